Context: an optimization exercise on an open-source flow, tuned for small area. The choices shown serve that exercise and are no tape-out recipe. Where RTL was checked, it was by simulation tests only, not by an equivalence proof against the original. The runs stand in the order in which they began. Some may have run side by side, so a run need not build on the results above it, and the first need not be the original design. Not every run is shown, and edits may drop behaviour that the tests do not exercise. Function not checked in run 2: the RTL went through the layout flow alone. Power and IR drop assume default switching activity.

File: design/flow/run.sh
#!/bin/bash
# synth_recipe.tcl (not shown) runs the flow's synth.tcl, then flattens the netlist and writes it again
# the make line also repeats each setting of config.mk as NAME=value (left out here)
make -C /OpenROAD-flow-scripts/flow DESIGN_CONFIG=/design/flow/config.mk WORK_HOME=/design/flow/orfs CLKGATE_MAP_FILE= SYNTH_SCRIPT=/design/flow/synth_recipe.tcl finish
File: design/flow/config.mk
export PLATFORM = sky130hd
export DESIGN_NAME = vga_display
export DESIGN_NICKNAME = vga_display
export VERILOG_FILES = /design/flow/design.v
export SDC_FILE = /design/flow/constraint.sdc
export NUM_CORES = 4
export LEC_CHECK = 0
export CAP_MARGIN = 20
export CORE_MARGIN = 2
export CORE_UTILIZATION = 40
export SLEW_MARGIN = 20
File: design/flow/constraint.sdc
create_clock -name core_clock -period 10.0 [get_ports {clk}]
set_input_delay 2.0000 -clock core_clock [delete_from_list [all_inputs] [get_ports {clk}]]
set_output_delay 2.0000 -clock core_clock [all_outputs]
set_load 0.01 [all_outputs]
File: design/flow/design.v
`timescale 1ns / 1ps
module vga_controller(input wire clk_25mhz, pixel_strobe, reset,
    output wire hSync, vSync, blank, active, screenEnd, animate, 
    output wire [9:0] xPos, 
    output wire [8:0] yPos
    );
    localparam hSync_start = 16;
    localparam hSync_end = hSync_start + 96;
    localparam hActive_start = hSync_start + hSync_end + 48;
    localparam vSync_start = 480 + 10;
    localparam vSync_end = vSync_start + 2;
    localparam vActive_end = 480;
    localparam line = 800;
    localparam screen = 525;
    reg [9:0] hCount, vCount;
    assign hSync = ~((hCount >= hSync_start) & (hCount < hSync_end));
    assign vSync = ~((vCount >= vSync_start) & (vCount < vSync_end));
    assign xPos = (hCount < hActive_start) ? 0 : (hCount - hActive_start);
    assign yPos = (vCount >= vActive_end) ? (vActive_end - 1) : (vCount);
    assign blank = ((hCount < hActive_start) | (vCount > vActive_end - 1));
    assign active = ~((hCount < hActive_start) | (vCount > vActive_end - 1));
    assign screenEnd = ((vCount == screen - 1) & (hCount == line));
    assign animate = ((vCount == vActive_end -1) & (hCount == line));
    always @ (posedge clk_25mhz) begin
        if (reset) begin
            hCount = 0;
            vCount = 0;
        end
        if (pixel_strobe) begin
            if (hCount == line) begin
                hCount = 0;
                vCount = vCount + 1;
            end
            else 
                hCount = hCount + 1;
            end
            if (vCount == screen)
                vCount = 0;
    end
endmodule
`timescale 1ns / 1ps
module vga_display(
    input wire clk, reset,
    input cpu_isAttacking,
    input wire [3:0] p1_health_out, cpu_health_out,
    input wire [3:0] keyboard_input,
    output wire hSync, vSync,
    output wire [11:0] VGA
    );
    reg [15:0] count;
    reg pixel_strobe;
    always @(posedge clk)
        if (reset)
            {pixel_strobe, count} <= 17'd0;
        else
            {pixel_strobe, count} <= count + 16'h4000;
    wire [9:0] x;
    wire [8:0] y;
    vga_controller display (.clk_25mhz(clk), .pixel_strobe(pixel_strobe), .reset(reset), .hSync(hSync), .vSync(vSync), .xPos(x), .yPos(y));
    reg [11:0] playerL11_reg;
    reg [11:0] playerL21_reg;
	reg [11:0] playerL22_reg;
	reg [11:0] playerL23_reg;
	reg [11:0] playerL24_reg;
	reg [11:0] playerL25_reg;
	reg [11:0] playerL26_reg;
	reg [11:0] playerL31_reg;
	reg [11:0] playerL32_reg;
	reg [11:0] playerL33_reg;
	reg [11:0] playerL34_reg;
	reg [11:0] playerL35_reg;
	reg [11:0] playerL36_reg;
	reg [11:0] playerL41_reg;
	reg [11:0] playerL42_reg;
	reg [11:0] playerL43_reg;
	reg [11:0] playerL44_reg;
	reg [11:0] playerL45_reg;
	reg [11:0] playerL46_reg;
	reg [11:0] playerL47_reg;
	reg [11:0] playerL51_reg;
	reg [11:0] playerL52_reg;
	reg [11:0] playerL53_reg;
	reg [11:0] playerL54_reg;
	reg [11:0] playerL55_reg;
	reg [11:0] playerL56_reg;
	reg [11:0] playerL57_reg;
	reg [11:0] playerL58_reg;
	reg [11:0] playerL61_reg;
	reg [11:0] playerL62_reg;
	reg [11:0] playerL63_reg;
	reg [11:0] playerL64_reg;
	reg [11:0] playerL65_reg;
	reg [11:0] playerL66_reg;
	reg [11:0] playerL67_reg;
	reg [11:0] playerL68_reg;
	reg [11:0] playerL71_reg;
	reg [11:0] playerL72_reg;
	reg [11:0] playerL73_reg;
	reg [11:0] playerL74_reg;
	reg [11:0] playerL75_reg;
	reg [11:0] playerL76_reg;
	reg [11:0] playerL77_reg;
	reg [11:0] playerL78_reg;	
	reg [11:0] playerL79_reg;
	reg [11:0] playerL81_reg;
	reg [11:0] playerL82_reg;
	reg [11:0] playerL83_reg;
	reg [11:0] playerL84_reg;
	reg [11:0] playerL85_reg;
	reg [11:0] playerL86_reg;
	reg [11:0] playerL87_reg;
	reg [11:0] playerL91_reg;
	reg [11:0] playerL92_reg;
	reg [11:0] playerL93_reg;
	reg [11:0] playerL101_reg;
	reg [11:0] playerL111_reg;
	reg [11:0] playerL121_reg;
	reg [11:0] playerL122_reg;
	reg [11:0] playerL131_reg;
	reg [11:0] playerL132_reg;
    reg [11:0] cpuL11_reg;
	reg [11:0] cpuL21_reg;
	reg [11:0] cpuL22_reg;
	reg [11:0] cpuL23_reg;
	reg [11:0] cpuL24_reg;
	reg [11:0] cpuL25_reg;
	reg [11:0] cpuL26_reg;
	reg [11:0] cpuL31_reg;
	reg [11:0] cpuL32_reg;
	reg [11:0] cpuL33_reg;
	reg [11:0] cpuL34_reg;
	reg [11:0] cpuL35_reg;
	reg [11:0] cpuL36_reg;
	reg [11:0] cpuL41_reg;
	reg [11:0] cpuL42_reg;
	reg [11:0] cpuL43_reg;
	reg [11:0] cpuL44_reg;
	reg [11:0] cpuL45_reg;
	reg [11:0] cpuL46_reg;
	reg [11:0] cpuL47_reg;	
	reg [11:0] cpuL51_reg;
	reg [11:0] cpuL52_reg;
	reg [11:0] cpuL53_reg;
	reg [11:0] cpuL54_reg;
	reg [11:0] cpuL55_reg;
	reg [11:0] cpuL56_reg;
	reg [11:0] cpuL57_reg;
	reg [11:0] cpuL58_reg;	
	reg [11:0] cpuL61_reg;
	reg [11:0] cpuL62_reg;
	reg [11:0] cpuL63_reg;
	reg [11:0] cpuL64_reg;
	reg [11:0] cpuL65_reg;
	reg [11:0] cpuL66_reg;
	reg [11:0] cpuL67_reg;
	reg [11:0] cpuL68_reg;	
	reg [11:0] cpuL71_reg;
	reg [11:0] cpuL72_reg;
	reg [11:0] cpuL73_reg;
	reg [11:0] cpuL74_reg;
	reg [11:0] cpuL75_reg;
	reg [11:0] cpuL76_reg;
	reg [11:0] cpuL77_reg;
	reg [11:0] cpuL78_reg;	
	reg [11:0] cpuL79_reg;	
	reg [11:0] cpuL81_reg;
	reg [11:0] cpuL82_reg;
	reg [11:0] cpuL83_reg;
	reg [11:0] cpuL84_reg;
	reg [11:0] cpuL85_reg;
	reg [11:0] cpuL86_reg;
	reg [11:0] cpuL87_reg; 
	reg [11:0] cpuL91_reg;
	reg [11:0] cpuL92_reg;
	reg [11:0] cpuL93_reg;
	reg [11:0] cpuL101_reg;
	reg [11:0] cpuL111_reg;
	reg [11:0] cpuL121_reg;
	reg [11:0] cpuL122_reg;
	reg [11:0] cpuL131_reg;
	reg [11:0] cpuL132_reg;
	reg [11:0] playerHealthBarFull, cpuHealthBarFull;
	always @(*) begin
	playerL11_reg = 0; playerL21_reg = 0; playerL22_reg = 0; playerL23_reg = 0; playerL24_reg = 0; playerL25_reg = 0;
	playerL26_reg = 0; playerL31_reg = 0; playerL32_reg = 0; playerL33_reg = 0; playerL34_reg = 0; playerL35_reg = 0;
	playerL36_reg = 0; playerL41_reg = 0; playerL42_reg = 0; playerL43_reg = 0; playerL44_reg = 0; playerL45_reg = 0;
	playerL46_reg = 0; playerL47_reg = 0; playerL51_reg = 0; playerL52_reg = 0; playerL53_reg = 0; playerL54_reg = 0;
	playerL55_reg = 0; playerL56_reg = 0; playerL57_reg = 0; playerL58_reg = 0; playerL61_reg = 0; playerL62_reg = 0;
	playerL63_reg = 0; playerL64_reg = 0; playerL65_reg = 0; playerL66_reg = 0; playerL67_reg = 0; playerL68_reg = 0;
	playerL71_reg = 0; playerL72_reg = 0; playerL73_reg = 0; playerL74_reg = 0; playerL75_reg = 0; playerL76_reg = 0;
	playerL77_reg = 0; playerL78_reg = 0; playerL79_reg = 0; playerL81_reg = 0; playerL82_reg = 0; playerL83_reg = 0;
	playerL84_reg = 0; playerL85_reg = 0; playerL86_reg = 0; playerL87_reg = 0; playerL91_reg = 0; playerL92_reg = 0;
	playerL93_reg = 0; playerL101_reg = 0; playerL111_reg = 0; playerL121_reg = 0; playerL122_reg = 0; playerL131_reg = 0;
	playerL132_reg = 0; cpuL11_reg = 0; cpuL21_reg = 0; cpuL22_reg = 0; cpuL23_reg = 0; cpuL24_reg = 0;
	cpuL25_reg = 0; cpuL26_reg = 0; cpuL31_reg = 0; cpuL32_reg = 0; cpuL33_reg = 0; cpuL34_reg = 0;
	cpuL35_reg = 0; cpuL36_reg = 0; cpuL41_reg = 0; cpuL42_reg = 0; cpuL43_reg = 0; cpuL44_reg = 0;
	cpuL45_reg = 0; cpuL46_reg = 0; cpuL47_reg = 0; cpuL51_reg = 0; cpuL52_reg = 0; cpuL53_reg = 0;
	cpuL54_reg = 0; cpuL55_reg = 0; cpuL56_reg = 0; cpuL57_reg = 0; cpuL58_reg = 0; cpuL61_reg = 0;
	cpuL62_reg = 0; cpuL63_reg = 0; cpuL64_reg = 0; cpuL65_reg = 0; cpuL66_reg = 0; cpuL67_reg = 0;
	cpuL68_reg = 0; cpuL71_reg = 0; cpuL72_reg = 0; cpuL73_reg = 0; cpuL74_reg = 0; cpuL75_reg = 0;
	cpuL76_reg = 0; cpuL77_reg = 0; cpuL78_reg = 0; cpuL79_reg = 0; cpuL81_reg = 0; cpuL82_reg = 0;
	cpuL83_reg = 0; cpuL84_reg = 0; cpuL85_reg = 0; cpuL86_reg = 0; cpuL87_reg = 0; cpuL91_reg = 0;
	cpuL92_reg = 0; cpuL93_reg = 0; cpuL101_reg = 0; cpuL111_reg = 0; cpuL121_reg = 0; cpuL122_reg = 0;
	cpuL131_reg = 0; cpuL132_reg = 0;
	if(cpu_health_out == 0 && p1_health_out > 0)
	   begin
	        playerL11_reg = ((x >= 31) & (y >=  333) & (x <= 50) & (y <= 412)) ? 12'hB20 : 0;  
            playerL21_reg = ((x >= 51) & (y >=  253) & (x <= 70) & (y <= 312)) ? 12'h29A : 0;
            playerL22_reg = ((x >= 51) & (y >=  313) & (x <= 70) & (y <= 332)) ? 12'h4BC : 0;
            playerL23_reg = ((x >= 51) & (y >=  333) & (x <= 70) & (y <= 372)) ? 12'hB20  : 0; 
            playerL24_reg = ((x >= 51) & (y >=  373) & (x <= 70) & (y <= 392)) ? 12'hC20  : 0; 
            playerL25_reg = ((x >= 51) & (y >=  393) & (x <= 70) & (y <= 412)) ? 12'h66D  : 0; 
            playerL26_reg = ((x >= 51) & (y >=  413) & (x <= 70) & (y <= 452)) ? 12'h29A  : 0;
            playerL31_reg = ((x >= 71) & (y >=  233) & (x <= 90) & (y <= 252)) ? 12'h29A  : 0;
            playerL32_reg = ((x >= 71) & (y >=  253) & (x <= 90) & (y <= 312)) ? 12'h5AC  : 0;
            playerL33_reg = ((x >= 71) & (y >=  313) & (x <= 90) & (y <= 332)) ? 12'h4BC  : 0; 
            playerL34_reg = ((x >= 71) & (y >=  333) & (x <= 90) & (y <= 352)) ? 12'hB20  : 0; 
            playerL35_reg = ((x >= 71) & (y >=  353) & (x <= 90) & (y <= 372)) ? 12'hC20  : 0; 
            playerL36_reg = ((x >= 71) & (y >=  413) & (x <= 90) & (y <= 452)) ? 12'h5AC  : 0;
            playerL41_reg = ((x >= 91) & (y >=  213) & (x <= 110) & (y <= 232)) ? 12'h29A  : 0;
            playerL42_reg = ((x >= 91) & (y >=  233) & (x <= 110) & (y <= 252)) ? 12'h5AC  : 0;
            playerL43_reg = ((x >= 91) & (y >=  253) & (x <= 110) & (y <= 292)) ? 12'h4BC  : 0; 
            playerL44_reg = ((x >= 91) & (y >=  293) & (x <= 110) & (y <= 332)) ? 12'h5AC  : 0; 
            playerL45_reg = ((x >= 91) & (y >=  333) & (x <= 110) & (y <= 352)) ? 12'hB20  : 0; 
            playerL46_reg = ((x >= 91) & (y >=  353) & (x <= 110) & (y <= 372)) ? 12'hC20  : 0; 
            playerL47_reg = ((x >= 91) & (y >=  433) & (x <= 110) & (y <= 452)) ? 12'h5AC  : 0;
            playerL51_reg = ((x >= 111) & (y >=  153) & (x <= 130) & (y <= 172)) ? 12'h29A  : 0;
            playerL52_reg = ((x >= 111) & (y >=  173) & (x <= 130) & (y <= 212)) ? 12'h4BC  : 0;
            playerL53_reg = ((x >= 111) & (y >=  213) & (x <= 130) & (y <= 232)) ? 12'h66D  : 0; 
            playerL54_reg = ((x >= 111) & (y >=  233) & (x <= 130) & (y <= 252)) ? 12'h4BC  : 0; 
            playerL55_reg = ((x >= 111) & (y >=  253) & (x <= 130) & (y <= 292)) ? 12'h66D  : 0; 
            playerL56_reg = ((x >= 111) & (y >=  293) & (x <= 130) & (y <= 312)) ? 12'h4BC  : 0; 
            playerL57_reg = ((x >= 111) & (y >=  313) & (x <= 130) & (y <= 352)) ? 12'h5AC  : 0; 
            playerL58_reg = ((x >= 111) & (y >=  353) & (x <= 130) & (y <= 412)) ? 12'hC20  : 0; 
            playerL61_reg = ((x >= 131) & (y >=  133) & (x <= 150) & (y <= 212)) ? 12'h4BC  : 0;
            playerL62_reg = ((x >= 131) & (y >=  213) & (x <= 150) & (y <= 232)) ? 12'h66D  : 0;
            playerL63_reg = ((x >= 131) & (y >=  233) & (x <= 150) & (y <= 252)) ? 12'h4BC  : 0; 
            playerL64_reg = ((x >= 131) & (y >=  253) & (x <= 150) & (y <= 332)) ? 12'h66D  : 0; 
            playerL65_reg = ((x >= 131) & (y >=  333) & (x <= 150) & (y <= 352)) ? 12'h4BC  : 0;
            playerL66_reg = ((x >= 131) & (y >=  353) & (x <= 150) & (y <= 372)) ? 12'h5AC  : 0; 
            playerL67_reg = ((x >= 131) & (y >=  373) & (x <= 150) & (y <= 412)) ? 12'hF30  : 0; 
            playerL68_reg = ((x >= 131) & (y >=  413) & (x <= 150) & (y <= 452)) ? 12'h29A  : 0; 
            playerL71_reg = ((x >= 151) & (y >=  133) & (x <= 170) & (y <= 172)) ? 12'h4BC  : 0;
            playerL72_reg = ((x >= 151) & (y >=  173) & (x <= 170) & (y <= 193)) ? 12'hF30  : 0;
            playerL73_reg = ((x >= 151) & (y >=  193) & (x <= 170) & (y <= 232)) ? 12'h66D  : 0; 
            playerL74_reg = ((x >= 151) & (y >=  233) & (x <= 170) & (y <= 252)) ? 12'h4BC  : 0; 
            playerL75_reg = ((x >= 151) & (y >=  253) & (x <= 170) & (y <= 272)) ? 12'h66D  : 0; 
            playerL76_reg = ((x >= 151) & (y >=  273) & (x <= 170) & (y <= 292)) ? 12'h4BC  : 0; 
            playerL77_reg = ((x >= 151) & (y >=  293) & (x <= 170) & (y <= 312)) ? 12'h66D  : 0; 
            playerL78_reg = ((x >= 151) & (y >=  333) & (x <= 170) & (y <= 412)) ? 12'h66D  : 0; 
            playerL79_reg = ((x >= 151) & (y >=  413) & (x <= 170) & (y <= 452)) ? 12'h5AC  : 0; 
            playerL81_reg = ((x >= 171) & (y >=  133) & (x <= 190) & (y <= 172)) ? 12'h66D  : 0;
            playerL82_reg = ((x >= 171) & (y >=  173) & (x <= 190) & (y <= 193)) ? 12'hB20  : 0;
            playerL83_reg = ((x >= 171) & (y >=  193) & (x <= 190) & (y <= 232)) ? 12'h66D  : 0; 
            playerL84_reg = ((x >= 171) & (y >=  273) & (x <= 190) & (y <= 332)) ? 12'h4BC  : 0; 
            playerL85_reg = ((x >= 171) & (y >=  373) & (x <= 190) & (y <= 392)) ? 12'h66D  : 0; 
            playerL86_reg = ((x >= 171) & (y >=  433) & (x <= 190) & (y <= 452)) ? 12'h5AC  : 0;
            playerL87_reg = 0; 
            playerL91_reg = ((x >= 191) & (y >=  173) & (x <= 210) & (y <= 212)) ? 12'h66D  : 0;
            playerL92_reg = ((x >= 191) & (y >=  273) & (x <= 210) & (y <= 292)) ? 12'h4BC  : 0;
            playerL93_reg = ((x >= 191) & (y >=  293) & (x <= 210) & (y <= 312)) ? 12'h66D  : 0; 
            playerL101_reg = ((x >= 211) & (y >=  273) & (x <= 230) & (y <= 292)) ? 12'h4BC  : 0;
            playerL111_reg = ((x >= 231) & (y >=  273) & (x <= 250) & (y <= 292)) ? 12'h4BC  : 0;
            playerL121_reg = ((x >= 251) & (y >=  253) & (x <= 270) & (y <= 272)) ? 12'h66D  : 0;
            playerL122_reg = ((x >= 251) & (y >=  273) & (x <= 270) & (y <= 292)) ? 12'h66D  : 0;
            playerL131_reg = ((x >= 271) & (y >=  253) & (x <= 290) & (y <= 272)) ? 12'h66D  : 0;
            playerL132_reg = ((x >= 271) & (y >=  273) & (x <= 290) & (y <= 292)) ? 12'h4BC  : 0;
            cpuL11_reg = ((x >= 314) & (y >=  433) & (x <= 393) & (y <= 452)) ? 12'hB20 : 0;  
            cpuL21_reg = ((x >= 274) & (y >=  413) & (x <= 313) & (y <= 432)) ? 12'h29A : 0;
            cpuL22_reg = ((x >= 314) & (y >=  413) & (x <= 333) & (y <= 432)) ? 12'h4BC : 0;
            cpuL23_reg = ((x >= 334) & (y >=  413) & (x <= 353) & (y <= 432)) ? 12'hB20  : 0; 
            cpuL24_reg = ((x >= 354) & (y >=  413) & (x <= 393) & (y <= 432)) ? 12'hC20  : 0; 
            cpuL25_reg = ((x >= 394) & (y >=  413) & (x <= 413) & (y <= 432)) ? 12'h66D  : 0; 
            cpuL26_reg = ((x >= 414) & (y >=  413) & (x <= 473) & (y <= 432)) ? 12'h29A  : 0; 
            cpuL31_reg = ((x >= 274) & (y >=  393) & (x <= 313) & (y <= 412)) ? 12'h29A  : 0;
            cpuL32_reg = ((x >= 354) & (y >=  393) & (x <= 373) & (y <= 412)) ? 12'h5AC  : 0;
            cpuL33_reg = ((x >= 374) & (y >=  393) & (x <= 393) & (y <= 412)) ? 12'h4BC  : 0; 
            cpuL34_reg = ((x >= 394) & (y >=  393) & (x <= 413) & (y <= 412)) ? 12'hB20  : 0; 
            cpuL35_reg = ((x >= 414) & (y >=  393) & (x <= 473) & (y <= 412)) ? 12'hC20  : 0; 
            cpuL36_reg = ((x >= 474) & (y >=  393) & (x <= 493) & (y <= 412)) ? 12'h5AC  : 0; 
            cpuL41_reg = ((x >= 274) & (y >=  373) & (x <= 293) & (y <= 293)) ? 12'h29A  : 0;
            cpuL42_reg = ((x >= 354) & (y >=  373) & (x <= 373) & (y <= 373)) ? 12'h5AC  : 0;
            cpuL43_reg = ((x >= 374) & (y >=  373) & (x <= 393) & (y <= 393)) ? 12'h4BC  : 0; 
            cpuL44_reg = ((x >= 394) & (y >=  373) & (x <= 230) & (y <= 433)) ? 12'h5AC  : 0; 
            cpuL45_reg = ((x >= 434) & (y >=  373) & (x <= 250) & (y <= 473)) ? 12'hB20  : 0; 
            cpuL46_reg = ((x >= 474) & (y >=  373) & (x <= 270) & (y <= 493)) ? 12'hC20  : 0; 
            cpuL47_reg = ((x >= 494) & (y >=  373) & (x <= 350) & (y <= 513)) ? 12'h5AC  : 0; 	
            cpuL51_reg = ((x >= 314) & (y >=  353) & (x <= 130) & (y <= 373)) ? 12'h29A  : 0;
            cpuL52_reg = ((x >= 374) & (y >=  353) & (x <= 130) & (y <= 413)) ? 12'h4BC  : 0;
            cpuL53_reg = ((x >= 414) & (y >=  353) & (x <= 130) & (y <= 433)) ? 12'h66D  : 0; 
            cpuL54_reg = ((x >= 434) & (y >=  353) & (x <= 130) & (y <= 473)) ? 12'h4BC  : 0; 
            cpuL55_reg = ((x >= 474) & (y >=  353) & (x <= 130) & (y <= 493)) ? 12'h66D  : 0; 
            cpuL56_reg = ((x >= 494) & (y >=  353) & (x <= 130) & (y <= 513)) ? 12'h4BC  : 0; 
            cpuL57_reg = ((x >= 514) & (y >=  353) & (x <= 130) & (y <= 553)) ? 12'h5AC  : 0; 
            cpuL58_reg = ((x >= 554) & (y >=  353) & (x <= 130) & (y <= 573)) ? 12'hC20  : 0; 
            cpuL61_reg = ((x >= 274) & (y >=  333) & (x <= 313) & (y <= 352)) ? 12'h4BC  : 0;
            cpuL62_reg = ((x >= 314) & (y >=  333) & (x <= 353) & (y <= 352)) ? 12'h66D  : 0;
            cpuL63_reg = ((x >= 354) & (y >=  333) & (x <= 373) & (y <= 352)) ? 12'h4BC  : 0; 
            cpuL64_reg = ((x >= 374) & (y >=  333) & (x <= 393) & (y <= 352)) ? 12'h66D  : 0; 
            cpuL65_reg = ((x >= 394) & (y >=  333) & (x <= 473) & (y <= 352)) ? 12'h4BC  : 0; 
            cpuL66_reg = ((x >= 474) & (y >=  333) & (x <= 493) & (y <= 352)) ? 12'h5AC  : 0; 
            cpuL67_reg = ((x >= 494) & (y >=  333) & (x <= 513) & (y <= 352)) ? 12'hF30  : 0; 
            cpuL68_reg = ((x >= 514) & (y >=  333) & (x <= 593) & (y <= 352)) ? 12'h29A  : 0; 
            cpuL71_reg = ((x >= 274) & (y >=  313) & (x <= 313) & (y <= 332)) ? 12'h4BC  : 0;
            cpuL72_reg = ((x >= 314) & (y >=  313) & (x <= 393) & (y <= 332)) ? 12'hF30  : 0;
            cpuL73_reg = ((x >= 434) & (y >=  313) & (x <= 493) & (y <= 332)) ? 12'h66D  : 0; 
            cpuL74_reg = ((x >= 494) & (y >=  313) & (x <= 533) & (y <= 332)) ? 12'h4BC  : 0; 
            cpuL75_reg = ((x >= 534) & (y >=  313) & (x <= 553) & (y <= 332)) ? 12'h66D  : 0; 
            cpuL76_reg = ((x >= 554) & (y >=  313) & (x <= 593) & (y <= 332)) ? 12'h4BC  : 0;
            cpuL77_reg = 0; 
            cpuL78_reg = 0; 
            cpuL79_reg = 0; 
            cpuL81_reg = ((x >= 274) & (y >=  293) & (x <= 294) & (y <= 312)) ? 12'h66D  : 0;
            cpuL82_reg = ((x >= 334) & (y >=  293) & (x <= 353) & (y <= 312)) ? 12'hB20  : 0;
            cpuL83_reg = ((x >= 394) & (y >=  293) & (x <= 433) & (y <= 312)) ? 12'h66D  : 0;
            cpuL84_reg = ((x >= 434) & (y >=  293) & (x <= 473) & (y <= 312)) ? 12'h4BC  : 0; 
            cpuL85_reg = ((x >= 494) & (y >=  293) & (x <= 533) & (y <= 312)) ? 12'h66D  : 0;
            cpuL86_reg = ((x >= 534) & (y >=  293) & (x <= 553) & (y <= 312)) ? 12'h66D  : 0;
            cpuL87_reg = ((x >= 554) & (y >=  293) & (x <= 593) & (y <= 312)) ? 12'h5AC  : 0; 
            cpuL91_reg = ((x >= 374) & (y >=  273) & (x <= 393) & (y <= 292)) ? 12'h66D  : 0;
            cpuL92_reg = ((x >= 394) & (y >=  273) & (x <= 433) & (y <= 292)) ? 12'h4BC  : 0;
            cpuL93_reg = ((x >= 514) & (y >=  273) & (x <= 553) & (y <= 292)) ? 12'h66D  : 0; 
            cpuL101_reg = ((x >= 354) & (y >=  253) & (x <= 393) & (y <= 272)) ? 12'h4BC  : 0;
            cpuL111_reg = ((x >= 374) & (y >=  233) & (x <= 393) & (y <= 252)) ? 12'h4BC  : 0;
            cpuL121_reg = 0;
            cpuL122_reg = 0;
            cpuL131_reg = 0;
            cpuL132_reg = 0;
	   end
	   else if(p1_health_out == 0 && cpu_health_out > 0)
	   begin
	        playerL11_reg = ((x >= 231) & (y >=  433) & (x <= 310) & (y <= 452)) ? 12'hB20 : 0;  
            playerL21_reg = ((x >= 151) & (y >=  413) & (x <= 210) & (y <= 432)) ? 12'h29A : 0;
            playerL22_reg = ((x >= 211) & (y >=  413) & (x <= 230) & (y <= 432)) ? 12'h4BC : 0;
            playerL23_reg = ((x >= 231) & (y >=  413) & (x <= 270) & (y <= 432)) ? 12'hB20  : 0; 
            playerL24_reg = ((x >= 271) & (y >=  413) & (x <= 290) & (y <= 432)) ? 12'hC20  : 0; 
            playerL25_reg = ((x >= 291) & (y >=  413) & (x <= 310) & (y <= 432)) ? 12'h66D  : 0; 
            playerL26_reg = ((x >= 311) & (y >=  413) & (x <= 350) & (y <= 432)) ? 12'h29A  : 0;
            playerL31_reg = ((x >= 131) & (y >=  393) & (x <= 150) & (y <= 412)) ? 12'h29A  : 0;
            playerL32_reg = ((x >= 151) & (y >=  393) & (x <= 210) & (y <= 412)) ? 12'h5AC  : 0;
            playerL33_reg = ((x >= 211) & (y >=  393) & (x <= 230) & (y <= 412)) ? 12'h4BC  : 0; 
            playerL34_reg = ((x >= 231) & (y >=  393) & (x <= 250) & (y <= 412)) ? 12'hB20  : 0; 
            playerL35_reg = ((x >= 251) & (y >=  393) & (x <= 270) & (y <= 412)) ? 12'hC20  : 0; 
            playerL36_reg = ((x >= 311) & (y >=  393) & (x <= 350) & (y <= 412)) ? 12'h5AC  : 0;
            playerL41_reg = ((x >= 111) & (y >=  373) & (x <= 130) & (y <= 392)) ? 12'h29A  : 0;
            playerL42_reg = ((x >= 131) & (y >=  373) & (x <= 150) & (y <= 392)) ? 12'h5AC  : 0;
            playerL43_reg = ((x >= 151) & (y >=  373) & (x <= 190) & (y <= 392)) ? 12'h4BC  : 0; 
            playerL44_reg = ((x >= 191) & (y >=  373) & (x <= 230) & (y <= 392)) ? 12'h5AC  : 0; 
            playerL45_reg = ((x >= 231) & (y >=  373) & (x <= 250) & (y <= 392)) ? 12'hB20  : 0; 
            playerL46_reg = ((x >= 251) & (y >=  373) & (x <= 270) & (y <= 392)) ? 12'hC20  : 0; 
            playerL47_reg = ((x >= 331) & (y >=  373) & (x <= 350) & (y <= 392)) ? 12'h5AC  : 0;
            playerL51_reg = ((x >= 51) & (y >=  353) & (x <= 130) & (y <= 372)) ? 12'h29A  : 0;
            playerL52_reg = ((x >= 71) & (y >=  353) & (x <= 130) & (y <= 372)) ? 12'h4BC  : 0;
            playerL53_reg = ((x >= 111) & (y >=  353) & (x <= 130) & (y <= 372)) ? 12'h66D  : 0; 
            playerL54_reg = ((x >= 131) & (y >=  353) & (x <= 130) & (y <= 372)) ? 12'h4BC  : 0; 
            playerL55_reg = ((x >= 151) & (y >=  353) & (x <= 130) & (y <= 372)) ? 12'h66D  : 0; 
            playerL56_reg = ((x >= 191) & (y >=  353) & (x <= 130) & (y <= 372)) ? 12'h4BC  : 0; 
            playerL57_reg = ((x >= 211) & (y >=  353) & (x <= 130) & (y <= 372)) ? 12'h5AC  : 0; 
            playerL58_reg = ((x >= 251) & (y >=  353) & (x <= 130) & (y <= 372)) ? 12'hC20  : 0;
            playerL61_reg = ((x >= 31) & (y >=  333) & (x <= 150) & (y <= 352)) ? 12'h4BC  : 0;
            playerL62_reg = ((x >= 111) & (y >=  333) & (x <= 150) & (y <= 352)) ? 12'h66D  : 0;
            playerL63_reg = ((x >= 131) & (y >=  333) & (x <= 150) & (y <= 352)) ? 12'h4BC  : 0; 
            playerL64_reg = ((x >= 151) & (y >=  333) & (x <= 150) & (y <= 352)) ? 12'h66D  : 0; 
            playerL65_reg = ((x >= 231) & (y >=  333) & (x <= 150) & (y <= 352)) ? 12'h4BC  : 0; 
            playerL66_reg = ((x >= 251) & (y >=  333) & (x <= 150) & (y <= 352)) ? 12'h5AC  : 0; 
            playerL67_reg = ((x >= 271) & (y >=  333) & (x <= 150) & (y <= 352)) ? 12'hF30  : 0; 
            playerL68_reg = ((x >= 311) & (y >=  333) & (x <= 150) & (y <= 352)) ? 12'h29A  : 0; 
            playerL71_reg = ((x >= 31) & (y >=  313) & (x <= 70) & (y <= 332)) ? 12'h4BC  : 0;
            playerL72_reg = ((x >= 71) & (y >=  313) & (x <= 90) & (y <= 332)) ? 12'hF30  : 0;
            playerL73_reg = ((x >= 91) & (y >=  313) & (x <= 130) & (y <= 332)) ? 12'h66D  : 0; 
            playerL74_reg = ((x >= 131) & (y >=  313) & (x <= 190) & (y <= 332)) ? 12'h4BC  : 0; 
            playerL75_reg = ((x >= 231) & (y >=  313) & (x <= 310) & (y <= 332)) ? 12'h66D  : 0; 
            playerL76_reg = ((x >= 311) & (y >=  313) & (x <= 350) & (y <= 332)) ? 12'h4BC  : 0;  
            playerL77_reg = 0; 
            playerL78_reg = 0; 
            playerL81_reg = ((x >= 31) & (y >=  293) & (x <= 70) & (y <= 312)) ? 12'h66D  : 0;
            playerL82_reg = ((x >= 71) & (y >=  293) & (x <= 90) & (y <= 312)) ? 12'hB20  : 0;
            playerL83_reg = ((x >= 91) & (y >=  293) & (x <= 130) & (y <= 312)) ? 12'h66D  : 0;
            playerL84_reg = ((x >= 151) & (y >=  293) & (x <= 190) & (y <= 312)) ? 12'h4BC  : 0; 
            playerL85_reg = ((x >= 191) & (y >=  293) & (x <= 230) & (y <= 312)) ? 12'h66D  : 0;
            playerL86_reg = ((x >= 271) & (y >=  293) & (x <= 290) & (y <= 312)) ? 12'h66D  : 0;
            playerL87_reg = ((x >= 331) & (y >=  293) & (x <= 350) & (y <= 312)) ? 12'h5AC  : 0; 
            playerL91_reg = ((x >= 71) & (y >=  273) & (x <= 110) & (y <= 292)) ? 12'h66D  : 0;
            playerL92_reg = ((x >= 191) & (y >=  273) & (x <= 230) & (y <= 292)) ? 12'h4BC  : 0;
            playerL93_reg = ((x >= 231) & (y >=  273) & (x <= 250) & (y <= 292)) ? 12'h66D  : 0; 
            playerL101_reg = ((x >= 231) & (y >=  253) & (x <= 270) & (y <= 272)) ? 12'h4BC  : 0;
            playerL111_reg = ((x >= 231) & (y >=  233) & (x <= 250) & (y <= 252)) ? 12'h4BC  : 0;
            playerL121_reg = 0;
            playerL122_reg = 0;
            playerL131_reg = 0;
            playerL132_reg = 0;
	        cpuL11_reg = ((x >= 576) & (y >=  333) & (x <= 595) & (y <= 412)) ? 12'h29A : 0;  
            cpuL21_reg = ((x >= 556) & (y >=  253) & (x <= 575) & (y <= 312)) ? 12'hB20 : 0;
            cpuL22_reg = ((x >= 556) & (y >=  313) & (x <= 575) & (y <= 332)) ? 12'hE30 : 0;
            cpuL23_reg = ((x >= 556) & (y >=  333) & (x <= 575) & (y <= 372)) ? 12'h29A : 0; 
            cpuL24_reg = ((x >= 556) & (y >=  373) & (x <= 575) & (y <= 392)) ? 12'h5AC : 0; 
            cpuL25_reg = ((x >= 556) & (y >=  393) & (x <= 575) & (y <= 412)) ? 12'h66D : 0; 
            cpuL26_reg = ((x >= 556) & (y >=  413) & (x <= 575) & (y <= 452)) ? 12'hB20 : 0; 
            cpuL31_reg = ((x >= 536) & (y >=  233) & (x <= 555) & (y <= 252)) ? 12'hB20 : 0;
            cpuL32_reg = ((x >= 536) & (y >=  253) & (x <= 555) & (y <= 312)) ? 12'hC20 : 0;
            cpuL33_reg = ((x >= 536) & (y >=  313) & (x <= 555) & (y <= 332)) ? 12'hE30 : 0; 
            cpuL34_reg = ((x >= 536) & (y >=  333) & (x <= 555) & (y <= 352)) ? 12'h29A : 0; 
            cpuL35_reg = ((x >= 536) & (y >=  353) & (x <= 555) & (y <= 372)) ? 12'h5AC : 0; 
            cpuL36_reg = ((x >= 536) & (y >=  413) & (x <= 555) & (y <= 452)) ? 12'hC20 : 0; 
            cpuL41_reg = ((x >= 516) & (y >=  213) & (x <= 535) & (y <= 232)) ? 12'hB20 : 0;
            cpuL42_reg = ((x >= 516) & (y >=  233) & (x <= 535) & (y <= 252)) ? 12'hC20 : 0;
            cpuL43_reg = ((x >= 516) & (y >=  253) & (x <= 535) & (y <= 292)) ? 12'hE30 : 0; 
            cpuL44_reg = ((x >= 516) & (y >=  293) & (x <= 535) & (y <= 332)) ? 12'hC20 : 0; 
            cpuL45_reg = ((x >= 516) & (y >=  333) & (x <= 535) & (y <= 352)) ? 12'h29A : 0; 
            cpuL46_reg = ((x >= 516) & (y >=  353) & (x <= 535) & (y <= 372)) ? 12'h5AC : 0; 
            cpuL47_reg = ((x >= 516) & (y >=  433) & (x <= 535) & (y <= 452)) ? 12'hC20 : 0; 	
            cpuL51_reg = ((x >= 496) & (y >=  153) & (x <= 515) & (y <= 172)) ? 12'hB20 : 0;
            cpuL52_reg = ((x >= 496) & (y >=  173) & (x <= 515) & (y <= 212)) ? 12'hE30 : 0;
            cpuL53_reg = ((x >= 496) & (y >=  213) & (x <= 515) & (y <= 232)) ? 12'hF30 : 0; 
            cpuL54_reg = ((x >= 496) & (y >=  233) & (x <= 515) & (y <= 252)) ? 12'hE30 : 0; 
            cpuL55_reg = ((x >= 496) & (y >=  253) & (x <= 515) & (y <= 292)) ? 12'hF30 : 0; 
            cpuL56_reg = ((x >= 496) & (y >=  293) & (x <= 515) & (y <= 312)) ? 12'hE30 : 0; 
            cpuL57_reg = ((x >= 496) & (y >=  313) & (x <= 515) & (y <= 352)) ? 12'hC20 : 0; 
            cpuL58_reg = ((x >= 496) & (y >=  353) & (x <= 515) & (y <= 412)) ? 12'h5AC : 0; 
            cpuL61_reg = ((x >= 476) & (y >=  133) & (x <= 495) & (y <= 212)) ? 12'hE30 : 0;
            cpuL62_reg = ((x >= 476) & (y >=  213) & (x <= 495) & (y <= 232)) ? 12'hF30 : 0;
            cpuL63_reg = ((x >= 476) & (y >=  233) & (x <= 495) & (y <= 252)) ? 12'hE30 : 0; 
            cpuL64_reg = ((x >= 476) & (y >=  253) & (x <= 495) & (y <= 332)) ? 12'hF30 : 0; 
            cpuL65_reg = ((x >= 476) & (y >=  333) & (x <= 495) & (y <= 352)) ? 12'hE30 : 0; 
            cpuL66_reg = ((x >= 476) & (y >=  353) & (x <= 495) & (y <= 372)) ? 12'hC20 : 0; 
            cpuL67_reg = ((x >= 476) & (y >=  373) & (x <= 495) & (y <= 412)) ? 12'h66D : 0; 
            cpuL68_reg = ((x >= 476) & (y >=  413) & (x <= 495) & (y <= 452)) ? 12'hB20 : 0; 
            cpuL71_reg = ((x >= 456) & (y >=  133) & (x <= 475) & (y <= 172)) ? 12'hE30 : 0;
            cpuL72_reg = ((x >= 456) & (y >=  173) & (x <= 475) & (y <= 193)) ? 12'h66D : 0;
            cpuL73_reg = ((x >= 456) & (y >=  193) & (x <= 475) & (y <= 232)) ? 12'hF30 : 0; 
            cpuL74_reg = ((x >= 456) & (y >=  233) & (x <= 475) & (y <= 252)) ? 12'hE30 : 0; 
            cpuL75_reg = ((x >= 456) & (y >=  253) & (x <= 475) & (y <= 272)) ? 12'hF30 : 0; 
            cpuL76_reg = ((x >= 456) & (y >=  273) & (x <= 475) & (y <= 292)) ? 12'hE30 : 0; 
            cpuL77_reg = ((x >= 456) & (y >=  293) & (x <= 475) & (y <= 312)) ? 12'hF30 : 0; 
            cpuL78_reg = ((x >= 456) & (y >=  333) & (x <= 475) & (y <= 412)) ? 12'hF30 : 0; 
            cpuL79_reg = ((x >= 456) & (y >=  413) & (x <= 475) & (y <= 452)) ? 12'hC20 : 0; 
            cpuL81_reg = ((x >= 436) & (y >=  133) & (x <= 455) & (y <= 172)) ? 12'hF30 : 0;
            cpuL82_reg = ((x >= 436) & (y >=  173) & (x <= 455) & (y <= 193)) ? 12'h29A : 0;
            cpuL83_reg = ((x >= 436) & (y >=  193) & (x <= 455) & (y <= 232)) ? 12'hF30 : 0; 
            cpuL84_reg = ((x >= 436) & (y >=  273) & (x <= 455) & (y <= 332)) ? 12'hE30 : 0; 
            cpuL85_reg = ((x >= 436) & (y >=  373) & (x <= 455) & (y <= 392)) ? 12'hF30 : 0; 
            cpuL86_reg = ((x >= 436) & (y >=  433) & (x <= 455) & (y <= 452)) ? 12'hC20 : 0; 
            cpuL91_reg = ((x >= 416) & (y >=  173) & (x <= 435) & (y <= 212)) ? 12'hF30 : 0;
            cpuL92_reg = ((x >= 416) & (y >=  273) & (x <= 435) & (y <= 292)) ? 12'hE30 : 0;
            cpuL93_reg = ((x >= 416) & (y >=  293) & (x <= 435) & (y <= 312)) ? 12'hF30 : 0; 
            cpuL101_reg = ((x >= 396) & (y >=  273) & (x <= 415) & (y <= 292)) ? 12'hE30 : 0;
            cpuL111_reg = ((x >= 376) & (y >=  273) & (x <= 395) & (y <= 292)) ? 12'hE30 : 0;
            cpuL121_reg = ((x >= 356) & (y >=  253) & (x <= 375) & (y <= 272)) ? 12'hF30 : 0;
            cpuL122_reg = ((x >= 356) & (y >=  273) & (x <= 375) & (y <= 292)) ? 12'hF30 : 0;
            cpuL131_reg = ((x >= 336) & (y >=  253) & (x <= 355) & (y <= 272)) ? 12'hF30 : 0;
            cpuL132_reg = ((x >= 336) & (y >=  273) & (x <= 355) & (y <= 292)) ? 12'hE30 : 0;
	   end
	   else begin
	   if(keyboard_input == 4'b0010 || keyboard_input == 4'b0001)
	   begin
	        playerL11_reg = ((x >= 31) & (y >=  333) & (x <= 50) & (y <= 412)) ? 12'hB20 : 0;  
            playerL21_reg = ((x >= 51) & (y >=  253) & (x <= 70) & (y <= 312)) ? 12'h29A : 0;
            playerL22_reg = ((x >= 51) & (y >=  313) & (x <= 70) & (y <= 332)) ? 12'h4BC : 0;
            playerL23_reg = ((x >= 51) & (y >=  333) & (x <= 70) & (y <= 372)) ? 12'hB20  : 0; 
            playerL24_reg = ((x >= 51) & (y >=  373) & (x <= 70) & (y <= 392)) ? 12'hC20  : 0; 
            playerL25_reg = ((x >= 51) & (y >=  393) & (x <= 70) & (y <= 412)) ? 12'h66D  : 0; 
            playerL26_reg = ((x >= 51) & (y >=  413) & (x <= 70) & (y <= 452)) ? 12'h29A  : 0;
            playerL31_reg = ((x >= 71) & (y >=  233) & (x <= 90) & (y <= 252)) ? 12'h29A  : 0;
            playerL32_reg = ((x >= 71) & (y >=  253) & (x <= 90) & (y <= 312)) ? 12'h5AC  : 0;
            playerL33_reg = ((x >= 71) & (y >=  313) & (x <= 90) & (y <= 332)) ? 12'h4BC  : 0; 
            playerL34_reg = ((x >= 71) & (y >=  333) & (x <= 90) & (y <= 352)) ? 12'hB20  : 0; 
            playerL35_reg = ((x >= 71) & (y >=  353) & (x <= 90) & (y <= 372)) ? 12'hC20  : 0; 
            playerL36_reg = ((x >= 71) & (y >=  413) & (x <= 90) & (y <= 452)) ? 12'h5AC  : 0;
            playerL41_reg = ((x >= 91) & (y >=  213) & (x <= 110) & (y <= 232)) ? 12'h29A  : 0;
            playerL42_reg = ((x >= 91) & (y >=  233) & (x <= 110) & (y <= 252)) ? 12'h5AC  : 0;
            playerL43_reg = ((x >= 91) & (y >=  253) & (x <= 110) & (y <= 292)) ? 12'h4BC  : 0; 
            playerL44_reg = ((x >= 91) & (y >=  293) & (x <= 110) & (y <= 332)) ? 12'h5AC  : 0; 
            playerL45_reg = ((x >= 91) & (y >=  333) & (x <= 110) & (y <= 352)) ? 12'hB20  : 0; 
            playerL46_reg = ((x >= 91) & (y >=  353) & (x <= 110) & (y <= 372)) ? 12'hC20  : 0; 
            playerL47_reg = ((x >= 91) & (y >=  433) & (x <= 110) & (y <= 452)) ? 12'h5AC  : 0;
            playerL51_reg = ((x >= 111) & (y >=  153) & (x <= 130) & (y <= 172)) ? 12'h29A  : 0;
            playerL52_reg = ((x >= 111) & (y >=  173) & (x <= 130) & (y <= 212)) ? 12'h4BC  : 0;
            playerL53_reg = ((x >= 111) & (y >=  213) & (x <= 130) & (y <= 232)) ? 12'h66D  : 0; 
            playerL54_reg = ((x >= 111) & (y >=  233) & (x <= 130) & (y <= 252)) ? 12'h4BC  : 0; 
            playerL55_reg = ((x >= 111) & (y >=  253) & (x <= 130) & (y <= 292)) ? 12'h66D  : 0; 
            playerL56_reg = ((x >= 111) & (y >=  293) & (x <= 130) & (y <= 312)) ? 12'h4BC  : 0; 
            playerL57_reg = ((x >= 111) & (y >=  313) & (x <= 130) & (y <= 352)) ? 12'h5AC  : 0; 
            playerL58_reg = ((x >= 111) & (y >=  353) & (x <= 130) & (y <= 412)) ? 12'hC20  : 0; 
            playerL61_reg = ((x >= 131) & (y >=  133) & (x <= 150) & (y <= 212)) ? 12'h4BC  : 0;
            playerL62_reg = ((x >= 131) & (y >=  213) & (x <= 150) & (y <= 232)) ? 12'h66D  : 0;
            playerL63_reg = ((x >= 131) & (y >=  233) & (x <= 150) & (y <= 252)) ? 12'h4BC  : 0; 
            playerL64_reg = ((x >= 131) & (y >=  253) & (x <= 150) & (y <= 332)) ? 12'h66D  : 0; 
            playerL65_reg = ((x >= 131) & (y >=  333) & (x <= 150) & (y <= 352)) ? 12'h4BC  : 0;
            playerL66_reg = ((x >= 131) & (y >=  353) & (x <= 150) & (y <= 372)) ? 12'h5AC  : 0; 
            playerL67_reg = ((x >= 131) & (y >=  373) & (x <= 150) & (y <= 412)) ? 12'hF30  : 0; 
            playerL68_reg = ((x >= 131) & (y >=  413) & (x <= 150) & (y <= 452)) ? 12'h29A  : 0; 
            playerL71_reg = ((x >= 151) & (y >=  133) & (x <= 170) & (y <= 172)) ? 12'h4BC  : 0;
            playerL72_reg = ((x >= 151) & (y >=  173) & (x <= 170) & (y <= 193)) ? 12'hF30  : 0;
            playerL73_reg = ((x >= 151) & (y >=  193) & (x <= 170) & (y <= 232)) ? 12'h66D  : 0; 
            playerL74_reg = ((x >= 151) & (y >=  233) & (x <= 170) & (y <= 252)) ? 12'h4BC  : 0; 
            playerL75_reg = ((x >= 151) & (y >=  253) & (x <= 170) & (y <= 272)) ? 12'h66D  : 0; 
            playerL76_reg = ((x >= 151) & (y >=  273) & (x <= 170) & (y <= 292)) ? 12'h4BC  : 0; 
            playerL77_reg = ((x >= 151) & (y >=  293) & (x <= 170) & (y <= 312)) ? 12'h66D  : 0; 
            playerL78_reg = ((x >= 151) & (y >=  333) & (x <= 170) & (y <= 412)) ? 12'h66D  : 0; 
            playerL79_reg = ((x >= 151) & (y >=  413) & (x <= 170) & (y <= 452)) ? 12'h5AC  : 0; 
            playerL81_reg = ((x >= 171) & (y >=  133) & (x <= 190) & (y <= 172)) ? 12'h66D  : 0;
            playerL82_reg = ((x >= 171) & (y >=  173) & (x <= 190) & (y <= 193)) ? 12'hB20  : 0;
            playerL83_reg = ((x >= 171) & (y >=  193) & (x <= 190) & (y <= 232)) ? 12'h66D  : 0; 
            playerL84_reg = ((x >= 171) & (y >=  273) & (x <= 190) & (y <= 332)) ? 12'h4BC  : 0; 
            playerL85_reg = ((x >= 171) & (y >=  373) & (x <= 190) & (y <= 392)) ? 12'h66D  : 0; 
            playerL86_reg = ((x >= 171) & (y >=  433) & (x <= 190) & (y <= 452)) ? 12'h5AC  : 0;
            playerL87_reg = 0; 
            playerL91_reg = ((x >= 191) & (y >=  173) & (x <= 210) & (y <= 212)) ? 12'h66D  : 0;
            playerL92_reg = ((x >= 191) & (y >=  273) & (x <= 210) & (y <= 292)) ? 12'h4BC  : 0;
            playerL93_reg = ((x >= 191) & (y >=  293) & (x <= 210) & (y <= 312)) ? 12'h66D  : 0; 
            playerL101_reg = ((x >= 211) & (y >=  273) & (x <= 230) & (y <= 292)) ? 12'h4BC  : 0;
            playerL111_reg = ((x >= 231) & (y >=  273) & (x <= 250) & (y <= 292)) ? 12'h4BC  : 0;
            playerL121_reg = ((x >= 251) & (y >=  253) & (x <= 270) & (y <= 272)) ? 12'h66D  : 0;
            playerL122_reg = ((x >= 251) & (y >=  273) & (x <= 270) & (y <= 292)) ? 12'h66D  : 0;
            playerL131_reg = ((x >= 271) & (y >=  253) & (x <= 290) & (y <= 272)) ? 12'h66D  : 0;
            playerL132_reg = ((x >= 271) & (y >=  273) & (x <= 290) & (y <= 292)) ? 12'h4BC  : 0;
            cpuL11_reg = ((x >= 576) & (y >=  333) & (x <= 595) & (y <= 412)) ? 12'h29A : 0;  
            cpuL21_reg = ((x >= 556) & (y >=  253) & (x <= 575) & (y <= 312)) ? 12'hB20 : 0;
            cpuL22_reg = ((x >= 556) & (y >=  313) & (x <= 575) & (y <= 332)) ? 12'hE30 : 0;
            cpuL23_reg = ((x >= 556) & (y >=  333) & (x <= 575) & (y <= 372)) ? 12'h29A : 0; 
            cpuL24_reg = ((x >= 556) & (y >=  373) & (x <= 575) & (y <= 392)) ? 12'h5AC : 0; 
            cpuL25_reg = ((x >= 556) & (y >=  393) & (x <= 575) & (y <= 412)) ? 12'h66D : 0; 
            cpuL26_reg = ((x >= 556) & (y >=  413) & (x <= 575) & (y <= 452)) ? 12'hB20 : 0; 
            cpuL31_reg = ((x >= 536) & (y >=  233) & (x <= 555) & (y <= 252)) ? 12'hB20 : 0;
            cpuL32_reg = ((x >= 536) & (y >=  253) & (x <= 555) & (y <= 312)) ? 12'hC20 : 0;
            cpuL33_reg = ((x >= 536) & (y >=  313) & (x <= 555) & (y <= 332)) ? 12'hE30 : 0; 
            cpuL34_reg = ((x >= 536) & (y >=  333) & (x <= 555) & (y <= 352)) ? 12'h29A : 0; 
            cpuL35_reg = ((x >= 536) & (y >=  353) & (x <= 555) & (y <= 372)) ? 12'h5AC : 0; 
            cpuL36_reg = ((x >= 536) & (y >=  413) & (x <= 555) & (y <= 452)) ? 12'hC20 : 0;
            cpuL41_reg = ((x >= 516) & (y >=  213) & (x <= 535) & (y <= 232)) ? 12'hB20 : 0;
            cpuL42_reg = ((x >= 516) & (y >=  233) & (x <= 535) & (y <= 252)) ? 12'hC20 : 0;
            cpuL43_reg = ((x >= 516) & (y >=  253) & (x <= 535) & (y <= 292)) ? 12'hE30 : 0; 
            cpuL44_reg = ((x >= 516) & (y >=  293) & (x <= 535) & (y <= 332)) ? 12'hC20 : 0; 
            cpuL45_reg = ((x >= 516) & (y >=  333) & (x <= 535) & (y <= 352)) ? 12'h29A : 0; 
            cpuL46_reg = ((x >= 516) & (y >=  353) & (x <= 535) & (y <= 372)) ? 12'h5AC : 0; 
            cpuL47_reg = ((x >= 516) & (y >=  433) & (x <= 535) & (y <= 452)) ? 12'hC20 : 0; 	
            cpuL51_reg = ((x >= 496) & (y >=  153) & (x <= 515) & (y <= 172)) ? 12'hB20 : 0;
            cpuL52_reg = ((x >= 496) & (y >=  173) & (x <= 515) & (y <= 212)) ? 12'hE30 : 0;
            cpuL53_reg = ((x >= 496) & (y >=  213) & (x <= 515) & (y <= 232)) ? 12'hF30 : 0; 
            cpuL54_reg = ((x >= 496) & (y >=  233) & (x <= 515) & (y <= 252)) ? 12'hE30 : 0; 
            cpuL55_reg = ((x >= 496) & (y >=  253) & (x <= 515) & (y <= 292)) ? 12'hF30 : 0; 
            cpuL56_reg = ((x >= 496) & (y >=  293) & (x <= 515) & (y <= 312)) ? 12'hE30 : 0; 
            cpuL57_reg = ((x >= 496) & (y >=  313) & (x <= 515) & (y <= 352)) ? 12'hC20 : 0; 
            cpuL58_reg = ((x >= 496) & (y >=  353) & (x <= 515) & (y <= 412)) ? 12'h5AC : 0;
            cpuL61_reg = ((x >= 476) & (y >=  133) & (x <= 495) & (y <= 212)) ? 12'hE30 : 0;
            cpuL62_reg = ((x >= 476) & (y >=  213) & (x <= 495) & (y <= 232)) ? 12'hF30 : 0;
            cpuL63_reg = ((x >= 476) & (y >=  233) & (x <= 495) & (y <= 252)) ? 12'hE30 : 0; 
            cpuL64_reg = ((x >= 476) & (y >=  253) & (x <= 495) & (y <= 332)) ? 12'hF30 : 0; 
            cpuL65_reg = ((x >= 476) & (y >=  333) & (x <= 495) & (y <= 352)) ? 12'hE30 : 0; 
            cpuL66_reg = ((x >= 476) & (y >=  353) & (x <= 495) & (y <= 372)) ? 12'hC20 : 0; 
            cpuL67_reg = ((x >= 476) & (y >=  373) & (x <= 495) & (y <= 412)) ? 12'h66D : 0; 
            cpuL68_reg = ((x >= 476) & (y >=  413) & (x <= 495) & (y <= 452)) ? 12'hB20 : 0;
            cpuL71_reg = ((x >= 456) & (y >=  133) & (x <= 475) & (y <= 172)) ? 12'hE30 : 0;
            cpuL72_reg = ((x >= 456) & (y >=  173) & (x <= 475) & (y <= 193)) ? 12'h66D : 0;
            cpuL73_reg = ((x >= 456) & (y >=  193) & (x <= 475) & (y <= 232)) ? 12'hF30 : 0; 
            cpuL74_reg = ((x >= 456) & (y >=  233) & (x <= 475) & (y <= 252)) ? 12'hE30 : 0; 
            cpuL75_reg = ((x >= 456) & (y >=  253) & (x <= 475) & (y <= 272)) ? 12'hF30 : 0; 
            cpuL76_reg = ((x >= 456) & (y >=  273) & (x <= 475) & (y <= 292)) ? 12'hE30 : 0; 
            cpuL77_reg = ((x >= 456) & (y >=  333) & (x <= 475) & (y <= 412)) ? 12'hF30 : 0; 
            cpuL78_reg = ((x >= 456) & (y >=  413) & (x <= 475) & (y <= 452)) ? 12'hC20 : 0;  
            cpuL79_reg = 0; 
            cpuL81_reg = ((x >= 436) & (y >=  133) & (x <= 455) & (y <= 172)) ? 12'hF30 : 0;
            cpuL82_reg = ((x >= 436) & (y >=  173) & (x <= 455) & (y <= 193)) ? 12'h29A : 0;
            cpuL83_reg = ((x >= 436) & (y >=  193) & (x <= 455) & (y <= 232)) ? 12'hF30 : 0; 
            cpuL84_reg = ((x >= 436) & (y >=  253) & (x <= 455) & (y <= 292)) ? 12'hE30 : 0; 
            cpuL85_reg = ((x >= 436) & (y >=  293) & (x <= 455) & (y <= 332)) ? 12'hF30 : 0; 
            cpuL86_reg = ((x >= 436) & (y >=  373) & (x <= 455) & (y <= 392)) ? 12'hF30 : 0; 
            cpuL87_reg = ((x >= 436) & (y >=  433) & (x <= 455) & (y <= 452)) ? 12'hC20 : 0;
            cpuL91_reg = ((x >= 416) & (y >=  173) & (x <= 435) & (y <= 212)) ? 12'hF30 : 0;
            cpuL92_reg = ((x >= 416) & (y >=  293) & (x <= 435) & (y <= 332)) ? 12'hE30 : 0;
            cpuL93_reg = ((x >= 416) & (y >=  333) & (x <= 435) & (y <= 352)) ? 12'hF30 : 0; 
            cpuL101_reg = ((x >= 396) & (y >=  333) & (x <= 415) & (y <= 372)) ? 12'hE30 : 0;
            cpuL111_reg = ((x >= 376) & (y >=  333) & (x <= 395) & (y <= 352)) ? 12'hE30 : 0;
            cpuL121_reg = 0;
            cpuL122_reg = 0;
            cpuL131_reg = 0;
            cpuL132_reg = 0;
	   end
	   else if(cpu_isAttacking == 1'b1)
	   begin
	       playerL11_reg = ((x >= 31) & (y >=  333) & (x <= 50) & (y <= 412)) ? 12'hB20 : 0;  
            playerL21_reg = ((x >= 51) & (y >=  253) & (x <= 70) & (y <= 312)) ? 12'h29A : 0;
            playerL22_reg = ((x >= 51) & (y >=  313) & (x <= 70) & (y <= 332)) ? 12'h4BC : 0;
            playerL23_reg = ((x >= 51) & (y >=  333) & (x <= 70) & (y <= 372)) ? 12'hB20 : 0; 
            playerL24_reg = ((x >= 51) & (y >=  373) & (x <= 70) & (y <= 392)) ? 12'hC20 : 0; 
            playerL25_reg = ((x >= 51) & (y >=  393) & (x <= 70) & (y <= 412)) ? 12'h66D : 0; 
            playerL26_reg = ((x >= 51) & (y >=  413) & (x <= 70) & (y <= 452)) ? 12'h29A : 0;
            playerL31_reg = ((x >= 71) & (y >=  233) & (x <= 90) & (y <= 252)) ? 12'h29A  : 0;
            playerL32_reg = ((x >= 71) & (y >=  253) & (x <= 90) & (y <= 312)) ? 12'h5AC  : 0;
            playerL33_reg = ((x >= 71) & (y >=  313) & (x <= 90) & (y <= 332)) ? 12'h4BC  : 0; 
            playerL34_reg = ((x >= 71) & (y >=  333) & (x <= 90) & (y <= 352)) ? 12'hB20  : 0; 
            playerL35_reg = ((x >= 71) & (y >=  353) & (x <= 90) & (y <= 372)) ? 12'hC20  : 0; 
            playerL36_reg = ((x >= 71) & (y >=  413) & (x <= 90) & (y <= 452)) ? 12'h5AC  : 0;
            playerL41_reg = ((x >= 91) & (y >=  213) & (x <= 110) & (y <= 232)) ? 12'h29A  : 0;
            playerL42_reg = ((x >= 91) & (y >=  233) & (x <= 110) & (y <= 252)) ? 12'h5AC  : 0;
            playerL43_reg = ((x >= 91) & (y >=  253) & (x <= 110) & (y <= 292)) ? 12'h4BC  : 0; 
            playerL44_reg = ((x >= 91) & (y >=  293) & (x <= 110) & (y <= 332)) ? 12'h5AC  : 0; 
            playerL45_reg = ((x >= 91) & (y >=  333) & (x <= 110) & (y <= 352)) ? 12'hB20  : 0; 
            playerL46_reg = ((x >= 91) & (y >=  353) & (x <= 110) & (y <= 372)) ? 12'hC20  : 0; 
            playerL47_reg = ((x >= 91) & (y >=  433) & (x <= 110) & (y <= 452)) ? 12'h5AC  : 0;
            playerL51_reg = ((x >= 111) & (y >=  153) & (x <= 130) & (y <= 172)) ? 12'h29A  : 0;
            playerL52_reg = ((x >= 111) & (y >=  173) & (x <= 130) & (y <= 212)) ? 12'h4BC  : 0;
            playerL53_reg = ((x >= 111) & (y >=  213) & (x <= 130) & (y <= 232)) ? 12'h66D  : 0; 
            playerL54_reg = ((x >= 111) & (y >=  233) & (x <= 130) & (y <= 252)) ? 12'h4BC  : 0; 
            playerL55_reg = ((x >= 111) & (y >=  253) & (x <= 130) & (y <= 292)) ? 12'h66D  : 0; 
            playerL56_reg = ((x >= 111) & (y >=  293) & (x <= 130) & (y <= 312)) ? 12'h4BC  : 0; 
            playerL57_reg = ((x >= 111) & (y >=  313) & (x <= 130) & (y <= 352)) ? 12'h5AC  : 0; 
            playerL58_reg = ((x >= 111) & (y >=  353) & (x <= 130) & (y <= 412)) ? 12'hC20  : 0;
            playerL61_reg = ((x >= 131) & (y >=  133) & (x <= 150) & (y <= 212)) ? 12'h4BC  : 0;
            playerL62_reg = ((x >= 131) & (y >=  213) & (x <= 150) & (y <= 232)) ? 12'h66D  : 0;
            playerL63_reg = ((x >= 131) & (y >=  233) & (x <= 150) & (y <= 252)) ? 12'h4BC  : 0; 
            playerL64_reg = ((x >= 131) & (y >=  253) & (x <= 150) & (y <= 332)) ? 12'h66D  : 0; 
            playerL65_reg = ((x >= 131) & (y >=  333) & (x <= 150) & (y <= 352)) ? 12'h4BC  : 0; 
            playerL66_reg = ((x >= 131) & (y >=  353) & (x <= 150) & (y <= 372)) ? 12'h5AC  : 0; 
            playerL67_reg = ((x >= 131) & (y >=  373) & (x <= 150) & (y <= 412)) ? 12'hF30  : 0; 
            playerL68_reg = ((x >= 131) & (y >=  413) & (x <= 150) & (y <= 452)) ? 12'h29A  : 0; 
            playerL71_reg = ((x >= 151) & (y >=  133) & (x <= 170) & (y <= 172)) ? 12'h4BC  : 0;
            playerL72_reg = ((x >= 151) & (y >=  173) & (x <= 170) & (y <= 193)) ? 12'hF30  : 0;
            playerL73_reg = ((x >= 151) & (y >=  193) & (x <= 170) & (y <= 232)) ? 12'h66D  : 0; 
            playerL74_reg = ((x >= 151) & (y >=  233) & (x <= 170) & (y <= 252)) ? 12'h4BC  : 0; 
            playerL75_reg = ((x >= 151) & (y >=  253) & (x <= 170) & (y <= 272)) ? 12'h66D  : 0; 
            playerL76_reg = ((x >= 151) & (y >=  273) & (x <= 170) & (y <= 292)) ? 12'h4BC  : 0; 
            playerL77_reg = ((x >= 151) & (y >=  333) & (x <= 170) & (y <= 412)) ? 12'h66D  : 0; 
            playerL78_reg = ((x >= 151) & (y >=  413) & (x <= 170) & (y <= 452)) ? 12'h5AC  : 0; 
            playerL81_reg = ((x >= 171) & (y >=  133) & (x <= 190) & (y <= 172)) ? 12'h66D  : 0;
            playerL82_reg = ((x >= 171) & (y >=  173) & (x <= 190) & (y <= 193)) ? 12'hB20  : 0;
            playerL83_reg = ((x >= 171) & (y >=  193) & (x <= 190) & (y <= 232)) ? 12'h66D  : 0;
            playerL84_reg = ((x >= 171) & (y >=  253) & (x <= 190) & (y <= 292)) ? 12'h4BC  : 0; 
            playerL85_reg = ((x >= 171) & (y >=  293) & (x <= 190) & (y <= 332)) ? 12'h66D  : 0;
            playerL86_reg = ((x >= 171) & (y >=  373) & (x <= 190) & (y <= 393)) ? 12'h66D  : 0;
            playerL87_reg = ((x >= 171) & (y >=  433) & (x <= 190) & (y <= 452)) ? 12'h5AC  : 0;
            playerL91_reg = ((x >= 191) & (y >=  173) & (x <= 210) & (y <= 212)) ? 12'h66D  : 0;
            playerL92_reg = ((x >= 191) & (y >=  293) & (x <= 210) & (y <= 332)) ? 12'h4BC  : 0;
            playerL93_reg = ((x >= 191) & (y >=  333) & (x <= 210) & (y <= 352)) ? 12'h66D  : 0; 
            playerL101_reg = ((x >= 211) & (y >=  333) & (x <= 230) & (y <= 372)) ? 12'h4BC  : 0;
            playerL111_reg = ((x >= 231) & (y >=  333) & (x <= 250) & (y <= 352)) ? 12'h4BC  : 0;
            playerL121_reg = 0;
            playerL122_reg = 0;
            playerL131_reg = 0;
            playerL132_reg = 0;
	        cpuL11_reg = ((x >= 576) & (y >=  333) & (x <= 595) & (y <= 412)) ? 12'h29A : 0;  
            cpuL21_reg = ((x >= 556) & (y >=  253) & (x <= 575) & (y <= 312)) ? 12'hB20 : 0;
            cpuL22_reg = ((x >= 556) & (y >=  313) & (x <= 575) & (y <= 332)) ? 12'hE30 : 0;
            cpuL23_reg = ((x >= 556) & (y >=  333) & (x <= 575) & (y <= 372)) ? 12'h29A : 0; 
            cpuL24_reg = ((x >= 556) & (y >=  373) & (x <= 575) & (y <= 392)) ? 12'h5AC : 0; 
            cpuL25_reg = ((x >= 556) & (y >=  393) & (x <= 575) & (y <= 412)) ? 12'h66D : 0; 
            cpuL26_reg = ((x >= 556) & (y >=  413) & (x <= 575) & (y <= 452)) ? 12'hB20 : 0; 
            cpuL31_reg = ((x >= 536) & (y >=  233) & (x <= 555) & (y <= 252)) ? 12'hB20 : 0;
            cpuL32_reg = ((x >= 536) & (y >=  253) & (x <= 555) & (y <= 312)) ? 12'hC20 : 0;
            cpuL33_reg = ((x >= 536) & (y >=  313) & (x <= 555) & (y <= 332)) ? 12'hE30 : 0; 
            cpuL34_reg = ((x >= 536) & (y >=  333) & (x <= 555) & (y <= 352)) ? 12'h29A : 0; 
            cpuL35_reg = ((x >= 536) & (y >=  353) & (x <= 555) & (y <= 372)) ? 12'h5AC : 0; 
            cpuL36_reg = ((x >= 536) & (y >=  413) & (x <= 555) & (y <= 452)) ? 12'hC20 : 0; 
            cpuL41_reg = ((x >= 516) & (y >=  213) & (x <= 535) & (y <= 232)) ? 12'hB20 : 0;
            cpuL42_reg = ((x >= 516) & (y >=  233) & (x <= 535) & (y <= 252)) ? 12'hC20 : 0;
            cpuL43_reg = ((x >= 516) & (y >=  253) & (x <= 535) & (y <= 292)) ? 12'hE30 : 0; 
            cpuL44_reg = ((x >= 516) & (y >=  293) & (x <= 535) & (y <= 332)) ? 12'hC20 : 0; 
            cpuL45_reg = ((x >= 516) & (y >=  333) & (x <= 535) & (y <= 352)) ? 12'h29A : 0; 
            cpuL46_reg = ((x >= 516) & (y >=  353) & (x <= 535) & (y <= 372)) ? 12'h5AC : 0; 
            cpuL47_reg = ((x >= 516) & (y >=  433) & (x <= 535) & (y <= 452)) ? 12'hC20 : 0; 	
            cpuL51_reg = ((x >= 496) & (y >=  153) & (x <= 515) & (y <= 172)) ? 12'hB20 : 0;
            cpuL52_reg = ((x >= 496) & (y >=  173) & (x <= 515) & (y <= 212)) ? 12'hE30 : 0;
            cpuL53_reg = ((x >= 496) & (y >=  213) & (x <= 515) & (y <= 232)) ? 12'hF30 : 0; 
            cpuL54_reg = ((x >= 496) & (y >=  233) & (x <= 515) & (y <= 252)) ? 12'hE30 : 0; 
            cpuL55_reg = ((x >= 496) & (y >=  253) & (x <= 515) & (y <= 292)) ? 12'hF30 : 0; 
            cpuL56_reg = ((x >= 496) & (y >=  293) & (x <= 515) & (y <= 312)) ? 12'hE30 : 0; 
            cpuL57_reg = ((x >= 496) & (y >=  313) & (x <= 515) & (y <= 352)) ? 12'hC20 : 0; 
            cpuL58_reg = ((x >= 496) & (y >=  353) & (x <= 515) & (y <= 412)) ? 12'h5AC : 0; 
            cpuL61_reg = ((x >= 476) & (y >=  133) & (x <= 495) & (y <= 212)) ? 12'hE30 : 0;
            cpuL62_reg = ((x >= 476) & (y >=  213) & (x <= 495) & (y <= 232)) ? 12'hF30 : 0;
            cpuL63_reg = ((x >= 476) & (y >=  233) & (x <= 495) & (y <= 252)) ? 12'hE30 : 0; 
            cpuL64_reg = ((x >= 476) & (y >=  253) & (x <= 495) & (y <= 332)) ? 12'hF30 : 0; 
            cpuL65_reg = ((x >= 476) & (y >=  333) & (x <= 495) & (y <= 352)) ? 12'hE30 : 0; 
            cpuL66_reg = ((x >= 476) & (y >=  353) & (x <= 495) & (y <= 372)) ? 12'hC20 : 0; 
            cpuL67_reg = ((x >= 476) & (y >=  373) & (x <= 495) & (y <= 412)) ? 12'h66D : 0; 
            cpuL68_reg = ((x >= 476) & (y >=  413) & (x <= 495) & (y <= 452)) ? 12'hB20 : 0; 
            cpuL71_reg = ((x >= 456) & (y >=  133) & (x <= 475) & (y <= 172)) ? 12'hE30 : 0;
            cpuL72_reg = ((x >= 456) & (y >=  173) & (x <= 475) & (y <= 193)) ? 12'h66D : 0;
            cpuL73_reg = ((x >= 456) & (y >=  193) & (x <= 475) & (y <= 232)) ? 12'hF30 : 0; 
            cpuL74_reg = ((x >= 456) & (y >=  233) & (x <= 475) & (y <= 252)) ? 12'hE30 : 0; 
            cpuL75_reg = ((x >= 456) & (y >=  253) & (x <= 475) & (y <= 272)) ? 12'hF30 : 0; 
            cpuL76_reg = ((x >= 456) & (y >=  273) & (x <= 475) & (y <= 292)) ? 12'hE30 : 0; 
            cpuL77_reg = ((x >= 456) & (y >=  293) & (x <= 475) & (y <= 312)) ? 12'hF30 : 0; 
            cpuL78_reg = ((x >= 456) & (y >=  333) & (x <= 475) & (y <= 412)) ? 12'hF30 : 0; 
            cpuL79_reg = ((x >= 456) & (y >=  413) & (x <= 475) & (y <= 452)) ? 12'hC20 : 0; 
            cpuL81_reg = ((x >= 436) & (y >=  133) & (x <= 455) & (y <= 172)) ? 12'hF30 : 0;
            cpuL82_reg = ((x >= 436) & (y >=  173) & (x <= 455) & (y <= 193)) ? 12'h29A : 0;
            cpuL83_reg = ((x >= 436) & (y >=  193) & (x <= 455) & (y <= 232)) ? 12'hF30 : 0; 
            cpuL84_reg = ((x >= 436) & (y >=  273) & (x <= 455) & (y <= 332)) ? 12'hE30 : 0; 
            cpuL85_reg = ((x >= 436) & (y >=  373) & (x <= 455) & (y <= 392)) ? 12'hF30 : 0; 
            cpuL86_reg = ((x >= 436) & (y >=  433) & (x <= 455) & (y <= 452)) ? 12'hC20 : 0; 
            cpuL91_reg = ((x >= 416) & (y >=  173) & (x <= 435) & (y <= 212)) ? 12'hF30 : 0;
            cpuL92_reg = ((x >= 416) & (y >=  273) & (x <= 435) & (y <= 292)) ? 12'hE30 : 0;
            cpuL93_reg = ((x >= 416) & (y >=  293) & (x <= 435) & (y <= 312)) ? 12'hF30 : 0; 
            cpuL101_reg = ((x >= 396) & (y >=  273) & (x <= 415) & (y <= 292)) ? 12'hE30 : 0;
            cpuL111_reg = ((x >= 376) & (y >=  273) & (x <= 395) & (y <= 292)) ? 12'hE30 : 0;
            cpuL121_reg = ((x >= 356) & (y >=  253) & (x <= 375) & (y <= 272)) ? 12'hF30 : 0;
            cpuL122_reg = ((x >= 356) & (y >=  273) & (x <= 375) & (y <= 292)) ? 12'hF30 : 0;
            cpuL131_reg = ((x >= 336) & (y >=  253) & (x <= 355) & (y <= 272)) ? 12'hF30 : 0;
            cpuL132_reg = ((x >= 336) & (y >=  273) & (x <= 355) & (y <= 292)) ? 12'hE30 : 0;
	   end
	   else if(cpu_isAttacking == 1'b1 && (keyboard_input == 4'b0010 || keyboard_input == 4'b0001))
	   begin
	       playerL11_reg = ((x >= 31) & (y >=  333) & (x <= 50) & (y <= 412)) ? 12'hB20 : 0;  
            playerL21_reg = ((x >= 51) & (y >=  253) & (x <= 70) & (y <= 312)) ? 12'h29A : 0;
            playerL22_reg = ((x >= 51) & (y >=  313) & (x <= 70) & (y <= 332)) ? 12'h4BC : 0;
            playerL23_reg = ((x >= 51) & (y >=  333) & (x <= 70) & (y <= 372)) ? 12'hB20  : 0; 
            playerL24_reg = ((x >= 51) & (y >=  373) & (x <= 70) & (y <= 392)) ? 12'hC20  : 0; 
            playerL25_reg = ((x >= 51) & (y >=  393) & (x <= 70) & (y <= 412)) ? 12'h66D  : 0; 
            playerL26_reg = ((x >= 51) & (y >=  413) & (x <= 70) & (y <= 452)) ? 12'h29A  : 0;
            playerL31_reg = ((x >= 71) & (y >=  233) & (x <= 90) & (y <= 252)) ? 12'h29A  : 0;
            playerL32_reg = ((x >= 71) & (y >=  253) & (x <= 90) & (y <= 312)) ? 12'h5AC  : 0;
            playerL33_reg = ((x >= 71) & (y >=  313) & (x <= 90) & (y <= 332)) ? 12'h4BC  : 0; 
            playerL34_reg = ((x >= 71) & (y >=  333) & (x <= 90) & (y <= 352)) ? 12'hB20  : 0; 
            playerL35_reg = ((x >= 71) & (y >=  353) & (x <= 90) & (y <= 372)) ? 12'hC20  : 0; 
            playerL36_reg = ((x >= 71) & (y >=  413) & (x <= 90) & (y <= 452)) ? 12'h5AC  : 0;
            playerL41_reg = ((x >= 91) & (y >=  213) & (x <= 110) & (y <= 232)) ? 12'h29A  : 0;
            playerL42_reg = ((x >= 91) & (y >=  233) & (x <= 110) & (y <= 252)) ? 12'h5AC  : 0;
            playerL43_reg = ((x >= 91) & (y >=  253) & (x <= 110) & (y <= 292)) ? 12'h4BC  : 0; 
            playerL44_reg = ((x >= 91) & (y >=  293) & (x <= 110) & (y <= 332)) ? 12'h5AC  : 0; 
            playerL45_reg = ((x >= 91) & (y >=  333) & (x <= 110) & (y <= 352)) ? 12'hB20  : 0; 
            playerL46_reg = ((x >= 91) & (y >=  353) & (x <= 110) & (y <= 372)) ? 12'hC20  : 0; 
            playerL47_reg = ((x >= 91) & (y >=  433) & (x <= 110) & (y <= 452)) ? 12'h5AC  : 0;
            playerL51_reg = ((x >= 111) & (y >=  153) & (x <= 130) & (y <= 172)) ? 12'h29A  : 0;
            playerL52_reg = ((x >= 111) & (y >=  173) & (x <= 130) & (y <= 212)) ? 12'h4BC  : 0;
            playerL53_reg = ((x >= 111) & (y >=  213) & (x <= 130) & (y <= 232)) ? 12'h66D  : 0; 
            playerL54_reg = ((x >= 111) & (y >=  233) & (x <= 130) & (y <= 252)) ? 12'h4BC  : 0; 
            playerL55_reg = ((x >= 111) & (y >=  253) & (x <= 130) & (y <= 292)) ? 12'h66D  : 0; 
            playerL56_reg = ((x >= 111) & (y >=  293) & (x <= 130) & (y <= 312)) ? 12'h4BC  : 0; 
            playerL57_reg = ((x >= 111) & (y >=  313) & (x <= 130) & (y <= 352)) ? 12'h5AC  : 0; 
            playerL58_reg = ((x >= 111) & (y >=  353) & (x <= 130) & (y <= 412)) ? 12'hC20  : 0; 
            playerL61_reg = ((x >= 131) & (y >=  133) & (x <= 150) & (y <= 212)) ? 12'h4BC  : 0;
            playerL62_reg = ((x >= 131) & (y >=  213) & (x <= 150) & (y <= 232)) ? 12'h66D  : 0;
            playerL63_reg = ((x >= 131) & (y >=  233) & (x <= 150) & (y <= 252)) ? 12'h4BC  : 0; 
            playerL64_reg = ((x >= 131) & (y >=  253) & (x <= 150) & (y <= 332)) ? 12'h66D  : 0; 
            playerL65_reg = ((x >= 131) & (y >=  333) & (x <= 150) & (y <= 352)) ? 12'h4BC  : 0;
            playerL66_reg = ((x >= 131) & (y >=  353) & (x <= 150) & (y <= 372)) ? 12'h5AC  : 0; 
            playerL67_reg = ((x >= 131) & (y >=  373) & (x <= 150) & (y <= 412)) ? 12'hF30  : 0; 
            playerL68_reg = ((x >= 131) & (y >=  413) & (x <= 150) & (y <= 452)) ? 12'h29A  : 0; 
            playerL71_reg = ((x >= 151) & (y >=  133) & (x <= 170) & (y <= 172)) ? 12'h4BC  : 0;
            playerL72_reg = ((x >= 151) & (y >=  173) & (x <= 170) & (y <= 193)) ? 12'hF30  : 0;
            playerL73_reg = ((x >= 151) & (y >=  193) & (x <= 170) & (y <= 232)) ? 12'h66D  : 0; 
            playerL74_reg = ((x >= 151) & (y >=  233) & (x <= 170) & (y <= 252)) ? 12'h4BC  : 0; 
            playerL75_reg = ((x >= 151) & (y >=  253) & (x <= 170) & (y <= 272)) ? 12'h66D  : 0; 
            playerL76_reg = ((x >= 151) & (y >=  273) & (x <= 170) & (y <= 292)) ? 12'h4BC  : 0; 
            playerL77_reg = ((x >= 151) & (y >=  293) & (x <= 170) & (y <= 312)) ? 12'h66D  : 0; 
            playerL78_reg = ((x >= 151) & (y >=  333) & (x <= 170) & (y <= 412)) ? 12'h66D  : 0; 
            playerL79_reg = ((x >= 151) & (y >=  413) & (x <= 170) & (y <= 452)) ? 12'h5AC  : 0; 
            playerL81_reg = ((x >= 171) & (y >=  133) & (x <= 190) & (y <= 172)) ? 12'h66D  : 0;
            playerL82_reg = ((x >= 171) & (y >=  173) & (x <= 190) & (y <= 193)) ? 12'hB20  : 0;
            playerL83_reg = ((x >= 171) & (y >=  193) & (x <= 190) & (y <= 232)) ? 12'h66D  : 0; 
            playerL84_reg = ((x >= 171) & (y >=  273) & (x <= 190) & (y <= 332)) ? 12'h4BC  : 0; 
            playerL85_reg = ((x >= 171) & (y >=  373) & (x <= 190) & (y <= 392)) ? 12'h66D  : 0; 
            playerL86_reg = ((x >= 171) & (y >=  433) & (x <= 190) & (y <= 452)) ? 12'h5AC  : 0;
            playerL87_reg = 0; 
            playerL91_reg = ((x >= 191) & (y >=  173) & (x <= 210) & (y <= 212)) ? 12'h66D  : 0;
            playerL92_reg = ((x >= 191) & (y >=  273) & (x <= 210) & (y <= 292)) ? 12'h4BC  : 0;
            playerL93_reg = ((x >= 191) & (y >=  293) & (x <= 210) & (y <= 312)) ? 12'h66D  : 0; 
            playerL101_reg = ((x >= 211) & (y >=  273) & (x <= 230) & (y <= 292)) ? 12'h4BC  : 0;
            playerL111_reg = ((x >= 231) & (y >=  273) & (x <= 250) & (y <= 292)) ? 12'h4BC  : 0;
            playerL121_reg = ((x >= 251) & (y >=  253) & (x <= 270) & (y <= 272)) ? 12'h66D  : 0;
            playerL122_reg = ((x >= 251) & (y >=  273) & (x <= 270) & (y <= 292)) ? 12'h66D  : 0;
            playerL131_reg = ((x >= 271) & (y >=  253) & (x <= 290) & (y <= 272)) ? 12'h66D  : 0;
            playerL132_reg = ((x >= 271) & (y >=  273) & (x <= 290) & (y <= 292)) ? 12'h4BC  : 0;
	   end
	   else
	   begin
	        playerL11_reg = ((x >= 31) & (y >=  333) & (x <= 50) & (y <= 412)) ? 12'hB20 : 0;  
            playerL21_reg = ((x >= 51) & (y >=  253) & (x <= 70) & (y <= 312)) ? 12'h29A : 0;
            playerL22_reg = ((x >= 51) & (y >=  313) & (x <= 70) & (y <= 332)) ? 12'h4BC : 0;
            playerL23_reg = ((x >= 51) & (y >=  333) & (x <= 70) & (y <= 372)) ? 12'hB20 : 0; 
            playerL24_reg = ((x >= 51) & (y >=  373) & (x <= 70) & (y <= 392)) ? 12'hC20 : 0; 
            playerL25_reg = ((x >= 51) & (y >=  393) & (x <= 70) & (y <= 412)) ? 12'h66D : 0; 
            playerL26_reg = ((x >= 51) & (y >=  413) & (x <= 70) & (y <= 452)) ? 12'h29A : 0;
            playerL31_reg = ((x >= 71) & (y >=  233) & (x <= 90) & (y <= 252)) ? 12'h29A  : 0;
            playerL32_reg = ((x >= 71) & (y >=  253) & (x <= 90) & (y <= 312)) ? 12'h5AC  : 0;
            playerL33_reg = ((x >= 71) & (y >=  313) & (x <= 90) & (y <= 332)) ? 12'h4BC  : 0; 
            playerL34_reg = ((x >= 71) & (y >=  333) & (x <= 90) & (y <= 352)) ? 12'hB20  : 0; 
            playerL35_reg = ((x >= 71) & (y >=  353) & (x <= 90) & (y <= 372)) ? 12'hC20  : 0; 
            playerL36_reg = ((x >= 71) & (y >=  413) & (x <= 90) & (y <= 452)) ? 12'h5AC  : 0;
            playerL41_reg = ((x >= 91) & (y >=  213) & (x <= 110) & (y <= 232)) ? 12'h29A  : 0;
            playerL42_reg = ((x >= 91) & (y >=  233) & (x <= 110) & (y <= 252)) ? 12'h5AC  : 0;
            playerL43_reg = ((x >= 91) & (y >=  253) & (x <= 110) & (y <= 292)) ? 12'h4BC  : 0; 
            playerL44_reg = ((x >= 91) & (y >=  293) & (x <= 110) & (y <= 332)) ? 12'h5AC  : 0; 
            playerL45_reg = ((x >= 91) & (y >=  333) & (x <= 110) & (y <= 352)) ? 12'hB20  : 0; 
            playerL46_reg = ((x >= 91) & (y >=  353) & (x <= 110) & (y <= 372)) ? 12'hC20  : 0; 
            playerL47_reg = ((x >= 91) & (y >=  433) & (x <= 110) & (y <= 452)) ? 12'h5AC  : 0;
            playerL51_reg = ((x >= 111) & (y >=  153) & (x <= 130) & (y <= 172)) ? 12'h29A  : 0;
            playerL52_reg = ((x >= 111) & (y >=  173) & (x <= 130) & (y <= 212)) ? 12'h4BC  : 0;
            playerL53_reg = ((x >= 111) & (y >=  213) & (x <= 130) & (y <= 232)) ? 12'h66D  : 0; 
            playerL54_reg = ((x >= 111) & (y >=  233) & (x <= 130) & (y <= 252)) ? 12'h4BC  : 0; 
            playerL55_reg = ((x >= 111) & (y >=  253) & (x <= 130) & (y <= 292)) ? 12'h66D  : 0; 
            playerL56_reg = ((x >= 111) & (y >=  293) & (x <= 130) & (y <= 312)) ? 12'h4BC  : 0; 
            playerL57_reg = ((x >= 111) & (y >=  313) & (x <= 130) & (y <= 352)) ? 12'h5AC  : 0; 
            playerL58_reg = ((x >= 111) & (y >=  353) & (x <= 130) & (y <= 412)) ? 12'hC20  : 0;
            playerL61_reg = ((x >= 131) & (y >=  133) & (x <= 150) & (y <= 212)) ? 12'h4BC  : 0;
            playerL62_reg = ((x >= 131) & (y >=  213) & (x <= 150) & (y <= 232)) ? 12'h66D  : 0;
            playerL63_reg = ((x >= 131) & (y >=  233) & (x <= 150) & (y <= 252)) ? 12'h4BC  : 0; 
            playerL64_reg = ((x >= 131) & (y >=  253) & (x <= 150) & (y <= 332)) ? 12'h66D  : 0; 
            playerL65_reg = ((x >= 131) & (y >=  333) & (x <= 150) & (y <= 352)) ? 12'h4BC  : 0; 
            playerL66_reg = ((x >= 131) & (y >=  353) & (x <= 150) & (y <= 372)) ? 12'h5AC  : 0; 
            playerL67_reg = ((x >= 131) & (y >=  373) & (x <= 150) & (y <= 412)) ? 12'hF30  : 0; 
            playerL68_reg = ((x >= 131) & (y >=  413) & (x <= 150) & (y <= 452)) ? 12'h29A  : 0; 
            playerL71_reg = ((x >= 151) & (y >=  133) & (x <= 170) & (y <= 172)) ? 12'h4BC  : 0;
            playerL72_reg = ((x >= 151) & (y >=  173) & (x <= 170) & (y <= 193)) ? 12'hF30  : 0;
            playerL73_reg = ((x >= 151) & (y >=  193) & (x <= 170) & (y <= 232)) ? 12'h66D  : 0; 
            playerL74_reg = ((x >= 151) & (y >=  233) & (x <= 170) & (y <= 252)) ? 12'h4BC  : 0; 
            playerL75_reg = ((x >= 151) & (y >=  253) & (x <= 170) & (y <= 272)) ? 12'h66D  : 0; 
            playerL76_reg = ((x >= 151) & (y >=  273) & (x <= 170) & (y <= 292)) ? 12'h4BC  : 0; 
            playerL77_reg = ((x >= 151) & (y >=  333) & (x <= 170) & (y <= 412)) ? 12'h66D  : 0; 
            playerL78_reg = ((x >= 151) & (y >=  413) & (x <= 170) & (y <= 452)) ? 12'h5AC  : 0; 
            playerL81_reg = ((x >= 171) & (y >=  133) & (x <= 190) & (y <= 172)) ? 12'h66D  : 0;
            playerL82_reg = ((x >= 171) & (y >=  173) & (x <= 190) & (y <= 193)) ? 12'hB20  : 0;
            playerL83_reg = ((x >= 171) & (y >=  193) & (x <= 190) & (y <= 232)) ? 12'h66D  : 0;
            playerL84_reg = ((x >= 171) & (y >=  253) & (x <= 190) & (y <= 292)) ? 12'h4BC  : 0; 
            playerL85_reg = ((x >= 171) & (y >=  293) & (x <= 190) & (y <= 332)) ? 12'h66D  : 0;
            playerL86_reg = ((x >= 171) & (y >=  373) & (x <= 190) & (y <= 393)) ? 12'h66D  : 0;
            playerL87_reg = ((x >= 171) & (y >=  433) & (x <= 190) & (y <= 452)) ? 12'h5AC  : 0;
            playerL91_reg = ((x >= 191) & (y >=  173) & (x <= 210) & (y <= 212)) ? 12'h66D  : 0;
            playerL92_reg = ((x >= 191) & (y >=  293) & (x <= 210) & (y <= 332)) ? 12'h4BC  : 0;
            playerL93_reg = ((x >= 191) & (y >=  333) & (x <= 210) & (y <= 352)) ? 12'h66D  : 0; 
            playerL101_reg = ((x >= 211) & (y >=  333) & (x <= 230) & (y <= 372)) ? 12'h4BC  : 0;
            playerL111_reg = ((x >= 231) & (y >=  333) & (x <= 250) & (y <= 352)) ? 12'h4BC  : 0;
            playerL121_reg = 0;
            playerL122_reg = 0;
            playerL131_reg = 0;
            playerL132_reg = 0;
            cpuL11_reg = ((x >= 576) & (y >=  333) & (x <= 595) & (y <= 412)) ? 12'h29A : 0;  
            cpuL21_reg = ((x >= 556) & (y >=  253) & (x <= 575) & (y <= 312)) ? 12'hB20 : 0;
            cpuL22_reg = ((x >= 556) & (y >=  313) & (x <= 575) & (y <= 332)) ? 12'hE30 : 0;
            cpuL23_reg = ((x >= 556) & (y >=  333) & (x <= 575) & (y <= 372)) ? 12'h29A : 0; 
            cpuL24_reg = ((x >= 556) & (y >=  373) & (x <= 575) & (y <= 392)) ? 12'h5AC : 0; 
            cpuL25_reg = ((x >= 556) & (y >=  393) & (x <= 575) & (y <= 412)) ? 12'h66D : 0; 
            cpuL26_reg = ((x >= 556) & (y >=  413) & (x <= 575) & (y <= 452)) ? 12'hB20 : 0; 
            cpuL31_reg = ((x >= 536) & (y >=  233) & (x <= 555) & (y <= 252)) ? 12'hB20 : 0;
            cpuL32_reg = ((x >= 536) & (y >=  253) & (x <= 555) & (y <= 312)) ? 12'hC20 : 0;
            cpuL33_reg = ((x >= 536) & (y >=  313) & (x <= 555) & (y <= 332)) ? 12'hE30 : 0; 
            cpuL34_reg = ((x >= 536) & (y >=  333) & (x <= 555) & (y <= 352)) ? 12'h29A : 0; 
            cpuL35_reg = ((x >= 536) & (y >=  353) & (x <= 555) & (y <= 372)) ? 12'h5AC : 0; 
            cpuL36_reg = ((x >= 536) & (y >=  413) & (x <= 555) & (y <= 452)) ? 12'hC20 : 0;
            cpuL41_reg = ((x >= 516) & (y >=  213) & (x <= 535) & (y <= 232)) ? 12'hB20 : 0;
            cpuL42_reg = ((x >= 516) & (y >=  233) & (x <= 535) & (y <= 252)) ? 12'hC20 : 0;
            cpuL43_reg = ((x >= 516) & (y >=  253) & (x <= 535) & (y <= 292)) ? 12'hE30 : 0; 
            cpuL44_reg = ((x >= 516) & (y >=  293) & (x <= 535) & (y <= 332)) ? 12'hC20 : 0; 
            cpuL45_reg = ((x >= 516) & (y >=  333) & (x <= 535) & (y <= 352)) ? 12'h29A : 0; 
            cpuL46_reg = ((x >= 516) & (y >=  353) & (x <= 535) & (y <= 372)) ? 12'h5AC : 0; 
            cpuL47_reg = ((x >= 516) & (y >=  433) & (x <= 535) & (y <= 452)) ? 12'hC20 : 0; 	
            cpuL51_reg = ((x >= 496) & (y >=  153) & (x <= 515) & (y <= 172)) ? 12'hB20 : 0;
            cpuL52_reg = ((x >= 496) & (y >=  173) & (x <= 515) & (y <= 212)) ? 12'hE30 : 0;
            cpuL53_reg = ((x >= 496) & (y >=  213) & (x <= 515) & (y <= 232)) ? 12'hF30 : 0; 
            cpuL54_reg = ((x >= 496) & (y >=  233) & (x <= 515) & (y <= 252)) ? 12'hE30 : 0; 
            cpuL55_reg = ((x >= 496) & (y >=  253) & (x <= 515) & (y <= 292)) ? 12'hF30 : 0; 
            cpuL56_reg = ((x >= 496) & (y >=  293) & (x <= 515) & (y <= 312)) ? 12'hE30 : 0; 
            cpuL57_reg = ((x >= 496) & (y >=  313) & (x <= 515) & (y <= 352)) ? 12'hC20 : 0; 
            cpuL58_reg = ((x >= 496) & (y >=  353) & (x <= 515) & (y <= 412)) ? 12'h5AC : 0;
            cpuL61_reg = ((x >= 476) & (y >=  133) & (x <= 495) & (y <= 212)) ? 12'hE30 : 0;
            cpuL62_reg = ((x >= 476) & (y >=  213) & (x <= 495) & (y <= 232)) ? 12'hF30 : 0;
            cpuL63_reg = ((x >= 476) & (y >=  233) & (x <= 495) & (y <= 252)) ? 12'hE30 : 0; 
            cpuL64_reg = ((x >= 476) & (y >=  253) & (x <= 495) & (y <= 332)) ? 12'hF30 : 0; 
            cpuL65_reg = ((x >= 476) & (y >=  333) & (x <= 495) & (y <= 352)) ? 12'hE30 : 0; 
            cpuL66_reg = ((x >= 476) & (y >=  353) & (x <= 495) & (y <= 372)) ? 12'hC20 : 0; 
            cpuL67_reg = ((x >= 476) & (y >=  373) & (x <= 495) & (y <= 412)) ? 12'h66D : 0; 
            cpuL68_reg = ((x >= 476) & (y >=  413) & (x <= 495) & (y <= 452)) ? 12'hB20 : 0;
            cpuL71_reg = ((x >= 456) & (y >=  133) & (x <= 475) & (y <= 172)) ? 12'hE30 : 0;
            cpuL72_reg = ((x >= 456) & (y >=  173) & (x <= 475) & (y <= 193)) ? 12'h66D : 0;
            cpuL73_reg = ((x >= 456) & (y >=  193) & (x <= 475) & (y <= 232)) ? 12'hF30 : 0; 
            cpuL74_reg = ((x >= 456) & (y >=  233) & (x <= 475) & (y <= 252)) ? 12'hE30 : 0; 
            cpuL75_reg = ((x >= 456) & (y >=  253) & (x <= 475) & (y <= 272)) ? 12'hF30 : 0; 
            cpuL76_reg = ((x >= 456) & (y >=  273) & (x <= 475) & (y <= 292)) ? 12'hE30 : 0; 
            cpuL77_reg = ((x >= 456) & (y >=  333) & (x <= 475) & (y <= 412)) ? 12'hF30 : 0; 
            cpuL78_reg = ((x >= 456) & (y >=  413) & (x <= 475) & (y <= 452)) ? 12'hC20 : 0;  
            cpuL79_reg = 0; 
            cpuL81_reg = ((x >= 436) & (y >=  133) & (x <= 455) & (y <= 172)) ? 12'hF30 : 0;
            cpuL82_reg = ((x >= 436) & (y >=  173) & (x <= 455) & (y <= 193)) ? 12'h29A : 0;
            cpuL83_reg = ((x >= 436) & (y >=  193) & (x <= 455) & (y <= 232)) ? 12'hF30 : 0; 
            cpuL84_reg = ((x >= 436) & (y >=  253) & (x <= 455) & (y <= 292)) ? 12'hE30 : 0; 
            cpuL85_reg = ((x >= 436) & (y >=  293) & (x <= 455) & (y <= 332)) ? 12'hF30 : 0; 
            cpuL86_reg = ((x >= 436) & (y >=  373) & (x <= 455) & (y <= 392)) ? 12'hF30 : 0; 
            cpuL87_reg = ((x >= 436) & (y >=  433) & (x <= 455) & (y <= 452)) ? 12'hC20 : 0;
            cpuL91_reg = ((x >= 416) & (y >=  173) & (x <= 435) & (y <= 212)) ? 12'hF30 : 0;
            cpuL92_reg = ((x >= 416) & (y >=  293) & (x <= 435) & (y <= 332)) ? 12'hE30 : 0;
            cpuL93_reg = ((x >= 416) & (y >=  333) & (x <= 435) & (y <= 352)) ? 12'hF30 : 0; 
            cpuL101_reg = ((x >= 396) & (y >=  333) & (x <= 415) & (y <= 372)) ? 12'hE30 : 0;
            cpuL111_reg = ((x >= 376) & (y >=  333) & (x <= 395) & (y <= 352)) ? 12'hE30 : 0;
            cpuL121_reg = 0;
            cpuL122_reg = 0;
            cpuL131_reg = 0;
            cpuL132_reg = 0;
	   end
	end
	end
	wire [11:0] playerL11;
    assign playerL11 = playerL11_reg;  
	wire [11:0] playerL21;
	wire [11:0] playerL22;
	wire [11:0] playerL23;
	wire [11:0] playerL24;
	wire [11:0] playerL25;
	wire [11:0] playerL26;
    assign playerL21 = playerL21_reg;
	assign playerL22 = playerL22_reg;
	assign playerL23 = playerL23_reg; 
	assign playerL24 = playerL24_reg;
	assign playerL25 = playerL25_reg; 
	assign playerL26 = playerL26_reg;
	wire [11:0] playerL31;
	wire [11:0] playerL32;
	wire [11:0] playerL33;
	wire [11:0] playerL34;
	wire [11:0] playerL35;
	wire [11:0] playerL36;
    assign playerL31 = playerL31_reg;
	assign playerL32 = playerL32_reg;
	assign playerL33 = playerL33_reg;
	assign playerL34 = playerL34_reg;
	assign playerL35 = playerL35_reg;
	assign playerL36 = playerL36_reg;
	wire [11:0] playerL41;
	wire [11:0] playerL42;
	wire [11:0] playerL43;
	wire [11:0] playerL44;
	wire [11:0] playerL45;
	wire [11:0] playerL46;
	wire [11:0] playerL47;
    assign playerL41 = playerL41_reg;
	assign playerL42 = playerL42_reg;
	assign playerL43 = playerL43_reg;
	assign playerL44 = playerL44_reg;
	assign playerL45 = playerL45_reg;
	assign playerL46 = playerL46_reg;
	assign playerL47 = playerL47_reg;
	wire [11:0] playerL51;
	wire [11:0] playerL52;
	wire [11:0] playerL53;
	wire [11:0] playerL54;
	wire [11:0] playerL55;
	wire [11:0] playerL56;
	wire [11:0] playerL57;
	wire [11:0] playerL58;	
    assign playerL51 = playerL51_reg;
	assign playerL52 = playerL52_reg;
	assign playerL53 = playerL53_reg;
	assign playerL54 = playerL54_reg; 
	assign playerL55 = playerL55_reg; 
	assign playerL56 = playerL56_reg;
	assign playerL57 = playerL57_reg; 
	assign playerL58 = playerL58_reg; 
	wire [11:0] playerL61;
	wire [11:0] playerL62;
	wire [11:0] playerL63;
	wire [11:0] playerL64;
	wire [11:0] playerL65;
	wire [11:0] playerL66;
	wire [11:0] playerL67;
	wire [11:0] playerL68;	
    assign playerL61 = playerL61_reg;
	assign playerL62 = playerL62_reg;
	assign playerL63 = playerL63_reg; 
	assign playerL64 = playerL64_reg; 
	assign playerL65 = playerL65_reg;
	assign playerL66 = playerL66_reg;
	assign playerL67 = playerL67_reg; 
	assign playerL68 = playerL68_reg; 
	wire [11:0] playerL71;
	wire [11:0] playerL72;
	wire [11:0] playerL73;
	wire [11:0] playerL74;
	wire [11:0] playerL75;
	wire [11:0] playerL76;
	wire [11:0] playerL77;
	wire [11:0] playerL78;	
	wire [11:0] playerL79;	
    assign playerL71 = playerL71_reg;
	assign playerL72 = playerL72_reg;
	assign playerL73 = playerL73_reg; 
	assign playerL74 = playerL74_reg;
	assign playerL75 = playerL75_reg;
	assign playerL76 = playerL76_reg; 
	assign playerL77 = playerL77_reg; 
	assign playerL78 = playerL78_reg; 
	assign playerL79 = playerL79_reg;
	wire [11:0] playerL81;
	wire [11:0] playerL82;
	wire [11:0] playerL83;
	wire [11:0] playerL84;
	wire [11:0] playerL85;
	wire [11:0] playerL86;
	wire [11:0] playerL87;
    assign playerL81 = playerL81_reg;
	assign playerL82 = playerL82_reg;
	assign playerL83 = playerL83_reg;
	assign playerL84 = playerL84_reg;
	assign playerL85 = playerL85_reg;
	assign playerL86 = playerL86_reg;
	assign playerL87 = playerL87_reg;  
	wire [11:0] playerL91;
	wire [11:0] playerL92;
	wire [11:0] playerL93;
	assign playerL91 = playerL91_reg;
	assign playerL92 = playerL92_reg;
	assign playerL93 = playerL93_reg; 
	wire [11:0] playerL101;
	assign playerL101 = playerL101_reg;
	wire [11:0] playerL111;
	assign playerL111 = playerL111_reg;
	wire [11:0] playerL121;
	wire [11:0] playerL122;
	assign playerL121 = playerL121_reg;
	assign playerL122 = playerL122_reg;
	wire [11:0] playerL131;
	wire [11:0] playerL132;
	assign playerL131 = playerL131_reg;
	assign playerL132 = playerL132_reg;
    wire [11:0] cpuL11;
    assign cpuL11 = cpuL11_reg;  
	wire [11:0] cpuL21;
	wire [11:0] cpuL22;
	wire [11:0] cpuL23;
	wire [11:0] cpuL24;
	wire [11:0] cpuL25;
	wire [11:0] cpuL26;
    assign cpuL21 = cpuL21_reg;
	assign cpuL22 = cpuL22_reg;
	assign cpuL23 = cpuL23_reg; 
	assign cpuL24 = cpuL24_reg;
	assign cpuL25 = cpuL25_reg; 
	assign cpuL26 = cpuL26_reg; 
	wire [11:0] cpuL31;
	wire [11:0] cpuL32;
	wire [11:0] cpuL33;
	wire [11:0] cpuL34;
	wire [11:0] cpuL35;
	wire [11:0] cpuL36;
    assign cpuL31 = cpuL31_reg;
	assign cpuL32 = cpuL32_reg;
	assign cpuL33 = cpuL33_reg;
	assign cpuL34 = cpuL34_reg;
	assign cpuL35 = cpuL35_reg;
	assign cpuL36 = cpuL36_reg;
	wire [11:0] cpuL41;
	wire [11:0] cpuL42;
	wire [11:0] cpuL43;
	wire [11:0] cpuL44;
	wire [11:0] cpuL45;
	wire [11:0] cpuL46;
	wire [11:0] cpuL47;
    assign cpuL41 = cpuL41_reg;
	assign cpuL42 = cpuL42_reg;
	assign cpuL43 = cpuL43_reg; 
	assign cpuL44 = cpuL44_reg; 
	assign cpuL45 = cpuL45_reg; 
	assign cpuL46 = cpuL46_reg;
	assign cpuL47 = cpuL47_reg;	
	wire [11:0] cpuL51;
	wire [11:0] cpuL52;
	wire [11:0] cpuL53;
	wire [11:0] cpuL54;
	wire [11:0] cpuL55;
	wire [11:0] cpuL56;
	wire [11:0] cpuL57;
	wire [11:0] cpuL58;	
    assign cpuL51 = cpuL51_reg;
	assign cpuL52 = cpuL52_reg;
	assign cpuL53 = cpuL53_reg;
	assign cpuL54 = cpuL54_reg; 
	assign cpuL55 = cpuL55_reg;
	assign cpuL56 = cpuL56_reg;
	assign cpuL57 = cpuL57_reg; 
	assign cpuL58 = cpuL58_reg; 
	wire [11:0] cpuL61;
	wire [11:0] cpuL62;
	wire [11:0] cpuL63;
	wire [11:0] cpuL64;
	wire [11:0] cpuL65;
	wire [11:0] cpuL66;
	wire [11:0] cpuL67;
	wire [11:0] cpuL68;	
    assign cpuL61 = cpuL61_reg;
	assign cpuL62 = cpuL62_reg;
	assign cpuL63 = cpuL63_reg; 
	assign cpuL64 = cpuL64_reg;
	assign cpuL65 = cpuL65_reg;
	assign cpuL66 = cpuL66_reg;
	assign cpuL67 = cpuL67_reg; 
	assign cpuL68 = cpuL68_reg; 
	wire [11:0] cpuL71;
	wire [11:0] cpuL72;
	wire [11:0] cpuL73;
	wire [11:0] cpuL74;
	wire [11:0] cpuL75;
	wire [11:0] cpuL76;
	wire [11:0] cpuL77;
	wire [11:0] cpuL78;	
	wire [11:0] cpuL79;	
    assign cpuL71 = cpuL71_reg;
	assign cpuL72 = cpuL72_reg;
	assign cpuL73 = cpuL73_reg; 
	assign cpuL74 = cpuL74_reg;
	assign cpuL75 = cpuL75_reg; 
	assign cpuL76 = cpuL76_reg;
	assign cpuL77 = cpuL77_reg; 
	assign cpuL78 = cpuL78_reg;
	assign cpuL79 = cpuL79_reg; 
	wire [11:0] cpuL81;
	wire [11:0] cpuL82;
	wire [11:0] cpuL83;
	wire [11:0] cpuL84;
	wire [11:0] cpuL85;
	wire [11:0] cpuL86;
    assign cpuL81 = cpuL81_reg;
	assign cpuL82 = cpuL82_reg;
	assign cpuL83 = cpuL83_reg; 
	assign cpuL84 = cpuL84_reg;
	assign cpuL85 = cpuL85_reg; 
	assign cpuL86 = cpuL86_reg; 
	wire [11:0] cpuL91;
	wire [11:0] cpuL92;
	wire [11:0] cpuL93;
	assign cpuL91 = cpuL91_reg;
	assign cpuL92 = cpuL92_reg;
	assign cpuL93 = cpuL93_reg; 
	wire [11:0] cpuL101;
	assign cpuL101 = cpuL101_reg;
	wire [11:0] cpuL111;
	assign cpuL111 = cpuL111_reg;
	wire [11:0] cpuL121;
	wire [11:0] cpuL122;
	assign cpuL121 = cpuL121_reg;
	assign cpuL122 = cpuL122_reg;
	wire [11:0] cpuL131;
	wire [11:0] cpuL132;
	assign cpuL131 = cpuL131_reg;
	assign cpuL132 = cpuL132_reg;
	wire [11:0] playerHealthBarThreeQuarter, cpuHealthBarThreeQuarter;
	wire [11:0] playerHealthBar, cpuHealthBar;
	assign playerHealthBarThreeQuarter  = ((x >= 31) & (y >= 93) & (x <= 180) & (y <= 113)) ? 12'h0F0 : 0;
	assign cpuHealthBarThreeQuarter = ((x >= 396) & (y >= 93) & (x <= 545) & (y <= 113)) ? 12'h0F0 : 0;
	wire [11:0] ground;
	wire [11:0] post1, post2;
	wire [11:0] r1, r2, r3, r4;
	assign ground = ((x >= 0) & (y >= 450)) ? 12'hFFF : 0;
	assign post1 = ((x <= 10) & (y >= 290)) ? 12'hF00 : 0;
	assign post2 = ((x >= 600) & (y >= 290)) ? 12'h00F : 0;
	assign r1 = ((x > 10) & (x < 600) & (y >= 300) & (y <= 310)) ? 12'hFFF : 0;
	assign r2 = ((x > 10) & (x < 600) & (y >= 350) & (y <= 360)) ? 12'hFFF : 0;
	assign r3 = ((x > 10) & (x < 600)& (y >= 400) & (y <= 410)) ? 12'hFFF : 0;
     assign VGA[11:0] = playerL11 | playerL21 | playerL22 | playerL23 | playerL24 | playerL25 | playerL26 | playerL31 | playerL32 | playerL33 | playerL34 | playerL35 | playerL36 |playerL41 | playerL42 | playerL43 | playerL44 | playerL45 | playerL46 | playerL47 | 
     playerL51 | playerL52 | playerL53 | playerL54 | playerL55 | playerL56 | playerL57 | playerL58 | playerL61 | playerL62 | playerL63 | playerL64 | playerL65 | playerL66 | playerL67 | playerL68 | playerL71 |
      playerL72 | playerL73 | playerL74 | playerL75 | playerL76 | playerL77 | playerL78 | playerL79 | playerL81 | playerL82 | playerL83 | playerL84 | playerL85 | playerL86 | playerL87 |
       playerL91 | playerL92 | playerL93 | playerL101 | playerL111 | playerL121 | playerL122 | playerL131 | playerL132 | cpuL11 | cpuL21 | cpuL22 | cpuL23 | cpuL24 | cpuL25 | cpuL26 | cpuL31 | cpuL32 | cpuL33 | cpuL34 | cpuL35 | cpuL36 |cpuL41 | cpuL42 | cpuL43 | cpuL44 | cpuL45 | cpuL46 | cpuL47 | 
     cpuL51 | cpuL52 | cpuL53 | cpuL54 | cpuL55 | cpuL56 | cpuL57 | cpuL58 | cpuL61 | cpuL62 | cpuL63 | cpuL64 | cpuL65 | cpuL66 | cpuL67 | cpuL68 | cpuL71 |
      cpuL72 | cpuL73 | cpuL74 | cpuL75 | cpuL76 | cpuL77 | cpuL78 | cpuL79 | cpuL81 | cpuL82 | cpuL83 | cpuL84 | cpuL85 | cpuL86 |
       cpuL91 | cpuL92 | cpuL93 | cpuL101 | cpuL111 | cpuL121 | cpuL122 | cpuL131 | cpuL132 | ground | post1 | post2 | r1 | r2 | r3;
endmodule
==> run_results.csv, run 1 <==
group,metric,value,unit
sta,slew_viol_final,0,
synth,ys_seq_area_share,7.216,%
layout,syn2layout_area_growth,5.804,%
synth,synth_seq_cells,23,
global_routing,grtUsageMet3,5.699,%
clock_network,clk_pin_slew,0.06,ns
placement,detailed_place_hpwl,22920,µm
synth,ys_types,105,
synth,synth-edff-count,0,
drt,dr.pass1.iters,6,
drt,post_drt_wl_per_cell,25.92,µm
flow_run,maxCapViolations,0,
sta,achievable-frequency,121.6,MHz
clock_network,numCtsBuffers,3,
die,start_util,40.61,%
worst_setup_path,cp.arrival,6.23,ns
sta,setup_violations,0,
drt,via_per_inst,7.307,
clock_network,clkLatencyLatePin,0.25,ns
global_routing,grt_max_degree,41,
die,die_area,16980,µm²
clock_network,cts_buffer_depth,2,
synth,synth_mux_area_share,1.490,%
synth,synth_area,6381,µm²
synth,netlist_instances,985,
worst_setup_path,path_cells,"inv_1 > ha_1 > inv_1 > a21oi_1 > nand4_1 > o2bb2ai_1 > nand2_1 > nor3_1 > a2111oi_0 > nand4b_1 > nor3b_2 > nand4b_1 > clkdlybuf4s50_1",
clock_network,holdBufCountCts,0,
clock_network,cts_tree,"done",
drt,drc_errors,0,
die,core-area,15710,µm²
sta,fin_crit_sh,82.26,%
worst_setup_path,crit_family,"compound AO/OA/AOI/OAI gates",
worst_setup_path,start_kind,"flop",
synth,syn_nets,1007,
drt,vias,8542,
global_routing,grt-busiest-layer,"met2",
clock_network,cts_max_level,1,
worst_setup_path,cp_num_buf_inv,3,
drt,drt-total-wl,30300,µm
global_routing,grt_use_total,34.99,%
worst_setup_path,endpoint_kind,"primary output",
synth,syn_area_per_cell,6.478,µm²
sta,relSlewSlack,26.03,%
synth,synth_simple_gate_area_share,42.10,%
layout,drive_above_1_share,7.240,%
layout,layout_commonest_cell,"nor2_1",
outcome,status,"complete, no violations",
global_routing,antenna_found_initial,0,
sta,setup_ws,1.774,ns
global_routing,grt_pass1_wl,45790,µm
placement,pre_cts_ws,1.912,ns
sta,fin_crit,8.226,ns
clock_network,cts.repair.resized,0,
drt,drt-initial-drc-count,1581,
placement,portBuffers,28,
synth,synth_async_sr_flop_share,0,%
global_routing,gr-usage-met2,53.34,%
clock_network,cts_sinks,23,
synth,synthAdderAreaFrac,1.529,%
worst_setup_path,cp_num_cells,13,
clock_network,cts_setup_buffers,0,
min_path,min_delay_path_depth,1,
sta,hold_violations,0,
global_routing,gr-total-overflow,0,
global_routing,grt_pass1_vias,7353,
synth,ys_warn_count,2,
layout,nNetsFinal,976,
worst_setup_path,slowest_delay,0.87,ns
sta,finalSetupTns,0,ns
clock_network,root_buffer,"clkbuf_16",
global_routing,met1_usage,48.47,%
worst_setup_path,r2r_cells,10,
worst_setup_path,crit_type,"reg -> out",
sta,fin_skew,0.001619,ns
worst_setup_path,required,8.00,ns
placement,gp_congestion,1.075,
die,die_y,130.3,µm
sta,worstMarginPinSlew,1.100,ns
die,row_count,46,
layout,final_cell_mix,"106 x nor2_1, 103 x nand2_1, 58 x a21oi_1, 46 x nor3_1, 45 x o21ai_0",
drt,detail-route-antenna-nets,0,
die,io_pins,29,
worst_setup_path,cp_slowest_cell,"ha_1",
synth,synth_compound_area_share,38.22,%
worst_setup_path,worst-path-max-fanout,22,
synth,synth_ff_type,"dfxtp_1",
min_path,hp-class,"reg -> reg",
synth,synth_top_family_by_area,"simple AND/OR/NAND/NOR gates",
synth,synthXorXnorAreaFrac,2.569,%
layout,insertedDiodeCount,0,
sta,grt_setup_unrepaired,"no",
die,die_x,130.3,µm
## per-layer routing
layer  up-vias  part of all wire (%)
met3       128                    12
met1      3920                    41
met4         0                   5.2
met2       731                    42
met5         -                     0
li1       3763                     -
## cell usage after synthesis (7+ instances only)
library cell,count,area [µm²]
a21o_1,12,90.09
nand2_1,103,386.6
a21oi_1,58,290.3
clkbuf_1,36,135.1
a31oi_1,16,100.1
inv_1,13,48.80
a211oi_1,12,90.09
a2111oi_0,9,78.83
nand2b_1,30,187.7
or2_2,13,81.33
and3_1,9,56.30
dfxtp_1,23,460.4
o32ai_1,15,131.4
nor3_1,46,230.2
o211ai_1,14,105.1
a22oi_1,7,52.55
and2_1,10,62.56
o21ai_0,45,225.2
ha_1,7,87.58
nor4_1,14,87.58
nand4b_1,12,105.1
o22ai_1,12,75.07
o2111ai_1,7,61.31
buf_2,29,145.1
nor2b_1,18,112.6
o21a_1,9,67.56
nand4_1,26,162.7
o2bb2ai_1,7,61.31
o41ai_1,7,61.31
nor2_1,107,401.6
xnor2_1,9,78.83
nand3_1,42,210.2
o31ai_1,12,90.09
or3_1,22,137.6
## state kept, by name, indices dropped and copies added, names as in the netlist
register / count
display.vCount: 10
count: 2
pixel_strobe: 1
display.hCount: 10
## logic make-up (layout without fill, tap and decap cells)
logic type,after synthesis,after routing
AND/OR/NAND/NOR,505,505
flip-flops,23,23
buffers and inverters,95,63
adder cells (fa/ha/maj),8,8
multiplexers,8,8
AO/OA/AOI/OAI,329,329
XOR/XNOR,17,17
## per-stage QoR
stage          std cells  instance area (µm²)  hold WS, ns  util [%]
2_1_floorplan        985                 6381       0.3896         -
3_3_place_gp        1165                 6671       0.4033     42.46
3_5_place_dp        1165                 6671       0.4081     42.46
4_1_cts             1169                 6751       0.4167     42.97
5_1_grt             1169                 6751       0.4541     42.97
6_report            1169                 6751       0.4127     42.97
## path summary, 6_finish.rpt
kind / startpoint / endpoint / slack, ns
hold / removal: count[14] / count[14] / 0.41
hold reg to reg: count[14] / count[14] / 0.41
setup / recovery: display.hCount[5] / VGA[5] / 1.77
setup reg to reg: display.hCount[8] / display.vCount[0] / 6.54
## cell type report
class,instances,area [µm²]
sequential,23,460.4
tap,216,270.3
multi-input combinational,867,5484
clock inverter,1,5.005
timing repair buffer,44,400.4
fill,1734,8961
clock buffer,3,75.07
inverter,15,56.30
Power of run 1 is not shown: the default activity estimate is doubtful for this run.
==> run 2: changes to the inputs <==
==> design/flow/design.v (replaced) <==
module vga_logic(
    input wire reset,
    input wire [1:0] count, input wire pixel_strobe,
    input wire [5:0] hq, input wire [4:0] hr, input wire [4:0] vq, input wire [4:0] vr,
    input wire cpu_isAttacking, input wire [3:0] p1_health_out, input wire [3:0] cpu_health_out, input wire [3:0] keyboard_input,
    output wire [1:0] count_n, output wire pixel_strobe_n,
    output wire [5:0] hq_n, output wire [4:0] hr_n, output wire [4:0] vq_n, output wire [4:0] vr_n,
    output wire hSync, output wire vSync, output wire [11:0] VGA
);
wire new_n78, new_n79, new_n80, new_n83, new_n84, new_n85, new_n86,
    new_n87, new_n88, new_n89, new_n90, new_n91, new_n92, new_n93, new_n94,
    new_n96, new_n97, new_n98, new_n100, new_n101, new_n102, new_n103,
    new_n105, new_n106, new_n107, new_n108, new_n109, new_n110, new_n111,
    new_n112, new_n113, new_n114, new_n115, new_n116, new_n117, new_n118,
    new_n119, new_n121, new_n122, new_n123, new_n125, new_n126, new_n127,
    new_n128, new_n129, new_n131, new_n132, new_n133, new_n134, new_n135,
    new_n137, new_n138, new_n139, new_n141, new_n142, new_n143, new_n146,
    new_n147, new_n149, new_n150, new_n151, new_n152, new_n153, new_n154,
    new_n155, new_n156, new_n158, new_n159, new_n160, new_n161, new_n162,
    new_n163, new_n164, new_n165, new_n166, new_n167, new_n168, new_n169,
    new_n170, new_n171, new_n172, new_n173, new_n174, new_n176, new_n177,
    new_n178, new_n180, new_n181, new_n182, new_n183, new_n184, new_n185,
    new_n187, new_n188, new_n189, new_n191, new_n192, new_n193, new_n195,
    new_n196, new_n198, new_n199, new_n200, new_n201, new_n203, new_n204,
    new_n205, new_n207, new_n208, new_n209, new_n210, new_n212, new_n213,
    new_n214, new_n215, new_n216, new_n217, new_n218, new_n219, new_n220,
    new_n221, new_n222, new_n223, new_n224, new_n225, new_n226, new_n228,
    new_n229, new_n230, new_n231, new_n232, new_n233, new_n234, new_n236,
    new_n237, new_n238, new_n239, new_n240, new_n241, new_n242, new_n243,
    new_n244, new_n245, new_n246, new_n247, new_n248, new_n249, new_n250,
    new_n251, new_n252, new_n253, new_n254, new_n255, new_n256, new_n257,
    new_n258, new_n259, new_n260, new_n261, new_n262, new_n263, new_n264,
    new_n265, new_n266, new_n267, new_n268, new_n269, new_n270, new_n271,
    new_n272, new_n273, new_n274, new_n275, new_n276, new_n277, new_n278,
    new_n279, new_n280, new_n281, new_n282, new_n283, new_n284, new_n285,
    new_n286, new_n287, new_n288, new_n289, new_n290, new_n291, new_n292,
    new_n293, new_n294, new_n295, new_n296, new_n297, new_n298, new_n299,
    new_n300, new_n301, new_n302, new_n303, new_n304, new_n305, new_n306,
    new_n307, new_n308, new_n309, new_n310, new_n311, new_n312, new_n313,
    new_n314, new_n315, new_n316, new_n317, new_n318, new_n319, new_n320,
    new_n321, new_n322, new_n323, new_n324, new_n325, new_n326, new_n327,
    new_n328, new_n329, new_n330, new_n331, new_n332, new_n333, new_n334,
    new_n335, new_n336, new_n337, new_n338, new_n339, new_n340, new_n341,
    new_n342, new_n343, new_n344, new_n345, new_n346, new_n347, new_n348,
    new_n349, new_n350, new_n351, new_n352, new_n353, new_n354, new_n355,
    new_n356, new_n357, new_n358, new_n359, new_n360, new_n361, new_n362,
    new_n363, new_n364, new_n365, new_n366, new_n367, new_n368, new_n369,
    new_n370, new_n371, new_n372, new_n373, new_n374, new_n375, new_n376,
    new_n377, new_n378, new_n379, new_n380, new_n381, new_n382, new_n383,
    new_n384, new_n385, new_n386, new_n387, new_n388, new_n389, new_n390,
    new_n391, new_n392, new_n393, new_n394, new_n395, new_n396, new_n397,
    new_n398, new_n399, new_n400, new_n401, new_n402, new_n403, new_n404,
    new_n405, new_n406, new_n407, new_n408, new_n409, new_n410, new_n411,
    new_n412, new_n413, new_n414, new_n415, new_n416, new_n417, new_n418,
    new_n419, new_n420, new_n421, new_n422, new_n423, new_n424, new_n425,
    new_n426, new_n427, new_n428, new_n429, new_n430, new_n431, new_n432,
    new_n433, new_n434, new_n435, new_n436, new_n437, new_n438, new_n439,
    new_n440, new_n441, new_n442, new_n443, new_n444, new_n445, new_n446,
    new_n447, new_n448, new_n449, new_n450, new_n451, new_n452, new_n453,
    new_n454, new_n455, new_n456, new_n457, new_n458, new_n459, new_n460,
    new_n461, new_n462, new_n463, new_n464, new_n465, new_n466, new_n467,
    new_n468, new_n469, new_n470, new_n471, new_n472, new_n473, new_n474,
    new_n475, new_n476, new_n477, new_n478, new_n479, new_n480, new_n481,
    new_n482, new_n483, new_n484, new_n485, new_n486, new_n487, new_n488,
    new_n489, new_n490, new_n491, new_n492, new_n493, new_n494, new_n495,
    new_n496, new_n497, new_n498, new_n499, new_n500, new_n501, new_n502,
    new_n503, new_n504, new_n505, new_n506, new_n507, new_n508, new_n509,
    new_n510, new_n511, new_n512, new_n513, new_n514, new_n515, new_n516,
    new_n517, new_n518, new_n519, new_n520, new_n521, new_n522, new_n523,
    new_n524, new_n525, new_n526, new_n527, new_n528, new_n529, new_n530,
    new_n531, new_n532, new_n533, new_n534, new_n535, new_n536, new_n537,
    new_n538, new_n539, new_n540, new_n541, new_n542, new_n543, new_n544,
    new_n545, new_n546, new_n547, new_n548, new_n549, new_n550, new_n551,
    new_n552, new_n553, new_n554, new_n555, new_n556, new_n557, new_n558,
    new_n559, new_n560, new_n561, new_n562, new_n563, new_n564, new_n565,
    new_n566, new_n567, new_n568, new_n569, new_n570, new_n571, new_n572,
    new_n573, new_n574, new_n575, new_n576, new_n577, new_n578, new_n579,
    new_n580, new_n581, new_n582, new_n583, new_n584, new_n585, new_n586,
    new_n587, new_n588, new_n589, new_n590, new_n591, new_n592, new_n593,
    new_n594, new_n595, new_n596, new_n597, new_n598, new_n599, new_n600,
    new_n601, new_n602, new_n603, new_n604, new_n605, new_n606, new_n607,
    new_n608, new_n609, new_n610, new_n611, new_n612, new_n613, new_n614,
    new_n615, new_n616, new_n617, new_n618, new_n619, new_n620, new_n621,
    new_n622, new_n623, new_n624, new_n625, new_n626, new_n627, new_n628,
    new_n629, new_n630, new_n631, new_n632, new_n633, new_n634, new_n635,
    new_n636, new_n637, new_n638, new_n639, new_n640, new_n641, new_n642,
    new_n643, new_n644, new_n645, new_n646, new_n647, new_n648, new_n649,
    new_n650, new_n651, new_n652, new_n653, new_n654, new_n655, new_n656,
    new_n657, new_n658, new_n659, new_n660, new_n661, new_n662, new_n663,
    new_n664, new_n665, new_n666, new_n667, new_n668, new_n669, new_n670,
    new_n671, new_n672, new_n673, new_n674, new_n675, new_n676, new_n677,
    new_n678, new_n679, new_n680, new_n681, new_n682, new_n683, new_n684,
    new_n685, new_n686, new_n687, new_n688, new_n689, new_n690, new_n691,
    new_n692, new_n693, new_n694, new_n695, new_n696, new_n697, new_n698,
    new_n699, new_n700, new_n701, new_n702, new_n703, new_n704, new_n705,
    new_n706, new_n707, new_n708, new_n709, new_n710, new_n711, new_n712,
    new_n713, new_n714, new_n715, new_n716, new_n717, new_n718, new_n719,
    new_n720, new_n721, new_n722, new_n723, new_n724, new_n725, new_n726,
    new_n727, new_n728, new_n729, new_n730, new_n731, new_n732, new_n733,
    new_n734, new_n735, new_n736, new_n737, new_n738, new_n739, new_n740,
    new_n741, new_n742, new_n743, new_n744, new_n745, new_n746, new_n747,
    new_n748, new_n749, new_n750, new_n751, new_n752, new_n753, new_n754,
    new_n755, new_n756, new_n757, new_n758, new_n759, new_n760, new_n761,
    new_n762, new_n763, new_n764, new_n765, new_n766, new_n767, new_n768,
    new_n769, new_n770, new_n771, new_n772, new_n773, new_n774, new_n775,
    new_n776, new_n777, new_n778, new_n779, new_n780, new_n781, new_n782,
    new_n783, new_n784, new_n785, new_n786, new_n787, new_n788, new_n789,
    new_n790, new_n791, new_n792, new_n793, new_n794, new_n795, new_n796,
    new_n797, new_n798, new_n799, new_n800, new_n801, new_n802, new_n803,
    new_n804, new_n805, new_n806, new_n807, new_n808, new_n809, new_n810,
    new_n811, new_n812, new_n813, new_n814, new_n815, new_n816, new_n817,
    new_n818, new_n819, new_n820, new_n821, new_n822, new_n823, new_n824,
    new_n825, new_n826, new_n827, new_n828, new_n829, new_n830, new_n832,
    new_n833, new_n834, new_n835, new_n836, new_n837, new_n838, new_n839,
    new_n840, new_n842, new_n843, new_n846, new_n847, new_n848, new_n850,
    new_n854, new_n855, new_n857, new_n858, new_n859, new_n862;
  assign count_n[0] = ~reset & ~count[0];
  assign new_n78 = count[0] & count[1];
  assign new_n79 = ~count[0] & ~count[1];
  assign new_n80 = ~reset & ~new_n79;
  assign count_n[1] = ~new_n78 & new_n80;
  assign pixel_strobe_n = ~reset & new_n78;
  assign new_n83 = hr[0] & hr[1];
  assign new_n84 = pixel_strobe & new_n83;
  assign new_n85 = hr[2] & new_n84;
  assign new_n86 = ~hr[3] & ~new_n85;
  assign new_n87 = hr[3] & new_n85;
  assign new_n88 = ~new_n86 & ~new_n87;
  assign new_n89 = hr[4] & new_n84;
  assign new_n90 = ~new_n88 & new_n89;
  assign new_n91 = ~hr[2] & new_n90;
  assign new_n92 = hq[0] & new_n91;
  assign new_n93 = ~hq[0] & ~new_n91;
  assign new_n94 = ~reset & ~new_n93;
  assign hq_n[0] = ~new_n92 & new_n94;
  assign new_n96 = hq[1] & new_n92;
  assign new_n97 = ~hq[1] & ~new_n92;
  assign new_n98 = ~reset & ~new_n97;
  assign hq_n[1] = ~new_n96 & new_n98;
  assign new_n100 = ~hq[2] & ~new_n96;
  assign new_n101 = hq[1] & hq[2];
  assign new_n102 = new_n92 & new_n101;
  assign new_n103 = ~reset & ~new_n102;
  assign hq_n[2] = ~new_n100 & new_n103;
  assign new_n105 = ~hq[3] & ~new_n102;
  assign new_n106 = hr[2] & hr[3];
  assign new_n107 = ~hr[4] & new_n106;
  assign new_n108 = ~hq[2] & hq[5];
  assign new_n109 = hr[0] & ~hr[1];
  assign new_n110 = new_n108 & new_n109;
  assign new_n111 = ~hq[0] & ~hq[1];
  assign new_n112 = hq[3] & ~hq[4];
  assign new_n113 = new_n111 & new_n112;
  assign new_n114 = new_n110 & new_n113;
  assign new_n115 = new_n107 & new_n114;
  assign new_n116 = pixel_strobe & new_n115;
  assign new_n117 = ~reset & ~new_n116;
  assign new_n118 = hq[3] & new_n102;
  assign new_n119 = new_n117 & ~new_n118;
  assign hq_n[3] = ~new_n105 & new_n119;
  assign new_n121 = hq[4] & new_n118;
  assign new_n122 = ~hq[4] & ~new_n118;
  assign new_n123 = ~reset & ~new_n122;
  assign hq_n[4] = ~new_n121 & new_n123;
  assign new_n125 = hq[5] & ~new_n121;
  assign new_n126 = hq[3] & hq[4];
  assign new_n127 = ~hq[5] & new_n126;
  assign new_n128 = new_n102 & new_n127;
  assign new_n129 = ~new_n125 & ~new_n128;
  assign hq_n[5] = new_n117 & ~new_n129;
  assign new_n131 = hr[0] & ~new_n115;
  assign new_n132 = ~reset & ~new_n131;
  assign new_n133 = pixel_strobe & ~new_n132;
  assign new_n134 = ~reset & ~pixel_strobe;
  assign new_n135 = ~hr[0] & new_n134;
  assign hr_n[0] = ~new_n133 & ~new_n135;
  assign new_n137 = ~reset & hr[1];
  assign new_n138 = ~new_n133 & new_n137;
  assign new_n139 = new_n133 & ~new_n137;
  assign hr_n[1] = new_n138 | new_n139;
  assign new_n141 = ~hr[2] & ~new_n84;
  assign new_n142 = ~new_n85 & ~new_n141;
  assign new_n143 = ~new_n90 & new_n142;
  assign hr_n[2] = reset | new_n143;
  assign hr_n[3] = reset | new_n88;
  assign new_n146 = ~hr[4] & ~new_n87;
  assign new_n147 = ~reset & ~new_n146;
  assign hr_n[4] = ~new_n90 & new_n147;
  assign new_n149 = ~vr[2] & ~vr[3];
  assign new_n150 = vr[4] & new_n149;
  assign new_n151 = vr[0] & vr[1];
  assign new_n152 = new_n116 & new_n151;
  assign new_n153 = new_n150 & new_n152;
  assign new_n154 = ~vq[0] & ~new_n153;
  assign new_n155 = vq[0] & new_n153;
  assign new_n156 = ~reset & ~new_n155;
  assign vq_n[0] = ~new_n154 & new_n156;
  assign new_n158 = ~vq[1] & ~new_n155;
  assign new_n159 = vq[0] & vq[1];
  assign new_n160 = new_n153 & new_n159;
  assign new_n161 = ~vr[1] & new_n150;
  assign new_n162 = vr[2] & new_n151;
  assign new_n163 = ~vr[3] & ~new_n162;
  assign new_n164 = ~vr[4] & ~new_n163;
  assign new_n165 = ~new_n161 & ~new_n164;
  assign new_n166 = ~vq[0] & ~vq[2];
  assign new_n167 = vq[4] & new_n166;
  assign new_n168 = vq[1] & new_n167;
  assign new_n169 = vq[3] & ~vr[2];
  assign new_n170 = new_n168 & new_n169;
  assign new_n171 = ~new_n165 & new_n170;
  assign new_n172 = new_n152 & new_n171;
  assign new_n173 = ~reset & ~new_n172;
  assign new_n174 = ~new_n160 & new_n173;
  assign vq_n[1] = ~new_n158 & new_n174;
  assign new_n176 = ~vq[2] & ~new_n160;
  assign new_n177 = vq[2] & new_n160;
  assign new_n178 = ~reset & ~new_n177;
  assign vq_n[2] = ~new_n176 & new_n178;
  assign new_n180 = ~vq[3] & ~new_n177;
  assign new_n181 = vq[2] & vq[3];
  assign new_n182 = vq[1] & new_n181;
  assign new_n183 = vq[0] & new_n182;
  assign new_n184 = new_n153 & new_n183;
  assign new_n185 = new_n173 & ~new_n184;
  assign vq_n[3] = ~new_n180 & new_n185;
  assign new_n187 = vq[4] & new_n184;
  assign new_n188 = ~vq[4] & ~new_n184;
  assign new_n189 = new_n173 & ~new_n188;
  assign vq_n[4] = ~new_n187 & new_n189;
  assign new_n191 = vr[0] & new_n116;
  assign new_n192 = ~vr[0] & ~new_n116;
  assign new_n193 = ~new_n191 & ~new_n192;
  assign vr_n[0] = ~new_n173 | new_n193;
  assign new_n195 = ~vr[1] & ~new_n191;
  assign new_n196 = ~new_n152 & ~new_n195;
  assign vr_n[1] = ~new_n173 | new_n196;
  assign new_n198 = ~vr[2] & ~new_n152;
  assign new_n199 = new_n116 & new_n162;
  assign new_n200 = ~new_n150 & ~new_n199;
  assign new_n201 = ~new_n198 & new_n200;
  assign vr_n[2] = reset | new_n201;
  assign new_n203 = ~vr[3] & ~new_n199;
  assign new_n204 = vr[3] & new_n199;
  assign new_n205 = ~new_n203 & ~new_n204;
  assign vr_n[3] = new_n173 & new_n205;
  assign new_n207 = ~vr[4] & new_n204;
  assign new_n208 = vr[4] & ~new_n204;
  assign new_n209 = ~new_n207 & ~new_n208;
  assign new_n210 = ~reset & ~new_n153;
  assign vr_n[4] = ~new_n209 & new_n210;
  assign new_n212 = ~hq[3] & ~hq[4];
  assign new_n213 = ~hr[3] & ~hr[4];
  assign new_n214 = ~hr[0] & ~hr[1];
  assign new_n215 = hr[2] & ~new_n214;
  assign new_n216 = new_n213 & ~new_n215;
  assign new_n217 = ~hq[0] & new_n216;
  assign new_n218 = new_n101 & ~new_n217;
  assign new_n219 = new_n212 & ~new_n218;
  assign new_n220 = ~hq[1] & ~hq[2];
  assign new_n221 = ~hr[2] & ~hr[4];
  assign new_n222 = new_n214 & new_n221;
  assign new_n223 = hq[0] & ~new_n213;
  assign new_n224 = ~new_n222 & new_n223;
  assign new_n225 = new_n220 & ~new_n224;
  assign new_n226 = ~hq[5] & ~new_n225;
  assign hSync = ~new_n219 | ~new_n226;
  assign new_n228 = ~vr[0] & ~vr[1];
  assign new_n229 = vq[4] & ~new_n151;
  assign new_n230 = ~new_n228 & new_n229;
  assign new_n231 = ~vq[0] & ~vq[1];
  assign new_n232 = ~vq[2] & vq[3];
  assign new_n233 = new_n231 & new_n232;
  assign new_n234 = new_n150 & new_n233;
  assign vSync = ~new_n230 | ~new_n234;
  assign new_n236 = ~vq[2] & vq[4];
  assign new_n237 = ~vq[1] & new_n236;
  assign new_n238 = ~vq[0] & new_n237;
  assign new_n239 = vq[2] & vq[4];
  assign new_n240 = new_n231 & new_n239;
  assign new_n241 = ~new_n236 & ~new_n240;
  assign new_n242 = ~new_n238 & ~new_n241;
  assign new_n243 = ~hq[5] & ~new_n126;
  assign new_n244 = hq[4] & new_n243;
  assign new_n245 = ~hq[2] & new_n244;
  assign new_n246 = new_n111 & new_n245;
  assign new_n247 = new_n242 & new_n246;
  assign new_n248 = ~hq[5] & new_n112;
  assign new_n249 = hq[2] & new_n248;
  assign new_n250 = hq[1] & new_n249;
  assign new_n251 = hq[0] & new_n250;
  assign new_n252 = ~new_n246 & ~new_n251;
  assign new_n253 = vq[0] & new_n252;
  assign new_n254 = new_n237 & ~new_n253;
  assign new_n255 = ~hq[1] & hq[2];
  assign new_n256 = new_n244 & new_n255;
  assign new_n257 = hq[0] & new_n256;
  assign new_n258 = hq[0] & hq[1];
  assign new_n259 = ~new_n111 & ~new_n258;
  assign new_n260 = new_n249 & new_n259;
  assign new_n261 = ~vq[0] & ~new_n260;
  assign new_n262 = ~new_n257 & new_n261;
  assign new_n263 = new_n182 & ~new_n262;
  assign new_n264 = ~new_n254 & ~new_n263;
  assign new_n265 = new_n251 & ~new_n264;
  assign new_n266 = ~new_n247 & ~new_n265;
  assign new_n267 = ~new_n183 & ~new_n238;
  assign new_n268 = ~new_n159 & ~new_n231;
  assign new_n269 = new_n181 & new_n268;
  assign new_n270 = new_n267 & ~new_n269;
  assign new_n271 = ~new_n252 & ~new_n270;
  assign new_n272 = new_n266 & new_n271;
  assign new_n273 = ~p1_health_out[0] & ~p1_health_out[1];
  assign new_n274 = ~p1_health_out[2] & ~p1_health_out[3];
  assign new_n275 = new_n273 & new_n274;
  assign new_n276 = ~cpu_health_out[0] & ~cpu_health_out[1];
  assign new_n277 = ~cpu_health_out[2] & ~cpu_health_out[3];
  assign new_n278 = new_n276 & new_n277;
  assign new_n279 = ~new_n275 & new_n278;
  assign new_n280 = keyboard_input[0] & ~keyboard_input[1];
  assign new_n281 = ~keyboard_input[0] & keyboard_input[1];
  assign new_n282 = ~new_n280 & ~new_n281;
  assign new_n283 = ~keyboard_input[2] & ~keyboard_input[3];
  assign new_n284 = ~new_n282 & new_n283;
  assign new_n285 = ~new_n279 & ~new_n284;
  assign new_n286 = ~hq[0] & new_n268;
  assign new_n287 = ~hq[1] & new_n245;
  assign new_n288 = hq[2] & new_n244;
  assign new_n289 = ~new_n287 & ~new_n288;
  assign new_n290 = ~new_n286 & ~new_n289;
  assign new_n291 = ~new_n101 & ~new_n220;
  assign new_n292 = ~new_n259 & new_n291;
  assign new_n293 = new_n244 & new_n292;
  assign new_n294 = ~new_n290 & ~new_n293;
  assign new_n295 = ~vq[0] & new_n182;
  assign new_n296 = ~new_n294 & new_n295;
  assign new_n297 = ~new_n285 & ~new_n296;
  assign new_n298 = hq[1] & new_n269;
  assign new_n299 = new_n288 & new_n298;
  assign new_n300 = new_n297 & new_n299;
  assign new_n301 = vq[0] & vq[2];
  assign new_n302 = vq[1] & ~vq[3];
  assign new_n303 = new_n301 & new_n302;
  assign new_n304 = ~new_n233 & ~new_n303;
  assign new_n305 = new_n149 & new_n228;
  assign new_n306 = ~vr[4] & new_n305;
  assign new_n307 = new_n240 & new_n306;
  assign new_n308 = new_n267 & ~new_n307;
  assign new_n309 = new_n285 & ~new_n308;
  assign new_n310 = new_n304 & ~new_n309;
  assign new_n311 = ~hq[0] & ~new_n310;
  assign new_n312 = vq[0] & new_n237;
  assign new_n313 = new_n285 & ~new_n312;
  assign new_n314 = ~new_n183 & ~new_n285;
  assign new_n315 = hq[0] & ~new_n314;
  assign new_n316 = ~new_n313 & new_n315;
  assign new_n317 = new_n232 & new_n268;
  assign new_n318 = new_n258 & ~new_n317;
  assign new_n319 = hq[0] & new_n242;
  assign new_n320 = vq[4] & new_n159;
  assign new_n321 = vq[1] & new_n232;
  assign new_n322 = ~new_n320 & ~new_n321;
  assign new_n323 = ~new_n258 & new_n322;
  assign new_n324 = ~new_n319 & new_n323;
  assign new_n325 = ~new_n318 & ~new_n324;
  assign new_n326 = ~new_n316 & ~new_n325;
  assign new_n327 = ~new_n311 & new_n326;
  assign new_n328 = ~new_n111 & new_n245;
  assign new_n329 = ~new_n327 & new_n328;
  assign new_n330 = ~new_n251 & ~new_n287;
  assign new_n331 = new_n159 & new_n232;
  assign new_n332 = ~vq[1] & new_n181;
  assign new_n333 = vq[0] & new_n332;
  assign new_n334 = ~new_n331 & ~new_n333;
  assign new_n335 = ~new_n330 & ~new_n334;
  assign new_n336 = new_n275 & ~new_n278;
  assign new_n337 = new_n111 & new_n240;
  assign new_n338 = new_n249 & new_n337;
  assign new_n339 = ~new_n336 & ~new_n338;
  assign new_n340 = ~new_n335 & new_n339;
  assign new_n341 = ~new_n329 & new_n340;
  assign new_n342 = ~new_n300 & new_n341;
  assign new_n343 = ~new_n272 & new_n342;
  assign new_n344 = ~new_n111 & new_n288;
  assign new_n345 = ~hq[2] & new_n127;
  assign new_n346 = new_n111 & new_n345;
  assign new_n347 = new_n238 & ~new_n346;
  assign new_n348 = ~new_n344 & new_n347;
  assign new_n349 = ~new_n183 & ~new_n348;
  assign new_n350 = ~new_n212 & new_n243;
  assign new_n351 = new_n183 & new_n350;
  assign new_n352 = new_n292 & new_n351;
  assign new_n353 = new_n258 & new_n288;
  assign new_n354 = ~new_n250 & ~new_n353;
  assign new_n355 = ~new_n352 & new_n354;
  assign new_n356 = ~new_n349 & new_n355;
  assign new_n357 = ~new_n264 & ~new_n356;
  assign new_n358 = vq[4] & new_n301;
  assign new_n359 = new_n346 & new_n358;
  assign new_n360 = new_n168 & new_n249;
  assign new_n361 = ~new_n111 & new_n360;
  assign new_n362 = new_n336 & ~new_n361;
  assign new_n363 = ~new_n359 & new_n362;
  assign new_n364 = ~new_n357 & new_n363;
  assign new_n365 = ~new_n343 & ~new_n364;
  assign new_n366 = hq[0] & ~new_n216;
  assign new_n367 = ~new_n217 & ~new_n366;
  assign new_n368 = hq[5] & new_n212;
  assign new_n369 = ~hq[2] & new_n368;
  assign new_n370 = ~hq[1] & ~new_n217;
  assign new_n371 = ~hq[0] & hq[1];
  assign new_n372 = new_n216 & new_n371;
  assign new_n373 = ~new_n370 & ~new_n372;
  assign new_n374 = new_n369 & ~new_n373;
  assign new_n375 = new_n367 & new_n374;
  assign new_n376 = vq[0] & ~vq[1];
  assign new_n377 = new_n375 & new_n376;
  assign new_n378 = hq[2] & new_n127;
  assign new_n379 = new_n367 & new_n378;
  assign new_n380 = ~hr[2] & new_n213;
  assign new_n381 = ~new_n83 & new_n380;
  assign new_n382 = hq[0] & ~new_n381;
  assign new_n383 = hq[1] & new_n382;
  assign new_n384 = hq[2] & new_n383;
  assign new_n385 = new_n126 & new_n384;
  assign new_n386 = ~hq[5] & ~new_n385;
  assign new_n387 = ~new_n379 & ~new_n386;
  assign new_n388 = ~new_n101 & new_n212;
  assign new_n389 = hq[5] & ~new_n388;
  assign new_n390 = ~hq[0] & new_n381;
  assign new_n391 = hq[1] & ~new_n390;
  assign new_n392 = ~hq[2] & ~new_n391;
  assign new_n393 = new_n368 & ~new_n392;
  assign new_n394 = ~hq[1] & ~new_n382;
  assign new_n395 = new_n369 & ~new_n391;
  assign new_n396 = ~new_n394 & new_n395;
  assign new_n397 = ~new_n393 & ~new_n396;
  assign new_n398 = ~new_n389 & new_n397;
  assign new_n399 = ~new_n374 & new_n398;
  assign new_n400 = ~new_n375 & ~new_n399;
  assign new_n401 = new_n387 & ~new_n400;
  assign new_n402 = ~vq[0] & vq[1];
  assign new_n403 = new_n306 & new_n402;
  assign new_n404 = new_n401 & new_n403;
  assign new_n405 = ~new_n377 & ~new_n404;
  assign new_n406 = new_n232 & ~new_n405;
  assign new_n407 = ~new_n367 & new_n374;
  assign new_n408 = ~new_n240 & ~new_n320;
  assign new_n409 = new_n407 & ~new_n408;
  assign new_n410 = new_n239 & ~new_n268;
  assign new_n411 = hq[2] & hq[5];
  assign new_n412 = new_n366 & new_n411;
  assign new_n413 = ~new_n389 & ~new_n412;
  assign new_n414 = new_n219 & ~new_n413;
  assign new_n415 = new_n410 & new_n414;
  assign new_n416 = ~new_n279 & ~new_n415;
  assign new_n417 = ~new_n409 & new_n416;
  assign new_n418 = ~new_n406 & new_n417;
  assign new_n419 = ~new_n382 & ~new_n390;
  assign new_n420 = ~hq[1] & new_n419;
  assign new_n421 = ~new_n292 & ~new_n420;
  assign new_n422 = ~hq[2] & ~new_n383;
  assign new_n423 = new_n368 & ~new_n422;
  assign new_n424 = ~new_n421 & new_n423;
  assign new_n425 = new_n378 & ~new_n383;
  assign new_n426 = ~new_n394 & new_n425;
  assign new_n427 = new_n288 & new_n383;
  assign new_n428 = new_n369 & new_n391;
  assign new_n429 = new_n346 & new_n380;
  assign new_n430 = ~new_n428 & ~new_n429;
  assign new_n431 = ~new_n427 & new_n430;
  assign new_n432 = ~new_n426 & new_n431;
  assign new_n433 = vq[0] & ~new_n432;
  assign new_n434 = ~new_n424 & ~new_n433;
  assign new_n435 = new_n182 & ~new_n434;
  assign new_n436 = new_n378 & new_n394;
  assign new_n437 = ~new_n345 & ~new_n436;
  assign new_n438 = ~new_n422 & ~new_n437;
  assign new_n439 = new_n419 & new_n438;
  assign new_n440 = new_n345 & ~new_n394;
  assign new_n441 = ~new_n383 & new_n440;
  assign new_n442 = ~new_n439 & ~new_n441;
  assign new_n443 = new_n312 & ~new_n442;
  assign new_n444 = new_n295 & new_n439;
  assign new_n445 = ~new_n384 & ~new_n420;
  assign new_n446 = new_n393 & new_n445;
  assign new_n447 = new_n238 & ~new_n389;
  assign new_n448 = ~new_n386 & new_n447;
  assign new_n449 = ~new_n446 & new_n448;
  assign new_n450 = new_n259 & new_n358;
  assign new_n451 = ~new_n419 & new_n450;
  assign new_n452 = new_n378 & new_n451;
  assign new_n453 = new_n279 & ~new_n452;
  assign new_n454 = ~new_n449 & new_n453;
  assign new_n455 = ~new_n444 & new_n454;
  assign new_n456 = ~new_n443 & new_n455;
  assign new_n457 = ~new_n435 & new_n456;
  assign new_n458 = ~new_n418 & ~new_n457;
  assign new_n459 = ~new_n365 & ~new_n458;
  assign new_n460 = ~new_n427 & new_n437;
  assign new_n461 = new_n442 & ~new_n460;
  assign new_n462 = new_n237 & new_n461;
  assign new_n463 = new_n386 & ~new_n426;
  assign new_n464 = new_n312 & ~new_n424;
  assign new_n465 = ~new_n217 & new_n411;
  assign new_n466 = ~new_n389 & ~new_n465;
  assign new_n467 = new_n464 & new_n466;
  assign new_n468 = ~new_n463 & new_n467;
  assign new_n469 = ~new_n396 & ~new_n438;
  assign new_n470 = new_n410 & ~new_n469;
  assign new_n471 = ~new_n320 & ~new_n332;
  assign new_n472 = new_n419 & ~new_n471;
  assign new_n473 = new_n306 & new_n320;
  assign new_n474 = ~new_n333 & ~new_n473;
  assign new_n475 = ~new_n472 & new_n474;
  assign new_n476 = new_n438 & ~new_n475;
  assign new_n477 = new_n295 & new_n426;
  assign new_n478 = new_n345 & new_n451;
  assign new_n479 = new_n279 & ~new_n478;
  assign new_n480 = ~new_n477 & new_n479;
  assign new_n481 = ~new_n476 & new_n480;
  assign new_n482 = ~new_n470 & new_n481;
  assign new_n483 = new_n437 & ~new_n446;
  assign new_n484 = new_n238 & ~new_n483;
  assign new_n485 = new_n183 & ~new_n386;
  assign new_n486 = new_n398 & new_n485;
  assign new_n487 = ~new_n484 & ~new_n486;
  assign new_n488 = new_n482 & new_n487;
  assign new_n489 = ~new_n468 & new_n488;
  assign new_n490 = ~new_n462 & new_n489;
  assign new_n491 = new_n379 & new_n391;
  assign new_n492 = ~new_n374 & ~new_n491;
  assign new_n493 = new_n183 & ~new_n492;
  assign new_n494 = vq[1] & new_n239;
  assign new_n495 = new_n401 & new_n494;
  assign new_n496 = ~new_n493 & ~new_n495;
  assign new_n497 = ~new_n438 & new_n463;
  assign new_n498 = new_n295 & ~new_n497;
  assign new_n499 = new_n496 & ~new_n498;
  assign new_n500 = hq[5] & ~new_n219;
  assign new_n501 = ~new_n499 & ~new_n500;
  assign new_n502 = new_n387 & new_n399;
  assign new_n503 = ~new_n267 & new_n502;
  assign new_n504 = cpu_isAttacking & ~new_n284;
  assign new_n505 = ~new_n336 & ~new_n504;
  assign new_n506 = ~new_n436 & ~new_n440;
  assign new_n507 = new_n269 & new_n373;
  assign new_n508 = ~new_n506 & new_n507;
  assign new_n509 = ~new_n505 & ~new_n508;
  assign new_n510 = new_n317 & new_n491;
  assign new_n511 = new_n509 & ~new_n510;
  assign new_n512 = ~new_n503 & new_n511;
  assign new_n513 = ~new_n501 & new_n512;
  assign new_n514 = ~new_n503 & new_n505;
  assign new_n515 = new_n269 & new_n466;
  assign new_n516 = new_n387 & new_n515;
  assign new_n517 = new_n236 & new_n268;
  assign new_n518 = ~new_n367 & new_n517;
  assign new_n519 = new_n426 & new_n518;
  assign new_n520 = new_n267 & ~new_n317;
  assign new_n521 = new_n491 & ~new_n520;
  assign new_n522 = new_n312 & new_n379;
  assign new_n523 = ~new_n521 & ~new_n522;
  assign new_n524 = ~new_n519 & new_n523;
  assign new_n525 = ~new_n516 & new_n524;
  assign new_n526 = new_n514 & new_n525;
  assign new_n527 = ~new_n513 & ~new_n526;
  assign new_n528 = new_n332 & new_n413;
  assign new_n529 = ~new_n374 & ~new_n398;
  assign new_n530 = new_n167 & ~new_n529;
  assign new_n531 = new_n219 & ~new_n270;
  assign new_n532 = new_n331 & new_n466;
  assign new_n533 = ~new_n531 & ~new_n532;
  assign new_n534 = ~new_n530 & new_n533;
  assign new_n535 = ~new_n375 & ~new_n534;
  assign new_n536 = ~new_n528 & ~new_n535;
  assign new_n537 = ~new_n399 & ~new_n536;
  assign new_n538 = ~new_n322 & new_n401;
  assign new_n539 = ~new_n367 & new_n424;
  assign new_n540 = new_n466 & ~new_n539;
  assign new_n541 = new_n413 & new_n494;
  assign new_n542 = ~new_n540 & new_n541;
  assign new_n543 = ~new_n239 & ~new_n517;
  assign new_n544 = new_n375 & ~new_n543;
  assign new_n545 = ~new_n279 & ~new_n544;
  assign new_n546 = ~new_n542 & new_n545;
  assign new_n547 = ~new_n538 & new_n546;
  assign new_n548 = new_n400 & new_n540;
  assign new_n549 = ~vq[3] & ~new_n237;
  assign new_n550 = new_n548 & ~new_n549;
  assign new_n551 = ~new_n304 & new_n387;
  assign new_n552 = ~new_n529 & new_n551;
  assign new_n553 = ~new_n231 & new_n239;
  assign new_n554 = new_n368 & new_n553;
  assign new_n555 = ~new_n373 & new_n554;
  assign new_n556 = ~new_n552 & ~new_n555;
  assign new_n557 = ~new_n550 & new_n556;
  assign new_n558 = new_n547 & new_n557;
  assign new_n559 = ~new_n537 & new_n558;
  assign new_n560 = ~new_n527 & new_n559;
  assign new_n561 = ~new_n512 & ~new_n526;
  assign new_n562 = vq[1] & ~new_n306;
  assign new_n563 = ~vq[2] & ~new_n159;
  assign new_n564 = ~new_n562 & new_n563;
  assign new_n565 = vq[3] & new_n540;
  assign new_n566 = ~new_n515 & ~new_n565;
  assign new_n567 = ~new_n564 & ~new_n566;
  assign new_n568 = ~new_n561 & ~new_n567;
  assign new_n569 = ~new_n560 & ~new_n568;
  assign new_n570 = new_n321 & new_n502;
  assign new_n571 = new_n168 & new_n413;
  assign new_n572 = new_n529 & new_n571;
  assign new_n573 = new_n237 & new_n407;
  assign new_n574 = new_n242 & new_n375;
  assign new_n575 = new_n219 & new_n238;
  assign new_n576 = ~new_n466 & new_n575;
  assign new_n577 = ~new_n279 & ~new_n576;
  assign new_n578 = ~new_n574 & new_n577;
  assign new_n579 = ~new_n573 & new_n578;
  assign new_n580 = ~new_n552 & new_n579;
  assign new_n581 = ~new_n572 & new_n580;
  assign new_n582 = ~new_n570 & new_n581;
  assign new_n583 = ~new_n241 & new_n540;
  assign new_n584 = new_n529 & new_n583;
  assign new_n585 = ~new_n237 & new_n584;
  assign new_n586 = new_n317 & new_n548;
  assign new_n587 = ~new_n585 & ~new_n586;
  assign new_n588 = new_n582 & new_n587;
  assign new_n589 = ~new_n569 & new_n588;
  assign new_n590 = ~new_n490 & ~new_n589;
  assign new_n591 = new_n258 & ~new_n267;
  assign new_n592 = new_n269 & new_n371;
  assign new_n593 = ~new_n591 & ~new_n592;
  assign new_n594 = new_n245 & ~new_n593;
  assign new_n595 = ~vq[0] & new_n259;
  assign new_n596 = new_n517 & ~new_n595;
  assign new_n597 = new_n256 & new_n596;
  assign new_n598 = new_n285 & ~new_n597;
  assign new_n599 = ~new_n594 & new_n598;
  assign new_n600 = ~vq[4] & ~new_n182;
  assign new_n601 = new_n371 & ~new_n600;
  assign new_n602 = new_n245 & new_n601;
  assign new_n603 = ~new_n270 & new_n602;
  assign new_n604 = new_n297 & ~new_n603;
  assign new_n605 = ~new_n599 & ~new_n604;
  assign new_n606 = ~new_n238 & ~new_n259;
  assign new_n607 = new_n249 & ~new_n606;
  assign new_n608 = ~new_n270 & new_n607;
  assign new_n609 = ~new_n252 & new_n317;
  assign new_n610 = ~new_n608 & ~new_n609;
  assign new_n611 = new_n250 & new_n332;
  assign new_n612 = ~new_n287 & ~new_n611;
  assign new_n613 = hq[0] & vq[2];
  assign new_n614 = vq[1] & ~new_n613;
  assign new_n615 = vq[3] & ~new_n301;
  assign new_n616 = ~new_n614 & new_n615;
  assign new_n617 = ~new_n303 & ~new_n616;
  assign new_n618 = ~new_n612 & ~new_n617;
  assign new_n619 = ~new_n245 & ~new_n249;
  assign new_n620 = ~hq[0] & ~vq[1];
  assign new_n621 = new_n259 & ~new_n620;
  assign new_n622 = new_n553 & new_n621;
  assign new_n623 = ~new_n619 & new_n622;
  assign new_n624 = ~new_n336 & ~new_n623;
  assign new_n625 = ~new_n618 & new_n624;
  assign new_n626 = new_n610 & new_n625;
  assign new_n627 = new_n266 & new_n626;
  assign new_n628 = ~new_n605 & new_n627;
  assign new_n629 = hq[0] & new_n248;
  assign new_n630 = hq[1] & new_n629;
  assign new_n631 = ~new_n246 & ~new_n630;
  assign new_n632 = ~new_n249 & new_n631;
  assign new_n633 = new_n345 & new_n595;
  assign new_n634 = new_n632 & ~new_n633;
  assign new_n635 = ~vq[0] & new_n250;
  assign new_n636 = new_n237 & ~new_n635;
  assign new_n637 = ~new_n634 & new_n636;
  assign new_n638 = new_n259 & ~new_n267;
  assign new_n639 = ~new_n320 & ~new_n638;
  assign new_n640 = new_n245 & ~new_n639;
  assign new_n641 = ~vq[1] & new_n239;
  assign new_n642 = ~new_n320 & ~new_n641;
  assign new_n643 = hq[2] & ~new_n642;
  assign new_n644 = ~new_n295 & ~new_n643;
  assign new_n645 = new_n293 & ~new_n644;
  assign new_n646 = new_n251 & new_n517;
  assign new_n647 = new_n336 & ~new_n646;
  assign new_n648 = ~new_n645 & new_n647;
  assign new_n649 = ~new_n640 & new_n648;
  assign new_n650 = ~new_n258 & new_n344;
  assign new_n651 = ~new_n262 & new_n332;
  assign new_n652 = new_n650 & new_n651;
  assign new_n653 = hq[1] & new_n345;
  assign new_n654 = ~new_n239 & ~new_n653;
  assign new_n655 = new_n259 & new_n345;
  assign new_n656 = ~new_n328 & ~new_n655;
  assign new_n657 = ~new_n654 & ~new_n656;
  assign new_n658 = new_n267 & new_n408;
  assign new_n659 = new_n657 & ~new_n658;
  assign new_n660 = ~new_n652 & ~new_n659;
  assign new_n661 = new_n649 & new_n660;
  assign new_n662 = ~new_n637 & new_n661;
  assign new_n663 = ~new_n628 & ~new_n662;
  assign new_n664 = ~new_n401 & ~new_n414;
  assign new_n665 = ~new_n279 & new_n320;
  assign new_n666 = ~new_n664 & new_n665;
  assign new_n667 = ~new_n663 & ~new_n666;
  assign new_n668 = ~new_n590 & new_n667;
  assign new_n669 = new_n181 & new_n231;
  assign new_n670 = new_n260 & new_n669;
  assign new_n671 = ~new_n361 & ~new_n670;
  assign new_n672 = new_n624 & new_n671;
  assign new_n673 = ~new_n331 & new_n371;
  assign new_n674 = new_n267 & new_n673;
  assign new_n675 = new_n111 & new_n320;
  assign new_n676 = new_n181 & ~new_n231;
  assign new_n677 = ~new_n553 & ~new_n676;
  assign new_n678 = ~hq[1] & new_n677;
  assign new_n679 = ~new_n675 & new_n678;
  assign new_n680 = ~new_n233 & new_n258;
  assign new_n681 = new_n241 & new_n680;
  assign new_n682 = new_n249 & ~new_n681;
  assign new_n683 = ~new_n679 & new_n682;
  assign new_n684 = ~new_n674 & new_n683;
  assign new_n685 = ~new_n237 & new_n247;
  assign new_n686 = new_n259 & new_n317;
  assign new_n687 = ~new_n562 & new_n686;
  assign new_n688 = ~new_n553 & ~new_n687;
  assign new_n689 = new_n287 & ~new_n688;
  assign new_n690 = ~new_n685 & ~new_n689;
  assign new_n691 = ~new_n684 & new_n690;
  assign new_n692 = new_n672 & new_n691;
  assign new_n693 = ~new_n166 & ~new_n255;
  assign new_n694 = ~new_n159 & ~new_n693;
  assign new_n695 = hq[0] & ~new_n301;
  assign new_n696 = ~new_n694 & ~new_n695;
  assign new_n697 = new_n290 & new_n696;
  assign new_n698 = new_n159 & new_n258;
  assign new_n699 = ~new_n619 & new_n698;
  assign new_n700 = ~new_n697 & ~new_n699;
  assign new_n701 = vq[4] & ~new_n700;
  assign new_n702 = ~new_n183 & new_n642;
  assign new_n703 = new_n657 & ~new_n702;
  assign new_n704 = new_n255 & new_n629;
  assign new_n705 = new_n167 & new_n704;
  assign new_n706 = new_n336 & ~new_n360;
  assign new_n707 = ~new_n705 & new_n706;
  assign new_n708 = ~new_n703 & new_n707;
  assign new_n709 = ~new_n701 & new_n708;
  assign new_n710 = ~new_n692 & ~new_n709;
  assign new_n711 = new_n438 & new_n473;
  assign new_n712 = ~new_n641 & ~new_n711;
  assign new_n713 = new_n461 & ~new_n712;
  assign new_n714 = vq[0] & ~new_n384;
  assign new_n715 = ~new_n397 & new_n714;
  assign new_n716 = new_n237 & new_n715;
  assign new_n717 = new_n378 & new_n391;
  assign new_n718 = ~new_n395 & ~new_n717;
  assign new_n719 = new_n641 & ~new_n718;
  assign new_n720 = ~new_n715 & new_n719;
  assign new_n721 = new_n358 & new_n438;
  assign new_n722 = new_n238 & ~new_n506;
  assign new_n723 = new_n279 & ~new_n722;
  assign new_n724 = ~new_n721 & new_n723;
  assign new_n725 = ~new_n720 & new_n724;
  assign new_n726 = ~new_n716 & new_n725;
  assign new_n727 = ~new_n713 & new_n726;
  assign new_n728 = ~vq[0] & new_n367;
  assign new_n729 = ~new_n509 & ~new_n728;
  assign new_n730 = new_n496 & ~new_n729;
  assign new_n731 = new_n391 & new_n522;
  assign new_n732 = new_n514 & ~new_n731;
  assign new_n733 = ~new_n730 & ~new_n732;
  assign new_n734 = ~new_n232 & ~new_n303;
  assign new_n735 = new_n502 & ~new_n734;
  assign new_n736 = new_n267 & ~new_n669;
  assign new_n737 = new_n539 & ~new_n736;
  assign new_n738 = ~new_n270 & ~new_n367;
  assign new_n739 = ~new_n333 & ~new_n738;
  assign new_n740 = new_n374 & ~new_n739;
  assign new_n741 = new_n465 & ~new_n677;
  assign new_n742 = new_n413 & new_n741;
  assign new_n743 = ~new_n510 & ~new_n742;
  assign new_n744 = ~new_n740 & new_n743;
  assign new_n745 = ~new_n737 & new_n744;
  assign new_n746 = ~new_n584 & new_n745;
  assign new_n747 = ~new_n735 & new_n746;
  assign new_n748 = ~new_n269 & ~new_n331;
  assign new_n749 = new_n548 & ~new_n748;
  assign new_n750 = new_n242 & ~new_n413;
  assign new_n751 = ~new_n415 & new_n750;
  assign new_n752 = ~vq[1] & new_n374;
  assign new_n753 = new_n517 & ~new_n752;
  assign new_n754 = ~new_n399 & new_n753;
  assign new_n755 = ~new_n751 & ~new_n754;
  assign new_n756 = new_n101 & new_n366;
  assign new_n757 = new_n212 & ~new_n756;
  assign new_n758 = ~new_n755 & new_n757;
  assign new_n759 = ~new_n749 & ~new_n758;
  assign new_n760 = new_n747 & new_n759;
  assign new_n761 = new_n547 & new_n760;
  assign new_n762 = ~new_n733 & new_n761;
  assign new_n763 = ~new_n727 & ~new_n762;
  assign new_n764 = ~new_n710 & ~new_n763;
  assign new_n765 = new_n668 & ~new_n764;
  assign new_n766 = new_n240 & new_n398;
  assign new_n767 = ~new_n463 & new_n766;
  assign new_n768 = ~hq[2] & ~new_n267;
  assign new_n769 = ~new_n553 & ~new_n768;
  assign new_n770 = ~new_n267 & new_n382;
  assign new_n771 = ~new_n392 & ~new_n770;
  assign new_n772 = ~new_n769 & new_n771;
  assign new_n773 = ~new_n494 & ~new_n772;
  assign new_n774 = ~new_n506 & ~new_n773;
  assign new_n775 = new_n428 & new_n464;
  assign new_n776 = new_n723 & ~new_n775;
  assign new_n777 = ~new_n774 & new_n776;
  assign new_n778 = ~new_n767 & new_n777;
  assign new_n779 = ~new_n560 & ~new_n778;
  assign new_n780 = ~new_n517 & ~new_n675;
  assign new_n781 = new_n330 & ~new_n780;
  assign new_n782 = ~new_n632 & new_n781;
  assign new_n783 = ~new_n408 & ~new_n631;
  assign new_n784 = new_n245 & new_n687;
  assign new_n785 = ~new_n336 & ~new_n360;
  assign new_n786 = ~new_n784 & new_n785;
  assign new_n787 = ~new_n783 & new_n786;
  assign new_n788 = ~new_n782 & new_n787;
  assign new_n789 = vq[1] & new_n346;
  assign new_n790 = ~new_n344 & ~new_n789;
  assign new_n791 = new_n553 & ~new_n790;
  assign new_n792 = vq[4] & ~new_n563;
  assign new_n793 = new_n650 & new_n792;
  assign new_n794 = ~new_n267 & new_n704;
  assign new_n795 = new_n336 & ~new_n794;
  assign new_n796 = ~new_n793 & new_n795;
  assign new_n797 = ~new_n791 & new_n796;
  assign new_n798 = ~new_n788 & ~new_n797;
  assign new_n799 = ~new_n779 & ~new_n798;
  assign new_n800 = new_n765 & ~new_n799;
  assign new_n801 = ~new_n765 & new_n799;
  assign new_n802 = ~new_n800 & ~new_n801;
  assign new_n803 = new_n668 & new_n764;
  assign new_n804 = new_n802 & ~new_n803;
  assign new_n805 = ~new_n459 & ~new_n804;
  assign new_n806 = new_n212 & ~new_n224;
  assign new_n807 = new_n389 & ~new_n806;
  assign new_n808 = vr[4] & ~new_n305;
  assign new_n809 = new_n295 & ~new_n808;
  assign new_n810 = ~new_n600 & ~new_n809;
  assign new_n811 = new_n807 & new_n810;
  assign new_n812 = ~new_n183 & ~new_n240;
  assign new_n813 = ~new_n165 & ~new_n812;
  assign new_n814 = ~vq[1] & ~new_n808;
  assign new_n815 = ~vr[3] & ~vr[4];
  assign new_n816 = ~vq[0] & ~new_n815;
  assign new_n817 = new_n517 & ~new_n816;
  assign new_n818 = ~new_n814 & new_n817;
  assign new_n819 = ~new_n813 & ~new_n818;
  assign new_n820 = hq[3] & ~new_n220;
  assign new_n821 = ~hq[4] & ~hq[5];
  assign new_n822 = ~new_n820 & new_n821;
  assign new_n823 = ~new_n807 & ~new_n822;
  assign new_n824 = ~new_n819 & new_n823;
  assign new_n825 = ~vq[0] & ~new_n808;
  assign new_n826 = new_n494 & ~new_n825;
  assign new_n827 = vq[3] & vq[4];
  assign new_n828 = ~new_n826 & ~new_n827;
  assign new_n829 = ~new_n824 & new_n828;
  assign new_n830 = ~new_n811 & new_n829;
  assign VGA[0] = new_n805 | ~new_n830;
  assign new_n832 = new_n799 & ~new_n803;
  assign new_n833 = new_n459 & ~new_n764;
  assign new_n834 = ~new_n668 & new_n833;
  assign new_n835 = new_n832 & ~new_n834;
  assign new_n836 = ~new_n764 & new_n835;
  assign new_n837 = ~new_n668 & ~new_n799;
  assign new_n838 = ~new_n459 & new_n837;
  assign new_n839 = new_n829 & ~new_n838;
  assign new_n840 = ~new_n811 & new_n839;
  assign VGA[1] = new_n836 | ~new_n840;
  assign new_n842 = new_n459 & new_n668;
  assign new_n843 = ~new_n837 & ~new_n842;
  assign VGA[2] = ~new_n830 | new_n843;
  assign VGA[3] = VGA[1] | new_n843;
  assign new_n846 = ~new_n799 & ~new_n803;
  assign new_n847 = ~new_n842 & new_n846;
  assign new_n848 = new_n829 & ~new_n835;
  assign VGA[4] = new_n847 | ~new_n848;
  assign new_n850 = new_n799 & new_n829;
  assign VGA[5] = ~new_n842 | ~new_n850;
  assign VGA[6] = new_n805 | ~new_n829;
  assign VGA[7] = new_n832 | ~new_n839;
  assign new_n854 = new_n810 & new_n822;
  assign new_n855 = new_n829 & ~new_n854;
  assign VGA[11] = ~new_n799 | ~new_n855;
  assign new_n857 = new_n459 & new_n855;
  assign new_n858 = ~new_n803 & new_n857;
  assign new_n859 = VGA[11] & ~new_n858;
  assign VGA[8] = new_n834 | new_n859;
  assign VGA[9] = new_n802 | ~new_n857;
  assign new_n862 = new_n842 & new_n855;
  assign VGA[10] = new_n800 | ~new_n862;
endmodule
module vga_display(
    input wire clk, reset,
    input cpu_isAttacking,
    input wire [3:0] p1_health_out, cpu_health_out,
    input wire [3:0] keyboard_input,
    output wire hSync, vSync,
    output wire [11:0] VGA
    );
    reg [1:0] count;
    reg pixel_strobe;
    reg [5:0] hq;
    reg [4:0] hr, vq, vr;
    wire [1:0] count_n;
    wire pixel_strobe_n;
    wire [5:0] hq_n;
    wire [4:0] hr_n, vq_n, vr_n;
    always @(posedge clk) begin
        count <= count_n;
        pixel_strobe <= pixel_strobe_n;
        hq <= hq_n;
        hr <= hr_n;
        vq <= vq_n;
        vr <= vr_n;
    end
    vga_logic logic_i (.reset(reset), .count(count), .pixel_strobe(pixel_strobe),
        .hq(hq), .hr(hr), .vq(vq), .vr(vr),
        .cpu_isAttacking(cpu_isAttacking), .p1_health_out(p1_health_out), .cpu_health_out(cpu_health_out),
        .keyboard_input(keyboard_input),
        .count_n(count_n), .pixel_strobe_n(pixel_strobe_n), .hq_n(hq_n), .hr_n(hr_n), .vq_n(vq_n), .vr_n(vr_n),
        .hSync(hSync), .vSync(vSync), .VGA(VGA));
endmodule
==> design/flow/flow/run.sh (new file) <==
#!/bin/bash
# Own layout flow: the standard ORFS flow (standard.sh), unchanged except that the
# technology-mapping ABC call of the standard synthesis uses an area-oriented script
# (flow/abc_area_own.script) instead of ORFS's delay-oriented one. Registers, their names and
# cell types are those of the standard synthesis.
set -euo pipefail
W=$(pwd)
{
  echo "proc abc {args} {"
  echo "  set i [lsearch -exact \$args -script]"
  echo "  if {\$i >= 0} { lset args [expr {\$i + 1}] $W/flow/abc_area_own.script }"
  echo "  yosys abc {*}\$args"
  echo "}"
  cat "$W/synth_recipe.tcl"
} > "$W/own_synth.tcl"
sed "s#SYNTH_SCRIPT=[^ ]*#SYNTH_SCRIPT=$W/own_synth.tcl#" "$W/standard.sh" > "$W/own_standard.sh"
grep -q "SYNTH_SCRIPT=$W/own_synth.tcl" "$W/own_standard.sh"
bash "$W/own_standard.sh" > "$W/flow_make.log" 2>&1
==> design/flow/flow/abc_area_own.script (new file) <==
strash
dch -f
map -a
topo
stime -c
==> design/flow/standard.sh (new file) <==
#!/bin/bash
# synth_recipe.tcl (not shown) runs the flow's synth.tcl, then flattens the netlist and writes it again
# the make line also repeats each setting of config.mk as NAME=value (left out here)
make -C /OpenROAD-flow-scripts/flow DESIGN_CONFIG=/design/flow/config.mk WORK_HOME=/design/flow/orfs CLKGATE_MAP_FILE= SYNTH_SCRIPT=/design/flow/synth_recipe.tcl "${@:-finish}"
removed: design/flow/run.sh
==> run_results.csv, run 2 <==
group,metric,value,unit
worst_setup_path,timing.rr.end,"vq[4]",
synth,synth_area_leaders,"dfxtp_1 14%, nor2_1 14%, clkinv_1 12%",
worst_setup_path,crit_type,"in -> out",
sta,fin_skew,0.009265,ns
synth,synth_top_area_cell,"dfxtp_1",
synth,synth_mux_area_share,0,%
synth,netlist_instances,605,
clock_network,holdBufCountCts,0,
drt,post_drt_wl_per_cell,21.07,µm
sta,hold_violations,0,
sta,grt_setup_unrepaired,"no",
layout,layout_commonest_cell,"nor2_1",
sta,fin_crit,8.046,ns
synth,synth_seq_cells,24,
global_routing,antenna_found_initial,0,
clock_network,clkLatencyLatePin,0.28,ns
worst_setup_path,regToRegSetupSlack,7.01,ns
synth,synth_compound_area_share,31.44,%
layout,nNetsFinal,675,
clock_network,clk_pin_slew,0.09,ns
clock_network,cts_buffer_depth,2,
sta,relSlewSlack,31.87,%
min_path,min_to,"pixel_strobe",
die,row_count,33,
global_routing,grt_pass1_vias,4396,
pwr,cellLeakagePower,1.394,nW
drt,dr.pass1.iters,8,
synth,synth_simple_gate_area_share,34.71,%
worst_setup_path,endpoint_kind,"primary output",
drt,drt-initial-drc-count,552,
clock_network,cts_max_level,1,
outcome,status,"complete, no violations",
layout,drive_above_1_share,2.500,%
drt,drt-total-wl,15700,µm
layout,n_fill_cell,899,
global_routing,grt_pass1_wl,24000,µm
sta,worstMarginPinSlew,0.9961,ns
pwr,pwr-share-seq,42.0,%
die,io_pins,29,
worst_setup_path,required,8.00,ns
sta,setup_ws,1.954,ns
synth,syn_area_per_cell,5.565,µm²
synth,synth_top_area_share,14.27,%
layout,syn2layout_area_growth,15.01,%
layout,final_cell_mix,"124 x nor2_1, 110 x clkinv_1, 82 x nand2_1, 57 x o21ai_0, 48 x a21oi_1",
flow_run,maxCapViolations,0,
drt,drc_errors,0,
worst_setup_path,slowest_delay,0.53,ns
worst_setup_path,worst-path-max-fanout,5,
drt,detail-route-antenna-nets,0,
placement,gp_congestion,1.110,
drt,vias,4708,
die,start_util,41.18,%
synth,synth-edff-count,0,
placement,detailed_place_hpwl,12800,µm
layout,fin_area,3872,µm²
worst_setup_path,crit_family,"buffers and inverters",
min_path,min-delay-start,"count[1]",
worst_setup_path,r2r_start,"vq[1]",
placement,portBuffers,28,
synth,synth_ff_type,"dfxtp_1",
pwr,pwr-share-comb,20.4,%
synth,ys_types,38,
synth,syn_nets,639,
pwr,ir_drop,0.05539,mV
clock_network,cts_tree,"done",
pwr,power.share.switching,25.08,%
synth,ys_warn_count,1,
die,die_x,95.75,µm
synth,ys_seq_area_share,14.27,%
synth,synth_top_family_by_area,"simple AND/OR/NAND/NOR gates",
layout,top_register,"hq",
pwr,powerDensity,60.08,nW/µm²
synth,synthAdderAreaFrac,7.061,%
sta,achievable-frequency,124.3,MHz
pwr,p_int,0.1743,mW
synth,synth_area,3367,µm²
synth,synthXorXnorAreaFrac,0.2601,%
clock_network,root_buffer,"clkbuf_8",
worst_setup_path,cp.arrival,6.05,ns
global_routing,grt_use_total,35.00,%
layout,largest_reg_flops,6,
min_path,hp-class,"reg -> reg",
worst_setup_path,cp_num_buf_inv,5,
worst_setup_path,start_kind,"input pin",
clock_network,cts_setup_buffers,0,
synth,synth_async_sr_flop_share,0,%
die,die_y,95.75,µm
global_routing,grt_max_degree,16,
sta,fin_crit_sh,80.46,%
worst_setup_path,r2r_cells,8,
sta,setup_violations,0,
clock_network,cts.repair.resized,0,
drt,via_per_inst,6.319,
synth,netlist_top_cells_count,"124 x nor2_1, 110 x clkinv_1, 82 x nand2_1",
die,core-area,8175,µm²
layout,insertedDiodeCount,0,
placement,dpl_cell_area,3801,µm²
worst_setup_path,cp_slowest_cell,"clkdlybuf4s50_1",
pwr,p_sw,0.05835,mW
clock_network,cts_sinks,24,
worst_setup_path,path_cells,"clkdlybuf4s50_1 > nor4_1 > clkinv_1 > nor2_1 > a21oi_1 > a31oi_1 > o211ai_1 > a221oi_1 > nand4_1 > a21oi_1 > clkinv_1 > ha_1 > a21oi_1 > clkinv_1 > nand2_1 > clkdlybuf4s50_1",
clock_network,numCtsBuffers,3,
placement,pre_cts_ws,1.998,ns
pwr,clockPowerShare,37.6,%
synth,post-synth-top-count-cell,"nor2_1",
sta,finalSetupTns,0,ns
die,die_area,9167,µm²
global_routing,gr-total-overflow,0,
min_path,min_delay_path_depth,2,
sta,slew_viol_final,0,
==> run 2: changes by cell type in the layout (fill, tap and decap cells not counted), moves of 13 or more <==
cell / delta
clkinv_1: +109
nand2b_1: -30
or3_1: -22
nand2_1: -21
nor3_1: -21
nand3_1: -20
nor2_1: +18
nor2b_1: -18
nand4_1: -16
o32ai_1: -15
buf_4: -13
inv_1: -13
==> run 2: per-layer routing <==
layer,track usage (%),vias up,share of wire (%)
li1,-,2170,-
met1,45.78,2116,40
met2,56.18,339,44
met3,3.211,83,9.4
met4,20.12,0,6.8
met5,0,-,0
==> run 2: power groups by stage <==
stage | Combinational [mW] | Sequential [mW] | Clock [mW]
2_1_floorplan | 0.0230 | 0.0998 | 0
3_3_place_gp | 0.0465 | 0.0999 | 0
3_5_place_dp | 0.0471 | 0.100 | 0
4_1_cts | 0.0473 | 0.0978 | 0.0880
5_1_grt | 0.0525 | 0.0980 | 0.0913
6_report | 0.0475 | 0.0978 | 0.0874
==> run 2: cells by family (layout without fill, tap and decap cells) <==
kind of cell    Yosys count  after routing
simple gates            278            278
xor+xnor                  1              1
flops                    24             24
fa+ha+maj                19             19
compound gates          173            173
buf+inv                 110            145
==> run 2: worst max-delay path by stage <==
| stage | startpoint | end | slack (ns) | cells after the start |
|---|---|---|---|---|
| finish | p1_health_out[1] | VGA[6] | 1.95 | 16 |
| global route | p1_health_out[1] | VGA[0] | 1.53 | 16 |
| CTS | p1_health_out[1] | VGA[6] | 1.98 | 16 |
| detailed placement | p1_health_out[1] | VGA[6] | 2.00 | 16 |
| global placement | p1_health_out[1] | VGA[0] | 2.11 | 15 |
| floorplan | cpu_health_out[1] | VGA[0] | 3.54 | 13 |
==> run 2: cell type report <==
| cell class | instances | area, µm² | share of cell area (%) |
|---|---|---|---|
| Clock buffer | 3 | 41.29 | 1.066 |
| Clock inverter | 1 | 30.03 | 0.7754 |
| Inverter | 110 | 412.9 | 10.66 |
| Multi-Input combinational cell | 471 | 2474 | 63.88 |
| Sequential cell | 24 | 480.5 | 12.41 |
| Tap cell | 105 | 131.4 | 3.393 |
| Timing Repair Buffer | 31 | 302.8 | 7.819 |
==> run 2: worst min-delay path: stages, from the launching register on <==
cell and delay, ns:
dfxtp_1 0.33, nand2_1 0.05, nor2_1 0.03
==> run 2: through the flow <==
step / hold WS (ns) / std cells / utilization (%) / power (mW)
after floorplan: 0.4068 / 605 / - / 0.1227
after global placement: 0.4179 / 741 / 46.50 / 0.1464
after detailed placement: 0.4381 / 741 / 46.50 / 0.1472
after CTS: 0.4544 / 745 / 47.37 / 0.2331
after global routing: 0.4793 / 745 / 47.37 / 0.2417
final: 0.4485 / 745 / 47.37 / 0.2327
--- run 3: outline of the changes from run 2 ---
design/flow/design.v: 935 -> 890 lines; modules unchanged: 1
  vga_logic: edited, 904 -> 859 lines, shown in part
==> module vga_logic, changes in run 3, first 25 of 1581 lines <==
@@ -8,24 +8,24 @@
     output wire hSync, output wire vSync, output wire [11:0] VGA
 );
 wire new_n78, new_n79, new_n80, new_n83, new_n84, new_n85, new_n86,
-    new_n87, new_n88, new_n89, new_n90, new_n91, new_n92, new_n93, new_n94,
-    new_n96, new_n97, new_n98, new_n100, new_n101, new_n102, new_n103,
+    new_n87, new_n88, new_n89, new_n90, new_n92, new_n93, new_n94, new_n96,
+    new_n97, new_n98, new_n99, new_n101, new_n102, new_n103, new_n104,
     new_n105, new_n106, new_n107, new_n108, new_n109, new_n110, new_n111,
     new_n112, new_n113, new_n114, new_n115, new_n116, new_n117, new_n118,
-    new_n119, new_n121, new_n122, new_n123, new_n125, new_n126, new_n127,
-    new_n128, new_n129, new_n131, new_n132, new_n133, new_n134, new_n135,
-    new_n137, new_n138, new_n139, new_n141, new_n142, new_n143, new_n146,
-    new_n147, new_n149, new_n150, new_n151, new_n152, new_n153, new_n154,
-    new_n155, new_n156, new_n158, new_n159, new_n160, new_n161, new_n162,
-    new_n163, new_n164, new_n165, new_n166, new_n167, new_n168, new_n169,
-    new_n170, new_n171, new_n172, new_n173, new_n174, new_n176, new_n177,
-    new_n178, new_n180, new_n181, new_n182, new_n183, new_n184, new_n185,
-    new_n187, new_n188, new_n189, new_n191, new_n192, new_n193, new_n195,
-    new_n196, new_n198, new_n199, new_n200, new_n201, new_n203, new_n204,
-    new_n205, new_n207, new_n208, new_n209, new_n210, new_n212, new_n213,
-    new_n214, new_n215, new_n216, new_n217, new_n218, new_n219, new_n220,
-    new_n221, new_n222, new_n223, new_n224, new_n225, new_n226, new_n228,
-    new_n229, new_n230, new_n231, new_n232, new_n233, new_n234, new_n236,
+    new_n119, new_n120, new_n122, new_n123, new_n124, new_n125, new_n127,
--- a/design/flow/flow/run.sh
+++ b/design/flow/flow/run.sh
@@ -2,7 +2,9 @@
 # Own layout flow: the standard ORFS flow (standard.sh), unchanged except that the
 # technology-mapping ABC call of the standard synthesis uses an area-oriented script
 # (flow/abc_area_own.script) instead of ORFS's delay-oriented one. Registers, their names and
-# cell types are those of the standard synthesis.
+# cell types are those of the standard synthesis. Ports are buffered as in the standard flow, with
+# the smallest buffer (buf_1) instead of ORFS's default choice. ORFS writes each tool's log under
+# orfs/logs/; make's own output goes to flow_make.log here.
 set -euo pipefail
 W=$(pwd)
 {
@@ -15,4 +17,5 @@
 } > "$W/own_synth.tcl"
 sed "s#SYNTH_SCRIPT=[^ ]*#SYNTH_SCRIPT=$W/own_synth.tcl#" "$W/standard.sh" > "$W/own_standard.sh"
 grep -q "SYNTH_SCRIPT=$W/own_synth.tcl" "$W/own_standard.sh"
+export BUFFER_PORTS_ARGS="-buffer_cell sky130_fd_sc_hd__buf_1"
 bash "$W/own_standard.sh" > "$W/flow_make.log" 2>&1
==> design/flow/flow/abc_area_own.script (replaced) <==
strash
dch -f
amap
topo
--- a/design/flow/config.mk
+++ b/design/flow/config.mk
@@ -7,5 +7,7 @@
 export LEC_CHECK = 0
 export CAP_MARGIN = 20
 export CORE_MARGIN = 2
-export CORE_UTILIZATION = 40
+export CORE_UTILIZATION = 50
+export CTS_BUF_LIST = sky130_fd_sc_hd__clkbuf_8
+export PLACE_DENSITY = 0.6
 export SLEW_MARGIN = 20
==> run_results.csv, run 3 <==
group,metric,value,unit
outcome,status,"complete, no violations",
worst_setup_path,worst-path-max-fanout,14,
synth,synth_top_family_by_area,"simple AND/OR/NAND/NOR gates",
clock_network,cts_buffer_depth,2,
placement,detailed_place_hpwl,10230,µm
synth,synthXorXnorAreaFrac,0,%
sta,finalSetupTns,0,ns
synth,synth_compound_area_share,32.15,%
pwr,cellLeakagePower,1.080,nW
drt,drt-total-wl,13410,µm
placement,dpl_cell_area,3351,µm²
synth,ys_seq_area_share,15.28,%
synth,synth_area_leaders,"nor2_1 16%, dfxtp_1 15%, clkinv_1 9.0%",
layout,largest_reg_flops,6,
drt,drt-initial-drc-count,876,
global_routing,grt_pass1_wl,21340,µm
synth,netlist_top_cells_count,"133 x nor2_1, 75 x clkinv_1, 47 x o21ai_0",
clock_network,cts.repair.resized,0,
sta,relSlewSlack,49.44,%
clock_network,holdBufCountCts,0,
synth,ys_warn_count,1,
synth,synth-edff-count,0,
clock_network,clkLatencyLatePin,0.26,ns
layout,top_register,"hq",
placement,portBuffers,28,
layout,drive_above_1_share,0.8803,%
worst_setup_path,start_kind,"flop",
synth,post-synth-top-count-cell,"nor2_1",
sta,fin_crit_sh,79.67,%
drt,detail-route-antenna-nets,0,
worst_setup_path,crit_type,"reg -> out",
synth,synth_seq_cells,24,
die,io_pins,29,
flow_run,maxCapViolations,0,
worst_setup_path,endpoint_kind,"primary output",
sta,hold_violations,0,
drt,post_drt_wl_per_cell,20.85,µm
drt,dr.pass1.iters,8,
global_routing,grt_use_total,37.33,%
worst_setup_path,required,8.00,ns
synth,ys_types,44,
sta,worstMarginPinSlew,0.7505,ns
die,die_y,83.30,µm
drt,drc_errors,0,
global_routing,grt_pass1_vias,4262,
layout,fin_area,3406,µm²
die,die_x,83.30,µm
die,die_area,6939,µm²
clock_network,cts_tree,"done",
drt,vias,4552,
die,row_count,28,
synth,syn_area_per_cell,5.877,µm²
clock_network,cts_setup_buffers,0,
synth,synthAdderAreaFrac,7.163,%
pwr,powerDensity,53.77,nW/µm²
layout,insertedDiodeCount,0,
clock_network,cts_sinks,24,
sta,grt_setup_unrepaired,"no",
global_routing,grt_max_degree,17,
synth,synth_top_area_share,15.88,%
worst_setup_path,path_cells,"clkinv_1 > ha_1 > nor2_1 > clkinv_1 > nor3_1 > a31oi_1 > nor2_1 > clkinv_1 > nor3_1 > or2_0 > a311oi_1 > nor2_1 > a2111oi_0 > nor3_1 > clkinv_1 > nor2_1 > nand2_1 > o21ai_0 > a22oi_1 > or2_0 > buf_1",
clock_network,root_buffer,"clkbuf_8",
sta,achievable-frequency,125.5,MHz
synth,synth_top_area_cell,"nor2_1",
pwr,ir_drop,0.1190,mV
layout,syn2layout_area_growth,8.317,%
global_routing,antenna_found_initial,0,
layout,nNetsFinal,602,
clock_network,cts_max_level,1,
worst_setup_path,cp_slowest_cell,"dfxtp_1",
sta,setup_violations,0,
clock_network,numCtsBuffers,3,
synth,synth_ff_type,"dfxtp_1",
sta,slew_viol_final,0,
global_routing,gr-total-overflow,0,
sta,fin_skew,0.004042,ns
sta,fin_crit,7.967,ns
layout,final_cell_mix,"133 x nor2_1, 75 x clkinv_1, 47 x o21ai_0, 46 x nand2_1, 28 x buf_1",
synth,synth_simple_gate_area_share,36.45,%
synth,synth_area,3144,µm²
clock_network,clk_pin_slew,0.08,ns
layout,layout_commonest_cell,"nor2_1",
drt,via_per_inst,7.079,
synth,synth_async_sr_flop_share,0,%
die,start_util,52.49,%
worst_setup_path,cp.arrival,5.97,ns
min_path,hp-class,"reg -> reg",
synth,synth_mux_area_share,0,%
worst_setup_path,slowest_delay,0.58,ns
sta,holdWs,0.4319,ns
placement,gp_congestion,1.102,
synth,netlist_instances,535,
synth,syn_nets,568,
die,core-area,5991,µm²
## run 3: changes by cell type in the layout (fill, tap and decap cells not counted), moves of 7 or more
cell | previous run | this run
nand2_1 | 82 | 46
clkinv_1 | 110 | 75
buf_1 | 0 | 28
clkdlybuf4s50_1 | 28 | 0
a21oi_1 | 48 | 26
o21ai_0 | 57 | 47
nor2_1 | 124 | 133
or3_1 | 0 | 9
or2_0 | 0 | 8
nand4_1 | 10 | 3
## run 3: area by class of cell
class	count	area (µm²)
multi-input combinational	436	2382
clock buffer	4	55.05
fill	603	2585
sequential	24	480.5
tap	75	93.84
inverter	75	281.5
timing repair buffer	29	112.6
## run 3: routing by layer
layer / global-route usage (%) / wire (µm) / up-vias / share of wire (%)
met5: 0 / 0 / - / 0
met4: 23.40 / 1024 / 0 / 7.6
met3: 9.245 / 1895 / 129 / 14
met2: 58.72 / 5645 / 466 / 42
met1: 45.39 / 4841 / 1973 / 36
li1: - / - / 1984 / -
## run 3: logic make-up (layout without fill, tap and decap cells)
family,count (synthesis),in the layout
simple gates,262,262
compound gates,156,156
buf+inv,75,108
flops,24,24
fa+ha+maj,18,18
## run 3: worst paths after layout
| kind | slack [ns] | from | depth (start not counted) | endpoint |
|---|---|---|---|---|
| setup / recovery | 2.03 | hq[0] | 21 | VGA[0] |
| hold / removal | 0.43 | count[1] | 1 | pixel_strobe |
| setup reg to reg | 6.64 | vq[0] | 8 | vq[1] |
| hold reg to reg | 0.43 | count[1] | 1 | pixel_strobe |
## run 3: power by group
part	total, mW	leakage [nW]	internal, mW	switching, mW
combinational	0.0225	0.856	0.00827	0.0143
clock	0.0632	0.0288	0.0351	0.0281
sequential	0.0974	0.194	0.0965	0.000912
## run 3: critical path: cells and delay by family (launching register included)
family / cells / cell delay (ns)
buffers and inverters: 5 / 1.55
AOI/OAI and AO/OA: 5 / 0.62
DFF: 1 / 0.58
and+or+nand+nor: 10 / 2.53
adders and majority gates: 1 / 0.43
## run 3: through the flow
stage	cells	util (%)	worst slack, ns	power, mW
after floorplan	535	-	2.952	0.1129
after global placement	639	55.93	2.450	0.1210
after detailed placement	639	55.93	2.302	0.1217
after CTS	643	56.85	2.300	0.1837
after global routing	643	56.85	1.632	0.1896
final	643	56.85	2.033	0.1831
--- run 4: outline of the changes from run 3 ---
design/flow/design.v: 890 -> 847 lines; modules unchanged: 1
  vga_logic: edited, 859 -> 816 lines, shown in part
==> module vga_logic, changes in run 4, first 24 of 1517 lines <==
@@ -12,23 +12,23 @@
     new_n97, new_n98, new_n99, new_n101, new_n102, new_n103, new_n104,
     new_n105, new_n106, new_n107, new_n108, new_n109, new_n110, new_n111,
     new_n112, new_n113, new_n114, new_n115, new_n116, new_n117, new_n118,
-    new_n119, new_n120, new_n122, new_n123, new_n124, new_n125, new_n127,
-    new_n128, new_n129, new_n130, new_n132, new_n133, new_n134, new_n135,
-    new_n137, new_n138, new_n140, new_n141, new_n142, new_n143, new_n144,
-    new_n145, new_n147, new_n148, new_n149, new_n150, new_n152, new_n153,
-    new_n154, new_n155, new_n156, new_n158, new_n159, new_n160, new_n161,
-    new_n162, new_n163, new_n164, new_n165, new_n167, new_n168, new_n169,
+    new_n120, new_n121, new_n122, new_n123, new_n125, new_n126, new_n127,
+    new_n129, new_n130, new_n131, new_n132, new_n134, new_n135, new_n136,
+    new_n138, new_n139, new_n140, new_n141, new_n143, new_n144, new_n145,
+    new_n147, new_n148, new_n149, new_n150, new_n152, new_n153, new_n154,
+    new_n155, new_n156, new_n157, new_n158, new_n159, new_n161, new_n162,
+    new_n163, new_n164, new_n165, new_n166, new_n167, new_n168, new_n169,
     new_n170, new_n171, new_n172, new_n173, new_n174, new_n175, new_n176,
-    new_n177, new_n178, new_n179, new_n180, new_n181, new_n183, new_n184,
-    new_n185, new_n187, new_n188, new_n189, new_n191, new_n192, new_n193,
-    new_n195, new_n196, new_n197, new_n199, new_n200, new_n202, new_n203,
-    new_n204, new_n205, new_n206, new_n208, new_n209, new_n210, new_n212,
-    new_n213, new_n214, new_n215, new_n217, new_n218, new_n219, new_n220,
-    new_n221, new_n223, new_n224, new_n225, new_n226, new_n227, new_n229,
-    new_n230, new_n231, new_n232, new_n233, new_n234, new_n235, new_n236,
==> run_results.csv, run 4 <==
group,metric,value,unit
drt,detail-route-antenna-nets,0,
synth,netlist_top_cells_count,"102 x nor2_1, 63 x clkinv_1, 50 x nand2_1",
placement,dpl_cell_area,3177,µm²
drt,drt-total-wl,11130,µm
drt,dr_wl_met3,1244,µm
synth,syn_area_per_cell,6.106,µm²
sta,worstMarginPinSlew,0.9023,ns
drt,vias,4014,
synth,post-synth-top-count-cell,"nor2_1",
synth,synth_async_sr_flop_share,0,%
drt,wl_met2,4781,µm
min_path,hp-class,"reg -> reg",
worst_setup_path,cp_slowest_cell,"or4_1",
layout,largest_reg_flops,6,
sta,setup_violations,0,
pwr,ir_drop,0.08922,mV
die,die_y,80.88,µm
clock_network,cts_max_level,1,
pwr,p_int,0.1689,mW
drt,top_layer,"met4",
synth,synth_top_area_share,16.26,%
drt,met1_length,4454,µm
synth,synth_top_area_cell,"dfxtp_1",
worst_setup_path,start_kind,"input pin",
layout,final_cell_mix,"102 x nor2_1, 63 x clkinv_1, 50 x nand2_1, 42 x o21ai_0, 28 x buf_1",
layout,layout_commonest_cell,"nor2_1",
sta,relSlewSlack,39.69,%
die,core-area,5816,µm²
synth,synth_area,2955,µm²
pwr,p_sw,0.06835,mW
drt,post_drt_wl_per_cell,18.73,µm
die,io_pins,29,
sta,fin_crit,9.373,ns
sta,holdWs,0.4446,ns
clock_network,clkLatencyLatePin,0.27,ns
placement,gp_congestion,1.017,
clock_network,clk_pin_slew,0.09,ns
flow_run,maxCapViolations,0,
clock_network,cts.repair.resized,0,
sta,fin_skew,0.002366,ns
drt,via_per_inst,6.758,
worst_setup_path,crit_type,"in -> out",
worst_setup_path,required,8.00,ns
global_routing,grt_max_degree,17,
worst_setup_path,endpoint_kind,"primary output",
pwr,power.share.switching,28.80,%
pwr,pwr-share-seq,42.1,%
pwr,powerDensity,73.02,nW/µm²
synth,ys_seq_area_share,16.26,%
worst_setup_path,path_cells,"buf_1 > or4_1 > nand2_1 > clkinv_1 > a31oi_1 > o21ai_0 > a31oi_1 > nor2_1 > a211o_1 > o21ai_0 > a31oi_1 > a211oi_1 > nor3_1 > o32ai_1 > a31oi_1 > o21ai_0 > a311oi_1 > a221o_1 > a21o_1 > or2_0 > a21o_1 > o21ai_0 > buf_1",
die,die_x,80.88,µm
layout,fin_util,55.87,%
drt,dr.pass1.iters,8,
synth,synth_ff_type,"dfxtp_1",
synth,synth_seq_cells,24,
clock_network,root_buffer,"clkbuf_8",
layout,insertedDiodeCount,0,
clock_network,cts_setup_buffers,0,
sta,finalSetupTns,0,ns
sta,slew_viol_final,0,
die,row_count,28,
synth,ys_types,41,
worst_setup_path,worst-path-max-fanout,5,
worst_setup_path,slowest_delay,0.53,ns
synth,synth-edff-count,0,
global_routing,grt_use_total,35.46,%
sta,hold_violations,0,
global_routing,gr-total-overflow,0,
die,die_area,6542,µm²
synth,synth_area_leaders,"dfxtp_1 16%, nor2_1 13%, clkinv_1 8.0%",
clock_network,cts_tree,"done",
die,start_util,50.82,%
sta,fin_crit_sh,93.73,%
clock_network,cts_buffer_depth,2,
global_routing,grt_pass1_vias,3768,
pwr,clockPowerShare,36.1,%
synth,netlist_instances,484,
layout,fin_area,3249,µm²
sta,achievable-frequency,106.7,MHz
layout,top_register,"hq",
worst_setup_path,cp.arrival,7.37,ns
clock_network,cts_sinks,24,
drt,drt-initial-drc-count,594,
clock_network,holdBufCountCts,0,
layout,drive_above_1_share,1.349,%
layout,n_fill_cell,632,
sta,grt_setup_unrepaired,"no",
placement,detailed_place_hpwl,8518,µm
layout,syn2layout_area_growth,9.949,%
pwr,cellLeakagePower,1.125,nW
placement,portBuffers,28,
layout,nNetsFinal,553,
outcome,status,"complete, no violations",
synth,syn_nets,517,
pwr,total_power,0.2373,mW
drt,drc_errors,0,
global_routing,antenna_found_initial,0,
global_routing,grt_pass1_wl,18360,µm
synth,ys_warn_count,1,
clock_network,numCtsBuffers,3,
pwr,pwr-share-comb,21.8,%
run 4: cell count changes in the layout (fill, tap and decap cells not counted), moves of 5 or more:
cell,delta
a31oi_1,+9
o21ai_0,-5
nor2_1,-31
clkinv_1,-12
run 4: power groups by stage:
| stage | Combinational [mW] | Sequential (mW) | Clock, mW |
|---|---|---|---|
| after global routing | 0.0573 | 0.100 | 0.0898 |
| after floorplan | 0.0340 | 0.101 | 0 |
| after detailed placement | 0.0499 | 0.102 | 0 |
| final | 0.0516 | 0.0999 | 0.0858 |
| after global placement | 0.0497 | 0.102 | 0 |
| after CTS | 0.0503 | 0.0997 | 0.0858 |
run 4: worst max-delay path, delay by kind of cell:
kind | cells | cell delay, ns
buffers and inverters | 3 | 0.37
AND/OR/NAND/NOR | 5 | 1.14
AO/OA/AOI/OAI | 15 | 3.84
run 4: cells by family (layout without fill, tap and decap cells):
group	after synthesis	after routing	share of synthesized area, %
and+or+nand+nor	227	227	34.08
AOI/OAI and AO/OA	152	152	34.04
DFF	24	24	16.26
adders and majority gates	18	18	7.621
buffers and inverters	63	98	8.002
run 4: area by class of cell:
cell class                      instances  area [µm²]  area share [%]
Timing Repair Buffer                   31       127.6           3.928
Sequential cell                        24       480.5           14.79
Clock inverter                          1       30.03          0.9241
Multi-Input combinational cell        397        2240           68.93
Tap cell                               75       93.84           2.888
Inverter                               63       236.5           7.278
Clock buffer                            3       41.29           1.271
run 4: per-stage QoR:
stage / std cells / setup WS [ns]
finish: 594 / 0.6266
global route: 594 / 0.08357
CTS: 594 / 0.7156
detailed placement: 590 / 0.7318
global placement: 590 / 1.074
floorplan: 484 / 1.561
run 4: path summary, 6_finish.rpt:
path / slack (ns) / from / endpoint / cells after the start
setup reg to reg: 6.44 / hq[4] / vq[4] / 12
hold / removal: 0.44 / count[0] / count[0] / 1
hold reg to reg: 0.44 / count[0] / count[0] / 1
setup / recovery: 0.63 / p1_health_out[0] / VGA[11] / 23
run 4: per-layer routing:
layer / GRT usage, % / up-vias
met1: 46.39 / 1786
met3: 4.667 / 66
met4: 17.29 / 0
met2: 57.36 / 312
li1: - / 1850
met5: 0 / -
==> run 5: changes to the inputs <==
==> design/flow/design.v (replaced) <==
module vga_logic(
    input wire reset,
    input wire [1:0] count, input wire pixel_strobe,
    input wire [5:0] hq, input wire [4:0] hr, input wire [4:0] vq, input wire [4:0] vr,
    input wire cpu_isAttacking, input wire [3:0] p1_health_out, input wire [3:0] cpu_health_out, input wire [3:0] keyboard_input,
    output wire [1:0] count_n, output wire pixel_strobe_n,
    output wire [5:0] hq_n, output wire [4:0] hr_n, output wire [4:0] vq_n, output wire [4:0] vr_n,
    output wire hSync, output wire vSync, output wire [11:0] VGA
);
wire new_n78, new_n79, new_n80, new_n83, new_n84, new_n85, new_n86,
    new_n87, new_n88, new_n89, new_n90, new_n92, new_n93, new_n94, new_n96,
    new_n97, new_n98, new_n99, new_n101, new_n102, new_n103, new_n104,
    new_n105, new_n106, new_n107, new_n108, new_n109, new_n110, new_n111,
    new_n112, new_n113, new_n114, new_n115, new_n116, new_n117, new_n118,
    new_n119, new_n120, new_n121, new_n122, new_n123, new_n124, new_n125,
    new_n127, new_n128, new_n129, new_n131, new_n132, new_n133, new_n134,
    new_n136, new_n137, new_n138, new_n139, new_n140, new_n142, new_n143,
    new_n144, new_n146, new_n147, new_n148, new_n149, new_n151, new_n152,
    new_n153, new_n154, new_n156, new_n157, new_n159, new_n160, new_n161,
    new_n162, new_n163, new_n164, new_n165, new_n166, new_n168, new_n169,
    new_n170, new_n171, new_n172, new_n173, new_n174, new_n175, new_n176,
    new_n177, new_n178, new_n179, new_n180, new_n181, new_n182, new_n183,
    new_n185, new_n186, new_n187, new_n188, new_n190, new_n191, new_n192,
    new_n193, new_n195, new_n196, new_n197, new_n199, new_n200, new_n202,
    new_n203, new_n205, new_n206, new_n207, new_n208, new_n210, new_n211,
    new_n212, new_n214, new_n215, new_n216, new_n217, new_n219, new_n220,
    new_n221, new_n222, new_n223, new_n224, new_n225, new_n226, new_n228,
    new_n229, new_n230, new_n231, new_n232, new_n234, new_n235, new_n236,
    new_n237, new_n238, new_n239, new_n240, new_n241, new_n242, new_n243,
    new_n244, new_n245, new_n246, new_n247, new_n248, new_n249, new_n250,
    new_n251, new_n252, new_n253, new_n254, new_n255, new_n256, new_n257,
    new_n258, new_n259, new_n260, new_n261, new_n262, new_n263, new_n264,
    new_n265, new_n266, new_n267, new_n268, new_n269, new_n270, new_n271,
    new_n272, new_n273, new_n274, new_n275, new_n276, new_n277, new_n278,
    new_n279, new_n280, new_n281, new_n282, new_n283, new_n284, new_n285,
    new_n286, new_n287, new_n288, new_n289, new_n290, new_n291, new_n292,
    new_n293, new_n294, new_n295, new_n296, new_n297, new_n298, new_n299,
    new_n300, new_n301, new_n302, new_n303, new_n304, new_n305, new_n306,
    new_n307, new_n308, new_n309, new_n310, new_n311, new_n312, new_n313,
    new_n314, new_n315, new_n316, new_n317, new_n318, new_n319, new_n320,
    new_n321, new_n322, new_n323, new_n324, new_n325, new_n326, new_n327,
    new_n328, new_n329, new_n330, new_n331, new_n332, new_n333, new_n334,
    new_n335, new_n336, new_n337, new_n338, new_n339, new_n340, new_n341,
    new_n342, new_n343, new_n344, new_n345, new_n346, new_n347, new_n348,
    new_n349, new_n350, new_n351, new_n352, new_n353, new_n354, new_n355,
    new_n356, new_n357, new_n358, new_n359, new_n360, new_n361, new_n362,
    new_n363, new_n364, new_n365, new_n366, new_n367, new_n368, new_n369,
    new_n370, new_n371, new_n372, new_n373, new_n374, new_n375, new_n376,
    new_n377, new_n378, new_n379, new_n380, new_n381, new_n382, new_n383,
    new_n384, new_n385, new_n386, new_n387, new_n388, new_n389, new_n390,
    new_n391, new_n392, new_n393, new_n394, new_n395, new_n396, new_n397,
    new_n398, new_n399, new_n400, new_n401, new_n402, new_n403, new_n404,
    new_n405, new_n406, new_n407, new_n408, new_n409, new_n410, new_n411,
    new_n412, new_n413, new_n414, new_n415, new_n416, new_n417, new_n418,
    new_n419, new_n420, new_n421, new_n422, new_n423, new_n424, new_n425,
    new_n426, new_n427, new_n428, new_n429, new_n430, new_n431, new_n432,
    new_n433, new_n434, new_n435, new_n436, new_n437, new_n438, new_n439,
    new_n440, new_n441, new_n442, new_n443, new_n444, new_n445, new_n446,
    new_n447, new_n448, new_n449, new_n450, new_n451, new_n452, new_n453,
    new_n454, new_n455, new_n456, new_n457, new_n458, new_n459, new_n460,
    new_n461, new_n462, new_n463, new_n464, new_n465, new_n466, new_n467,
    new_n468, new_n469, new_n470, new_n471, new_n472, new_n473, new_n474,
    new_n475, new_n476, new_n477, new_n478, new_n479, new_n480, new_n481,
    new_n482, new_n483, new_n484, new_n485, new_n486, new_n487, new_n488,
    new_n489, new_n490, new_n491, new_n492, new_n493, new_n494, new_n495,
    new_n496, new_n497, new_n498, new_n499, new_n500, new_n501, new_n502,
    new_n503, new_n504, new_n505, new_n506, new_n507, new_n508, new_n509,
    new_n510, new_n511, new_n512, new_n513, new_n514, new_n515, new_n516,
    new_n517, new_n518, new_n519, new_n520, new_n521, new_n522, new_n523,
    new_n524, new_n525, new_n526, new_n527, new_n528, new_n529, new_n530,
    new_n531, new_n532, new_n533, new_n534, new_n535, new_n536, new_n537,
    new_n538, new_n539, new_n540, new_n541, new_n542, new_n543, new_n544,
    new_n545, new_n546, new_n547, new_n548, new_n549, new_n550, new_n551,
    new_n552, new_n553, new_n554, new_n555, new_n556, new_n557, new_n558,
    new_n559, new_n560, new_n561, new_n562, new_n563, new_n564, new_n565,
    new_n566, new_n567, new_n568, new_n569, new_n570, new_n571, new_n572,
    new_n573, new_n574, new_n575, new_n576, new_n577, new_n578, new_n579,
    new_n580, new_n581, new_n582, new_n583, new_n584, new_n585, new_n586,
    new_n587, new_n588, new_n589, new_n590, new_n591, new_n592, new_n593,
    new_n594, new_n595, new_n596, new_n597, new_n598, new_n599, new_n600,
    new_n601, new_n602, new_n603, new_n604, new_n605, new_n606, new_n607,
    new_n608, new_n609, new_n610, new_n611, new_n612, new_n613, new_n614,
    new_n615, new_n616, new_n617, new_n618, new_n619, new_n620, new_n621,
    new_n622, new_n623, new_n624, new_n625, new_n626, new_n627, new_n628,
    new_n629, new_n630, new_n631, new_n632, new_n633, new_n634, new_n635,
    new_n636, new_n637, new_n638, new_n639, new_n640, new_n641, new_n642,
    new_n643, new_n644, new_n645, new_n646, new_n647, new_n648, new_n649,
    new_n650, new_n651, new_n652, new_n653, new_n654, new_n655, new_n656,
    new_n657, new_n658, new_n659, new_n660, new_n661, new_n662, new_n663,
    new_n664, new_n665, new_n666, new_n667, new_n668, new_n671, new_n672,
    new_n673, new_n674, new_n675, new_n676, new_n677, new_n678, new_n679,
    new_n680, new_n681, new_n682, new_n683, new_n684, new_n685, new_n686,
    new_n687, new_n688, new_n689, new_n690, new_n691, new_n692, new_n694,
    new_n695, new_n696, new_n697, new_n698, new_n699, new_n700, new_n701,
    new_n703, new_n704, new_n706, new_n707, new_n708, new_n709, new_n710,
    new_n711, new_n712, new_n713, new_n714, new_n715, new_n716, new_n717,
    new_n718, new_n719, new_n720, new_n721, new_n722, new_n724, new_n725,
    new_n726, new_n727, new_n728, new_n729, new_n730, new_n731, new_n732,
    new_n733, new_n734, new_n735, new_n736, new_n737, new_n738, new_n741,
    new_n742, new_n743, new_n744, new_n746, new_n747, new_n748, new_n749,
    new_n750, new_n751, new_n752, new_n755, new_n756;
  assign count_n[0] = ~reset & ~count[0];
  assign new_n78 = count[0] & count[1];
  assign new_n79 = ~count[0] & ~count[1];
  assign new_n80 = ~reset & ~new_n79;
  assign count_n[1] = ~new_n78 & new_n80;
  assign pixel_strobe_n = reset | ~new_n78;
  assign new_n83 = hr[2] & ~hr[3];
  assign new_n84 = ~hr[0] & ~hr[1];
  assign new_n85 = ~pixel_strobe & new_n84;
  assign new_n86 = hr[4] & new_n85;
  assign new_n87 = new_n83 & new_n86;
  assign new_n88 = hq[0] & ~new_n87;
  assign new_n89 = ~hq[0] & new_n87;
  assign new_n90 = ~new_n88 & ~new_n89;
  assign hq_n[0] = ~reset & ~new_n90;
  assign new_n92 = hq[1] & new_n89;
  assign new_n93 = ~hq[1] & ~new_n89;
  assign new_n94 = ~new_n92 & ~new_n93;
  assign hq_n[1] = reset | new_n94;
  assign new_n96 = ~hq[2] & ~new_n92;
  assign new_n97 = hq[1] & hq[2];
  assign new_n98 = new_n89 & new_n97;
  assign new_n99 = ~new_n96 & ~new_n98;
  assign hq_n[2] = reset | new_n99;
  assign new_n101 = hr[1] & ~hr[4];
  assign new_n102 = ~hr[2] & hr[3];
  assign new_n103 = ~hr[4] & ~new_n102;
  assign new_n104 = hq[1] & ~hq[4];
  assign new_n105 = ~hq[0] & hq[2];
  assign new_n106 = new_n104 & new_n105;
  assign new_n107 = ~new_n103 & new_n106;
  assign new_n108 = ~new_n101 & new_n107;
  assign new_n109 = ~hq[5] & ~new_n108;
  assign new_n110 = hr[0] & hr[1];
  assign new_n111 = hr[3] & ~new_n110;
  assign new_n112 = hq[0] & new_n103;
  assign new_n113 = ~new_n111 & new_n112;
  assign new_n114 = ~hq[3] & ~hq[4];
  assign new_n115 = new_n97 & new_n114;
  assign new_n116 = ~new_n113 & new_n115;
  assign new_n117 = new_n109 & new_n116;
  assign new_n118 = hr[0] & new_n101;
  assign new_n119 = new_n107 & ~new_n118;
  assign new_n120 = new_n117 & new_n119;
  assign new_n121 = ~pixel_strobe & new_n120;
  assign new_n122 = ~reset & ~new_n121;
  assign new_n123 = hq[3] & ~new_n98;
  assign new_n124 = ~hq[3] & new_n98;
  assign new_n125 = ~new_n123 & ~new_n124;
  assign hq_n[3] = ~new_n122 | ~new_n125;
  assign new_n127 = hq[4] & ~new_n124;
  assign new_n128 = ~hq[4] & new_n124;
  assign new_n129 = ~new_n127 & ~new_n128;
  assign hq_n[4] = ~reset & ~new_n129;
  assign new_n131 = ~hq[5] & ~new_n128;
  assign new_n132 = hq[5] & new_n114;
  assign new_n133 = new_n98 & new_n132;
  assign new_n134 = ~new_n131 & ~new_n133;
  assign hq_n[5] = ~new_n122 | new_n134;
  assign new_n136 = ~hr[0] & ~new_n120;
  assign new_n137 = ~reset & ~new_n136;
  assign new_n138 = ~pixel_strobe & ~new_n137;
  assign new_n139 = ~reset & pixel_strobe;
  assign new_n140 = hr[0] & new_n139;
  assign hr_n[0] = new_n138 | new_n140;
  assign new_n142 = ~reset & ~hr[1];
  assign new_n143 = ~new_n138 & new_n142;
  assign new_n144 = new_n138 & ~new_n142;
  assign hr_n[1] = ~new_n143 & ~new_n144;
  assign new_n146 = ~hr[2] & new_n85;
  assign new_n147 = ~hr[3] & ~new_n146;
  assign new_n148 = hr[3] & new_n146;
  assign new_n149 = ~new_n147 & ~new_n148;
  assign hr_n[3] = reset | new_n149;
  assign new_n151 = new_n86 & ~hr_n[3];
  assign new_n152 = hr[2] & ~new_n85;
  assign new_n153 = ~new_n146 & ~new_n152;
  assign new_n154 = ~reset & ~new_n153;
  assign hr_n[2] = new_n151 | new_n154;
  assign new_n156 = ~hr[4] & ~new_n148;
  assign new_n157 = ~reset & ~new_n156;
  assign hr_n[4] = ~new_n151 & new_n157;
  assign new_n159 = vr[2] & ~vr[3];
  assign new_n160 = ~vr[4] & new_n159;
  assign new_n161 = vr[0] & new_n121;
  assign new_n162 = vr[1] & new_n161;
  assign new_n163 = new_n160 & new_n162;
  assign new_n164 = vq[0] & ~new_n163;
  assign new_n165 = ~vq[0] & new_n163;
  assign new_n166 = ~new_n164 & ~new_n165;
  assign vq_n[0] = ~reset & ~new_n166;
  assign new_n168 = vq[1] & ~new_n165;
  assign new_n169 = ~vq[0] & ~vq[1];
  assign new_n170 = ~vr[2] & vr[3];
  assign new_n171 = vr[4] & ~new_n170;
  assign new_n172 = new_n169 & ~new_n171;
  assign new_n173 = ~vq[2] & vq[3];
  assign new_n174 = ~vq[4] & new_n173;
  assign new_n175 = ~new_n172 & new_n174;
  assign new_n176 = vr[0] & vr[1];
  assign new_n177 = vr[3] & new_n169;
  assign new_n178 = new_n176 & new_n177;
  assign new_n179 = new_n175 & new_n178;
  assign new_n180 = ~reset & ~new_n179;
  assign new_n181 = ~new_n122 & ~new_n180;
  assign new_n182 = new_n163 & new_n169;
  assign new_n183 = ~new_n181 & ~new_n182;
  assign vq_n[1] = new_n168 | ~new_n183;
  assign new_n185 = ~vq[2] & ~new_n182;
  assign new_n186 = vq[2] & new_n169;
  assign new_n187 = new_n163 & new_n186;
  assign new_n188 = ~reset & ~new_n187;
  assign vq_n[2] = ~new_n185 & new_n188;
  assign new_n190 = vq[3] & ~new_n187;
  assign new_n191 = vq[2] & ~vq[3];
  assign new_n192 = new_n182 & new_n191;
  assign new_n193 = ~new_n190 & ~new_n192;
  assign vq_n[3] = ~new_n181 & ~new_n193;
  assign new_n195 = vq[4] & new_n192;
  assign new_n196 = ~vq[4] & ~new_n192;
  assign new_n197 = ~reset & ~new_n196;
  assign vq_n[4] = ~new_n195 & new_n197;
  assign new_n199 = ~vr[0] & ~new_n121;
  assign new_n200 = ~new_n161 & ~new_n199;
  assign vr_n[0] = ~new_n180 | new_n200;
  assign new_n202 = ~vr[1] & ~new_n161;
  assign new_n203 = ~new_n162 & ~new_n202;
  assign vr_n[1] = ~new_n180 | new_n203;
  assign new_n205 = ~vr[2] & new_n162;
  assign new_n206 = vr[2] & ~new_n162;
  assign new_n207 = ~new_n160 & ~new_n206;
  assign new_n208 = ~new_n205 & new_n207;
  assign vr_n[2] = ~reset & ~new_n208;
  assign new_n210 = ~vr[3] & ~new_n205;
  assign new_n211 = new_n162 & new_n170;
  assign new_n212 = ~new_n181 & ~new_n211;
  assign vr_n[3] = ~new_n210 & new_n212;
  assign new_n214 = vr[4] & ~new_n211;
  assign new_n215 = ~vr[4] & new_n211;
  assign new_n216 = ~reset & ~new_n163;
  assign new_n217 = ~new_n215 & new_n216;
  assign vr_n[4] = new_n214 | ~new_n217;
  assign new_n219 = ~hq[1] & ~hq[2];
  assign new_n220 = new_n113 & new_n219;
  assign new_n221 = ~hr[4] & new_n83;
  assign new_n222 = ~hr[3] & new_n118;
  assign new_n223 = ~new_n221 & ~new_n222;
  assign new_n224 = new_n105 & new_n223;
  assign new_n225 = ~new_n97 & new_n132;
  assign new_n226 = ~new_n224 & new_n225;
  assign hSync = new_n220 | ~new_n226;
  assign new_n228 = ~vq[0] & vq[1];
  assign new_n229 = ~vr[0] & ~vr[1];
  assign new_n230 = ~new_n176 & ~new_n229;
  assign new_n231 = new_n228 & new_n230;
  assign new_n232 = new_n160 & new_n174;
  assign vSync = ~new_n231 | ~new_n232;
  assign new_n234 = new_n159 & new_n229;
  assign new_n235 = ~vr[4] & ~new_n234;
  assign new_n236 = new_n186 & new_n235;
  assign new_n237 = vq[3] & ~new_n236;
  assign new_n238 = vq[4] & ~new_n237;
  assign new_n239 = new_n117 & new_n238;
  assign new_n240 = ~vq[3] & vq[4];
  assign new_n241 = new_n236 & new_n240;
  assign new_n242 = ~new_n175 & ~new_n241;
  assign new_n243 = hq[3] & new_n119;
  assign new_n244 = ~new_n109 & ~new_n132;
  assign new_n245 = ~new_n243 & new_n244;
  assign new_n246 = ~new_n242 & ~new_n245;
  assign new_n247 = vq[0] & ~new_n235;
  assign new_n248 = ~vr[3] & vr[4];
  assign new_n249 = ~vq[0] & ~new_n248;
  assign new_n250 = ~vq[1] & ~vq[2];
  assign new_n251 = ~new_n249 & new_n250;
  assign new_n252 = ~new_n247 & new_n251;
  assign new_n253 = ~vr[2] & new_n176;
  assign new_n254 = ~vr[3] & ~new_n253;
  assign new_n255 = vr[4] & ~new_n254;
  assign new_n256 = ~vr[1] & new_n160;
  assign new_n257 = ~new_n255 & ~new_n256;
  assign new_n258 = ~vq[0] & ~vq[2];
  assign new_n259 = vq[1] & ~new_n258;
  assign new_n260 = vq[1] & vq[2];
  assign new_n261 = ~new_n250 & ~new_n260;
  assign new_n262 = vq[0] & ~new_n261;
  assign new_n263 = new_n259 & ~new_n262;
  assign new_n264 = ~new_n257 & new_n263;
  assign new_n265 = ~new_n252 & ~new_n264;
  assign new_n266 = hq[3] & new_n219;
  assign new_n267 = hq[0] & hq[4];
  assign new_n268 = new_n266 & new_n267;
  assign new_n269 = ~hq[5] & ~new_n268;
  assign new_n270 = new_n240 & new_n269;
  assign new_n271 = ~new_n116 & new_n270;
  assign new_n272 = ~new_n265 & new_n271;
  assign new_n273 = ~new_n246 & ~new_n272;
  assign new_n274 = ~hq[5] & vq[4];
  assign new_n275 = ~cpu_health_out[0] & ~cpu_health_out[1];
  assign new_n276 = ~cpu_health_out[2] & ~cpu_health_out[3];
  assign new_n277 = new_n275 & new_n276;
  assign new_n278 = ~p1_health_out[0] & ~p1_health_out[1];
  assign new_n279 = ~p1_health_out[2] & ~p1_health_out[3];
  assign new_n280 = new_n278 & new_n279;
  assign new_n281 = new_n277 & ~new_n280;
  assign new_n282 = hr[2] & ~new_n84;
  assign new_n283 = new_n281 & ~new_n282;
  assign new_n284 = ~new_n223 & ~new_n283;
  assign new_n285 = hq[0] & new_n284;
  assign new_n286 = ~hq[4] & new_n266;
  assign new_n287 = new_n285 & ~new_n286;
  assign new_n288 = ~hq[3] & hq[4];
  assign new_n289 = new_n97 & new_n288;
  assign new_n290 = ~new_n285 & ~new_n289;
  assign new_n291 = new_n281 & ~new_n290;
  assign new_n292 = ~new_n287 & new_n291;
  assign new_n293 = new_n274 & new_n292;
  assign new_n294 = ~hq[0] & ~new_n221;
  assign new_n295 = vq[1] & ~vq[3];
  assign new_n296 = ~vq[2] & new_n295;
  assign new_n297 = vq[0] & new_n296;
  assign new_n298 = ~new_n294 & new_n297;
  assign new_n299 = ~new_n285 & new_n298;
  assign new_n300 = new_n293 & new_n299;
  assign new_n301 = new_n273 & ~new_n300;
  assign new_n302 = ~hq[4] & ~new_n285;
  assign new_n303 = ~hq[4] & ~new_n219;
  assign new_n304 = ~new_n302 & ~new_n303;
  assign new_n305 = hq[3] & ~new_n304;
  assign new_n306 = ~hq[3] & new_n304;
  assign new_n307 = ~new_n305 & ~new_n306;
  assign new_n308 = ~new_n104 & ~new_n302;
  assign new_n309 = hq[2] & ~new_n308;
  assign new_n310 = ~hq[2] & new_n308;
  assign new_n311 = ~new_n309 & ~new_n310;
  assign new_n312 = ~hq[1] & ~new_n302;
  assign new_n313 = new_n104 & ~new_n285;
  assign new_n314 = ~new_n312 & ~new_n313;
  assign new_n315 = ~hq[4] & ~new_n284;
  assign new_n316 = hq[0] & ~new_n315;
  assign new_n317 = ~hq[0] & new_n315;
  assign new_n318 = ~new_n316 & ~new_n317;
  assign new_n319 = new_n314 & new_n318;
  assign new_n320 = vq[0] & new_n319;
  assign new_n321 = new_n311 & ~new_n320;
  assign new_n322 = ~new_n250 & new_n321;
  assign new_n323 = vq[2] & new_n228;
  assign new_n324 = ~new_n322 & ~new_n323;
  assign new_n325 = ~vq[2] & new_n314;
  assign new_n326 = new_n259 & ~new_n325;
  assign new_n327 = new_n311 & new_n326;
  assign new_n328 = ~hq[4] & new_n281;
  assign new_n329 = ~vq[3] & new_n328;
  assign new_n330 = ~new_n327 & new_n329;
  assign new_n331 = ~new_n324 & new_n330;
  assign new_n332 = ~new_n311 & new_n314;
  assign new_n333 = vq[2] & vq[3];
  assign new_n334 = new_n169 & new_n333;
  assign new_n335 = new_n332 & ~new_n334;
  assign new_n336 = ~new_n311 & ~new_n314;
  assign new_n337 = ~new_n296 & new_n336;
  assign new_n338 = ~new_n335 & ~new_n337;
  assign new_n339 = vq[2] & ~new_n169;
  assign new_n340 = ~vq[3] & new_n339;
  assign new_n341 = ~new_n338 & ~new_n340;
  assign new_n342 = ~new_n277 & new_n280;
  assign new_n343 = hq[4] & new_n342;
  assign new_n344 = ~vq[0] & new_n318;
  assign new_n345 = vq[0] & vq[1];
  assign new_n346 = ~new_n314 & ~new_n345;
  assign new_n347 = ~new_n344 & new_n346;
  assign new_n348 = new_n333 & new_n347;
  assign new_n349 = new_n311 & ~new_n348;
  assign new_n350 = new_n343 & ~new_n349;
  assign new_n351 = ~new_n341 & new_n350;
  assign new_n352 = ~new_n331 & ~new_n351;
  assign new_n353 = ~new_n307 & ~new_n352;
  assign new_n354 = vq[3] & new_n250;
  assign new_n355 = vr[4] & new_n234;
  assign new_n356 = ~vq[0] & ~new_n355;
  assign new_n357 = new_n354 & ~new_n356;
  assign new_n358 = ~new_n344 & new_n357;
  assign new_n359 = keyboard_input[0] & keyboard_input[1];
  assign new_n360 = ~keyboard_input[0] & ~keyboard_input[1];
  assign new_n361 = ~keyboard_input[2] & ~keyboard_input[3];
  assign new_n362 = ~new_n360 & new_n361;
  assign new_n363 = ~new_n359 & new_n362;
  assign new_n364 = ~new_n281 & ~new_n363;
  assign new_n365 = hq[4] & ~new_n364;
  assign new_n366 = ~hq[4] & cpu_isAttacking;
  assign new_n367 = new_n364 & new_n366;
  assign new_n368 = ~new_n342 & ~new_n367;
  assign new_n369 = ~new_n365 & new_n368;
  assign new_n370 = vq[0] & ~new_n314;
  assign new_n371 = ~new_n318 & new_n370;
  assign new_n372 = ~vq[1] & new_n333;
  assign new_n373 = ~new_n319 & new_n372;
  assign new_n374 = ~new_n371 & new_n373;
  assign new_n375 = new_n311 & ~new_n374;
  assign new_n376 = ~new_n369 & ~new_n375;
  assign new_n377 = ~new_n297 & ~new_n354;
  assign new_n378 = ~new_n318 & ~new_n377;
  assign new_n379 = new_n335 & ~new_n378;
  assign new_n380 = new_n376 & ~new_n379;
  assign new_n381 = ~vq[2] & ~vq[3];
  assign new_n382 = ~vq[1] & new_n318;
  assign new_n383 = vq[1] & ~new_n318;
  assign new_n384 = ~new_n382 & ~new_n383;
  assign new_n385 = ~new_n345 & ~new_n384;
  assign new_n386 = new_n381 & new_n385;
  assign new_n387 = new_n339 & ~new_n345;
  assign new_n388 = new_n318 & new_n387;
  assign new_n389 = ~new_n386 & ~new_n388;
  assign new_n390 = new_n380 & new_n389;
  assign new_n391 = vq[0] & ~vq[1];
  assign new_n392 = ~new_n314 & ~new_n318;
  assign new_n393 = ~new_n169 & new_n381;
  assign new_n394 = ~new_n334 & ~new_n393;
  assign new_n395 = new_n392 & ~new_n394;
  assign new_n396 = new_n391 & new_n395;
  assign new_n397 = new_n384 & ~new_n391;
  assign new_n398 = new_n381 & ~new_n397;
  assign new_n399 = new_n314 & ~new_n378;
  assign new_n400 = ~new_n398 & new_n399;
  assign new_n401 = ~new_n311 & ~new_n400;
  assign new_n402 = ~new_n396 & ~new_n401;
  assign new_n403 = new_n369 & ~new_n402;
  assign new_n404 = ~new_n307 & ~new_n403;
  assign new_n405 = ~vq[3] & ~new_n260;
  assign new_n406 = ~new_n384 & new_n405;
  assign new_n407 = vq[1] & new_n344;
  assign new_n408 = new_n333 & new_n407;
  assign new_n409 = new_n191 & new_n344;
  assign new_n410 = ~new_n234 & new_n409;
  assign new_n411 = ~new_n408 & ~new_n410;
  assign new_n412 = ~new_n406 & new_n411;
  assign new_n413 = ~new_n404 & new_n412;
  assign new_n414 = ~new_n390 & ~new_n413;
  assign new_n415 = ~new_n358 & ~new_n414;
  assign new_n416 = ~new_n380 & new_n404;
  assign new_n417 = ~new_n336 & ~new_n416;
  assign new_n418 = ~new_n415 & ~new_n417;
  assign new_n419 = ~new_n328 & ~new_n343;
  assign new_n420 = ~vq[1] & ~new_n318;
  assign new_n421 = new_n311 & ~new_n420;
  assign new_n422 = new_n325 & ~new_n421;
  assign new_n423 = ~new_n262 & ~new_n407;
  assign new_n424 = ~new_n422 & new_n423;
  assign new_n425 = new_n311 & new_n314;
  assign new_n426 = vq[2] & ~new_n425;
  assign new_n427 = ~vq[0] & new_n420;
  assign new_n428 = new_n314 & ~new_n427;
  assign new_n429 = ~new_n311 & ~new_n428;
  assign new_n430 = ~vq[3] & new_n307;
  assign new_n431 = ~new_n429 & new_n430;
  assign new_n432 = ~new_n426 & new_n431;
  assign new_n433 = ~new_n424 & new_n432;
  assign new_n434 = ~new_n318 & new_n433;
  assign new_n435 = ~new_n419 & ~new_n434;
  assign new_n436 = ~new_n260 & new_n319;
  assign new_n437 = ~vq[1] & ~new_n314;
  assign new_n438 = ~vq[3] & ~new_n393;
  assign new_n439 = ~new_n437 & new_n438;
  assign new_n440 = new_n311 & ~new_n439;
  assign new_n441 = ~new_n436 & ~new_n440;
  assign new_n442 = vq[0] & vq[3];
  assign new_n443 = new_n383 & new_n442;
  assign new_n444 = ~vq[2] & new_n443;
  assign new_n445 = new_n425 & ~new_n444;
  assign new_n446 = ~vq[2] & ~new_n295;
  assign new_n447 = ~new_n443 & ~new_n446;
  assign new_n448 = ~new_n445 & ~new_n447;
  assign new_n449 = ~vq[3] & new_n382;
  assign new_n450 = new_n370 & new_n449;
  assign new_n451 = ~new_n448 & ~new_n450;
  assign new_n452 = ~new_n441 & new_n451;
  assign new_n453 = new_n307 & ~new_n452;
  assign new_n454 = ~new_n435 & ~new_n453;
  assign new_n455 = ~new_n418 & new_n454;
  assign new_n456 = ~new_n353 & ~new_n455;
  assign new_n457 = new_n343 & new_n433;
  assign new_n458 = new_n456 & ~new_n457;
  assign new_n459 = ~new_n314 & new_n357;
  assign new_n460 = ~new_n369 & new_n381;
  assign new_n461 = ~vq[2] & ~new_n460;
  assign new_n462 = new_n383 & new_n461;
  assign new_n463 = ~vq[0] & new_n333;
  assign new_n464 = new_n318 & new_n460;
  assign new_n465 = ~new_n463 & ~new_n464;
  assign new_n466 = ~new_n462 & new_n465;
  assign new_n467 = ~new_n459 & new_n466;
  assign new_n468 = new_n389 & new_n467;
  assign new_n469 = ~new_n416 & new_n468;
  assign new_n470 = new_n311 & new_n318;
  assign new_n471 = ~new_n307 & ~new_n470;
  assign new_n472 = ~new_n469 & new_n471;
  assign new_n473 = new_n311 & ~new_n376;
  assign new_n474 = vq[2] & new_n295;
  assign new_n475 = new_n319 & new_n474;
  assign new_n476 = new_n307 & ~new_n475;
  assign new_n477 = ~new_n473 & ~new_n476;
  assign new_n478 = ~new_n472 & new_n477;
  assign new_n479 = new_n307 & new_n311;
  assign new_n480 = vq[1] & new_n314;
  assign new_n481 = ~new_n385 & new_n480;
  assign new_n482 = ~new_n347 & ~new_n481;
  assign new_n483 = new_n311 & new_n393;
  assign new_n484 = ~new_n482 & new_n483;
  assign new_n485 = ~new_n333 & ~new_n354;
  assign new_n486 = new_n425 & ~new_n485;
  assign new_n487 = ~new_n169 & new_n325;
  assign new_n488 = ~new_n372 & ~new_n487;
  assign new_n489 = new_n470 & ~new_n488;
  assign new_n490 = ~new_n486 & ~new_n489;
  assign new_n491 = ~new_n484 & new_n490;
  assign new_n492 = new_n381 & new_n491;
  assign new_n493 = new_n191 & new_n383;
  assign new_n494 = new_n314 & ~new_n493;
  assign new_n495 = ~new_n228 & new_n333;
  assign new_n496 = new_n494 & ~new_n495;
  assign new_n497 = ~vq[3] & new_n169;
  assign new_n498 = ~new_n314 & ~new_n497;
  assign new_n499 = ~new_n408 & new_n498;
  assign new_n500 = ~new_n496 & ~new_n499;
  assign new_n501 = vq[2] & new_n392;
  assign new_n502 = ~new_n296 & ~new_n501;
  assign new_n503 = ~new_n383 & ~new_n502;
  assign new_n504 = ~new_n500 & ~new_n503;
  assign new_n505 = ~new_n492 & new_n504;
  assign new_n506 = new_n479 & ~new_n505;
  assign new_n507 = new_n419 & ~new_n506;
  assign new_n508 = ~new_n478 & new_n507;
  assign new_n509 = ~new_n250 & ~new_n407;
  assign new_n510 = ~vq[3] & ~new_n509;
  assign new_n511 = ~vq[0] & new_n319;
  assign new_n512 = ~new_n370 & ~new_n511;
  assign new_n513 = new_n460 & new_n512;
  assign new_n514 = new_n395 & new_n513;
  assign new_n515 = hq[4] & new_n391;
  assign new_n516 = ~vq[3] & ~new_n515;
  assign new_n517 = new_n314 & ~new_n516;
  assign new_n518 = new_n321 & ~new_n517;
  assign new_n519 = new_n345 & new_n369;
  assign new_n520 = ~new_n169 & ~new_n519;
  assign new_n521 = new_n332 & new_n520;
  assign new_n522 = ~new_n518 & ~new_n521;
  assign new_n523 = new_n394 & ~new_n513;
  assign new_n524 = ~new_n522 & ~new_n523;
  assign new_n525 = ~new_n514 & new_n524;
  assign new_n526 = ~new_n510 & new_n525;
  assign new_n527 = new_n258 & new_n369;
  assign new_n528 = new_n491 & new_n527;
  assign new_n529 = new_n307 & ~new_n528;
  assign new_n530 = new_n425 & new_n510;
  assign new_n531 = new_n529 & ~new_n530;
  assign new_n532 = ~new_n526 & new_n531;
  assign new_n533 = new_n295 & new_n501;
  assign new_n534 = ~vq[3] & new_n391;
  assign new_n535 = new_n319 & new_n534;
  assign new_n536 = ~new_n259 & new_n393;
  assign new_n537 = ~new_n535 & ~new_n536;
  assign new_n538 = ~new_n533 & new_n537;
  assign new_n539 = new_n349 & new_n538;
  assign new_n540 = new_n345 & ~new_n355;
  assign new_n541 = new_n340 & ~new_n540;
  assign new_n542 = ~new_n314 & new_n541;
  assign new_n543 = new_n539 & ~new_n542;
  assign new_n544 = ~new_n258 & ~new_n394;
  assign new_n545 = ~new_n311 & ~new_n544;
  assign new_n546 = ~vq[0] & new_n295;
  assign new_n547 = ~new_n494 & new_n546;
  assign new_n548 = new_n545 & ~new_n547;
  assign new_n549 = ~new_n543 & ~new_n548;
  assign new_n550 = ~vq[1] & new_n191;
  assign new_n551 = new_n320 & new_n550;
  assign new_n552 = ~new_n307 & ~new_n551;
  assign new_n553 = ~new_n549 & new_n552;
  assign new_n554 = ~new_n532 & ~new_n553;
  assign new_n555 = new_n328 & ~new_n554;
  assign new_n556 = new_n437 & new_n463;
  assign new_n557 = ~new_n381 & ~new_n556;
  assign new_n558 = ~new_n345 & ~new_n512;
  assign new_n559 = ~new_n383 & ~new_n481;
  assign new_n560 = ~new_n558 & new_n559;
  assign new_n561 = new_n307 & new_n560;
  assign new_n562 = new_n325 & new_n383;
  assign new_n563 = new_n228 & ~new_n307;
  assign new_n564 = ~new_n501 & ~new_n563;
  assign new_n565 = ~new_n562 & new_n564;
  assign new_n566 = ~new_n561 & new_n565;
  assign new_n567 = ~new_n557 & ~new_n566;
  assign new_n568 = new_n307 & ~new_n321;
  assign new_n569 = ~new_n169 & new_n560;
  assign new_n570 = ~new_n568 & ~new_n569;
  assign new_n571 = new_n191 & ~new_n561;
  assign new_n572 = ~new_n570 & new_n571;
  assign new_n573 = ~new_n567 & ~new_n572;
  assign new_n574 = new_n311 & ~new_n573;
  assign new_n575 = ~new_n307 & new_n474;
  assign new_n576 = ~new_n297 & ~new_n575;
  assign new_n577 = ~new_n311 & new_n512;
  assign new_n578 = ~new_n576 & new_n577;
  assign new_n579 = new_n343 & ~new_n578;
  assign new_n580 = ~new_n574 & new_n579;
  assign new_n581 = ~new_n555 & ~new_n580;
  assign new_n582 = ~new_n508 & new_n581;
  assign new_n583 = vq[1] & ~new_n392;
  assign new_n584 = new_n311 & ~new_n583;
  assign new_n585 = new_n513 & new_n584;
  assign new_n586 = new_n529 & ~new_n585;
  assign new_n587 = new_n318 & new_n391;
  assign new_n588 = ~new_n325 & new_n587;
  assign new_n589 = new_n311 & ~new_n339;
  assign new_n590 = ~new_n588 & new_n589;
  assign new_n591 = new_n369 & ~new_n480;
  assign new_n592 = ~new_n545 & new_n591;
  assign new_n593 = ~new_n590 & new_n592;
  assign new_n594 = ~new_n539 & new_n593;
  assign new_n595 = ~new_n307 & ~new_n594;
  assign new_n596 = ~new_n586 & ~new_n595;
  assign new_n597 = ~new_n419 & ~new_n596;
  assign new_n598 = new_n357 & ~new_n587;
  assign new_n599 = new_n369 & new_n409;
  assign new_n600 = ~new_n598 & ~new_n599;
  assign new_n601 = vq[1] & ~new_n234;
  assign new_n602 = ~new_n307 & ~new_n601;
  assign new_n603 = new_n336 & new_n602;
  assign new_n604 = ~new_n600 & new_n603;
  assign new_n605 = new_n475 & new_n479;
  assign new_n606 = new_n419 & ~new_n605;
  assign new_n607 = ~new_n604 & new_n606;
  assign new_n608 = ~new_n597 & ~new_n607;
  assign new_n609 = new_n582 & ~new_n608;
  assign new_n610 = new_n307 & ~new_n493;
  assign new_n611 = ~new_n510 & new_n610;
  assign new_n612 = new_n332 & ~new_n611;
  assign new_n613 = new_n491 & ~new_n612;
  assign new_n614 = ~new_n416 & ~new_n613;
  assign new_n615 = vq[0] & ~new_n318;
  assign new_n616 = ~new_n344 & ~new_n615;
  assign new_n617 = new_n357 & ~new_n616;
  assign new_n618 = ~new_n307 & ~new_n550;
  assign new_n619 = ~new_n617 & new_n618;
  assign new_n620 = ~new_n414 & new_n619;
  assign new_n621 = ~new_n614 & ~new_n620;
  assign new_n622 = new_n419 & ~new_n621;
  assign new_n623 = ~vq[1] & ~new_n615;
  assign new_n624 = ~new_n392 & ~new_n623;
  assign new_n625 = new_n191 & ~new_n624;
  assign new_n626 = new_n296 & ~new_n370;
  assign new_n627 = ~new_n320 & new_n626;
  assign new_n628 = ~new_n625 & ~new_n627;
  assign new_n629 = ~new_n369 & ~new_n628;
  assign new_n630 = new_n369 & ~new_n538;
  assign new_n631 = new_n349 & ~new_n630;
  assign new_n632 = ~new_n629 & new_n631;
  assign new_n633 = ~vq[3] & new_n259;
  assign new_n634 = ~new_n369 & new_n633;
  assign new_n635 = ~new_n512 & new_n634;
  assign new_n636 = new_n369 & new_n534;
  assign new_n637 = ~new_n297 & ~new_n636;
  assign new_n638 = ~new_n551 & new_n637;
  assign new_n639 = ~new_n338 & new_n638;
  assign new_n640 = ~new_n635 & new_n639;
  assign new_n641 = ~new_n632 & ~new_n640;
  assign new_n642 = ~new_n307 & ~new_n641;
  assign new_n643 = new_n307 & ~new_n525;
  assign new_n644 = ~new_n419 & ~new_n643;
  assign new_n645 = ~new_n642 & new_n644;
  assign new_n646 = ~new_n622 & ~new_n645;
  assign new_n647 = ~new_n609 & new_n646;
  assign new_n648 = new_n458 & ~new_n647;
  assign new_n649 = ~new_n582 & new_n608;
  assign new_n650 = new_n646 & new_n649;
  assign new_n651 = ~new_n648 & ~new_n650;
  assign new_n652 = ~hq[4] & new_n274;
  assign new_n653 = ~new_n651 & new_n652;
  assign new_n654 = hq[4] & new_n274;
  assign new_n655 = new_n608 & ~new_n646;
  assign new_n656 = ~new_n608 & new_n646;
  assign new_n657 = new_n582 & ~new_n656;
  assign new_n658 = ~new_n655 & ~new_n657;
  assign new_n659 = new_n458 & new_n658;
  assign new_n660 = new_n654 & ~new_n659;
  assign new_n661 = ~new_n653 & ~new_n660;
  assign new_n662 = ~hq[4] & ~new_n456;
  assign new_n663 = ~new_n609 & ~new_n649;
  assign new_n664 = ~new_n656 & ~new_n663;
  assign new_n665 = ~new_n458 & new_n608;
  assign new_n666 = ~new_n664 & ~new_n665;
  assign new_n667 = ~new_n662 & ~new_n666;
  assign new_n668 = ~new_n661 & new_n667;
  assign VGA[6] = ~new_n301 | new_n668;
  assign VGA[0] = new_n239 | VGA[6];
  assign new_n671 = new_n653 & new_n658;
  assign new_n672 = ~new_n458 & ~new_n609;
  assign new_n673 = new_n646 & ~new_n672;
  assign new_n674 = new_n671 & ~new_n673;
  assign new_n675 = new_n582 & ~new_n646;
  assign new_n676 = new_n654 & ~new_n675;
  assign new_n677 = ~new_n656 & new_n676;
  assign new_n678 = ~new_n609 & ~new_n677;
  assign new_n679 = new_n660 & new_n678;
  assign new_n680 = new_n286 & new_n342;
  assign new_n681 = ~new_n292 & ~new_n680;
  assign new_n682 = hq[0] & vq[0];
  assign new_n683 = new_n274 & new_n295;
  assign new_n684 = ~new_n682 & new_n683;
  assign new_n685 = new_n680 & new_n684;
  assign new_n686 = new_n274 & ~new_n345;
  assign new_n687 = new_n340 & new_n686;
  assign new_n688 = ~new_n685 & new_n687;
  assign new_n689 = ~new_n681 & new_n688;
  assign new_n690 = new_n273 & ~new_n689;
  assign new_n691 = ~new_n239 & new_n690;
  assign new_n692 = ~new_n679 & new_n691;
  assign VGA[1] = new_n674 | ~new_n692;
  assign new_n694 = new_n664 & ~new_n674;
  assign new_n695 = ~new_n661 & ~new_n694;
  assign new_n696 = ~new_n458 & ~new_n646;
  assign new_n697 = ~new_n582 & ~new_n696;
  assign new_n698 = new_n695 & ~new_n697;
  assign new_n699 = new_n293 & new_n536;
  assign new_n700 = ~new_n685 & ~new_n699;
  assign new_n701 = ~VGA[0] & new_n700;
  assign VGA[2] = new_n698 | ~new_n701;
  assign new_n703 = new_n301 & new_n700;
  assign new_n704 = new_n691 & new_n703;
  assign VGA[3] = ~new_n661 | ~new_n704;
  assign new_n706 = new_n672 & new_n695;
  assign new_n707 = new_n608 & ~new_n697;
  assign new_n708 = new_n652 & ~new_n707;
  assign new_n709 = new_n456 & ~new_n655;
  assign new_n710 = new_n708 & ~new_n709;
  assign new_n711 = ~new_n671 & ~new_n710;
  assign new_n712 = ~new_n646 & ~new_n711;
  assign new_n713 = hq[4] & new_n649;
  assign new_n714 = ~new_n655 & ~new_n713;
  assign new_n715 = new_n274 & new_n458;
  assign new_n716 = ~new_n714 & new_n715;
  assign new_n717 = new_n690 & new_n700;
  assign new_n718 = ~new_n258 & new_n685;
  assign new_n719 = new_n273 & new_n718;
  assign new_n720 = ~new_n717 & ~new_n719;
  assign new_n721 = ~new_n716 & ~new_n720;
  assign new_n722 = ~new_n712 & new_n721;
  assign VGA[4] = new_n706 | ~new_n722;
  assign new_n724 = ~new_n695 & ~new_n712;
  assign new_n725 = new_n609 & ~new_n724;
  assign new_n726 = new_n169 & new_n608;
  assign new_n727 = ~new_n662 & ~new_n726;
  assign new_n728 = ~new_n697 & new_n727;
  assign new_n729 = new_n677 & ~new_n728;
  assign new_n730 = new_n274 & ~new_n727;
  assign new_n731 = new_n697 & new_n730;
  assign new_n732 = ~new_n729 & ~new_n731;
  assign new_n733 = ~new_n725 & new_n732;
  assign new_n734 = ~new_n654 & ~new_n708;
  assign new_n735 = ~new_n653 & new_n734;
  assign new_n736 = ~new_n608 & new_n697;
  assign new_n737 = ~new_n735 & ~new_n736;
  assign new_n738 = new_n703 & ~new_n737;
  assign VGA[5] = ~new_n733 | ~new_n738;
  assign VGA[7] = new_n695 | ~new_n717;
  assign new_n741 = new_n238 & ~new_n269;
  assign new_n742 = ~new_n245 & new_n741;
  assign new_n743 = new_n273 & ~new_n742;
  assign new_n744 = ~new_n718 & new_n743;
  assign VGA[8] = ~new_n733 | ~new_n744;
  assign new_n746 = ~new_n646 & new_n672;
  assign new_n747 = new_n727 & new_n746;
  assign new_n748 = ~new_n673 & ~new_n747;
  assign new_n749 = ~new_n649 & ~new_n748;
  assign new_n750 = ~new_n734 & ~new_n749;
  assign new_n751 = ~new_n689 & ~new_n742;
  assign new_n752 = new_n301 & new_n751;
  assign VGA[9] = new_n750 | ~new_n752;
  assign VGA[10] = ~new_n738 | new_n742;
  assign new_n755 = ~new_n651 & new_n676;
  assign new_n756 = new_n743 & ~new_n755;
  assign VGA[11] = new_n710 | ~new_n756;
endmodule
module vga_display(
    input wire clk, reset,
    input cpu_isAttacking,
    input wire [3:0] p1_health_out, cpu_health_out,
    input wire [3:0] keyboard_input,
    output wire hSync, vSync,
    output wire [11:0] VGA
    );
    reg [1:0] count;
    reg pixel_strobe;
    reg [5:0] hq;
    reg [4:0] hr, vq, vr;
    wire [1:0] count_n;
    wire pixel_strobe_n;
    wire [5:0] hq_n;
    wire [4:0] hr_n, vq_n, vr_n;
    always @(posedge clk) begin
        count <= count_n;
        pixel_strobe <= pixel_strobe_n;
        hq <= hq_n;
        hr <= hr_n;
        vq <= vq_n;
        vr <= vr_n;
    end
    vga_logic logic_i (.reset(reset), .count(count), .pixel_strobe(pixel_strobe),
        .hq(hq), .hr(hr), .vq(vq), .vr(vr),
        .cpu_isAttacking(cpu_isAttacking), .p1_health_out(p1_health_out), .cpu_health_out(cpu_health_out),
        .keyboard_input(keyboard_input),
        .count_n(count_n), .pixel_strobe_n(pixel_strobe_n), .hq_n(hq_n), .hr_n(hr_n), .vq_n(vq_n), .vr_n(vr_n),
        .hSync(hSync), .vSync(vSync), .VGA(VGA));
endmodule
==> run_results.csv, run 5 <==
group,metric,value,unit
clock_network,cts_buffer_depth,2,
global_routing,grt_use_total,33.05,%
synth,netlist_instances,477,
synth,synth_ff_type,"dfxtp_1",
synth,syn_nets,512,
worst_setup_path,crit_type,"in -> out",
worst_setup_path,worst-path-max-fanout,6,
synth,synth_top_area_share,16.64,%
drt,via_per_inst,6.523,
global_routing,grt_max_degree,19,
drt,drt-total-wl,10550,µm
layout,insertedDiodeCount,0,
global_routing,gr-total-overflow,0,
layout,syn2layout_area_growth,13.57,%
worst_setup_path,start_kind,"input pin",
pwr,cellLeakagePower,1.167,nW
clock_network,clk_pin_slew,0.08,ns
sta,fin_crit,9.460,ns
layout,nNetsFinal,559,
placement,dp.cells,590,
pwr,total_power,0.1979,mW
clock_network,cts_tree,"done",
pwr,powerDensity,60.37,nW/µm²
sta,setup_violations,0,
worst_setup_path,cp.arrival,7.46,ns
outcome,status,"complete, no violations",
synth,synth-edff-count,0,
die,start_util,52.10,%
layout,final_cell_mix,"112 x nor2_1, 61 x clkinv_1, 43 x o21ai_0, 40 x nand2_1, 28 x buf_1",
clock_network,holdBufCountCts,0,
synth,synth_seq_cells,24,
drt,vias,3881,
flow_run,maxCapViolations,0,
synth,synth_area_leaders,"dfxtp_1 17%, nor2_1 15%, ha_1 8.7%",
die,row_count,27,
synth,synth_async_sr_flop_share,0,%
layout,drive_above_1_share,4.780,%
global_routing,grt_pass1_wl,16790,µm
layout,finalNonFillerCells,595,
synth,ys_warn_count,1,
die,die_y,79.98,µm
die,io_pins,29,
synth,ys_types,44,
layout,top_register,"hq",
drt,drt-initial-drc-count,814,
layout,fin_util,59.17,%
sta,worstMarginPinSlew,0.6763,ns
synth,post-synth-top-count-cell,"nor2_1",
die,die_area,6397,µm²
sta,hold_violations,0,
synth,netlist_top_cells_count,"115 x nor2_1, 63 x clkinv_1, 47 x o21ai_0",
drt,drc_errors,0,
layout,fin_area,3278,µm²
layout,largest_reg_flops,6,
placement,gp_congestion,1.087,
drt,dr.pass1.iters,8,
clock_network,numCtsBuffers,3,
worst_setup_path,endpoint_kind,"primary output",
pwr,ir_drop,0.1052,mV
global_routing,antenna_found_initial,0,
min_path,hp-class,"reg -> reg",
sta,achievable-frequency,105.7,MHz
clock_network,cts_max_level,1,
die,die_x,79.98,µm
sta,slew_viol_final,0,
sta,relSlewSlack,54.85,%
worst_setup_path,required,8.00,ns
sta,fin_crit_sh,94.60,%
layout,n_fill_cell,552,
clock_network,root_buffer,"clkbuf_8",
placement,portBuffers,28,
synth,synth_area,2887,µm²
clock_network,cts_sinks,24,
synth,ys_seq_area_share,16.64,%
drt,post_drt_wl_per_cell,17.73,µm
synth,syn_area_per_cell,6.051,µm²
clock_network,clkLatencyLatePin,0.26,ns
die,core-area,5540,µm²
placement,dpl_cell_area,3179,µm²
synth,synth_top_area_cell,"dfxtp_1",
sta,fin_skew,0.001643,ns
global_routing,grt_pass1_vias,3496,
drt,detail-route-antenna-nets,0,
layout,layout_commonest_cell,"nor2_1",
placement,detailed_place_hpwl,8151,µm
-- run 5: final cells by class --
type	instances	area [µm²]	area share, %
clock buffers	3	41.29	1.260
clock inverters	1	30.03	0.9160
inverters	63	240.2	7.328
multi-input cells	390	2186	66.68
flip-flops and latches	24	480.5	14.66
well taps	72	90.09	2.748
repair buffers	42	210.2	6.412
-- run 5: metrics by stage --
step / hold slack, ns / TNS (ns) / setup WS (ns)
after floorplan: 0.3781 / 0 / 0.7666
after global placement: 0.3908 / 0 / 0.5494
after detailed placement: 0.4091 / 0 / 0.5291
after CTS: 0.4325 / 0 / 0.5035
after global routing: 0.4551 / -0.01433 / -0.01433
final: 0.4277 / 0 / 0.5404
-- run 5: cells by family after synthesis --
kind of cell	count (synthesis)	share of synthesized area (%)
fa+ha+maj	20	8.669
xor+xnor	1	0.3035
compound gates	143	31.95
flops	24	16.64
buf+inv	63	8.193
simple gates	226	34.24
-- run 5: final timing paths --
kind | from | end | slack, ns | cells after the start
max | p1_health_out[0] | VGA[5] | 0.54 | 27
min | count[1] | pixel_strobe | 0.43 | 1
max reg2reg | hr[3] | vq[4] | 6.93 | 14
min reg2reg | count[1] | pixel_strobe | 0.43 | 1
-- run 5: routing by layer --
metal	routed length, µm	global-route usage, %
met5	0	0
met1	4099	42.66
met4	626	15.76
met3	1135	5.090
met2	4689	53.50
-- run 5: timing repair --
| item | CTS | global route |
|---|---|---|
| hold endpoints to repair | 0 | 0 |
| buffers inserted | 0 | 1 |
| setup endpoints to repair | 0 | 5 |
| gates resized for setup | 0 | 11 |
-- run 5: worst max-delay path: stages --
cell,delay (ns)
buf_1,0.07
or4_1,0.54
nand2_1,0.12
o21ai_0,0.16
nand2_1,0.15
nor2_1,0.07
a21oi_2,0.30
clkinv_1,0.20
buf_4,0.20
nand2_1,0.17
nor2_1,0.11
nor2_1,0.24
clkinv_1,0.15
nor2_1,0.14
a31oi_1,0.05
a311oi_1,0.35
a21oi_1,0.12
o22ai_1,0.32
clkinv_1,0.27
o21ai_0,0.41
a211oi_1,0.17
or2_0,0.27
nor2_1,0.12
a21oi_1,0.05
or3_1,0.32
or2_0,0.24
buf_1,0.14
-- run 5: where the power goes --
| part | leakage, nW | internal (mW) | switching [mW] |
|---|---|---|---|
| clock network | 0.0357 | 0.0534 | 0.0293 |
| registers | 0.195 | 0.0967 | 0.00108 |
| logic | 0.937 | 0.00587 | 0.0115 |
==> run 6: changes to the inputs <==
==> design/flow/flow/run.sh (replaced) <==
#!/bin/bash
# Own layout flow: the standard ORFS flow (standard.sh), unchanged except that the
# technology-mapping ABC call of the standard synthesis uses an area-oriented script
# (flow/abc_area_own.script) instead of ORFS's delay-oriented one. Registers, their names and
# cell types are those of the standard synthesis. Half and full adders are left to ABC as plain
# gates (ADDER_MAP_FILE empty) instead of being mapped to adder cells before ABC. Ports are buffered as in the standard flow, with
# the smallest buffer (buf_1) instead of ORFS's default choice. ORFS writes each tool's log under
# orfs/logs/; make's own output goes to flow_make.log here.
set -euo pipefail
W=$(pwd)
{
  echo "proc abc {args} {"
  echo "  set i [lsearch -exact \$args -script]"
  echo "  if {\$i >= 0} { lset args [expr {\$i + 1}] $W/flow/abc_area_own.script }"
  echo "  yosys abc {*}\$args"
  echo "}"
  cat "$W/synth_recipe.tcl"
} > "$W/own_synth.tcl"
sed "s#SYNTH_SCRIPT=[^ ]*#SYNTH_SCRIPT=$W/own_synth.tcl ADDER_MAP_FILE=#" "$W/standard.sh" > "$W/own_standard.sh"
grep -q "SYNTH_SCRIPT=$W/own_synth.tcl" "$W/own_standard.sh"
export BUFFER_PORTS_ARGS="-buffer_cell sky130_fd_sc_hd__buf_1"
bash "$W/own_standard.sh" > "$W/flow_make.log" 2>&1
==> run_results.csv, run 6 <==
group,metric,value,unit
synth,synth_ff_type,"dfxtp_1",
worst_setup_path,cp_slowest_cell,"or4_1",
synth,synth_top_area_cell,"nor2_1",
drt,via_per_inst,6.496,
global_routing,grt_pass1_wl,16620,µm
layout,drive_above_1_share,3.071,%
global_routing,gr-total-overflow,0,
worst_setup_path,timing.rr.end,"vq[4]",
sta,relSlewSlack,28.32,%
clock_network,cts_sinks,24,
worst_setup_path,regToRegSetupSlack,6.79,ns
layout,final_cell_mix,"132 x nor2_1, 58 x clkinv_1, 49 x o21ai_0, 44 x nand2_1",
worst_setup_path,crit_type,"in -> out",
die,die_area,6104,µm²
synth,synth_area_leaders,"nor2_1 18%, dfxtp_1 17%, o21ai_0 9.7%",
min_path,hp-class,"reg -> reg",
global_routing,grt_pass1_vias,3623,
synth,post-synth-top-count-cell,"nor2_1",
sta,fin_crit_sh,95.03,%
min_path,min_delay_path_depth,1,
drt,drt-initial-drc-count,581,
layout,largest_reg_flops,6,
placement,portBuffers,28,
synth,syn_area_per_cell,5.712,µm²
synth,netlist_instances,481,
sta,fin_skew,0.002275,ns
synth,netlist_top_cells_count,"134 x nor2_1, 59 x clkinv_1, 53 x o21ai_0",
pwr,ir_drop,0.1068,mV
sta,holdWs,0.4166,ns
pwr,powerDensity,64.24,nW/µm²
sta,finalSetupTns,0,ns
pwr,cellLeakagePower,1.076,nW
die,die_x,78.13,µm
drt,drt-total-wl,10450,µm
clock_network,root_buffer,"clkbuf_8",
sta,slew_viol_final,0,
drt,post_drt_wl_per_cell,17.67,µm
min_path,min-delay-start,"count[1]",
drt,vias,3839,
die,core-area,5205,µm²
synth,synth_async_sr_flop_share,0,%
sta,grt_setup_unrepaired,"no",
die,start_util,52.79,%
clock_network,clkLatencyLatePin,0.26,ns
placement,detailed_place_hpwl,7984,µm
clock_network,cts_setup_buffers,0,
synth,ys_types,46,
sta,hold_violations,0,
synth,ys_seq_area_share,17.49,%
worst_setup_path,worst-path-max-fanout,5,
synth,synth_area,2748,µm²
global_routing,antenna_found_initial,0,
worst_setup_path,cp.arrival,7.50,ns
clock_network,cts_max_level,1,
worst_setup_path,start_kind,"input pin",
synth,synth-edff-count,0,
worst_setup_path,required,8.00,ns
synth,synth_top_area_share,18.31,%
outcome,status,"complete, no violations",
synth,ys_warn_count,1,
synth,syn_nets,496,
worst_setup_path,slowest_delay,0.53,ns
synth,synth_seq_cells,24,
sta,fin_crit,9.503,ns
worst_setup_path,endpoint_kind,"primary output",
drt,detail-route-antenna-nets,0,
clock_network,clk_pin_slew,0.08,ns
placement,gp_congestion,1.029,
sta,worstMarginPinSlew,1.065,ns
die,io_pins,29,
clock_network,numCtsBuffers,3,
layout,nNetsFinal,537,
worst_setup_path,r2r_cells,16,
layout,top_register,"hq",
layout,n_fill_cell,514,
drt,dr.pass1.iters,6,
layout,syn2layout_area_growth,12.39,%
layout,layout_commonest_cell,"nor2_1",
clock_network,cts_buffer_depth,2,
drt,drc_errors,0,
sta,achievable-frequency,105.2,MHz
global_routing,grt_use_total,33.18,%
min_path,min_to,"pixel_strobe",
die,row_count,26,
flow_run,maxCapViolations,0,
global_routing,grt_max_degree,15,
worst_setup_path,r2r_start,"hq[4]",
layout,insertedDiodeCount,0,
sta,setup_violations,0,
die,die_y,78.13,µm
clock_network,cts_tree,"done",
==> run 6: cell types whose count changed after synthesis, sizes merged, moves of 6 or more <==
cell,delta
a21oi,+6
o21ai,+6
or2,-6
ha,-20
nor2,+19
==> run 6: critical path: cells and delay by family <==
kind	cells	cell delay, ns
AND/OR/NAND/NOR	15	2.41
AO/OA/AOI/OAI	14	1.92
buffers and inverters	9	1.18
==> run 6: area by class of cell <==
type / instances / area [µm²] / share of cell area [%]
multi-input combinational: 398 / 2062 / 66.77
sequential: 24 / 480.5 / 15.56
inverter: 59 / 221.5 / 7.172
timing repair buffer: 36 / 165.2 / 5.348
tap: 70 / 87.58 / 2.836
clock buffer: 3 / 41.29 / 1.337
clock inverter: 1 / 30.03 / 0.9724
==> run 6: cell families (layout without fill, tap and decap cells) <==
logic type | after synthesis | count (layout) | share of synthesized area, %
AND/OR/NAND/NOR | 240 | 240 | 37.34
buffers and inverters | 59 | 99 | 8.060
AO/OA/AOI/OAI | 157 | 157 | 36.79
flip-flops | 24 | 24 | 17.49
XOR/XNOR | 1 | 1 | 0.3188
==> run 6: how the worst max path moves through the flow <==
stage	startpoint	endpoint	slack, ns	cells past startpoint
after floorplan	p1_health_out[0]	VGA[8]	0.87	28
after global placement	p1_health_out[0]	VGA[8]	0.50	33
after detailed placement	p1_health_out[0]	VGA[8]	0.49	32
after CTS	p1_health_out[0]	VGA[8]	0.46	32
after global routing	p1_health_out[0]	VGA[5]	0.0006	38
final	p1_health_out[0]	VGA[8]	0.50	38
==> run 6: power breakdown <==
group	internal, mW	leakage [nW]	switching, mW
sequential	0.0967	0.195	0.00131
clock	0.0535	0.0357	0.0300
combinational	0.00570	0.846	0.0112
==> run 6: metrics by stage <==
| stage | instance area, µm² | setup WS (ns) | total power, mW | utilization, % | cells |
|---|---|---|---|---|---|
| floorplan | 2748 | 0.8700 | 0.1097 | - | 481 |
| global placement | 3000 | 0.5030 | 0.1160 | 57.64 | 587 |
| detailed placement | 3000 | 0.4887 | 0.1160 | 57.64 | 587 |
| CTS | 3072 | 0.4640 | 0.1984 | 59.01 | 591 |
| global route | 3088 | 0.0005675 | 0.2045 | 59.33 | 591 |
| finish | 3088 | 0.4967 | 0.1984 | 59.33 | 591 |
==> run 6: timing repair <==
action                                  in CTS  in global routing
resized for setup                            0                  8
hold buffers                                 0                  0
endpoints found under the setup margin       0                  5
==> run 6: layer usage <==
metal  up-vias  wire (µm)  track usage (%)  share of wire (%)
li1       1813          -                -                  -
met1      1677       4049            41.79                 39
met2       296       4842            55.00                 46
met3        53       1156            5.862                 11
met4         0        397            15.44                3.8
met5         -          0                0                  0
==> run 7: changes to the inputs <==
==> design/flow/flow/run.sh (replaced) <==
#!/bin/bash
# Own layout flow: the standard ORFS flow (standard.sh) with three changes to synthesis and
# placement, none to the registers (their names and cell types are the standard synthesis's):
#  - the technology-mapping ABC call uses an area-oriented script (flow/abc_area_own.script)
#    instead of ORFS's delay-oriented one;
#  - half and full adders are left to ABC as plain gates (ADDER_MAP_FILE empty) instead of being
#    mapped to adder cells before ABC;
#  - ports are buffered as in the standard flow, but with the smallest buffer (buf_1).
# ORFS writes each tool's log under orfs/logs/; make's own output goes to flow_make.log here.
set -euo pipefail
W=$(pwd)
{
  echo "proc abc {args} {"
  echo "  set i [lsearch -exact \$args -script]"
  echo "  if {\$i >= 0} { lset args [expr {\$i + 1}] $W/flow/abc_area_own.script }"
  echo "  yosys abc {*}\$args"
  echo "}"
  cat "$W/synth_recipe.tcl"
} > "$W/own_synth.tcl"
sed "s#SYNTH_SCRIPT=[^ ]*#SYNTH_SCRIPT=$W/own_synth.tcl ADDER_MAP_FILE=#" "$W/standard.sh" > "$W/own_standard.sh"
grep -q "SYNTH_SCRIPT=$W/own_synth.tcl" "$W/own_standard.sh"
export BUFFER_PORTS_ARGS="-buffer_cell sky130_fd_sc_hd__buf_1"
bash "$W/own_standard.sh" > "$W/flow_make.log" 2>&1
==> run_results.csv, run 7 <==
group,metric,value,unit
synth,netlist_top_cells_count,"134 x nor2_1, 59 x clkinv_1, 53 x o21ai_0",
min_path,min_to,"pixel_strobe",
clock_network,cts_tree,"done",
synth,synth_mux_area_share,0,%
flow_run,maxCapViolations,0,
min_path,min_delay_path_depth,1,
sta,relSlewSlack,28.32,%
synth,synth_top_family_by_area,"simple AND/OR/NAND/NOR gates",
clock_network,root_buffer,"clkbuf_8",
placement,dpl_cell_area,3000,µm²
clock_network,cts_sinks,24,
layout,n_fill_cell,514,
worst_setup_path,cp.arrival,7.50,ns
drt,detail-route-antenna-nets,0,
clock_network,clk_pin_slew,0.08,ns
sta,fin_crit_sh,95.03,%
die,row_count,26,
die,start_util,52.79,%
clock_network,cts.repair.resized,0,
drt,via_per_inst,6.496,
sta,fin_skew,0.002275,ns
layout,nNetsFinal,537,
drt,vias,3839,
layout,drive_above_1_share,3.071,%
sta,hold_violations,0,
sta,setup_ws,0.4967,ns
synth,netlist_instances,481,
synth,synth_simple_gate_area_share,37.34,%
global_routing,grt_use_total,33.18,%
global_routing,grt_pass1_vias,3623,
sta,worstMarginPinSlew,1.065,ns
synth,synthXorXnorAreaFrac,0.3188,%
synth,ys_seq_area_share,17.49,%
layout,insertedDiodeCount,0,
placement,gp_congestion,1.029,
placement,detailed_place_hpwl,7984,µm
global_routing,antenna_found_initial,0,
drt,drt-total-wl,10450,µm
min_path,min-delay-start,"count[1]",
synth,ys_warn_count,1,
pwr,powerDensity,64.24,nW/µm²
sta,fin_crit,9.503,ns
worst_setup_path,r2r_start,"hq[4]",
die,die_y,78.13,µm
layout,layout_commonest_cell,"nor2_1",
drt,post_drt_wl_per_cell,17.67,µm
placement,portBuffers,28,
min_path,hp-class,"reg -> reg",
die,die_area,6104,µm²
sta,achievable-frequency,105.2,MHz
die,core-area,5205,µm²
clock_network,holdBufCountCts,0,
worst_setup_path,timing.rr.end,"vq[4]",
clock_network,clkLatencyLatePin,0.26,ns
worst_setup_path,crit_start,"p1_health_out[0]",
global_routing,grt_pass1_wl,16620,µm
synth,synth_compound_area_share,36.79,%
clock_network,cts_buffer_depth,2,
synth,synth_seq_cells,24,
synth,post-synth-top-count-cell,"nor2_1",
synth,synth_async_sr_flop_share,0,%
clock_network,cts_max_level,1,
worst_setup_path,regToRegSetupSlack,6.79,ns
pwr,cellLeakagePower,1.076,nW
layout,multi_input_area,2062,µm²
worst_setup_path,r2r_cells,16,
drt,drc_errors,0,
layout,largest_reg_flops,6,
synth,synth_area_leaders,"nor2_1 18%, dfxtp_1 17%, o21ai_0 9.7%",
synth,synth_top_area_share,18.31,%
synth,ys_types,46,
sta,setup_violations,0,
worst_setup_path,crit_type,"in -> out",
synth,synth_ff_type,"dfxtp_1",
worst_setup_path,required,8.00,ns
outcome,status,"complete, no violations",
worst_setup_path,endpoint_kind,"primary output",
synth,synthAdderAreaFrac,0,%
worst_setup_path,cp_slowest_cell,"or4_1",
synth,synth-edff-count,0,
layout,fin_area,3088,µm²
synth,syn_area_per_cell,5.712,µm²
clock_network,numCtsBuffers,3,
pwr,ir_drop,0.1068,mV
layout,final_cell_mix,"132 x nor2_1, 58 x clkinv_1, 49 x o21ai_0, 44 x nand2_1",
global_routing,gr-total-overflow,0,
synth,synth_top_area_cell,"nor2_1",
placement,pre_cts_ws,0.4887,ns
synth,synth_area,2748,µm²
synth,syn_nets,496,
sta,grt_setup_unrepaired,"no",
die,io_pins,29,
worst_setup_path,worst-path-max-fanout,5,
drt,drt-initial-drc-count,581,
global_routing,grt_max_degree,15,
clock_network,cts_setup_buffers,0,
layout,register_area,480.5,µm²
worst_setup_path,slowest_delay,0.53,ns
layout,top_register,"hq",
layout,finalNonFillerCells,591,
sta,finalSetupTns,0,ns
die,die_x,78.13,µm
placement,dp.cells,587,
drt,dr.pass1.iters,6,
layout,syn2layout_area_growth,12.39,%
worst_setup_path,start_kind,"input pin",
sta,slew_viol_final,0,
sta,holdWs,0.4166,ns
run 7: through the flow:
step,power (mW),util (%)
after floorplan,0.1097,-
after global placement,0.1160,57.64
after detailed placement,0.1160,57.64
after CTS,0.1984,59.01
after global routing,0.2045,59.33
final,0.1984,59.33
run 7: worst max path at each step:
stage	slack, ns	end
2_1_floorplan	0.87	VGA[8]
3_3_place_gp	0.50	VGA[8]
3_5_place_dp	0.49	VGA[8]
4_1_cts	0.46	VGA[8]
5_1_grt	0.0006	VGA[5]
6_report	0.50	VGA[8]
run 7: area by class of cell:
| class | instances | area share, % |
|---|---|---|
| inverter | 59 | 7.172 |
| tap | 70 | 2.836 |
| timing repair buffer | 36 | 5.348 |
| sequential | 24 | 15.56 |
| clock inverter | 1 | 0.9724 |
| clock buffer | 3 | 1.337 |
| multi-input combinational | 398 | 66.77 |
run 7: power breakdown:
part	total, mW	switching (mW)	internal (mW)	leakage (nW)
Combinational	0.0169	0.0112	0.00570	0.846
Sequential	0.0980	0.00131	0.0967	0.195
Clock	0.0834	0.0300	0.0535	0.0357
run 7: routing by layer:
layer / global-route usage, % / share of wire (%) / vias to the layer above
li1: - / - / 1813
met1: 41.79 / 39 / 1677
met2: 55.00 / 46 / 296
met3: 5.862 / 11 / 53
met4: 15.44 / 3.8 / 0
met5: 0 / 0 / -
run 7: critical path, delay by kind of cell:
family | cells | cell delay, ns
AOI/OAI and AO/OA | 14 | 1.92
buffers and inverters | 9 | 1.18
and+or+nand+nor | 15 | 2.41
run 7: cell families after synthesis:
| logic type | after synthesis |
|---|---|
| and+or+nand+nor | 240 |
| xor gates and xnor gates | 1 |
| DFF | 24 |
| buffers and inverters | 59 |
| AOI/OAI and AO/OA | 157 |
==> run 8: changes to the inputs <==
--- a/design/flow/config.mk
+++ b/design/flow/config.mk
@@ -9,5 +9,8 @@
 export CORE_MARGIN = 2
 export CORE_UTILIZATION = 50
 export CTS_BUF_LIST = sky130_fd_sc_hd__clkbuf_8
+export CTS_CLUSTER_DIAMETER = 200
+export CTS_CLUSTER_SIZE = 30
+export GPL_TIMING_DRIVEN = 0
 export PLACE_DENSITY = 0.6
 export SLEW_MARGIN = 20
==> run_results.csv, run 8 <==
group,metric,value,unit
worst_setup_path,crit_start,"p1_health_out[0]",
worst_setup_path,endpoint_kind,"primary output",
worst_setup_path,cp_num_buf_inv,9,
die,die_area,6104,µm²
worst_setup_path,r2r_cells,16,
pwr,ir_drop,0.1215,mV
worst_setup_path,cp_num_cells,36,
layout,nNetsFinal,532,
sta,setup_violations,0,
pwr,power.share.switching,21.23,%
synth,synth_area,2748,µm²
placement,gp_congestion,1.002,
global_routing,gr-total-overflow,0,
worst_setup_path,crit_type,"in -> out",
die,io_pins,29,
clock_network,clkLatencyLatePin,0.26,ns
die,row_count,26,
layout,layout_commonest_cell,"nor2_1",
layout,fin_area,3094,µm²
sta,finalSetupTns,0,ns
global_routing,grt_pass1_wl,15940,µm
drt,drt-initial-drc-count,604,
clock_network,cts_max_level,1,
sta,holdWs,0.4123,ns
synth,synth_async_sr_flop_share,0,%
pwr,p_sw,0.04188,mW
worst_setup_path,cp.arrival,7.58,ns
drt,post_drt_wl_per_cell,17.13,µm
drt,drt-total-wl,10040,µm
die,die_x,78.13,µm
drt,drc_errors,0,
layout,final_cell_mix,"129 x nor2_1, 56 x clkinv_1, 47 x o21ai_0, 44 x nand2_1, 28 x buf_1",
global_routing,grt_pass1_vias,3438,
pwr,pwr-share-seq,49.7,%
worst_setup_path,cp_slowest_cell,"or4_1",
worst_setup_path,required,8.00,ns
clock_network,cts_tree,"done",
clock_network,holdBufCountCts,0,
die,start_util,52.79,%
placement,portBuffers,28,
layout,syn2layout_area_growth,12.61,%
synth,netlist_top_cells_count,"134 x nor2_1, 59 x clkinv_1, 53 x o21ai_0",
drt,vias,3842,
outcome,status,"complete, no violations",
layout,largest_reg_flops,6,
layout,fin_util,59.45,%
layout,insertedDiodeCount,0,
drt,via_per_inst,6.556,
min_path,hp-class,"reg -> reg",
clock_network,root_buffer,"clkbuf_8",
synth,ys_warn_count,1,
placement,dpl_cell_area,2955,µm²
layout,top_register,"hq",
worst_setup_path,r2r_start,"hq[4]",
sta,hold_violations,0,
worst_setup_path,start_kind,"input pin",
drt,dr.pass1.iters,12,
clock_network,clk_pin_slew,0.09,ns
worst_setup_path,timing.rr.end,"vq[4]",
worst_setup_path,regToRegSetupSlack,6.76,ns
clock_network,numCtsBuffers,3,
synth,synth_area_leaders,"nor2_1 18%, dfxtp_1 17%, o21ai_0 9.7%",
sta,fin_crit,9.576,ns
worst_setup_path,slowest_delay,0.54,ns
sta,fin_crit_sh,95.76,%
sta,fin_skew,0.006627,ns
sta,relSlewSlack,29.02,%
placement,detailed_place_hpwl,7529,µm
pwr,total_power,0.1973,mW
synth,ys_seq_area_share,17.49,%
synth,netlist_instances,481,
die,core-area,5205,µm²
synth,post-synth-top-count-cell,"nor2_1",
worst_setup_path,crit_family,"compound AO/OA/AOI/OAI gates",
sta,achievable-frequency,104.4,MHz
synth,synth_top_area_share,18.31,%
pwr,cellLeakagePower,1.073,nW
sta,slew_viol_final,0,
synth,ys_types,46,
die,die_y,78.13,µm
worst_setup_path,worst-path-max-fanout,9,
synth,synth_ff_type,"dfxtp_1",
clock_network,cts_sinks,24,
pwr,p_int,0.1554,mW
synth,syn_nets,496,
synth,synth-edff-count,0,
global_routing,antenna_found_initial,0,
drt,detail-route-antenna-nets,0,
worst_setup_path,critPathCapture,"VGA[8]",
sta,worstMarginPinSlew,1.055,ns
global_routing,grt_use_total,31.83,%
global_routing,grt_max_degree,16,
pwr,clockPowerShare,42.3,%
synth,syn_area_per_cell,5.712,µm²
synth,synth_top_area_cell,"nor2_1",
flow_run,maxCapViolations,0,
synth,synth_seq_cells,24,
pwr,powerDensity,63.75,nW/µm²
pwr,pwr-share-comb,8.1,%
clock_network,cts_buffer_depth,2,
layout,drive_above_1_share,4.070,%
-- run 8: cell types whose count changed in the layout (fill, tap and decap cells not counted), moves of 2 or more --
| cell | delta |
|---|---|
| inv_4 | +2 |
| nor2_2 | +4 |
| clkinv_1 | -2 |
| o21ai_0 | -2 |
| buf_4 | -6 |
| nor2_1 | -3 |
| a21oi_1 | -2 |
| a21oi_4 | +2 |
| o21ai_2 | +3 |
-- run 8: layout make-up --
cell class	count	area, µm²
fill	517	2111
multi-input combinational	398	2097
sequential	24	480.5
inverter	59	226.5
timing repair buffer	31	131.4
tap	70	87.58
clock buffer	3	41.29
clock inverter	1	30.03
-- run 8: worst register-to-register path, stage by stage (launching register included) --
cell and delay, ns:
dfxtp_1 0.65, nor2_1 0.15, nand4_1 0.14, a21oi_1 0.06
nor2_1 0.17, nand2_1 0.09, or2_0 0.23, nor2_1 0.19
and2_0 0.22, nand2_1 0.11, nor2_1 0.22, clkinv_1 0.19
nor2_1 0.19, clkinv_1 0.11, nor2_1 0.19, nor2_1 0.06
a211oi_1 0.19
-- run 8: layer usage --
layer	vias up	track usage, %	routed length (µm)	share of wire [%]
met5	-	0	0	0
met4	0	16.84	389	3.9
met3	45	3.793	985	9.8
met2	278	51.12	4602	46
met1	1712	41.73	4062	40
li1	1807	-	-	-
-- run 8: cells by family after synthesis --
kind of cell | count (synthesis) | share of synthesized area [%]
and+or+nand+nor | 240 | 37.34
AOI/OAI and AO/OA | 157 | 36.79
buffers and inverters | 59 | 8.060
DFF | 24 | 17.49
xor gates and xnor gates | 1 | 0.3188
-- run 8: metrics by stage --
step           setup slack (ns)  instances
2_1_floorplan            0.8700        481
3_3_place_gp            -0.9275        579
3_5_place_dp            -0.6381        580
4_1_cts                 0.03450        584
5_1_grt                -0.02326        586
6_report                 0.4244        586
-- run 8: worst min path at each step --
| stage | startpoint | to | slack [ns] | cells after the start |
|---|---|---|---|---|
| after global routing | count[1] | pixel_strobe | 0.44 | 1 |
| after global placement | count[1] | pixel_strobe | 0.39 | 1 |
| final | count[1] | pixel_strobe | 0.41 | 1 |
| after detailed placement | count[1] | pixel_strobe | 0.40 | 1 |
| after floorplan | count[1] | pixel_strobe | 0.38 | 1 |
| after CTS | count[1] | pixel_strobe | 0.41 | 1 |
-- run 8: power groups by stage --
stage	Sequential, mW	Combinational, mW	Clock (mW)
global placement	0.100	0.0148	0
CTS	0.0979	0.0151	0.0844
global route	0.0982	0.0176	0.0892
floorplan	0.0999	0.00972	0
detailed placement	0.100	0.0150	0
finish	0.0980	0.0160	0.0834
-- run 8: repair_timing --
action,CTS,global route
cloned,0,0
buffers inserted,0,2
endpoints found under the setup margin,8,8
resized for setup,6,15
==> run 9: changes to the inputs <==
==> design/flow/config.mk (replaced) <==
export PLATFORM = sky130hd
export DESIGN_NAME = vga_display
export DESIGN_NICKNAME = vga_display
export VERILOG_FILES = /design/flow/design.v
export SDC_FILE = /design/flow/constraint.sdc
export NUM_CORES = 4
export LEC_CHECK = 0
export CAP_MARGIN = 5
export CORE_MARGIN = 2
export CORE_UTILIZATION = 50
export CTS_BUF_LIST = sky130_fd_sc_hd__clkbuf_8
export PLACE_DENSITY = 0.6
export SLEW_MARGIN = 5
==> run_results.csv, run 9 <==
group,metric,value,unit
outcome,status,"complete, no violations",
worst_setup_path,endpoint_kind,"primary output",
layout,insertedDiodeCount,0,
sta,finalSetupTns,0,ns
worst_setup_path,start_kind,"input pin",
synth,synth_area,2748,µm²
placement,detailed_place_hpwl,7984,µm
drt,detail-route-antenna-nets,0,
sta,setup_ws,0.4967,ns
clock_network,cts_tree,"done",
synth,post-synth-top-count-cell,"nor2_1",
layout,largest_reg_flops,6,
clock_network,numCtsBuffers,3,
sta,fin_skew,0.002275,ns
synth,synth_area_leaders,"nor2_1 18%, dfxtp_1 17%, o21ai_0 9.7%",
synth,synth_top_area_cell,"nor2_1",
synth,synth_ff_type,"dfxtp_1",
placement,gp_congestion,1.029,
sta,setup_violations,0,
layout,nNetsFinal,537,
clock_network,cts_buffer_depth,2,
sta,relSlewSlack,28.32,%
worst_setup_path,cp_slowest_cell,"or4_1",
layout,finalNonFillerCells,591,
die,start_util,52.79,%
flow_run,maxCapViolations,0,
placement,pre_cts_ws,0.4887,ns
worst_setup_path,cp.arrival,7.50,ns
synth,synth_seq_cells,24,
global_routing,grt_use_total,33.18,%
clock_network,clk_pin_slew,0.08,ns
drt,post_drt_wl_per_cell,17.67,µm
synth,netlist_top_cells_count,"134 x nor2_1, 59 x clkinv_1, 53 x o21ai_0",
drt,drc_errors,0,
die,io_pins,29,
sta,fin_crit,9.503,ns
layout,final_cell_mix,"132 x nor2_1, 58 x clkinv_1, 49 x o21ai_0, 44 x nand2_1",
worst_setup_path,required,8.00,ns
die,die_y,78.13,µm
pwr,clockPowerShare,42.0,%
synth,synth_top_area_share,18.31,%
pwr,pwr-share-seq,49.4,%
placement,portBuffers,28,
layout,n_fill_cell,514,
min_path,hp-class,"reg -> reg",
synth,synth_async_sr_flop_share,0,%
worst_setup_path,crit_type,"in -> out",
sta,grt_setup_unrepaired,"no",
synth,syn_nets,496,
clock_network,cts_setup_buffers,0,
synth,synth-edff-count,0,
synth,ys_seq_area_share,17.49,%
drt,vias,3839,
drt,drt-initial-drc-count,581,
global_routing,grt_pass1_vias,3623,
pwr,ir_drop,0.1068,mV
synth,syn_area_per_cell,5.712,µm²
synth,ys_types,46,
global_routing,grt_pass1_wl,16620,µm
synth,ys_warn_count,1,
clock_network,cts_sinks,24,
drt,drt-total-wl,10450,µm
clock_network,cts.repair.resized,0,
sta,slew_viol_final,0,
clock_network,holdBufCountCts,0,
worst_setup_path,worst-path-max-fanout,5,
die,row_count,26,
layout,drive_above_1_share,3.071,%
pwr,p_sw,0.04249,mW
die,die_area,6104,µm²
pwr,power.share.switching,21.42,%
clock_network,cts_max_level,1,
sta,hold_violations,0,
pwr,pwr-share-comb,8.5,%
die,die_x,78.13,µm
worst_setup_path,slowest_delay,0.53,ns
layout,layout_commonest_cell,"nor2_1",
pwr,cellLeakagePower,1.076,nW
pwr,p_int,0.1559,mW
layout,top_register,"hq",
clock_network,root_buffer,"clkbuf_8",
sta,worstMarginPinSlew,1.065,ns
global_routing,antenna_found_initial,0,
synth,netlist_instances,481,
layout,fin_area,3088,µm²
layout,syn2layout_area_growth,12.39,%
global_routing,gr-total-overflow,0,
pwr,powerDensity,64.24,nW/µm²
placement,dp.cells,587,
drt,dr.pass1.iters,6,
die,core-area,5205,µm²
global_routing,grt_max_degree,15,
placement,dpl_cell_area,3000,µm²
clock_network,clkLatencyLatePin,0.26,ns
sta,achievable-frequency,105.2,MHz
sta,fin_crit_sh,95.03,%
drt,via_per_inst,6.496,
-- run 9: cell counts after synthesis --
Identical to the previous run, type by type.
-- run 9: cells by family after synthesis --
group | after synthesis | synth area share (%)
AO/OA/AOI/OAI | 157 | 36.79
AND/OR/NAND/NOR | 240 | 37.34
XOR/XNOR | 1 | 0.3188
buffers and inverters | 59 | 8.060
flip-flops | 24 | 17.49
-- run 9: power groups by stage --
stage / Sequential [mW] / Clock [mW] / Combinational (mW)
after floorplan: 0.0999 / 0 / 0.00972
after global placement: 0.100 / 0 / 0.0158
after detailed placement: 0.100 / 0 / 0.0158
after CTS: 0.0980 / 0.0846 / 0.0158
after global routing: 0.0982 / 0.0874 / 0.0188
final: 0.0980 / 0.0834 / 0.0169
-- run 9: final timing paths --
| path | start | end | slack (ns) | cells past startpoint |
|---|---|---|---|---|
| worst min register to register | count[1] | pixel_strobe | 0.42 | 1 |
| worst min-delay path | count[1] | pixel_strobe | 0.42 | 1 |
| worst max-delay path | p1_health_out[0] | VGA[8] | 0.50 | 38 |
| worst max register to register | hq[4] | vq[4] | 6.79 | 16 |
-- run 9: area by class of cell --
cell class              count  area, µm²  area share (%)
flip-flops and latches     24      480.5           15.56
clock inverters             1      30.03          0.9724
well taps                  70      87.58           2.836
repair buffers             36      165.2           5.348
clock buffers               3      41.29           1.337
inverters                  59      221.5           7.172
multi-input cells         398       2062           66.77
-- run 9: critical path, delay by kind of cell --
family	cells	cell delay (ns)
buf+inv	9	1.18
simple gates	15	2.41
compound gates	14	1.92
-- run 9: per-stage QoR --
stage | hold slack (ns) | power [mW] | utilization (%)
3_5_place_dp | 0.3909 | 0.1160 | 57.64
2_1_floorplan | 0.3781 | 0.1097 | -
3_3_place_gp | 0.3857 | 0.1160 | 57.64
6_report | 0.4166 | 0.1984 | 59.33
4_1_cts | 0.4104 | 0.1984 | 59.01
5_1_grt | 0.4246 | 0.2045 | 59.33
-- run 9: metal layers --
layer  routed length, µm  vias to the layer above  share of wire (%)  GRT usage (%)
li1                    -                     1813                  -              -
met1                4049                     1677                 39          41.79
met2                4842                      296                 46          55.00
met3                1156                       53                 11          5.862
met4                 397                        0                3.8          15.44
met5                   0                        -                  0              0
==> run 10: changes to the inputs <==
==> design/flow/design.v (replaced) <==
module vga_logic(
    input wire reset,
    input wire [1:0] count, input wire pixel_strobe,
    input wire [5:0] hq, input wire [4:0] hr, input wire [4:0] vq, input wire [4:0] vr,
    input wire cpu_isAttacking, input wire [3:0] p1_health_out, input wire [3:0] cpu_health_out, input wire [3:0] keyboard_input,
    output wire [1:0] count_n, output wire pixel_strobe_n,
    output wire [5:0] hq_n, output wire [4:0] hr_n, output wire [4:0] vq_n, output wire [4:0] vr_n,
    output wire hSync, output wire vSync, output wire [11:0] VGA
);
wire new_n78, new_n79, new_n80, new_n83, new_n84, new_n85, new_n86,
    new_n87, new_n88, new_n89, new_n90, new_n91, new_n92, new_n93, new_n94,
    new_n95, new_n96, new_n97, new_n99, new_n100, new_n101, new_n103,
    new_n104, new_n105, new_n107, new_n108, new_n109, new_n111, new_n112,
    new_n113, new_n115, new_n116, new_n117, new_n119, new_n120, new_n121,
    new_n122, new_n123, new_n125, new_n126, new_n127, new_n128, new_n130,
    new_n131, new_n132, new_n133, new_n135, new_n136, new_n137, new_n138,
    new_n140, new_n141, new_n142, new_n144, new_n145, new_n146, new_n147,
    new_n148, new_n149, new_n150, new_n151, new_n152, new_n153, new_n154,
    new_n155, new_n157, new_n158, new_n159, new_n160, new_n161, new_n163,
    new_n164, new_n165, new_n166, new_n167, new_n169, new_n170, new_n171,
    new_n172, new_n174, new_n175, new_n176, new_n178, new_n179, new_n181,
    new_n182, new_n184, new_n185, new_n186, new_n187, new_n189, new_n190,
    new_n191, new_n192, new_n194, new_n196, new_n197, new_n198, new_n199,
    new_n200, new_n201, new_n202, new_n203, new_n204, new_n205, new_n206,
    new_n207, new_n208, new_n210, new_n211, new_n212, new_n213, new_n214,
    new_n215, new_n216, new_n217, new_n218, new_n219, new_n221, new_n222,
    new_n223, new_n224, new_n225, new_n226, new_n227, new_n228, new_n229,
    new_n230, new_n231, new_n232, new_n233, new_n234, new_n235, new_n236,
    new_n237, new_n238, new_n239, new_n240, new_n241, new_n242, new_n243,
    new_n244, new_n245, new_n246, new_n247, new_n248, new_n249, new_n250,
    new_n251, new_n252, new_n253, new_n254, new_n255, new_n256, new_n257,
    new_n258, new_n259, new_n260, new_n261, new_n262, new_n263, new_n264,
    new_n265, new_n266, new_n267, new_n268, new_n269, new_n270, new_n271,
    new_n272, new_n273, new_n274, new_n275, new_n276, new_n277, new_n278,
    new_n279, new_n280, new_n281, new_n282, new_n283, new_n284, new_n285,
    new_n286, new_n287, new_n288, new_n289, new_n290, new_n291, new_n292,
    new_n293, new_n294, new_n295, new_n296, new_n297, new_n298, new_n299,
    new_n300, new_n301, new_n302, new_n303, new_n304, new_n305, new_n306,
    new_n307, new_n308, new_n309, new_n310, new_n311, new_n312, new_n313,
    new_n314, new_n315, new_n316, new_n317, new_n318, new_n319, new_n320,
    new_n321, new_n322, new_n323, new_n324, new_n325, new_n326, new_n327,
    new_n328, new_n329, new_n330, new_n331, new_n332, new_n333, new_n334,
    new_n335, new_n336, new_n337, new_n338, new_n339, new_n340, new_n341,
    new_n342, new_n343, new_n344, new_n345, new_n346, new_n347, new_n348,
    new_n349, new_n350, new_n351, new_n352, new_n353, new_n354, new_n355,
    new_n356, new_n357, new_n358, new_n359, new_n360, new_n361, new_n362,
    new_n363, new_n364, new_n365, new_n366, new_n367, new_n368, new_n369,
    new_n370, new_n371, new_n372, new_n373, new_n374, new_n375, new_n376,
    new_n377, new_n378, new_n379, new_n380, new_n381, new_n382, new_n383,
    new_n384, new_n385, new_n386, new_n387, new_n388, new_n389, new_n390,
    new_n391, new_n392, new_n393, new_n394, new_n395, new_n396, new_n397,
    new_n398, new_n399, new_n400, new_n401, new_n402, new_n403, new_n404,
    new_n405, new_n406, new_n407, new_n408, new_n409, new_n410, new_n411,
    new_n412, new_n413, new_n414, new_n415, new_n416, new_n417, new_n418,
    new_n419, new_n420, new_n421, new_n422, new_n423, new_n424, new_n425,
    new_n426, new_n427, new_n428, new_n429, new_n430, new_n431, new_n432,
    new_n433, new_n434, new_n435, new_n436, new_n437, new_n438, new_n439,
    new_n440, new_n441, new_n442, new_n443, new_n444, new_n445, new_n446,
    new_n447, new_n448, new_n449, new_n450, new_n451, new_n452, new_n453,
    new_n454, new_n455, new_n456, new_n457, new_n458, new_n459, new_n460,
    new_n461, new_n462, new_n463, new_n464, new_n465, new_n466, new_n467,
    new_n468, new_n469, new_n470, new_n471, new_n472, new_n473, new_n474,
    new_n475, new_n476, new_n477, new_n478, new_n479, new_n480, new_n481,
    new_n482, new_n483, new_n484, new_n485, new_n486, new_n487, new_n488,
    new_n489, new_n490, new_n491, new_n492, new_n493, new_n494, new_n495,
    new_n496, new_n497, new_n498, new_n499, new_n500, new_n501, new_n502,
    new_n503, new_n504, new_n505, new_n506, new_n507, new_n508, new_n509,
    new_n510, new_n511, new_n512, new_n513, new_n514, new_n515, new_n516,
    new_n517, new_n518, new_n519, new_n520, new_n521, new_n522, new_n523,
    new_n524, new_n525, new_n526, new_n527, new_n528, new_n529, new_n530,
    new_n531, new_n532, new_n533, new_n534, new_n535, new_n536, new_n537,
    new_n538, new_n539, new_n540, new_n541, new_n542, new_n543, new_n544,
    new_n545, new_n546, new_n547, new_n548, new_n549, new_n550, new_n551,
    new_n552, new_n553, new_n554, new_n555, new_n556, new_n557, new_n558,
    new_n559, new_n560, new_n561, new_n562, new_n563, new_n564, new_n565,
    new_n566, new_n567, new_n568, new_n569, new_n570, new_n571, new_n572,
    new_n573, new_n574, new_n575, new_n576, new_n577, new_n578, new_n579,
    new_n580, new_n581, new_n582, new_n583, new_n584, new_n585, new_n586,
    new_n587, new_n588, new_n589, new_n590, new_n591, new_n592, new_n593,
    new_n594, new_n595, new_n596, new_n597, new_n598, new_n599, new_n600,
    new_n601, new_n602, new_n603, new_n604, new_n605, new_n606, new_n607,
    new_n608, new_n609, new_n610, new_n611, new_n612, new_n613, new_n614,
    new_n615, new_n616, new_n617, new_n618, new_n619, new_n620, new_n621,
    new_n622, new_n623, new_n624, new_n625, new_n626, new_n627, new_n628,
    new_n629, new_n630, new_n631, new_n632, new_n633, new_n634, new_n635,
    new_n636, new_n637, new_n638, new_n639, new_n640, new_n641, new_n642,
    new_n643, new_n644, new_n645, new_n646, new_n647, new_n648, new_n649,
    new_n650, new_n651, new_n652, new_n653, new_n654, new_n655, new_n656,
    new_n657, new_n658, new_n659, new_n660, new_n661, new_n662, new_n663,
    new_n664, new_n665, new_n666, new_n667, new_n668, new_n669, new_n670,
    new_n673, new_n674, new_n676, new_n677, new_n678, new_n679, new_n680,
    new_n681, new_n682, new_n683, new_n684, new_n685, new_n686, new_n687,
    new_n688, new_n689, new_n690, new_n691, new_n692, new_n693, new_n694,
    new_n695, new_n696, new_n697, new_n698, new_n699, new_n700, new_n701,
    new_n702, new_n703, new_n704, new_n705, new_n706, new_n707, new_n708,
    new_n709, new_n710, new_n711, new_n713, new_n714, new_n715, new_n716,
    new_n717, new_n718, new_n719, new_n720, new_n722, new_n723, new_n725,
    new_n726, new_n727, new_n728, new_n729, new_n731, new_n732, new_n733,
    new_n734, new_n735, new_n736, new_n738, new_n740, new_n741;
  assign count_n[0] = ~reset & ~count[0];
  assign new_n78 = count[0] & count[1];
  assign new_n79 = ~count[0] & ~count[1];
  assign new_n80 = ~reset & ~new_n79;
  assign count_n[1] = ~new_n78 & new_n80;
  assign pixel_strobe_n = reset | ~new_n78;
  assign new_n83 = ~pixel_strobe & ~hr[0];
  assign new_n84 = hq[1] & hq[2];
  assign new_n85 = ~hq[3] & ~hq[4];
  assign new_n86 = new_n84 & new_n85;
  assign new_n87 = ~hr[2] & hr[3];
  assign new_n88 = ~hq[0] & ~hq[5];
  assign new_n89 = new_n87 & new_n88;
  assign new_n90 = new_n86 & new_n89;
  assign new_n91 = new_n83 & new_n90;
  assign new_n92 = ~reset & ~new_n91;
  assign new_n93 = ~hr[1] & new_n83;
  assign new_n94 = hr[4] & new_n93;
  assign new_n95 = hq[0] & ~new_n94;
  assign new_n96 = ~hq[0] & new_n94;
  assign new_n97 = ~new_n95 & ~new_n96;
  assign hq_n[0] = new_n92 & ~new_n97;
  assign new_n99 = hq[1] & new_n96;
  assign new_n100 = ~hq[1] & ~new_n96;
  assign new_n101 = ~new_n99 & ~new_n100;
  assign hq_n[1] = ~new_n92 | new_n101;
  assign new_n103 = ~hq[2] & ~new_n99;
  assign new_n104 = hq[2] & new_n99;
  assign new_n105 = ~new_n103 & ~new_n104;
  assign hq_n[2] = ~new_n92 | new_n105;
  assign new_n107 = hq[3] & ~new_n104;
  assign new_n108 = ~hq[3] & new_n104;
  assign new_n109 = new_n92 & ~new_n108;
  assign hq_n[3] = new_n107 | ~new_n109;
  assign new_n111 = hq[4] & ~new_n108;
  assign new_n112 = new_n86 & new_n96;
  assign new_n113 = ~new_n111 & ~new_n112;
  assign hq_n[4] = new_n92 & ~new_n113;
  assign new_n115 = ~hq[5] & new_n112;
  assign new_n116 = hq[5] & ~new_n112;
  assign new_n117 = new_n92 & ~new_n116;
  assign hq_n[5] = new_n115 | ~new_n117;
  assign new_n119 = new_n83 & ~new_n90;
  assign new_n120 = ~reset & pixel_strobe;
  assign new_n121 = hr[0] & new_n120;
  assign new_n122 = reset & ~pixel_strobe;
  assign new_n123 = ~new_n121 & ~new_n122;
  assign hr_n[0] = new_n119 | ~new_n123;
  assign new_n125 = ~hr[1] & ~new_n119;
  assign new_n126 = new_n92 & new_n125;
  assign new_n127 = hr[1] & new_n119;
  assign new_n128 = ~new_n122 & ~new_n127;
  assign hr_n[1] = ~new_n126 & new_n128;
  assign new_n130 = hr[2] & ~hr[4];
  assign new_n131 = new_n93 & ~new_n130;
  assign new_n132 = hr[2] & ~new_n93;
  assign new_n133 = ~new_n131 & ~new_n132;
  assign hr_n[2] = new_n92 & ~new_n133;
  assign new_n135 = hr[3] & ~new_n131;
  assign new_n136 = ~hr[3] & ~hr[4];
  assign new_n137 = new_n131 & new_n136;
  assign new_n138 = ~new_n135 & ~new_n137;
  assign hr_n[3] = ~new_n92 | ~new_n138;
  assign new_n140 = new_n87 & new_n93;
  assign new_n141 = ~hr[4] & ~new_n140;
  assign new_n142 = ~new_n94 & ~new_n141;
  assign hr_n[4] = new_n92 & new_n142;
  assign new_n144 = vr[0] & new_n91;
  assign new_n145 = vr[1] & new_n144;
  assign new_n146 = ~vr[4] & new_n145;
  assign new_n147 = ~vq[0] & new_n146;
  assign new_n148 = vq[0] & ~new_n146;
  assign new_n149 = ~new_n147 & ~new_n148;
  assign new_n150 = vq[3] & ~vq[4];
  assign new_n151 = ~vq[0] & ~vq[1];
  assign new_n152 = vr[1] & vr[3];
  assign new_n153 = new_n151 & new_n152;
  assign new_n154 = new_n150 & new_n153;
  assign new_n155 = ~reset & ~new_n154;
  assign vq_n[0] = ~new_n149 & new_n155;
  assign new_n157 = vq[1] & ~new_n147;
  assign new_n158 = new_n144 & new_n154;
  assign new_n159 = ~reset & ~new_n158;
  assign new_n160 = new_n146 & new_n151;
  assign new_n161 = new_n159 & ~new_n160;
  assign vq_n[1] = new_n157 | ~new_n161;
  assign new_n163 = ~vq[2] & ~new_n160;
  assign new_n164 = ~vq[0] & vq[2];
  assign new_n165 = ~vq[1] & new_n164;
  assign new_n166 = new_n146 & new_n165;
  assign new_n167 = new_n159 & ~new_n166;
  assign vq_n[2] = ~new_n163 & new_n167;
  assign new_n169 = vq[3] & ~new_n166;
  assign new_n170 = vq[2] & ~vq[3];
  assign new_n171 = new_n160 & new_n170;
  assign new_n172 = ~new_n169 & ~new_n171;
  assign vq_n[3] = new_n159 & ~new_n172;
  assign new_n174 = vq[4] & new_n171;
  assign new_n175 = ~vq[4] & ~new_n171;
  assign new_n176 = ~reset & ~new_n175;
  assign vq_n[4] = ~new_n174 & new_n176;
  assign new_n178 = ~vr[0] & new_n92;
  assign new_n179 = new_n144 & new_n155;
  assign vr_n[0] = ~new_n178 & ~new_n179;
  assign new_n181 = ~vr[1] & ~new_n144;
  assign new_n182 = ~new_n145 & ~new_n181;
  assign vr_n[1] = ~new_n155 | new_n182;
  assign new_n184 = ~vr[2] & new_n145;
  assign new_n185 = vr[2] & ~new_n145;
  assign new_n186 = ~new_n146 & ~new_n185;
  assign new_n187 = ~new_n184 & new_n186;
  assign vr_n[2] = new_n159 & ~new_n187;
  assign new_n189 = vr[3] & new_n184;
  assign new_n190 = ~vr[3] & ~new_n184;
  assign new_n191 = ~new_n146 & new_n159;
  assign new_n192 = ~new_n190 & new_n191;
  assign vr_n[3] = ~new_n189 & new_n192;
  assign new_n194 = vr[4] & ~new_n189;
  assign vr_n[4] = ~new_n191 | new_n194;
  assign new_n196 = hr[0] & hr[1];
  assign new_n197 = ~hr[2] & ~new_n196;
  assign new_n198 = new_n136 & ~new_n197;
  assign new_n199 = ~hq[0] & ~new_n198;
  assign new_n200 = ~hq[1] & ~new_n199;
  assign new_n201 = hq[2] & ~new_n200;
  assign new_n202 = new_n130 & new_n196;
  assign new_n203 = ~new_n136 & ~new_n202;
  assign new_n204 = ~hq[1] & ~hq[2];
  assign new_n205 = hq[0] & new_n204;
  assign new_n206 = ~new_n203 & new_n205;
  assign new_n207 = hq[5] & new_n85;
  assign new_n208 = ~new_n206 & new_n207;
  assign hSync = new_n201 | ~new_n208;
  assign new_n210 = vr[2] & ~vr[3];
  assign new_n211 = ~vr[1] & new_n210;
  assign new_n212 = ~vr[0] & new_n211;
  assign new_n213 = vq[1] & ~new_n212;
  assign new_n214 = ~vr[4] & new_n150;
  assign new_n215 = vr[0] & vr[1];
  assign new_n216 = ~vq[0] & ~vq[2];
  assign new_n217 = new_n210 & new_n216;
  assign new_n218 = ~new_n215 & new_n217;
  assign new_n219 = new_n214 & new_n218;
  assign vSync = ~new_n213 | ~new_n219;
  assign new_n221 = ~cpu_health_out[0] & ~cpu_health_out[1];
  assign new_n222 = ~cpu_health_out[2] & ~cpu_health_out[3];
  assign new_n223 = new_n221 & new_n222;
  assign new_n224 = ~p1_health_out[0] & ~p1_health_out[1];
  assign new_n225 = ~p1_health_out[2] & ~p1_health_out[3];
  assign new_n226 = new_n224 & new_n225;
  assign new_n227 = new_n223 & ~new_n226;
  assign new_n228 = ~hq[4] & new_n227;
  assign new_n229 = ~new_n223 & new_n226;
  assign new_n230 = hq[4] & new_n229;
  assign new_n231 = ~new_n228 & ~new_n230;
  assign new_n232 = ~hr[0] & ~hr[1];
  assign new_n233 = hr[2] & ~new_n232;
  assign new_n234 = new_n227 & ~new_n233;
  assign new_n235 = new_n198 & ~new_n234;
  assign new_n236 = new_n205 & new_n235;
  assign new_n237 = hq[3] & new_n236;
  assign new_n238 = hq[3] & hq[4];
  assign new_n239 = ~new_n85 & ~new_n238;
  assign new_n240 = ~new_n236 & ~new_n239;
  assign new_n241 = ~new_n237 & ~new_n240;
  assign new_n242 = keyboard_input[0] & keyboard_input[1];
  assign new_n243 = ~keyboard_input[0] & ~keyboard_input[1];
  assign new_n244 = ~keyboard_input[2] & ~keyboard_input[3];
  assign new_n245 = ~new_n243 & new_n244;
  assign new_n246 = ~new_n242 & new_n245;
  assign new_n247 = ~new_n227 & ~new_n246;
  assign new_n248 = hq[4] & ~new_n247;
  assign new_n249 = ~hq[4] & cpu_isAttacking;
  assign new_n250 = new_n247 & new_n249;
  assign new_n251 = ~new_n229 & ~new_n250;
  assign new_n252 = ~new_n248 & new_n251;
  assign new_n253 = new_n241 & new_n252;
  assign new_n254 = ~hq[4] & ~new_n235;
  assign new_n255 = hq[0] & ~new_n254;
  assign new_n256 = ~hq[0] & new_n254;
  assign new_n257 = ~new_n255 & ~new_n256;
  assign new_n258 = hq[0] & new_n235;
  assign new_n259 = ~hq[4] & ~new_n258;
  assign new_n260 = ~hq[1] & ~new_n259;
  assign new_n261 = hq[1] & new_n259;
  assign new_n262 = ~new_n260 & ~new_n261;
  assign new_n263 = ~hq[4] & ~new_n260;
  assign new_n264 = hq[2] & new_n263;
  assign new_n265 = ~hq[2] & ~new_n263;
  assign new_n266 = ~new_n264 & ~new_n265;
  assign new_n267 = new_n262 & new_n266;
  assign new_n268 = new_n257 & new_n267;
  assign new_n269 = ~new_n257 & ~new_n262;
  assign new_n270 = vq[1] & new_n252;
  assign new_n271 = ~vq[0] & new_n270;
  assign new_n272 = ~new_n269 & new_n271;
  assign new_n273 = ~new_n268 & new_n272;
  assign new_n274 = ~new_n253 & ~new_n273;
  assign new_n275 = ~vq[2] & ~vq[3];
  assign new_n276 = ~new_n268 & new_n275;
  assign new_n277 = vq[0] & ~vq[3];
  assign new_n278 = ~vq[1] & new_n277;
  assign new_n279 = ~vq[2] & new_n278;
  assign new_n280 = ~new_n276 & ~new_n279;
  assign new_n281 = vq[0] & ~new_n262;
  assign new_n282 = ~new_n252 & ~new_n281;
  assign new_n283 = new_n266 & new_n282;
  assign new_n284 = ~new_n280 & new_n283;
  assign new_n285 = new_n274 & ~new_n284;
  assign new_n286 = vq[0] & vq[1];
  assign new_n287 = ~new_n151 & ~new_n286;
  assign new_n288 = new_n275 & new_n287;
  assign new_n289 = vq[3] & new_n164;
  assign new_n290 = vq[1] & new_n257;
  assign new_n291 = new_n289 & new_n290;
  assign new_n292 = ~vq[1] & vq[2];
  assign new_n293 = ~new_n257 & new_n292;
  assign new_n294 = ~vq[3] & new_n151;
  assign new_n295 = new_n275 & new_n286;
  assign new_n296 = ~new_n294 & ~new_n295;
  assign new_n297 = ~new_n262 & new_n296;
  assign new_n298 = ~new_n293 & new_n297;
  assign new_n299 = ~new_n291 & new_n298;
  assign new_n300 = ~new_n286 & ~new_n292;
  assign new_n301 = vq[3] & new_n300;
  assign new_n302 = ~vq[3] & new_n292;
  assign new_n303 = vq[0] & ~vq[2];
  assign new_n304 = vq[1] & new_n303;
  assign new_n305 = ~new_n302 & ~new_n304;
  assign new_n306 = ~new_n301 & new_n305;
  assign new_n307 = new_n267 & ~new_n306;
  assign new_n308 = ~new_n299 & ~new_n307;
  assign new_n309 = new_n257 & new_n266;
  assign new_n310 = ~vq[3] & ~new_n151;
  assign new_n311 = new_n309 & new_n310;
  assign new_n312 = new_n308 & ~new_n311;
  assign new_n313 = new_n288 & new_n312;
  assign new_n314 = new_n275 & new_n281;
  assign new_n315 = ~vq[1] & new_n289;
  assign new_n316 = ~new_n262 & new_n315;
  assign new_n317 = ~new_n314 & ~new_n316;
  assign new_n318 = ~new_n313 & new_n317;
  assign new_n319 = ~new_n165 & ~new_n266;
  assign new_n320 = new_n318 & new_n319;
  assign new_n321 = ~new_n257 & new_n266;
  assign new_n322 = new_n151 & new_n321;
  assign new_n323 = vq[0] & new_n262;
  assign new_n324 = new_n302 & new_n323;
  assign new_n325 = ~vq[1] & new_n314;
  assign new_n326 = new_n266 & ~new_n325;
  assign new_n327 = ~new_n324 & new_n326;
  assign new_n328 = ~new_n321 & ~new_n327;
  assign new_n329 = ~vq[1] & ~vq[3];
  assign new_n330 = ~new_n164 & ~new_n170;
  assign new_n331 = new_n269 & ~new_n330;
  assign new_n332 = new_n281 & new_n292;
  assign new_n333 = ~new_n331 & ~new_n332;
  assign new_n334 = ~new_n329 & ~new_n333;
  assign new_n335 = ~new_n328 & ~new_n334;
  assign new_n336 = ~new_n322 & ~new_n335;
  assign new_n337 = ~new_n320 & new_n336;
  assign new_n338 = new_n241 & ~new_n337;
  assign new_n339 = ~new_n285 & ~new_n338;
  assign new_n340 = ~new_n231 & ~new_n339;
  assign new_n341 = vq[1] & new_n275;
  assign new_n342 = ~vq[3] & ~new_n303;
  assign new_n343 = ~new_n304 & ~new_n342;
  assign new_n344 = ~new_n341 & ~new_n343;
  assign new_n345 = new_n267 & ~new_n344;
  assign new_n346 = ~new_n262 & ~new_n266;
  assign new_n347 = ~new_n262 & ~new_n286;
  assign new_n348 = ~vq[3] & ~new_n262;
  assign new_n349 = ~new_n257 & ~new_n348;
  assign new_n350 = ~new_n347 & new_n349;
  assign new_n351 = ~new_n346 & ~new_n350;
  assign new_n352 = ~new_n345 & ~new_n351;
  assign new_n353 = ~vq[2] & ~new_n262;
  assign new_n354 = ~new_n170 & new_n266;
  assign new_n355 = ~new_n353 & new_n354;
  assign new_n356 = new_n292 & ~new_n298;
  assign new_n357 = ~new_n341 & ~new_n356;
  assign new_n358 = ~new_n355 & new_n357;
  assign new_n359 = ~new_n352 & ~new_n358;
  assign new_n360 = ~new_n241 & ~new_n359;
  assign new_n361 = ~vq[0] & new_n257;
  assign new_n362 = new_n170 & ~new_n213;
  assign new_n363 = new_n252 & new_n362;
  assign new_n364 = new_n361 & new_n363;
  assign new_n365 = ~vq[1] & ~vq[2];
  assign new_n366 = vq[3] & new_n365;
  assign new_n367 = vq[0] & new_n366;
  assign new_n368 = ~new_n257 & new_n367;
  assign new_n369 = vr[4] & new_n212;
  assign new_n370 = ~vr[4] & ~new_n212;
  assign new_n371 = ~vq[1] & ~new_n370;
  assign new_n372 = ~vr[2] & new_n215;
  assign new_n373 = ~vr[3] & vr[4];
  assign new_n374 = ~new_n372 & new_n373;
  assign new_n375 = ~new_n371 & ~new_n374;
  assign new_n376 = ~new_n164 & ~new_n303;
  assign new_n377 = new_n375 & ~new_n376;
  assign new_n378 = ~vq[2] & new_n151;
  assign new_n379 = new_n373 & new_n378;
  assign new_n380 = ~new_n377 & ~new_n379;
  assign new_n381 = new_n369 & ~new_n380;
  assign new_n382 = ~new_n368 & ~new_n381;
  assign new_n383 = ~new_n364 & new_n382;
  assign new_n384 = new_n346 & ~new_n383;
  assign new_n385 = ~new_n360 & new_n384;
  assign new_n386 = new_n268 & new_n360;
  assign new_n387 = new_n231 & ~new_n386;
  assign new_n388 = ~new_n385 & new_n387;
  assign new_n389 = ~new_n340 & ~new_n388;
  assign new_n390 = ~vq[2] & ~new_n257;
  assign new_n391 = ~new_n270 & new_n390;
  assign new_n392 = new_n308 & new_n391;
  assign new_n393 = new_n346 & ~new_n392;
  assign new_n394 = ~new_n309 & new_n315;
  assign new_n395 = new_n257 & new_n262;
  assign new_n396 = new_n262 & ~new_n366;
  assign new_n397 = ~new_n395 & ~new_n396;
  assign new_n398 = new_n275 & ~new_n290;
  assign new_n399 = ~new_n397 & ~new_n398;
  assign new_n400 = ~vq[1] & new_n257;
  assign new_n401 = new_n348 & new_n400;
  assign new_n402 = ~new_n257 & new_n294;
  assign new_n403 = new_n262 & new_n402;
  assign new_n404 = new_n252 & ~new_n403;
  assign new_n405 = ~new_n401 & new_n404;
  assign new_n406 = ~new_n399 & new_n405;
  assign new_n407 = ~new_n266 & ~new_n295;
  assign new_n408 = new_n396 & new_n407;
  assign new_n409 = ~new_n406 & new_n408;
  assign new_n410 = vq[3] & new_n292;
  assign new_n411 = ~new_n269 & new_n410;
  assign new_n412 = new_n266 & ~new_n411;
  assign new_n413 = ~new_n395 & ~new_n412;
  assign new_n414 = ~new_n409 & new_n413;
  assign new_n415 = ~new_n394 & ~new_n414;
  assign new_n416 = ~new_n252 & ~new_n415;
  assign new_n417 = ~new_n326 & new_n406;
  assign new_n418 = new_n241 & ~new_n417;
  assign new_n419 = ~new_n416 & new_n418;
  assign new_n420 = ~new_n393 & ~new_n419;
  assign new_n421 = vq[2] & new_n287;
  assign new_n422 = new_n257 & new_n421;
  assign new_n423 = ~new_n213 & ~new_n416;
  assign new_n424 = new_n422 & ~new_n423;
  assign new_n425 = vq[1] & new_n390;
  assign new_n426 = ~vq[3] & new_n425;
  assign new_n427 = new_n257 & new_n275;
  assign new_n428 = ~vq[1] & new_n427;
  assign new_n429 = ~new_n291 & ~new_n428;
  assign new_n430 = ~new_n426 & new_n429;
  assign new_n431 = ~new_n419 & new_n430;
  assign new_n432 = ~new_n424 & new_n431;
  assign new_n433 = ~new_n368 & new_n432;
  assign new_n434 = ~new_n420 & ~new_n433;
  assign new_n435 = new_n257 & new_n381;
  assign new_n436 = new_n170 & new_n312;
  assign new_n437 = new_n241 & ~new_n436;
  assign new_n438 = ~new_n398 & ~new_n410;
  assign new_n439 = new_n266 & ~new_n438;
  assign new_n440 = ~new_n312 & new_n439;
  assign new_n441 = ~new_n437 & ~new_n440;
  assign new_n442 = ~new_n435 & ~new_n441;
  assign new_n443 = ~new_n329 & new_n354;
  assign new_n444 = ~vq[3] & ~new_n292;
  assign new_n445 = new_n257 & new_n286;
  assign new_n446 = new_n444 & ~new_n445;
  assign new_n447 = ~new_n266 & new_n446;
  assign new_n448 = ~new_n443 & ~new_n447;
  assign new_n449 = new_n262 & ~new_n425;
  assign new_n450 = ~new_n448 & new_n449;
  assign new_n451 = ~new_n442 & ~new_n450;
  assign new_n452 = new_n231 & ~new_n451;
  assign new_n453 = ~new_n434 & new_n452;
  assign new_n454 = ~new_n262 & new_n341;
  assign new_n455 = new_n262 & new_n315;
  assign new_n456 = ~new_n454 & ~new_n455;
  assign new_n457 = new_n407 & new_n456;
  assign new_n458 = new_n262 & ~new_n422;
  assign new_n459 = ~vq[3] & ~new_n347;
  assign new_n460 = ~new_n458 & new_n459;
  assign new_n461 = new_n457 & ~new_n460;
  assign new_n462 = vq[0] & ~new_n321;
  assign new_n463 = new_n341 & ~new_n462;
  assign new_n464 = ~new_n281 & new_n463;
  assign new_n465 = vq[0] & ~new_n257;
  assign new_n466 = new_n302 & ~new_n465;
  assign new_n467 = new_n266 & ~new_n466;
  assign new_n468 = new_n333 & new_n467;
  assign new_n469 = ~new_n464 & new_n468;
  assign new_n470 = ~new_n461 & ~new_n469;
  assign new_n471 = new_n241 & ~new_n470;
  assign new_n472 = new_n230 & ~new_n471;
  assign new_n473 = vq[1] & new_n309;
  assign new_n474 = ~new_n151 & ~new_n262;
  assign new_n475 = ~new_n473 & new_n474;
  assign new_n476 = ~new_n280 & ~new_n475;
  assign new_n477 = new_n170 & new_n290;
  assign new_n478 = new_n323 & new_n477;
  assign new_n479 = ~new_n316 & ~new_n478;
  assign new_n480 = ~new_n476 & new_n479;
  assign new_n481 = ~new_n457 & ~new_n480;
  assign new_n482 = new_n472 & new_n481;
  assign new_n483 = ~vq[0] & new_n482;
  assign new_n484 = ~new_n241 & ~new_n463;
  assign new_n485 = ~new_n267 & new_n277;
  assign new_n486 = new_n484 & ~new_n485;
  assign new_n487 = vq[2] & ~new_n266;
  assign new_n488 = new_n262 & ~new_n487;
  assign new_n489 = new_n266 & new_n303;
  assign new_n490 = ~new_n241 & ~new_n489;
  assign new_n491 = ~new_n488 & new_n490;
  assign new_n492 = ~new_n486 & ~new_n491;
  assign new_n493 = new_n472 & new_n492;
  assign new_n494 = ~new_n483 & ~new_n493;
  assign new_n495 = ~new_n453 & new_n494;
  assign new_n496 = ~new_n288 & new_n335;
  assign new_n497 = ~new_n278 & new_n457;
  assign new_n498 = ~new_n496 & ~new_n497;
  assign new_n499 = new_n241 & ~new_n498;
  assign new_n500 = new_n318 & new_n484;
  assign new_n501 = ~hq[3] & new_n84;
  assign new_n502 = ~new_n258 & new_n501;
  assign new_n503 = ~new_n237 & ~new_n502;
  assign new_n504 = new_n228 & new_n503;
  assign new_n505 = ~new_n500 & new_n504;
  assign new_n506 = ~new_n499 & new_n505;
  assign new_n507 = new_n495 & ~new_n506;
  assign new_n508 = ~new_n266 & ~new_n477;
  assign new_n509 = new_n312 & ~new_n508;
  assign new_n510 = new_n309 & new_n341;
  assign new_n511 = ~new_n509 & ~new_n510;
  assign new_n512 = new_n303 & ~new_n511;
  assign new_n513 = ~vq[0] & ~vq[3];
  assign new_n514 = new_n487 & new_n513;
  assign new_n515 = new_n252 & ~new_n514;
  assign new_n516 = ~new_n512 & new_n515;
  assign new_n517 = ~new_n302 & ~new_n341;
  assign new_n518 = new_n241 & ~new_n517;
  assign new_n519 = ~new_n328 & new_n518;
  assign new_n520 = new_n516 & ~new_n519;
  assign new_n521 = ~new_n241 & new_n444;
  assign new_n522 = vq[3] & ~new_n333;
  assign new_n523 = ~new_n521 & ~new_n522;
  assign new_n524 = new_n257 & ~new_n266;
  assign new_n525 = new_n151 & ~new_n321;
  assign new_n526 = ~new_n524 & new_n525;
  assign new_n527 = ~new_n295 & ~new_n526;
  assign new_n528 = ~new_n523 & new_n527;
  assign new_n529 = ~hq[1] & vq[1];
  assign new_n530 = ~new_n151 & new_n170;
  assign new_n531 = ~new_n529 & ~new_n530;
  assign new_n532 = ~new_n315 & new_n531;
  assign new_n533 = ~new_n266 & ~new_n532;
  assign new_n534 = ~new_n528 & ~new_n533;
  assign new_n535 = new_n321 & new_n513;
  assign new_n536 = vq[3] & new_n346;
  assign new_n537 = ~new_n535 & ~new_n536;
  assign new_n538 = ~new_n491 & new_n537;
  assign new_n539 = ~new_n534 & new_n538;
  assign new_n540 = ~new_n516 & ~new_n539;
  assign new_n541 = ~new_n231 & ~new_n540;
  assign new_n542 = ~new_n520 & new_n541;
  assign new_n543 = ~new_n367 & ~new_n381;
  assign new_n544 = ~new_n361 & ~new_n543;
  assign new_n545 = new_n432 & ~new_n544;
  assign new_n546 = ~new_n420 & ~new_n545;
  assign new_n547 = new_n231 & ~new_n360;
  assign new_n548 = ~new_n546 & new_n547;
  assign new_n549 = ~new_n542 & ~new_n548;
  assign new_n550 = ~new_n507 & ~new_n549;
  assign new_n551 = new_n286 & ~new_n369;
  assign new_n552 = new_n530 & ~new_n551;
  assign new_n553 = ~new_n262 & new_n552;
  assign new_n554 = new_n496 & ~new_n553;
  assign new_n555 = vq[0] & ~new_n395;
  assign new_n556 = new_n170 & ~new_n555;
  assign new_n557 = ~new_n509 & new_n556;
  assign new_n558 = new_n318 & new_n457;
  assign new_n559 = ~new_n557 & new_n558;
  assign new_n560 = ~new_n554 & ~new_n559;
  assign new_n561 = new_n253 & ~new_n560;
  assign new_n562 = ~hq[0] & ~new_n262;
  assign new_n563 = new_n358 & ~new_n562;
  assign new_n564 = new_n266 & ~new_n563;
  assign new_n565 = new_n358 & new_n461;
  assign new_n566 = ~new_n564 & ~new_n565;
  assign new_n567 = ~vq[1] & ~new_n323;
  assign new_n568 = new_n241 & new_n342;
  assign new_n569 = ~new_n567 & new_n568;
  assign new_n570 = ~new_n566 & new_n569;
  assign new_n571 = new_n252 & new_n266;
  assign new_n572 = new_n341 & ~new_n395;
  assign new_n573 = new_n300 & new_n310;
  assign new_n574 = new_n262 & new_n573;
  assign new_n575 = ~new_n316 & ~new_n574;
  assign new_n576 = ~new_n572 & new_n575;
  assign new_n577 = new_n571 & ~new_n576;
  assign new_n578 = new_n274 & ~new_n577;
  assign new_n579 = ~new_n570 & new_n578;
  assign new_n580 = ~new_n231 & ~new_n579;
  assign new_n581 = ~new_n561 & new_n580;
  assign new_n582 = ~new_n241 & new_n511;
  assign new_n583 = ~new_n289 & ~new_n422;
  assign new_n584 = ~new_n309 & ~new_n583;
  assign new_n585 = ~new_n270 & new_n427;
  assign new_n586 = ~new_n425 & new_n543;
  assign new_n587 = ~new_n585 & new_n586;
  assign new_n588 = ~new_n571 & new_n587;
  assign new_n589 = ~new_n584 & new_n588;
  assign new_n590 = ~new_n392 & ~new_n589;
  assign new_n591 = new_n414 & ~new_n590;
  assign new_n592 = new_n241 & ~new_n591;
  assign new_n593 = new_n231 & ~new_n592;
  assign new_n594 = ~new_n582 & new_n593;
  assign new_n595 = ~new_n482 & ~new_n594;
  assign new_n596 = ~new_n581 & new_n595;
  assign new_n597 = ~new_n550 & new_n596;
  assign new_n598 = ~new_n389 & new_n597;
  assign new_n599 = new_n389 & new_n507;
  assign new_n600 = ~hq[4] & ~new_n389;
  assign new_n601 = new_n596 & ~new_n600;
  assign new_n602 = ~hq[4] & new_n389;
  assign new_n603 = new_n507 & ~new_n602;
  assign new_n604 = hq[4] & ~new_n389;
  assign new_n605 = new_n603 & ~new_n604;
  assign new_n606 = ~new_n601 & ~new_n605;
  assign new_n607 = new_n599 & new_n606;
  assign new_n608 = new_n596 & new_n604;
  assign new_n609 = ~new_n603 & ~new_n608;
  assign new_n610 = ~new_n596 & ~new_n604;
  assign new_n611 = new_n549 & ~new_n610;
  assign new_n612 = ~new_n609 & new_n611;
  assign new_n613 = ~hq[5] & vq[4];
  assign new_n614 = ~hq[4] & ~new_n549;
  assign new_n615 = new_n613 & ~new_n614;
  assign new_n616 = ~new_n612 & new_n615;
  assign new_n617 = ~new_n607 & new_n616;
  assign new_n618 = ~new_n598 & new_n617;
  assign new_n619 = new_n329 & new_n491;
  assign new_n620 = new_n618 & ~new_n619;
  assign new_n621 = hq[0] & ~new_n203;
  assign new_n622 = new_n86 & ~new_n621;
  assign new_n623 = new_n205 & new_n238;
  assign new_n624 = ~hq[5] & ~new_n623;
  assign new_n625 = ~new_n622 & new_n624;
  assign new_n626 = ~new_n292 & ~new_n625;
  assign new_n627 = ~vq[3] & vq[4];
  assign new_n628 = vq[1] & ~vr[4];
  assign new_n629 = ~new_n211 & new_n628;
  assign new_n630 = new_n627 & ~new_n629;
  assign new_n631 = ~new_n626 & new_n630;
  assign new_n632 = ~new_n380 & new_n631;
  assign new_n633 = ~new_n150 & ~new_n632;
  assign new_n634 = new_n239 & new_n613;
  assign new_n635 = new_n227 & new_n634;
  assign new_n636 = ~new_n503 & new_n635;
  assign new_n637 = ~hr[3] & new_n130;
  assign new_n638 = ~hq[0] & ~new_n637;
  assign new_n639 = new_n295 & ~new_n638;
  assign new_n640 = ~new_n258 & new_n639;
  assign new_n641 = new_n636 & new_n640;
  assign new_n642 = new_n633 & ~new_n641;
  assign new_n643 = ~new_n620 & new_n642;
  assign new_n644 = ~new_n597 & new_n602;
  assign new_n645 = ~new_n389 & new_n549;
  assign new_n646 = new_n596 & ~new_n645;
  assign new_n647 = new_n507 & ~new_n646;
  assign new_n648 = new_n550 & new_n608;
  assign new_n649 = new_n613 & ~new_n648;
  assign new_n650 = ~new_n647 & new_n649;
  assign new_n651 = ~new_n644 & new_n650;
  assign new_n652 = ~new_n549 & new_n613;
  assign new_n653 = new_n599 & new_n652;
  assign new_n654 = hq[3] & ~hq[4];
  assign new_n655 = vq[4] & new_n654;
  assign new_n656 = new_n204 & new_n655;
  assign new_n657 = new_n229 & new_n656;
  assign new_n658 = ~hq[5] & new_n657;
  assign new_n659 = ~new_n636 & ~new_n658;
  assign new_n660 = new_n170 & new_n287;
  assign new_n661 = ~new_n659 & new_n660;
  assign new_n662 = ~vq[0] & new_n229;
  assign new_n663 = new_n661 & ~new_n662;
  assign new_n664 = new_n315 & new_n375;
  assign new_n665 = ~new_n295 & ~new_n627;
  assign new_n666 = ~new_n664 & new_n665;
  assign new_n667 = ~new_n624 & ~new_n666;
  assign new_n668 = new_n642 & ~new_n667;
  assign new_n669 = ~new_n663 & new_n668;
  assign new_n670 = ~new_n653 & new_n669;
  assign VGA[9] = new_n651 | ~new_n670;
  assign VGA[6] = ~new_n643 & VGA[9];
  assign new_n673 = ~hq[5] & new_n622;
  assign new_n674 = ~new_n666 & new_n673;
  assign VGA[0] = VGA[6] | new_n674;
  assign new_n676 = ~new_n495 & ~new_n601;
  assign new_n677 = hq[4] & new_n389;
  assign new_n678 = new_n495 & new_n596;
  assign new_n679 = ~new_n677 & new_n678;
  assign new_n680 = new_n549 & new_n613;
  assign new_n681 = ~new_n679 & new_n680;
  assign new_n682 = ~new_n676 & new_n681;
  assign new_n683 = ~new_n606 & new_n682;
  assign new_n684 = ~new_n507 & ~new_n610;
  assign new_n685 = new_n507 & new_n610;
  assign new_n686 = ~new_n608 & new_n652;
  assign new_n687 = ~new_n685 & new_n686;
  assign new_n688 = ~new_n684 & new_n687;
  assign new_n689 = ~new_n683 & ~new_n688;
  assign new_n690 = new_n543 & ~new_n689;
  assign new_n691 = ~hq[4] & ~new_n507;
  assign new_n692 = ~new_n677 & ~new_n691;
  assign new_n693 = ~new_n549 & new_n601;
  assign new_n694 = ~new_n692 & new_n693;
  assign new_n695 = new_n549 & new_n692;
  assign new_n696 = new_n507 & new_n600;
  assign new_n697 = hq[4] & ~new_n469;
  assign new_n698 = new_n389 & ~new_n697;
  assign new_n699 = ~new_n596 & ~new_n698;
  assign new_n700 = ~new_n614 & new_n699;
  assign new_n701 = ~new_n696 & ~new_n700;
  assign new_n702 = ~new_n695 & new_n701;
  assign new_n703 = ~new_n694 & new_n702;
  assign new_n704 = ~new_n690 & ~new_n703;
  assign new_n705 = ~new_n617 & ~new_n653;
  assign new_n706 = ~new_n610 & new_n682;
  assign new_n707 = ~new_n705 & ~new_n706;
  assign new_n708 = ~new_n704 & new_n707;
  assign new_n709 = new_n651 & new_n708;
  assign new_n710 = new_n633 & ~new_n663;
  assign new_n711 = ~new_n674 & new_n710;
  assign VGA[1] = new_n709 | ~new_n711;
  assign new_n713 = hq[0] & vq[0];
  assign new_n714 = vq[1] & ~vq[3];
  assign new_n715 = ~new_n713 & new_n714;
  assign new_n716 = new_n658 & new_n715;
  assign new_n717 = new_n288 & new_n636;
  assign new_n718 = ~new_n716 & ~new_n717;
  assign new_n719 = new_n642 & new_n718;
  assign new_n720 = ~new_n618 & new_n719;
  assign VGA[2] = new_n674 | ~new_n720;
  assign new_n722 = ~new_n661 & ~new_n674;
  assign new_n723 = new_n719 & new_n722;
  assign VGA[3] = ~new_n705 | ~new_n723;
  assign new_n725 = new_n613 & new_n703;
  assign new_n726 = ~new_n216 & new_n715;
  assign new_n727 = new_n657 & new_n726;
  assign new_n728 = ~new_n718 & ~new_n727;
  assign new_n729 = new_n710 & ~new_n728;
  assign VGA[4] = new_n725 | ~new_n729;
  assign new_n731 = ~vq[3] & new_n389;
  assign new_n732 = ~new_n604 & ~new_n731;
  assign new_n733 = new_n652 & new_n732;
  assign new_n734 = ~new_n706 & ~new_n733;
  assign new_n735 = ~new_n598 & ~new_n734;
  assign new_n736 = new_n720 & ~new_n735;
  assign VGA[5] = ~new_n689 | ~new_n736;
  assign new_n738 = new_n710 & new_n718;
  assign VGA[7] = new_n708 | ~new_n738;
  assign new_n740 = new_n633 & ~new_n667;
  assign new_n741 = ~new_n727 & new_n740;
  assign VGA[8] = ~new_n689 | ~new_n741;
  assign VGA[10] = new_n667 | ~new_n736;
  assign VGA[11] = ~new_n734 | ~new_n740;
endmodule
module vga_display(
    input wire clk, reset,
    input cpu_isAttacking,
    input wire [3:0] p1_health_out, cpu_health_out,
    input wire [3:0] keyboard_input,
    output wire hSync, vSync,
    output wire [11:0] VGA
    );
    reg [1:0] count;
    reg pixel_strobe;
    reg [5:0] hq;
    reg [4:0] hr, vq, vr;
    wire [1:0] count_n;
    wire pixel_strobe_n;
    wire [5:0] hq_n;
    wire [4:0] hr_n, vq_n, vr_n;
    always @(posedge clk) begin
        count <= count_n;
        pixel_strobe <= pixel_strobe_n;
        hq <= hq_n;
        hr <= hr_n;
        vq <= vq_n;
        vr <= vr_n;
    end
    vga_logic logic_i (.reset(reset), .count(count), .pixel_strobe(pixel_strobe),
        .hq(hq), .hr(hr), .vq(vq), .vr(vr),
        .cpu_isAttacking(cpu_isAttacking), .p1_health_out(p1_health_out), .cpu_health_out(cpu_health_out),
        .keyboard_input(keyboard_input),
        .count_n(count_n), .pixel_strobe_n(pixel_strobe_n), .hq_n(hq_n), .hr_n(hr_n), .vq_n(vq_n), .vr_n(vr_n),
        .hSync(hSync), .vSync(vSync), .VGA(VGA));
endmodule
--- a/design/flow/config.mk
+++ b/design/flow/config.mk
@@ -5,9 +5,9 @@
 export SDC_FILE = /design/flow/constraint.sdc
 export NUM_CORES = 4
 export LEC_CHECK = 0
-export CAP_MARGIN = 5
+export CAP_MARGIN = 20
 export CORE_MARGIN = 2
 export CORE_UTILIZATION = 50
 export CTS_BUF_LIST = sky130_fd_sc_hd__clkbuf_8
 export PLACE_DENSITY = 0.6
-export SLEW_MARGIN = 5
+export SLEW_MARGIN = 20
==> run_results.csv, run 10 <==
group,metric,value,unit
placement,portBuffers,28,
layout,insertedDiodeCount,0,
placement,gp_congestion,1.092,
synth,synth_top_family_by_area,"simple AND/OR/NAND/NOR gates",
synth,synthAdderAreaFrac,0,%
global_routing,gr-total-overflow,0,
worst_setup_path,crit_family,"simple AND/OR/NAND/NOR gates",
sta,setup_ws,0.3722,ns
drt,drc_errors,0,
worst_setup_path,required,8.00,ns
worst_setup_path,cp_slowest_cell,"or4_1",
synth,ys_types,42,
global_routing,grt_pass1_wl,16550,µm
clock_network,cts_max_level,1,
worst_setup_path,cp_num_buf_inv,5,
synth,synth-edff-count,0,
synth,synth_compound_area_share,35.20,%
synth,synth_async_sr_flop_share,0,%
clock_network,clkLatencyLatePin,0.26,ns
die,io_pins,29,
synth,synth_area,2719,µm²
sta,finalSetupTns,0,ns
drt,via_per_inst,6.519,
drt,drt-initial-drc-count,667,
sta,fin_crit,9.628,ns
worst_setup_path,cp.arrival,7.63,ns
sta,relSlewSlack,37.62,%
clock_network,cts_buffer_depth,2,
placement,detailed_place_hpwl,7909,µm
layout,drive_above_1_share,4.971,%
worst_setup_path,start_kind,"input pin",
global_routing,grt_use_total,33.14,%
layout,largest_reg_flops,6,
worst_setup_path,crit_type,"in -> out",
global_routing,antenna_found_initial,0,
clock_network,clk_pin_slew,0.08,ns
synth,netlist_top_cells_count,"131 x nor2_1, 68 x clkinv_1, 49 x nand2_1",
synth,syn_area_per_cell,5.712,µm²
die,die_y,77.74,µm
clock_network,cts_sinks,24,
sta,fin_skew,0.002768,ns
layout,final_cell_mix,"131 x nor2_1, 67 x clkinv_1, 49 x nand2_1, 30 x a21oi_1",
synth,ys_warn_count,1,
synth,post-synth-top-count-cell,"nor2_1",
layout,syn2layout_area_growth,14.50,%
synth,synthXorXnorAreaFrac,0.3221,%
flow_run,maxCapViolations,0,
layout,layout_commonest_cell,"nor2_1",
sta,worstMarginPinSlew,0.9236,ns
die,start_util,52.56,%
clock_network,root_buffer,"clkbuf_8",
drt,post_drt_wl_per_cell,17.03,µm
synth,ys_seq_area_share,17.67,%
synth,synth_simple_gate_area_share,37.41,%
layout,top_register,"hq",
worst_setup_path,worst-path-max-fanout,10,
worst_setup_path,endpoint_kind,"primary output",
sta,grt_setup_unrepaired,"no",
outcome,status,"complete, no violations",
global_routing,grt_max_degree,14,
sta,fin_crit_sh,96.28,%
die,row_count,26,
pwr,ir_drop,0.1497,mV
drt,dr.pass1.iters,6,
synth,synth_top_area_cell,"nor2_1",
synth,synth_ff_type,"dfxtp_1",
die,die_x,77.74,µm
drt,drt-total-wl,10100,µm
die,die_area,6044,µm²
drt,detail-route-antenna-nets,0,
sta,hold_violations,0,
sta,setup_violations,0,
placement,pre_cts_ws,0.02954,ns
clock_network,cts_tree,"done",
layout,nNetsFinal,539,
worst_setup_path,slowest_delay,0.54,ns
synth,syn_nets,491,
synth,netlist_instances,476,
global_routing,grt_pass1_vias,3495,
clock_network,numCtsBuffers,3,
synth,synth_area_leaders,"nor2_1 18%, dfxtp_1 18%, clkinv_1 9.4%",
synth,synth_mux_area_share,0,%
sta,achievable-frequency,103.9,MHz
pwr,powerDensity,58.27,nW/µm²
sta,slew_viol_final,0,
die,core-area,5172,µm²
synth,synth_top_area_share,18.09,%
pwr,cellLeakagePower,1.129,nW
drt,vias,3866,
synth,synth_seq_cells,24,
min_path,hp-class,"reg -> reg",
worst_setup_path,crit_top_cell,"nor2_1",
run 10: changes by cell type after synthesis, moves of 4 or more:
cell | before | now
o211ai_1 | 3 | 7
o21ai_0 | 53 | 29
nor3_1 | 19 | 24
nand2_1 | 44 | 49
a22oi_1 | 5 | 1
o21a_1 | 5 | 11
nand3_1 | 12 | 5
nor4_1 | 8 | 4
clkinv_1 | 59 | 68
run 10: metrics by stage:
step	area, µm²	util (%)	cells	hold slack (ns)	power, mW
after global routing	3113	60.18	593	0.4684	0.1882
after global placement	3017	58.32	588	0.4144	0.1172
final	3113	60.18	593	0.4385	0.1814
after CTS	3072	59.39	592	0.4383	0.1812
after floorplan	2719	-	476	0.4015	0.1111
after detailed placement	3017	58.32	588	0.4193	0.1176
run 10: kinds of logic (layout without fill, tap and decap cells):
| logic type | after synthesis | count (layout) |
|---|---|---|
| xor+xnor | 1 | 1 |
| simple gates | 239 | 239 |
| flops | 24 | 24 |
| compound gates | 144 | 144 |
| buf+inv | 68 | 115 |
run 10: layout make-up:
type | instances | area (µm²)
inverter | 68 | 255.2
multi-input combinational | 384 | 2017
clock buffer | 4 | 55.05
sequential | 24 | 480.5
fill | 532 | 2059
timing repair buffer | 43 | 217.7
tap | 70 | 87.58
run 10: worst paths after layout:
kind,startpoint,end,slack [ns],cells past startpoint
worst min-delay path,count[0],count[0],0.44,1
worst max-delay path,cpu_health_out[0],VGA[0],0.37,28
worst max register to register,hq[1],vq[3],7.52,13
worst min register to register,count[0],count[0],0.44,1
run 10: repair_timing:
action                                  4_1_cts  5_1_grt
setup buffers                                 0        1
endpoints found under the setup margin        1        8
gates resized for setup                       1       10
pin swaps                                     0        1
hold buffers                                  0        0
run 10: power by group:
part / switching (mW) / internal, mW / total, mW
Sequential: 0.000876 / 0.0970 / 0.0978
Clock: 0.0294 / 0.0351 / 0.0645
Combinational: 0.0122 / 0.00691 / 0.0191
run 10: layer usage:
layer  up-vias  track usage (%)  part of all wire, %
met5         -                0                    0
met4         0            13.75                  4.5
met3        55            2.558                   11
met2       282            54.05                   45
met1      1724            44.94                   40
li1       1805                -                    -
==> run 11: changes to the inputs <==
--- a/design/flow/flow/run.sh
+++ b/design/flow/flow/run.sh
@@ -5,7 +5,8 @@
 #    instead of ORFS's delay-oriented one;
 #  - half and full adders are left to ABC as plain gates (ADDER_MAP_FILE empty) instead of being
 #    mapped to adder cells before ABC;
-#  - ports are buffered as in the standard flow, but with the smallest buffer (buf_1).
+#  - ports are buffered as in the standard flow, but with the smallest buffer (buf_1);
+#  - clock tree synthesis clusters up to 30 sinks per buffer and inserts no dummy loads.
 # ORFS writes each tool's log under orfs/logs/; make's own output goes to flow_make.log here.
 set -euo pipefail
 W=$(pwd)
@@ -20,4 +21,5 @@
 sed "s#SYNTH_SCRIPT=[^ ]*#SYNTH_SCRIPT=$W/own_synth.tcl ADDER_MAP_FILE=#" "$W/standard.sh" > "$W/own_standard.sh"
 grep -q "SYNTH_SCRIPT=$W/own_synth.tcl" "$W/own_standard.sh"
 export BUFFER_PORTS_ARGS="-buffer_cell sky130_fd_sc_hd__buf_1"
+export CTS_ARGS="-sink_clustering_enable -repair_clock_nets -buf_list sky130_fd_sc_hd__clkbuf_8 -sink_clustering_size 30 -sink_clustering_max_diameter 500 -dont_use_dummy_load"
 bash "$W/own_standard.sh" > "$W/flow_make.log" 2>&1
==> run_results.csv, run 11 <==
group,metric,value,unit
sta,setup_ws,0.3812,ns
synth,synth-edff-count,0,
drt,via_per_inst,6.573,
die,io_pins,29,
placement,gp_congestion,1.092,
die,start_util,52.56,%
layout,largest_reg_flops,6,
sta,holdWs,0.4415,ns
placement,portBuffers,28,
die,die_y,77.74,µm
clock_network,cts_max_level,1,
worst_setup_path,endpoint_kind,"primary output",
pwr,ir_drop,0.1069,mV
synth,syn_area_per_cell,5.712,µm²
clock_network,cts_tree,"done",
layout,layout_commonest_cell,"nor2_1",
worst_setup_path,crit_type,"in -> out",
synth,synth_seq_cells,24,
synth,synth_ff_type,"dfxtp_1",
min_path,hp-class,"reg -> reg",
layout,fin_util,59.92,%
clock_network,cts_buffer_depth,2,
die,row_count,26,
synth,post-synth-top-count-cell,"nor2_1",
global_routing,grt_pass1_vias,3522,
pwr,powerDensity,55.28,nW/µm²
synth,synth_top_area_share,18.09,%
sta,slew_viol_final,0,
pwr,cellLeakagePower,1.121,nW
layout,nNetsFinal,539,
clock_network,clkLatencyLatePin,0.26,ns
synth,netlist_instances,476,
synth,synth_top_area_cell,"nor2_1",
sta,finalSetupTns,0,ns
drt,post_drt_wl_per_cell,17.12,µm
placement,pre_cts_ws,0.02954,ns
global_routing,grt_max_degree,14,
clock_network,cts_sinks,24,
clock_network,holdBufCountCts,0,
worst_setup_path,start_kind,"input pin",
layout,syn2layout_area_growth,13.99,%
sta,setup_violations,0,
global_routing,gr-total-overflow,0,
sta,achievable-frequency,104.0,MHz
synth,ys_warn_count,1,
synth,ys_seq_area_share,17.67,%
worst_setup_path,cp.arrival,7.62,ns
layout,n_fill_cell,530,
die,core-area,5172,µm²
sta,fin_crit,9.619,ns
drt,dr.pass1.iters,8,
die,die_x,77.74,µm
clock_network,clk_pin_slew,0.07,ns
synth,synth_area_leaders,"nor2_1 18%, dfxtp_1 18%, clkinv_1 9.4%",
layout,drive_above_1_share,4.789,%
synth,ys_types,42,
layout,top_register,"hq",
drt,vias,3891,
worst_setup_path,r2r_cells,13,
outcome,status,"complete, no violations",
synth,syn_nets,491,
sta,fin_crit_sh,96.19,%
sta,hold_violations,0,
drt,detail-route-antenna-nets,0,
clock_network,numCtsBuffers,3,
drt,drc_errors,0,
sta,grt_setup_unrepaired,"no",
worst_setup_path,worst-path-max-fanout,10,
sta,fin_skew,0.009319,ns
layout,final_cell_mix,"131 x nor2_1, 67 x clkinv_1, 49 x nand2_1, 30 x a21oi_1",
drt,drt-total-wl,10130,µm
clock_network,root_buffer,"clkbuf_8",
synth,synth_area,2719,µm²
placement,detailed_place_hpwl,7909,µm
min_path,min_delay_path_depth,1,
global_routing,grt_pass1_wl,16590,µm
global_routing,antenna_found_initial,0,
synth,synth_async_sr_flop_share,0,%
drt,drt-initial-drc-count,809,
global_routing,grt_use_total,33.36,%
layout,insertedDiodeCount,0,
sta,worstMarginPinSlew,0.8985,ns
flow_run,maxCapViolations,0,
synth,netlist_top_cells_count,"131 x nor2_1, 68 x clkinv_1, 49 x nand2_1",
worst_setup_path,required,8.00,ns
sta,relSlewSlack,39.32,%
die,die_area,6044,µm²
==> run 11: path summary, 6_finish.rpt <==
kind	start	to	slack (ns)
worst min register to register	count[0]	count[0]	0.44
worst min-delay path	count[0]	count[0]	0.44
worst max register to register	hq[1]	vq[3]	7.51
worst max-delay path	cpu_health_out[0]	VGA[0]	0.38
==> run 11: what timing repair did <==
action | in CTS | in global routing
pin swaps | 0 | 1
hold endpoints to repair | 0 | 0
endpoints found under the setup margin | 1 | 8
gates resized for setup | 1 | 10
buffers inserted | 0 | 1
==> run 11: power by group <==
part | switching, mW | internal, mW
Clock | 0.0278 | 0.0269
Sequential | 0.000861 | 0.0970
Combinational | 0.0119 | 0.00691
==> run 11: through the flow <==
stage	cells	power [mW]	area (µm²)
3_5_place_dp	588	0.1176	3017
3_3_place_gp	588	0.1172	3017
6_report	592	0.1713	3099
2_1_floorplan	476	0.1111	2719
4_1_cts	591	0.1721	3058
5_1_grt	592	0.1790	3099
==> run 11: area by class of cell <==
type / instances / area (µm²) / area share (%)
tap: 70 / 87.58 / 2.826
inverter: 68 / 255.2 / 8.236
multi-input combinational: 384 / 2017 / 65.08
sequential: 24 / 480.5 / 15.50
clock buffer: 3 / 41.29 / 1.332
timing repair buffer: 43 / 217.7 / 7.025
==> run 11: layer usage <==
| metal | routed length (µm) | track usage (%) | up-vias | part of all wire (%) |
|---|---|---|---|---|
| li1 | - | - | 1801 | - |
| met1 | 4050 | 44.72 | 1712 | 40 |
| met2 | 4570 | 54.57 | 312 | 45 |
| met3 | 1026 | 2.558 | 66 | 10 |
| met4 | 487 | 14.82 | 0 | 4.8 |
| met5 | 0 | 0 | - | 0 |
==> run 11: logic make-up (layout without fill, tap and decap cells) <==
logic type / Yosys count / in the layout / synth area share (%)
AO/OA/AOI/OAI: 144 / 144 / 35.21
XOR/XNOR: 1 / 1 / 0.3222
buffers and inverters: 68 / 114 / 9.388
flip-flops: 24 / 24 / 17.67
AND/OR/NAND/NOR: 239 / 239 / 37.41
==> run 11: worst max-delay path, cell delays in order <==
cell      delay [ns]
buf_1           0.07
or4_1           0.54
nor2_1          0.18
clkinv_1        0.15
o21ai_1         0.23
nor2_1          0.10
nor2_1          0.16
nor2_1          0.06
a21oi_1         0.21
buf_4           0.22
nor3_1          0.06
nor4_1          0.43
o311ai_1        0.20
o21a_1          0.15
nor2_1          0.18
a211oi_2        0.08
or4_1           0.51
o22ai_1         0.16
nand3_1         0.13
o311ai_1        0.18
a41oi_1         0.14
buf_4           0.20
o21ai_0         0.21
a221oi_1        0.16
or3_1           0.41
o21a_1          0.14
or2_0           0.23
buf_1           0.13
--- run 12: outline of the changes from run 11 ---
design/flow/design.v: 799 -> 837 lines; modules unchanged: 1
  vga_logic: edited, 768 -> 17 lines
  vga_core: new, 442 lines, shown in part
  vga_rom4: new, 347 lines, not shown
==> module vga_logic as of run 12 <==
module vga_logic(
    input wire reset,
    input wire [1:0] count, input wire pixel_strobe,
    input wire [5:0] hq, input wire [4:0] hr, input wire [4:0] vq, input wire [4:0] vr,
    input wire cpu_isAttacking, input wire [3:0] p1_health_out, input wire [3:0] cpu_health_out, input wire [3:0] keyboard_input,
    output wire [1:0] count_n, output wire pixel_strobe_n,
    output wire [5:0] hq_n, output wire [4:0] hr_n, output wire [4:0] vq_n, output wire [4:0] vr_n,
    output wire hSync, output wire vSync, output wire [11:0] VGA);
    wire [3:0] c0, c1, c2, c3, lcA, lcB, row;
    wire vr0;
    vga_core core (.reset(reset), .count(count), .pixel_strobe(pixel_strobe), .hq(hq), .hr(hr), .vq(vq), .vr(vr),
        .cpu_isAttacking(cpu_isAttacking), .p1_health_out(p1_health_out), .cpu_health_out(cpu_health_out),
        .keyboard_input(keyboard_input), .count_n(count_n), .pixel_strobe_n(pixel_strobe_n), .hq_n(hq_n), .hr_n(hr_n),
        .vq_n(vq_n), .vr_n(vr_n), .hSync(hSync), .vSync(vSync), .VGA(VGA),
        .c0(c0), .c1(c1), .c2(c2), .c3(c3), .lcA(lcA), .lcB(lcB), .row(row), .vr0(vr0));
    vga_rom4 rom (.lcA(lcA), .lcB(lcB), .row(row), .vr0(vr0), .c0(c0), .c1(c1), .c2(c2), .c3(c3));
endmodule
==> module vga_core as of run 12, first 25 of 442 lines <==
module vga_core(
    input wire reset,
    input wire [1:0] count, input wire pixel_strobe,
    input wire [5:0] hq, input wire [4:0] hr, input wire [4:0] vq, input wire [4:0] vr,
    input wire cpu_isAttacking, input wire [3:0] p1_health_out, input wire [3:0] cpu_health_out, input wire [3:0] keyboard_input,
    output wire [1:0] count_n, output wire pixel_strobe_n,
    output wire [5:0] hq_n, output wire [4:0] hr_n, output wire [4:0] vq_n, output wire [4:0] vr_n,
    output wire hSync, output wire vSync, output wire [11:0] VGA,
    input wire [3:0] c0, input wire [3:0] c1, input wire [3:0] c2, input wire [3:0] c3,
    output wire [3:0] lcA, output wire [3:0] lcB, output wire [3:0] row, output wire vr0
);
wire new_n107, new_n108, new_n109, new_n112, new_n113, new_n114, new_n115,
    new_n116, new_n117, new_n118, new_n119, new_n120, new_n121, new_n122,
    new_n123, new_n124, new_n125, new_n126, new_n128, new_n129, new_n130,
    new_n132, new_n133, new_n134, new_n136, new_n137, new_n138, new_n140,
    new_n141, new_n142, new_n144, new_n145, new_n146, new_n148, new_n149,
    new_n150, new_n151, new_n153, new_n154, new_n155, new_n157, new_n158,
    new_n159, new_n160, new_n162, new_n163, new_n164, new_n165, new_n167,
    new_n168, new_n169, new_n171, new_n172, new_n173, new_n174, new_n175,
    new_n176, new_n177, new_n178, new_n179, new_n180, new_n181, new_n182,
    new_n184, new_n185, new_n186, new_n188, new_n189, new_n190, new_n192,
    new_n193, new_n194, new_n196, new_n197, new_n198, new_n200, new_n201,
    new_n203, new_n204, new_n206, new_n207, new_n208, new_n209, new_n211,
    new_n212, new_n213, new_n214, new_n216, new_n217, new_n219, new_n220,
    new_n221, new_n222, new_n223, new_n224, new_n225, new_n226, new_n227,
==> run_results.csv, run 12 <==
group,metric,value,unit
outcome,status,"complete, no violations",
synth,synth_area,2730,µm²
die,row_count,26,
die,core-area,5172,µm²
worst_setup_path,crit_family,"compound AO/OA/AOI/OAI gates",
clock_network,cts_max_level,1,
drt,vias,3769,
synth,synth_top_area_cell,"dfxtp_1",
synth,synth-edff-count,0,
die,start_util,52.78,%
layout,n_fill_cell,532,
clock_network,clk_pin_slew,0.08,ns
sta,grt_setup_unrepaired,"no",
layout,syn2layout_area_growth,11.27,%
pwr,ir_drop,0.08576,mV
sta,finalSetupTns,0,ns
global_routing,grt_pass1_vias,3449,
synth,synth_ff_type,"dfxtp_1",
worst_setup_path,crit_type,"reg -> out",
worst_setup_path,required,8.00,ns
clock_network,clkLatencyLatePin,0.26,ns
layout,drive_above_1_share,2.697,%
sta,slew_viol_final,0,
drt,dr.pass1.iters,5,
worst_setup_path,start_kind,"flop",
global_routing,grt_pass1_wl,15770,µm
synth,ys_warn_count,1,
sta,hold_violations,0,
sta,fin_skew,0.01423,ns
worst_setup_path,cp_slowest_cell,"dfxtp_1",
clock_network,cts_tree,"done",
synth,ys_types,40,
global_routing,antenna_found_initial,0,
placement,detailed_place_hpwl,7333,µm
layout,insertedDiodeCount,0,
clock_network,cts_buffer_depth,2,
synth,syn_area_per_cell,5.688,µm²
layout,layout_commonest_cell,"nor2_1",
worst_setup_path,worst-path-max-fanout,15,
sta,setup_violations,0,
sta,relSlewSlack,41.95,%
clock_network,holdBufCountCts,0,
die,die_area,6068,µm²
clock_network,cts_sinks,24,
pwr,powerDensity,55.24,nW/µm²
drt,drc_errors,0,
synth,synth_area_leaders,"dfxtp_1 18%, nor2_1 18%, clkinv_1 8.8%",
pwr,total_power,0.1678,mW
sta,achievable-frequency,106.7,MHz
synth,post-synth-top-count-cell,"nor2_1",
synth,netlist_instances,480,
placement,portBuffers,28,
global_routing,grt_use_total,31.05,%
global_routing,grt_max_degree,19,
drt,post_drt_wl_per_cell,15.99,µm
flow_run,maxCapViolations,0,
synth,syn_nets,495,
clock_network,root_buffer,"clkbuf_8",
layout,largest_reg_flops,6,
sta,fin_crit,9.375,ns
min_path,hp-class,"reg -> reg",
drt,drt-total-wl,9417,µm
worst_setup_path,cp.arrival,7.37,ns
drt,via_per_inst,6.399,
layout,nNetsFinal,536,
die,die_x,77.90,µm
die,io_pins,29,
sta,worstMarginPinSlew,0.8708,ns
pwr,cellLeakagePower,0.9955,nW
synth,synth_seq_cells,24,
worst_setup_path,endpoint_kind,"primary output",
global_routing,gr-total-overflow,0,
layout,final_cell_mix,"127 x nor2_1, 63 x clkinv_1, 45 x o21ai_0, 38 x a21oi_1, 36 x nor3_1",
die,die_y,77.90,µm
synth,synth_top_area_share,17.60,%
drt,drt-initial-drc-count,436,
synth,netlist_top_cells_count,"128 x nor2_1, 64 x clkinv_1, 46 x o21ai_0",
layout,top_register,"hq",
synth,ys_seq_area_share,17.60,%
worst_setup_path,crit_top_cell,"o21ai_0",
sta,fin_crit_sh,93.75,%
placement,gp_congestion,1.096,
worst_setup_path,slowest_delay,0.62,ns
worst_setup_path,cp_num_buf_inv,3,
synth,synth_async_sr_flop_share,0,%
drt,detail-route-antenna-nets,0,
clock_network,numCtsBuffers,3,
-- run 12: layout make-up --
class	count	area, µm²	share of cell area, %
multi-input combinational	392	2019	66.47
inverter	64	244.0	8.031
tap	70	87.58	2.883
timing repair buffer	36	165.2	5.437
sequential	24	480.5	15.82
clock buffer	3	41.29	1.359
-- run 12: worst paths after layout --
check                 from            to  slack, ns  cells past startpoint
setup reg to reg     hq[2]         vr[4]       6.95                     10
hold reg to reg   count[1]  pixel_strobe       0.43                      1
setup / recovery     vq[2]        VGA[3]       0.63                     29
hold / removal    count[1]  pixel_strobe       0.43                      1
-- run 12: report_power, final --
group	internal [mW]	switching [mW]
Clock	0.0269	0.0270
Sequential	0.0968	0.00109
Combinational	0.00555	0.0105
-- run 12: per-stage QoR --
stage | hold WS [ns] | area [µm²] | setup WS (ns) | instances | utilization, %
after floorplan | 0.3901 | 2730 | 1.834 | 480 | -
after global placement | 0.4083 | 2975 | 1.273 | 585 | 57.52
after detailed placement | 0.4112 | 2975 | 1.019 | 585 | 57.52
after CTS | 0.4330 | 3017 | 0.6891 | 588 | 58.32
after global routing | 0.4579 | 3038 | 0.01015 | 589 | 58.73
final | 0.4282 | 3038 | 0.6252 | 589 | 58.73
-- run 12: per-layer routing --
layer / vias up / part of all wire (%) / GRT usage (%)
li1: 1816 / - / -
met1: 1681 / 42 / 41.16
met2: 236 / 45 / 51.55
met3: 36 / 10 / 4.535
met4: 0 / 2.4 / 10.35
met5: - / 0 / 0
-- run 12: logic make-up (layout without fill, tap and decap cells) --
family | after synthesis | after routing | synth area share (%)
AND/OR/NAND/NOR | 238 | 238 | 38.04
AO/OA/AOI/OAI | 153 | 153 | 35.24
buffers and inverters | 64 | 103 | 8.799
flip-flops | 24 | 24 | 17.60
XOR/XNOR | 1 | 1 | 0.3209
-- run 12: worst reg2reg max path, delay by kind of cell (launching register included) --
| kind | cells | cell delay (ns) |
|---|---|---|
| flip-flops | 1 | 0.41 |
| buffers and inverters | 3 | 0.66 |
| AO/OA/AOI/OAI | 2 | 0.74 |
| AND/OR/NAND/NOR | 5 | 1.14 |
-- run 12: repair_timing --
action                     in CTS  in global routing
buffers inserted                0                  1
setup endpoints to repair       0                  5
hold endpoints to repair        0                  0
resized for setup               0                  3
==> run 13: changes to the inputs <==
--- a/design/flow/config.mk
+++ b/design/flow/config.mk
@@ -9,5 +9,6 @@
 export CORE_MARGIN = 2
 export CORE_UTILIZATION = 50
 export CTS_BUF_LIST = sky130_fd_sc_hd__clkbuf_8
+export GPL_TIMING_DRIVEN = 0
 export PLACE_DENSITY = 0.6
 export SLEW_MARGIN = 20
==> run_results.csv, run 13 <==
group,metric,value,unit
worst_setup_path,required,8.00,ns
die,die_area,6068,µm²
flow_run,maxCapViolations,0,
worst_setup_path,regToRegSetupSlack,6.61,ns
placement,dpl_cell_area,2924,µm²
drt,vias,3768,
drt,drt-initial-drc-count,557,
layout,fin_area,3080,µm²
sta,worstMarginPinSlew,1.052,ns
worst_setup_path,slowest_delay,0.41,ns
min_path,min_to,"pixel_strobe",
global_routing,antenna_found_initial,0,
worst_setup_path,timing.rr.end,"vq[1]",
sta,grt_setup_unrepaired,"no",
synth,synth-edff-count,0,
sta,fin_crit,9.461,ns
synth,synth_ff_type,"dfxtp_1",
sta,slew_viol_final,0,
sta,finalSetupTns,0,ns
min_path,min_delay_path_depth,1,
clock_network,clk_pin_slew,0.08,ns
layout,nNetsFinal,533,
sta,fin_skew,0.01013,ns
global_routing,gr-total-overflow,0,
worst_setup_path,crit_type,"reg -> out",
die,die_y,77.90,µm
min_path,min-delay-start,"count[1]",
global_routing,grt_use_total,30.50,%
die,start_util,52.78,%
worst_setup_path,endpoint_kind,"primary output",
clock_network,cts_sinks,24,
clock_network,numCtsBuffers,3,
sta,setup_ws,0.5388,ns
layout,drive_above_1_share,4.264,%
sta,achievable-frequency,105.7,MHz
pwr,cellLeakagePower,0.9870,nW
synth,synth_area_leaders,"dfxtp_1 18%, nor2_1 18%, clkinv_1 8.8%",
synth,syn_nets,495,
min_path,hp-class,"reg -> reg",
global_routing,grt_pass1_vias,3390,
clock_network,cts_tree,"done",
global_routing,grt_max_degree,20,
synth,ys_seq_area_share,17.60,%
layout,insertedDiodeCount,0,
drt,drc_errors,0,
layout,largest_reg_flops,6,
layout,layout_commonest_cell,"nor2_1",
worst_setup_path,r2r_cells,10,
worst_setup_path,worst-path-max-fanout,9,
die,core-area,5172,µm²
clock_network,clkLatencyLatePin,0.26,ns
clock_network,root_buffer,"clkbuf_8",
sta,fin_crit_sh,94.61,%
drt,dr.pass1.iters,5,
worst_setup_path,r2r_start,"hq[1]",
clock_network,holdBufCountCts,0,
placement,pre_cts_ws,0.1085,ns
layout,syn2layout_area_growth,12.83,%
synth,syn_area_per_cell,5.688,µm²
drt,via_per_inst,6.430,
worst_setup_path,cp_slowest_cell,"o311ai_0",
clock_network,cts_max_level,1,
sta,holdWs,0.4146,ns
global_routing,grt_pass1_wl,15370,µm
layout,final_cell_mix,"126 x nor2_1, 61 x clkinv_1, 41 x o21ai_0, 35 x nor3_1, 35 x a21oi_1",
die,die_x,77.90,µm
die,io_pins,29,
synth,post-synth-top-count-cell,"nor2_1",
drt,detail-route-antenna-nets,0,
pwr,ir_drop,0.08177,mV
synth,synth_area,2730,µm²
synth,netlist_instances,480,
synth,ys_types,40,
clock_network,cts_buffer_depth,2,
worst_setup_path,start_kind,"flop",
pwr,powerDensity,54.88,nW/µm²
synth,synth_async_sr_flop_share,0,%
placement,gp_congestion,1.044,
die,row_count,26,
synth,synth_seq_cells,24,
layout,fin_util,59.55,%
synth,ys_warn_count,1,
synth,synth_top_area_cell,"dfxtp_1",
drt,drt-total-wl,9422,µm
outcome,status,"complete, no violations",
worst_setup_path,crit_top_cell,"nor2_1",
drt,post_drt_wl_per_cell,16.08,µm
layout,top_register,"hq",
placement,detailed_place_hpwl,7119,µm
sta,setup_violations,0,
sta,hold_violations,0,
synth,synth_top_area_share,17.60,%
layout,n_fill_cell,524,
synth,netlist_top_cells_count,"128 x nor2_1, 64 x clkinv_1, 46 x o21ai_0",
placement,portBuffers,28,
sta,relSlewSlack,29.66,%
worst_setup_path,cp.arrival,7.46,ns
[run 13: cell count changes in the layout (fill, tap and decap cells not counted), sizes merged]
| cell | before | now |
|---|---|---|
| buf | 36 | 33 |
| clkinv | 63 | 61 |
| clkinvlp | 1 | 3 |
[run 13: layout make-up]
class / instances / area, µm² / share of cell area [%]
Sequential cell: 24 / 481.7 / 15.64
Multi-Input combinational cell: 392 / 2076 / 67.38
Tap cell: 70 / 87.58 / 2.843
Timing Repair Buffer: 33 / 142.6 / 4.630
Clock buffer: 3 / 41.29 / 1.340
Inverter: 64 / 251.5 / 8.164
[run 13: per-layer routing]
| layer | up-vias | global-route usage [%] | routed length (µm) |
|---|---|---|---|
| met5 | - | 0 | 0 |
| met4 | 0 | 10.35 | 283 |
| met3 | 31 | 4.767 | 908 |
| met2 | 251 | 50.34 | 4268 |
| met1 | 1677 | 40.40 | 3961 |
| li1 | 1809 | - | - |
[run 13: worst max path at each step]
stage                         to  slack (ns)   from  cells after the start
after CTS                 VGA[3]        0.07  hr[3]                     33
after global routing      VGA[3]        0.02  hr[3]                     33
after detailed placement  VGA[3]        0.11  hr[3]                     35
after floorplan           VGA[3]        1.83  hr[3]                     34
after global placement    VGA[3]        0.17  hr[3]                     35
final                     VGA[3]        0.54  hr[4]                     33
[run 13: what timing repair did]
action	in CTS	in global routing
setup buffers	0	5
gates resized for setup	1	21
endpoints found under the setup margin	3	11
pin swaps	0	3
cloned	0	0
[run 13: stage by stage]
stage / total power [mW] / instances
4_1_cts: 0.1701 / 581
2_1_floorplan: 0.1107 / 480
6_report: 0.1691 / 586
3_3_place_gp: 0.1155 / 578
3_5_place_dp: 0.1158 / 578
5_1_grt: 0.1775 / 586
[run 13: kinds of logic (layout without fill, tap and decap cells)]
family | after synthesis | count (layout) | synth area share, %
AOI/OAI and AO/OA | 153 | 153 | 35.24
DFF | 24 | 24 | 17.60
buffers and inverters | 64 | 100 | 8.799
xor gates and xnor gates | 1 | 1 | 0.3209
and+or+nand+nor | 238 | 238 | 38.04
[run 13: critical path: cells and delay by family, from the launching register on]
family                 cells  cell delay [ns]
AOI/OAI and AO/OA         18             4.16
and+or+nand+nor           12             2.11
DFF                        1             0.32
buffers and inverters      3             0.61
[run 13: where the power goes]
part / switching [mW] / internal [mW]
combinational: 0.0107 / 0.00561
clock: 0.0280 / 0.0269
sequential: 0.00110 / 0.0967
==> run 14: changes to the inputs <==
--- a/design/flow/design.v
+++ b/design/flow/design.v
@@ -31,112 +31,110 @@
     new_n123, new_n124, new_n125, new_n126, new_n128, new_n129, new_n130,
     new_n132, new_n133, new_n134, new_n136, new_n137, new_n138, new_n140,
     new_n141, new_n142, new_n144, new_n145, new_n146, new_n148, new_n149,
-    new_n150, new_n151, new_n153, new_n154, new_n155, new_n157, new_n158,
-    new_n159, new_n160, new_n162, new_n163, new_n164, new_n165, new_n167,
+    new_n150, new_n151, new_n152, new_n154, new_n155, new_n156, new_n158,
+    new_n159, new_n160, new_n161, new_n163, new_n164, new_n165, new_n166,
     new_n168, new_n169, new_n171, new_n172, new_n173, new_n174, new_n175,
     new_n176, new_n177, new_n178, new_n179, new_n180, new_n181, new_n182,
     new_n184, new_n185, new_n186, new_n188, new_n189, new_n190, new_n192,
     new_n193, new_n194, new_n196, new_n197, new_n198, new_n200, new_n201,
     new_n203, new_n204, new_n206, new_n207, new_n208, new_n209, new_n211,
-    new_n212, new_n213, new_n214, new_n216, new_n217, new_n219, new_n220,
+    new_n212, new_n213, new_n214, new_n216, new_n218, new_n219, new_n220,
     new_n221, new_n222, new_n223, new_n224, new_n225, new_n226, new_n227,
-    new_n228, new_n229, new_n231, new_n232, new_n234, new_n235, new_n236,
-    new_n237, new_n238, new_n239, new_n240, new_n241, new_n242, new_n243,
-    new_n245, new_n246, new_n247, new_n248, new_n249, new_n250, new_n251,
-    new_n252, new_n253, new_n254, new_n256, new_n257, new_n258, new_n259,
-    new_n260, new_n261, new_n262, new_n263, new_n264, new_n265, new_n266,
-    new_n267, new_n268, new_n269, new_n270, new_n271, new_n272, new_n273,
-    new_n274, new_n275, new_n276, new_n277, new_n278, new_n279, new_n280,
-    new_n281, new_n282, new_n283, new_n284, new_n285, new_n286, new_n287,
-    new_n288, new_n289, new_n290, new_n291, new_n292, new_n293, new_n294,
-    new_n295, new_n296, new_n297, new_n298, new_n299, new_n300, new_n301,
-    new_n302, new_n303, new_n304, new_n305, new_n306, new_n307, new_n308,
-    new_n309, new_n310, new_n311, new_n312, new_n313, new_n314, new_n315,
-    new_n316, new_n317, new_n318, new_n319, new_n320, new_n321, new_n322,
-    new_n323, new_n324, new_n325, new_n326, new_n327, new_n328, new_n329,
-    new_n330, new_n331, new_n332, new_n333, new_n334, new_n335, new_n336,
-    new_n337, new_n338, new_n339, new_n340, new_n341, new_n342, new_n343,
-    new_n344, new_n345, new_n346, new_n347, new_n348, new_n349, new_n350,
-    new_n351, new_n352, new_n353, new_n354, new_n355, new_n356, new_n357,
-    new_n358, new_n359, new_n360, new_n361, new_n362, new_n363, new_n364,
-    new_n365, new_n366, new_n367, new_n368, new_n369, new_n370, new_n371,
-    new_n372, new_n373, new_n374, new_n375, new_n376, new_n377, new_n378,
-    new_n379, new_n380, new_n381, new_n382, new_n383, new_n384, new_n385,
-    new_n386, new_n388, new_n389, new_n390, new_n391, new_n392, new_n393,
-    new_n395, new_n396, new_n397, new_n398, new_n399, new_n400, new_n401,
-    new_n402, new_n403, new_n404, new_n405, new_n406, new_n407, new_n408,
-    new_n409, new_n410, new_n411, new_n412, new_n413, new_n414, new_n415,
-    new_n417, new_n418, new_n419, new_n420, new_n421, new_n422, new_n423,
-    new_n424, new_n426, new_n427, new_n429, new_n430, new_n431, new_n432,
-    new_n433, new_n434, new_n435, new_n436, new_n437, new_n438, new_n439,
-    new_n441, new_n442, new_n443, new_n444, new_n445, new_n448, new_n449,
-    new_n450, new_n451, new_n452, new_n453, new_n454, new_n455, new_n456,
-    new_n457, new_n459, new_n460, new_n463, new_n464, new_n465, new_n467,
-    new_n469, new_n470, new_n471, new_n472, new_n474, new_n476, new_n478,
-    new_n479, new_n481;
+    new_n228, new_n229, new_n230, new_n231, new_n233, new_n234, new_n235,
+    new_n236, new_n237, new_n238, new_n239, new_n240, new_n241, new_n242,
+    new_n244, new_n245, new_n246, new_n247, new_n248, new_n249, new_n250,
+    new_n251, new_n252, new_n253, new_n254, new_n255, new_n256, new_n257,
+    new_n258, new_n259, new_n260, new_n261, new_n262, new_n263, new_n264,
+    new_n265, new_n266, new_n267, new_n268, new_n269, new_n270, new_n271,
+    new_n272, new_n273, new_n274, new_n275, new_n276, new_n277, new_n278,
+    new_n279, new_n280, new_n281, new_n282, new_n283, new_n284, new_n285,
+    new_n286, new_n287, new_n288, new_n289, new_n290, new_n291, new_n292,
+    new_n293, new_n294, new_n295, new_n296, new_n297, new_n298, new_n299,
+    new_n300, new_n301, new_n302, new_n303, new_n304, new_n305, new_n306,
+    new_n307, new_n308, new_n309, new_n310, new_n311, new_n312, new_n313,
+    new_n314, new_n315, new_n316, new_n317, new_n318, new_n319, new_n320,
+    new_n321, new_n322, new_n323, new_n324, new_n325, new_n326, new_n327,
+    new_n328, new_n329, new_n330, new_n331, new_n332, new_n333, new_n334,
+    new_n335, new_n336, new_n337, new_n338, new_n339, new_n340, new_n341,
+    new_n342, new_n343, new_n344, new_n345, new_n346, new_n347, new_n348,
+    new_n349, new_n350, new_n351, new_n352, new_n353, new_n354, new_n355,
+    new_n356, new_n357, new_n358, new_n359, new_n360, new_n361, new_n362,
+    new_n363, new_n364, new_n365, new_n366, new_n367, new_n368, new_n369,
+    new_n370, new_n371, new_n372, new_n373, new_n374, new_n375, new_n376,
+    new_n377, new_n378, new_n379, new_n380, new_n381, new_n382, new_n383,
+    new_n384, new_n385, new_n386, new_n387, new_n388, new_n389, new_n390,
+    new_n391, new_n394, new_n395, new_n396, new_n397, new_n398, new_n399,
+    new_n400, new_n401, new_n402, new_n403, new_n404, new_n405, new_n406,
+    new_n408, new_n409, new_n410, new_n411, new_n412, new_n413, new_n414,
+    new_n416, new_n419, new_n420, new_n421, new_n422, new_n423, new_n424,
+    new_n425, new_n426, new_n427, new_n428, new_n429, new_n431, new_n432,
+    new_n433, new_n434, new_n436, new_n437, new_n438, new_n439, new_n440,
+    new_n441, new_n442, new_n443, new_n444, new_n445, new_n446, new_n448,
+    new_n449, new_n450, new_n453, new_n455, new_n457, new_n459, new_n461,
+    new_n463, new_n465, new_n466, new_n468, new_n469, new_n471, new_n472;
   assign count_n[0] = ~reset & ~count[0];
-  assign new_n107 = count[0] & count[1];
-  assign new_n108 = ~count[0] & ~count[1];
+  assign new_n107 = ~count[0] & ~count[1];
+  assign new_n108 = count[0] & count[1];
   assign new_n109 = ~reset & ~new_n108;
   assign count_n[1] = ~new_n107 & new_n109;
-  assign pixel_strobe_n = reset | ~new_n107;
-  assign new_n112 = hq[1] & hq[2];
-  assign new_n113 = ~hq[3] & ~hq[4];
-  assign new_n114 = new_n112 & new_n113;
-  assign new_n115 = ~hr[2] & hr[3];
-  assign new_n116 = ~pixel_strobe & ~hr[0];
-  assign new_n117 = ~hq[0] & ~hq[5];
-  assign new_n118 = new_n116 & new_n117;
-  assign new_n119 = new_n115 & new_n118;
-  assign new_n120 = new_n114 & new_n119;
+  assign pixel_strobe_n = reset | ~new_n108;
+  assign new_n112 = ~pixel_strobe & ~hr[0];
+  assign new_n113 = hq[1] & hq[2];
+  assign new_n114 = ~hq[3] & ~hq[4];
+  assign new_n115 = ~hq[5] & new_n114;
+  assign new_n116 = new_n113 & new_n115;
+  assign new_n117 = ~hq[0] & ~hr[2];
+  assign new_n118 = hr[3] & new_n117;
+  assign new_n119 = new_n116 & new_n118;
+  assign new_n120 = new_n112 & new_n119;
   assign new_n121 = ~reset & ~new_n120;
-  assign new_n122 = ~hr[1] & new_n116;
+  assign new_n122 = ~hr[1] & new_n112;
   assign new_n123 = hr[4] & new_n122;
-  assign new_n124 = hq[0] & ~new_n123;
-  assign new_n125 = ~hq[0] & new_n123;
+  assign new_n124 = ~hq[0] & new_n123;
+  assign new_n125 = hq[0] & ~new_n123;
   assign new_n126 = ~new_n124 & ~new_n125;
   assign hq_n[0] = new_n121 & ~new_n126;
-  assign new_n128 = hq[1] & new_n125;
-  assign new_n129 = ~hq[1] & ~new_n125;
+  assign new_n128 = ~hq[1] & ~new_n124;
+  assign new_n129 = hq[1] & new_n124;
   assign new_n130 = ~new_n128 & ~new_n129;
   assign hq_n[1] = ~new_n121 | new_n130;
-  assign new_n132 = ~hq[2] & ~new_n128;
-  assign new_n133 = hq[2] & new_n128;
+  assign new_n132 = ~hq[2] & ~new_n129;
+  assign new_n133 = new_n113 & new_n124;
   assign new_n134 = ~new_n132 & ~new_n133;
   assign hq_n[2] = ~new_n121 | new_n134;
-  assign new_n136 = hq[3] & ~new_n133;
-  assign new_n137 = ~hq[3] & new_n133;
+  assign new_n136 = ~hq[3] & new_n133;
+  assign new_n137 = hq[3] & ~new_n133;
   assign new_n138 = new_n121 & ~new_n137;
   assign hq_n[3] = new_n136 | ~new_n138;
-  assign new_n140 = hq[4] & ~new_n137;
-  assign new_n141 = new_n114 & new_n125;
+  assign new_n140 = hq[4] & ~new_n136;
+  assign new_n141 = ~hq[4] & new_n136;
   assign new_n142 = ~new_n140 & ~new_n141;
   assign hq_n[4] = new_n121 & ~new_n142;
   assign new_n144 = ~hq[5] & new_n141;
   assign new_n145 = hq[5] & ~new_n141;
   assign new_n146 = new_n121 & ~new_n145;
   assign hq_n[5] = new_n144 | ~new_n146;
-  assign new_n148 = ~hr[0] & ~new_n120;
-  assign new_n149 = ~reset & ~new_n148;
-  assign new_n150 = ~pixel_strobe & ~new_n149;
-  assign new_n151 = pixel_strobe & new_n149;
-  assign hr_n[0] = new_n150 | new_n151;
-  assign new_n153 = ~reset & ~hr[1];
-  assign new_n154 = ~new_n150 & ~new_n153;
-  assign new_n155 = new_n116 & new_n153;
-  assign hr_n[1] = new_n154 | new_n155;
-  assign new_n157 = hr[2] & ~hr[4];
-  assign new_n158 = new_n122 & ~new_n157;
-  assign new_n159 = hr[2] & ~new_n122;
-  assign new_n160 = ~new_n158 & ~new_n159;
-  assign hr_n[2] = new_n121 & ~new_n160;
-  assign new_n162 = hr[3] & ~new_n158;
+  assign new_n148 = new_n112 & ~new_n119;
+  assign new_n149 = reset & ~pixel_strobe;
+  assign new_n150 = ~reset & pixel_strobe;
+  assign new_n151 = hr[0] & new_n150;
+  assign new_n152 = ~new_n149 & ~new_n151;
+  assign hr_n[0] = new_n148 | ~new_n152;
+  assign new_n154 = hr[1] & ~new_n112;
+  assign new_n155 = ~new_n122 & ~new_n154;
+  assign new_n156 = new_n121 & new_n155;
+  assign hr_n[1] = ~new_n149 & ~new_n156;
+  assign new_n158 = hr[2] & ~new_n122;
+  assign new_n159 = hr[2] & ~hr[4];
+  assign new_n160 = new_n122 & ~new_n159;
+  assign new_n161 = ~new_n158 & ~new_n160;
+  assign hr_n[2] = new_n121 & ~new_n161;
   assign new_n163 = ~hr[3] & ~hr[4];
-  assign new_n164 = new_n158 & new_n163;
-  assign new_n165 = ~new_n162 & ~new_n164;
-  assign hr_n[3] = ~new_n121 | ~new_n165;
-  assign new_n167 = new_n115 & new_n122;
-  assign new_n168 = ~hr[4] & ~new_n167;
+  assign new_n164 = new_n160 & ~new_n163;
+  assign new_n165 = ~hr[3] & ~new_n160;
+  assign new_n166 = ~new_n164 & ~new_n165;
+  assign hr_n[3] = ~new_n121 | new_n166;
+  assign new_n168 = ~hr[4] & ~new_n164;
   assign new_n169 = ~new_n123 & ~new_n168;
   assign hr_n[4] = new_n121 & new_n169;
   assign new_n171 = vr[0] & new_n120;
@@ -145,27 +143,27 @@
   assign new_n174 = ~vq[0] & new_n173;
   assign new_n175 = vq[0] & ~new_n173;
   assign new_n176 = ~new_n174 & ~new_n175;
-  assign new_n177 = ~vq[0] & ~vq[1];
-  assign new_n178 = vq[3] & ~vq[4];
+  assign new_n177 = vq[3] & ~vq[4];
+  assign new_n178 = ~vq[0] & ~vq[1];
   assign new_n179 = vr[3] & new_n178;
   assign new_n180 = new_n177 & new_n179;
   assign new_n181 = new_n172 & new_n180;
   assign new_n182 = ~reset & ~new_n181;
   assign vq_n[0] = ~new_n176 & new_n182;
-  assign new_n184 = ~vq[1] & new_n174;
-  assign new_n185 = vq[1] & ~new_n174;
+  assign new_n184 = vq[1] & ~new_n174;
+  assign new_n185 = new_n173 & new_n178;
   assign new_n186 = new_n182 & ~new_n185;
   assign vq_n[1] = new_n184 | ~new_n186;
-  assign new_n188 = ~vq[2] & ~new_n184;
-  assign new_n189 = vq[2] & new_n184;
+  assign new_n188 = vq[2] & new_n185;
+  assign new_n189 = ~vq[2] & ~new_n185;
   assign new_n190 = new_n182 & ~new_n189;
   assign vq_n[2] = ~new_n188 & new_n190;
-  assign new_n192 = ~vq[3] & new_n189;
-  assign new_n193 = vq[3] & ~new_n189;
+  assign new_n192 = vq[3] & ~new_n188;
+  assign new_n193 = ~vq[3] & new_n188;
   assign new_n194 = ~new_n192 & ~new_n193;
   assign vq_n[3] = new_n182 & ~new_n194;
-  assign new_n196 = vq[4] & new_n192;
-  assign new_n197 = ~vq[4] & ~new_n192;
+  assign new_n196 = vq[4] & new_n193;
+  assign new_n197 = ~vq[4] & ~new_n193;
   assign new_n198 = ~reset & ~new_n197;
   assign vq_n[4] = ~new_n196 & new_n198;
   assign new_n200 = ~vr[0] & ~new_n120;
@@ -179,279 +177,270 @@
   assign new_n208 = ~new_n173 & ~new_n207;
   assign new_n209 = ~new_n206 & new_n208;
   assign vr_n[2] = new_n182 & ~new_n209;
-  assign new_n211 = ~vr[3] & vr[4];
-  assign new_n212 = ~new_n208 & ~new_n211;
+  assign new_n211 = ~new_n173 & new_n182;
+  assign new_n212 = vr[3] & new_n207;
   assign new_n213 = ~vr[3] & ~new_n207;
-  assign new_n214 = new_n182 & ~new_n213;
-  assign vr_n[3] = ~new_n212 & new_n214;
+  assign new_n214 = ~new_n212 & ~new_n213;
+  assign vr_n[3] = new_n211 & new_n214;
   assign new_n216 = vr[4] & ~new_n212;
-  assign new_n217 = ~new_n173 & new_n182;
-  assign vr_n[4] = new_n216 | ~new_n217;
-  assign new_n219 = hr[2] & new_n163;
+  assign vr_n[4] = ~new_n211 | new_n216;
+  assign new_n218 = ~hr[3] & new_n159;
+  assign new_n219 = ~hq[0] & ~new_n218;
   assign new_n220 = hr[0] & hr[1];
   assign new_n221 = new_n163 & new_n220;
-  assign new_n222 = ~hq[4] & ~new_n221;
-  assign new_n223 = ~new_n219 & new_n222;
-  assign new_n224 = hq[0] & ~new_n223;
-  assign new_n225 = ~hq[4] & ~new_n224;
-  assign new_n226 = ~hq[1] & ~new_n225;
-  assign new_n227 = ~hq[4] & ~new_n226;
-  assign new_n228 = hq[2] & ~new_n227;
-  assign new_n229 = ~hq[2] & new_n227;
-  assign lcA[2] = new_n228 | new_n229;
-  assign new_n231 = ~hq[0] & ~new_n219;
-  assign new_n232 = new_n222 & new_n231;
-  assign lcA[0] = ~new_n224 & ~new_n232;
-  assign new_n234 = ~lcA[2] & ~lcA[0];
-  assign new_n235 = ~hq[1] & ~hq[2];
-  assign new_n236 = hr[2] & new_n220;
-  assign new_n237 = hr[3] & ~new_n236;
-  assign new_n238 = hq[0] & ~hr[4];
-  assign new_n239 = ~new_n237 & new_n238;
-  assign new_n240 = new_n235 & new_n239;
-  assign new_n241 = hq[5] & ~new_n112;
-  assign new_n242 = new_n113 & new_n241;
-  assign new_n243 = ~new_n240 & new_n242;
-  assign hSync = new_n234 | ~new_n243;
-  assign new_n245 = vr[2] & ~vr[3];
-  assign new_n246 = ~vr[1] & new_n245;
-  assign new_n247 = ~vr[0] & new_n246;
-  assign new_n248 = new_n178 & new_n245;
-  assign new_n249 = ~vq[0] & ~vq[2];
-  assign new_n250 = vq[1] & ~vr[4];
-  assign new_n251 = vr[0] & vr[1];
-  assign new_n252 = new_n250 & ~new_n251;
-  assign new_n253 = new_n249 & new_n252;
-  assign new_n254 = new_n248 & new_n253;
-  assign vSync = new_n247 | ~new_n254;
-  assign new_n256 = ~p1_health_out[0] & ~p1_health_out[1];
-  assign new_n257 = ~p1_health_out[2] & ~p1_health_out[3];
-  assign new_n258 = new_n256 & new_n257;
-  assign new_n259 = ~cpu_health_out[0] & ~cpu_health_out[1];
-  assign new_n260 = ~cpu_health_out[2] & ~cpu_health_out[3];
-  assign new_n261 = new_n259 & new_n260;
-  assign new_n262 = ~new_n258 & new_n261;
-  assign new_n263 = keyboard_input[0] & keyboard_input[1];
-  assign new_n264 = ~keyboard_input[0] & ~keyboard_input[1];
-  assign new_n265 = ~keyboard_input[2] & ~keyboard_input[3];
-  assign new_n266 = ~new_n264 & new_n265;
-  assign new_n267 = ~new_n263 & new_n266;
-  assign new_n268 = ~new_n262 & ~new_n267;
-  assign new_n269 = new_n258 & ~new_n261;
-  assign new_n270 = hq[4] & ~new_n269;
-  assign new_n271 = ~new_n268 & new_n270;
-  assign new_n272 = ~hq[4] & new_n269;
+  assign new_n222 = new_n219 & ~new_n221;
+  assign new_n223 = ~hq[1] & ~new_n222;
+  assign new_n224 = hq[2] & ~new_n223;
+  assign new_n225 = new_n159 & new_n220;
+  assign new_n226 = ~new_n163 & ~new_n225;
+  assign new_n227 = hq[0] & ~new_n226;
+  assign new_n228 = ~hq[1] & ~hq[2];
+  assign new_n229 = new_n227 & new_n228;
+  assign new_n230 = hq[5] & new_n114;
+  assign new_n231 = ~new_n229 & new_n230;
+  assign hSync = new_n224 | ~new_n231;
+  assign new_n233 = vr[2] & ~vr[3];
+  assign new_n234 = ~vr[1] & new_n233;
+  assign new_n235 = ~vr[0] & new_n234;
+  assign new_n236 = new_n177 & new_n233;
+  assign new_n237 = ~vq[0] & ~vq[2];
+  assign new_n238 = vq[1] & ~vr[4];
+  assign new_n239 = vr[0] & vr[1];
+  assign new_n240 = new_n238 & ~new_n239;
+  assign new_n241 = new_n237 & new_n240;
+  assign new_n242 = new_n236 & new_n241;
+  assign vSync = new_n235 | ~new_n242;
+  assign new_n244 = vq[0] & vq[1];
+  assign new_n245 = ~vq[2] & new_n244;
+  assign new_n246 = ~vq[4] & ~new_n245;
+  assign new_n247 = ~vq[3] & ~new_n246;
+  assign new_n248 = ~vr[4] & ~new_n235;
+  assign new_n249 = ~vq[1] & ~new_n248;
+  assign new_n250 = ~vr[2] & new_n239;
+  assign new_n251 = ~vr[3] & vr[4];
+  assign new_n252 = ~new_n250 & new_n251;
+  assign new_n253 = ~new_n249 & ~new_n252;
+  assign new_n254 = ~new_n237 & ~new_n253;
+  assign new_n255 = ~new_n234 & new_n238;
+  assign new_n256 = ~vq[1] & new_n251;
+  assign new_n257 = new_n237 & ~new_n256;
+  assign new_n258 = vq[0] & vq[2];
+  assign new_n259 = vq[4] & ~new_n258;
+  assign new_n260 = ~new_n257 & new_n259;
+  assign new_n261 = ~new_n255 & new_n260;
+  assign new_n262 = ~new_n254 & new_n261;
+  assign new_n263 = ~vq[1] & vq[2];
+  assign new_n264 = new_n262 & new_n263;
+  assign new_n265 = ~new_n247 & ~new_n264;
+  assign new_n266 = new_n116 & ~new_n227;
+  assign new_n267 = ~new_n265 & new_n266;
+  assign new_n268 = keyboard_input[0] & ~keyboard_input[1];
+  assign new_n269 = ~keyboard_input[0] & keyboard_input[1];
+  assign new_n270 = ~new_n268 & ~new_n269;
+  assign new_n271 = ~keyboard_input[2] & ~keyboard_input[3];
+  assign new_n272 = ~new_n270 & new_n271;
   assign new_n273 = ~hq[4] & cpu_isAttacking;
-  assign new_n274 = new_n268 & new_n273;
-  assign new_n275 = ~new_n272 & ~new_n274;
-  assign new_n276 = ~new_n271 & new_n275;
-  assign new_n277 = ~new_n262 & ~new_n269;
+  assign new_n274 = ~new_n272 & new_n273;
+  assign new_n275 = hq[4] & new_n272;
+  assign new_n276 = ~cpu_health_out[0] & ~cpu_health_out[1];
+  assign new_n277 = ~cpu_health_out[2] & ~cpu_health_out[3];
   assign new_n278 = new_n276 & new_n277;
-  assign new_n279 = ~c1[1] & new_n278;
-  assign new_n280 = ~hq[4] & new_n262;
-  assign new_n281 = ~c3[1] & new_n280;
-  assign new_n282 = ~c0[1] & ~new_n276;
-  assign new_n283 = ~new_n281 & ~new_n282;
-  assign new_n284 = ~new_n279 & new_n283;
-  assign new_n285 = hq[4] & new_n269;
-  assign new_n286 = ~c2[1] & new_n285;
-  assign new_n287 = new_n284 & ~new_n286;
-  assign new_n288 = ~c1[3] & new_n278;
-  assign new_n289 = ~c3[3] & new_n280;
-  assign new_n290 = ~c0[3] & ~new_n276;
-  assign new_n291 = ~new_n289 & ~new_n290;
-  assign new_n292 = ~new_n288 & new_n291;
-  assign new_n293 = ~c2[3] & new_n285;
-  assign new_n294 = new_n292 & ~new_n293;
-  assign new_n295 = new_n287 & new_n294;
-  assign new_n296 = ~hq[5] & vq[4];
-  assign new_n297 = hq[4] & new_n296;
-  assign new_n298 = new_n295 & new_n297;
-  assign new_n299 = ~vr[4] & ~new_n247;
-  assign new_n300 = ~vq[1] & ~new_n299;
-  assign new_n301 = ~vr[2] & new_n251;
-  assign new_n302 = new_n211 & ~new_n301;
-  assign new_n303 = ~new_n300 & ~new_n302;
-  assign new_n304 = ~new_n249 & ~new_n303;
-  assign new_n305 = vq[0] & vq[2];
-  assign new_n306 = vq[4] & ~new_n305;
-  assign new_n307 = ~new_n304 & new_n306;
-  assign new_n308 = ~vq[1] & vq[2];
-  assign new_n309 = new_n114 & ~new_n239;
-  assign new_n310 = hq[3] & new_n235;
-  assign new_n311 = hq[0] & hq[4];
-  assign new_n312 = new_n310 & new_n311;
-  assign new_n313 = ~hq[5] & ~new_n312;
-  assign new_n314 = ~new_n309 & new_n313;
-  assign new_n315 = ~new_n308 & ~new_n314;
-  assign new_n316 = ~vq[1] & new_n211;
-  assign new_n317 = new_n249 & ~new_n316;
-  assign new_n318 = ~new_n246 & new_n250;
-  assign new_n319 = ~vq[3] & ~new_n318;
-  assign new_n320 = ~new_n317 & new_n319;
-  assign new_n321 = ~new_n315 & new_n320;
-  assign new_n322 = new_n307 & new_n321;
-  assign new_n323 = ~new_n178 & ~new_n322;
-  assign new_n324 = ~hr[0] & ~hr[1];
-  assign new_n325 = new_n219 & ~new_n324;
-  assign new_n326 = hq[0] & new_n325;
-  assign new_n327 = hq[1] & ~new_n326;
-  assign new_n328 = hq[2] & ~hq[3];
-  assign new_n329 = hq[4] & new_n328;
-  assign new_n330 = new_n262 & new_n329;
-  assign new_n331 = new_n327 & new_n330;
-  assign new_n332 = ~vq[3] & new_n296;
-  assign new_n333 = vq[0] & vq[1];
-  assign new_n334 = ~vq[2] & new_n333;
-  assign new_n335 = new_n332 & new_n334;
-  assign new_n336 = ~new_n231 & new_n335;
-  assign new_n337 = new_n331 & new_n336;
-  assign new_n338 = new_n323 & ~new_n337;
-  assign new_n339 = ~new_n298 & new_n338;
-  assign new_n340 = ~hq[4] & new_n284;
-  assign new_n341 = c1[0] & new_n278;
-  assign new_n342 = c3[0] & new_n280;
-  assign new_n343 = c0[0] & ~new_n276;
+  assign new_n279 = ~p1_health_out[0] & ~p1_health_out[1];
+  assign new_n280 = ~p1_health_out[2] & ~p1_health_out[3];
+  assign new_n281 = new_n279 & new_n280;
+  assign new_n282 = ~new_n278 & new_n281;
+  assign new_n283 = new_n278 & ~new_n281;
+  assign new_n284 = ~new_n282 & ~new_n283;
+  assign new_n285 = ~new_n275 & new_n284;
+  assign new_n286 = ~new_n274 & new_n285;
+  assign new_n287 = hq[4] & new_n282;
+  assign new_n288 = ~hq[4] & new_n283;
+  assign new_n289 = ~new_n287 & ~new_n288;
+  assign new_n290 = ~new_n286 & new_n289;
+  assign new_n291 = ~c0[1] & new_n290;
+  assign new_n292 = ~c2[1] & new_n287;
+  assign new_n293 = ~c1[1] & new_n286;
+  assign new_n294 = ~new_n292 & ~new_n293;
+  assign new_n295 = ~new_n291 & new_n294;
+  assign new_n296 = ~c3[1] & new_n288;
+  assign new_n297 = new_n295 & ~new_n296;
+  assign new_n298 = ~hq[4] & new_n297;
+  assign new_n299 = ~c0[0] & new_n290;
+  assign new_n300 = ~c3[0] & new_n288;
+  assign new_n301 = ~c1[0] & new_n286;
+  assign new_n302 = ~new_n300 & ~new_n301;
+  assign new_n303 = ~new_n299 & new_n302;
+  assign new_n304 = ~c2[0] & new_n287;
+  assign new_n305 = new_n303 & ~new_n304;
+  assign new_n306 = ~new_n297 & ~new_n305;
+  assign new_n307 = hq[4] & new_n306;
+  assign new_n308 = ~c0[2] & new_n290;
+  assign new_n309 = ~c2[2] & new_n287;
+  assign new_n310 = ~c1[2] & new_n286;
+  assign new_n311 = ~new_n309 & ~new_n310;
+  assign new_n312 = ~new_n308 & new_n311;
+  assign new_n313 = ~c3[2] & new_n288;
+  assign new_n314 = new_n312 & ~new_n313;
+  assign new_n315 = ~c0[3] & new_n290;
+  assign new_n316 = ~c3[3] & new_n288;
+  assign new_n317 = ~c1[3] & new_n286;
+  assign new_n318 = ~new_n316 & ~new_n317;
+  assign new_n319 = ~new_n315 & new_n318;
+  assign new_n320 = ~c2[3] & new_n287;
+  assign new_n321 = new_n319 & ~new_n320;
+  assign new_n322 = new_n314 & ~new_n321;
+  assign new_n323 = ~new_n314 & new_n321;
+  assign new_n324 = ~new_n322 & ~new_n323;
+  assign new_n325 = new_n307 & ~new_n324;
+  assign new_n326 = ~new_n298 & ~new_n325;
+  assign new_n327 = new_n297 & new_n305;
+  assign new_n328 = ~new_n314 & ~new_n327;
+  assign new_n329 = ~new_n321 & new_n328;
+  assign new_n330 = ~hq[5] & vq[4];
+  assign new_n331 = ~hq[4] & new_n303;
+  assign new_n332 = ~new_n314 & ~new_n331;
+  assign new_n333 = ~new_n297 & new_n331;
+  assign new_n334 = hq[4] & ~new_n312;
+  assign new_n335 = ~hq[4] & new_n319;
+  assign new_n336 = ~new_n334 & ~new_n335;
+  assign new_n337 = ~new_n333 & ~new_n336;
+  assign new_n338 = ~new_n332 & new_n337;
+  assign new_n339 = new_n330 & ~new_n338;
+  assign new_n340 = ~new_n329 & new_n339;
+  assign new_n341 = new_n326 & new_n340;
+  assign new_n342 = ~new_n321 & new_n334;
+  assign new_n343 = new_n321 & ~new_n334;
   assign new_n344 = ~new_n342 & ~new_n343;
-  assign new_n345 = ~new_n341 & new_n344;
-  assign new_n346 = c2[0] & new_n285;
-  assign new_n347 = new_n345 & ~new_n346;
-  assign new_n348 = hq[4] & ~new_n287;
-  assign new_n349 = new_n347 & new_n348;
-  assign new_n350 = ~new_n340 & ~new_n349;
-  assign new_n351 = c1[2] & new_n278;
-  assign new_n352 = c0[2] & ~new_n276;
-  assign new_n353 = c2[2] & new_n285;
-  assign new_n354 = ~new_n352 & ~new_n353;
-  assign new_n355 = ~new_n351 & new_n354;
-  assign new_n356 = new_n287 & new_n355;
-  assign new_n357 = ~new_n294 & ~new_n356;
-  assign new_n358 = ~hq[4] & new_n345;
-  assign new_n359 = new_n296 & ~new_n340;
-  assign new_n360 = ~new_n358 & new_n359;
-  assign new_n361 = c3[2] & new_n280;
-  assign new_n362 = new_n355 & ~new_n361;
-  assign new_n363 = new_n294 & new_n362;
-  assign new_n364 = new_n360 & ~new_n363;
-  assign new_n365 = ~new_n357 & new_n364;
-  assign new_n366 = ~new_n350 & ~new_n365;
-  assign new_n367 = new_n287 & ~new_n347;
-  assign new_n368 = new_n362 & ~new_n367;
-  assign new_n369 = ~new_n294 & new_n368;
-  assign new_n370 = new_n296 & new_n368;
-  assign new_n371 = ~new_n294 & new_n296;
-  assign new_n372 = ~new_n360 & ~new_n371;
-  assign new_n373 = ~new_n370 & new_n372;
-  assign new_n374 = ~new_n369 & ~new_n373;
-  assign new_n375 = ~new_n366 & new_n374;
-  assign new_n376 = ~new_n284 & new_n292;
-  assign new_n377 = ~new_n292 & new_n345;
-  assign new_n378 = ~hq[4] & new_n296;
-  assign new_n379 = ~new_n377 & new_n378;
-  assign new_n380 = ~new_n376 & new_n379;
-  assign new_n381 = new_n368 & new_n380;
-  assign new_n382 = ~new_n365 & ~new_n381;
-  assign new_n383 = new_n347 & new_n375;
-  assign new_n384 = ~new_n362 & new_n383;
-  assign new_n385 = new_n382 & ~new_n384;
-  assign new_n386 = new_n375 & new_n385;
-  assign VGA[6] = ~new_n339 | new_n386;
-  assign new_n388 = new_n307 & new_n308;
-  assign new_n389 = ~vq[4] & ~new_n334;
-  assign new_n390 = ~vq[3] & ~new_n389;
-  assign new_n391 = ~new_n388 & ~new_n390;
-  assign new_n392 = ~hq[5] & new_n309;
-  assign new_n393 = ~new_n391 & new_n392;
-  assign VGA[0] = VGA[6] | new_n393;
-  assign new_n395 = ~new_n357 & new_n370;
-  assign new_n396 = ~new_n294 & new_n380;
-  assign new_n397 = new_n297 & ~new_n347;
-  assign new_n398 = ~new_n356 & new_n397;
-  assign new_n399 = ~new_n396 & ~new_n398;
-  assign new_n400 = ~new_n395 & new_n399;
-  assign new_n401 = ~new_n382 & ~new_n400;
-  assign new_n402 = new_n310 & new_n326;
-  assign new_n403 = new_n280 & new_n402;
-  assign new_n404 = ~new_n331 & ~new_n403;
-  assign new_n405 = ~new_n177 & ~new_n333;
-  assign new_n406 = ~new_n404 & new_n405;
-  assign new_n407 = new_n272 & new_n310;
-  assign new_n408 = ~new_n249 & ~new_n308;
-  assign new_n409 = ~new_n177 & ~new_n408;
-  assign new_n410 = new_n407 & new_n409;
-  assign new_n411 = ~new_n406 & ~new_n410;
-  assign new_n412 = new_n332 & ~new_n411;
-  assign new_n413 = vq[2] & new_n412;
-  assign new_n414 = new_n323 & ~new_n393;
-  assign new_n415 = ~new_n413 & new_n414;
-  assign VGA[1] = new_n401 | ~new_n415;
-  assign new_n417 = ~vq[2] & new_n412;
-  assign new_n418 = hq[0] & vq[0];
-  assign new_n419 = vq[1] & ~new_n418;
-  assign new_n420 = new_n332 & new_n419;
-  assign new_n421 = new_n407 & new_n420;
-  assign new_n422 = new_n338 & ~new_n421;
-  assign new_n423 = ~new_n417 & new_n422;
-  assign new_n424 = ~new_n393 & new_n423;
-  assign VGA[2] = new_n375 | ~new_n424;
-  assign new_n426 = ~new_n412 & ~new_n421;
-  assign new_n427 = new_n385 & new_n426;
-  assign VGA[3] = VGA[0] | ~new_n427;
-  assign new_n429 = new_n340 & new_n374;
-  assign new_n430 = ~new_n365 & ~new_n429;
-  assign new_n431 = ~new_n295 & new_n347;
-  assign new_n432 = new_n374 & new_n431;
-  assign new_n433 = ~new_n430 & ~new_n432;
-  assign new_n434 = hq[4] & ~new_n294;
-  assign new_n435 = ~new_n287 & new_n362;
-  assign new_n436 = ~new_n434 & new_n435;
-  assign new_n437 = new_n360 & new_n436;
-  assign new_n438 = new_n323 & ~new_n412;
-  assign new_n439 = ~new_n437 & new_n438;
-  assign VGA[4] = new_n433 | ~new_n439;
-  assign new_n441 = ~new_n374 & new_n423;
-  assign new_n442 = ~new_n294 & ~new_n398;
-  assign new_n443 = ~new_n358 & ~new_n442;
-  assign new_n444 = ~new_n340 & ~new_n443;
-  assign new_n445 = new_n370 & ~new_n444;
-  assign VGA[5] = ~new_n441 | new_n445;
-  assign VGA[7] = ~new_n323 | ~new_n427;
-  assign new_n448 = ~new_n347 & ~new_n375;
-  assign new_n449 = ~new_n383 & ~new_n448;
-  assign new_n450 = new_n296 & ~new_n362;
-  assign new_n451 = ~new_n295 & new_n450;
-  assign new_n452 = ~new_n449 & new_n451;
-  assign new_n453 = new_n411 & new_n421;
-  assign new_n454 = ~new_n313 & ~new_n391;
-  assign new_n455 = new_n323 & ~new_n454;
-  assign new_n456 = ~new_n445 & new_n455;
-  assign new_n457 = ~new_n453 & new_n456;
-  assign VGA[8] = new_n452 | ~new_n457;
-  assign new_n459 = ~new_n413 & ~new_n454;
-  assign new_n460 = new_n339 & new_n459;
-  assign VGA[9] = ~new_n400 | ~new_n460;
-  assign VGA[10] = ~new_n441 | new_n454;
-  assign new_n463 = ~new_n340 & new_n355;
-  assign new_n464 = new_n371 & ~new_n463;
-  assign new_n465 = ~new_n350 & new_n464;
-  assign VGA[11] = ~new_n456 | new_n465;
-  assign new_n467 = hq[1] & new_n225;
-  assign lcA[1] = ~new_n226 & ~new_n467;
-  assign new_n469 = ~hq[4] & ~new_n235;
-  assign new_n470 = ~new_n225 & ~new_n469;
-  assign new_n471 = hq[3] & ~new_n470;
-  assign new_n472 = ~hq[3] & new_n470;
-  assign lcA[3] = new_n471 | new_n472;
-  assign new_n474 = ~hq[0] & ~new_n325;
-  assign lcB[0] = ~new_n326 & ~new_n474;
-  assign new_n476 = ~hq[1] & new_n326;
-  assign lcB[1] = ~new_n327 & ~new_n476;
-  assign new_n478 = hq[2] & ~new_n476;
-  assign new_n479 = new_n235 & new_n326;
-  assign lcB[2] = ~new_n478 & ~new_n479;
-  assign new_n481 = ~hq[3] & ~new_n479;
-  assign lcB[3] = ~new_n402 & ~new_n481;
-  assign vr0 = vr[4] & new_n247;
+  assign new_n345 = new_n297 & ~new_n344;
+  assign new_n346 = ~new_n297 & ~new_n332;
+  assign new_n347 = new_n324 & new_n346;
+  assign new_n348 = ~new_n345 & ~new_n347;
+  assign new_n349 = new_n339 & ~new_n348;
+  assign new_n350 = ~new_n305 & ~new_n321;
+  assign new_n351 = new_n341 & new_n350;
+  assign new_n352 = ~new_n349 & ~new_n351;
+  assign new_n353 = new_n341 & new_n352;
+  assign new_n354 = hq[4] & new_n295;
+  assign new_n355 = new_n321 & new_n330;
+  assign new_n356 = new_n354 & new_n355;
+  assign new_n357 = hq[3] & new_n228;
+  assign new_n358 = hq[0] & hq[4];
+  assign new_n359 = new_n357 & new_n358;
+  assign new_n360 = ~hq[5] & ~new_n359;
+  assign new_n361 = ~new_n267 & new_n360;
+  assign new_n362 = ~new_n263 & ~new_n361;
+  assign new_n363 = ~vq[3] & new_n262;
+  assign new_n364 = ~new_n362 & new_n363;
+  assign new_n365 = ~new_n177 & ~new_n364;
+  assign new_n366 = ~hr[0] & ~hr[1];
+  assign new_n367 = new_n218 & ~new_n366;
+  assign new_n368 = hq[0] & new_n367;
+  assign new_n369 = ~hq[4] & ~new_n221;
+  assign new_n370 = ~new_n218 & new_n369;
+  assign new_n371 = hq[0] & ~new_n370;
+  assign new_n372 = ~hq[4] & ~new_n371;
+  assign new_n373 = ~hq[1] & ~new_n372;
+  assign new_n374 = ~hq[4] & ~new_n373;
+  assign new_n375 = ~hq[2] & ~new_n374;
+  assign new_n376 = ~hq[4] & ~new_n375;
+  assign new_n377 = ~hq[3] & ~new_n376;
+  assign new_n378 = new_n113 & new_n377;
+  assign new_n379 = ~new_n368 & ~new_n378;
+  assign new_n380 = ~hq[4] & new_n357;
+  assign new_n381 = new_n368 & ~new_n380;
+  assign new_n382 = ~vq[3] & ~new_n178;
+  assign new_n383 = new_n330 & new_n382;
+  assign new_n384 = new_n283 & new_n383;
+  assign new_n385 = ~new_n381 & new_n384;
+  assign new_n386 = ~new_n379 & new_n385;
+  assign new_n387 = hq[4] & new_n245;
+  assign new_n388 = ~new_n219 & new_n387;
+  assign new_n389 = new_n386 & new_n388;
+  assign new_n390 = new_n365 & ~new_n389;
+  assign new_n391 = ~new_n356 & new_n390;
+  assign VGA[6] = new_n353 | ~new_n391;
+  assign VGA[0] = new_n267 | VGA[6];
+  assign new_n394 = ~new_n244 & new_n386;
+  assign new_n395 = new_n282 & new_n380;
+  assign new_n396 = new_n383 & new_n395;
+  assign new_n397 = ~vq[1] & new_n396;
+  assign new_n398 = ~new_n394 & ~new_n397;
+  assign new_n399 = vq[2] & ~new_n398;
+  assign new_n400 = new_n365 & ~new_n399;
+  assign new_n401 = new_n306 & ~new_n321;
+  assign new_n402 = new_n305 & new_n336;
+  assign new_n403 = ~new_n328 & ~new_n402;
+  assign new_n404 = ~new_n401 & ~new_n403;
+  assign new_n405 = new_n349 & new_n404;
+  assign new_n406 = ~new_n267 & ~new_n405;
+  assign VGA[1] = ~new_n400 | ~new_n406;
+  assign new_n408 = ~vq[2] & new_n394;
+  assign new_n409 = hq[0] & vq[0];
+  assign new_n410 = vq[1] & ~new_n409;
+  assign new_n411 = new_n396 & new_n410;
+  assign new_n412 = ~new_n408 & ~new_n411;
+  assign new_n413 = new_n390 & new_n412;
+  assign new_n414 = ~new_n267 & ~new_n341;
+  assign VGA[2] = ~new_n413 | ~new_n414;
+  assign new_n416 = new_n352 & new_n412;
+  assign VGA[7] = ~new_n400 | ~new_n416;
+  assign VGA[3] = VGA[0] | VGA[7];
+  assign new_n419 = ~new_n306 & new_n340;
+  assign new_n420 = ~new_n405 & ~new_n419;
+  assign new_n421 = new_n305 & ~new_n353;
+  assign new_n422 = new_n344 & ~new_n421;
+  assign new_n423 = ~new_n420 & ~new_n422;
+  assign new_n424 = new_n237 & new_n396;
+  assign new_n425 = ~new_n297 & new_n334;
+  assign new_n426 = new_n355 & new_n425;
+  assign new_n427 = ~new_n424 & ~new_n426;
+  assign new_n428 = ~new_n394 & new_n427;
+  assign new_n429 = new_n400 & new_n428;
+  assign VGA[4] = new_n423 | ~new_n429;
+  assign new_n431 = ~new_n340 & new_n413;
+  assign new_n432 = new_n330 & ~new_n354;
+  assign new_n433 = ~new_n306 & new_n432;
+  assign new_n434 = new_n332 & new_n433;
+  assign VGA[5] = ~new_n431 | new_n434;
+  assign new_n436 = ~new_n324 & new_n423;
+  assign new_n437 = new_n328 & new_n419;
+  assign new_n438 = ~new_n265 & ~new_n360;
+  assign new_n439 = ~new_n434 & ~new_n438;
+  assign new_n440 = new_n365 & new_n439;
+  assign new_n441 = ~new_n437 & new_n440;
+  assign new_n442 = new_n307 & new_n355;
+  assign new_n443 = ~new_n237 & new_n411;
+  assign new_n444 = ~new_n442 & ~new_n443;
+  assign new_n445 = ~new_n351 & new_n444;
+  assign new_n446 = new_n441 & new_n445;
+  assign VGA[8] = new_n436 | ~new_n446;
+  assign new_n448 = new_n330 & new_n404;
+  assign new_n449 = ~new_n438 & ~new_n448;
+  assign new_n450 = new_n391 & new_n449;
+  assign VGA[9] = new_n399 | ~new_n450;
+  assign VGA[10] = ~new_n431 | new_n438;
+  assign new_n453 = ~new_n326 & new_n340;
+  assign VGA[11] = ~new_n441 | new_n453;
+  assign new_n455 = new_n219 & new_n369;
+  assign lcA[0] = ~new_n371 & ~new_n455;
+  assign new_n457 = hq[1] & new_n372;
+  assign lcA[1] = ~new_n373 & ~new_n457;
+  assign new_n459 = hq[2] & new_n374;
+  assign lcA[2] = ~new_n375 & ~new_n459;
+  assign new_n461 = hq[3] & new_n376;
+  assign lcA[3] = new_n377 | new_n461;
+  assign new_n463 = ~hq[0] & ~new_n367;
+  assign lcB[0] = ~new_n368 & ~new_n463;
+  assign new_n465 = hq[1] & ~new_n368;
+  assign new_n466 = ~hq[1] & new_n368;
+  assign lcB[1] = ~new_n465 & ~new_n466;
+  assign new_n468 = hq[2] & ~new_n466;
+  assign new_n469 = ~hq[2] & new_n466;
+  assign lcB[2] = ~new_n468 & ~new_n469;
+  assign new_n471 = hq[3] & ~new_n469;
+  assign new_n472 = ~hq[3] & new_n469;
+  assign lcB[3] = new_n471 | new_n472;
+  assign vr0 = vr[4] & new_n235;
   assign row[0] = ~vq[0];
   assign row[1] = ~vq[1];
   assign row[3] = ~vq[3];
--- a/design/flow/config.mk
+++ b/design/flow/config.mk
@@ -9,6 +9,5 @@
 export CORE_MARGIN = 2
 export CORE_UTILIZATION = 50
 export CTS_BUF_LIST = sky130_fd_sc_hd__clkbuf_8
-export GPL_TIMING_DRIVEN = 0
 export PLACE_DENSITY = 0.6
 export SLEW_MARGIN = 20
==> run_results.csv, run 14 <==
group,metric,value,unit
layout,largest_reg_flops,6,
layout,finalNonFillerCells,593,
layout,drive_above_1_share,1.721,%
sta,achievable-frequency,107.4,MHz
layout,n_fill_cell,537,
layout,final_cell_mix,"126 x nor2_1, 68 x clkinv_1, 54 x o21ai_0, 45 x nand2_1, 32 x a21oi_1",
sta,finalSetupTns,0,ns
clock_network,cts_tree,"done",
drt,detail-route-antenna-nets,0,
synth,netlist_top_cells_count,"127 x nor2_1, 69 x clkinv_1, 54 x o21ai_0",
sta,worstMarginPinSlew,1.075,ns
worst_setup_path,cp_slowest_cell,"or3_1",
worst_setup_path,endpoint_kind,"primary output",
synth,synth_area,2738,µm²
worst_setup_path,timing.rr.end,"vq[2]",
drt,drt-total-wl,9442,µm
placement,portBuffers,28,
synth,post-synth-top-count-cell,"nor2_1",
global_routing,grt_max_degree,20,
die,io_pins,29,
worst_setup_path,slowest_delay,0.39,ns
global_routing,antenna_found_initial,0,
placement,detailed_place_hpwl,7501,µm
die,row_count,26,
drt,drc_errors,0,
pwr,ir_drop,0.08794,mV
global_routing,gr-total-overflow,0,
pwr,cellLeakagePower,0.9865,nW
layout,syn2layout_area_growth,9.369,%
die,die_x,78.00,µm
clock_network,numCtsBuffers,3,
worst_setup_path,worst-path-max-fanout,6,
layout,insertedDiodeCount,0,
layout,top_register,"hq",
placement,pre_cts_ws,0.9130,ns
min_path,min_delay_path_depth,1,
synth,ys_warn_count,1,
synth,ys_seq_area_share,17.55,%
min_path,hp-class,"reg -> reg",
placement,dpl_cell_area,2939,µm²
worst_setup_path,required,8.00,ns
synth,synth_async_sr_flop_share,0,%
layout,fin_area,2994,µm²
worst_setup_path,crit_family,"simple AND/OR/NAND/NOR gates",
synth,synth_area_leaders,"dfxtp_1 18%, nor2_1 17%, o21ai_0 9.9%",
global_routing,grt_pass1_wl,15280,µm
worst_setup_path,crit_type,"reg -> out",
sta,fin_crit_sh,93.12,%
worst_setup_path,cp.arrival,7.31,ns
worst_setup_path,r2r_start,"hq[2]",
die,die_area,6083,µm²
synth,synth-edff-count,0,
worst_setup_path,crit_top_cell,"nor2_1",
die,start_util,52.60,%
synth,synth_top_area_share,17.55,%
die,core-area,5205,µm²
layout,nNetsFinal,540,
worst_setup_path,cp_num_buf_inv,6,
outcome,status,"complete, no violations",
drt,vias,3833,
min_path,min_to,"pixel_strobe",
placement,dp.cells,590,
global_routing,grt_pass1_vias,3225,
global_routing,grt_use_total,30.85,%
clock_network,root_buffer,"clkbuf_8",
synth,synth_top_area_cell,"dfxtp_1",
clock_network,holdBufCountCts,0,
synth,syn_nets,506,
drt,post_drt_wl_per_cell,15.92,µm
sta,setup_ws,0.6883,ns
clock_network,clk_pin_slew,0.09,ns
pwr,total_power,0.1761,mW
synth,ys_types,37,
synth,syn_area_per_cell,5.576,µm²
layout,register_area,480.5,µm²
sta,fin_crit,9.312,ns
min_path,min-delay-start,"count[1]",
synth,netlist_instances,491,
worst_setup_path,regToRegSetupSlack,6.74,ns
sta,setup_violations,0,
pwr,powerDensity,58.83,nW/µm²
clock_network,cts_sinks,24,
worst_setup_path,start_kind,"flop",
sta,relSlewSlack,28.14,%
layout,layout_commonest_cell,"nor2_1",
clock_network,cts_max_level,1,
sta,slew_viol_final,0,
drt,drt-initial-drc-count,631,
worst_setup_path,r2r_cells,11,
flow_run,maxCapViolations,0,
placement,gp_congestion,1.064,
clock_network,cts_buffer_depth,2,
die,die_y,78.00,µm
sta,hold_violations,0,
drt,dr.pass1.iters,6,
drt,via_per_inst,6.464,
layout,multi_input_area,2013,µm²
synth,synth_seq_cells,24,
worst_setup_path,crit_start,"hr[4]",
sta,fin_skew,0.01410,ns
clock_network,clkLatencyLatePin,0.27,ns
synth,synth_ff_type,"dfxtp_1",
[run 14: kinds of logic after synthesis]
family / synth area share [%]
DFF: 17.55
buffers and inverters: 9.461
and+or+nand+nor: 39.31
AOI/OAI and AO/OA: 33.68
[run 14: through the flow]
stage | utilization (%) | hold WS, ns
floorplan | - | 0.3901
global placement | 56.47 | 0.4079
detailed placement | 56.47 | 0.4029
CTS | 57.26 | 0.4283
global route | 57.52 | 0.4485
finish | 57.52 | 0.4245
[run 14: power breakdown]
part | total [mW] | internal [mW] | leakage (nW) | switching (mW)
combinational | 0.0227 | 0.00755 | 0.770 | 0.0152
clock | 0.0553 | 0.0269 | 0.0216 | 0.0284
sequential | 0.0981 | 0.0969 | 0.195 | 0.00123
[run 14: final cells by class]
class | count | share of cell area, %
multi-input cells | 398 | 67.24
flip-flops and latches | 24 | 16.05
inverters | 69 | 8.650
repair buffers | 29 | 3.761
well taps | 70 | 2.925
clock buffers | 3 | 1.379
[run 14: timing repair]
action	in CTS	in global routing
setup endpoints to repair	0	6
endpoints found under the hold margin	0	0
buffers inserted	0	0
gates resized for setup	0	5
[run 14: how the worst max path moves through the flow]
stage	end	depth (start not counted)
final	VGA[3]	38
after detailed placement	VGA[3]	37
after CTS	VGA[3]	37
after global placement	VGA[3]	37
after global routing	VGA[3]	38
after floorplan	VGA[3]	34
[run 14: routing by layer]
layer	global-route usage, %	up-vias	wire [µm]
met1	41.70	1684	3781
met3	5.116	56	1095
li1	-	1817	-
met4	14.21	0	447
met2	47.84	276	4118
met5	0	-	0
[run 14: worst reg2reg max path, delay by kind of cell, from the launching register on]
family,cells,cell delay [ns]
AND/OR/NAND/NOR,6,1.10
AO/OA/AOI/OAI,3,1.05
buffers and inverters,2,0.52
flip-flops,1,0.46
==> run 15: changes to the inputs <==
--- a/design/flow/design.v
+++ b/design/flow/design.v
@@ -26,23 +26,23 @@
     input wire [3:0] c0, input wire [3:0] c1, input wire [3:0] c2, input wire [3:0] c3,
     output wire [3:0] lcA, output wire [3:0] lcB, output wire [3:0] row, output wire vr0
 );
-wire new_n107, new_n108, new_n109, new_n112, new_n113, new_n114, new_n115,
+wire new_n107, new_n109, new_n110, new_n112, new_n113, new_n114, new_n115,
     new_n116, new_n117, new_n118, new_n119, new_n120, new_n121, new_n122,
     new_n123, new_n124, new_n125, new_n126, new_n128, new_n129, new_n130,
     new_n132, new_n133, new_n134, new_n136, new_n137, new_n138, new_n140,
-    new_n141, new_n142, new_n144, new_n145, new_n146, new_n148, new_n149,
-    new_n150, new_n151, new_n152, new_n154, new_n155, new_n156, new_n158,
-    new_n159, new_n160, new_n161, new_n163, new_n164, new_n165, new_n166,
-    new_n168, new_n169, new_n171, new_n172, new_n173, new_n174, new_n175,
+    new_n141, new_n142, new_n143, new_n145, new_n146, new_n147, new_n149,
+    new_n150, new_n151, new_n152, new_n153, new_n155, new_n156, new_n157,
+    new_n159, new_n160, new_n161, new_n162, new_n164, new_n165, new_n166,
+    new_n167, new_n169, new_n170, new_n172, new_n173, new_n174, new_n175,
     new_n176, new_n177, new_n178, new_n179, new_n180, new_n181, new_n182,
-    new_n184, new_n185, new_n186, new_n188, new_n189, new_n190, new_n192,
-    new_n193, new_n194, new_n196, new_n197, new_n198, new_n200, new_n201,
-    new_n203, new_n204, new_n206, new_n207, new_n208, new_n209, new_n211,
-    new_n212, new_n213, new_n214, new_n216, new_n218, new_n219, new_n220,
+    new_n183, new_n185, new_n186, new_n187, new_n189, new_n190, new_n191,
+    new_n193, new_n194, new_n195, new_n197, new_n198, new_n199, new_n201,
+    new_n202, new_n204, new_n205, new_n207, new_n208, new_n209, new_n210,
+    new_n211, new_n212, new_n214, new_n215, new_n216, new_n217, new_n219,
     new_n221, new_n222, new_n223, new_n224, new_n225, new_n226, new_n227,
-    new_n228, new_n229, new_n230, new_n231, new_n233, new_n234, new_n235,
-    new_n236, new_n237, new_n238, new_n239, new_n240, new_n241, new_n242,
-    new_n244, new_n245, new_n246, new_n247, new_n248, new_n249, new_n250,
+    new_n228, new_n229, new_n230, new_n231, new_n232, new_n233, new_n234,
+    new_n235, new_n237, new_n238, new_n239, new_n240, new_n241, new_n242,
+    new_n243, new_n244, new_n245, new_n247, new_n248, new_n249, new_n250,
     new_n251, new_n252, new_n253, new_n254, new_n255, new_n256, new_n257,
     new_n258, new_n259, new_n260, new_n261, new_n262, new_n263, new_n264,
     new_n265, new_n266, new_n267, new_n268, new_n269, new_n270, new_n271,
@@ -60,387 +60,383 @@
     new_n349, new_n350, new_n351, new_n352, new_n353, new_n354, new_n355,
     new_n356, new_n357, new_n358, new_n359, new_n360, new_n361, new_n362,
     new_n363, new_n364, new_n365, new_n366, new_n367, new_n368, new_n369,
-    new_n370, new_n371, new_n372, new_n373, new_n374, new_n375, new_n376,
-    new_n377, new_n378, new_n379, new_n380, new_n381, new_n382, new_n383,
-    new_n384, new_n385, new_n386, new_n387, new_n388, new_n389, new_n390,
-    new_n391, new_n394, new_n395, new_n396, new_n397, new_n398, new_n399,
-    new_n400, new_n401, new_n402, new_n403, new_n404, new_n405, new_n406,
-    new_n408, new_n409, new_n410, new_n411, new_n412, new_n413, new_n414,
-    new_n416, new_n419, new_n420, new_n421, new_n422, new_n423, new_n424,
-    new_n425, new_n426, new_n427, new_n428, new_n429, new_n431, new_n432,
-    new_n433, new_n434, new_n436, new_n437, new_n438, new_n439, new_n440,
-    new_n441, new_n442, new_n443, new_n444, new_n445, new_n446, new_n448,
-    new_n449, new_n450, new_n453, new_n455, new_n457, new_n459, new_n461,
-    new_n463, new_n465, new_n466, new_n468, new_n469, new_n471, new_n472;
+    new_n370, new_n371, new_n372, new_n373, new_n374, new_n375, new_n377,
+    new_n378, new_n379, new_n380, new_n381, new_n382, new_n384, new_n385,
+    new_n386, new_n387, new_n388, new_n389, new_n390, new_n391, new_n392,
+    new_n393, new_n394, new_n395, new_n396, new_n397, new_n398, new_n399,
+    new_n400, new_n401, new_n402, new_n403, new_n404, new_n405, new_n407,
+    new_n408, new_n409, new_n410, new_n411, new_n412, new_n413, new_n416,
+    new_n417, new_n418, new_n419, new_n420, new_n421, new_n422, new_n423,
+    new_n424, new_n426, new_n427, new_n428, new_n429, new_n432, new_n433,
+    new_n434, new_n435, new_n436, new_n437, new_n438, new_n440, new_n441,
+    new_n442, new_n443, new_n446, new_n448, new_n450, new_n451, new_n452,
+    new_n454, new_n455, new_n456, new_n458, new_n459, new_n460, new_n462,
+    new_n464, new_n466, new_n468;
   assign count_n[0] = ~reset & ~count[0];
-  assign new_n107 = ~count[0] & ~count[1];
-  assign new_n108 = count[0] & count[1];
-  assign new_n109 = ~reset & ~new_n108;
-  assign count_n[1] = ~new_n107 & new_n109;
-  assign pixel_strobe_n = reset | ~new_n108;
-  assign new_n112 = ~pixel_strobe & ~hr[0];
-  assign new_n113 = hq[1] & hq[2];
-  assign new_n114 = ~hq[3] & ~hq[4];
-  assign new_n115 = ~hq[5] & new_n114;
-  assign new_n116 = new_n113 & new_n115;
-  assign new_n117 = ~hq[0] & ~hr[2];
+  assign new_n107 = ~reset & count[0];
+  assign pixel_strobe_n = ~count[1] & new_n107;
+  assign new_n109 = ~count[0] & count[1];
+  assign new_n110 = ~reset & ~new_n109;
+  assign count_n[1] = pixel_strobe_n | ~new_n110;
+  assign new_n112 = pixel_strobe & hr[0];
+  assign new_n113 = ~hq[1] & hq[2];
+  assign new_n114 = ~hq[3] & new_n113;
+  assign new_n115 = ~hq[4] & hq[5];
+  assign new_n116 = new_n114 & new_n115;
+  assign new_n117 = hq[0] & ~hr[2];
   assign new_n118 = hr[3] & new_n117;
   assign new_n119 = new_n116 & new_n118;
   assign new_n120 = new_n112 & new_n119;
   assign new_n121 = ~reset & ~new_n120;
-  assign new_n122 = ~hr[1] & new_n112;
+  assign new_n122 = hr[1] & new_n112;
   assign new_n123 = hr[4] & new_n122;
-  assign new_n124 = ~hq[0] & new_n123;
-  assign new_n125 = hq[0] & ~new_n123;
+  assign new_n124 = hq[0] & new_n123;
+  assign new_n125 = ~hq[0] & ~new_n123;
   assign new_n126 = ~new_n124 & ~new_n125;
-  assign hq_n[0] = new_n121 & ~new_n126;
-  assign new_n128 = ~hq[1] & ~new_n124;
-  assign new_n129 = hq[1] & new_n124;
+  assign hq_n[0] = ~new_n121 | new_n126;
+  assign new_n128 = hq[1] & ~new_n124;
+  assign new_n129 = ~hq[1] & new_n124;
   assign new_n130 = ~new_n128 & ~new_n129;
-  assign hq_n[1] = ~new_n121 | new_n130;
+  assign hq_n[1] = new_n121 & ~new_n130;
   assign new_n132 = ~hq[2] & ~new_n129;
   assign new_n133 = new_n113 & new_n124;
   assign new_n134 = ~new_n132 & ~new_n133;
   assign hq_n[2] = ~new_n121 | new_n134;
-  assign new_n136 = ~hq[3] & new_n133;
-  assign new_n137 = hq[3] & ~new_n133;
+  assign new_n136 = hq[3] & ~new_n133;
+  assign new_n137 = ~hq[3] & new_n133;
   assign new_n138 = new_n121 & ~new_n137;
   assign hq_n[3] = new_n136 | ~new_n138;
-  assign new_n140 = hq[4] & ~new_n136;
-  assign new_n141 = ~hq[4] & new_n136;
-  assign new_n142 = ~new_n140 & ~new_n141;
-  assign hq_n[4] = new_n121 & ~new_n142;
-  assign new_n144 = ~hq[5] & new_n141;
-  assign new_n145 = hq[5] & ~new_n141;
-  assign new_n146 = new_n121 & ~new_n145;
-  assign hq_n[5] = new_n144 | ~new_n146;
-  assign new_n148 = new_n112 & ~new_n119;
-  assign new_n149 = reset & ~pixel_strobe;
-  assign new_n150 = ~reset & pixel_strobe;
-  assign new_n151 = hr[0] & new_n150;
-  assign new_n152 = ~new_n149 & ~new_n151;
-  assign hr_n[0] = new_n148 | ~new_n152;
-  assign new_n154 = hr[1] & ~new_n112;
-  assign new_n155 = ~new_n122 & ~new_n154;
-  assign new_n156 = new_n121 & new_n155;
-  assign hr_n[1] = ~new_n149 & ~new_n156;
-  assign new_n158 = hr[2] & ~new_n122;
+  assign new_n140 = hq[4] & ~new_n137;
+  assign new_n141 = ~hq[3] & ~hq[4];
+  assign new_n142 = new_n133 & new_n141;
+  assign new_n143 = ~new_n140 & ~new_n142;
+  assign hq_n[4] = new_n121 & ~new_n143;
+  assign new_n145 = hq[5] & new_n142;
+  assign new_n146 = ~hq[5] & ~new_n142;
+  assign new_n147 = new_n121 & ~new_n146;
+  assign hq_n[5] = ~new_n145 & new_n147;
+  assign new_n149 = hr[0] & ~new_n119;
+  assign new_n150 = ~reset & ~new_n149;
+  assign new_n151 = pixel_strobe & ~new_n150;
+  assign new_n152 = ~reset & ~pixel_strobe;
+  assign new_n153 = ~hr[0] & new_n152;
+  assign hr_n[0] = ~new_n151 & ~new_n153;
+  assign new_n155 = ~reset & hr[1];
+  assign new_n156 = ~new_n151 & ~new_n155;
+  assign new_n157 = ~reset & new_n122;
+  assign hr_n[1] = ~new_n156 & ~new_n157;
   assign new_n159 = hr[2] & ~hr[4];
   assign new_n160 = new_n122 & ~new_n159;
-  assign new_n161 = ~new_n158 & ~new_n160;
-  assign hr_n[2] = new_n121 & ~new_n161;
-  assign new_n163 = ~hr[3] & ~hr[4];
-  assign new_n164 = new_n160 & ~new_n163;
-  assign new_n165 = ~hr[3] & ~new_n160;
-  assign new_n166 = ~new_n164 & ~new_n165;
-  assign hr_n[3] = ~new_n121 | new_n166;
-  assign new_n168 = ~hr[4] & ~new_n164;
-  assign new_n169 = ~new_n123 & ~new_n168;
-  assign hr_n[4] = new_n121 & new_n169;
-  assign new_n171 = vr[0] & new_n120;
-  assign new_n172 = vr[1] & new_n171;
-  assign new_n173 = ~vr[4] & new_n172;
-  assign new_n174 = ~vq[0] & new_n173;
-  assign new_n175 = vq[0] & ~new_n173;
-  assign new_n176 = ~new_n174 & ~new_n175;
-  assign new_n177 = vq[3] & ~vq[4];
+  assign new_n161 = hr[2] & ~new_n122;
+  assign new_n162 = ~new_n160 & ~new_n161;
+  assign hr_n[2] = new_n121 & ~new_n162;
+  assign new_n164 = ~hr[3] & ~hr[4];
+  assign new_n165 = new_n160 & ~new_n164;
+  assign new_n166 = ~hr[3] & ~new_n160;
+  assign new_n167 = ~new_n165 & ~new_n166;
+  assign hr_n[3] = ~new_n121 | new_n167;
+  assign new_n169 = ~hr[4] & ~new_n165;
+  assign new_n170 = ~new_n123 & ~new_n169;
+  assign hr_n[4] = new_n121 & new_n170;
+  assign new_n172 = ~vr[0] & new_n120;
+  assign new_n173 = vr[1] & new_n172;
+  assign new_n174 = vr[4] & new_n173;
+  assign new_n175 = vq[0] & ~new_n174;
+  assign new_n176 = ~vq[0] & new_n174;
+  assign new_n177 = ~new_n175 & ~new_n176;
   assign new_n178 = ~vq[0] & ~vq[1];
-  assign new_n179 = vr[3] & new_n178;
-  assign new_n180 = new_n177 & new_n179;
-  assign new_n181 = new_n172 & new_n180;
-  assign new_n182 = ~reset & ~new_n181;
-  assign vq_n[0] = ~new_n176 & new_n182;
-  assign new_n184 = vq[1] & ~new_n174;
-  assign new_n185 = new_n173 & new_n178;
-  assign new_n186 = new_n182 & ~new_n185;
-  assign vq_n[1] = new_n184 | ~new_n186;
-  assign new_n188 = vq[2] & new_n185;
-  assign new_n189 = ~vq[2] & ~new_n185;
-  assign new_n190 = new_n182 & ~new_n189;
-  assign vq_n[2] = ~new_n188 & new_n190;
-  assign new_n192 = vq[3] & ~new_n188;
-  assign new_n193 = ~vq[3] & new_n188;
-  assign new_n194 = ~new_n192 & ~new_n193;
-  assign vq_n[3] = new_n182 & ~new_n194;
-  assign new_n196 = vq[4] & new_n193;
-  assign new_n197 = ~vq[4] & ~new_n193;
-  assign new_n198 = ~reset & ~new_n197;
-  assign vq_n[4] = ~new_n196 & new_n198;
-  assign new_n200 = ~vr[0] & ~new_n120;
-  assign new_n201 = ~new_n171 & ~new_n200;
-  assign vr_n[0] = ~new_n182 | new_n201;
-  assign new_n203 = ~vr[1] & ~new_n171;
-  assign new_n204 = ~new_n172 & ~new_n203;
-  assign vr_n[1] = ~new_n182 | new_n204;
-  assign new_n206 = vr[2] & ~new_n172;
-  assign new_n207 = ~vr[2] & new_n172;
-  assign new_n208 = ~new_n173 & ~new_n207;
-  assign new_n209 = ~new_n206 & new_n208;
-  assign vr_n[2] = new_n182 & ~new_n209;
-  assign new_n211 = ~new_n173 & new_n182;
-  assign new_n212 = vr[3] & new_n207;
-  assign new_n213 = ~vr[3] & ~new_n207;
-  assign new_n214 = ~new_n212 & ~new_n213;
-  assign vr_n[3] = new_n211 & new_n214;
-  assign new_n216 = vr[4] & ~new_n212;
-  assign vr_n[4] = ~new_n211 | new_n216;
-  assign new_n218 = ~hr[3] & new_n159;
-  assign new_n219 = ~hq[0] & ~new_n218;
-  assign new_n220 = hr[0] & hr[1];
-  assign new_n221 = new_n163 & new_n220;
-  assign new_n222 = new_n219 & ~new_n221;
-  assign new_n223 = ~hq[1] & ~new_n222;
-  assign new_n224 = hq[2] & ~new_n223;
-  assign new_n225 = new_n159 & new_n220;
-  assign new_n226 = ~new_n163 & ~new_n225;
-  assign new_n227 = hq[0] & ~new_n226;
-  assign new_n228 = ~hq[1] & ~hq[2];
-  assign new_n229 = new_n227 & new_n228;
-  assign new_n230 = hq[5] & new_n114;
-  assign new_n231 = ~new_n229 & new_n230;
-  assign hSync = new_n224 | ~new_n231;
-  assign new_n233 = vr[2] & ~vr[3];
-  assign new_n234 = ~vr[1] & new_n233;
-  assign new_n235 = ~vr[0] & new_n234;
-  assign new_n236 = new_n177 & new_n233;
-  assign new_n237 = ~vq[0] & ~vq[2];
-  assign new_n238 = vq[1] & ~vr[4];
-  assign new_n239 = vr[0] & vr[1];
-  assign new_n240 = new_n238 & ~new_n239;
-  assign new_n241 = new_n237 & new_n240;
-  assign new_n242 = new_n236 & new_n241;
-  assign vSync = new_n235 | ~new_n242;
-  assign new_n244 = vq[0] & vq[1];
-  assign new_n245 = ~vq[2] & new_n244;
-  assign new_n246 = ~vq[4] & ~new_n245;
-  assign new_n247 = ~vq[3] & ~new_n246;
-  assign new_n248 = ~vr[4] & ~new_n235;
-  assign new_n249 = ~vq[1] & ~new_n248;
-  assign new_n250 = ~vr[2] & new_n239;
-  assign new_n251 = ~vr[3] & vr[4];
-  assign new_n252 = ~new_n250 & new_n251;
-  assign new_n253 = ~new_n249 & ~new_n252;
-  assign new_n254 = ~new_n237 & ~new_n253;
-  assign new_n255 = ~new_n234 & new_n238;
-  assign new_n256 = ~vq[1] & new_n251;
-  assign new_n257 = new_n237 & ~new_n256;
-  assign new_n258 = vq[0] & vq[2];
-  assign new_n259 = vq[4] & ~new_n258;
-  assign new_n260 = ~new_n257 & new_n259;
-  assign new_n261 = ~new_n255 & new_n260;
-  assign new_n262 = ~new_n254 & new_n261;
-  assign new_n263 = ~vq[1] & vq[2];
-  assign new_n264 = new_n262 & new_n263;
-  assign new_n265 = ~new_n247 & ~new_n264;
-  assign new_n266 = new_n116 & ~new_n227;
-  assign new_n267 = ~new_n265 & new_n266;
-  assign new_n268 = keyboard_input[0] & ~keyboard_input[1];
-  assign new_n269 = ~keyboard_input[0] & keyboard_input[1];
-  assign new_n270 = ~new_n268 & ~new_n269;
-  assign new_n271 = ~keyboard_input[2] & ~keyboard_input[3];
-  assign new_n272 = ~new_n270 & new_n271;
-  assign new_n273 = ~hq[4] & cpu_isAttacking;
-  assign new_n274 = ~new_n272 & new_n273;
-  assign new_n275 = hq[4] & new_n272;
-  assign new_n276 = ~cpu_health_out[0] & ~cpu_health_out[1];
-  assign new_n277 = ~cpu_health_out[2] & ~cpu_health_out[3];
+  assign new_n179 = vq[3] & ~vq[4];
+  assign new_n180 = ~vr[3] & new_n179;
+  assign new_n181 = new_n178 & new_n180;
+  assign new_n182 = new_n173 & new_n181;
+  assign new_n183 = ~reset & ~new_n182;
+  assign vq_n[0] = ~new_n177 & new_n183;
+  assign new_n185 = vq[1] & ~new_n176;
+  assign new_n186 = new_n174 & new_n178;
+  assign new_n187 = new_n183 & ~new_n186;
+  assign vq_n[1] = new_n185 | ~new_n187;
+  assign new_n189 = vq[2] & new_n186;
+  assign new_n190 = ~vq[2] & ~new_n186;
+  assign new_n191 = new_n183 & ~new_n190;
+  assign vq_n[2] = ~new_n189 & new_n191;
+  assign new_n193 = ~vq[3] & new_n189;
+  assign new_n194 = vq[3] & ~new_n189;
+  assign new_n195 = ~new_n193 & ~new_n194;
+  assign vq_n[3] = new_n183 & ~new_n195;
+  assign new_n197 = vq[4] & new_n193;
+  assign new_n198 = ~vq[4] & ~new_n193;
+  assign new_n199 = ~reset & ~new_n198;
+  assign vq_n[4] = ~new_n197 & new_n199;
+  assign new_n201 = vr[0] & ~new_n120;
+  assign new_n202 = ~new_n172 & ~new_n201;
+  assign vr_n[0] = new_n183 & ~new_n202;
+  assign new_n204 = ~vr[1] & ~new_n172;
+  assign new_n205 = ~new_n173 & ~new_n204;
+  assign vr_n[1] = ~new_n183 | new_n205;
+  assign new_n207 = vr[2] & ~new_n173;
+  assign new_n208 = ~vr[0] & vr[1];
+  assign new_n209 = ~vr[2] & new_n208;
+  assign new_n210 = new_n120 & new_n209;
+  assign new_n211 = ~new_n174 & ~new_n210;
+  assign new_n212 = ~new_n207 & new_n211;
+  assign vr_n[2] = new_n183 & ~new_n212;
+  assign new_n214 = ~new_n174 & new_n183;
+  assign new_n215 = ~vr[3] & new_n210;
+  assign new_n216 = vr[3] & ~new_n210;
+  assign new_n217 = ~new_n215 & ~new_n216;
+  assign vr_n[3] = ~new_n214 | ~new_n217;
+  assign new_n219 = ~vr[4] & ~new_n215;
+  assign vr_n[4] = new_n214 & ~new_n219;
+  assign new_n221 = ~hr[0] & ~hr[1];
+  assign new_n222 = ~hr[2] & ~new_n221;
+  assign new_n223 = new_n164 & ~new_n222;
+  assign new_n224 = ~hq[4] & ~new_n223;
+  assign new_n225 = hq[0] & new_n224;
+  assign new_n226 = hq[1] & ~new_n225;
+  assign new_n227 = hq[2] & ~new_n226;
+  assign new_n228 = hq[1] & ~hq[2];
+  assign new_n229 = hr[2] & new_n221;
+  assign new_n230 = hr[3] & ~new_n229;
+  assign new_n231 = ~hq[0] & ~hr[4];
+  assign new_n232 = ~new_n230 & new_n231;
+  assign new_n233 = new_n228 & new_n232;
+  assign new_n234 = ~hq[5] & new_n141;
+  assign new_n235 = ~new_n233 & new_n234;
+  assign hSync = new_n227 | ~new_n235;
+  assign new_n237 = vr[2] & vr[3];
+  assign new_n238 = ~vr[1] & new_n237;
+  assign new_n239 = vr[0] & new_n238;
+  assign new_n240 = vr[4] & ~new_n239;
+  assign new_n241 = vq[1] & new_n179;
+  assign new_n242 = ~vq[0] & ~vq[2];
+  assign new_n243 = ~new_n208 & new_n237;
+  assign new_n244 = new_n242 & new_n243;
+  assign new_n245 = new_n241 & new_n244;
+  assign vSync = ~new_n240 | ~new_n245;
+  assign new_n247 = new_n240 & ~new_n242;
+  assign new_n248 = vr[3] & ~vr[4];
+  assign new_n249 = new_n242 & new_n248;
+  assign new_n250 = ~new_n247 & ~new_n249;
+  assign new_n251 = ~vq[1] & ~new_n250;
+  assign new_n252 = vr[4] & ~new_n238;
+  assign new_n253 = ~new_n209 & new_n248;
+  assign new_n254 = vq[1] & ~new_n242;
+  assign new_n255 = ~new_n253 & new_n254;
+  assign new_n256 = ~new_n252 & new_n255;
+  assign new_n257 = ~new_n251 & ~new_n256;
+  assign new_n258 = ~vq[1] & vq[2];
+  assign new_n259 = new_n116 & ~new_n232;
+  assign new_n260 = hq[3] & new_n228;
+  assign new_n261 = ~hq[0] & hq[4];
+  assign new_n262 = new_n260 & new_n261;
+  assign new_n263 = hq[5] & ~new_n262;
+  assign new_n264 = ~new_n259 & new_n263;
+  assign new_n265 = ~new_n258 & ~new_n264;
+  assign new_n266 = vq[0] & vq[2];
+  assign new_n267 = ~vq[3] & vq[4];
+  assign new_n268 = ~new_n266 & new_n267;
+  assign new_n269 = ~new_n265 & new_n268;
+  assign new_n270 = ~new_n257 & new_n269;
+  assign new_n271 = ~new_n179 & ~new_n270;
+  assign new_n272 = hr[2] & new_n164;
+  assign new_n273 = hr[0] & hr[1];
+  assign new_n274 = new_n272 & ~new_n273;
+  assign new_n275 = ~hq[0] & new_n274;
+  assign new_n276 = hq[5] & vq[4];
+  assign new_n277 = hq[4] & ~vq[3];
   assign new_n278 = new_n276 & new_n277;
-  assign new_n279 = ~p1_health_out[0] & ~p1_health_out[1];
-  assign new_n280 = ~p1_health_out[2] & ~p1_health_out[3];
-  assign new_n281 = new_n279 & new_n280;
-  assign new_n282 = ~new_n278 & new_n281;
-  assign new_n283 = new_n278 & ~new_n281;
-  assign new_n284 = ~new_n282 & ~new_n283;
-  assign new_n285 = ~new_n275 & new_n284;
-  assign new_n286 = ~new_n274 & new_n285;
-  assign new_n287 = hq[4] & new_n282;
-  assign new_n288 = ~hq[4] & new_n283;
-  assign new_n289 = ~new_n287 & ~new_n288;
-  assign new_n290 = ~new_n286 & new_n289;
-  assign new_n291 = ~c0[1] & new_n290;
-  assign new_n292 = ~c2[1] & new_n287;
-  assign new_n293 = ~c1[1] & new_n286;
-  assign new_n294 = ~new_n292 & ~new_n293;
-  assign new_n295 = ~new_n291 & new_n294;
-  assign new_n296 = ~c3[1] & new_n288;
-  assign new_n297 = new_n295 & ~new_n296;
-  assign new_n298 = ~hq[4] & new_n297;
-  assign new_n299 = ~c0[0] & new_n290;
-  assign new_n300 = ~c3[0] & new_n288;
-  assign new_n301 = ~c1[0] & new_n286;
-  assign new_n302 = ~new_n300 & ~new_n301;
-  assign new_n303 = ~new_n299 & new_n302;
-  assign new_n304 = ~c2[0] & new_n287;
-  assign new_n305 = new_n303 & ~new_n304;
-  assign new_n306 = ~new_n297 & ~new_n305;
-  assign new_n307 = hq[4] & new_n306;
-  assign new_n308 = ~c0[2] & new_n290;
-  assign new_n309 = ~c2[2] & new_n287;
-  assign new_n310 = ~c1[2] & new_n286;
-  assign new_n311 = ~new_n309 & ~new_n310;
-  assign new_n312 = ~new_n308 & new_n311;
-  assign new_n313 = ~c3[2] & new_n288;
-  assign new_n314 = new_n312 & ~new_n313;
-  assign new_n315 = ~c0[3] & new_n290;
-  assign new_n316 = ~c3[3] & new_n288;
-  assign new_n317 = ~c1[3] & new_n286;
-  assign new_n318 = ~new_n316 & ~new_n317;
-  assign new_n319 = ~new_n315 & new_n318;
-  assign new_n320 = ~c2[3] & new_n287;
-  assign new_n321 = new_n319 & ~new_n320;
-  assign new_n322 = new_n314 & ~new_n321;
-  assign new_n323 = ~new_n314 & new_n321;
-  assign new_n324 = ~new_n322 & ~new_n323;
-  assign new_n325 = new_n307 & ~new_n324;
-  assign new_n326 = ~new_n298 & ~new_n325;
-  assign new_n327 = new_n297 & new_n305;
-  assign new_n328 = ~new_n314 & ~new_n327;
-  assign new_n329 = ~new_n321 & new_n328;
-  assign new_n330 = ~hq[5] & vq[4];
-  assign new_n331 = ~hq[4] & new_n303;
-  assign new_n332 = ~new_n314 & ~new_n331;
-  assign new_n333 = ~new_n297 & new_n331;
-  assign new_n334 = hq[4] & ~new_n312;
-  assign new_n335 = ~hq[4] & new_n319;
+  assign new_n279 = new_n114 & new_n278;
+  assign new_n280 = ~new_n275 & new_n279;
+  assign new_n281 = ~cpu_health_out[0] & ~cpu_health_out[1];
+  assign new_n282 = ~cpu_health_out[2] & ~cpu_health_out[3];
+  assign new_n283 = new_n281 & new_n282;
+  assign new_n284 = ~p1_health_out[0] & ~p1_health_out[1];
+  assign new_n285 = ~p1_health_out[2] & ~p1_health_out[3];
+  assign new_n286 = new_n284 & new_n285;
+  assign new_n287 = new_n283 & ~new_n286;
+  assign new_n288 = hq[0] & ~new_n272;
+  assign new_n289 = vq[0] & vq[1];
+  assign new_n290 = ~vq[2] & new_n289;
+  assign new_n291 = ~new_n288 & new_n290;
+  assign new_n292 = new_n287 & new_n291;
+  assign new_n293 = new_n280 & new_n292;
+  assign new_n294 = new_n271 & ~new_n293;
+  assign new_n295 = ~new_n283 & new_n286;
+  assign new_n296 = hq[4] & new_n295;
+  assign new_n297 = ~c2[3] & new_n296;
+  assign new_n298 = ~c3[3] & new_n287;
+  assign new_n299 = ~new_n287 & ~new_n295;
+  assign new_n300 = ~c1[3] & new_n299;
+  assign new_n301 = ~new_n298 & ~new_n300;
+  assign new_n302 = keyboard_input[0] & keyboard_input[1];
+  assign new_n303 = ~keyboard_input[0] & ~keyboard_input[1];
+  assign new_n304 = ~keyboard_input[2] & ~keyboard_input[3];
+  assign new_n305 = ~new_n303 & new_n304;
+  assign new_n306 = ~new_n302 & new_n305;
+  assign new_n307 = ~new_n287 & ~new_n306;
+  assign new_n308 = ~new_n295 & ~new_n307;
+  assign new_n309 = ~cpu_isAttacking & ~new_n295;
+  assign new_n310 = ~hq[4] & ~new_n309;
+  assign new_n311 = ~new_n308 & new_n310;
+  assign new_n312 = hq[4] & new_n308;
+  assign new_n313 = ~new_n311 & ~new_n312;
+  assign new_n314 = ~new_n301 & new_n313;
+  assign new_n315 = ~c0[3] & ~new_n313;
+  assign new_n316 = ~new_n314 & ~new_n315;
+  assign new_n317 = ~new_n297 & new_n316;
+  assign new_n318 = ~c1[1] & new_n299;
+  assign new_n319 = ~c2[1] & new_n295;
+  assign new_n320 = ~c3[1] & new_n287;
+  assign new_n321 = ~new_n319 & ~new_n320;
+  assign new_n322 = ~new_n318 & new_n321;
+  assign new_n323 = new_n313 & ~new_n322;
+  assign new_n324 = ~c0[1] & ~new_n313;
+  assign new_n325 = ~new_n323 & ~new_n324;
+  assign new_n326 = new_n317 & new_n325;
+  assign new_n327 = ~c2[2] & new_n296;
+  assign new_n328 = ~c3[2] & new_n287;
+  assign new_n329 = ~c1[2] & new_n299;
+  assign new_n330 = ~new_n328 & ~new_n329;
+  assign new_n331 = new_n313 & ~new_n330;
+  assign new_n332 = ~c0[2] & ~new_n313;
+  assign new_n333 = ~new_n331 & ~new_n332;
+  assign new_n334 = ~new_n327 & new_n333;
+  assign new_n335 = ~hq[4] & new_n325;
   assign new_n336 = ~new_n334 & ~new_n335;
-  assign new_n337 = ~new_n333 & ~new_n336;
-  assign new_n338 = ~new_n332 & new_n337;
-  assign new_n339 = new_n330 & ~new_n338;
-  assign new_n340 = ~new_n329 & new_n339;
-  assign new_n341 = new_n326 & new_n340;
-  assign new_n342 = ~new_n321 & new_n334;
-  assign new_n343 = new_n321 & ~new_n334;
+  assign new_n337 = ~c1[0] & new_n299;
+  assign new_n338 = ~c3[0] & new_n287;
+  assign new_n339 = ~c2[0] & new_n295;
+  assign new_n340 = ~new_n338 & ~new_n339;
+  assign new_n341 = ~new_n337 & new_n340;
+  assign new_n342 = new_n313 & ~new_n341;
+  assign new_n343 = ~c0[0] & ~new_n313;
   assign new_n344 = ~new_n342 & ~new_n343;
-  assign new_n345 = new_n297 & ~new_n344;
-  assign new_n346 = ~new_n297 & ~new_n332;
-  assign new_n347 = new_n324 & new_n346;
-  assign new_n348 = ~new_n345 & ~new_n347;
-  assign new_n349 = new_n339 & ~new_n348;
-  assign new_n350 = ~new_n305 & ~new_n321;
-  assign new_n351 = new_n341 & new_n350;
-  assign new_n352 = ~new_n349 & ~new_n351;
-  assign new_n353 = new_n341 & new_n352;
-  assign new_n354 = hq[4] & new_n295;
-  assign new_n355 = new_n321 & new_n330;
-  assign new_n356 = new_n354 & new_n355;
-  assign new_n357 = hq[3] & new_n228;
-  assign new_n358 = hq[0] & hq[4];
-  assign new_n359 = new_n357 & new_n358;
-  assign new_n360 = ~hq[5] & ~new_n359;
-  assign new_n361 = ~new_n267 & new_n360;
-  assign new_n362 = ~new_n263 & ~new_n361;
-  assign new_n363 = ~vq[3] & new_n262;
-  assign new_n364 = ~new_n362 & new_n363;
-  assign new_n365 = ~new_n177 & ~new_n364;
-  assign new_n366 = ~hr[0] & ~hr[1];
-  assign new_n367 = new_n218 & ~new_n366;
-  assign new_n368 = hq[0] & new_n367;
-  assign new_n369 = ~hq[4] & ~new_n221;
-  assign new_n370 = ~new_n218 & new_n369;
-  assign new_n371 = hq[0] & ~new_n370;
-  assign new_n372 = ~hq[4] & ~new_n371;
-  assign new_n373 = ~hq[1] & ~new_n372;
-  assign new_n374 = ~hq[4] & ~new_n373;
-  assign new_n375 = ~hq[2] & ~new_n374;
-  assign new_n376 = ~hq[4] & ~new_n375;
-  assign new_n377 = ~hq[3] & ~new_n376;
-  assign new_n378 = new_n113 & new_n377;
-  assign new_n379 = ~new_n368 & ~new_n378;
-  assign new_n380 = ~hq[4] & new_n357;
-  assign new_n381 = new_n368 & ~new_n380;
-  assign new_n382 = ~vq[3] & ~new_n178;
-  assign new_n383 = new_n330 & new_n382;
-  assign new_n384 = new_n283 & new_n383;
-  assign new_n385 = ~new_n381 & new_n384;
-  assign new_n386 = ~new_n379 & new_n385;
-  assign new_n387 = hq[4] & new_n245;
-  assign new_n388 = ~new_n219 & new_n387;
-  assign new_n389 = new_n386 & new_n388;
-  assign new_n390 = new_n365 & ~new_n389;
-  assign new_n391 = ~new_n356 & new_n390;
-  assign VGA[6] = new_n353 | ~new_n391;
-  assign VGA[0] = new_n267 | VGA[6];
-  assign new_n394 = ~new_n244 & new_n386;
-  assign new_n395 = new_n282 & new_n380;
-  assign new_n396 = new_n383 & new_n395;
-  assign new_n397 = ~vq[1] & new_n396;
-  assign new_n398 = ~new_n394 & ~new_n397;
-  assign new_n399 = vq[2] & ~new_n398;
-  assign new_n400 = new_n365 & ~new_n399;
-  assign new_n401 = new_n306 & ~new_n321;
-  assign new_n402 = new_n305 & new_n336;
-  assign new_n403 = ~new_n328 & ~new_n402;
-  assign new_n404 = ~new_n401 & ~new_n403;
-  assign new_n405 = new_n349 & new_n404;
-  assign new_n406 = ~new_n267 & ~new_n405;
-  assign VGA[1] = ~new_n400 | ~new_n406;
-  assign new_n408 = ~vq[2] & new_n394;
-  assign new_n409 = hq[0] & vq[0];
-  assign new_n410 = vq[1] & ~new_n409;
-  assign new_n411 = new_n396 & new_n410;
-  assign new_n412 = ~new_n408 & ~new_n411;
-  assign new_n413 = new_n390 & new_n412;
-  assign new_n414 = ~new_n267 & ~new_n341;
-  assign VGA[2] = ~new_n413 | ~new_n414;
-  assign new_n416 = new_n352 & new_n412;
-  assign VGA[7] = ~new_n400 | ~new_n416;
-  assign VGA[3] = VGA[0] | VGA[7];
-  assign new_n419 = ~new_n306 & new_n340;
-  assign new_n420 = ~new_n405 & ~new_n419;
-  assign new_n421 = new_n305 & ~new_n353;
-  assign new_n422 = new_n344 & ~new_n421;
-  assign new_n423 = ~new_n420 & ~new_n422;
-  assign new_n424 = new_n237 & new_n396;
-  assign new_n425 = ~new_n297 & new_n334;
-  assign new_n426 = new_n355 & new_n425;
-  assign new_n427 = ~new_n424 & ~new_n426;
-  assign new_n428 = ~new_n394 & new_n427;
-  assign new_n429 = new_n400 & new_n428;
-  assign VGA[4] = new_n423 | ~new_n429;
-  assign new_n431 = ~new_n340 & new_n413;
-  assign new_n432 = new_n330 & ~new_n354;
-  assign new_n433 = ~new_n306 & new_n432;
-  assign new_n434 = new_n332 & new_n433;
-  assign VGA[5] = ~new_n431 | new_n434;
-  assign new_n436 = ~new_n324 & new_n423;
-  assign new_n437 = new_n328 & new_n419;
-  assign new_n438 = ~new_n265 & ~new_n360;
-  assign new_n439 = ~new_n434 & ~new_n438;
-  assign new_n440 = new_n365 & new_n439;
-  assign new_n441 = ~new_n437 & new_n440;
-  assign new_n442 = new_n307 & new_n355;
-  assign new_n443 = ~new_n237 & new_n411;
-  assign new_n444 = ~new_n442 & ~new_n443;
-  assign new_n445 = ~new_n351 & new_n444;
-  assign new_n446 = new_n441 & new_n445;
-  assign VGA[8] = new_n436 | ~new_n446;
-  assign new_n448 = new_n330 & new_n404;
-  assign new_n449 = ~new_n438 & ~new_n448;
-  assign new_n450 = new_n391 & new_n449;
-  assign VGA[9] = new_n399 | ~new_n450;
-  assign VGA[10] = ~new_n431 | new_n438;
-  assign new_n453 = ~new_n326 & new_n340;
-  assign VGA[11] = ~new_n441 | new_n453;
-  assign new_n455 = new_n219 & new_n369;
-  assign lcA[0] = ~new_n371 & ~new_n455;
-  assign new_n457 = hq[1] & new_n372;
-  assign lcA[1] = ~new_n373 & ~new_n457;
-  assign new_n459 = hq[2] & new_n374;
-  assign lcA[2] = ~new_n375 & ~new_n459;
-  assign new_n461 = hq[3] & new_n376;
-  assign lcA[3] = new_n377 | new_n461;
-  assign new_n463 = ~hq[0] & ~new_n367;
-  assign lcB[0] = ~new_n368 & ~new_n463;
-  assign new_n465 = hq[1] & ~new_n368;
-  assign new_n466 = ~hq[1] & new_n368;
-  assign lcB[1] = ~new_n465 & ~new_n466;
-  assign new_n468 = hq[2] & ~new_n466;
-  assign new_n469 = ~hq[2] & new_n466;
-  assign lcB[2] = ~new_n468 & ~new_n469;
-  assign new_n471 = hq[3] & ~new_n469;
-  assign new_n472 = ~hq[3] & new_n469;
-  assign lcB[3] = new_n471 | new_n472;
-  assign vr0 = vr[4] & new_n235;
+  assign new_n345 = ~new_n336 & new_n344;
+  assign new_n346 = ~hq[4] & ~new_n344;
+  assign new_n347 = hq[4] & ~new_n325;
+  assign new_n348 = ~new_n346 & ~new_n347;
+  assign new_n349 = ~new_n345 & new_n348;
+  assign new_n350 = ~new_n317 & ~new_n349;
+  assign new_n351 = new_n317 & new_n336;
+  assign new_n352 = new_n325 & new_n344;
+  assign new_n353 = ~new_n334 & ~new_n352;
+  assign new_n354 = ~hq[4] & new_n316;
+  assign new_n355 = ~new_n353 & new_n354;
+  assign new_n356 = new_n276 & ~new_n355;
+  assign new_n357 = new_n276 & ~new_n325;
+  assign new_n358 = ~new_n346 & new_n357;
+  assign new_n359 = ~new_n356 & ~new_n358;
+  assign new_n360 = ~new_n351 & ~new_n359;
+  assign new_n361 = ~new_n350 & new_n360;
+  assign new_n362 = ~new_n325 & ~new_n344;
+  assign new_n363 = ~hq[4] & new_n276;
+  assign new_n364 = ~new_n316 & new_n363;
+  assign new_n365 = new_n333 & new_n364;
+  assign new_n366 = new_n362 & new_n365;
+  assign new_n367 = ~new_n361 & ~new_n366;
+  assign new_n368 = ~new_n326 & ~new_n367;
+  assign new_n369 = ~new_n317 & new_n353;
+  assign new_n370 = ~new_n359 & ~new_n369;
+  assign new_n371 = ~new_n344 & new_n347;
+  assign new_n372 = ~new_n335 & ~new_n371;
+  assign new_n373 = ~new_n368 & ~new_n372;
+  assign new_n374 = new_n370 & ~new_n373;
+  assign new_n375 = ~new_n368 & new_n374;
+  assign VGA[6] = ~new_n294 | new_n375;
+  assign new_n377 = ~vq[4] & ~new_n290;
+  assign new_n378 = ~vq[3] & ~new_n377;
+  assign new_n379 = vq[4] & new_n178;
+  assign new_n380 = new_n247 & new_n379;
+  assign new_n381 = ~new_n378 & ~new_n380;
+  assign new_n382 = new_n259 & ~new_n381;
+  assign VGA[0] = VGA[6] | new_n382;
+  assign new_n384 = ~vq[3] & new_n363;
+  assign new_n385 = hq[1] & new_n275;
+  assign new_n386 = ~hq[2] & new_n385;
+  assign new_n387 = hq[3] & new_n386;
+  assign new_n388 = new_n384 & new_n387;
+  assign new_n389 = ~new_n280 & ~new_n388;
+  assign new_n390 = ~new_n178 & ~new_n289;
+  assign new_n391 = new_n287 & new_n390;
+  assign new_n392 = ~new_n389 & new_n391;
+  assign new_n393 = new_n260 & new_n295;
+  assign new_n394 = new_n384 & new_n393;
+  assign new_n395 = vq[0] & ~vq[1];
+  assign new_n396 = new_n394 & new_n395;
+  assign new_n397 = ~new_n392 & ~new_n396;
+  assign new_n398 = vq[2] & ~new_n397;
+  assign new_n399 = new_n271 & ~new_n398;
+  assign new_n400 = new_n367 & new_n399;
+  assign new_n401 = new_n356 & ~new_n362;
+  assign new_n402 = ~new_n345 & ~new_n353;
+  assign new_n403 = new_n401 & ~new_n402;
+  assign new_n404 = new_n399 & ~new_n403;
+  assign new_n405 = ~new_n400 & ~new_n404;
+  assign VGA[1] = new_n382 | new_n405;
+  assign new_n407 = ~vq[2] & new_n392;
+  assign new_n408 = ~hq[0] & vq[0];
+  assign new_n409 = vq[1] & ~new_n408;
+  assign new_n410 = new_n394 & new_n409;
+  assign new_n411 = ~new_n407 & ~new_n410;
+  assign new_n412 = new_n294 & new_n411;
+  assign new_n413 = ~new_n382 & new_n412;
+  assign VGA[2] = new_n374 | ~new_n413;
+  assign VGA[3] = ~new_n400 | VGA[2];
+  assign new_n416 = new_n317 & new_n358;
+  assign new_n417 = ~new_n361 & ~new_n416;
+  assign new_n418 = new_n334 & ~new_n344;
+  assign new_n419 = new_n368 & new_n418;
+  assign new_n420 = ~new_n417 & ~new_n419;
+  assign new_n421 = ~new_n254 & ~new_n411;
+  assign new_n422 = new_n352 & new_n364;
+  assign new_n423 = new_n399 & ~new_n422;
+  assign new_n424 = ~new_n421 & new_n423;
+  assign VGA[4] = new_n420 | ~new_n424;
+  assign new_n426 = new_n353 & new_n401;
+  assign new_n427 = ~new_n416 & ~new_n426;
+  assign new_n428 = ~new_n368 & ~new_n427;
+  assign new_n429 = ~new_n370 & new_n412;
+  assign VGA[5] = new_n428 | ~new_n429;
+  assign VGA[7] = ~new_n400 | ~new_n411;
+  assign new_n432 = ~new_n263 & ~new_n381;
+  assign new_n433 = new_n271 & ~new_n432;
+  assign new_n434 = ~new_n428 & new_n433;
+  assign new_n435 = ~new_n242 & new_n410;
+  assign new_n436 = new_n333 & new_n422;
+  assign new_n437 = ~new_n435 & ~new_n436;
+  assign new_n438 = ~new_n419 & new_n437;
+  assign VGA[8] = ~new_n434 | ~new_n438;
+  assign new_n440 = new_n317 & new_n356;
+  assign new_n441 = ~new_n419 & new_n440;
+  assign new_n442 = ~new_n293 & ~new_n432;
+  assign new_n443 = new_n404 & new_n442;
+  assign VGA[9] = new_n441 | ~new_n443;
+  assign VGA[10] = ~new_n429 | new_n432;
+  assign new_n446 = new_n370 & new_n373;
+  assign VGA[11] = ~new_n434 | new_n446;
+  assign new_n448 = ~hq[0] & ~new_n224;
+  assign lcA[0] = ~new_n225 & ~new_n448;
+  assign new_n450 = ~hq[4] & ~new_n448;
+  assign new_n451 = hq[1] & ~new_n450;
+  assign new_n452 = ~hq[1] & new_n450;
+  assign lcA[1] = ~new_n451 & ~new_n452;
+  assign new_n454 = ~hq[4] & ~new_n451;
+  assign new_n455 = ~hq[2] & ~new_n454;
+  assign new_n456 = hq[2] & new_n454;
+  assign lcA[2] = ~new_n455 & ~new_n456;
+  assign new_n458 = ~hq[4] & ~new_n455;
+  assign new_n459 = hq[3] & ~new_n458;
+  assign new_n460 = ~hq[3] & new_n458;
+  assign lcA[3] = ~new_n459 & ~new_n460;
+  assign new_n462 = hq[0] & ~new_n274;
+  assign lcB[0] = ~new_n275 & ~new_n462;
+  assign new_n464 = ~hq[1] & ~new_n275;
+  assign lcB[1] = ~new_n385 & ~new_n464;
+  assign new_n466 = hq[2] & ~new_n385;
+  assign lcB[2] = ~new_n386 & ~new_n466;
+  assign new_n468 = ~hq[3] & ~new_n386;
+  assign lcB[3] = ~new_n387 & ~new_n468;
+  assign vr0 = ~vr[4] & new_n239;
   assign row[0] = ~vq[0];
   assign row[1] = ~vq[1];
   assign row[3] = ~vq[3];
==> run_results.csv, run 15 <==
group,metric,value,unit
drt,detail-route-antenna-nets,0,
drt,dr.pass1.iters,5,
drt,via_per_inst,6.337,
sta,holdWs,0.4416,ns
pwr,p_int,0.1306,mW
drt,drc_errors,0,
pwr,power.share.switching,23.95,%
synth,synth_area_leaders,"nor2_1 19%, dfxtp_1 18%, clkinv_1 8.9%",
synth,ys_warn_count,1,
placement,gp_congestion,1.079,
synth,synth_ff_type,"dfxtp_1",
sta,achievable-frequency,109.1,MHz
pwr,clockPowerShare,31.5,%
synth,syn_area_per_cell,5.665,µm²
min_path,min_delay_path_depth,1,
placement,pre_cts_ws,0.9996,ns
synth,synth_top_area_cell,"nor2_1",
die,io_pins,29,
synth,ys_types,41,
sta,finalSetupTns,0,ns
pwr,ir_drop,0.1331,mV
layout,top_register,"hq",
clock_network,clkLatencyLatePin,0.26,ns
sta,relSlewSlack,37.77,%
pwr,pwr-share-seq,57.0,%
die,core-area,5140,µm²
worst_setup_path,endpoint_kind,"primary output",
outcome,status,"complete, no violations",
die,die_x,77.44,µm
synth,syn_nets,491,
die,die_area,5996,µm²
layout,nNetsFinal,538,
global_routing,grt_pass1_wl,15770,µm
sta,fin_crit_sh,91.69,%
min_path,hp-class,"reg -> reg",
sta,setup_ws,0.8306,ns
drt,vias,3745,
worst_setup_path,start_kind,"flop",
global_routing,grt_use_total,31.91,%
clock_network,cts_buffer_depth,2,
drt,drt-initial-drc-count,517,
layout,final_cell_mix,"133 x nor2_1, 64 x clkinv_1, 39 x nand2_1, 38 x a21oi_1, 33 x o21ai_0",
synth,netlist_instances,476,
layout,largest_reg_flops,6,
layout,finalNonFillerCells,591,
drt,post_drt_wl_per_cell,16.17,µm
placement,detailed_place_hpwl,7534,µm
sta,hold_violations,0,
synth,synth_top_area_share,18.52,%
pwr,powerDensity,56.07,nW/µm²
pwr,cellLeakagePower,1.053,nW
min_path,min-delay-start,"count[0]",
synth,synth_async_sr_flop_share,0,%
synth,netlist_top_cells_count,"133 x nor2_1, 64 x clkinv_1, 39 x a21oi_1, 39 x nand2_1, 35 x o21ai_0",
worst_setup_path,r2r_cells,14,
die,start_util,52.46,%
synth,ys_seq_area_share,17.82,%
sta,grt_setup_unrepaired,"no",
worst_setup_path,crit_top_cell,"a21oi_1",
global_routing,gr-total-overflow,0,
placement,portBuffers,28,
worst_setup_path,crit_type,"reg -> out",
layout,fin_area,3062,µm²
clock_network,clk_pin_slew,0.08,ns
die,row_count,26,
placement,dpl_cell_area,2987,µm²
synth,synth-edff-count,0,
worst_setup_path,worst-path-max-fanout,9,
global_routing,antenna_found_initial,0,
worst_setup_path,r2r_start,"hq[2]",
global_routing,grt_max_degree,23,
flow_run,maxCapViolations,0,
sta,fin_crit,9.169,ns
worst_setup_path,regToRegSetupSlack,6.88,ns
layout,syn2layout_area_growth,13.55,%
pwr,p_sw,0.04110,mW
die,die_y,77.44,µm
placement,dp.cells,586,
clock_network,numCtsBuffers,3,
sta,slew_viol_final,0,
worst_setup_path,timing.rr.end,"vq[4]",
synth,post-synth-top-count-cell,"nor2_1",
global_routing,grt_pass1_vias,3279,
layout,layout_commonest_cell,"nor2_1",
worst_setup_path,cp.arrival,7.17,ns
pwr,pwr-share-comb,11.5,%
worst_setup_path,required,8.00,ns
clock_network,root_buffer,"clkbuf_8",
worst_setup_path,cp_slowest_cell,"or4_1",
layout,drive_above_1_share,4.223,%
layout,insertedDiodeCount,0,
drt,drt-total-wl,9556,µm
sta,worstMarginPinSlew,0.9100,ns
sta,setup_violations,0,
synth,synth_seq_cells,24,
sta,fin_skew,0.007740,ns
synth,synth_area,2696,µm²
min_path,min_to,"count[0]",
clock_network,cts_tree,"done",
clock_network,cts_max_level,1,
worst_setup_path,slowest_delay,0.39,ns
clock_network,cts_sinks,24,
-- run 15: worst max path at each step --
stage | slack [ns] | endpoint | cells after the start | start
detailed placement | 1.0 | VGA[4] | 39 | hr[4]
global route | 0.07 | VGA[4] | 42 | hr[0]
floorplan | 1.62 | VGA[0] | 37 | hr[4]
global placement | 1.09 | VGA[4] | 39 | hr[4]
CTS | 0.69 | VGA[4] | 39 | hr[4]
finish | 0.83 | VGA[4] | 39 | hr[4]
-- run 15: cell families after synthesis --
logic type             after synthesis  synth area share (%)
AND/OR/NAND/NOR                    242                 38.70
flip-flops                          24                 17.82
buffers and inverters               64                 8.909
AO/OA/AOI/OAI                      146                 34.57
-- run 15: critical path, delay by kind of cell (launching register included) --
family	cells	cell delay [ns]
flops	1	0.35
simple gates	11	1.75
compound gates	22	3.84
buf+inv	6	1.00
-- run 15: what timing repair did --
action                                 4_1_cts  5_1_grt
hold buffers                                 0        0
resized for setup                            0        7
setup buffers                                0        2
setup endpoints to repair                    0        7
endpoints found under the hold margin        0        0
-- run 15: cell type report --
class | count | area, µm²
flip-flops and latches | 24 | 480.5
well taps | 70 | 87.58
repair buffers | 42 | 210.2
clock buffers | 3 | 41.29
inverters | 64 | 240.2
multi-input cells | 388 | 2002
fillers | 571 | 2078
-- run 15: power groups by stage --
stage	logic, mW	clock network, mW	registers, mW
2_1_floorplan	0.0129	0	0.0999
6_report	0.0198	0.0540	0.0979
3_5_place_dp	0.0189	0	0.100
3_3_place_gp	0.0187	0	0.100
5_1_grt	0.0224	0.0589	0.0981
4_1_cts	0.0191	0.0558	0.0978
-- run 15: through the flow --
step | utilization (%) | power, mW
2_1_floorplan | - | 0.1128
3_3_place_gp | 57.96 | 0.1187
3_5_place_dp | 58.11 | 0.1190
4_1_cts | 58.91 | 0.1727
5_1_grt | 59.57 | 0.1794
6_report | 59.57 | 0.1717
-- run 15: per-layer routing --
layer / vias to the layer above / global-route usage, % / wire length (µm)
met5: - / 0 / 0
met2: 256 / 51.22 / 4271
met4: 0 / 13.39 / 371
met1: 1641 / 42.93 / 3936
li1: 1805 / - / -
met3: 43 / 4.302 / 977
==> run 16: changes to the inputs <==
==> design/flow/design.v: back to that of run 14 <==
--- a/design/flow/config.mk
+++ b/design/flow/config.mk
@@ -7,7 +7,7 @@
 export LEC_CHECK = 0
 export CAP_MARGIN = 20
 export CORE_MARGIN = 2
-export CORE_UTILIZATION = 50
+export CORE_UTILIZATION = 40
 export CTS_BUF_LIST = sky130_fd_sc_hd__clkbuf_8
-export PLACE_DENSITY = 0.6
+export PLACE_DENSITY = 0.5
 export SLEW_MARGIN = 20
==> run_results.csv, run 16 <==
group,metric,value,unit
outcome,status,"complete, no violations",
pwr,ir_drop,0.08181,mV
sta,fin_crit,9.354,ns
worst_setup_path,crit_family,"simple AND/OR/NAND/NOR gates",
synth,synth_ff_type,"dfxtp_1",
synth,netlist_top_cells_count,"127 x nor2_1, 69 x clkinv_1, 54 x o21ai_0",
layout,syn2layout_area_growth,10.05,%
clock_network,holdBufCountCts,0,
clock_network,root_buffer,"clkbuf_8",
synth,ys_seq_area_share,17.55,%
placement,detailed_place_hpwl,7986,µm
global_routing,antenna_found_initial,0,
sta,grt_setup_unrepaired,"no",
synth,synth_seq_cells,24,
synth,synth_top_area_cell,"dfxtp_1",
synth,syn_area_per_cell,5.576,µm²
sta,setup_violations,0,
die,die_x,86.73,µm
pwr,cellLeakagePower,0.9971,nW
clock_network,cts_sinks,24,
die,die_y,86.73,µm
placement,dpl_cell_area,2965,µm²
sta,hold_violations,0,
layout,largest_reg_flops,6,
synth,synth_top_area_share,17.55,%
drt,via_per_inst,6.268,
drt,drt-total-wl,9960,µm
synth,synth_async_sr_flop_share,0,%
drt,detail-route-antenna-nets,0,
clock_network,clkLatencyLatePin,0.27,ns
pwr,powerDensity,59.01,nW/µm²
layout,layout_commonest_cell,"nor2_1",
global_routing,grt_pass1_wl,16190,µm
worst_setup_path,cp.arrival,7.35,ns
worst_setup_path,endpoint_kind,"primary output",
layout,final_cell_mix,"126 x nor2_1, 69 x clkinv_1, 53 x o21ai_0, 45 x nand2_1, 34 x a21oi_1",
layout,fin_area,3013,µm²
synth,synth_area_leaders,"dfxtp_1 18%, nor2_1 17%, o21ai_0 9.9%",
worst_setup_path,cp_num_buf_inv,5,
die,io_pins,29,
layout,insertedDiodeCount,0,
clock_network,cts_tree,"done",
global_routing,grt_max_degree,20,
sta,achievable-frequency,106.9,MHz
drt,vias,3792,
drt,post_drt_wl_per_cell,16.46,µm
worst_setup_path,worst-path-max-fanout,8,
synth,ys_warn_count,1,
die,core-area,6719,µm²
sta,fin_crit_sh,93.54,%
sta,finalSetupTns,0,ns
worst_setup_path,start_kind,"flop",
drt,dr.pass1.iters,5,
worst_setup_path,crit_top_cell,"nor2_1",
synth,syn_nets,506,
sta,slew_viol_final,0,
placement,gp_congestion,1.085,
worst_setup_path,slowest_delay,0.40,ns
global_routing,grt_use_total,26.48,%
clock_network,clk_pin_slew,0.09,ns
sta,fin_skew,0.01297,ns
clock_network,cts_buffer_depth,2,
sta,worstMarginPinSlew,0.9870,ns
die,die_area,7522,µm²
min_path,hp-class,"reg -> reg",
synth,post-synth-top-count-cell,"nor2_1",
sta,relSlewSlack,33.34,%
synth,synth-edff-count,0,
drt,drc_errors,0,
clock_network,cts_max_level,1,
die,row_count,30,
layout,nNetsFinal,542,
placement,pre_cts_ws,0.7516,ns
flow_run,maxCapViolations,0,
die,start_util,40.74,%
synth,netlist_instances,491,
sta,holdWs,0.4270,ns
worst_setup_path,required,8.00,ns
layout,top_register,"hq",
clock_network,cts_setup_buffers,0,
worst_setup_path,crit_type,"reg -> out",
clock_network,numCtsBuffers,3,
synth,ys_types,37,
worst_setup_path,cp_slowest_cell,"or3_1",
layout,drive_above_1_share,1.524,%
global_routing,gr-total-overflow,0,
global_routing,grt_pass1_vias,3302,
drt,drt-initial-drc-count,425,
sta,setup_ws,0.6456,ns
synth,synth_area,2738,µm²
placement,portBuffers,28,
run 16: cell count changes in the layout (fill, tap and decap cells not counted), moves of 3 or more:
cell	change
a21oi_1	-4
nand3_1	-3
a211oi_1	-4
o21ai_0	+20
o31ai_1	-3
nand2_1	+6
nor2_1	-7
o221ai_1	+3
nor3_1	+4
clkinv_1	+5
or3_1	+3
a31oi_1	+3
o21a_1	-4
buf_4	-11
run 16: where the power goes:
group	switching [mW]	total [mW]	internal [mW]
Combinational	0.0151	0.0227	0.00755
Sequential	0.00118	0.0980	0.0969
Clock	0.0301	0.0571	0.0270
Total	0.0464	0.178	0.131
run 16: per-stage QoR:
| stage | std cells | power (mW) | util (%) |
|---|---|---|---|
| floorplan | 491 | 0.1159 | - |
| global placement | 602 | 0.1229 | 44.13 |
| detailed placement | 602 | 0.1223 | 44.13 |
| CTS | 605 | 0.1783 | 44.75 |
| global route | 605 | 0.1844 | 44.84 |
| finish | 605 | 0.1778 | 44.84 |
run 16: timing repair:
item / in CTS / in global routing
endpoints found under the hold margin: 0 / 0
endpoints found under the setup margin: 0 / 6
resized for setup: 0 / 3
run 16: routing by layer:
layer  GRT usage (%)  part of all wire, %  vias up
met1           35.64                   44     1702
met3           2.381                  8.1       28
met2           44.83                   46      233
met4           7.955                  2.3        0
met5               0                    0        -
li1                -                    -     1829
run 16: layout make-up:
type / instances / area (µm²)
Sequential cell: 24 / 480.5
Tap cell: 80 / 100.1
Clock buffer: 3 / 41.29
Timing Repair Buffer: 31 / 127.6
Inverter: 69 / 259.0
Multi-Input combinational cell: 398 / 2004
Fill cell: 742 / 3706
run 16: final timing paths:
kind	from	end	slack (ns)	cells past startpoint
min reg2reg	count[1]	pixel_strobe	0.43	1
min	count[1]	pixel_strobe	0.43	1
max	hr[4]	VGA[3]	0.65	37
max reg2reg	vq[3]	vq[2]	6.68	7
run 16: worst register-to-register path, delay by kind of cell (launching register included):
family                 cells  cell delay [ns]
AO/OA/AOI/OAI              3             1.09
buffers and inverters      3             0.97
AND/OR/NAND/NOR            1             0.34
flip-flops                 1             0.79
run 16: cell families after synthesis:
family	after synthesis	share of synthesized area (%)
buffers and inverters	69	9.461
and+or+nand+nor	247	39.31
AOI/OAI and AO/OA	151	33.68
DFF	24	17.55

[re-timing with driven ports]
In the flow no input, the clock included, has a driving cell. The finished layouts below were timed again as built, in two steps.
Step 1 sets driving cells, clkbuf_16 on the clock port and buf_2 on the other inputs (assumed; they add their load-dependent delay and slew).
Step 2 adds t to the input delays and takes it off the output delays; t is the mean of the earliest and latest rising clock arrival at the registers after step 1. Input paths then give back, and output paths get back, about the clock's delay inside the block.
Three values: ideal ports, drivers, drivers and shift; two values: the first two.
run	t, ns	setup slack, ns	worst setup path at the end	latest minus earliest clock arrival (ns)
run 1	0.291	1.774 / 1.735 / 1.793	input to output	0.002 / 0.001
run 2	0.306	1.954 / 1.932 / 1.932	input to output	0.009 / 0.009
run 3	0.283	2.033 / 2.010 / 2.161	input to output	0.004 / 0.004
run 4	0.290	0.627 / 0.607 / 0.607	input to output	0.002 / 0.002
run 5	0.284	0.540 / 0.517 / 0.517	input to output	0.001 / 0.002
run 6	0.284	0.497 / 0.476 / 0.476	input to output	0.003 / 0.003
run 7	0.284	0.497 / 0.476 / 0.476	input to output	0.003 / 0.003
run 8	0.283	0.424 / 0.403 / 0.403	input to output	0.007 / 0.007
run 9	0.284	0.497 / 0.476 / 0.476	input to output	0.003 / 0.003
run 10	0.283	0.372 / 0.351 / 0.351	input to output	0.003 / 0.003
run 11	0.283	0.381 / 0.360 / 0.360	input to output	0.009 / 0.010
run 12	0.279	0.625 / 0.603 / 0.882	register to output	0.014 / 0.014
run 13	0.282	0.539 / 0.514 / 0.796	register to output	0.011 / 0.010
run 14	0.285	0.688 / 0.663 / 0.948	register to output	0.015 / 0.014
run 15	0.278	0.831 / 0.805 / 1.084	register to output	0.008 / 0.007
run 16	0.289	0.646 / 0.619 / 0.909	register to output	0.013 / 0.013
After both steps setup and hold are still met in every run listed. For run 5, which loses most, drivers alone change the setup slack by -0.023 ns; drivers and shift together by -0.023 ns.
